Context: an optimization exercise on an open-source flow, tuned for small area and a short achievable clock period. The choices shown serve that exercise and are no tape-out recipe. At most, simulation tests tie the RTL to the original design; equivalence was not proved. Order is by start time. A run may have started before the one above it ended, and the first run may already hold edits. Not every run is shown, and edits may drop behaviour that the tests do not exercise. The RTL of runs 2 to 12, 16, 19, 21 and 25 was laid out without a check of its function. Power and IR drop assume default switching activity.

### flow/config.mk
export PLATFORM = sky130hd
export DESIGN_NAME = fir_filter
export DESIGN_NICKNAME = fir_filter
export VERILOG_FILES = /design/flow/design.v
export SDC_FILE = /design/flow/constraint.sdc
export NUM_CORES = 4
export LEC_CHECK = 0
export CAP_MARGIN = 20
export CORE_MARGIN = 2
export CORE_UTILIZATION = 40
export SLEW_MARGIN = 20
### flow/constraint.sdc
create_clock -name core_clock -period 7.0 [get_ports {clk}]
set_input_delay 1.4000 -clock core_clock [delete_from_list [all_inputs] [get_ports {clk}]]
set_output_delay 1.4000 -clock core_clock [all_outputs]
set_load 0.01 [all_outputs]
### flow/design.v
`timescale 1ns/1ps
module fir_filter #(
    parameter DATA_WIDTH = 16,
    parameter TAPS       = 8
)(
    input  wire                      clk,
    input  wire                      rst,
    input  wire [DATA_WIDTH-1:0]     s_axis_tdata,
    input  wire                      s_axis_tvalid,
    output wire                      s_axis_tready,   
    input  wire                      s_axis_tlast,
    output reg  [DATA_WIDTH-1:0]     m_axis_tdata,
    output reg                       m_axis_tvalid,
    input  wire                      m_axis_tready,   
    output reg                       m_axis_tlast
);
    reg signed [DATA_WIDTH-1:0] coeffs [0:TAPS-1];
    integer i;
    initial begin
        coeffs[0] = 16'd2;
        coeffs[1] = 16'd4;
        coeffs[2] = 16'd6;
        coeffs[3] = 16'd8;
        coeffs[4] = 16'd6;
        coeffs[5] = 16'd4;
        coeffs[6] = 16'd2;
        coeffs[7] = 16'd1;
    end
    reg signed [DATA_WIDTH-1:0] shift_reg [0:TAPS-1];
    reg signed [2*DATA_WIDTH-1:0] acc;
    reg flushing;   
    reg [$clog2(TAPS):0] flush_count;   
    assign s_axis_tready = !flushing;
    always @(posedge clk) begin
        if (rst) begin
            m_axis_tdata    <= 0;
            m_axis_tvalid   <= 0;
            m_axis_tlast    <= 0;
            flushing        <= 0;
            flush_count     <= 0;
            for (i = 0; i < TAPS; i = i + 1)
                shift_reg[i] <= 0;
        end else begin
            m_axis_tvalid <= 0;
            m_axis_tlast  <= 0;
            if (s_axis_tvalid && !flushing) begin
                for (i = TAPS-1; i > 0; i = i - 1)
                    shift_reg[i] <= shift_reg[i-1];
                shift_reg[0] <= s_axis_tdata;
                acc = 0;
                for (i = 0; i < TAPS; i = i + 1)
                    acc = acc + shift_reg[i] * coeffs[i];
                m_axis_tdata  <= acc[DATA_WIDTH-1:0];
                m_axis_tvalid <= 1;
                if (s_axis_tlast) begin
                    flushing    <= 1;
                    flush_count <= TAPS - 1;  
                end
            end 
            else if (flushing) begin
                for (i = TAPS-1; i > 0; i = i - 1)
                    shift_reg[i] <= shift_reg[i-1];
                shift_reg[0] <= 0;
                acc = 0;
                for (i = 0; i < TAPS; i = i + 1)
                    acc = acc + shift_reg[i] * coeffs[i];
                m_axis_tdata  <= acc[DATA_WIDTH-1:0];
                m_axis_tvalid <= 1;
                if (flush_count == 0) begin
                    m_axis_tlast <= 1;
                    flushing    <= 0;
                end else begin
                    flush_count <= flush_count - 1;
                end
            end
        end
    end
endmodule
### flow/run.sh
#!/bin/bash
# synth_recipe.tcl (not shown) runs the flow's synth.tcl, then flattens the netlist and writes it again
# the make line also repeats each setting of config.mk as NAME=value (left out here)
make -C /OpenROAD-flow-scripts/flow DESIGN_CONFIG=/design/flow/config.mk WORK_HOME=/design/flow/orfs CLKGATE_MAP_FILE= SYNTH_SCRIPT=/design/flow/synth_recipe.tcl finish
==> flow_summary.toml, run 1 <==
[sta]
worst_pin_slew_ps = 1040
fin_setup_tns_ps = 0
rsz0062_at_grt = "false"
fin_skew_ps = 10.0
slew_headroom_pct = 30.5
setup_viol = 0
drv_slew = 0
period_minus_slack_ps = 6380
period_share_pct = 91.2
hold_viol_final = 0
timing.fmax_mhz = 157

[route]
first_pass_iters = 4
drt-initial-drc-count = 360
post_drt_via_cell_ratio = 4.77
vias = 7146
wl_per_cell_um = 14.0
totalWireLength_um = 21000
ant_nets = 0
drc = 0

[yosys]
post_synth_num_cell_types = 38
netlist_area_sq_um = 10300
ys_top_cells_by_area = "dfxtp_1, ha_1, fa_1"
yosysTopAreaCell = "dfxtp_1"
ys_seq_area_share_pct = 29.3
synth_top_area_share_pct = 29.3
syn_inst = 1140
syn_area_per_cell_sq_um = 9.04
synth_warnings = 2
ys_seq_elements = 151
syn_nets = 1420

[place]
post-dp-hpwl_um = 15400
gp_congestion = 0.796
portBuffers = 38

[clocking]
root_buffer = "clkbuf_16"
clock_sinks = 151
clk_latency_ps = 440
cts_setup_buffers = 0
numCtsBuffers = 17
cts_tree = "done"
cts_resized = 0
htreeDepth = 4
ctsHoldBuffers = 0
path_clk_slew_ps = 70
cts_buffer_depth = 2

[worst_setup_path]
crit_path_top_delay_cell = "fa_1"
r2r_cells = 22
end_kind = "flop"
max_stage_delay_ps = 540
worstSetupStartpointType = "flop"
path_common_cell = "ha_1"
path_delay_family = "adder cells"
r2r_end = "m_axis_tdata[15]"
r2r-start = "shift_reg[4][5]"
setup.worst_path.class = "reg -> reg"
cp.depth = 22
crit_required_ps = 7340
setup.worst_path.end = "m_axis_tdata[15]"
critPathBufInv = 4
cp.arrival_ps = 6730
reg2reg_slack_ps = 620
cp_cell_sequence = "ha_1 > ha_1 > ha_1 > ha_1 > ha_1 > inv_1 > fa_1 > inv_1 > fa_1 > fa_1 > fa_1 > inv_1 > fa_1 > inv_1 > ha_1 > a21o_1 > a21oi_2 > o211ai_2 > a21o_1 > o311a_1 > or3_1 > a311oi_1"
cp_max_fo = 4
startpoint = "shift_reg[4][5]"

[finish]
diodes = 0
layout-drive-gt1-share_pct = 3.85
fin_util_pct = 45.8
finalNetCount = 1436
largest_register_ffs = 128
syn2layout_area_growth_pct = 12.1
num-fill-cells = 2457

[floorplanning]
die_area_sq_um = 27100
start_util_pct = 40.8
rows = 58
fp.dieH_um = 165
io_pins = 40
die_w_um = 165
coreArea_sq_um = 25300

[grt]
antenna_found_initial = 0
grt_use_total_pct = 16.7
grt-ovfl-total = 0
grt_max_degree = 101
grt_pass1_wl_um = 35000
grt_pass1_vias = 6927

[run]
timing.max_cap.violations = 0

[power]
power.total_mw = 2.04
power_leakage_nw = 5.50
p_per_area_nw_per_um2 = 177
ir_drop_uv = 119

[status]
outcome = "timing/DRC/antenna clean"

[hold_path]
hold_path.class = "reg -> reg"
worst register-to-register path, delay by kind of cell, from the launching register on:
| kind | cells | cell delay [ps] |
|---|---|---|
| fa+ha+maj | 11 | 4230 |
| flops | 1 | 340 |
| simple gates | 1 | 310 |
| buf+inv | 4 | 190 |
| compound gates | 6 | 1210 |
cell type report:
class                           count  area [sq um]  area share, %
Timing Repair Buffer               44           443           3.83
Sequential cell                   151          3020           26.2
Clock inverter                     14           133           1.15
Tap cell                          330           413           3.57
Clock buffer                       18           429           3.71
Multi-Input combinational cell    770          6470           56.0
Inverter                          172           646           5.59
cells in the mapped netlist, drive strengths merged:
| master | instances |
|---|---|
| a21oi | 133 |
| nand2b | 1 |
| o21a | 2 |
| nand3b | 2 |
| o21bai | 2 |
| clkbuf | 43 |
| mux2i | 16 |
| inv | 172 |
| buf | 4 |
| o311a | 1 |
| nand3 | 3 |
| xor2 | 10 |
| a21o | 6 |
| nor2 | 28 |
| nor4 | 1 |
| and2 | 3 |
| a31oi | 1 |
| a311oi | 1 |
| nand2 | 246 |
| nand4 | 1 |
| or3 | 1 |
| o21ba | 1 |
| fa | 89 |
| o21ai | 4 |
| o221ai | 1 |
| o211ai | 1 |
| or4 | 3 |
| ha | 170 |
| dfxtp | 151 |
| a211o | 1 |
| nand4b | 3 |
| and3 | 1 |
| a211oi | 3 |
| nor3 | 4 |
| or2 | 2 |
| xnor2 | 29 |
power breakdown:
group          leakage (nW)  internal, mW  switching, mW
clock                 0.263         0.469          0.431
combinational          4.01        0.0944          0.143
sequential             1.22         0.882         0.0215
per-layer routing:
layer / vias to the layer above / track usage (%) / wire [um]
li1: 3649 / - / -
met1: 3402 / 20.4 / 9330
met2: 73 / 30.0 / 10900
met3: 22 / 2.66 / 446
met4: 0 / 5.10 / 358
met5: - / 0 / 0
worst min path at each step:
stage	start	end	slack, ps	depth (start not counted)
after CTS	shift_reg[7][13]	shift_reg[7][13]	450	2
final	shift_reg[7][13]	shift_reg[7][13]	450	2
after floorplan	shift_reg[7][10]	shift_reg[7][10]	430	2
after global routing	m_axis_tdata[9]	m_axis_tdata[9]	470	2
after detailed placement	shift_reg[3][14]	shift_reg[3][14]	450	2
after global placement	m_axis_tdata[1]	m_axis_tdata[1]	440	2
kinds of logic (layout without fill, tap and decap cells):
group                      Yosys count  after routing  share of synthesized area [%]
and+or+nand+nor                    299            299                           11.5
adders and majority gates          259            259                           37.9
buffers and inverters              219            248                           7.97
AOI/OAI and AO/OA                  157            157                           8.37
DFF                                151            151                           29.3
xor gates and xnor gates            39             39                           3.31
muxes                               16             16                           1.55
through the flow:
step                worst slack, ps  cells  hold WS, ps  instance area, sq um
floorplan                       882   1140          432                 10300
global placement                653   1466          438                 11000
detailed placement              579   1466          445                 11000
CTS                             563   1498          455                 11500
global route                    333   1499          472                 11600
finish                          616   1499          451                 11600
layout by cell type (no fill, tap or decap), types with 2 or more instances in the layout:
master	Yosys	layout
nand2_1	246	246
inv_1	172	172
ha_1	170	170
dfxtp_1	151	151
a21oi_1	131	131
fa_1	89	89
clkdlybuf4s50_1	0	37
xnor2_1	29	29
nor2_1	28	27
clkbuf_16	0	17
mux2i_1	16	16
xor2_1	10	10
a21o_1	6	6
buf_4	0	6
o21ai_0	4	4
nor3_1	4	4
clkinvlp_4	0	4
inv_6	0	4
and2_1	3	3
nand4b_1	3	3
a211oi_1	3	3
nand3_1	3	3
or4_1	3	3
inv_8	0	3
o21a_1	2	2
nand3b_1	2	2
o21bai_1	2	2
clkinv_4	0	2
==> run 2, diff against run 1 <==
==> flow/design.v (replaced) <==
`timescale 1ns/1ps
module fir_filter #(
    parameter DATA_WIDTH = 16,
    parameter TAPS       = 8
)(
    input  wire                      clk,
    input  wire                      rst,
    input  wire [DATA_WIDTH-1:0]     s_axis_tdata,
    input  wire                      s_axis_tvalid,
    output wire                      s_axis_tready,   
    input  wire                      s_axis_tlast,
    output reg  [DATA_WIDTH-1:0]     m_axis_tdata,
    output reg                       m_axis_tvalid,
    input  wire                      m_axis_tready,   
    output reg                       m_axis_tlast
);
    reg [15:0] s0, b1, b2, b3, b4, b5, b6, b7;
    reg       flushing;
    reg [2:0] flush_count;
    assign s_axis_tready = !flushing;
    wire step = s_axis_tvalid | flushing;
    wire [15:0] x = flushing ? 16'd0 : s_axis_tdata;
    wire [15:0] s0x2 = {s0[14:0], 1'b0};
    wire [15:0] s0x4 = {s0[13:0], 2'b0};
    wire [15:0] s0x8 = {s0[12:0], 3'b0};
    wire [15:0] s0x6 = s0x4 + s0x2;
    always @(posedge clk) begin
        m_axis_tdata <= s0x2 + b1;
        if (rst) begin
            s0 <= 0; b1 <= 0; b2 <= 0; b3 <= 0;
            b4 <= 0; b5 <= 0; b6 <= 0; b7 <= 0;
        end else if (step) begin
            s0 <= x;
            b1 <= s0x4 + b2;
            b2 <= s0x6 + b3;
            b3 <= s0x8 + b4;
            b4 <= s0x6 + b5;
            b5 <= s0x4 + b6;
            b6 <= s0x2 + b7;
            b7 <= s0;
        end
        if (rst) begin
            m_axis_tvalid <= 0;
            m_axis_tlast  <= 0;
            flushing      <= 0;
            flush_count   <= 0;
        end else begin
            m_axis_tvalid <= step;
            m_axis_tlast  <= flushing && flush_count == 0;
            if (!flushing) begin
                if (s_axis_tvalid && s_axis_tlast) begin
                    flushing    <= 1;
                    flush_count <= 3'd7;
                end
            end else begin
                if (flush_count == 0)
                    flushing <= 0;
                flush_count <= flush_count - 1'b1;
            end
        end
    end
endmodule
==> run 2 against run 1 <==
Synthesized cell count fell by 1.6%; critical path depth decreased by 4; maximum frequency up 45%; cell area is 8.2% lower; clock-buffer cell count did not move; global-route usage grew 1.3 points; cell count shrank 1.9%; first-iteration DRC count decreased by 2.8%; sequential cell count down 1; clock power rose by 2.3%; via count rose by 8.5%; power rose by 19%; largest cell class unchanged; largest power group unchanged.
==> flow_summary.toml, run 2 <==
[clocking]
clk_latency_ps = 430
htreeDepth = 4
clock_sinks = 150
cts_setup_buffers = 0
cts_tree = "done"
ctsHoldBuffers = 0
cts_buffer_depth = 2
numCtsBuffers = 17
cts_resized = 0
path_clk_slew_ps = 70
root_buffer = "clkbuf_16"

[place]
post-dp-hpwl_um = 15500
gp_congestion = 0.834
preCtsSetupSlack_ps = 2620
portBuffers = 38

[power]
p_per_area_nw_per_um2 = 229
power_leakage_nw = 4.63
power.total_mw = 2.43
ir_drop_uv = 160

[finish]
layout-drive-gt1-share_pct = 4.15
finalNetCount = 1284
fin_util_pct = 46.6
syn2layout_area_growth_pct = 13.6
seq_area_sq_um = 3000
layout_common_cells = "nand2_1, dfxtp_1, a21oi_1"
layout_commonest_cell = "nand2_1"
diodes = 0
num-fill-cells = 2215
multiInputGateArea_sq_um = 6050

[worst_setup_path]
r2r-start = "s0[1]"
crit_required_ps = 7320
cp_max_fo = 11
cp.arrival_ps = 4740
cp_cell_sequence = "ha_1 > fa_1 > a21o_1 > a21oi_1 > o21bai_1 > a21oi_1 > o21ai_0 > a31oi_1 > xnor2_1 > ha_1 > and4_1 > a21oi_1 > o21ai_0 > a21o_1 > a21oi_1 > xor2_1 > xnor2_1 > a22o_1"
path_common_cell = "a21oi_1"
setup.worst_path.class = "reg -> reg"
path_delay_family = "compound AO/OA/AOI/OAI gates"
worstSetupStartpointType = "flop"
end_kind = "flop"
max_stage_delay_ps = 490
crit_path_top_delay_cell = "dfxtp_1"
critPathBufInv = 0
reg2reg_slack_ps = 2580
startpoint = "s0[1]"

[route]
ant_nets = 0
drc = 0
wl_per_cell_um = 14.6
first_pass_iters = 5
vias = 7750
post_drt_via_cell_ratio = 5.27
drt-initial-drc-count = 350
totalWireLength_um = 21500

[sta]
period_share_pct = 63.1
setup_viol = 0
drv_slew = 0
setup_slack_ps = 2580
period_minus_slack_ps = 4420
fin_hold_ws_ps = 359
worst_pin_slew_ps = 826
hold_viol_final = 0
fin_setup_tns_ps = 0
slew_headroom_pct = 44.9
timing.fmax_mhz = 226
rsz0062_at_grt = "false"
fin_skew_ps = 11.3

[floorplanning]
coreArea_sq_um = 22800
die_area_sq_um = 24600
start_util_pct = 41.0
die_w_um = 157
rows = 55
io_pins = 40
fp.dieH_um = 157

[yosys]
ys.flop_type = "dfxtp_1"
syn_inst = 1122
synthTopCellsByCount = "nand2_1, dfxtp_1, a21oi_1, ha_1, nor2_1"
ys_seq_area_share_pct = 32.1
synth_most_common_cell = "nand2_1"
post_synth_num_cell_types = 53
async_reset_ff_share_pct = 0
ys_seq_elements = 150
synth_warnings = 1
syn_area_per_cell_sq_um = 8.33
synth_top_area_share_pct = 32.1
syn_nets = 1262
ys_top_cells_by_area = "dfxtp_1, ha_1, a21oi_1"
synth-edff-count = 0
netlist_area_sq_um = 9340
yosysTopAreaCell = "dfxtp_1"

[hold_path]
worstHoldStart = "b1[0]"
hold_path.class = "reg -> reg"

[grt]
grt_max_degree = 72
grt_pass1_vias = 7430
antenna_found_initial = 0
grt-ovfl-total = 0
grt_pass1_wl_um = 35500
grt_use_total_pct = 18.0

[run]
timing.max_cap.violations = 0

[status]
outcome = "timing/DRC/antenna clean"
run 2: cell count changes in the layout (fill, tap and decap cells not counted), sizes merged, moves of 18 or more:
cell    previous run  this run
a21o               6        32
o21ai              4        43
nor3               4        22
nand2            246       168
inv              179        45
a211oi             3        22
ha               170       111
xnor2             29        73
nor2              28        86
fa                89         8
run 2: cells by family (layout without fill, tap and decap cells):
logic type | after synthesis | count (layout) | synth area share [%]
buffers and inverters | 81 | 116 | 3.25
AOI/OAI and AO/OA | 332 | 332 | 22.4
and+or+nand+nor | 332 | 332 | 15.2
xor gates and xnor gates | 89 | 89 | 8.34
adders and majority gates | 119 | 119 | 16.6
DFF | 150 | 150 | 32.1
muxes | 19 | 19 | 2.04
run 2: final cells by class:
cell class	instances	area share, %
clock buffers	18	4.05
clock inverters	14	1.50
inverters	39	1.38
multi-input cells	891	57.0
flip-flops and latches	150	28.3
well taps	313	3.69
repair buffers	45	4.06
run 2: worst paths after layout:
path / to / cells after the start
max: b2[15] / 18
min: m_axis_tdata[0] / 0
max reg2reg: b2[15] / 18
min reg2reg: m_axis_tdata[0] / 0
run 2: metrics by stage:
stage               cells  area [sq um]
floorplan            1122          9340
global placement     1438         10000
detailed placement   1438         10000
CTS                  1470         10600
global route         1470         10600
finish               1470         10600
run 2: report_power, final:
part,internal (mW),switching (mW)
combinational,0.236,0.288
clock,0.507,0.413
sequential,0.928,0.0544
run 2: metal layers:
| metal | vias to the layer above | global-route usage, % | wire length [um] |
|---|---|---|---|
| met5 | - | 0 | 0 |
| li1 | 4031 | - | - |
| met2 | 88 | 30.7 | 9840 |
| met3 | 23 | 3.21 | 554 |
| met4 | 0 | 5.24 | 387 |
| met1 | 3608 | 23.1 | 10700 |
==> run 3, diff against run 2 <==
--- a/flow/config.mk
+++ b/flow/config.mk
@@ -5,7 +5,9 @@
 export SDC_FILE = /design/flow/constraint.sdc
 export NUM_CORES = 4
 export LEC_CHECK = 0
+export ABC_CLOCK_PERIOD_IN_PS = 2500
 export CAP_MARGIN = 20
 export CORE_MARGIN = 2
 export CORE_UTILIZATION = 40
+export SETUP_SLACK_MARGIN = 4.5
 export SLEW_MARGIN = 20
==> run 3 against run 2 <==
Setup slack better by 760 ps; register-to-register slack better by 760 ps; hold slack worse by 7.1 ps; cell area up 16%; non-clock buffer count grew 79; first-iteration DRC count increased by 49%; clock skew is 1.2 ps higher; power is 4.6% higher; clock-buffer cell count up 1; die area unchanged; largest cell class unchanged; largest power group unchanged; highest routed layer unchanged.
==> flow_summary.toml, run 3 <==
[yosys]
synth_most_common_cell = "nand2_1"
ys_top_cells_by_area = "dfxtp_1, ha_1, a21oi_1"
syn_inst = 1122
ys_seq_elements = 150
syn_nets = 1262
yosysTopAreaCell = "dfxtp_1"
synthTopCellsByCount = "nand2_1, dfxtp_1, a21oi_1, ha_1, nor2_1"
synth_top_area_share_pct = 32.1
synth_warnings = 1
netlist_area_sq_um = 9340
ys.flop_type = "dfxtp_1"
ys_seq_area_share_pct = 32.1
synth-edff-count = 0
post_synth_num_cell_types = 53
async_reset_ff_share_pct = 0
syn_area_per_cell_sq_um = 8.33

[grt]
grt-ovfl-total = 0
grt_use_total_pct = 21.0
antenna_found_initial = 0
grt_pass1_vias = 8038
grt_pass1_wl_um = 40600
grt_max_degree = 66

[place]
post-dp-hpwl_um = 15700
placedCellCount = 1438
portBuffers = 38
gp_congestion = 0.862

[worst_setup_path]
cp.arrival_ps = 3980
end_kind = "flop"
r2r_cells = 18
crit_required_ps = 7320
setup.worst_path.class = "reg -> reg"
worstSetupStartpointType = "flop"
cp_max_fo = 4

[hold_path]
holdPathStages = 0
hold_path.class = "reg -> reg"

[route]
vias = 8245
drc = 0
first_pass_iters = 4
totalWireLength_um = 25300
post_drt_via_cell_ratio = 5.31
wl_per_cell_um = 16.3
drt-initial-drc-count = 521
ant_nets = 0

[finish]
finalNetCount = 1366
layout_commonest_cell = "nand2_1"
layout-drive-gt1-share_pct = 21.9
layout_common_cells = "nand2_1, dfxtp_1, a21oi_1"
diodes = 0
num-fill-cells = 2046
syn2layout_area_growth_pct = 31.3
fin_util_pct = 53.9
stdcell_count = 1552

[power]
p_per_area_nw_per_um2 = 207
power.total_mw = 2.54
power_leakage_nw = 5.31
ir_drop_uv = 165

[status]
outcome = "timing/DRC/antenna clean"

[sta]
slew_headroom_pct = 59.8
fin_setup_tns_ps = 0
hold_viol_final = 0
drv_slew = 0
timing.fmax_mhz = 273
rsz0062_at_grt = "true"
worst_pin_slew_ps = 603
period_minus_slack_ps = 3660
setup_viol = 0
period_share_pct = 52.3
fin_skew_ps = 12.5

[clocking]
numCtsBuffers = 17
clk_latency_ps = 430
htreeDepth = 4
cts_tree = "done"
cts_buffer_depth = 2
root_buffer = "clkbuf_16"
clock_sinks = 150
path_clk_slew_ps = 70

[floorplanning]
fp.dieH_um = 157
rows = 55
coreArea_sq_um = 22800
die_w_um = 157
die_area_sq_um = 24600
start_util_pct = 41.0
io_pins = 40

[run]
timing.max_cap.violations = 0
==> run 3: where the power goes <==
part           switching, mW  leakage [nW]  internal [mW]
Clock                  0.408         0.266          0.475
Sequential            0.0563          1.23          0.927
Combinational          0.362          3.82          0.310
Total                  0.826          5.31           1.71
==> run 3: logic make-up after synthesis <==
kind of cell	Yosys count	share of synthesized area, %
AO/OA/AOI/OAI	332	22.4
AND/OR/NAND/NOR	332	15.2
flip-flops	150	32.1
adder cells (fa/ha/maj)	119	16.6
XOR/XNOR	89	8.34
buffers and inverters	81	3.25
multiplexers	19	2.04
==> run 3: area by class of cell <==
| class | instances | area [sq um] | area share (%) |
|---|---|---|---|
| repair buffers | 124 | 1170 | 9.51 |
| clock buffers | 19 | 443 | 3.61 |
| flip-flops and latches | 150 | 3030 | 24.7 |
| clock inverters | 13 | 111 | 0.908 |
| multi-input cells | 894 | 6980 | 56.9 |
| inverters | 39 | 153 | 1.24 |
| well taps | 313 | 392 | 3.19 |
==> run 3: path summary, 6_finish.rpt <==
kind,start,slack [ps],endpoint
setup reg to reg,s0[1],3340,b2[15]
hold reg to reg,b1[0],350,m_axis_tdata[0]
setup / recovery,s0[1],3340,b2[15]
hold / removal,b1[0],350,m_axis_tdata[0]
==> run 3: critical path, cell delays in order (launching register included) <==
cell and delay [ps]:
dfxtp_4 380, ha_4 180, fa_2 330, a21o_1 200, a21oi_2 150, o21bai_1 100
a21oi_2 220, o21ai_2 90, a31oi_2 240, xnor2_2 210, ha_1 320, and4_1 170
a21oi_1 130, o21ai_1 80, a21o_1 180, a21oi_2 130, xor2_1 180, xnor2_1 80
a22o_1 170
==> run 3: per-layer routing <==
layer	wire [um]	up-vias	track usage (%)	share of wire, %
met2	12200	139	36.0	48
met3	898	38	3.18	3.5
li1	-	4194	-	-
met1	11700	3874	26.5	46
met5	0	-	0	0
met4	514	0	7.65	2.0
==> run 3: repair_timing <==
action / 4_1_cts / 5_1_grt
resized for setup: 136 / 86
pin swaps: 103 / 74
endpoints found under the setup margin: 151 / 82
hold endpoints to repair: 0 / 0
buffers inserted: 62 / 16
hold buffers: 0 / 0
gates cloned: 4 / 0
==> run 3: per-stage QoR <==
step / cell area (sq um) / hold slack (ps) / setup WS, ps
2_1_floorplan: 9490 / 331 / 3590
3_3_place_gp: 10100 / 335 / 2970
3_5_place_dp: 10100 / 337 / 2960
4_1_cts: 11700 / 352 / 3410
5_1_grt: 12300 / 357 / 3200
6_report: 12300 / 352 / 3340
==> run 4, diff against run 3 <==
--- a/flow/design.v
+++ b/flow/design.v
@@ -23,7 +23,6 @@
     wire [15:0] s0x2 = {s0[14:0], 1'b0};
     wire [15:0] s0x4 = {s0[13:0], 2'b0};
     wire [15:0] s0x8 = {s0[12:0], 3'b0};
-    wire [15:0] s0x6 = s0x4 + s0x2;
     always @(posedge clk) begin
         m_axis_tdata <= s0x2 + b1;
         if (rst) begin
@@ -32,9 +31,9 @@
         end else if (step) begin
             s0 <= x;
             b1 <= s0x4 + b2;
-            b2 <= s0x6 + b3;
+            b2 <= s0x4 + s0x2 + b3;
             b3 <= s0x8 + b4;
-            b4 <= s0x6 + b5;
+            b4 <= s0x4 + s0x2 + b5;
             b5 <= s0x4 + b6;
             b6 <= s0x2 + b7;
             b7 <= s0;
==> run 4 against run 3 <==
Cell count about the same; setup slack improved by 24 ps; utilization decreased by 1.1 points; cell area increased by 0.34%; largest cell class unchanged; register-to-register slack improved by 20 ps; via count about the same; global-route usage decreased by 0.88 points; synthesized cell count decreased by 0.18%; sequential share of layout area about the same; power increased by 1.6%; highest routed layer unchanged; die area increased by 1.1%; combinational power decreased by 1%.
==> flow_summary.toml, run 4 <==
[status]
outcome = "timing/DRC/antenna clean"

[floorplanning]
die_area_sq_um = 24900
die_w_um = 158
fp.dieH_um = 158
start_util_pct = 40.5
coreArea_sq_um = 23300
io_pins = 40
rows = 56

[worst_setup_path]
max_stage_delay_ps = 380
end_kind = "flop"
worstSetupStartpointType = "flop"
critPathBufInv = 1
crit_required_ps = 7340
path_delay_family = "compound AO/OA/AOI/OAI gates"
path_common_cell = "a21oi_2"
r2r-start = "s0[1]"
crit_path_top_delay_cell = "dfxtp_4"
cp_cell_sequence = "ha_4 > fa_2 > a21o_1 > a21oi_2 > o21bai_1 > a21oi_2 > buf_4 > o21bai_1 > a21oi_1 > xnor2_1 > ha_1 > a21oi_2 > o21bai_1 > a22oi_2 > a21oi_2 > xor2_1 > xnor2_1 > a22o_1"
cp.arrival_ps = 3970
r2r_end = "b2[15]"
r2r_cells = 18
startpoint = "s0[1]"
reg2reg_slack_ps = 3360
setup.worst_path.class = "reg -> reg"
cp_max_fo = 4

[route]
wl_per_cell_um = 16.4
totalWireLength_um = 25400
first_pass_iters = 5
ant_nets = 0
drc = 0
drt-initial-drc-count = 409
post_drt_via_cell_ratio = 5.31
vias = 8250

[yosys]
async_reset_ff_share_pct = 0
ys_top_cells_by_area = "dfxtp_1, ha_1, a21oi_1"
ys_seq_area_share_pct = 31.8
synth_warnings = 1
syn_nets = 1260
ys.flop_type = "dfxtp_1"
synth_most_common_cell = "nand2_1"
post_synth_num_cell_types = 58
synth_top_area_share_pct = 31.8
syn_inst = 1120
ys_seq_elements = 150
netlist_area_sq_um = 9440
yosysTopAreaCell = "dfxtp_1"
syn_area_per_cell_sq_um = 8.43
synthTopCellsByCount = "nand2_1, dfxtp_1, a21oi_1, ha_1"
synth-edff-count = 0

[hold_path]
worstHoldStart = "b1[0]"
holdPathStages = 0
hold_path.class = "reg -> reg"
worstHoldEndpoint = "m_axis_tdata[0]"

[sta]
fin_skew_ps = 12.0
fin_setup_tns_ps = 0
hold_viol_final = 0
worst_pin_slew_ps = 760
timing.fmax_mhz = 275
drv_slew = 0
setup_slack_ps = 3360
rsz0062_at_grt = "true"
setup_viol = 0
period_minus_slack_ps = 3640
period_share_pct = 51.9
slew_headroom_pct = 49.3

[clocking]
clock_sinks = 150
cts_buffer_depth = 2
htreeDepth = 4
clk_latency_ps = 440
numCtsBuffers = 17
path_clk_slew_ps = 70
cts_tree = "done"
root_buffer = "clkbuf_16"

[grt]
grt_max_degree = 61
grt_pass1_vias = 7913
antenna_found_initial = 0
grt-ovfl-total = 0
grt_pass1_wl_um = 39400
grt_use_total_pct = 20.1

[place]
gp_congestion = 0.840
post-dp-hpwl_um = 15600
preCtsSetupSlack_ps = 3130
portBuffers = 38

[power]
p_per_area_nw_per_um2 = 209
ir_drop_uv = 184
power_leakage_nw = 5.35
power.total_mw = 2.58

[finish]
finalNetCount = 1361
layout_commonest_cell = "nand2_1"
diodes = 0
layout-drive-gt1-share_pct = 23.3
layout_common_cells = "nand2_1, dfxtp_1, a21oi_1"
syn2layout_area_growth_pct = 30.4

[run]
timing.max_cap.violations = 0
## run 4: cell count changes in the layout (fill, tap and decap cells not counted), sizes merged, moves of 6 or more
cell / change
a211oi: +6
and2: +9
nor2: -10
inv: -10
a311oi: +6
a211o: -8
a21o: -7
o21ai: -9
## run 4: per-layer routing
metal  part of all wire [%]  vias to the layer above  global-route usage (%)
met5                      0                        -                       0
met4                    1.6                        0                    6.32
met3                    3.4                       30                    2.85
met2                     50                      165                    34.5
met1                     46                     3874                    26.0
li1                       -                     4181                       -
## run 4: timing repair
item / in CTS / in global routing
buffers inserted: 48 / 27
endpoints found under the hold margin: 0 / 0
hold buffers: 0 / 0
setup endpoints to repair: 136 / 106
gates cloned: 3 / 2
gates resized for setup: 122 / 100
pin swaps: 73 / 114
## run 4: metrics by stage
step,util (%),area (sq um),cells,hold WS [ps]
2_1_floorplan,-,9530,1120,331
3_3_place_gp,43.7,10200,1441,335
3_5_place_dp,43.7,10200,1441,338
4_1_cts,49.7,11600,1524,349
5_1_grt,52.8,12300,1553,366
6_report,52.8,12300,1553,349
## run 4: cell families after synthesis
group	after synthesis	synth area share (%)
adders and majority gates	119	16.4
and+or+nand+nor	354	16.8
DFF	150	31.8
AOI/OAI and AO/OA	312	21.5
buffers and inverters	73	2.90
xor gates and xnor gates	96	8.90
muxes	16	1.70
## run 4: layout make-up
cell class                      count  area, sq um
Fill cell                        2120        11000
Inverter                           30          116
Clock buffer                       19          454
Sequential cell                   150         3040
Multi-Input combinational cell    899         7000
Tap cell                          319          399
Timing Repair Buffer              123         1170
Clock inverter                     13          135
## run 4: how the worst max path moves through the flow
stage / to / cells after the start
after floorplan: b4[15] / 17
after global placement: b2[2] / 6
after detailed placement: b4[3] / 6
after CTS: b4[15] / 17
after global routing: b2[15] / 18
final: b2[15] / 18
## run 4: where the power goes
part | internal (mW) | switching (mW)
registers | 0.926 | 0.0570
logic | 0.309 | 0.355
clock network | 0.521 | 0.410
==> run 5, diff against run 4 <==
--- a/flow/design.v
+++ b/flow/design.v
@@ -20,22 +20,34 @@
     assign s_axis_tready = !flushing;
     wire step = s_axis_tvalid | flushing;
     wire [15:0] x = flushing ? 16'd0 : s_axis_tdata;
-    wire [15:0] s0x2 = {s0[14:0], 1'b0};
-    wire [15:0] s0x4 = {s0[13:0], 2'b0};
-    wire [15:0] s0x8 = {s0[12:0], 3'b0};
+    wire [15:0] y, n1, n2, n3, n4, n5, n6;
+    fir_add #(15) a_y (.a(s0[14:0]), .b(b1[15:1]), .s(y[15:1]));
+    assign y[0] = b1[0];
+    fir_add #(14) a_1 (.a(s0[13:0]), .b(b2[15:2]), .s(n1[15:2]));
+    assign n1[1:0] = b2[1:0];
+    fir_add3 #(15) a_2 (.a({s0[13:0], 1'b0}), .b(s0[14:0]), .c(b3[15:1]), .s(n2[15:1]));
+    assign n2[0] = b3[0];
+    fir_add #(13) a_3 (.a(s0[12:0]), .b(b4[15:3]), .s(n3[15:3]));
+    assign n3[2:0] = b4[2:0];
+    fir_add3 #(15) a_4 (.a({s0[13:0], 1'b0}), .b(s0[14:0]), .c(b5[15:1]), .s(n4[15:1]));
+    assign n4[0] = b5[0];
+    fir_add #(14) a_5 (.a(s0[13:0]), .b(b6[15:2]), .s(n5[15:2]));
+    assign n5[1:0] = b6[1:0];
+    fir_add #(15) a_6 (.a(s0[14:0]), .b(b7[15:1]), .s(n6[15:1]));
+    assign n6[0] = b7[0];
     always @(posedge clk) begin
-        m_axis_tdata <= s0x2 + b1;
+        m_axis_tdata <= y;
         if (rst) begin
             s0 <= 0; b1 <= 0; b2 <= 0; b3 <= 0;
             b4 <= 0; b5 <= 0; b6 <= 0; b7 <= 0;
         end else if (step) begin
             s0 <= x;
-            b1 <= s0x4 + b2;
-            b2 <= s0x4 + s0x2 + b3;
-            b3 <= s0x8 + b4;
-            b4 <= s0x4 + s0x2 + b5;
-            b5 <= s0x4 + b6;
-            b6 <= s0x2 + b7;
+            b1 <= n1;
+            b2 <= n2;
+            b3 <= n3;
+            b4 <= n4;
+            b5 <= n5;
+            b6 <= n6;
             b7 <= s0;
         end
         if (rst) begin
@@ -59,3 +71,44 @@
         end
     end
 endmodule
+module fir_add #(
+    parameter W = 16
+)(
+    input  wire [W-1:0] a,
+    input  wire [W-1:0] b,
+    output wire [W-1:0] s
+);
+    localparam L = $clog2(W);
+    wire [W-1:0] g [0:L];
+    wire [W-1:0] p [0:L];
+    assign g[0] = a & b;
+    assign p[0] = a ^ b;
+    genvar l, i;
+    generate
+        for (l = 0; l < L; l = l + 1) begin : lvl
+            for (i = 0; i < W; i = i + 1) begin : bt
+                if ((i >> l) & 1) begin : merge
+                    localparam integer J = ((i >> l) << l) - 1;
+                    assign g[l+1][i] = g[l][i] | (p[l][i] & g[l][J]);
+                    assign p[l+1][i] = p[l][i] & p[l][J];
+                end else begin : pass
+                    assign g[l+1][i] = g[l][i];
+                    assign p[l+1][i] = p[l][i];
+                end
+            end
+        end
+    endgenerate
+    assign s = p[0] ^ {g[L][W-2:0], 1'b0};
+endmodule
+module fir_add3 #(
+    parameter W = 16
+)(
+    input  wire [W-1:0] a,
+    input  wire [W-1:0] b,
+    input  wire [W-1:0] c,
+    output wire [W-1:0] s
+);
+    wire [W-1:0] hs = a ^ b ^ c;
+    wire [W-1:0] hc = (a & b) | (a & c) | (b & c);
+    fir_add #(W) add (.a(hs), .b({hc[W-2:0], 1'b0}), .s(s));
+endmodule
==> run 5 against run 4 <==
Clock-buffer cell count up 1; still clean; sequential power up 0.4%; combinational power down 12%; via count down 13%.
==> flow_summary.toml, run 5 <==
[floorplanning]
die_w_um = 155
coreArea_sq_um = 22600
start_util_pct = 40.5
io_pins = 40
die_area_sq_um = 24100
fp.dieH_um = 155
rows = 55

[yosys]
yosysTopAreaCell = "dfxtp_1"
synth.mux.area_fraction_pct = 1.86
ys.flop_type = "dfxtp_1"
synth-edff-count = 0
syn_nets = 1182
async_reset_ff_share_pct = 0
syn_inst = 1018
synth_warnings = 4
synth_top_family_by_area = "adder cells"
synthAdderAreaFrac_pct = 23.8
synth_top_area_share_pct = 32.8
ys_top_cells_by_area = "dfxtp_1, ha_1, fa_1"
ys_seq_area_share_pct = 32.8
ys_seq_elements = 150
synth_compound_area_share_pct = 17.3
syn_area_per_cell_sq_um = 8.99
synthSimpleGateAreaFrac_pct = 14.0
netlist_area_sq_um = 9150
post_synth_num_cell_types = 56
synth_xor_area_share_pct = 5.93
synth_most_common_cell = "nand2_1"
synthTopCellsByCount = "nand2_1, dfxtp_1, a21oi_1, ha_1, nor2_1"

[finish]
diodes = 0
num-fill-cells = 2120
design_area_sq_um = 11400
layout_common_cells = "nand2_1, dfxtp_1, a21oi_1"
layout_commonest_cell = "nand2_1"
finalNetCount = 1260
syn2layout_area_growth_pct = 24.5
layout-drive-gt1-share_pct = 19.2

[clocking]
clk_latency_ps = 430
cts_tree = "done"
numCtsBuffers = 17
htreeDepth = 4
clock_sinks = 150
cts_buffer_depth = 2
ctsHoldBuffers = 0
path_clk_slew_ps = 70
root_buffer = "clkbuf_16"

[route]
drt-initial-drc-count = 371
vias = 7150
ant_nets = 0
wl_per_cell_um = 14.9
first_pass_iters = 4
totalWireLength_um = 20800
post_drt_via_cell_ratio = 5.13
drc = 0

[grt]
antenna_found_initial = 0
grt_pass1_vias = 7093
grt_use_total_pct = 18.0
grt_pass1_wl_um = 34400
grt-ovfl-total = 0
grt_max_degree = 75

[power]
p_per_area_nw_per_um2 = 227
ir_drop_uv = 166
power.total_mw = 2.58
power_leakage_nw = 4.79

[worst_setup_path]
crit_path_top_delay_cell = "fa_1"
max_stage_delay_ps = 580
critPathBufInv = 0
cp.arrival_ps = 3120
worstSetupStartpointType = "flop"
end_kind = "flop"
path_delay_family = "adder cells"
cp_cell_sequence = "fa_1 > ha_4 > a211oi_4 > o21bai_4 > or4_4 > nand2_2 > fa_1 > a211oi_1"
setup.worst_path.class = "reg -> reg"
path_common_cell = "fa_1"
crit_required_ps = 7350
cp_max_fo = 6

[hold_path]
hold_path.class = "reg -> reg"

[sta]
timing.fmax_mhz = 360
period_minus_slack_ps = 2780
period_share_pct = 39.7
hold_viol_final = 0
setup_slack_ps = 4220
fin_setup_tns_ps = 0
rsz0062_at_grt = "true"
drv_slew = 0
worst_pin_slew_ps = 918
fin_skew_ps = 7.49
setup_viol = 0
slew_headroom_pct = 38.7

[place]
place_area_sq_um = 9850
portBuffers = 38
gp_congestion = 0.798
post-dp-hpwl_um = 12600
preCtsSetupSlack_ps = 2380

[run]
timing.max_cap.violations = 0

[status]
outcome = "timing/DRC/antenna clean"
[run 5: kinds of logic after synthesis]
group           Yosys count
mux                      17
buf+inv                 103
compound gates          247
simple gates            296
fa+ha+maj               143
flops                   150
xor+xnor                 62
[run 5: power by group]
group	switching [mW]	internal [mW]	leakage [nW]	total [mW]
Clock	0.393	0.617	0.311	1.01
Sequential	0.0575	0.930	1.24	0.987
Combinational	0.310	0.274	3.24	0.584
Total	0.761	1.82	4.79	2.58
[run 5: worst reg2reg max path, cell delays in order (launching register included)]
cell and delay, ps:
dfxtp_4 390, fa_1 590, ha_4 230, a211oi_4 260, o21bai_4 100, or4_4 440
nand2_2 90, fa_1 400, a211oi_1 190
[run 5: worst paths after layout]
check,endpoint,from,cells past startpoint,slack [ps]
worst max-delay path,b4[9],s0[1],8,4220
worst min-delay path,m_axis_tdata[0],b1[0],0,350
worst min register to register,m_axis_tdata[0],b1[0],0,350
worst max register to register,b4[9],s0[1],8,4220
[run 5: metrics by stage]
step           instances  util, %  hold WS (ps)
2_1_floorplan       1018        -           331
3_3_place_gp        1300     43.6           337
3_5_place_dp        1300     43.6           343
4_1_cts             1382     49.2           356
5_1_grt             1394     50.5           378
6_report            1394     50.5           353
[run 5: area by class of cell]
class                   count  area, sq um  area share, %
well taps                 285          357           3.13
clock buffers              20          489           4.29
flip-flops and latches    150         3050           26.8
repair buffers            100          872           7.66
clock inverters            12          160           1.41
multi-input cells         768         6230           54.7
inverters                  59          228           2.00
[run 5: metal layers]
metal  up-vias  global-route usage, %  wire length [um]
li1       3667                      -                 -
met1      3350                   23.9              9750
met2       110                   30.0              9780
met3        23                   3.48               983
met4         0                   5.37               283
met5         -                      0                 0
[run 5: what timing repair did]
action | 4_1_cts | 5_1_grt
buffers inserted | 47 | 12
endpoints found under the setup margin | 155 | 49
resized for setup | 83 | 41
pin swaps | 41 | 52
cloned | 3 | 0
==> run 6, diff against run 5 <==
--- a/flow/config.mk
+++ b/flow/config.mk
@@ -9,5 +9,7 @@
 export CAP_MARGIN = 20
 export CORE_MARGIN = 2
 export CORE_UTILIZATION = 40
+export CTS_BUF_LIST = sky130_fd_sc_hd__clkbuf_8
+export CTS_CLUSTER_SIZE = 30
 export SETUP_SLACK_MARGIN = 4.5
 export SLEW_MARGIN = 20
==> run 6 against run 5 <==
Clock skew grew 6.5 ps; critical path depth is the same; cell area shrank 1.7%; global-route usage shrank 0.074 points; clock power shrank 21%; largest cell class unchanged; highest routed layer unchanged.
==> flow_summary.toml, run 6 <==
[status]
outcome = "timing/DRC/antenna clean"

[worst_setup_path]
crit_required_ps = 7380
reg2reg_slack_ps = 4210
crit_path_top_delay_cell = "fa_1"
cp_max_fo = 4
max_stage_delay_ps = 580
setup.worst_path.class = "reg -> reg"
end_kind = "flop"
path_common_cell = "fa_1"
cp.arrival_ps = 3170
cp_cell_sequence = "fa_1 > ha_4 > a211oi_4 > o21bai_2 > or4_4 > nand2_2 > fa_1 > a211oi_1"
worstSetupStartpointType = "flop"

[route]
post_drt_via_cell_ratio = 5.13
totalWireLength_um = 20600
first_pass_iters = 4
ant_nets = 0
drt-initial-drc-count = 337
vias = 7153
drc = 0
wl_per_cell_um = 14.8

[finish]
layout_commonest_cell = "nand2_1"
layout_common_cells = "nand2_1, dfxtp_1, a21oi_1"
diodes = 0
finalNetCount = 1259
layout-drive-gt1-share_pct = 19.0
syn2layout_area_growth_pct = 22.4

[power]
p_per_area_nw_per_um2 = 211
power.total_mw = 2.37
power_leakage_nw = 4.70
ir_drop_uv = 117

[yosys]
syn_area_per_cell_sq_um = 8.99
synth_top_area_share_pct = 32.8
netlist_area_sq_um = 9150
synth-edff-count = 0
syn_inst = 1018
syn_nets = 1182
async_reset_ff_share_pct = 0
synth_most_common_cell = "nand2_1"
ys_seq_elements = 150
synthTopCellsByCount = "nand2_1, dfxtp_1, a21oi_1, ha_1, nor2_1"
post_synth_num_cell_types = 56
synth_warnings = 4
ys.flop_type = "dfxtp_1"
yosysTopAreaCell = "dfxtp_1"
ys_seq_area_share_pct = 32.8
ys_top_cells_by_area = "dfxtp_1, ha_1, fa_1"

[sta]
worst_pin_slew_ps = 864
slew_headroom_pct = 42.4
setup_viol = 0
timing.fmax_mhz = 358
rsz0062_at_grt = "true"
period_minus_slack_ps = 2790
fin_setup_tns_ps = 0
drv_slew = 0
fin_skew_ps = 14.0
hold_viol_final = 0
period_share_pct = 39.9

[grt]
grt_use_total_pct = 17.9
grt_pass1_vias = 7106
grt_pass1_wl_um = 34300
grt-ovfl-total = 0
antenna_found_initial = 1
grt_max_degree = 75

[clocking]
numCtsBuffers = 17
cts_buffer_depth = 2
path_clk_slew_ps = 90
cts_tree = "done"
root_buffer = "clkbuf_8"
htreeDepth = 4
clock_sinks = 150
clk_latency_ps = 470

[place]
gp_congestion = 0.798
post-dp-hpwl_um = 12600
portBuffers = 38

[floorplanning]
die_area_sq_um = 24100
io_pins = 40
die_w_um = 155
start_util_pct = 40.5
rows = 55
fp.dieH_um = 155
coreArea_sq_um = 22600

[hold_path]
hold_path.class = "reg -> reg"

[run]
timing.max_cap.violations = 0
## run 6: stage by stage
stage,hold WS [ps],cells,worst slack [ps],cell area [sq um],utilization [%]
after floorplan,331,1018,4280,9250,-
after global placement,337,1300,2380,9850,43.6
after detailed placement,343,1300,2380,9850,43.6
after CTS,360,1380,4210,11000,48.6
after global routing,382,1393,4110,11200,49.6
final,359,1393,4210,11200,49.6
## run 6: kinds of logic (layout without fill, tap and decap cells)
logic type      after synthesis  count (layout)  share of synthesized area (%)
simple gates                296             299                           14.0
mux                          17              17                           1.86
fa+ha+maj                   143             143                           23.8
buf+inv                     103             190                           4.28
compound gates              247             247                           17.3
xor+xnor                     62              62                           5.93
flops                       150             150                           32.8
## run 6: layout make-up
type / instances / area (sq um)
tap: 285 / 357
inverter: 59 / 225
multi-input combinational: 768 / 6220
clock inverter: 14 / 220
sequential: 150 / 3060
fill: 2135 / 11400
timing repair buffer: 99 / 872
clock buffer: 18 / 248
## run 6: critical path, delay by kind of cell, from the launching register on
kind / cells / cell delay, ps
AOI/OAI and AO/OA: 3 / 580
adders and majority gates: 3 / 1210
DFF: 1 / 380
and+or+nand+nor: 2 / 540
## run 6: repair_timing
action                                  CTS  global route
gates cloned                              3             0
buffers inserted                         45            13
pin swaps                                45            48
gates resized for setup                  93            35
hold buffers                              0             0
endpoints found under the setup margin  155            77
## run 6: per-layer routing
layer	wire, um	track usage, %
met4	343	6.33
met1	10200	23.8
met3	557	2.90
met2	9520	29.8
met5	0	0
## run 6: path summary, 6_finish.rpt
path / to / start / depth (start not counted)
setup / recovery: b4[9] / s0[2] / 8
hold / removal: m_axis_tdata[0] / b1[0] / 0
setup reg to reg: b4[9] / s0[2] / 8
hold reg to reg: m_axis_tdata[0] / b1[0] / 0
## run 6: power by group
group	switching (mW)	internal, mW
logic	0.308	0.272
registers	0.0570	0.928
clock network	0.363	0.438
total	0.728	1.64
==> run 7, diff against run 6 <==
--- a/flow/design.v
+++ b/flow/design.v
@@ -14,41 +14,42 @@
     input  wire                      m_axis_tready,   
     output reg                       m_axis_tlast
 );
-    reg [15:0] s0, b1, b2, b3, b4, b5, b6, b7;
+    reg [15:0] s0, s1, t, r1, r2, r3, r4, r5, r6;
     reg       flushing;
     reg [2:0] flush_count;
     assign s_axis_tready = !flushing;
     wire step = s_axis_tvalid | flushing;
     wire [15:0] x = flushing ? 16'd0 : s_axis_tdata;
-    wire [15:0] y, n1, n2, n3, n4, n5, n6;
-    fir_add #(15) a_y (.a(s0[14:0]), .b(b1[15:1]), .s(y[15:1]));
-    assign y[0] = b1[0];
-    fir_add #(14) a_1 (.a(s0[13:0]), .b(b2[15:2]), .s(n1[15:2]));
-    assign n1[1:0] = b2[1:0];
-    fir_add3 #(15) a_2 (.a({s0[13:0], 1'b0}), .b(s0[14:0]), .c(b3[15:1]), .s(n2[15:1]));
-    assign n2[0] = b3[0];
-    fir_add #(13) a_3 (.a(s0[12:0]), .b(b4[15:3]), .s(n3[15:3]));
-    assign n3[2:0] = b4[2:0];
-    fir_add3 #(15) a_4 (.a({s0[13:0], 1'b0}), .b(s0[14:0]), .c(b5[15:1]), .s(n4[15:1]));
-    assign n4[0] = b5[0];
-    fir_add #(14) a_5 (.a(s0[13:0]), .b(b6[15:2]), .s(n5[15:2]));
-    assign n5[1:0] = b6[1:0];
-    fir_add #(15) a_6 (.a(s0[14:0]), .b(b7[15:1]), .s(n6[15:1]));
-    assign n6[0] = b7[0];
+    wire [15:0] y, nt, n1, n2, n3, n4, n5;
+    fir_add3 #(15) a_y (.a(s0[14:0]), .b({s1[13:0], 1'b0}), .c(r1[15:1]), .s(y[15:1]));
+    assign y[0] = r1[0];
+    fir_add #(15) a_t (.a(s0[14:0]), .b(s0[15:1]), .s(nt[15:1]));
+    assign nt[0] = s0[0];
+    fir_add #(15) a_1 (.a(t[14:0]), .b(r2[15:1]), .s(n1[15:1]));
+    assign n1[0] = r2[0];
+    fir_add #(13) a_2 (.a(s1[12:0]), .b(r3[15:3]), .s(n2[15:3]));
+    assign n2[2:0] = r3[2:0];
+    fir_add #(15) a_3 (.a(t[14:0]), .b(r4[15:1]), .s(n3[15:1]));
+    assign n3[0] = r4[0];
+    fir_add #(14) a_4 (.a(s1[13:0]), .b(r5[15:2]), .s(n4[15:2]));
+    assign n4[1:0] = r5[1:0];
+    fir_add #(15) a_5 (.a(s1[14:0]), .b(r6[15:1]), .s(n5[15:1]));
+    assign n5[0] = r6[0];
     always @(posedge clk) begin
         m_axis_tdata <= y;
         if (rst) begin
-            s0 <= 0; b1 <= 0; b2 <= 0; b3 <= 0;
-            b4 <= 0; b5 <= 0; b6 <= 0; b7 <= 0;
+            s0 <= 0; s1 <= 0; t <= 0;
+            r1 <= 0; r2 <= 0; r3 <= 0; r4 <= 0; r5 <= 0; r6 <= 0;
         end else if (step) begin
             s0 <= x;
-            b1 <= n1;
-            b2 <= n2;
-            b3 <= n3;
-            b4 <= n4;
-            b5 <= n5;
-            b6 <= n6;
-            b7 <= s0;
+            s1 <= s0;
+            t  <= nt;
+            r1 <= n1;
+            r2 <= n2;
+            r3 <= n3;
+            r4 <= n4;
+            r5 <= n5;
+            r6 <= s1;
         end
         if (rst) begin
             m_axis_tvalid <= 0;
==> run 7 against run 6 <==
Still clean on timing, DRC and antenna; setup slack better by 230 ps; cell area increased by 2.4%; power shrank 8.3%; critical path type unchanged; critical endpoint is now r5[9].
==> flow_summary.toml, run 7 <==
[status]
outcome = "timing/DRC/antenna clean"

[yosys]
ys_seq_elements = 164
syn_area_per_cell_sq_um = 8.83
synth_warnings = 4
syn_nets = 1237
ys_seq_area_share_pct = 34.2
netlist_area_sq_um = 9590
synth_most_common_cell = "nand2_1"
post_synth_num_cell_types = 61
ys.flop_type = "dfxtp_1"
async_reset_ff_share_pct = 0
synthTopCellsByCount = "nand2_1, dfxtp_1, a21oi_1, ha_1, inv_1"
synth_top_area_share_pct = 34.2
yosysTopAreaCell = "dfxtp_1"
ys_top_cells_by_area = "dfxtp_1, ha_1, fa_1"
synth-edff-count = 0
syn_inst = 1086

[sta]
fin_setup_tns_ps = 0
fin_skew_ps = 21.7
period_minus_slack_ps = 2570
rsz0062_at_grt = "true"
setup_viol = 0
timing.fmax_mhz = 389
fin_hold_ws_ps = 364
drv_slew = 0
slew_headroom_pct = 59.9
period_share_pct = 36.7
worst_pin_slew_ps = 601
hold_viol_final = 0

[clocking]
path_clk_slew_ps = 90
cts_tree = "done"
ctsHoldBuffers = 0
cts_buffer_depth = 2
root_buffer = "clkbuf_8"
clock_sinks = 164
clk_latency_ps = 470
numCtsBuffers = 17
htreeDepth = 4

[worst_setup_path]
crit_path_top_delay_cell = "fa_2"
cp_max_fo = 6
setup.worst_path.class = "reg -> reg"
setup.worst_path.end = "r5[9]"
r2r-start = "s1[0]"
cp_cell_sequence = "buf_12 > ha_4 > fa_2 > a211oi_4 > o21ai_2 > a21oi_2 > nor2b_1 > nor2_1 > fa_2 > a211oi_2"
cp.arrival_ps = 2960
end_kind = "flop"
max_stage_delay_ps = 460
reg2reg_slack_ps = 4430
path_common_cell = "fa_2"
worstSetupStartpointType = "flop"
r2r_end = "r5[9]"
crit_required_ps = 7390
r2r_cells = 10
startpoint = "s1[0]"

[route]
drt-initial-drc-count = 435
totalWireLength_um = 22400
first_pass_iters = 4
ant_nets = 0
post_drt_via_cell_ratio = 5.27
drc = 0
wl_per_cell_um = 15.2
vias = 7783

[grt]
antenna_found_initial = 0
grt-ovfl-total = 0
grt_max_degree = 94
grt_use_total_pct = 18.0
grt_pass1_wl_um = 37100
grt_pass1_vias = 7676

[place]
post-dp-hpwl_um = 14400
gp_congestion = 0.795
portBuffers = 38

[floorplanning]
io_pins = 40
fp.dieH_um = 159
die_w_um = 159
rows = 56
coreArea_sq_um = 23500
die_area_sq_um = 25200
start_util_pct = 40.8

[finish]
diodes = 0
finalNetCount = 1297
layout-drive-gt1-share_pct = 16.0
layout_common_cells = "nand2_1, dfxtp_1, a21oi_1"
seq_area_sq_um = 3340
syn2layout_area_growth_pct = 19.7
num-fill-cells = 2215
multiInputGateArea_sq_um = 6210
layout_commonest_cell = "nand2_1"

[power]
power_leakage_nw = 4.73
power.total_mw = 2.17
p_per_area_nw_per_um2 = 189
ir_drop_uv = 115

[run]
timing.max_cap.violations = 0

[hold_path]
hold_path.class = "reg -> reg"
## run 7: layout make-up
class / instances / area share, %
well taps: 319 / 3.48
multi-input cells: 811 / 54.2
inverters: 63 / 2.08
repair buffers: 89 / 7.69
clock buffers: 18 / 2.16
clock inverters: 14 / 1.30
flip-flops and latches: 164 / 29.1
## run 7: cells by family after synthesis
logic type	share of synthesized area [%]
adders and majority gates	20.1
muxes	1.88
AOI/OAI and AO/OA	18.5
and+or+nand+nor	16.3
buffers and inverters	4.63
DFF	34.2
xor gates and xnor gates	4.29
## run 7: per-layer routing
layer,up-vias,global-route usage (%),wire [um]
met5,-,0,0
met4,0,5.75,334
met3,26,3.27,693
met2,121,29.6,10500
met1,3715,24.1,10800
li1,3921,-,-
## run 7: per-stage QoR
stage	instance area (sq um)	setup slack, ps	cells	util (%)
final	11500	4430	1478	48.9
after global routing	11500	4300	1478	48.9
after CTS	11100	4430	1463	47.4
after detailed placement	10200	2960	1398	43.6
after global placement	10200	3000	1398	43.6
after floorplan	9630	4420	1086	-
## run 7: worst min-delay path by stage
| stage | start | end | slack, ps | cells after the start |
|---|---|---|---|---|
| after floorplan | r1[0] | m_axis_tdata[0] | 330 | 0 |
| after global placement | r1[0] | m_axis_tdata[0] | 340 | 0 |
| after detailed placement | r1[0] | m_axis_tdata[0] | 350 | 0 |
| after CTS | r1[0] | m_axis_tdata[0] | 360 | 0 |
| after global routing | r1[0] | m_axis_tdata[0] | 370 | 0 |
| final | r1[0] | m_axis_tdata[0] | 360 | 0 |
## run 7: repair_timing
item	CTS	global route
endpoints found under the setup margin	172	84
gates cloned	5	0
setup buffers	28	15
resized for setup	93	59
pin swaps	32	47
## run 7: critical path: cells and delay by family, from the launching register on
family	cells	cell delay, ps
adder cells (fa/ha/maj)	3	1020
AO/OA/AOI/OAI	4	730
flip-flops	1	400
AND/OR/NAND/NOR	2	210
buffers and inverters	1	140
## run 7: power breakdown
part / switching, mW / internal (mW)
combinational: 0.231 / 0.189
clock: 0.377 / 0.329
sequential: 0.0493 / 0.995
==> run 8, diff against run 7 <==
==> flow/flow/run.sh (new file) <==
#!/bin/bash
# Standard ORFS layout, with the port buffers made of plain buffers
# (buf_2) instead of delay cells, and the resizer free to swap a cell for
# one of another footprint. ORFS keeps each step's own log under orfs/logs.
set -euo pipefail
cat >> config.mk <<'EOC'
export BUFFER_PORTS_ARGS = -buffer_cell sky130_fd_sc_hd__buf_2
EOC
bash standard.sh MATCH_CELL_FOOTPRINT=0 finish > layout.log 2>&1
==> flow/standard.sh (new file) <==
#!/bin/bash
# synth_recipe.tcl (not shown) runs the flow's synth.tcl, then flattens the netlist and writes it again
# the make line also repeats each setting of config.mk as NAME=value (left out here)
make -C /OpenROAD-flow-scripts/flow DESIGN_CONFIG=/design/flow/config.mk WORK_HOME=/design/flow/orfs CLKGATE_MAP_FILE= SYNTH_SCRIPT=/design/flow/synth_recipe.tcl "${@:-finish}"
--- a/flow/config.mk
+++ b/flow/config.mk
@@ -13,3 +13,4 @@
 export CTS_CLUSTER_SIZE = 30
 export SETUP_SLACK_MARGIN = 4.5
 export SLEW_MARGIN = 20
+export BUFFER_PORTS_ARGS = -buffer_cell sky130_fd_sc_hd__buf_2
removed: flow/run.sh
==> run 8 against run 7 <==
Still clean; cell count is 0.20% lower; critical path depth down 2; die area is the same; wire length shrank 2.5%; global-route usage decreased by 0.82 points; sequential cell count is the same; clock power rose by 7.1%; synthesized area stayed put; first-iteration DRC count decreased by 24%; clock skew fell by 4.9 ps; register-to-register slack hardly changed; largest cell class unchanged; largest power group unchanged; highest routed layer unchanged.
==> flow_summary.toml, run 8 <==
[clocking]
cts_buffer_depth = 2
cts_tree = "done"
clk_latency_ps = 480
path_clk_slew_ps = 90
numCtsBuffers = 17
root_buffer = "clkbuf_8"
htreeDepth = 4
ctsHoldBuffers = 0
clock_sinks = 164

[yosys]
yosysTopAreaCell = "dfxtp_1"
synthTopCellsByCount = "nand2_1, dfxtp_1, a21oi_1, ha_1, inv_1"
synth_top_area_share_pct = 34.2
post_synth_num_cell_types = 61
async_reset_ff_share_pct = 0
syn_area_per_cell_sq_um = 8.83
synth_warnings = 4
ys_seq_area_share_pct = 34.2
ys.flop_type = "dfxtp_1"
ys_top_cells_by_area = "dfxtp_1, ha_1, fa_1"
syn_inst = 1086
syn_nets = 1237
synth_most_common_cell = "nand2_1"
synth-edff-count = 0
netlist_area_sq_um = 9590
ys_seq_elements = 164

[worst_setup_path]
end_kind = "flop"
cp.arrival_ps = 2940
cp_cell_sequence = "fa_1 > ha_4 > o211ai_1 > o211ai_1 > buf_4 > a41oi_4 > or4b_1 > o311ai_1"
cp_max_fo = 4
setup.worst_path.class = "reg -> reg"
crit_path_top_delay_cell = "fa_1"
worstSetupStartpointType = "flop"
path_common_cell = "o211ai_1"
max_stage_delay_ps = 600
crit_required_ps = 7380

[sta]
fin_setup_tns_ps = 0
setup_viol = 0
slew_headroom_pct = 44.2
worst_pin_slew_ps = 837
rsz0062_at_grt = "true"
period_share_pct = 36.6
hold_viol_final = 0
timing.fmax_mhz = 390
fin_hold_ws_ps = 355
setup_slack_ps = 4440
fin_skew_ps = 16.8
drv_slew = 0
period_minus_slack_ps = 2560

[floorplanning]
io_pins = 40
rows = 56
die_w_um = 159
start_util_pct = 40.8
coreArea_sq_um = 23500
die_area_sq_um = 25200
fp.dieH_um = 159

[grt]
antenna_found_initial = 0
grt_pass1_vias = 7356
grt_max_degree = 81
grt_pass1_wl_um = 35500
grt-ovfl-total = 0
grt_use_total_pct = 17.2

[place]
portBuffers = 38
preCtsSetupSlack_ps = 3130
post-dp-hpwl_um = 14200
place_area_sq_um = 10000
gp_congestion = 0.795

[status]
outcome = "timing/DRC/antenna clean"

[finish]
layout-drive-gt1-share_pct = 18.3
finalNetCount = 1294
fin_util_pct = 48.0
design_area_sq_um = 11300
layout_common_cells = "nand2_1, dfxtp_1, a21oi_1"
syn2layout_area_growth_pct = 17.4
diodes = 0
layout_commonest_cell = "nand2_1"

[power]
ir_drop_uv = 110
power_leakage_nw = 4.67
p_per_area_nw_per_um2 = 194

[route]
first_pass_iters = 4
drc = 0
drt-initial-drc-count = 332
totalWireLength_um = 21800
post_drt_via_cell_ratio = 5.20
wl_per_cell_um = 14.8
vias = 7675
ant_nets = 0

[run]
timing.max_cap.violations = 0

[hold_path]
hold_path.class = "reg -> reg"
[run 8: cell counts after synthesis]
No cell type changed its count.
[run 8: per-stage QoR]
step | instances | total power [mW]
finish | 1475 | 2.19
global route | 1475 | 2.30
CTS | 1464 | 2.20
detailed placement | 1397 | 1.42
global placement | 1397 | 1.41
floorplan | 1086 | 1.32
[run 8: path summary, 6_finish.rpt]
path / from / endpoint / slack, ps / depth (start not counted)
worst max-delay path: r1[4] / m_axis_tdata[14] / 4440 / 8
worst min-delay path: r1[0] / m_axis_tdata[0] / 350 / 0
worst max register to register: r1[4] / m_axis_tdata[14] / 4440 / 8
worst min register to register: r1[0] / m_axis_tdata[0] / 350 / 0
[run 8: cells by family after synthesis]
kind of cell,share of synthesized area [%]
and+or+nand+nor,16.3
buffers and inverters,4.63
AOI/OAI and AO/OA,18.5
muxes,1.88
DFF,34.2
xor gates and xnor gates,4.29
adders and majority gates,20.1
[run 8: worst max-delay path: cells and delay by family (launching register included)]
kind                       cells  cell delay (ps)
adders and majority gates      2              830
and+or+nand+nor                1              460
AOI/OAI and AO/OA              4              670
DFF                            1              350
buffers and inverters          1              170
[run 8: report_power, final]
group          internal [mW]  switching (mW)
Combinational          0.163           0.226
Clock                  0.363           0.393
Sequential             0.995          0.0487
Total                   1.52           0.668
[run 8: final cells by class]
class / instances / area [sq um]
Tap cell: 319 / 399
Clock inverter: 15 / 195
Multi-Input combinational cell: 810 / 6210
Clock buffer: 17 / 234
Fill cell: 2222 / 12200
Sequential cell: 164 / 3340
Inverter: 63 / 239
Timing Repair Buffer: 87 / 634
[run 8: what timing repair did]
item                                    CTS  global route
setup buffers                            33            11
endpoints found under the setup margin  136            31
cloned                                    2             0
resized for setup                        78            51
pin swaps                                35            39
[run 8: per-layer routing]
layer,vias up,global-route usage (%),routed length (um),share of wire [%]
met5,-,0,0,0
met2,82,29.0,10500,48
met3,21,2.43,495,2.3
met1,3651,22.8,10500,48
li1,3921,-,-,-
met4,0,5.42,301,1.4
==> run 9, diff against run 8 <==
--- a/flow/config.mk
+++ b/flow/config.mk
@@ -11,6 +11,6 @@
 export CORE_UTILIZATION = 40
 export CTS_BUF_LIST = sky130_fd_sc_hd__clkbuf_8
 export CTS_CLUSTER_SIZE = 30
-export SETUP_SLACK_MARGIN = 4.5
+export SETUP_SLACK_MARGIN = 5
 export SLEW_MARGIN = 20
 export BUFFER_PORTS_ARGS = -buffer_cell sky130_fd_sc_hd__buf_2
==> run 9 against run 8 <==
Still clean; clock power shrank 4.8%; synthesized cell count unchanged; clock-buffer cell count is 1 higher; die area unchanged; hold slack better by 7.2 ps; sequential share of layout area down 4.8 points; wire length is 34% higher; register-to-register slack worse by 40 ps; global-route usage grew 4.5 points; critical endpoint is now r1[9].
==> flow_summary.toml, run 9 <==
[yosys]
synth.mux.area_fraction_pct = 1.88
syn_nets = 1237
async_reset_ff_share_pct = 0
syn_inst = 1086
netlist_area_sq_um = 9590
synthTopCellsByCount = "nand2_1, dfxtp_1, a21oi_1, ha_1, inv_1"
yosysTopAreaCell = "dfxtp_1"
synth_warnings = 4
synthSimpleGateAreaFrac_pct = 16.3
ys_seq_elements = 164
synth_top_family_by_area = "adder cells"
synth_xor_area_share_pct = 4.29
synth_most_common_cell = "nand2_1"
ys_seq_area_share_pct = 34.2
synth_top_area_share_pct = 34.2
ys_top_cells_by_area = "dfxtp_1, ha_1, fa_1"
ys.flop_type = "dfxtp_1"
synth-edff-count = 0
syn_area_per_cell_sq_um = 8.83
post_synth_num_cell_types = 61
synthAdderAreaFrac_pct = 20.1
synth_compound_area_share_pct = 18.5

[place]
preCtsSetupSlack_ps = 2950
portBuffers = 38
placedCellCount = 1395
post-dp-hpwl_um = 14400
gp_congestion = 0.777

[floorplanning]
die_area_sq_um = 25200
io_pins = 40
fp.dieH_um = 159
rows = 56
start_util_pct = 40.8
coreArea_sq_um = 23500
die_w_um = 159

[sta]
fin_skew_ps = 19.8
worst_pin_slew_ps = 518
setup_viol = 0
period_share_pct = 37.1
hold_viol_final = 0
setup_slack_ps = 4400
slew_headroom_pct = 65.3
fin_setup_tns_ps = 0
period_minus_slack_ps = 2600
drv_slew = 0
timing.fmax_mhz = 385
rsz0062_at_grt = "true"

[clocking]
cts_buffer_depth = 2
clock_sinks = 164
cts_tree = "done"
ctsHoldBuffers = 0
clk_latency_ps = 480
root_buffer = "clkbuf_8"
path_clk_slew_ps = 100
htreeDepth = 4
numCtsBuffers = 17

[route]
vias = 8515
ant_nets = 0
first_pass_iters = 5
drt-initial-drc-count = 540
post_drt_via_cell_ratio = 5.45
drc = 0
wl_per_cell_um = 18.8
totalWireLength_um = 29300

[grt]
antenna_found_initial = 0
grt_pass1_wl_um = 43600
grt_use_total_pct = 21.7
grt_pass1_vias = 8242
grt_max_degree = 65
grt-ovfl-total = 0

[status]
outcome = "timing/DRC/antenna clean"

[worst_setup_path]
cp.arrival_ps = 2990
crit_path_top_delay_cell = "fa_2"
cp_cell_sequence = "buf_6 > ha_4 > fa_2 > a211oi_4 > o21ai_2 > a211o_1 > nand2_2 > fa_2 > a211oi_2"
worstSetupStartpointType = "flop"
cp_max_fo = 7
crit_required_ps = 7390
path_common_cell = "fa_2"
setup.worst_path.class = "reg -> reg"
path_delay_family = "adder cells"
critPathBufInv = 1
end_kind = "flop"
max_stage_delay_ps = 450

[finish]
diodes = 0
num-fill-cells = 1952
syn2layout_area_growth_pct = 40.8
finalNetCount = 1380
layout_common_cells = "nand2_1, dfxtp_1, ha_1"
layout_commonest_cell = "nand2_1"
layout-drive-gt1-share_pct = 39.0
stdcell_count = 1561

[hold_path]
hold_path.class = "reg -> reg"

[power]
ir_drop_uv = 116
p_per_area_nw_per_um2 = 175
power_leakage_nw = 5.62

[run]
timing.max_cap.violations = 0
[run 9: cell counts after synthesis]
Identical to the previous run, type by type.
[run 9: worst register-to-register path, cell delays in order, from the launching register on]
cell	delay (ps)
dfxtp_4	410
buf_6	140
ha_4	150
fa_2	390
a211oi_4	280
o21ai_2	110
a211o_1	320
nand2_2	110
fa_2	450
a211oi_2	170
[run 9: cell families after synthesis]
family          Yosys count
flops                   164
fa+ha+maj               130
buf+inv                 114
xor+xnor                 47
simple gates            341
compound gates          272
mux                      18
[run 9: through the flow]
step	hold slack [ps]	cell area (sq um)	utilization (%)	total power [mW]
detailed placement	350	10200	43.4	1.43
global placement	346	10200	43.4	1.42
finish	362	13500	57.5	2.36
global route	374	13500	57.5	2.46
CTS	364	12300	52.4	2.27
floorplan	331	10000	-	1.35
[run 9: power breakdown]
part           internal (mW)  total, mW  switching, mW
logic                  0.276      0.587          0.311
clock network          0.330      0.720          0.390
registers              0.997       1.05         0.0554
total                   1.60       2.36          0.756
[run 9: worst paths after layout]
kind	start	endpoint	slack (ps)	cells past startpoint
worst min register to register	r1[0]	m_axis_tdata[0]	360	0
worst min-delay path	r1[0]	m_axis_tdata[0]	360	0
worst max register to register	s1[0]	r1[9]	4400	9
worst max-delay path	s1[0]	r1[9]	4400	9
[run 9: per-layer routing]
layer	wire, um	GRT usage, %	share of wire, %
met1	13600	29.8	46
met2	13800	35.3	47
met3	1210	3.42	4.1
met4	699	6.13	2.4
met5	0	0	0
[run 9: timing repair]
item,CTS,global route
gates cloned,21,6
pin swaps,100,146
endpoints found under the setup margin,174,142
setup buffers,73,34
gates resized for setup,183,211
[run 9: cell type report]
| cell class | instances | area [sq um] | area share [%] |
|---|---|---|---|
| Multi-Input combinational cell | 812 | 7210 | 53.4 |
| Sequential cell | 164 | 3360 | 24.9 |
| Timing Repair Buffer | 171 | 1900 | 14.0 |
| Tap cell | 319 | 399 | 2.96 |
| Clock buffer | 18 | 248 | 1.83 |
| Inverter | 63 | 241 | 1.79 |
| Clock inverter | 14 | 151 | 1.12 |
==> run 10, diff against run 9 <==
==> flow/run.sh (new file) <==
#!/bin/bash
# synth_recipe.tcl (not shown) runs the flow's synth.tcl, then flattens the netlist and writes it again
# the make line also repeats each setting of config.mk as NAME=value (left out here)
make -C /OpenROAD-flow-scripts/flow DESIGN_CONFIG=/design/flow/config.mk WORK_HOME=/design/flow/orfs CLKGATE_MAP_FILE= SYNTH_SCRIPT=/design/flow/synth_recipe.tcl finish
--- a/flow/config.mk
+++ b/flow/config.mk
@@ -13,4 +13,3 @@
 export CTS_CLUSTER_SIZE = 30
 export SETUP_SLACK_MARGIN = 5
 export SLEW_MARGIN = 20
-export BUFFER_PORTS_ARGS = -buffer_cell sky130_fd_sc_hd__buf_2
removed: flow/flow/run.sh
removed: flow/standard.sh
==> run 10 against run 9 <==
Via count is 2.0% higher; sequential share of layout area down 1.0 points; wire length is 1.6% higher; register-to-register slack is essentially flat; critical path type unchanged; critical endpoint is now r3[9]; largest power group unchanged.
==> flow_summary.toml, run 10 <==
[worst_setup_path]
critPathBufInv = 1
path_common_cell = "fa_2"
end_kind = "flop"
crit_path_top_delay_cell = "fa_2"
cp.arrival_ps = 2980
cp_max_fo = 7
worstSetupStartpointType = "flop"
max_stage_delay_ps = 430
path_delay_family = "adder cells"
crit_required_ps = 7380
cp_cell_sequence = "buf_4 > ha_4 > fa_2 > a211oi_4 > o21ai_2 > a21oi_2 > nor2b_1 > nor2_2 > fa_2 > a211oi_1"
setup.worst_path.class = "reg -> reg"

[clocking]
root_buffer = "clkbuf_8"
path_clk_slew_ps = 90
clock_sinks = 164
cts_tree = "done"
ctsHoldBuffers = 0
numCtsBuffers = 17
clk_latency_ps = 470
cts_buffer_depth = 2
htreeDepth = 4

[grt]
use_met3_pct = 3.47
busiest_layer = "met2"
antenna_found_initial = 0
grt_use_total_pct = 22.6
met1_usage_pct = 30.2
grt_max_degree = 65
grt_util_met2_pct = 37.8
grt-ovfl-total = 0
grt_pass1_wl_um = 45100
grt_pass1_vias = 8336

[route]
post_drt_via_cell_ratio = 5.46
vias = 8688
drc = 0
totalWireLength_um = 29800
drt-initial-drc-count = 510
wl_per_cell_um = 18.7
first_pass_iters = 5
ant_nets = 0

[yosys]
synth-edff-count = 0
syn_area_per_cell_sq_um = 8.83
syn_inst = 1086
ys.flop_type = "dfxtp_1"
synth_most_common_cell = "nand2_1"
yosysTopAreaCell = "dfxtp_1"
synth_warnings = 4
netlist_area_sq_um = 9590
syn_nets = 1237
ys_seq_elements = 164
async_reset_ff_share_pct = 0
ys_top_cells_by_area = "dfxtp_1, ha_1, fa_1"
post_synth_num_cell_types = 61
synth_top_area_share_pct = 34.2
ys_seq_area_share_pct = 34.2
synthTopCellsByCount = "nand2_1, dfxtp_1, a21oi_1, ha_1, inv_1"

[finish]
layout-drive-gt1-share_pct = 39.1
num-fill-cells = 1889
fin_util_pct = 59.9
finalNetCount = 1409
layout_common_cells = "dfxtp_1, nand2_1, ha_1"
multiInputGateArea_sq_um = 7300
layout_commonest_cell = "dfxtp_1"
syn2layout_area_growth_pct = 46.6
diodes = 0
seq_area_sq_um = 3350

[power]
power.total_mw = 2.36
p_per_area_nw_per_um2 = 168
ir_drop_uv = 128
power_leakage_nw = 5.95

[sta]
worst_pin_slew_ps = 512
fin_setup_tns_ps = 0
setup_viol = 0
rsz0062_at_grt = "true"
fin_skew_ps = 17.4
drv_slew = 0
setup_slack_ps = 4390
period_share_pct = 37.2
slew_headroom_pct = 65.5
period_minus_slack_ps = 2610
timing.fmax_mhz = 384
hold_viol_final = 0

[floorplanning]
start_util_pct = 40.8
io_pins = 40
die_area_sq_um = 25200
fp.dieH_um = 159
coreArea_sq_um = 23500
rows = 56
die_w_um = 159

[place]
gp_congestion = 0.791
portBuffers = 38
preCtsSetupSlack_ps = 2750
post-dp-hpwl_um = 14700

[hold_path]
hold_path.class = "reg -> reg"

[status]
outcome = "timing/DRC/antenna clean"

[run]
timing.max_cap.violations = 0
[run 10: path summary, 6_finish.rpt]
check         from         endpoint  slack [ps]  depth (start not counted)
max          s1[0]            r3[9]        4390                         10
min          r1[0]  m_axis_tdata[0]         370                          0
max reg2reg  s1[0]            r3[9]        4390                         10
min reg2reg  r1[0]  m_axis_tdata[0]         370                          0
[run 10: cell families after synthesis]
family,share of synthesized area [%]
DFF,34.2
muxes,1.88
buffers and inverters,4.63
xor gates and xnor gates,4.29
adders and majority gates,20.1
and+or+nand+nor,16.3
AOI/OAI and AO/OA,18.5
[run 10: area by class of cell]
| type | count | share of cell area, % |
|---|---|---|
| multi-input combinational | 814 | 51.9 |
| sequential | 164 | 23.9 |
| timing repair buffer | 197 | 17.1 |
| tap | 319 | 2.84 |
| clock buffer | 18 | 1.76 |
| inverter | 63 | 1.75 |
| clock inverter | 14 | 0.801 |
| timing repair inverter | 1 | 0.0445 |
[run 10: where the power goes]
part / switching [mW] / internal (mW)
logic: 0.328 / 0.323
clock network: 0.370 / 0.287
registers: 0.0535 / 0.995
total: 0.751 / 1.61
[run 10: timing repair]
item,CTS,global route
buffers inserted,94,38
endpoints found under the setup margin,177,154
resized for setup,311,188
pin swaps,138,150
gates cloned,27,2
[run 10: routing by layer]
| metal | part of all wire, % | wire (um) |
|---|---|---|
| met1 | 44 | 13100 |
| met3 | 5.0 | 1490 |
| met2 | 49 | 14500 |
| met4 | 2.3 | 689 |
| met5 | 0 | 0 |
[run 10: metrics by stage]
step	instance area (sq um)	std cells	hold WS, ps
after floorplan	10100	1086	331
after global placement	10400	1396	344
after detailed placement	10400	1397	340
after CTS	13000	1550	362
after global routing	14100	1590	371
final	14100	1590	366
==> run 11, diff against run 10 <==
==> flow/design.v (replaced) <==
`timescale 1ns/1ps
module fir_filter #(
    parameter DATA_WIDTH = 16,
    parameter TAPS       = 8
)(
    input  wire                      clk,
    input  wire                      rst,
    input  wire [DATA_WIDTH-1:0]     s_axis_tdata,
    input  wire                      s_axis_tvalid,
    output wire                      s_axis_tready,   
    input  wire                      s_axis_tlast,
    output reg  [DATA_WIDTH-1:0]     m_axis_tdata,
    output reg                       m_axis_tvalid,
    input  wire                      m_axis_tready,   
    output reg                       m_axis_tlast
);
    reg [15:0] s0, s1, t, r1, r2, r3, r4, r5, r6;
    reg       flushing;
    reg [2:0] flush_count;
    assign s_axis_tready = !flushing;
    wire step = s_axis_tvalid | flushing;
    wire [15:0] x = flushing ? 16'd0 : s_axis_tdata;
    wire [15:0] y, nt, n1, n2, n3, n4, n5;
    fir_add3_15 a_y (.a(s0[14:0]), .b({s1[13:0], 1'b0}), .c(r1[15:1]), .s(y[15:1]));
    assign y[0] = r1[0];
    fir_add15 a_t (.a(s0[14:0]), .b(s0[15:1]), .s(nt[15:1]));
    assign nt[0] = s0[0];
    fir_add15 a_1 (.a(t[14:0]), .b(r2[15:1]), .s(n1[15:1]));
    assign n1[0] = r2[0];
    fir_add13 a_2 (.a(s1[12:0]), .b(r3[15:3]), .s(n2[15:3]));
    assign n2[2:0] = r3[2:0];
    fir_add15 a_3 (.a(t[14:0]), .b(r4[15:1]), .s(n3[15:1]));
    assign n3[0] = r4[0];
    fir_add14 a_4 (.a(s1[13:0]), .b(r5[15:2]), .s(n4[15:2]));
    assign n4[1:0] = r5[1:0];
    fir_add15 a_5 (.a(s1[14:0]), .b(r6[15:1]), .s(n5[15:1]));
    assign n5[0] = r6[0];
    always @(posedge clk) begin
        m_axis_tdata <= y;
        if (rst) begin
            s0 <= 0; s1 <= 0; t <= 0;
            r1 <= 0; r2 <= 0; r3 <= 0; r4 <= 0; r5 <= 0; r6 <= 0;
        end else if (step) begin
            s0 <= x;
            s1 <= s0;
            t  <= nt;
            r1 <= n1;
            r2 <= n2;
            r3 <= n3;
            r4 <= n4;
            r5 <= n5;
            r6 <= s1;
        end
        if (rst) begin
            m_axis_tvalid <= 0;
            m_axis_tlast  <= 0;
            flushing      <= 0;
            flush_count   <= 0;
        end else begin
            m_axis_tvalid <= step;
            m_axis_tlast  <= flushing && flush_count == 0;
            if (!flushing) begin
                if (s_axis_tvalid && s_axis_tlast) begin
                    flushing    <= 1;
                    flush_count <= 3'd7;
                end
            end else begin
                if (flush_count == 0)
                    flushing <= 0;
                flush_count <= flush_count - 1'b1;
            end
        end
    end
endmodule
module fir_add3_15 (
    input  wire [14:0] a,
    input  wire [14:0] b,
    input  wire [14:0] c,
    output wire [14:0] s
);
    wire [14:0] hs = a ^ b ^ c;
    wire [14:0] hc = (a & b) | (a & c) | (b & c);
    fir_add15 add (.a(hs), .b({hc[13:0], 1'b0}), .s(s));
endmodule
module fir_add13 (
    input  wire [12:0] a,
    input  wire [12:0] b,
    output wire [12:0] s
);
    wire [12:0] p0 = a ^ b;
    wire [12:0] g0 = a & b;
    wire g1_1 = g0[1] | (p0[1] & g0[0]);
    wire p1_1 = p0[1] & p0[0];
    wire g1_3 = g0[3] | (p0[3] & g0[2]);
    wire p1_3 = p0[3] & p0[2];
    wire g1_5 = g0[5] | (p0[5] & g0[4]);
    wire p1_5 = p0[5] & p0[4];
    wire g1_7 = g0[7] | (p0[7] & g0[6]);
    wire p1_7 = p0[7] & p0[6];
    wire g1_9 = g0[9] | (p0[9] & g0[8]);
    wire p1_9 = p0[9] & p0[8];
    wire g1_11 = g0[11] | (p0[11] & g0[10]);
    wire p1_11 = p0[11] & p0[10];
    wire g2_2 = g0[2] | (p0[2] & g1_1);
    wire p2_2 = p0[2] & p1_1;
    wire g2_3 = g1_3 | (p1_3 & g1_1);
    wire p2_3 = p1_3 & p1_1;
    wire g2_6 = g0[6] | (p0[6] & g1_5);
    wire p2_6 = p0[6] & p1_5;
    wire g2_7 = g1_7 | (p1_7 & g1_5);
    wire p2_7 = p1_7 & p1_5;
    wire g2_10 = g0[10] | (p0[10] & g1_9);
    wire p2_10 = p0[10] & p1_9;
    wire g2_11 = g1_11 | (p1_11 & g1_9);
    wire p2_11 = p1_11 & p1_9;
    wire g3_4 = g0[4] | (p0[4] & g2_3);
    wire p3_4 = p0[4] & p2_3;
    wire g3_5 = g1_5 | (p1_5 & g2_3);
    wire p3_5 = p1_5 & p2_3;
    wire g3_6 = g2_6 | (p2_6 & g2_3);
    wire p3_6 = p2_6 & p2_3;
    wire g3_7 = g2_7 | (p2_7 & g2_3);
    wire p3_7 = p2_7 & p2_3;
    wire g3_12 = g0[12] | (p0[12] & g2_11);
    wire p3_12 = p0[12] & p2_11;
    wire g4_8 = g0[8] | (p0[8] & g3_7);
    wire p4_8 = p0[8] & p3_7;
    wire g4_9 = g1_9 | (p1_9 & g3_7);
    wire p4_9 = p1_9 & p3_7;
    wire g4_10 = g2_10 | (p2_10 & g3_7);
    wire p4_10 = p2_10 & p3_7;
    wire g4_11 = g2_11 | (p2_11 & g3_7);
    wire p4_11 = p2_11 & p3_7;
    wire g4_12 = g3_12 | (p3_12 & g3_7);
    wire p4_12 = p3_12 & p3_7;
    assign s[0] = p0[0];
    assign s[1] = p0[1] ^ g0[0];
    assign s[2] = p0[2] ^ g1_1;
    assign s[3] = p0[3] ^ g2_2;
    assign s[4] = p0[4] ^ g2_3;
    assign s[5] = p0[5] ^ g3_4;
    assign s[6] = p0[6] ^ g3_5;
    assign s[7] = p0[7] ^ g3_6;
    assign s[8] = p0[8] ^ g3_7;
    assign s[9] = p0[9] ^ g4_8;
    assign s[10] = p0[10] ^ g4_9;
    assign s[11] = p0[11] ^ g4_10;
    assign s[12] = p0[12] ^ g4_11;
endmodule
module fir_add14 (
    input  wire [13:0] a,
    input  wire [13:0] b,
    output wire [13:0] s
);
    wire [13:0] p0 = a ^ b;
    wire [13:0] g0 = a & b;
    wire g1_1 = g0[1] | (p0[1] & g0[0]);
    wire p1_1 = p0[1] & p0[0];
    wire g1_3 = g0[3] | (p0[3] & g0[2]);
    wire p1_3 = p0[3] & p0[2];
    wire g1_5 = g0[5] | (p0[5] & g0[4]);
    wire p1_5 = p0[5] & p0[4];
    wire g1_7 = g0[7] | (p0[7] & g0[6]);
    wire p1_7 = p0[7] & p0[6];
    wire g1_9 = g0[9] | (p0[9] & g0[8]);
    wire p1_9 = p0[9] & p0[8];
    wire g1_11 = g0[11] | (p0[11] & g0[10]);
    wire p1_11 = p0[11] & p0[10];
    wire g1_13 = g0[13] | (p0[13] & g0[12]);
    wire p1_13 = p0[13] & p0[12];
    wire g2_2 = g0[2] | (p0[2] & g1_1);
    wire p2_2 = p0[2] & p1_1;
    wire g2_3 = g1_3 | (p1_3 & g1_1);
    wire p2_3 = p1_3 & p1_1;
    wire g2_6 = g0[6] | (p0[6] & g1_5);
    wire p2_6 = p0[6] & p1_5;
    wire g2_7 = g1_7 | (p1_7 & g1_5);
    wire p2_7 = p1_7 & p1_5;
    wire g2_10 = g0[10] | (p0[10] & g1_9);
    wire p2_10 = p0[10] & p1_9;
    wire g2_11 = g1_11 | (p1_11 & g1_9);
    wire p2_11 = p1_11 & p1_9;
    wire g3_4 = g0[4] | (p0[4] & g2_3);
    wire p3_4 = p0[4] & p2_3;
    wire g3_5 = g1_5 | (p1_5 & g2_3);
    wire p3_5 = p1_5 & p2_3;
    wire g3_6 = g2_6 | (p2_6 & g2_3);
    wire p3_6 = p2_6 & p2_3;
    wire g3_7 = g2_7 | (p2_7 & g2_3);
    wire p3_7 = p2_7 & p2_3;
    wire g3_12 = g0[12] | (p0[12] & g2_11);
    wire p3_12 = p0[12] & p2_11;
    wire g3_13 = g1_13 | (p1_13 & g2_11);
    wire p3_13 = p1_13 & p2_11;
    wire g4_8 = g0[8] | (p0[8] & g3_7);
    wire p4_8 = p0[8] & p3_7;
    wire g4_9 = g1_9 | (p1_9 & g3_7);
    wire p4_9 = p1_9 & p3_7;
    wire g4_10 = g2_10 | (p2_10 & g3_7);
    wire p4_10 = p2_10 & p3_7;
    wire g4_11 = g2_11 | (p2_11 & g3_7);
    wire p4_11 = p2_11 & p3_7;
    wire g4_12 = g3_12 | (p3_12 & g3_7);
    wire p4_12 = p3_12 & p3_7;
    wire g4_13 = g3_13 | (p3_13 & g3_7);
    wire p4_13 = p3_13 & p3_7;
    assign s[0] = p0[0];
    assign s[1] = p0[1] ^ g0[0];
    assign s[2] = p0[2] ^ g1_1;
    assign s[3] = p0[3] ^ g2_2;
    assign s[4] = p0[4] ^ g2_3;
    assign s[5] = p0[5] ^ g3_4;
    assign s[6] = p0[6] ^ g3_5;
    assign s[7] = p0[7] ^ g3_6;
    assign s[8] = p0[8] ^ g3_7;
    assign s[9] = p0[9] ^ g4_8;
    assign s[10] = p0[10] ^ g4_9;
    assign s[11] = p0[11] ^ g4_10;
    assign s[12] = p0[12] ^ g4_11;
    assign s[13] = p0[13] ^ g4_12;
endmodule
module fir_add15 (
    input  wire [14:0] a,
    input  wire [14:0] b,
    output wire [14:0] s
);
    wire [14:0] p0 = a ^ b;
    wire [14:0] g0 = a & b;
    wire g1_1 = g0[1] | (p0[1] & g0[0]);
    wire p1_1 = p0[1] & p0[0];
    wire g1_3 = g0[3] | (p0[3] & g0[2]);
    wire p1_3 = p0[3] & p0[2];
    wire g1_5 = g0[5] | (p0[5] & g0[4]);
    wire p1_5 = p0[5] & p0[4];
    wire g1_7 = g0[7] | (p0[7] & g0[6]);
    wire p1_7 = p0[7] & p0[6];
    wire g1_9 = g0[9] | (p0[9] & g0[8]);
    wire p1_9 = p0[9] & p0[8];
    wire g1_11 = g0[11] | (p0[11] & g0[10]);
    wire p1_11 = p0[11] & p0[10];
    wire g1_13 = g0[13] | (p0[13] & g0[12]);
    wire p1_13 = p0[13] & p0[12];
    wire g2_2 = g0[2] | (p0[2] & g1_1);
    wire p2_2 = p0[2] & p1_1;
    wire g2_3 = g1_3 | (p1_3 & g1_1);
    wire p2_3 = p1_3 & p1_1;
    wire g2_6 = g0[6] | (p0[6] & g1_5);
    wire p2_6 = p0[6] & p1_5;
    wire g2_7 = g1_7 | (p1_7 & g1_5);
    wire p2_7 = p1_7 & p1_5;
    wire g2_10 = g0[10] | (p0[10] & g1_9);
    wire p2_10 = p0[10] & p1_9;
    wire g2_11 = g1_11 | (p1_11 & g1_9);
    wire p2_11 = p1_11 & p1_9;
    wire g2_14 = g0[14] | (p0[14] & g1_13);
    wire p2_14 = p0[14] & p1_13;
    wire g3_4 = g0[4] | (p0[4] & g2_3);
    wire p3_4 = p0[4] & p2_3;
    wire g3_5 = g1_5 | (p1_5 & g2_3);
    wire p3_5 = p1_5 & p2_3;
    wire g3_6 = g2_6 | (p2_6 & g2_3);
    wire p3_6 = p2_6 & p2_3;
    wire g3_7 = g2_7 | (p2_7 & g2_3);
    wire p3_7 = p2_7 & p2_3;
    wire g3_12 = g0[12] | (p0[12] & g2_11);
    wire p3_12 = p0[12] & p2_11;
    wire g3_13 = g1_13 | (p1_13 & g2_11);
    wire p3_13 = p1_13 & p2_11;
    wire g3_14 = g2_14 | (p2_14 & g2_11);
    wire p3_14 = p2_14 & p2_11;
    wire g4_8 = g0[8] | (p0[8] & g3_7);
    wire p4_8 = p0[8] & p3_7;
    wire g4_9 = g1_9 | (p1_9 & g3_7);
    wire p4_9 = p1_9 & p3_7;
    wire g4_10 = g2_10 | (p2_10 & g3_7);
    wire p4_10 = p2_10 & p3_7;
    wire g4_11 = g2_11 | (p2_11 & g3_7);
    wire p4_11 = p2_11 & p3_7;
    wire g4_12 = g3_12 | (p3_12 & g3_7);
    wire p4_12 = p3_12 & p3_7;
    wire g4_13 = g3_13 | (p3_13 & g3_7);
    wire p4_13 = p3_13 & p3_7;
    wire g4_14 = g3_14 | (p3_14 & g3_7);
    wire p4_14 = p3_14 & p3_7;
    assign s[0] = p0[0];
    assign s[1] = p0[1] ^ g0[0];
    assign s[2] = p0[2] ^ g1_1;
    assign s[3] = p0[3] ^ g2_2;
    assign s[4] = p0[4] ^ g2_3;
    assign s[5] = p0[5] ^ g3_4;
    assign s[6] = p0[6] ^ g3_5;
    assign s[7] = p0[7] ^ g3_6;
    assign s[8] = p0[8] ^ g3_7;
    assign s[9] = p0[9] ^ g4_8;
    assign s[10] = p0[10] ^ g4_9;
    assign s[11] = p0[11] ^ g4_10;
    assign s[12] = p0[12] ^ g4_11;
    assign s[13] = p0[13] ^ g4_12;
    assign s[14] = p0[14] ^ g4_13;
endmodule
==> flow/flow/run.sh (new file) <==
#!/bin/bash
# Standard ORFS layout, with the port buffers made of plain buffers
# (buf_2) instead of delay cells, and the resizer free to swap a cell for
# one of another footprint. ORFS keeps each step's own log under orfs/logs.
set -euo pipefail
cat >> config.mk <<'EOC'
export BUFFER_PORTS_ARGS = -buffer_cell sky130_fd_sc_hd__buf_2
EOC
bash standard.sh MATCH_CELL_FOOTPRINT=0 finish > layout.log 2>&1
==> flow/standard.sh (new file) <==
#!/bin/bash
# synth_recipe.tcl (not shown) runs the flow's synth.tcl, then flattens the netlist and writes it again
# the make line also repeats each setting of config.mk as NAME=value (left out here)
make -C /OpenROAD-flow-scripts/flow DESIGN_CONFIG=/design/flow/config.mk WORK_HOME=/design/flow/orfs CLKGATE_MAP_FILE= SYNTH_SCRIPT=/design/flow/synth_recipe.tcl "${@:-finish}"
--- a/flow/config.mk
+++ b/flow/config.mk
@@ -11,5 +11,6 @@
 export CORE_UTILIZATION = 40
 export CTS_BUF_LIST = sky130_fd_sc_hd__clkbuf_8
 export CTS_CLUSTER_SIZE = 30
-export SETUP_SLACK_MARGIN = 5
+export SETUP_SLACK_MARGIN = 4.5
 export SLEW_MARGIN = 20
+export BUFFER_PORTS_ARGS = -buffer_cell sky130_fd_sc_hd__buf_2
removed: flow/run.sh
==> run 11 against run 10 <==
Maximum frequency is 2.1% higher; cell count is 6.6% lower; hold slack worse by 8.7 ps; setup slack better by 53 ps; combinational power is 37% lower; register-to-register slack better by 50 ps; sequential share of layout area is 5.3 points higher; wire length is 23% lower; sequential cell count stayed put; synthesized cell count is 0.55% higher; power is 3.2% lower; critical path type unchanged; highest routed layer unchanged.
==> flow_summary.toml, run 11 <==
[status]
outcome = "timing/DRC/antenna clean"

[sta]
setup_slack_ps = 4450
period_minus_slack_ps = 2550
slew_headroom_pct = 50.6
setup_viol = 0
drv_slew = 0
rsz0062_at_grt = "true"
fin_skew_ps = 15.4
fin_setup_tns_ps = 0
period_share_pct = 36.5
timing.fmax_mhz = 391
worst_pin_slew_ps = 741
hold_viol_final = 0

[clocking]
numCtsBuffers = 17
ctsHoldBuffers = 0
cts_buffer_depth = 2
clk_latency_ps = 470
root_buffer = "clkbuf_8"
clock_sinks = 164
htreeDepth = 4
cts_tree = "done"
path_clk_slew_ps = 90

[worst_setup_path]
r2r_cells = 11
startpoint = "s1[0]"
path_delay_family = "adder cells"
path_common_cell = "inv_1"
worstSetupStartpointType = "flop"
max_stage_delay_ps = 510
cp_cell_sequence = "inv_1 > fa_2 > inv_1 > ha_4 > a21oi_4 > nor2_4 > a211o_1 > a21o_1 > a21oi_2 > fa_1 > inv_1"
r2r-start = "s1[0]"
reg2reg_slack_ps = 4450
end_kind = "flop"
crit_required_ps = 7420
setup.worst_path.class = "reg -> reg"
cp.arrival_ps = 2970
crit_path_top_delay_cell = "fa_2"
cp.depth = 11
critPathBufInv = 3
cp_max_fo = 5

[route]
wl_per_cell_um = 15.5
vias = 7741
ant_nets = 0
drt-initial-drc-count = 458
post_drt_via_cell_ratio = 5.21
drc = 0
totalWireLength_um = 22900
first_pass_iters = 5

[grt]
grt_pass1_vias = 7540
grt_max_degree = 69
antenna_found_initial = 0
grt_use_total_pct = 18.9
grt_pass1_wl_um = 36900
grt-ovfl-total = 0

[finish]
diodes = 0
syn2layout_area_growth_pct = 20.4
num-fill-cells = 2253
multiInputGateArea_sq_um = 6310
layout_commonest_cell = "nand2_1"
finalNetCount = 1305
layout_common_cells = "nand2_1, dfxtp_1, a21oi_1"
layout-drive-gt1-share_pct = 20.5
seq_area_sq_um = 3340
design_area_sq_um = 11500

[yosys]
yosysTopAreaCell = "dfxtp_1"
ys.flop_type = "dfxtp_1"
syn_inst = 1092
post_synth_num_cell_types = 67
synth_top_area_share_pct = 34.5
syn_area_per_cell_sq_um = 8.72
synth_most_common_cell = "nand2_1"
synth-edff-count = 0
syn_nets = 1243
async_reset_ff_share_pct = 0
netlist_area_sq_um = 9520
ys_seq_area_share_pct = 34.5
ys_seq_elements = 164
ys_top_cells_by_area = "dfxtp_1, ha_1, fa_1"
synthTopCellsByCount = "nand2_1, dfxtp_1, a21oi_1, ha_1, nor2_1"
synth_warnings = 1

[power]
power.total_mw = 2.28
ir_drop_uv = 117
p_per_area_nw_per_um2 = 199
power_leakage_nw = 4.78

[floorplanning]
coreArea_sq_um = 23400
start_util_pct = 40.7
die_w_um = 158
fp.dieH_um = 158
die_area_sq_um = 25100
io_pins = 40
rows = 56

[hold_path]
holdPathStages = 0
hold_path.class = "reg -> reg"
worstHoldStart = "r1[0]"

[run]
timing.max_cap.violations = 0

[place]
portBuffers = 38
gp_congestion = 0.842
preCtsSetupSlack_ps = 3020
post-dp-hpwl_um = 14400
place_area_sq_um = 9960
## run 11: cell types whose count changed in the layout (fill, tap and decap cells not counted), moves of 16 or more
cell             before  now
buf_6                49    5
a211oi_1              7   28
nand2_4              38    0
nand3_1              17   34
nand2_1             118  175
buf_2                16   35
a21oi_2              69    7
buf_4                71   43
buf_16               21    2
clkdlybuf4s50_1      16    0
a21oi_1              49   98
nor2_1               48   70
nand2_2              20    2
## run 11: routing by layer
metal	track usage (%)	vias up	share of wire (%)
met1	24.3	3659	47
met3	3.57	26	3.6
met5	0	-	0
met2	32.1	127	47
met4	5.96	0	2.0
li1	-	3929	-
## run 11: logic make-up after synthesis
family / after synthesis / synth area share [%]
and+or+nand+nor: 367 / 17.3
AOI/OAI and AO/OA: 255 / 17.2
DFF: 164 / 34.5
adders and majority gates: 130 / 20.2
buffers and inverters: 116 / 5.06
xor gates and xnor gates: 44 / 4.05
muxes: 16 / 1.68
## run 11: power breakdown
part / switching, mW / internal [mW]
Sequential: 0.0504 / 0.997
Combinational: 0.237 / 0.175
Clock: 0.368 / 0.454
## run 11: final cells by class
class / instances / area share, %
Timing Repair Buffer: 89 / 6.00
Clock inverter: 11 / 1.72
Inverter: 68 / 2.29
Clock buffer: 20 / 2.40
Tap cell: 319 / 3.48
Multi-Input combinational cell: 814 / 55.0
Sequential cell: 164 / 29.1
## run 11: final timing paths
kind                     endpoint
setup / recovery  m_axis_tdata[9]
setup reg to reg  m_axis_tdata[9]
hold / removal    m_axis_tdata[0]
hold reg to reg   m_axis_tdata[0]
## run 11: stage by stage
stage	hold slack, ps	utilization (%)	cells
3_5_place_dp	339	42.6	1406
6_report	357	49.0	1485
4_1_cts	357	46.8	1467
3_3_place_gp	336	42.6	1406
5_1_grt	373	49.0	1485
2_1_floorplan	331	-	1092
## run 11: what timing repair did
item                                    CTS  global route
endpoints found under the hold margin     0             0
buffers inserted                         27            17
pin swaps                                26            59
resized for setup                        81            84
cloned                                    3             1
endpoints found under the setup margin  147            31
==> run 12, diff against run 11 <==
--- a/flow/design.v
+++ b/flow/design.v
@@ -101,51 +101,45 @@
     wire p1_9 = p0[9] & p0[8];
     wire g1_11 = g0[11] | (p0[11] & g0[10]);
     wire p1_11 = p0[11] & p0[10];
-    wire g2_2 = g0[2] | (p0[2] & g1_1);
-    wire p2_2 = p0[2] & p1_1;
     wire g2_3 = g1_3 | (p1_3 & g1_1);
     wire p2_3 = p1_3 & p1_1;
-    wire g2_6 = g0[6] | (p0[6] & g1_5);
-    wire p2_6 = p0[6] & p1_5;
     wire g2_7 = g1_7 | (p1_7 & g1_5);
     wire p2_7 = p1_7 & p1_5;
-    wire g2_10 = g0[10] | (p0[10] & g1_9);
-    wire p2_10 = p0[10] & p1_9;
     wire g2_11 = g1_11 | (p1_11 & g1_9);
     wire p2_11 = p1_11 & p1_9;
-    wire g3_4 = g0[4] | (p0[4] & g2_3);
-    wire p3_4 = p0[4] & p2_3;
-    wire g3_5 = g1_5 | (p1_5 & g2_3);
-    wire p3_5 = p1_5 & p2_3;
-    wire g3_6 = g2_6 | (p2_6 & g2_3);
-    wire p3_6 = p2_6 & p2_3;
     wire g3_7 = g2_7 | (p2_7 & g2_3);
     wire p3_7 = p2_7 & p2_3;
-    wire g3_12 = g0[12] | (p0[12] & g2_11);
-    wire p3_12 = p0[12] & p2_11;
-    wire g4_8 = g0[8] | (p0[8] & g3_7);
-    wire p4_8 = p0[8] & p3_7;
-    wire g4_9 = g1_9 | (p1_9 & g3_7);
-    wire p4_9 = p1_9 & p3_7;
-    wire g4_10 = g2_10 | (p2_10 & g3_7);
-    wire p4_10 = p2_10 & p3_7;
-    wire g4_11 = g2_11 | (p2_11 & g3_7);
-    wire p4_11 = p2_11 & p3_7;
-    wire g4_12 = g3_12 | (p3_12 & g3_7);
-    wire p4_12 = p3_12 & p3_7;
+    wire g5_11 = g2_11 | (p2_11 & g3_7);
+    wire p5_11 = p2_11 & p3_7;
+    wire g6_5 = g1_5 | (p1_5 & g2_3);
+    wire p6_5 = p1_5 & p2_3;
+    wire g6_9 = g1_9 | (p1_9 & g3_7);
+    wire p6_9 = p1_9 & p3_7;
+    wire g7_2 = g0[2] | (p0[2] & g1_1);
+    wire p7_2 = p0[2] & p1_1;
+    wire g7_4 = g0[4] | (p0[4] & g2_3);
+    wire p7_4 = p0[4] & p2_3;
+    wire g7_6 = g0[6] | (p0[6] & g6_5);
+    wire p7_6 = p0[6] & p6_5;
+    wire g7_8 = g0[8] | (p0[8] & g3_7);
+    wire p7_8 = p0[8] & p3_7;
+    wire g7_10 = g0[10] | (p0[10] & g6_9);
+    wire p7_10 = p0[10] & p6_9;
+    wire g7_12 = g0[12] | (p0[12] & g5_11);
+    wire p7_12 = p0[12] & p5_11;
     assign s[0] = p0[0];
     assign s[1] = p0[1] ^ g0[0];
     assign s[2] = p0[2] ^ g1_1;
-    assign s[3] = p0[3] ^ g2_2;
+    assign s[3] = p0[3] ^ g7_2;
     assign s[4] = p0[4] ^ g2_3;
-    assign s[5] = p0[5] ^ g3_4;
-    assign s[6] = p0[6] ^ g3_5;
-    assign s[7] = p0[7] ^ g3_6;
+    assign s[5] = p0[5] ^ g7_4;
+    assign s[6] = p0[6] ^ g6_5;
+    assign s[7] = p0[7] ^ g7_6;
     assign s[8] = p0[8] ^ g3_7;
-    assign s[9] = p0[9] ^ g4_8;
-    assign s[10] = p0[10] ^ g4_9;
-    assign s[11] = p0[11] ^ g4_10;
-    assign s[12] = p0[12] ^ g4_11;
+    assign s[9] = p0[9] ^ g7_8;
+    assign s[10] = p0[10] ^ g6_9;
+    assign s[11] = p0[11] ^ g7_10;
+    assign s[12] = p0[12] ^ g5_11;
 endmodule
 module fir_add14 (
     input  wire [13:0] a,
@@ -168,56 +162,48 @@
     wire p1_11 = p0[11] & p0[10];
     wire g1_13 = g0[13] | (p0[13] & g0[12]);
     wire p1_13 = p0[13] & p0[12];
-    wire g2_2 = g0[2] | (p0[2] & g1_1);
-    wire p2_2 = p0[2] & p1_1;
     wire g2_3 = g1_3 | (p1_3 & g1_1);
     wire p2_3 = p1_3 & p1_1;
-    wire g2_6 = g0[6] | (p0[6] & g1_5);
-    wire p2_6 = p0[6] & p1_5;
     wire g2_7 = g1_7 | (p1_7 & g1_5);
     wire p2_7 = p1_7 & p1_5;
-    wire g2_10 = g0[10] | (p0[10] & g1_9);
-    wire p2_10 = p0[10] & p1_9;
     wire g2_11 = g1_11 | (p1_11 & g1_9);
     wire p2_11 = p1_11 & p1_9;
-    wire g3_4 = g0[4] | (p0[4] & g2_3);
-    wire p3_4 = p0[4] & p2_3;
-    wire g3_5 = g1_5 | (p1_5 & g2_3);
-    wire p3_5 = p1_5 & p2_3;
-    wire g3_6 = g2_6 | (p2_6 & g2_3);
-    wire p3_6 = p2_6 & p2_3;
     wire g3_7 = g2_7 | (p2_7 & g2_3);
     wire p3_7 = p2_7 & p2_3;
-    wire g3_12 = g0[12] | (p0[12] & g2_11);
-    wire p3_12 = p0[12] & p2_11;
-    wire g3_13 = g1_13 | (p1_13 & g2_11);
-    wire p3_13 = p1_13 & p2_11;
-    wire g4_8 = g0[8] | (p0[8] & g3_7);
-    wire p4_8 = p0[8] & p3_7;
-    wire g4_9 = g1_9 | (p1_9 & g3_7);
-    wire p4_9 = p1_9 & p3_7;
-    wire g4_10 = g2_10 | (p2_10 & g3_7);
-    wire p4_10 = p2_10 & p3_7;
-    wire g4_11 = g2_11 | (p2_11 & g3_7);
-    wire p4_11 = p2_11 & p3_7;
-    wire g4_12 = g3_12 | (p3_12 & g3_7);
-    wire p4_12 = p3_12 & p3_7;
-    wire g4_13 = g3_13 | (p3_13 & g3_7);
-    wire p4_13 = p3_13 & p3_7;
+    wire g5_11 = g2_11 | (p2_11 & g3_7);
+    wire p5_11 = p2_11 & p3_7;
+    wire g6_5 = g1_5 | (p1_5 & g2_3);
+    wire p6_5 = p1_5 & p2_3;
+    wire g6_9 = g1_9 | (p1_9 & g3_7);
+    wire p6_9 = p1_9 & p3_7;
+    wire g6_13 = g1_13 | (p1_13 & g5_11);
+    wire p6_13 = p1_13 & p5_11;
+    wire g7_2 = g0[2] | (p0[2] & g1_1);
+    wire p7_2 = p0[2] & p1_1;
+    wire g7_4 = g0[4] | (p0[4] & g2_3);
+    wire p7_4 = p0[4] & p2_3;
+    wire g7_6 = g0[6] | (p0[6] & g6_5);
+    wire p7_6 = p0[6] & p6_5;
+    wire g7_8 = g0[8] | (p0[8] & g3_7);
+    wire p7_8 = p0[8] & p3_7;
+    wire g7_10 = g0[10] | (p0[10] & g6_9);
+    wire p7_10 = p0[10] & p6_9;
+    wire g7_12 = g0[12] | (p0[12] & g5_11);
+    wire p7_12 = p0[12] & p5_11;
     assign s[0] = p0[0];
     assign s[1] = p0[1] ^ g0[0];
     assign s[2] = p0[2] ^ g1_1;
-    assign s[3] = p0[3] ^ g2_2;
+    assign s[3] = p0[3] ^ g7_2;
     assign s[4] = p0[4] ^ g2_3;
-    assign s[5] = p0[5] ^ g3_4;
-    assign s[6] = p0[6] ^ g3_5;
-    assign s[7] = p0[7] ^ g3_6;
+    assign s[5] = p0[5] ^ g7_4;
+    assign s[6] = p0[6] ^ g6_5;
+    assign s[7] = p0[7] ^ g7_6;
     assign s[8] = p0[8] ^ g3_7;
-    assign s[9] = p0[9] ^ g4_8;
-    assign s[10] = p0[10] ^ g4_9;
-    assign s[11] = p0[11] ^ g4_10;
-    assign s[12] = p0[12] ^ g4_11;
-    assign s[13] = p0[13] ^ g4_12;
+    assign s[9] = p0[9] ^ g7_8;
+    assign s[10] = p0[10] ^ g6_9;
+    assign s[11] = p0[11] ^ g7_10;
+    assign s[12] = p0[12] ^ g5_11;
+    assign s[13] = p0[13] ^ g7_12;
 endmodule
 module fir_add15 (
     input  wire [14:0] a,
@@ -240,61 +226,49 @@
     wire p1_11 = p0[11] & p0[10];
     wire g1_13 = g0[13] | (p0[13] & g0[12]);
     wire p1_13 = p0[13] & p0[12];
-    wire g2_2 = g0[2] | (p0[2] & g1_1);
-    wire p2_2 = p0[2] & p1_1;
     wire g2_3 = g1_3 | (p1_3 & g1_1);
     wire p2_3 = p1_3 & p1_1;
-    wire g2_6 = g0[6] | (p0[6] & g1_5);
-    wire p2_6 = p0[6] & p1_5;
     wire g2_7 = g1_7 | (p1_7 & g1_5);
     wire p2_7 = p1_7 & p1_5;
-    wire g2_10 = g0[10] | (p0[10] & g1_9);
-    wire p2_10 = p0[10] & p1_9;
     wire g2_11 = g1_11 | (p1_11 & g1_9);
     wire p2_11 = p1_11 & p1_9;
-    wire g2_14 = g0[14] | (p0[14] & g1_13);
-    wire p2_14 = p0[14] & p1_13;
-    wire g3_4 = g0[4] | (p0[4] & g2_3);
-    wire p3_4 = p0[4] & p2_3;
-    wire g3_5 = g1_5 | (p1_5 & g2_3);
-    wire p3_5 = p1_5 & p2_3;
-    wire g3_6 = g2_6 | (p2_6 & g2_3);
-    wire p3_6 = p2_6 & p2_3;
     wire g3_7 = g2_7 | (p2_7 & g2_3);
     wire p3_7 = p2_7 & p2_3;
-    wire g3_12 = g0[12] | (p0[12] & g2_11);
-    wire p3_12 = p0[12] & p2_11;
-    wire g3_13 = g1_13 | (p1_13 & g2_11);
-    wire p3_13 = p1_13 & p2_11;
-    wire g3_14 = g2_14 | (p2_14 & g2_11);
-    wire p3_14 = p2_14 & p2_11;
-    wire g4_8 = g0[8] | (p0[8] & g3_7);
-    wire p4_8 = p0[8] & p3_7;
-    wire g4_9 = g1_9 | (p1_9 & g3_7);
-    wire p4_9 = p1_9 & p3_7;
-    wire g4_10 = g2_10 | (p2_10 & g3_7);
-    wire p4_10 = p2_10 & p3_7;
-    wire g4_11 = g2_11 | (p2_11 & g3_7);
-    wire p4_11 = p2_11 & p3_7;
-    wire g4_12 = g3_12 | (p3_12 & g3_7);
-    wire p4_12 = p3_12 & p3_7;
-    wire g4_13 = g3_13 | (p3_13 & g3_7);
-    wire p4_13 = p3_13 & p3_7;
-    wire g4_14 = g3_14 | (p3_14 & g3_7);
-    wire p4_14 = p3_14 & p3_7;
+    wire g5_11 = g2_11 | (p2_11 & g3_7);
+    wire p5_11 = p2_11 & p3_7;
+    wire g6_5 = g1_5 | (p1_5 & g2_3);
+    wire p6_5 = p1_5 & p2_3;
+    wire g6_9 = g1_9 | (p1_9 & g3_7);
+    wire p6_9 = p1_9 & p3_7;
+    wire g6_13 = g1_13 | (p1_13 & g5_11);
+    wire p6_13 = p1_13 & p5_11;
+    wire g7_2 = g0[2] | (p0[2] & g1_1);
+    wire p7_2 = p0[2] & p1_1;
+    wire g7_4 = g0[4] | (p0[4] & g2_3);
+    wire p7_4 = p0[4] & p2_3;
+    wire g7_6 = g0[6] | (p0[6] & g6_5);
+    wire p7_6 = p0[6] & p6_5;
+    wire g7_8 = g0[8] | (p0[8] & g3_7);
+    wire p7_8 = p0[8] & p3_7;
+    wire g7_10 = g0[10] | (p0[10] & g6_9);
+    wire p7_10 = p0[10] & p6_9;
+    wire g7_12 = g0[12] | (p0[12] & g5_11);
+    wire p7_12 = p0[12] & p5_11;
+    wire g7_14 = g0[14] | (p0[14] & g6_13);
+    wire p7_14 = p0[14] & p6_13;
     assign s[0] = p0[0];
     assign s[1] = p0[1] ^ g0[0];
     assign s[2] = p0[2] ^ g1_1;
-    assign s[3] = p0[3] ^ g2_2;
+    assign s[3] = p0[3] ^ g7_2;
     assign s[4] = p0[4] ^ g2_3;
-    assign s[5] = p0[5] ^ g3_4;
-    assign s[6] = p0[6] ^ g3_5;
-    assign s[7] = p0[7] ^ g3_6;
+    assign s[5] = p0[5] ^ g7_4;
+    assign s[6] = p0[6] ^ g6_5;
+    assign s[7] = p0[7] ^ g7_6;
     assign s[8] = p0[8] ^ g3_7;
-    assign s[9] = p0[9] ^ g4_8;
-    assign s[10] = p0[10] ^ g4_9;
-    assign s[11] = p0[11] ^ g4_10;
-    assign s[12] = p0[12] ^ g4_11;
-    assign s[13] = p0[13] ^ g4_12;
-    assign s[14] = p0[14] ^ g4_13;
-endmodule
+    assign s[9] = p0[9] ^ g7_8;
+    assign s[10] = p0[10] ^ g6_9;
+    assign s[11] = p0[11] ^ g7_10;
+    assign s[12] = p0[12] ^ g5_11;
+    assign s[13] = p0[13] ^ g7_12;
+    assign s[14] = p0[14] ^ g6_13;
+endmodule
==> run 12 against run 11 <==
Still clean; wire length is 13% lower; utilization is 0.52 points lower; first-iteration DRC count is 43% lower; synthesized area is 2.6% lower; die area is 2.5% lower; combinational power is 4% lower; synthesized cell count is 7.0% lower; critical path depth is 2 higher; clock-buffer cell count is 2 lower; largest cell class unchanged; largest power group unchanged.
==> flow_summary.toml, run 12 <==
[status]
outcome = "timing/DRC/antenna clean"

[grt]
grt_pass1_wl_um = 33500
grt_pass1_vias = 6759
grt_max_degree = 78
antenna_found_initial = 0
grt_use_total_pct = 17.1
grt-ovfl-total = 0

[route]
vias = 6896
first_pass_iters = 5
totalWireLength_um = 20000
ant_nets = 0
drt-initial-drc-count = 261
drc = 0
wl_per_cell_um = 14.5
post_drt_via_cell_ratio = 5.02

[clocking]
clock_sinks = 164
clk_latency_ps = 470
cts_buffer_depth = 2
path_clk_slew_ps = 100
cts_tree = "done"
numCtsBuffers = 17
ctsHoldBuffers = 0
htreeDepth = 4
root_buffer = "clkbuf_8"

[yosys]
synth_compound_area_share_pct = 14.9
yosysTopAreaCell = "dfxtp_1"
ys.flop_type = "dfxtp_1"
netlist_area_sq_um = 9280
synth_warnings = 1
syn_nets = 1184
post_synth_num_cell_types = 56
ys_seq_area_share_pct = 35.4
syn_inst = 1016
synthAdderAreaFrac_pct = 24.6
ys_top_cells_by_area = "dfxtp_1, fa_1, ha_1"
syn_area_per_cell_sq_um = 9.13
synth_top_family_by_area = "adder cells"
synthSimpleGateAreaFrac_pct = 13.9
synth_xor_area_share_pct = 4.72
ys_seq_elements = 164
async_reset_ff_share_pct = 0
synth.mux.area_fraction_pct = 1.83
synth_most_common_cell = "nand2_1"
synthTopCellsByCount = "nand2_1, dfxtp_1, a21oi_1, ha_1, nor2_1"
synth-edff-count = 0
synth_top_area_share_pct = 35.4

[floorplanning]
io_pins = 40
rows = 55
die_area_sq_um = 24400
die_w_um = 156
start_util_pct = 40.8
fp.dieH_um = 156
coreArea_sq_um = 22700

[worst_setup_path]
worstSetupStartpointType = "flop"
reg2reg_slack_ps = 4130
r2r_end = "m_axis_tdata[12]"
r2r-start = "s1[0]"
setup.worst_path.class = "reg -> reg"
crit_required_ps = 7350
r2r_cells = 13
end_kind = "flop"
cp_max_fo = 7
cp.arrival_ps = 3220

[hold_path]
holdPathStages = 0
worstHoldStart = "r1[0]"
worstHoldEndpoint = "m_axis_tdata[0]"
hold_path.class = "reg -> reg"

[power]
swShare_pct = 29.7
power_leakage_nw = 4.66
switchingPower_uw = 649
power_frac_seq_pct = 48.7
internal_power_mw = 1.53
p_per_area_nw_per_um2 = 198
combPwrFrac_pct = 18.1
ir_drop_uv = 112
pwr-share-clk_pct = 33.2

[finish]
layout_common_cells = "nand2_1, dfxtp_1, a21oi_1"
fin_util_pct = 48.5
layout-drive-gt1-share_pct = 22.8
layout_commonest_cell = "nand2_1"
num-fill-cells = 2166
design_area_sq_um = 11000
syn2layout_area_growth_pct = 18.7
diodes = 0
finalNetCount = 1245

[place]
portBuffers = 38
gp_congestion = 0.795
post-dp-hpwl_um = 12900
preCtsSetupSlack_ps = 3350
place_area_sq_um = 9800

[run]
timing.max_cap.violations = 0

[sta]
period_minus_slack_ps = 2870
timing.fmax_mhz = 348
setup_viol = 0
fin_skew_ps = 14.3
rsz0062_at_grt = "true"
period_share_pct = 41.0
fin_setup_tns_ps = 0
worst_pin_slew_ps = 823
slew_headroom_pct = 45.0
hold_viol_final = 0
setup_slack_ps = 4130
drv_slew = 0
[run 12: cell count changes after synthesis, sizes merged, moves of 5 or more]
cell,previous run,this run
or3,10,1
o21ai,29,19
o211ai,10,5
xnor2,35,42
a211oi,31,42
nand2,178,186
o31ai,9,1
or4,5,0
fa,40,59
nand3,35,6
nor3,17,3
[run 12: worst max-delay path by stage]
stage                             start               end  slack (ps)
after global routing              s1[7]            r4[15]        4030
after floorplan                   s1[0]            r4[15]        4360
after CTS                         s1[0]            r4[15]        4180
final                             s1[0]  m_axis_tdata[12]        4130
after global placement    s_axis_tvalid            r1[15]        3340
after detailed placement  s_axis_tvalid            r1[15]        3350
[run 12: layout make-up]
| type | instances | area [sq um] | share of cell area (%) |
|---|---|---|---|
| Clock inverter | 14 | 163 | 1.48 |
| Tap cell | 285 | 357 | 3.24 |
| Sequential cell | 164 | 3330 | 30.3 |
| Clock buffer | 18 | 248 | 2.25 |
| Inverter | 67 | 256 | 2.33 |
| Multi-Input combinational cell | 743 | 6030 | 54.8 |
| Timing Repair Buffer | 84 | 624 | 5.67 |
[run 12: power groups by stage]
stage	Combinational (mW)	Sequential, mW	Clock, mW
after CTS	0.381	1.07	0.750
after global routing	0.451	1.08	0.793
after floorplan	0.265	1.08	0
after global placement	0.355	1.09	0
final	0.394	1.06	0.725
after detailed placement	0.359	1.09	0
[run 12: layer usage]
layer | wire [um] | track usage [%] | share of wire [%] | up-vias
met1 | 9520 | 23.1 | 48 | 3293
met5 | 0 | 0 | 0 | -
met3 | 335 | 2.77 | 1.7 | 16
met4 | 202 | 4.85 | 1.0 | 0
li1 | - | - | - | 3538
met2 | 9920 | 28.5 | 50 | 49
[run 12: per-stage QoR]
stage          instances  power, mW  hold slack, ps
2_1_floorplan       1016       1.35             331
3_3_place_gp        1298       1.44             338
3_5_place_dp        1298       1.45             343
4_1_cts             1363       2.20             360
5_1_grt             1375       2.32             368
6_report            1375       2.18             358
[run 12: cells by family after synthesis]
family	count (synthesis)
compound gates	219
flops	164
mux	17
fa+ha+maj	147
buf+inv	112
simple gates	307
xor+xnor	50
[run 12: critical path: stages (launching register included)]
cell and delay, ps:
dfxtp_4 420, buf_4 130, inv_2 30, fa_2 510, inv_2 40, ha_4 160
a21oi_4 130, and4b_1 240, o211ai_2 260, a21oi_2 90, o21ai_1 130, nand2b_1 90
fa_2 340, xor2_1 160
[run 12: what timing repair did]
action                     4_1_cts  5_1_grt
cloned                           3        0
gates resized for setup         80       61
setup endpoints to repair      140       85
buffers inserted                30       12
pin swaps                       48       45
==> run 13, diff against run 12 <==
==> flow/design.v (replaced) <==
`timescale 1ns/1ps
module fir_filter #(
    parameter DATA_WIDTH = 16,
    parameter TAPS       = 8
)(
    input  wire                      clk,
    input  wire                      rst,
    input  wire [DATA_WIDTH-1:0]     s_axis_tdata,
    input  wire                      s_axis_tvalid,
    output wire                      s_axis_tready,   
    input  wire                      s_axis_tlast,
    output reg  [DATA_WIDTH-1:0]     m_axis_tdata,
    output reg                       m_axis_tvalid,
    input  wire                      m_axis_tready,   
    output reg                       m_axis_tlast
);
    reg [15:0] s0, s1, t, r1, r2, r3, r4, r5, r6;
    reg       ready;
    reg [2:0] flush_count;
    assign s_axis_tready = ready;
    wire step = s_axis_tvalid | !ready;
    wire [15:0] x = ready ? s_axis_tdata : 16'd0;
    wire [15:0] y, nt, n1, n2, n3, n4, n5;
    fir_add3 #(15) a_y (.a(s0[14:0]), .b({s1[13:0], 1'b0}), .c(r1[15:1]), .s(y[15:1]));
    assign y[0] = r1[0];
    fir_add #(15) a_t (.a(s0[14:0]), .b(s0[15:1]), .s(nt[15:1]));
    assign nt[0] = s0[0];
    fir_add #(15) a_1 (.a(t[14:0]), .b(r2[15:1]), .s(n1[15:1]));
    assign n1[0] = r2[0];
    fir_add #(13) a_2 (.a(s1[12:0]), .b(r3[15:3]), .s(n2[15:3]));
    assign n2[2:0] = r3[2:0];
    fir_add #(15) a_3 (.a(t[14:0]), .b(r4[15:1]), .s(n3[15:1]));
    assign n3[0] = r4[0];
    fir_add #(14) a_4 (.a(s1[13:0]), .b(r5[15:2]), .s(n4[15:2]));
    assign n4[1:0] = r5[1:0];
    fir_add #(15) a_5 (.a(s1[14:0]), .b(r6[15:1]), .s(n5[15:1]));
    assign n5[0] = r6[0];
    always @(posedge clk) begin
        m_axis_tdata <= y;
        if (rst) begin
            s0 <= 0; s1 <= 0; t <= 0;
            r1 <= 0; r2 <= 0; r3 <= 0; r4 <= 0; r5 <= 0; r6 <= 0;
        end else if (step) begin
            s0 <= x;
            s1 <= s0;
            t  <= nt;
            r1 <= n1;
            r2 <= n2;
            r3 <= n3;
            r4 <= n4;
            r5 <= n5;
            r6 <= s1;
        end
        if (rst) begin
            m_axis_tvalid <= 0;
            m_axis_tlast  <= 0;
            ready         <= 1;
            flush_count   <= 0;
        end else begin
            m_axis_tvalid <= step;
            m_axis_tlast  <= !ready && flush_count == 0;
            if (ready) begin
                if (s_axis_tvalid && s_axis_tlast) begin
                    ready       <= 0;
                    flush_count <= 3'd7;
                end
            end else begin
                if (flush_count == 0)
                    ready <= 1;
                flush_count <= flush_count - 1'b1;
            end
        end
    end
endmodule
module fir_add #(
    parameter W = 16
)(
    input  wire [W-1:0] a,
    input  wire [W-1:0] b,
    output wire [W-1:0] s
);
    localparam L = $clog2(W);
    wire [W-1:0] g [0:L];
    wire [W-1:0] p [0:L];
    assign g[0] = a & b;
    assign p[0] = a ^ b;
    genvar l, i;
    generate
        for (l = 0; l < L; l = l + 1) begin : lvl
            for (i = 0; i < W; i = i + 1) begin : bt
                if ((i >> l) & 1) begin : merge
                    localparam integer J = ((i >> l) << l) - 1;
                    assign g[l+1][i] = g[l][i] | (p[l][i] & g[l][J]);
                    assign p[l+1][i] = p[l][i] & p[l][J];
                end else begin : pass
                    assign g[l+1][i] = g[l][i];
                    assign p[l+1][i] = p[l][i];
                end
            end
        end
    endgenerate
    assign s = p[0] ^ {g[L][W-2:0], 1'b0};
endmodule
module fir_add3 #(
    parameter W = 16
)(
    input  wire [W-1:0] a,
    input  wire [W-1:0] b,
    input  wire [W-1:0] c,
    output wire [W-1:0] s
);
    wire [W-1:0] hs = a ^ b ^ c;
    wire [W-1:0] hc = (a & b) | (a & c) | (b & c);
    fir_add #(W) add (.a(hs), .b({hc[W-2:0], 1'b0}), .s(s));
endmodule
--- a/flow/config.mk
+++ b/flow/config.mk
@@ -8,9 +8,11 @@
 export ABC_CLOCK_PERIOD_IN_PS = 2500
 export CAP_MARGIN = 20
 export CORE_MARGIN = 2
-export CORE_UTILIZATION = 40
+export CORE_UTILIZATION = 55
 export CTS_BUF_LIST = sky130_fd_sc_hd__clkbuf_8
-export CTS_CLUSTER_SIZE = 30
-export SETUP_SLACK_MARGIN = 4.5
+export CTS_CLUSTER_DIAMETER = 60
+export CTS_CLUSTER_SIZE = 40
+export PLACE_DENSITY = 0.7
+export SETUP_SLACK_MARGIN = 4.6
 export SLEW_MARGIN = 20
 export BUFFER_PORTS_ARGS = -buffer_cell sky130_fd_sc_hd__buf_2
==> run 13 against run 12 <==
Critical endpoint is now r5[9]; still clean; sequential power is essentially flat; hold slack worse by 0.83 ps; first-iteration DRC count grew 110%; via count is 17% higher; die area down 25%; highest routed layer unchanged; non-clock buffer count increased by 17.
==> flow_summary.toml, run 13 <==
[route]
post_drt_via_cell_ratio = 5.78
totalWireLength_um = 24100
first_pass_iters = 5
drc = 0
drt-initial-drc-count = 538
ant_nets = 0
wl_per_cell_um = 17.3
vias = 8058

[yosys]
synth_most_common_cell = "nand2_1"
syn_inst = 1080
ys_top_cells_by_area = "dfxtp_1, ha_1, fa_1"
netlist_area_sq_um = 9500
syn_nets = 1231
yosysTopAreaCell = "dfxtp_1"
synth-edff-count = 0
synthTopCellsByCount = "nand2_1, dfxtp_1, a21oi_1, ha_1, inv_1"
syn_area_per_cell_sq_um = 8.79
synth_warnings = 4
ys_seq_elements = 164
post_synth_num_cell_types = 63
ys.flop_type = "dfxtp_1"
async_reset_ff_share_pct = 0
synth_top_area_share_pct = 34.6
ys_seq_area_share_pct = 34.6

[place]
portBuffers = 38
post-dp-hpwl_um = 14100
place_area_sq_um = 9840
gp_congestion = 0.816

[sta]
slew_headroom_pct = 45.6
period_minus_slack_ps = 2490
timing.fmax_mhz = 402
worst_pin_slew_ps = 814
fin_hold_ws_ps = 358
period_share_pct = 35.5
setup_viol = 0
rsz0062_at_grt = "true"
drv_slew = 0
hold_viol_final = 0
fin_setup_tns_ps = 0
fin_skew_ps = 13.6

[floorplanning]
rows = 48
io_pins = 40
coreArea_sq_um = 17100
start_util_pct = 55.7
die_w_um = 135
fp.dieH_um = 135
die_area_sq_um = 18300

[hold_path]
hold_path.class = "reg -> reg"

[clocking]
ctsHoldBuffers = 0
clock_sinks = 164
htreeDepth = 4
numCtsBuffers = 17
path_clk_slew_ps = 100
cts_tree = "done"
root_buffer = "clkbuf_8"
clk_latency_ps = 460
cts_buffer_depth = 2

[power]
power_leakage_nw = 4.76
p_per_area_nw_per_um2 = 190
ir_drop_uv = 180

[status]
outcome = "timing/DRC/antenna clean"

[grt]
grt_pass1_vias = 7788
grt_use_total_pct = 26.4
grt_pass1_wl_um = 38300
grt_max_degree = 98
grt-ovfl-total = 0
antenna_found_initial = 0

[finish]
design_area_sq_um = 11300
layout_commonest_cell = "nand2_1"
syn2layout_area_growth_pct = 19.2
diodes = 0
layout_common_cells = "nand2_1, dfxtp_1, a21oi_1"
layout-drive-gt1-share_pct = 20.9
finalNetCount = 1308
fin_util_pct = 66.4

[worst_setup_path]
cp_max_fo = 8
worstSetupStartpointType = "flop"
cp.arrival_ps = 2870
critPathBufInv = 0
setup.worst_path.class = "reg -> reg"
cp_cell_sequence = "ha_2 > fa_2 > a211oi_4 > o21ai_2 > a21oi_2 > nor2b_1 > nor2_1 > fa_2 > a211oi_2"
crit_required_ps = 7380
path_delay_family = "adder cells"
end_kind = "flop"
crit_path_top_delay_cell = "fa_2"
path_common_cell = "fa_2"
max_stage_delay_ps = 460

[run]
timing.max_cap.violations = 0
run 13: cell count changes in the layout (fill, tap and decap cells not counted), sizes merged, moves of 15 or more:
cell    before  now
a211oi      42   26
nand3        6   39
fa          59   40
nor2        74   54
buf         84   99
run 13: cell families (layout without fill, tap and decap cells):
logic type | after synthesis | in the layout | share of synthesized area (%)
AND/OR/NAND/NOR | 344 | 348 | 16.0
flip-flops | 164 | 164 | 34.6
XOR/XNOR | 48 | 48 | 4.43
multiplexers | 17 | 17 | 1.79
AO/OA/AOI/OAI | 274 | 274 | 18.3
buffers and inverters | 103 | 189 | 4.65
adder cells (fa/ha/maj) | 130 | 130 | 20.3
run 13: through the flow:
step / instances / total power [mW] / setup slack (ps)
floorplan: 1080 / 1.32 / 4470
global placement: 1300 / 1.40 / 3020
detailed placement: 1300 / 1.40 / 2990
CTS: 1383 / 2.14 / 4490
global route: 1395 / 2.27 / 4420
finish: 1395 / 2.16 / 4510
run 13: layout make-up:
| type | instances | area [sq um] |
|---|---|---|
| clock inverter | 15 | 159 |
| multi-input combinational | 817 | 6260 |
| tap | 225 | 282 |
| timing repair buffer | 101 | 833 |
| sequential | 164 | 3340 |
| inverter | 56 | 218 |
| clock buffer | 17 | 234 |
| fill | 1379 | 5730 |
run 13: power by group:
| part | switching [mW] | leakage (nW) | internal, mW |
|---|---|---|---|
| Combinational | 0.240 | 3.22 | 0.175 |
| Clock | 0.376 | 0.197 | 0.321 |
| Sequential | 0.0487 | 1.35 | 0.995 |
run 13: path summary, 6_finish.rpt:
path | slack, ps | cells past startpoint | endpoint | startpoint
hold / removal | 360 | 0 | m_axis_tdata[0] | r1[0]
hold reg to reg | 360 | 0 | m_axis_tdata[0] | r1[0]
setup / recovery | 4510 | 9 | r5[9] | s1[0]
setup reg to reg | 4510 | 9 | r5[9] | s1[0]
run 13: timing repair:
action / 4_1_cts / 5_1_grt
pin swaps: 54 / 48
setup buffers: 46 / 11
resized for setup: 95 / 35
endpoints found under the setup margin: 135 / 33
cloned: 5 / 1
run 13: layer usage:
metal,share of wire (%),global-route usage (%),up-vias
met5,0,0,-
met2,49,44.5,171
met4,2.8,9.32,0
met3,4.0,5.13,49
met1,44,34.0,3871
li1,-,-,3967
run 13: worst register-to-register path, delay by kind of cell, from the launching register on:
family,cells,cell delay [ps]
adders and majority gates,3,1040
AOI/OAI and AO/OA,4,740
and+or+nand+nor,2,200
DFF,1,410
==> run 14, diff against run 13 <==
--- a/flow/config.mk
+++ b/flow/config.mk
@@ -8,11 +8,9 @@
 export ABC_CLOCK_PERIOD_IN_PS = 2500
 export CAP_MARGIN = 20
 export CORE_MARGIN = 2
-export CORE_UTILIZATION = 55
+export CORE_UTILIZATION = 40
 export CTS_BUF_LIST = sky130_fd_sc_hd__clkbuf_8
-export CTS_CLUSTER_DIAMETER = 60
-export CTS_CLUSTER_SIZE = 40
-export PLACE_DENSITY = 0.7
-export SETUP_SLACK_MARGIN = 4.6
+export CTS_CLUSTER_SIZE = 30
+export SETUP_SLACK_MARGIN = 4.5
 export SLEW_MARGIN = 20
 export BUFFER_PORTS_ARGS = -buffer_cell sky130_fd_sc_hd__buf_2
==> run 14 against run 13 <==
Setup slack got worse by 56 ps; clock-buffer cell count unchanged; synthesized cell count unchanged; maximum frequency decreased by 2.2%; clock skew increased by 3.0 ps; hold slack improved by 4.3 ps; first-iteration DRC count decreased by 30%; cell area decreased by 1.2%; sequential share of layout area increased by 0.38 points.
==> flow_summary.toml, run 14 <==
[finish]
layout-drive-gt1-share_pct = 19.6
layout_common_cells = "nand2_1, dfxtp_1, a21oi_1"
design_area_sq_um = 11200
syn2layout_area_growth_pct = 17.8
finalNetCount = 1300
multiInputGateArea_sq_um = 6150
num-fill-cells = 2326
seq_area_sq_um = 3340
layout_commonest_cell = "nand2_1"
fin_util_pct = 47.8
diodes = 0

[route]
drc = 0
first_pass_iters = 5
wl_per_cell_um = 15.8
totalWireLength_um = 23400
ant_nets = 0
post_drt_via_cell_ratio = 5.29
vias = 7838
drt-initial-drc-count = 378

[floorplanning]
rows = 56
die_area_sq_um = 25000
die_w_um = 158
coreArea_sq_um = 23400
start_util_pct = 40.6
fp.dieH_um = 158
io_pins = 40

[power]
power.total_mw = 2.09
ir_drop_uv = 108
power_leakage_nw = 4.67
p_per_area_nw_per_um2 = 187

[worst_setup_path]
critPathBufInv = 1
cp_cell_sequence = "buf_4 > ha_1 > o211ai_1 > o21ai_2 > a21oi_2 > nor2b_1 > nor2_2 > fa_2 > a211oi_1"
end_kind = "flop"
r2r-start = "s0[4]"
crit_path_top_delay_cell = "o211ai_1"
cp_max_fo = 4
setup.worst_path.class = "reg -> reg"
cp.arrival_ps = 2930
path_delay_family = "compound AO/OA/AOI/OAI gates"
max_stage_delay_ps = 460
crit_required_ps = 7380
worstSetupStartpointType = "flop"
startpoint = "s0[4]"

[clocking]
cts_buffer_depth = 2
clk_latency_ps = 470
cts_tree = "done"
numCtsBuffers = 17
clock_sinks = 164
path_clk_slew_ps = 100
htreeDepth = 4
root_buffer = "clkbuf_8"

[sta]
timing.fmax_mhz = 393
fin_setup_tns_ps = 0
hold_viol_final = 0
period_minus_slack_ps = 2540
drv_slew = 0
slew_headroom_pct = 50.5
fin_hold_ws_ps = 362
rsz0062_at_grt = "true"
worst_pin_slew_ps = 743
setup_viol = 0
period_share_pct = 36.3
fin_skew_ps = 16.6

[yosys]
synth_xor_area_share_pct = 4.43
ys_seq_elements = 164
ys.flop_type = "dfxtp_1"
async_reset_ff_share_pct = 0
synth_compound_area_share_pct = 18.3
syn_area_per_cell_sq_um = 8.79
synth-edff-count = 0
syn_inst = 1080
ys_top_cells_by_area = "dfxtp_1, ha_1, fa_1"
post_synth_num_cell_types = 63
synth_most_common_cell = "nand2_1"
ys_seq_area_share_pct = 34.6
synth.mux.area_fraction_pct = 1.79
synth_warnings = 4
syn_nets = 1231
synth_top_family_by_area = "adder cells"
synthSimpleGateAreaFrac_pct = 16.0
synthAdderAreaFrac_pct = 20.3
synthTopCellsByCount = "nand2_1, dfxtp_1, a21oi_1, ha_1, inv_1"
yosysTopAreaCell = "dfxtp_1"
netlist_area_sq_um = 9500
synth_top_area_share_pct = 34.6

[grt]
grt_pass1_vias = 7503
met1_usage_pct = 25.6
antenna_found_initial = 0
use_met3_pct = 3.64
busiest_layer = "met2"
grt-ovfl-total = 0
grt_use_total_pct = 18.9
grt_max_degree = 84
grt_pass1_wl_um = 37600
grt_util_met2_pct = 30.8

[place]
gp_congestion = 0.803
place_area_sq_um = 9930
post-dp-hpwl_um = 14800
portBuffers = 38

[hold_path]
worstHoldStart = "r1[0]"
hold_path.class = "reg -> reg"

[run]
timing.max_cap.violations = 0

[status]
outcome = "timing/DRC/antenna clean"
## run 14: cell counts after synthesis
Identical to the previous run, type by type.
## run 14: final cells by class
type / count / area share [%]
inverters: 56 / 1.95
well taps: 319 / 3.57
clock buffers: 17 / 2.09
clock inverters: 15 / 1.09
multi-input cells: 815 / 55.0
repair buffers: 95 / 6.42
flip-flops and latches: 164 / 29.9
## run 14: cells by family after synthesis
logic type	count (synthesis)
mux	17
compound gates	274
flops	164
xor+xnor	48
fa+ha+maj	130
buf+inv	103
simple gates	344
## run 14: through the flow
stage / worst slack, ps / instances
4_1_cts: 4440 / 1467
3_5_place_dp: 2980 / 1395
2_1_floorplan: 4470 / 1080
5_1_grt: 4400 / 1481
6_report: 4460 / 1481
3_3_place_gp: 2950 / 1395
## run 14: metal layers
metal / vias to the layer above / part of all wire, %
met3: 26 / 3.2
met2: 101 / 48
li1: 3932 / -
met4: 0 / 1.3
met5: - / 0
met1: 3779 / 48
## run 14: worst paths after layout
| path | slack [ps] | to | cells after the start |
|---|---|---|---|
| hold reg to reg | 360 | m_axis_tdata[0] | 0 |
| setup reg to reg | 4460 | t[9] | 9 |
| hold / removal | 360 | m_axis_tdata[0] | 0 |
| setup / recovery | 4460 | t[9] | 9 |
## run 14: report_power, final
group / total, mW / switching, mW / internal [mW] / leakage (nW)
Combinational: 0.391 / 0.226 / 0.165 / 3.14
Sequential: 1.04 / 0.0479 / 0.995 / 1.35
Clock: 0.653 / 0.399 / 0.254 / 0.178
Total: 2.09 / 0.673 / 1.41 / 4.67
## run 14: timing repair
action	4_1_cts	5_1_grt
resized for setup	69	66
setup endpoints to repair	132	35
hold buffers	0	0
buffers inserted	37	14
pin swaps	33	51
gates cloned	3	0
endpoints found under the hold margin	0	0
==> run 15, diff against run 14 <==
==> flow/flow/run.sh (replaced) <==
#!/bin/bash
# Standard ORFS layout, except: the port buffers are plain buffers (buf_2)
# instead of delay cells, the resizer may swap a cell for one of another
# footprint, and CTS adds no dummy loads to balance the clock tree.
# ORFS keeps each step's own log under orfs/logs; make's output goes to layout.log.
set -euo pipefail
cat >> config.mk <<'EOC'
export BUFFER_PORTS_ARGS = -buffer_cell sky130_fd_sc_hd__buf_2
export CTS_ARGS = -sink_clustering_enable -repair_clock_nets -dont_use_dummy_load -sink_clustering_size 30 -buf_list sky130_fd_sc_hd__clkbuf_8
EOC
bash standard.sh MATCH_CELL_FOOTPRINT=0 finish > layout.log 2>&1
--- a/flow/config.mk
+++ b/flow/config.mk
@@ -14,3 +14,4 @@
 export SETUP_SLACK_MARGIN = 4.5
 export SLEW_MARGIN = 20
 export BUFFER_PORTS_ARGS = -buffer_cell sky130_fd_sc_hd__buf_2
+export CTS_ARGS = -sink_clustering_enable -repair_clock_nets -dont_use_dummy_load -sink_clustering_size 30 -buf_list sky130_fd_sc_hd__clkbuf_8
==> run 15 against run 14 <==
Critical path depth decreased by 3; cell count decreased by 1.0%; setup slack improved by 50 ps; utilization decreased by 0.45 points; via count decreased by 1.2%; combinational power about the same; synthesized cell count unchanged; cell area decreased by 0.95%; sequential cell count unchanged; clock power decreased by about 20%; hold slack improved by 11 ps; global-route usage decreased by 0.30 points; critical path type is now in -> reg; critical endpoint is now r1[15].
==> flow_summary.toml, run 15 <==
[floorplanning]
fp.dieH_um = 158
rows = 56
die_w_um = 158
coreArea_sq_um = 23400
start_util_pct = 40.6
io_pins = 40
die_area_sq_um = 25000

[hold_path]
worstHoldStart = "r1[0]"
worstHoldEndpoint = "m_axis_tdata[0]"
holdPathStages = 0
hold_path.class = "reg -> reg"

[worst_setup_path]
crit_required_ps = 7360
setup.worst_path.class = "in -> reg"
max_stage_delay_ps = 440
end_kind = "flop"
cp.arrival_ps = 2850
r2r-start = "s1[0]"
path_delay_family = "simple AND/OR/NAND/NOR gates"
r2r_end = "r5[9]"
worstSetupStartpointType = "input port"
cp_cell_sequence = "buf_12 > nand2b_4 > nand2_8 > or3_1 > or4_1 > o211ai_1"
r2r_cells = 9
critPathBufInv = 1
crit_path_top_delay_cell = "or4_1"
cp_max_fo = 21
reg2reg_slack_ps = 4520

[power]
ir_drop_uv = 108
power_leakage_nw = 4.61
internal_power_mw = 1.38
switchingPower_uw = 584
swShare_pct = 29.8
power_frac_seq_pct = 53.3
pwr-share-clk_pct = 26.7
p_per_area_nw_per_um2 = 177
power.total_mw = 1.96
combPwrFrac_pct = 20.0

[grt]
grt_pass1_wl_um = 37100
grt_pass1_vias = 7461
antenna_found_initial = 0
grt_use_total_pct = 18.6
grt_max_degree = 84
grt-ovfl-total = 0

[route]
first_pass_iters = 4
drt-initial-drc-count = 371
wl_per_cell_um = 15.8
post_drt_via_cell_ratio = 5.28
vias = 7744
totalWireLength_um = 23100
ant_nets = 0
drc = 0

[yosys]
syn_area_per_cell_sq_um = 8.79
synthSimpleGateAreaFrac_pct = 16.0
netlist_area_sq_um = 9500
ys_seq_area_share_pct = 34.6
synth_most_common_cell = "nand2_1"
synth-edff-count = 0
ys_top_cells_by_area = "dfxtp_1, ha_1, fa_1"
syn_nets = 1231
synth_xor_area_share_pct = 4.43
synth_top_family_by_area = "adder cells"
syn_inst = 1080
post_synth_num_cell_types = 63
yosysTopAreaCell = "dfxtp_1"
synth.mux.area_fraction_pct = 1.79
synthAdderAreaFrac_pct = 20.3
synthTopCellsByCount = "nand2_1, dfxtp_1, a21oi_1, ha_1, inv_1"
synth_compound_area_share_pct = 18.3
synth_top_area_share_pct = 34.6
ys_seq_elements = 164
async_reset_ff_share_pct = 0
synth_warnings = 4
ys.flop_type = "dfxtp_1"

[run]
timing.max_cap.violations = 0

[place]
portBuffers = 38
preCtsSetupSlack_ps = 2980
post-dp-hpwl_um = 14800
gp_congestion = 0.803
place_area_sq_um = 9930

[finish]
layout_common_cells = "nand2_1, dfxtp_1, a21oi_1"
num-fill-cells = 2350
layout_commonest_cell = "nand2_1"
design_area_sq_um = 11100
seq_area_sq_um = 3330
syn2layout_area_growth_pct = 16.7
multiInputGateArea_sq_um = 6170
layout-drive-gt1-share_pct = 18.3
diodes = 0
finalNetCount = 1300

[sta]
fin_skew_ps = 33.9
setup_slack_ps = 4510
period_minus_slack_ps = 2490
setup_viol = 0
timing.fmax_mhz = 401
slew_headroom_pct = 50.1
fin_setup_tns_ps = 0
drv_slew = 0
hold_viol_final = 0
period_share_pct = 35.6
worst_pin_slew_ps = 749
rsz0062_at_grt = "true"

[clocking]
clock_sinks = 164
numCtsBuffers = 17
htreeDepth = 4
cts_tree = "done"
path_clk_slew_ps = 80
root_buffer = "clkbuf_8"
clk_latency_ps = 470
cts_buffer_depth = 2

[status]
outcome = "timing/DRC/antenna clean"
==> run 15: worst max path at each step <==
stage                              from      to  slack [ps]  depth (start not counted)
after global routing              s1[0]   r1[9]        4410                          9
after CTS                         s1[0]  r2[12]        4430                          9
final                     s_axis_tvalid  r1[15]        4510                          6
after floorplan           s_axis_tvalid  r1[15]        4470                          6
after detailed placement  s_axis_tvalid  r1[14]        2980                          6
after global placement    s_axis_tvalid  r1[14]        2950                          6
==> run 15: per-layer routing <==
| layer | part of all wire (%) | vias to the layer above | track usage, % |
|---|---|---|---|
| met2 | 47 | 81 | 30.4 |
| met4 | 1.8 | 0 | 4.89 |
| met1 | 49 | 3721 | 25.3 |
| li1 | - | 3917 | - |
| met3 | 2.5 | 25 | 3.42 |
| met5 | 0 | - | 0 |
==> run 15: layout make-up <==
class                   count  area share, %
repair buffers             95           6.61
clock buffers              17           2.11
multi-input cells         815           55.7
well taps                 319           3.60
inverters                  56           1.97
flip-flops and latches    164           30.0
==> run 15: cells by family (layout without fill, tap and decap cells) <==
group / Yosys count / count (layout)
muxes: 17 / 17
buffers and inverters: 103 / 168
AOI/OAI and AO/OA: 274 / 274
adders and majority gates: 130 / 130
xor gates and xnor gates: 48 / 48
DFF: 164 / 164
and+or+nand+nor: 344 / 346
==> run 15: through the flow <==
step	hold slack, ps	utilization (%)	instances
3_3_place_gp	341	42.5	1395
3_5_place_dp	341	42.5	1395
5_1_grt	386	47.3	1466
4_1_cts	378	45.7	1454
6_report	373	47.3	1466
2_1_floorplan	331	-	1080
==> run 15: power groups by stage <==
stage                     clock (mW)  sequential [mW]  combinational, mW
after floorplan                    0             1.06              0.250
after global placement             0             1.07              0.330
after detailed placement           0             1.07              0.337
after CTS                      0.543             1.05              0.368
after global routing           0.583             1.05              0.439
final                          0.524             1.04              0.391
==> run 15: timing repair <==
item                       in CTS  in global routing
pin swaps                      35                 53
hold buffers                    0                  0
setup buffers                  39                 12
gates resized for setup        69                 63
hold endpoints to repair        0                  0
setup endpoints to repair     135                 36
cloned                          3                  0
==> run 16, diff against run 15 <==
--- a/flow/design.v
+++ b/flow/design.v
@@ -79,27 +79,7 @@
     input  wire [W-1:0] b,
     output wire [W-1:0] s
 );
-    localparam L = $clog2(W);
-    wire [W-1:0] g [0:L];
-    wire [W-1:0] p [0:L];
-    assign g[0] = a & b;
-    assign p[0] = a ^ b;
-    genvar l, i;
-    generate
-        for (l = 0; l < L; l = l + 1) begin : lvl
-            for (i = 0; i < W; i = i + 1) begin : bt
-                if ((i >> l) & 1) begin : merge
-                    localparam integer J = ((i >> l) << l) - 1;
-                    assign g[l+1][i] = g[l][i] | (p[l][i] & g[l][J]);
-                    assign p[l+1][i] = p[l][i] & p[l][J];
-                end else begin : pass
-                    assign g[l+1][i] = g[l][i];
-                    assign p[l+1][i] = p[l][i];
-                end
-            end
-        end
-    endgenerate
-    assign s = p[0] ^ {g[L][W-2:0], 1'b0};
+    assign s = a + b;
 endmodule
 module fir_add3 #(
     parameter W = 16
@@ -111,5 +91,5 @@
 );
     wire [W-1:0] hs = a ^ b ^ c;
     wire [W-1:0] hc = (a & b) | (a & c) | (b & c);
-    fir_add #(W) add (.a(hs), .b({hc[W-2:0], 1'b0}), .s(s));
+    assign s = hs + {hc[W-2:0], 1'b0};
 endmodule
==> run 16 against run 15 <==
Critical endpoint is now m_axis_tdata[12]; clock skew decreased by 2.1 ps; maximum frequency decreased by 3.4%; hold slack got worse by 15 ps; synthesized cell count increased by 8.9%; utilization is 1.3 points lower; non-clock buffer count fell by 22; critical path depth up 5.
==> flow_summary.toml, run 16 <==
[status]
outcome = "timing/DRC/antenna clean"

[grt]
grt_max_degree = 95
grt-ovfl-total = 0
grt_pass1_wl_um = 40000
grt_use_total_pct = 19.1
antenna_found_initial = 0
grt_pass1_vias = 8160

[yosys]
synthSimpleGateAreaFrac_pct = 18.3
synth_warnings = 1
synth_most_common_cell = "nand2_1"
synth.mux.area_fraction_pct = 2.23
synth_top_area_share_pct = 33.2
synth-edff-count = 0
async_reset_ff_share_pct = 0
synth_xor_area_share_pct = 6.02
ys_seq_area_share_pct = 33.2
synth_compound_area_share_pct = 20.5
netlist_area_sq_um = 9890
synth_top_family_by_area = "compound AO/OA/AOI/OAI gates"
ys_top_cells_by_area = "dfxtp_1, ha_1, nand2_1"
syn_inst = 1176
post_synth_num_cell_types = 66
ys.flop_type = "dfxtp_1"
ys_seq_elements = 164
yosysTopAreaCell = "dfxtp_1"
syn_area_per_cell_sq_um = 8.41
synthTopCellsByCount = "nand2_1, dfxtp_1, a21oi_1, ha_1, nor2_1"
syn_nets = 1313
synthAdderAreaFrac_pct = 16.2

[floorplanning]
die_w_um = 161
io_pins = 40
die_area_sq_um = 26000
start_util_pct = 40.6
fp.dieH_um = 161
coreArea_sq_um = 24300
rows = 57

[route]
drc = 0
ant_nets = 0
first_pass_iters = 5
post_drt_via_cell_ratio = 5.46
totalWireLength_um = 24600
wl_per_cell_um = 16.0
drt-initial-drc-count = 562
vias = 8415

[clocking]
clock_sinks = 164
numCtsBuffers = 17
path_clk_slew_ps = 100
root_buffer = "clkbuf_8"
clk_latency_ps = 460
ctsHoldBuffers = 0
cts_buffer_depth = 2
htreeDepth = 4
cts_tree = "done"

[sta]
worst_pin_slew_ps = 818
drv_slew = 0
fin_setup_tns_ps = 0
setup_slack_ps = 4420
hold_viol_final = 0
period_minus_slack_ps = 2580
slew_headroom_pct = 45.5
fin_skew_ps = 31.9
timing.fmax_mhz = 387
rsz0062_at_grt = "true"
period_share_pct = 36.9
setup_viol = 0

[worst_setup_path]
cp.arrival_ps = 2910
r2r_cells = 11
crit_required_ps = 7330
setup.worst_path.class = "reg -> reg"
cp_max_fo = 7
end_kind = "flop"
worstSetupStartpointType = "flop"

[finish]
layout_common_cells = "nand2_1, dfxtp_1, a21oi_1"
diodes = 0
layout_commonest_cell = "nand2_1"
layout-drive-gt1-share_pct = 14.6
syn2layout_area_growth_pct = 13.2
fin_util_pct = 46.0
stdcell_count = 1541
finalNetCount = 1356

[power]
internal_power_mw = 1.37
power_frac_seq_pct = 53.0
switchingPower_uw = 599
swShare_pct = 30.4
pwr-share-clk_pct = 26.6
p_per_area_nw_per_um2 = 176
ir_drop_uv = 116
power_leakage_nw = 4.84
combPwrFrac_pct = 20.4

[run]
timing.max_cap.violations = 0

[place]
placedCellCount = 1491
preCtsSetupSlack_ps = 2910
gp_congestion = 0.885
post-dp-hpwl_um = 16200
portBuffers = 38

[hold_path]
holdPathStages = 0
hold_path.class = "reg -> reg"
[run 16: power groups by stage]
stage / Combinational, mW / Clock (mW) / Sequential [mW]
floorplan: 0.277 / 0 / 1.06
global placement: 0.361 / 0 / 1.07
detailed placement: 0.368 / 0 / 1.07
CTS: 0.390 / 0.546 / 1.04
global route: 0.452 / 0.578 / 1.05
finish: 0.402 / 0.524 / 1.04
[run 16: worst max-delay path, stage by stage, from the launching register on]
cell and delay, ps:
dfxtp_4 400, fa_1 490, ha_2 180, inv_2 40
fa_2 330, nor2b_1 120, o21a_1 150, o21ai_2 80
a21oi_2 190, a41oi_2 170, nor2b_2 190, xnor2_1 110
[run 16: logic make-up after synthesis]
logic type	after synthesis
simple gates	401
xor+xnor	68
fa+ha+maj	116
compound gates	323
flops	164
buf+inv	82
mux	22
[run 16: per-stage QoR]
| stage | total power [mW] | hold slack [ps] | instance area [sq um] |
|---|---|---|---|
| final | 1.97 | 357 | 11200 |
| after floorplan | 1.34 | 331 | 9900 |
| after CTS | 1.98 | 359 | 10800 |
| after global placement | 1.43 | 341 | 10300 |
| after detailed placement | 1.44 | 346 | 10300 |
| after global routing | 2.08 | 367 | 11200 |
[run 16: path summary, 6_finish.rpt]
| kind | startpoint | endpoint | slack [ps] |
|---|---|---|---|
| max reg2reg | s1[0] | m_axis_tdata[12] | 4420 |
| min | r1[0] | m_axis_tdata[0] | 360 |
| min reg2reg | r1[0] | m_axis_tdata[0] | 360 |
| max | s1[0] | m_axis_tdata[12] | 4420 |
[run 16: area by class of cell]
cell class,instances,area [sq um]
clock buffer,17,234
fill,2397,13100
inverter,30,113
multi-input combinational,933,6600
sequential,164,3320
tap,324,405
timing repair buffer,73,520
[run 16: metal layers]
layer,share of wire (%),wire length (um),global-route usage [%]
met2,49,12100,33.5
met5,0,0,0
met3,3.3,813,2.59
met1,46,11400,24.3
met4,1.2,305,6.17
[run 16: what timing repair did]
action                                 in CTS  in global routing
gates cloned                                3                  0
setup endpoints to repair                 136                 34
setup buffers                              13                 17
pin swaps                                  11                 48
endpoints found under the hold margin       0                  0
resized for setup                          55                 51
==> run 17, diff against run 16 <==
--- a/flow/design.v
+++ b/flow/design.v
@@ -79,7 +79,27 @@
     input  wire [W-1:0] b,
     output wire [W-1:0] s
 );
-    assign s = a + b;
+    localparam L = $clog2(W);
+    wire [W-1:0] g [0:L];
+    wire [W-1:0] p [0:L];
+    assign g[0] = a & b;
+    assign p[0] = a ^ b;
+    genvar l, i;
+    generate
+        for (l = 0; l < L; l = l + 1) begin : lvl
+            for (i = 0; i < W; i = i + 1) begin : bt
+                if ((i >> l) & 1) begin : merge
+                    localparam integer J = ((i >> l) << l) - 1;
+                    assign g[l+1][i] = g[l][i] | (p[l][i] & g[l][J]);
+                    assign p[l+1][i] = p[l][i] & p[l][J];
+                end else begin : pass
+                    assign g[l+1][i] = g[l][i];
+                    assign p[l+1][i] = p[l][i];
+                end
+            end
+        end
+    endgenerate
+    assign s = p[0] ^ {g[L][W-2:0], 1'b0};
 endmodule
 module fir_add3 #(
     parameter W = 16
@@ -91,5 +111,5 @@
 );
     wire [W-1:0] hs = a ^ b ^ c;
     wire [W-1:0] hc = (a & b) | (a & c) | (b & c);
-    assign s = hs + {hc[W-2:0], 1'b0};
+    fir_add #(W) add (.a(hs), .b({hc[W-2:0], 1'b0}), .s(s));
 endmodule
--- a/flow/config.mk
+++ b/flow/config.mk
@@ -11,7 +11,7 @@
 export CORE_UTILIZATION = 40
 export CTS_BUF_LIST = sky130_fd_sc_hd__clkbuf_8
 export CTS_CLUSTER_SIZE = 30
-export SETUP_SLACK_MARGIN = 4.5
+export SETUP_SLACK_MARGIN = 4.75
 export SLEW_MARGIN = 20
 export BUFFER_PORTS_ARGS = -buffer_cell sky130_fd_sc_hd__buf_2
 export CTS_ARGS = -sink_clustering_enable -repair_clock_nets -dont_use_dummy_load -sink_clustering_size 30 -buf_list sky130_fd_sc_hd__clkbuf_8
==> run 17 against run 16 <==
Still clean; synthesized cell count shrank 8.2%; die area shrank 3.9%; maximum frequency grew 3.1%; non-clock buffer count grew 45; via count shrank 4.3%; sequential share of layout area shrank 1.0 points; sequential power is essentially flat; clock power grew 2%; register-to-register slack gained 80 ps; sequential cell count is the same; utilization grew 3.9 points; critical endpoint is now r1[9].
==> flow_summary.toml, run 17 <==
[yosys]
ys_top_cells_by_area = "dfxtp_1, ha_1, fa_1"
netlist_area_sq_um = 9500
ys.flop_type = "dfxtp_1"
ys_seq_area_share_pct = 34.6
synth-edff-count = 0
synthTopCellsByCount = "nand2_1, dfxtp_1, a21oi_1, ha_1, inv_1"
syn_nets = 1231
synth_top_area_share_pct = 34.6
syn_inst = 1080
ys_seq_elements = 164
async_reset_ff_share_pct = 0
yosysTopAreaCell = "dfxtp_1"
synth_warnings = 4
post_synth_num_cell_types = 63
syn_area_per_cell_sq_um = 8.79
synth_most_common_cell = "nand2_1"

[power]
power_frac_seq_pct = 51.6
ir_drop_uv = 109
internal_power_mw = 1.41
pwr-share-clk_pct = 26.4
switchingPower_uw = 618
combPwrFrac_pct = 22.0
power_leakage_nw = 4.84
p_per_area_nw_per_um2 = 174
swShare_pct = 30.5

[worst_setup_path]
cp_max_fo = 8
reg2reg_slack_ps = 4500
worstSetupStartpointType = "flop"
crit_required_ps = 7370
setup.worst_path.class = "reg -> reg"
end_kind = "flop"
cp.arrival_ps = 2880

[place]
post-dp-hpwl_um = 14700
gp_congestion = 0.810
portBuffers = 38
placedCellCount = 1396

[sta]
hold_viol_final = 0
slew_headroom_pct = 42.3
period_minus_slack_ps = 2500
worst_pin_slew_ps = 864
period_share_pct = 35.8
setup_viol = 0
fin_skew_ps = 30.2
drv_slew = 0
fin_setup_tns_ps = 0
timing.fmax_mhz = 399
rsz0062_at_grt = "true"

[floorplanning]
die_area_sq_um = 25000
start_util_pct = 40.6
coreArea_sq_um = 23400
die_w_um = 158
io_pins = 40
rows = 56
fp.dieH_um = 158

[finish]
layout_commonest_cell = "nand2_1"
syn2layout_area_growth_pct = 22.9
stdcell_count = 1491
diodes = 0
finalNetCount = 1325
layout-drive-gt1-share_pct = 23.3
layout_common_cells = "nand2_1, dfxtp_1, a21oi_1"

[route]
vias = 8056
drc = 0
wl_per_cell_um = 17.5
first_pass_iters = 5
totalWireLength_um = 26100
ant_nets = 0
post_drt_via_cell_ratio = 5.40
drt-initial-drc-count = 490

[grt]
grt_use_total_pct = 20.8
antenna_found_initial = 0
grt-ovfl-total = 0
grt_pass1_wl_um = 40100
grt_max_degree = 68
grt_pass1_vias = 7478

[hold_path]
hold_path.class = "reg -> reg"

[clocking]
htreeDepth = 4
root_buffer = "clkbuf_8"
cts_tree = "done"
clock_sinks = 164
numCtsBuffers = 17
path_clk_slew_ps = 80
cts_buffer_depth = 2
clk_latency_ps = 470

[run]
timing.max_cap.violations = 0

[status]
outcome = "timing/DRC/antenna clean"
[run 17: worst paths after layout]
check | startpoint | to | depth (start not counted)
worst min-delay path | r1[0] | m_axis_tdata[0] | 0
worst max-delay path | s1[0] | r1[9] | 9
worst min register to register | r1[0] | m_axis_tdata[0] | 0
worst max register to register | s1[0] | r1[9] | 9
[run 17: per-stage QoR]
step	setup slack, ps	hold WS (ps)	utilization, %	cell area [sq um]	power [mW]
3_3_place_gp	2920	340	42.9	10000	1.40
6_report	4500	357	49.9	11700	2.03
3_5_place_dp	2880	346	42.9	10000	1.41
5_1_grt	4410	361	49.9	11700	2.13
4_1_cts	4490	359	47.6	11100	2.00
2_1_floorplan	4470	331	-	9650	1.32
[run 17: critical path: stages, from the launching register on]
cell	delay, ps
dfxtp_4	400
ha_4	170
fa_2	380
a211oi_4	320
o21ai_2	120
a21oi_2	180
nor2b_1	80
nor2_2	150
fa_2	450
a211oi_2	170
[run 17: cells by family (layout without fill, tap and decap cells)]
kind of cell             Yosys count  count (layout)  share of synthesized area (%)
AO/OA/AOI/OAI                    274             274                           18.3
AND/OR/NAND/NOR                  344             348                           16.0
multiplexers                      17              17                           1.79
adder cells (fa/ha/maj)          130             130                           20.3
flip-flops                       164             164                           34.6
buffers and inverters            103             191                           4.65
XOR/XNOR                          48              48                           4.43
[run 17: routing by layer]
| metal | GRT usage [%] | vias up | wire, um |
|---|---|---|---|
| met5 | 0 | - | 0 |
| met4 | 5.45 | 0 | 374 |
| met3 | 3.28 | 28 | 843 |
| met2 | 33.4 | 158 | 12400 |
| met1 | 29.2 | 3898 | 12500 |
| li1 | - | 3972 | - |
[run 17: layout make-up]
cell class / count / area, sq um
sequential: 164 / 3340
fill: 2262 / 11700
multi-input combinational: 817 / 6360
inverter: 56 / 218
tap: 319 / 399
clock buffer: 17 / 234
timing repair buffer: 118 / 1120
[run 17: power groups by stage]
stage	Sequential (mW)	Combinational [mW]	Clock, mW
floorplan	1.07	0.255	0
global placement	1.07	0.333	0
detailed placement	1.07	0.340	0
CTS	1.04	0.409	0.544
global route	1.05	0.491	0.584
finish	1.05	0.445	0.535
[run 17: repair_timing]
action / in CTS / in global routing
hold buffers: 0 / 0
setup buffers: 42 / 24
endpoints found under the setup margin: 171 / 65
endpoints found under the hold margin: 0 / 0
gates cloned: 10 / 2
pin swaps: 57 / 74
resized for setup: 92 / 65
==> run 18, diff against run 17 <==
==> flow/config.mk (replaced) <==
export PLATFORM = sky130hd
export DESIGN_NAME = fir_filter
export DESIGN_NICKNAME = fir_filter
export VERILOG_FILES = /design/flow/design.v
export SDC_FILE = /design/flow/constraint.sdc
export NUM_CORES = 4
export LEC_CHECK = 0
export ABC_AREA = 1
export CAP_MARGIN = 20
export CORE_MARGIN = 2
export CORE_UTILIZATION = 40
export CTS_BUF_LIST = sky130_fd_sc_hd__clkbuf_8
export CTS_CLUSTER_SIZE = 30
export SETUP_SLACK_MARGIN = 4.5
export SLEW_MARGIN = 20
export BUFFER_PORTS_ARGS = -buffer_cell sky130_fd_sc_hd__buf_2
export CTS_ARGS = -sink_clustering_enable -repair_clock_nets -dont_use_dummy_load -sink_clustering_size 30 -buf_list sky130_fd_sc_hd__clkbuf_8
==> run 18 against run 17 <==
Sequential power grew 9%; sequential cell count unchanged; die area grew 2.1%; critical endpoint is now t[14]; maximum frequency increased by 2.4%; cell area fell by 9.8%; utilization down 5.3 points; synthesized area up 2.1%; sequential share of layout area increased by 2.7 points; via count fell by 1.8%; power increased by 14%; clock skew up 5.8 ps; still clean.
==> flow_summary.toml, run 18 <==
[run]
timing.max_cap.violations = 0

[route]
wl_per_cell_um = 13.7
totalWireLength_um = 22300
ant_nets = 0
drt-initial-drc-count = 372
post_drt_via_cell_ratio = 4.85
vias = 7913
first_pass_iters = 5
drc = 0

[sta]
timing.fmax_mhz = 409
setup_viol = 0
period_minus_slack_ps = 2450
period_share_pct = 35.0
worst_pin_slew_ps = 638
fin_setup_tns_ps = 0
rsz0062_at_grt = "false"
hold_viol_final = 0
drv_slew = 0
slew_headroom_pct = 57.4
fin_skew_ps = 36.0

[hold_path]
worstHoldEndpoint = "m_axis_tdata[0]"
holdPathStages = 0
hold_path.class = "reg -> reg"
worstHoldStart = "r1[0]"

[grt]
grt_pass1_wl_um = 37400
met1_usage_pct = 25.5
grt_util_met2_pct = 29.2
grt_use_total_pct = 18.0
antenna_found_initial = 0
use_met3_pct = 2.60
grt_max_degree = 89
grt-ovfl-total = 0
grt_pass1_vias = 7567
busiest_layer = "met2"

[worst_setup_path]
cp_max_fo = 67
crit_required_ps = 7340
r2r_cells = 9
cp_cell_sequence = "clkbuf_4 > nor2_8 > inv_8 > buf_16 > nand3_1 > nand2_1 > inv_1"
crit_path_top_delay_cell = "clkbuf_4"
setup.worst_path.class = "in -> reg"
r2r-start = "s1[3]"
reg2reg_slack_ps = 4630
cp.arrival_ps = 2780
end_kind = "flop"
r2r_end = "m_axis_tdata[9]"
max_stage_delay_ps = 340
worstSetupStartpointType = "input port"

[power]
p_per_area_nw_per_um2 = 219
power_frac_seq_pct = 49.4
power_leakage_nw = 5.28
swShare_pct = 33.8
ir_drop_uv = 124
internal_power_mw = 1.53
combPwrFrac_pct = 27.8
switchingPower_uw = 781
pwr-share-clk_pct = 22.8
power.total_mw = 2.31

[floorplanning]
coreArea_sq_um = 23600
die_area_sq_um = 25500
io_pins = 40
fp.dieH_um = 160
die_w_um = 160
rows = 56
start_util_pct = 41.1

[status]
outcome = "timing/DRC/antenna clean"

[clocking]
clock_sinks = 164
root_buffer = "clkbuf_8"
cts_tree = "done"
path_clk_slew_ps = 100
htreeDepth = 4
cts_buffer_depth = 2
clk_latency_ps = 460
numCtsBuffers = 17

[yosys]
synth_warnings = 4
ys_top_cells_by_area = "dfxtp_1, ha_1, nand2_1"
synthSimpleGateAreaFrac_pct = 20.4
async_reset_ff_share_pct = 0
synth_top_area_share_pct = 33.8
syn_inst = 1291
synthAdderAreaFrac_pct = 19.9
yosysTopAreaCell = "dfxtp_1"
synth_top_family_by_area = "simple AND/OR/NAND/NOR gates"
ys_seq_elements = 164
ys.flop_type = "dfxtp_1"
post_synth_num_cell_types = 30
syn_nets = 1442
synth_xor_area_share_pct = 3.43
synthTopCellsByCount = "nand2_1, nor2_1, dfxtp_1, inv_1, o21ai_0"
synth-edff-count = 0
netlist_area_sq_um = 9700
synth_compound_area_share_pct = 13.8
synth.mux.area_fraction_pct = 0
synth_most_common_cell = "nand2_1"
ys_seq_area_share_pct = 33.8
syn_area_per_cell_sq_um = 7.51

[finish]
layout_common_cells = "nand2_1, nor2_1, inv_1"
syn2layout_area_growth_pct = 8.62
diodes = 0
layout_commonest_cell = "nand2_1"
finalNetCount = 1464
layout-drive-gt1-share_pct = 7.48

[place]
gp_congestion = 0.798
post-dp-hpwl_um = 14500
portBuffers = 38
## run 18: cell types whose count changed after synthesis, moves of 16 or more
cell,before,now
mux2i_1,17,0
a21o_1,20,4
o211ai_1,18,0
nor2_1,52,174
nand2_1,186,234
nand3_1,39,71
a211oi_1,25,1
o21ai_0,31,123
inv_1,55,161
## run 18: kinds of logic (layout without fill, tap and decap cells)
family | after synthesis | count (layout)
adders and majority gates | 130 | 130
DFF | 164 | 164
and+or+nand+nor | 492 | 495
AOI/OAI and AO/OA | 258 | 258
buffers and inverters | 209 | 226
xor gates and xnor gates | 38 | 38
## run 18: how the worst max path moves through the flow
stage / startpoint / slack, ps / depth (start not counted) / to
3_3_place_gp: s_axis_tvalid / 2760 / 7 / r5[7]
3_5_place_dp: s_axis_tvalid / 2690 / 7 / r2[9]
5_1_grt: s1[3] / 4500 / 9 / m_axis_tdata[10]
6_report: s_axis_tvalid / 4550 / 7 / t[14]
2_1_floorplan: s1[1] / 4640 / 9 / m_axis_tdata[10]
4_1_cts: s1[4] / 4510 / 9 / m_axis_tdata[9]
## run 18: timing repair
action                     CTS  global route
setup buffers                2             1
pin swaps                    2             2
setup endpoints to repair  134            22
resized for setup           26            17
hold buffers                 0             0
cloned                       4             1
## run 18: per-stage QoR
stage,std cells,worst slack (ps),hold slack [ps],area (sq um),utilization [%]
floorplan,1291,4640,331,9700,-
detailed placement,1604,2690,353,10100,42.7
CTS,1627,4510,367,10400,44.2
global placement,1604,2760,342,10100,42.7
global route,1630,4500,377,10500,44.6
finish,1630,4550,368,10500,44.6
## run 18: worst max-delay path: cells and delay by family
kind,cells,cell delay (ps)
buffers and inverters,4,980
and+or+nand+nor,3,350
## run 18: per-layer routing
metal,wire length (um),vias up
li1,-,4171
met1,11500,3630
met2,9960,98
met3,669,14
met4,167,0
met5,0,-
## run 18: cell type report
class | instances | area [sq um]
Fill cell | 2432 | 13100
Sequential cell | 164 | 3300
Clock buffer | 17 | 234
Multi-Input combinational cell | 921 | 5650
Tap cell | 319 | 399
Inverter | 163 | 624
Timing Repair Buffer | 46 | 329
## run 18: power by group through the flow
stage | clock (mW) | combinational, mW | sequential, mW
after global routing | 0.575 | 0.743 | 1.16
after CTS | 0.542 | 0.634 | 1.14
after detailed placement | 0 | 0.609 | 1.16
final | 0.527 | 0.641 | 1.14
after floorplan | 0 | 0.452 | 1.15
after global placement | 0 | 0.599 | 1.16
==> run 19, diff against run 18 <==
==> flow/design.v (replaced) <==
`timescale 1ns/1ps
module fir_filter #(
    parameter DATA_WIDTH = 16,
    parameter TAPS       = 8
)(
    input  wire                      clk,
    input  wire                      rst,
    input  wire [DATA_WIDTH-1:0]     s_axis_tdata,
    input  wire                      s_axis_tvalid,
    output wire                      s_axis_tready,   
    input  wire                      s_axis_tlast,
    output reg  [DATA_WIDTH-1:0]     m_axis_tdata,
    output reg                       m_axis_tvalid,
    input  wire                      m_axis_tready,   
    output reg                       m_axis_tlast
);
    reg [15:0] s0, s1, t, r1, r2, r3, r4, r5, r6;
    reg       ready;
    reg [2:0] flush_count;
    assign s_axis_tready = ready;
    wire step = s_axis_tvalid | !ready;
    wire [15:0] x = ready ? s_axis_tdata : 16'd0;
    wire [15:0] y, nt, n1, n2, n3, n4, n5;
    fir_add3_15 a_y (.a(s0[14:0]), .b({s1[13:0], 1'b0}), .c(r1[15:1]), .s(y[15:1]));
    assign y[0] = r1[0];
    fir_add15 a_t (.a(s0[14:0]), .b(s0[15:1]), .s(nt[15:1]));
    assign nt[0] = s0[0];
    fir_add15 a_1 (.a(t[14:0]), .b(r2[15:1]), .s(n1[15:1]));
    assign n1[0] = r2[0];
    fir_add13 a_2 (.a(s1[12:0]), .b(r3[15:3]), .s(n2[15:3]));
    assign n2[2:0] = r3[2:0];
    fir_add15 a_3 (.a(t[14:0]), .b(r4[15:1]), .s(n3[15:1]));
    assign n3[0] = r4[0];
    fir_add14 a_4 (.a(s1[13:0]), .b(r5[15:2]), .s(n4[15:2]));
    assign n4[1:0] = r5[1:0];
    fir_add15 a_5 (.a(s1[14:0]), .b(r6[15:1]), .s(n5[15:1]));
    assign n5[0] = r6[0];
    always @(posedge clk) begin
        m_axis_tdata <= y;
        if (rst) begin
            s0 <= 0; s1 <= 0; t <= 0;
            r1 <= 0; r2 <= 0; r3 <= 0; r4 <= 0; r5 <= 0; r6 <= 0;
        end else if (step) begin
            s0 <= x;
            s1 <= s0;
            t  <= nt;
            r1 <= n1;
            r2 <= n2;
            r3 <= n3;
            r4 <= n4;
            r5 <= n5;
            r6 <= s1;
        end
        if (rst) begin
            m_axis_tvalid <= 0;
            m_axis_tlast  <= 0;
            ready         <= 1;
            flush_count   <= 0;
        end else begin
            m_axis_tvalid <= step;
            m_axis_tlast  <= !ready && flush_count == 0;
            if (ready) begin
                if (s_axis_tvalid && s_axis_tlast) begin
                    ready       <= 0;
                    flush_count <= 3'd7;
                end
            end else begin
                if (flush_count == 0)
                    ready <= 1;
                flush_count <= flush_count - 1'b1;
            end
        end
    end
endmodule
module fir_add3_15 (
    input  wire [14:0] a,
    input  wire [14:0] b,
    input  wire [14:0] c,
    output wire [14:0] s
);
    wire [14:0] hs = a ^ b ^ c;
    wire [14:0] hc = (a & b) | (a & c) | (b & c);
    fir_add15 add (.a(hs), .b({hc[13:0], 1'b0}), .s(s));
endmodule
module fir_add13 (
    input  wire [12:0] a,
    input  wire [12:0] b,
    output wire [12:0] s
);
    wire [12:0] p0 = a ^ b;
    wire [12:0] g0 = a & b;
    wire g1_1 = g0[1] | (p0[1] & g0[0]);
    wire p1_1 = p0[1] & p0[0];
    wire g1_3 = g0[3] | (p0[3] & g0[2]);
    wire p1_3 = p0[3] & p0[2];
    wire g1_5 = g0[5] | (p0[5] & g0[4]);
    wire p1_5 = p0[5] & p0[4];
    wire g1_7 = g0[7] | (p0[7] & g0[6]);
    wire p1_7 = p0[7] & p0[6];
    wire g1_9 = g0[9] | (p0[9] & g0[8]);
    wire p1_9 = p0[9] & p0[8];
    wire g1_11 = g0[11] | (p0[11] & g0[10]);
    wire p1_11 = p0[11] & p0[10];
    wire g2_3 = g1_3 | (p1_3 & g1_1);
    wire p2_3 = p1_3 & p1_1;
    wire g2_7 = g1_7 | (p1_7 & g1_5);
    wire p2_7 = p1_7 & p1_5;
    wire g2_11 = g1_11 | (p1_11 & g1_9);
    wire p2_11 = p1_11 & p1_9;
    wire g3_7 = g2_7 | (p2_7 & g2_3);
    wire p3_7 = p2_7 & p2_3;
    wire g5_11 = g2_11 | (p2_11 & g3_7);
    wire p5_11 = p2_11 & p3_7;
    wire g6_5 = g1_5 | (p1_5 & g2_3);
    wire p6_5 = p1_5 & p2_3;
    wire g6_9 = g1_9 | (p1_9 & g3_7);
    wire p6_9 = p1_9 & p3_7;
    wire g7_2 = g0[2] | (p0[2] & g1_1);
    wire p7_2 = p0[2] & p1_1;
    wire g7_4 = g0[4] | (p0[4] & g2_3);
    wire p7_4 = p0[4] & p2_3;
    wire g7_6 = g0[6] | (p0[6] & g6_5);
    wire p7_6 = p0[6] & p6_5;
    wire g7_8 = g0[8] | (p0[8] & g3_7);
    wire p7_8 = p0[8] & p3_7;
    wire g7_10 = g0[10] | (p0[10] & g6_9);
    wire p7_10 = p0[10] & p6_9;
    wire g7_12 = g0[12] | (p0[12] & g5_11);
    wire p7_12 = p0[12] & p5_11;
    assign s[0] = p0[0];
    assign s[1] = p0[1] ^ g0[0];
    assign s[2] = p0[2] ^ g1_1;
    assign s[3] = p0[3] ^ g7_2;
    assign s[4] = p0[4] ^ g2_3;
    assign s[5] = p0[5] ^ g7_4;
    assign s[6] = p0[6] ^ g6_5;
    assign s[7] = p0[7] ^ g7_6;
    assign s[8] = p0[8] ^ g3_7;
    assign s[9] = p0[9] ^ g7_8;
    assign s[10] = p0[10] ^ g6_9;
    assign s[11] = p0[11] ^ g7_10;
    assign s[12] = p0[12] ^ g5_11;
endmodule
module fir_add14 (
    input  wire [13:0] a,
    input  wire [13:0] b,
    output wire [13:0] s
);
    wire [13:0] p0 = a ^ b;
    wire [13:0] g0 = a & b;
    wire g1_1 = g0[1] | (p0[1] & g0[0]);
    wire p1_1 = p0[1] & p0[0];
    wire g1_3 = g0[3] | (p0[3] & g0[2]);
    wire p1_3 = p0[3] & p0[2];
    wire g1_5 = g0[5] | (p0[5] & g0[4]);
    wire p1_5 = p0[5] & p0[4];
    wire g1_7 = g0[7] | (p0[7] & g0[6]);
    wire p1_7 = p0[7] & p0[6];
    wire g1_9 = g0[9] | (p0[9] & g0[8]);
    wire p1_9 = p0[9] & p0[8];
    wire g1_11 = g0[11] | (p0[11] & g0[10]);
    wire p1_11 = p0[11] & p0[10];
    wire g1_13 = g0[13] | (p0[13] & g0[12]);
    wire p1_13 = p0[13] & p0[12];
    wire g2_3 = g1_3 | (p1_3 & g1_1);
    wire p2_3 = p1_3 & p1_1;
    wire g2_7 = g1_7 | (p1_7 & g1_5);
    wire p2_7 = p1_7 & p1_5;
    wire g2_11 = g1_11 | (p1_11 & g1_9);
    wire p2_11 = p1_11 & p1_9;
    wire g3_7 = g2_7 | (p2_7 & g2_3);
    wire p3_7 = p2_7 & p2_3;
    wire g5_11 = g2_11 | (p2_11 & g3_7);
    wire p5_11 = p2_11 & p3_7;
    wire g6_5 = g1_5 | (p1_5 & g2_3);
    wire p6_5 = p1_5 & p2_3;
    wire g6_9 = g1_9 | (p1_9 & g3_7);
    wire p6_9 = p1_9 & p3_7;
    wire g6_13 = g1_13 | (p1_13 & g5_11);
    wire p6_13 = p1_13 & p5_11;
    wire g7_2 = g0[2] | (p0[2] & g1_1);
    wire p7_2 = p0[2] & p1_1;
    wire g7_4 = g0[4] | (p0[4] & g2_3);
    wire p7_4 = p0[4] & p2_3;
    wire g7_6 = g0[6] | (p0[6] & g6_5);
    wire p7_6 = p0[6] & p6_5;
    wire g7_8 = g0[8] | (p0[8] & g3_7);
    wire p7_8 = p0[8] & p3_7;
    wire g7_10 = g0[10] | (p0[10] & g6_9);
    wire p7_10 = p0[10] & p6_9;
    wire g7_12 = g0[12] | (p0[12] & g5_11);
    wire p7_12 = p0[12] & p5_11;
    assign s[0] = p0[0];
    assign s[1] = p0[1] ^ g0[0];
    assign s[2] = p0[2] ^ g1_1;
    assign s[3] = p0[3] ^ g7_2;
    assign s[4] = p0[4] ^ g2_3;
    assign s[5] = p0[5] ^ g7_4;
    assign s[6] = p0[6] ^ g6_5;
    assign s[7] = p0[7] ^ g7_6;
    assign s[8] = p0[8] ^ g3_7;
    assign s[9] = p0[9] ^ g7_8;
    assign s[10] = p0[10] ^ g6_9;
    assign s[11] = p0[11] ^ g7_10;
    assign s[12] = p0[12] ^ g5_11;
    assign s[13] = p0[13] ^ g7_12;
endmodule
module fir_add15 (
    input  wire [14:0] a,
    input  wire [14:0] b,
    output wire [14:0] s
);
    wire [14:0] p0 = a ^ b;
    wire [14:0] g0 = a & b;
    wire g1_1 = g0[1] | (p0[1] & g0[0]);
    wire p1_1 = p0[1] & p0[0];
    wire g1_3 = g0[3] | (p0[3] & g0[2]);
    wire p1_3 = p0[3] & p0[2];
    wire g1_5 = g0[5] | (p0[5] & g0[4]);
    wire p1_5 = p0[5] & p0[4];
    wire g1_7 = g0[7] | (p0[7] & g0[6]);
    wire p1_7 = p0[7] & p0[6];
    wire g1_9 = g0[9] | (p0[9] & g0[8]);
    wire p1_9 = p0[9] & p0[8];
    wire g1_11 = g0[11] | (p0[11] & g0[10]);
    wire p1_11 = p0[11] & p0[10];
    wire g1_13 = g0[13] | (p0[13] & g0[12]);
    wire p1_13 = p0[13] & p0[12];
    wire g2_3 = g1_3 | (p1_3 & g1_1);
    wire p2_3 = p1_3 & p1_1;
    wire g2_7 = g1_7 | (p1_7 & g1_5);
    wire p2_7 = p1_7 & p1_5;
    wire g2_11 = g1_11 | (p1_11 & g1_9);
    wire p2_11 = p1_11 & p1_9;
    wire g3_7 = g2_7 | (p2_7 & g2_3);
    wire p3_7 = p2_7 & p2_3;
    wire g5_11 = g2_11 | (p2_11 & g3_7);
    wire p5_11 = p2_11 & p3_7;
    wire g6_5 = g1_5 | (p1_5 & g2_3);
    wire p6_5 = p1_5 & p2_3;
    wire g6_9 = g1_9 | (p1_9 & g3_7);
    wire p6_9 = p1_9 & p3_7;
    wire g6_13 = g1_13 | (p1_13 & g5_11);
    wire p6_13 = p1_13 & p5_11;
    wire g7_2 = g0[2] | (p0[2] & g1_1);
    wire p7_2 = p0[2] & p1_1;
    wire g7_4 = g0[4] | (p0[4] & g2_3);
    wire p7_4 = p0[4] & p2_3;
    wire g7_6 = g0[6] | (p0[6] & g6_5);
    wire p7_6 = p0[6] & p6_5;
    wire g7_8 = g0[8] | (p0[8] & g3_7);
    wire p7_8 = p0[8] & p3_7;
    wire g7_10 = g0[10] | (p0[10] & g6_9);
    wire p7_10 = p0[10] & p6_9;
    wire g7_12 = g0[12] | (p0[12] & g5_11);
    wire p7_12 = p0[12] & p5_11;
    wire g7_14 = g0[14] | (p0[14] & g6_13);
    wire p7_14 = p0[14] & p6_13;
    assign s[0] = p0[0];
    assign s[1] = p0[1] ^ g0[0];
    assign s[2] = p0[2] ^ g1_1;
    assign s[3] = p0[3] ^ g7_2;
    assign s[4] = p0[4] ^ g2_3;
    assign s[5] = p0[5] ^ g7_4;
    assign s[6] = p0[6] ^ g6_5;
    assign s[7] = p0[7] ^ g7_6;
    assign s[8] = p0[8] ^ g3_7;
    assign s[9] = p0[9] ^ g7_8;
    assign s[10] = p0[10] ^ g6_9;
    assign s[11] = p0[11] ^ g7_10;
    assign s[12] = p0[12] ^ g5_11;
    assign s[13] = p0[13] ^ g7_12;
    assign s[14] = p0[14] ^ g6_13;
endmodule
==> run 19 against run 18 <==
Utilization increased by 0.73 points; sequential share of layout area increased by 0.98 points; clock power fell by 1%; largest cell class unchanged.
==> flow_summary.toml, run 19 <==
[clocking]
cts_tree = "done"
numCtsBuffers = 17
htreeDepth = 4
root_buffer = "clkbuf_8"
ctsHoldBuffers = 0
clk_latency_ps = 470
clock_sinks = 164
cts_buffer_depth = 2
path_clk_slew_ps = 80

[sta]
period_share_pct = 35.1
timing.fmax_mhz = 407
fin_skew_ps = 40.4
slew_headroom_pct = 71.1
drv_slew = 0
worst_pin_slew_ps = 433
fin_setup_tns_ps = 0
hold_viol_final = 0
period_minus_slack_ps = 2460
setup_viol = 0
rsz0062_at_grt = "true"

[floorplanning]
die_w_um = 156
start_util_pct = 40.9
io_pins = 40
fp.dieH_um = 156
rows = 55
die_area_sq_um = 24500
coreArea_sq_um = 22700

[place]
place_area_sq_um = 9630
post-dp-hpwl_um = 12600
portBuffers = 38
placedCellCount = 1350
gp_congestion = 0.764

[finish]
layout-drive-gt1-share_pct = 14.2
layout_common_cells = "dfxtp_1, nor2_1, a21oi_1"
fin_util_pct = 45.3
stdcell_count = 1381
layout_commonest_cell = "dfxtp_1"
finalNetCount = 1266
syn2layout_area_growth_pct = 10.8
num-fill-cells = 2280
diodes = 0
design_area_sq_um = 10300

[yosys]
post_synth_num_cell_types = 34
ys.flop_type = "dfxtp_1"
netlist_area_sq_um = 9300
ys_seq_area_share_pct = 35.3
syn_area_per_cell_sq_um = 8.67
synth_most_common_cell = "dfxtp_1"
ys_top_cells_by_area = "dfxtp_1, fa_1, ha_1"
yosysTopAreaCell = "dfxtp_1"
async_reset_ff_share_pct = 0
syn_nets = 1240
synth-edff-count = 0
synthTopCellsByCount = "dfxtp_1, nor2_1, a21oi_1, nand2_1, inv_1"
ys_seq_elements = 164
syn_inst = 1072
synth_top_area_share_pct = 35.3
synth_warnings = 1

[route]
totalWireLength_um = 19900
drt-initial-drc-count = 268
vias = 6932
first_pass_iters = 4
wl_per_cell_um = 14.4
ant_nets = 0
drc = 0
post_drt_via_cell_ratio = 5.02

[worst_setup_path]
setup.worst_path.class = "reg -> reg"
r2r-start = "s1[4]"
r2r_end = "m_axis_tdata[12]"
cp_max_fo = 3
r2r_cells = 11
reg2reg_slack_ps = 4540
crit_required_ps = 7330
worstSetupStartpointType = "flop"
end_kind = "flop"
cp.arrival_ps = 2790

[grt]
grt_max_degree = 98
antenna_found_initial = 0
grt_pass1_wl_um = 33000
grt_use_total_pct = 16.9
grt-ovfl-total = 0
grt_pass1_vias = 6633

[power]
p_per_area_nw_per_um2 = 220
power_leakage_nw = 4.69
ir_drop_uv = 118

[hold_path]
holdPathStages = 0
worstHoldEndpoint = "m_axis_tdata[0]"
hold_path.class = "reg -> reg"
worstHoldStart = "r1[0]"

[status]
outcome = "timing/DRC/antenna clean"

[run]
timing.max_cap.violations = 0
-- run 19: per-stage QoR --
| step | setup WS, ps | power [mW] | hold slack, ps |
|---|---|---|---|
| global route | 4380 | 2.42 | 368 |
| floorplan | 4520 | 1.57 | 331 |
| global placement | 3000 | 1.71 | 342 |
| CTS | 4480 | 2.27 | 356 |
| detailed placement | 2950 | 1.71 | 340 |
| finish | 4540 | 2.27 | 353 |
-- run 19: report_power, final --
group | internal, mW | switching (mW) | total (mW)
logic | 0.255 | 0.348 | 0.602
registers | 1.05 | 0.0909 | 1.14
clock network | 0.215 | 0.305 | 0.520
-- run 19: per-layer routing --
layer	GRT usage, %	wire length, um
met1	24.1	10300
met2	26.9	8970
met3	2.10	410
met4	4.98	272
met5	0	0
-- run 19: worst max-delay path, stage by stage (launching register included) --
cell and delay [ps]:
dfxtp_4 370, clkinvlp_4 140, fa_1 500, inv_1 70
ha_4 230, a21o_1 180, nand3_2 90, nand3_4 100
nand3_1 80, nand2_1 60, fa_1 370, xor2_1 170
-- run 19: cell type report --
cell class	instances	area, sq um	area share (%)
clock buffers	17	234	2.27
multi-input cells	758	5560	54.0
inverters	101	409	3.97
well taps	285	357	3.46
flip-flops and latches	164	3330	32.3
repair buffers	56	407	3.95
-- run 19: kinds of logic (layout without fill, tap and decap cells) --
group	count (synthesis)	in the layout	synth area share, %
AND/OR/NAND/NOR	296	296	13.5
AO/OA/AOI/OAI	265	265	15.1
flip-flops	164	164	35.3
buffers and inverters	150	174	6.78
adder cells (fa/ha/maj)	147	147	24.5
XOR/XNOR	50	50	4.71
-- run 19: what timing repair did --
action | in CTS | in global routing
resized for setup | 63 | 32
pin swaps | 4 | 12
gates cloned | 2 | 1
setup buffers | 7 | 4
setup endpoints to repair | 136 | 93
-- run 19: worst max path at each step --
stage,start,endpoint,slack [ps],cells past startpoint
2_1_floorplan,s1[4],m_axis_tdata[12],4520,11
3_3_place_gp,s_axis_tvalid,r4[5],3000,7
3_5_place_dp,s_axis_tvalid,r4[3],2950,7
5_1_grt,s0[0],t[14],4380,17
4_1_cts,s0[3],t[14],4480,17
6_report,s1[4],m_axis_tdata[12],4540,11
==> run 20, diff against run 19 <==
==> flow/design.v: back to that of run 13 <==
--- a/flow/config.mk
+++ b/flow/config.mk
@@ -11,7 +11,7 @@
 export CORE_UTILIZATION = 40
 export CTS_BUF_LIST = sky130_fd_sc_hd__clkbuf_8
 export CTS_CLUSTER_SIZE = 30
-export SETUP_SLACK_MARGIN = 4.5
+export SETUP_SLACK_MARGIN = 4.85
 export SLEW_MARGIN = 20
 export BUFFER_PORTS_ARGS = -buffer_cell sky130_fd_sc_hd__buf_2
 export CTS_ARGS = -sink_clustering_enable -repair_clock_nets -dont_use_dummy_load -sink_clustering_size 30 -buf_list sky130_fd_sc_hd__clkbuf_8
==> run 20 against run 19 <==
Non-clock buffer count rose by 27; first-iteration DRC count rose by 23%; sequential power barely moved; sequential cell count did not move; hold slack improved by 3.8 ps; synthesized area rose by 4.3%; critical path depth fell by 2; global-route usage rose by 1.3 points; setup slack improved by 87 ps; wire length rose by 19%; via count rose by 19%; still clean; largest cell class unchanged.
==> flow_summary.toml, run 20 <==
[status]
outcome = "timing/DRC/antenna clean"

[floorplanning]
fp.dieH_um = 160
io_pins = 40
die_w_um = 160
die_area_sq_um = 25500
start_util_pct = 41.1
coreArea_sq_um = 23600
rows = 56

[sta]
period_share_pct = 33.9
timing.fmax_mhz = 421
fin_hold_ws_ps = 357
drv_slew = 0
setup_viol = 0
slew_headroom_pct = 70.2
period_minus_slack_ps = 2370
fin_setup_tns_ps = 0
hold_viol_final = 0
fin_skew_ps = 43.8
rsz0062_at_grt = "true"
worst_pin_slew_ps = 446

[worst_setup_path]
crit_required_ps = 7360
crit_path_top_delay_cell = "fa_1"
cp_cell_sequence = "inv_4 > fa_1 > inv_2 > ha_4 > nand4_1 > o21ai_4 > inv_2 > fa_2 > inv_1"
reg2reg_slack_ps = 4630
max_stage_delay_ps = 550
worstSetupStartpointType = "flop"
setup.worst_path.class = "reg -> reg"
critPathBufInv = 4
cp.arrival_ps = 2740
path_common_cell = "inv_2"
cp_max_fo = 2
path_delay_family = "adder cells"
end_kind = "flop"

[place]
gp_congestion = 0.805
placedCellCount = 1606
portBuffers = 38
post-dp-hpwl_um = 14500

[route]
first_pass_iters = 5
drc = 0
vias = 8221
wl_per_cell_um = 14.2
ant_nets = 0
drt-initial-drc-count = 330
totalWireLength_um = 23800
post_drt_via_cell_ratio = 4.93

[yosys]
netlist_area_sq_um = 9700
ys_seq_elements = 164
yosysTopAreaCell = "dfxtp_1"
syn_area_per_cell_sq_um = 7.51
ys_seq_area_share_pct = 33.8
syn_nets = 1442
synth_warnings = 4
post_synth_num_cell_types = 30
ys.flop_type = "dfxtp_1"
synth-edff-count = 0
async_reset_ff_share_pct = 0
synth_top_area_share_pct = 33.8
synthTopCellsByCount = "nand2_1, nor2_1, dfxtp_1, inv_1, o21ai_0"
ys_top_cells_by_area = "dfxtp_1, ha_1, nand2_1"
syn_inst = 1291
synth_most_common_cell = "nand2_1"

[grt]
grt_use_total_pct = 18.2
grt_pass1_vias = 7684
grt-ovfl-total = 0
grt_max_degree = 55
grt_pass1_wl_um = 37900
antenna_found_initial = 0

[hold_path]
hold_path.class = "reg -> reg"

[finish]
layout-drive-gt1-share_pct = 19.0
syn2layout_area_growth_pct = 20.0
layout_commonest_cell = "nand2_1"
stdcell_count = 1668
finalNetCount = 1502
layout_common_cells = "nand2_1, nor2_1, inv_1"
diodes = 0

[clocking]
htreeDepth = 4
ctsHoldBuffers = 0
cts_tree = "done"
root_buffer = "clkbuf_8"
path_clk_slew_ps = 100
clock_sinks = 164
clk_latency_ps = 470
numCtsBuffers = 17
cts_buffer_depth = 2

[power]
ir_drop_uv = 108
power_leakage_nw = 5.73
p_per_area_nw_per_um2 = 209

[run]
timing.max_cap.violations = 0
run 20: cell type report:
| type | count | area (sq um) |
|---|---|---|
| well taps | 319 | 399 |
| clock buffers | 17 | 234 |
| multi-input cells | 919 | 6150 |
| repair buffers | 83 | 803 |
| flip-flops and latches | 164 | 3340 |
| fillers | 2295 | 12000 |
| repair inverters | 3 | 42.5 |
| inverters | 163 | 667 |
run 20: path summary, 6_finish.rpt:
path | startpoint | to | cells past startpoint
setup reg to reg | s0[4] | m_axis_tdata[9] | 9
setup / recovery | s0[4] | m_axis_tdata[9] | 9
hold reg to reg | r1[0] | m_axis_tdata[0] | 0
hold / removal | r1[0] | m_axis_tdata[0] | 0
run 20: report_power, final:
group	leakage, nW	internal (mW)	switching, mW	total [mW]
sequential	1.37	1.06	0.0865	1.14
clock	0.122	0.215	0.314	0.529
combinational	4.24	0.327	0.428	0.755
total	5.73	1.60	0.828	2.43
run 20: kinds of logic after synthesis:
logic type      count (synthesis)  share of synthesized area, %
xor+xnor                       38                          3.43
buf+inv                       209                          8.64
flops                         164                          33.8
fa+ha+maj                     130                          19.9
simple gates                  492                          20.4
compound gates                258                          13.8
run 20: per-layer routing:
| metal | vias up | routed length (um) | global-route usage, % |
|---|---|---|---|
| li1 | 4245 | - | - |
| met5 | - | 0 | 0 |
| met1 | 3842 | 11400 | 24.9 |
| met3 | 25 | 820 | 2.91 |
| met4 | 0 | 253 | 3.60 |
| met2 | 109 | 11200 | 30.6 |
run 20: what timing repair did:
| action | 4_1_cts | 5_1_grt |
|---|---|---|
| gates cloned | 6 | 4 |
| endpoints found under the setup margin | 157 | 90 |
| pin swaps | 33 | 40 |
| buffers inserted | 24 | 11 |
| gates resized for setup | 113 | 105 |
run 20: worst reg2reg max path: cells and delay by family (launching register included):
| kind | cells | cell delay [ps] |
|---|---|---|
| compound gates | 1 | 250 |
| simple gates | 1 | 130 |
| buf+inv | 4 | 190 |
| fa+ha+maj | 3 | 1330 |
| flops | 1 | 370 |
run 20: per-stage QoR:
stage	setup slack [ps]	util (%)	cell area, sq um	total power, mW
2_1_floorplan	4740	-	9820	1.63
3_3_place_gp	3110	43.1	10200	1.77
3_5_place_dp	3090	43.1	10200	1.78
4_1_cts	4620	46.9	11100	2.38
5_1_grt	4550	49.3	11600	2.60
6_report	4630	49.3	11600	2.43
==> run 21, diff against run 20 <==
==> flow/design.v: back to that of run 19 <==
--- a/flow/config.mk
+++ b/flow/config.mk
@@ -11,7 +11,7 @@
 export CORE_UTILIZATION = 40
 export CTS_BUF_LIST = sky130_fd_sc_hd__clkbuf_8
 export CTS_CLUSTER_SIZE = 30
-export SETUP_SLACK_MARGIN = 4.85
+export SETUP_SLACK_MARGIN = 4.7
 export SLEW_MARGIN = 20
 export BUFFER_PORTS_ARGS = -buffer_cell sky130_fd_sc_hd__buf_2
 export CTS_ARGS = -sink_clustering_enable -repair_clock_nets -dont_use_dummy_load -sink_clustering_size 30 -buf_list sky130_fd_sc_hd__clkbuf_8
==> run 21 against run 20 <==
Via count fell by 13%; cell count decreased by 15%; maximum frequency fell by 2.2%; highest routed layer unchanged; still clean; clock power barely moved; wire length decreased by 10%; power decreased by 2.8%.
==> flow_summary.toml, run 21 <==
[yosys]
synth_xor_area_share_pct = 4.71
post_synth_num_cell_types = 34
ys_top_cells_by_area = "dfxtp_1, fa_1, ha_1"
synthAdderAreaFrac_pct = 24.5
synthSimpleGateAreaFrac_pct = 13.5
syn_inst = 1072
async_reset_ff_share_pct = 0
ys.flop_type = "dfxtp_1"
ys_seq_elements = 164
synth_compound_area_share_pct = 15.1
yosysTopAreaCell = "dfxtp_1"
syn_area_per_cell_sq_um = 8.67
ys_seq_area_share_pct = 35.3
netlist_area_sq_um = 9300
synth_most_common_cell = "dfxtp_1"
synth-edff-count = 0
synth_warnings = 1
synth_top_area_share_pct = 35.3
synth.mux.area_fraction_pct = 0
synth_top_family_by_area = "adder cells"
synthTopCellsByCount = "dfxtp_1, nor2_1, a21oi_1, nand2_1, inv_1"
syn_nets = 1240

[finish]
layout_common_cells = "dfxtp_1, nor2_1, a21oi_1"
diodes = 0
syn2layout_area_growth_pct = 18.2
stdcell_count = 1414
layout_commonest_cell = "dfxtp_1"
finalNetCount = 1299
layout-drive-gt1-share_pct = 23.2

[sta]
timing.fmax_mhz = 412
setup_viol = 0
drv_slew = 0
slew_headroom_pct = 66.4
worst_pin_slew_ps = 505
setup_slack_ps = 4580
hold_viol_final = 0
fin_setup_tns_ps = 0
fin_skew_ps = 28.2
period_minus_slack_ps = 2420
period_share_pct = 34.6
rsz0062_at_grt = "true"

[worst_setup_path]
cp.arrival_ps = 2750
reg2reg_slack_ps = 4580
end_kind = "flop"
worstSetupStartpointType = "flop"
setup.worst_path.class = "reg -> reg"
r2r-start = "s1[2]"
cp_max_fo = 5
r2r_end = "m_axis_tdata[11]"
r2r_cells = 11
crit_required_ps = 7330

[hold_path]
worstHoldStart = "r1[0]"
hold_path.class = "reg -> reg"
holdPathStages = 0
worstHoldEndpoint = "m_axis_tdata[0]"

[power]
power_frac_seq_pct = 48.6
ir_drop_uv = 134
power.total_mw = 2.36
pwr-share-clk_pct = 22.4
power_leakage_nw = 4.91
internal_power_mw = 1.57
combPwrFrac_pct = 29.0
switchingPower_uw = 786
p_per_area_nw_per_um2 = 215
swShare_pct = 33.3

[route]
ant_nets = 0
first_pass_iters = 5
totalWireLength_um = 21300
post_drt_via_cell_ratio = 5.04
vias = 7124
drt-initial-drc-count = 383
drc = 0
wl_per_cell_um = 15.1

[grt]
antenna_found_initial = 0
grt_pass1_vias = 6863
grt_max_degree = 122
grt-ovfl-total = 0
grt_use_total_pct = 17.1
grt_pass1_wl_um = 33700

[clocking]
clock_sinks = 164
cts_tree = "done"
clk_latency_ps = 470
root_buffer = "clkbuf_8"
cts_buffer_depth = 2
numCtsBuffers = 17
htreeDepth = 4
path_clk_slew_ps = 80

[floorplanning]
rows = 55
fp.dieH_um = 156
die_w_um = 156
start_util_pct = 40.9
coreArea_sq_um = 22700
io_pins = 40
die_area_sq_um = 24500

[place]
portBuffers = 38
gp_congestion = 0.751
placedCellCount = 1351
post-dp-hpwl_um = 12900
preCtsSetupSlack_ps = 3370

[status]
outcome = "timing/DRC/antenna clean"

[run]
timing.max_cap.violations = 0
[run 21: cell count changes after synthesis, sizes merged, moves of 6 or more]
cell / before / now
nand3: 71 / 38
xnor2: 18 / 28
buf: 19 / 38
o21ai: 124 / 130
nor3: 1 / 7
nand2: 234 / 118
clkbuf: 27 / 11
fa: 40 / 59
inv: 163 / 101
nor2: 175 / 129
[run 21: logic make-up after synthesis]
group | count (synthesis)
buffers and inverters | 150
flip-flops | 164
AND/OR/NAND/NOR | 296
adder cells (fa/ha/maj) | 147
AO/OA/AOI/OAI | 265
XOR/XNOR | 50
[run 21: power groups by stage]
stage	Combinational, mW	Clock, mW	Sequential (mW)
global placement	0.553	0	1.17
finish	0.683	0.529	1.15
detailed placement	0.556	0	1.16
CTS	0.617	0.545	1.14
floorplan	0.415	0	1.16
global route	0.774	0.574	1.16
[run 21: worst max path at each step]
stage                                  end  slack, ps  depth (start not counted)           from
after floorplan                     r1[15]       4690                          7  s_axis_tvalid
after global placement               t[14]       3360                          9  s_axis_tvalid
after detailed placement             t[14]       3370                          9  s_axis_tvalid
after CTS                 m_axis_tdata[13]       4580                         11          r1[4]
after global routing      m_axis_tdata[13]       4490                         11          r1[4]
final                     m_axis_tdata[11]       4580                         11          s1[2]
[run 21: cell type report]
class / instances / area, sq um
multi-input combinational: 758 / 5830
inverter: 101 / 428
fill: 2169 / 11700
timing repair inverter: 2 / 22.5
timing repair buffer: 87 / 764
sequential: 164 / 3350
tap: 285 / 357
clock buffer: 17 / 234
[run 21: repair_timing]
action,4_1_cts,5_1_grt
pin swaps,19,51
hold buffers,0,0
setup endpoints to repair,160,125
buffers inserted,22,19
cloned,2,3
gates resized for setup,96,101
[run 21: through the flow]
step                      hold slack (ps)  util, %  cell area [sq um]
after floorplan                       331        -               9360
after global placement                344     42.7               9700
after detailed placement              344     42.7               9700
after CTS                             357     45.8              10400
after global routing                  356     48.4              11000
final                                 348     48.4              11000
[run 21: per-layer routing]
metal	up-vias	share of wire, %	track usage, %
met5	-	0	0
met4	0	1.0	3.63
met3	24	3.6	2.99
met2	104	46	27.0
met1	3365	50	24.5
li1	3631	-	-
[run 21: critical path: stages, from the launching register on]
cell      delay, ps
dfxtp_4         390
inv_6            60
fa_1            500
inv_2            50
ha_4            280
inv_2            40
o211ai_4        190
nand2_2         100
nand3_4          90
nand3_2          70
nand2_2          70
fa_2            440
==> run 22, diff against run 21 <==
==> flow/design.v: back to that of run 13 <==
==> run 22 against run 21 <==
Sequential share of layout area grew 0.30 points; synthesized cell count grew 20%; critical path depth shrank 10; non-clock buffer count shrank 30; first-iteration DRC count shrank 12%; clock power grew 0.9%; via count grew 13%; die area grew 4.2%; cell area shrank 1.3%.
==> flow_summary.toml, run 22 <==
[floorplanning]
start_util_pct = 41.1
die_w_um = 160
io_pins = 40
coreArea_sq_um = 23600
fp.dieH_um = 160
die_area_sq_um = 25500
rows = 56

[grt]
grt_pass1_vias = 7722
grt_pass1_wl_um = 38100
antenna_found_initial = 0
grt_use_total_pct = 18.3
grt_max_degree = 71
grt-ovfl-total = 0

[yosys]
ys_seq_area_share_pct = 33.8
ys_top_cells_by_area = "dfxtp_1, ha_1, nand2_1"
syn_nets = 1442
async_reset_ff_share_pct = 0
ys.flop_type = "dfxtp_1"
synth_warnings = 4
synthTopCellsByCount = "nand2_1, nor2_1, dfxtp_1, inv_1, o21ai_0"
syn_area_per_cell_sq_um = 7.51
synth-edff-count = 0
post_synth_num_cell_types = 30
yosysTopAreaCell = "dfxtp_1"
synth_top_area_share_pct = 33.8
syn_inst = 1291
netlist_area_sq_um = 9700
synth_most_common_cell = "nand2_1"
ys_seq_elements = 164

[worst_setup_path]
max_stage_delay_ps = 360
cp_max_fo = 2
cp_cell_sequence = "buf_6"
critPathBufInv = 1
worstSetupStartpointType = "flop"
setup.worst_path.class = "reg -> out"
crit_required_ps = 5600
crit_path_top_delay_cell = "dfxtp_4"
end_kind = "output port"
path_delay_family = "flip-flops"
cp.arrival_ps = 950

[run]
timing.max_cap.violations = 0

[hold_path]
hold_path.class = "reg -> reg"

[finish]
layout_common_cells = "nand2_1, nor2_1, inv_1"
syn2layout_area_growth_pct = 11.8
diodes = 0
layout_commonest_cell = "nand2_1"
stdcell_count = 1642
fin_util_pct = 45.9
layout-drive-gt1-share_pct = 11.3
finalNetCount = 1476
num-fill-cells = 2382

[sta]
drv_slew = 0
timing.fmax_mhz = 426
setup_viol = 0
period_share_pct = 33.5
period_minus_slack_ps = 2350
slew_headroom_pct = 52.6
fin_setup_tns_ps = 0
hold_viol_final = 0
rsz0062_at_grt = "true"
worst_pin_slew_ps = 710
fin_hold_ws_ps = 352
fin_skew_ps = 41.4

[route]
drc = 0
first_pass_iters = 5
wl_met2_um = 10200
ant_nets = 0
totalWireLength_um = 22800
drt-initial-drc-count = 337
post_drt_via_cell_ratio = 4.89
wl_met1_um = 11600
routed-wl-met3_um = 702
dr.max_layer_used = "met4"
vias = 8029
wl_per_cell_um = 13.9

[clocking]
numCtsBuffers = 17
htreeDepth = 4
clock_sinks = 164
cts_buffer_depth = 2
path_clk_slew_ps = 110
cts_tree = "done"
ctsHoldBuffers = 0
root_buffer = "clkbuf_8"
clk_latency_ps = 470

[place]
portBuffers = 38
placedCellCount = 1604
post-dp-hpwl_um = 14500
gp_congestion = 0.804

[power]
ir_drop_uv = 144
p_per_area_nw_per_um2 = 218
power_leakage_nw = 5.35

[status]
outcome = "timing/DRC/antenna clean"
==> run 22: cell types whose count changed after synthesis, moves of 35 or more <==
cell     before  now
inv_1        98  161
o21ai_0      86  123
nand2_1     106  234
nor2_1      128  174
o21ai_1      44    0
nand3_1      36   71
==> run 22: where the power goes <==
part | internal, mW | switching (mW)
Combinational | 0.286 | 0.398
Clock | 0.215 | 0.319
Sequential | 1.06 | 0.0857
==> run 22: path summary, 6_finish.rpt <==
path / start / to / slack (ps) / depth (start not counted)
setup / recovery: ready / s_axis_tready / 4650 / 1
hold reg to reg: r1[0] / m_axis_tdata[0] / 350 / 0
setup reg to reg: r1[3] / m_axis_tdata[10] / 4670 / 9
hold / removal: r1[0] / m_axis_tdata[0] / 350 / 0
==> run 22: final cells by class <==
type                       count  area (sq um)  area share, %
multi-input combinational    922          5770           53.2
sequential                   164          3340           30.8
inverter                     163           644           5.94
timing repair buffer          57           450           4.15
tap                          319           399           3.68
clock buffer                  17           234           2.16
==> run 22: kinds of logic (layout without fill, tap and decap cells) <==
kind of cell / after synthesis / count (layout) / synth area share, %
buffers and inverters: 209 / 237 / 8.64
adders and majority gates: 130 / 130 / 19.9
DFF: 164 / 164 / 33.8
xor gates and xnor gates: 38 / 38 / 3.43
AOI/OAI and AO/OA: 258 / 258 / 13.8
and+or+nand+nor: 492 / 496 / 20.4
==> run 22: metrics by stage <==
| step | power [mW] | cell area, sq um | worst slack (ps) |
|---|---|---|---|
| floorplan | 1.61 | 9710 | 4710 |
| global placement | 1.76 | 10100 | 2770 |
| detailed placement | 1.77 | 10100 | 2790 |
| CTS | 2.35 | 10700 | 4630 |
| global route | 2.53 | 10800 | 4570 |
| finish | 2.36 | 10800 | 4650 |
==> run 22: timing repair <==
item                                    CTS  global route
resized for setup                        74            38
endpoints found under the setup margin  166            49
gates cloned                              5             1
setup buffers                            10             5
pin swaps                                 8            13
==> run 22: per-layer routing <==
| metal | GRT usage [%] | vias up |
|---|---|---|
| met1 | 25.9 | 3701 |
| met5 | 0 | - |
| met2 | 29.5 | 105 |
| met3 | 2.99 | 19 |
| li1 | - | 4204 |
| met4 | 4.13 | 0 |
==> run 23, diff against run 22 <==
--- a/flow/flow/run.sh
+++ b/flow/flow/run.sh
@@ -6,6 +6,6 @@
 set -euo pipefail
 cat >> config.mk <<'EOC'
 export BUFFER_PORTS_ARGS = -buffer_cell sky130_fd_sc_hd__buf_2
-export CTS_ARGS = -sink_clustering_enable -repair_clock_nets -dont_use_dummy_load -sink_clustering_size 30 -buf_list sky130_fd_sc_hd__clkbuf_8
+export CTS_ARGS = -sink_clustering_enable -repair_clock_nets -dont_use_dummy_load -sink_clustering_size 40 -sink_clustering_max_diameter 100 -root_buf sky130_fd_sc_hd__clkbuf_16 -buf_list sky130_fd_sc_hd__clkbuf_16
 EOC
 bash standard.sh MATCH_CELL_FOOTPRINT=0 finish > layout.log 2>&1
--- a/flow/config.mk
+++ b/flow/config.mk
@@ -14,4 +14,4 @@
 export SETUP_SLACK_MARGIN = 4.7
 export SLEW_MARGIN = 20
 export BUFFER_PORTS_ARGS = -buffer_cell sky130_fd_sc_hd__buf_2
-export CTS_ARGS = -sink_clustering_enable -repair_clock_nets -dont_use_dummy_load -sink_clustering_size 30 -buf_list sky130_fd_sc_hd__clkbuf_8
+export CTS_ARGS = -sink_clustering_enable -repair_clock_nets -dont_use_dummy_load -sink_clustering_size 40 -sink_clustering_max_diameter 100 -root_buf sky130_fd_sc_hd__clkbuf_16 -buf_list sky130_fd_sc_hd__clkbuf_16
==> run 23 against run 22 <==
Largest cell class unchanged; clock power grew 44%; sequential cell count is the same; cell count decreased by 0.12%; sequential power about the same; synthesized area unchanged; clock skew is 12 ps lower; hold slack lost 5.6 ps; sequential share of layout area down 0.57 points; utilization is 0.81 points higher; combinational power is 0.6% higher.
==> flow_summary.toml, run 23 <==
[status]
outcome = "timing/DRC/antenna clean"

[floorplanning]
coreArea_sq_um = 23600
die_area_sq_um = 25500
die_w_um = 160
fp.dieH_um = 160
start_util_pct = 41.1
io_pins = 40
rows = 56

[clocking]
root_buffer = "clkbuf_16"
numCtsBuffers = 17
clk_latency_ps = 430
cts_buffer_depth = 2
htreeDepth = 4
path_clk_slew_ps = 80
cts_tree = "done"
clock_sinks = 164

[yosys]
synthTopCellsByCount = "nand2_1, nor2_1, dfxtp_1, inv_1, o21ai_0"
async_reset_ff_share_pct = 0
synth_warnings = 4
netlist_area_sq_um = 9700
syn_inst = 1291
synth-edff-count = 0
synth_top_area_share_pct = 33.8
syn_nets = 1442
ys_seq_elements = 164
ys_seq_area_share_pct = 33.8
ys_top_cells_by_area = "dfxtp_1, ha_1, nand2_1"
ys.flop_type = "dfxtp_1"
post_synth_num_cell_types = 30
yosysTopAreaCell = "dfxtp_1"
syn_area_per_cell_sq_um = 7.51
synth_most_common_cell = "nand2_1"

[route]
wl_met2_um = 10300
wl_met1_um = 11700
post_drt_via_cell_ratio = 4.94
first_pass_iters = 4
vias = 8102
drc = 0
wl_per_cell_um = 14.1
routed-wl-met3_um = 728
ant_nets = 0
totalWireLength_um = 23100
dr.max_layer_used = "met4"
drt-initial-drc-count = 404

[finish]
design_area_sq_um = 11000
layout_commonest_cell = "nand2_1"
diodes = 0
layout-drive-gt1-share_pct = 11.4
finalNetCount = 1474
num-fill-cells = 2355
fin_util_pct = 46.7
layout_common_cells = "nand2_1, nor2_1, inv_1"
syn2layout_area_growth_pct = 13.7

[power]
p_per_area_nw_per_um2 = 235
ir_drop_uv = 164
power.total_mw = 2.60
power_leakage_nw = 5.43

[worst_setup_path]
cp_max_fo = 3
cp.arrival_ps = 2690
setup.worst_path.class = "reg -> reg"
worstSetupStartpointType = "flop"
crit_required_ps = 7330
end_kind = "flop"

[sta]
slew_headroom_pct = 53.1
drv_slew = 0
period_share_pct = 33.8
fin_skew_ps = 29.2
hold_viol_final = 0
rsz0062_at_grt = "true"
worst_pin_slew_ps = 703
timing.fmax_mhz = 423
period_minus_slack_ps = 2360
setup_viol = 0
fin_setup_tns_ps = 0
setup_slack_ps = 4640

[place]
place_area_sq_um = 10100
portBuffers = 38
gp_congestion = 0.804
post-dp-hpwl_um = 14500
preCtsSetupSlack_ps = 2790

[grt]
grt_pass1_vias = 7804
grt_max_degree = 71
grt-ovfl-total = 0
grt_pass1_wl_um = 38400
antenna_found_initial = 0
grt_use_total_pct = 18.5

[hold_path]
hold_path.class = "reg -> reg"

[run]
timing.max_cap.violations = 0
## run 23: per-layer routing
metal / GRT usage, % / vias to the layer above
met5: 0 / -
met3: 3.19 / 19
met4: 5.21 / 0
li1: - / 4198
met1: 25.8 / 3775
met2: 29.5 / 110
## run 23: path summary, 6_finish.rpt
kind               from         endpoint  slack, ps  cells past startpoint
setup / recovery  s0[4]  m_axis_tdata[9]       4640                      9
hold reg to reg   r1[0]  m_axis_tdata[0]        350                      0
setup reg to reg  s0[4]  m_axis_tdata[9]       4640                      9
hold / removal    r1[0]  m_axis_tdata[0]        350                      0
## run 23: cell type report
cell class,count,area [sq um],share of cell area (%)
Clock buffer,17,425,3.86
Inverter,163,647,5.86
Multi-Input combinational cell,922,5800,52.6
Sequential cell,164,3340,30.3
Tap cell,319,399,3.62
Timing Repair Buffer,55,420,3.81
## run 23: per-stage QoR
stage	hold slack, ps	cells
after detailed placement	344	1604
after global placement	341	1604
after global routing	364	1640
after CTS	357	1635
final	346	1640
after floorplan	331	1291
## run 23: power breakdown
part	total (mW)	switching, mW	leakage [nW]	internal (mW)
Combinational	0.688	0.404	3.85	0.284
Clock	0.770	0.348	0.209	0.422
Sequential	1.14	0.0833	1.37	1.06
Total	2.60	0.835	5.43	1.76
## run 23: kinds of logic (layout without fill, tap and decap cells)
| family | after synthesis | count (layout) | synth area share [%] |
|---|---|---|---|
| AOI/OAI and AO/OA | 258 | 258 | 13.8 |
| xor gates and xnor gates | 38 | 38 | 3.43 |
| adders and majority gates | 130 | 130 | 19.9 |
| buffers and inverters | 209 | 235 | 8.64 |
| DFF | 164 | 164 | 33.8 |
| and+or+nand+nor | 492 | 496 | 20.4 |
## run 23: what timing repair did
item,CTS,global route
hold endpoints to repair,0,0
cloned,5,2
pin swaps,9,13
hold buffers,0,0
gates resized for setup,75,39
setup endpoints to repair,148,43
buffers inserted,9,3
## run 23: worst max-delay path: stages (launching register included)
cell,delay (ps)
dfxtp_4,370
inv_4,40
fa_1,550
inv_2,60
ha_4,260
nand4_1,120
o21ai_4,240
inv_2,60
fa_2,530
inv_2,30
==> run 24, diff against run 23 <==
--- a/flow/flow/run.sh
+++ b/flow/flow/run.sh
@@ -6,6 +6,6 @@
 set -euo pipefail
 cat >> config.mk <<'EOC'
 export BUFFER_PORTS_ARGS = -buffer_cell sky130_fd_sc_hd__buf_2
-export CTS_ARGS = -sink_clustering_enable -repair_clock_nets -dont_use_dummy_load -sink_clustering_size 40 -sink_clustering_max_diameter 100 -root_buf sky130_fd_sc_hd__clkbuf_16 -buf_list sky130_fd_sc_hd__clkbuf_16
+export CTS_ARGS = -sink_clustering_enable -repair_clock_nets -dont_use_dummy_load -sink_clustering_size 30 -buf_list sky130_fd_sc_hd__clkbuf_8
 EOC
 bash standard.sh MATCH_CELL_FOOTPRINT=0 finish > layout.log 2>&1
==> flow/config.mk (replaced) <==
export PLATFORM = sky130hd
export DESIGN_NAME = fir_filter
export DESIGN_NICKNAME = fir_filter
export VERILOG_FILES = /design/flow/design.v
export SDC_FILE = /design/flow/constraint.sdc
export NUM_CORES = 4
export LEC_CHECK = 0
export ABC_AREA = 1
export CAP_MARGIN = 20
export CORE_MARGIN = 2
export CORE_UTILIZATION = 40
export PLACE_DENSITY = 0.6
export SETUP_SLACK_MARGIN = 4.7
export SLEW_MARGIN = 20
export BUFFER_PORTS_ARGS = -buffer_cell sky130_fd_sc_hd__buf_2
export CTS_ARGS = -sink_clustering_enable -repair_clock_nets -dont_use_dummy_load -sink_clustering_size 30 -buf_list sky130_fd_sc_hd__clkbuf_8
==> run 24 against run 23 <==
Critical path depth decreased by 8; non-clock buffer count increased by 2; synthesized area unchanged; clock power decreased by 31%; maximum frequency increased by 0.72%; first-iteration DRC count decreased by 17%; cell area decreased by 1.7%; wire length decreased by 1.5%; power decreased by 9.1%; combinational power decreased by 0.6%; register-to-register slack improved by 30 ps; critical endpoint is now s_axis_tready; highest routed layer unchanged.
==> flow_summary.toml, run 24 <==
[worst_setup_path]
max_stage_delay_ps = 360
end_kind = "output port"
setup.worst_path.class = "reg -> out"
path_delay_family = "flip-flops"
crit_path_top_delay_cell = "dfxtp_4"
critPathBufInv = 1
cp_cell_sequence = "buf_6"
crit_required_ps = 5600
worstSetupStartpointType = "flop"
cp_max_fo = 2
cp.arrival_ps = 950

[sta]
timing.fmax_mhz = 426
period_minus_slack_ps = 2350
period_share_pct = 33.5
hold_viol_final = 0
rsz0062_at_grt = "true"
fin_setup_tns_ps = 0
slew_headroom_pct = 52.6
drv_slew = 0
fin_skew_ps = 41.4
setup_viol = 0
worst_pin_slew_ps = 710

[finish]
syn2layout_area_growth_pct = 11.8
fin_util_pct = 45.9
finalNetCount = 1476
seq_area_sq_um = 3340
diodes = 0
layout-drive-gt1-share_pct = 11.3
layout_common_cells = "nand2_1, nor2_1, inv_1"
num-fill-cells = 2382
layout_commonest_cell = "nand2_1"
multiInputGateArea_sq_um = 5770

[yosys]
post_synth_num_cell_types = 30
async_reset_ff_share_pct = 0
syn_area_per_cell_sq_um = 7.51
ys.flop_type = "dfxtp_1"
synthTopCellsByCount = "nand2_1, nor2_1, dfxtp_1, inv_1, o21ai_0"
synth-edff-count = 0
synth_most_common_cell = "nand2_1"
synth_top_area_share_pct = 33.8
ys_seq_elements = 164
yosysTopAreaCell = "dfxtp_1"
syn_inst = 1291
ys_seq_area_share_pct = 33.8
netlist_area_sq_um = 9700
syn_nets = 1442
synth_warnings = 4
ys_top_cells_by_area = "dfxtp_1, ha_1, nand2_1"

[route]
drt-initial-drc-count = 337
drc = 0
wl_per_cell_um = 13.9
first_pass_iters = 5
totalWireLength_um = 22800
vias = 8029
post_drt_via_cell_ratio = 4.89
ant_nets = 0

[floorplanning]
die_w_um = 160
io_pins = 40
fp.dieH_um = 160
die_area_sq_um = 25500
start_util_pct = 41.1
coreArea_sq_um = 23600
rows = 56

[place]
portBuffers = 38
gp_congestion = 0.804
post-dp-hpwl_um = 14500

[clocking]
cts_buffer_depth = 2
ctsHoldBuffers = 0
cts_tree = "done"
clock_sinks = 164
clk_latency_ps = 470
numCtsBuffers = 17
path_clk_slew_ps = 110
root_buffer = "clkbuf_8"
htreeDepth = 4

[power]
p_per_area_nw_per_um2 = 218
ir_drop_uv = 144
power_leakage_nw = 5.35
power.total_mw = 2.36

[grt]
antenna_found_initial = 0
busiest_layer = "met2"
grt_util_met2_pct = 29.5
use_met3_pct = 2.99
grt_use_total_pct = 18.3
grt-ovfl-total = 0
grt_pass1_wl_um = 38100
grt_pass1_vias = 7722
met1_usage_pct = 25.9
grt_max_degree = 71

[run]
timing.max_cap.violations = 0

[status]
outcome = "timing/DRC/antenna clean"

[hold_path]
hold_path.class = "reg -> reg"
-- run 24: cell count changes in the layout (fill, tap and decap cells not counted), sizes merged --
cell and delta:
buf +2
-- run 24: through the flow --
step                      setup WS, ps  instances  cell area, sq um  hold WS [ps]
after global routing              4570       1642             10800           370
final                             4650       1642             10800           352
after floorplan                   4710       1291              9710           331
after detailed placement          2790       1604             10100           344
after global placement            2770       1604             10100           341
after CTS                         4630       1636             10700           361
-- run 24: area by class of cell --
type,count,area share (%)
Multi-Input combinational cell,922,53.2
Sequential cell,164,30.8
Inverter,163,5.94
Timing Repair Buffer,57,4.15
Tap cell,319,3.68
Clock buffer,17,2.16
-- run 24: power breakdown --
| part | internal (mW) | leakage (nW) | switching (mW) |
|---|---|---|---|
| combinational | 0.286 | 3.86 | 0.398 |
| clock | 0.215 | 0.122 | 0.319 |
| sequential | 1.06 | 1.37 | 0.0857 |
-- run 24: logic make-up after synthesis --
| kind of cell | synth area share (%) |
|---|---|
| flops | 33.8 |
| fa+ha+maj | 19.9 |
| simple gates | 20.4 |
| xor+xnor | 3.43 |
| compound gates | 13.8 |
| buf+inv | 8.64 |
-- run 24: what timing repair did --
action / 4_1_cts / 5_1_grt
gates resized for setup: 74 / 38
gates cloned: 5 / 1
endpoints found under the setup margin: 166 / 49
pin swaps: 8 / 13
buffers inserted: 10 / 5
-- run 24: routing by layer --
layer / wire, um / share of wire [%]
met2: 10200 / 45
met3: 702 / 3.1
met4: 246 / 1.1
met1: 11600 / 51
met5: 0 / 0
-- run 24: path summary, 6_finish.rpt --
kind | startpoint | end | slack [ps] | cells after the start
setup / recovery | ready | s_axis_tready | 4650 | 1
hold / removal | r1[0] | m_axis_tdata[0] | 350 | 0
hold reg to reg | r1[0] | m_axis_tdata[0] | 350 | 0
setup reg to reg | r1[3] | m_axis_tdata[10] | 4670 | 9
==> run 25, diff against run 24 <==
==> flow/design.v: back to that of run 19 <==
--- a/flow/config.mk
+++ b/flow/config.mk
@@ -9,8 +9,7 @@
 export CAP_MARGIN = 20
 export CORE_MARGIN = 2
 export CORE_UTILIZATION = 40
-export PLACE_DENSITY = 0.6
-export SETUP_SLACK_MARGIN = 4.7
+export SETUP_SLACK_MARGIN = 4.6
 export SLEW_MARGIN = 20
 export BUFFER_PORTS_ARGS = -buffer_cell sky130_fd_sc_hd__buf_2
 export CTS_ARGS = -sink_clustering_enable -repair_clock_nets -dont_use_dummy_load -sink_clustering_size 30 -buf_list sky130_fd_sc_hd__clkbuf_8
==> run 25 against run 24 <==
Setup slack got worse by 120 ps; utilization rose by 0.67 points; critical path depth up 7; combinational power is 7.2% lower; critical endpoint is now m_axis_tdata[14]; largest cell class unchanged; die area is 4.1% lower; synthesized cell count shrank 17%; clock skew down 14 ps; clock-buffer cell count is the same; wire length is 11% lower; critical path type is now reg -> reg; sequential share of layout area up 0.75 points.
==> flow_summary.toml, run 25 <==
[status]
outcome = "timing/DRC/antenna clean"

[yosys]
syn_inst = 1072
ys_top_cells_by_area = "dfxtp_1, fa_1, ha_1"
synth_warnings = 1
ys_seq_elements = 164
async_reset_ff_share_pct = 0
synth_top_area_share_pct = 35.3
ys_seq_area_share_pct = 35.3
netlist_area_sq_um = 9300
syn_nets = 1240
yosysTopAreaCell = "dfxtp_1"
synthTopCellsByCount = "dfxtp_1, nor2_1, a21oi_1, nand2_1, inv_1"
syn_area_per_cell_sq_um = 8.67
synth-edff-count = 0
synth_most_common_cell = "dfxtp_1"
post_synth_num_cell_types = 34
ys.flop_type = "dfxtp_1"

[route]
first_pass_iters = 4
drc = 0
vias = 7033
post_drt_via_cell_ratio = 5.05
totalWireLength_um = 20300
wl_per_cell_um = 14.6
drt-initial-drc-count = 417
ant_nets = 0

[worst_setup_path]
crit_path_top_delay_cell = "dfxtp_2"
worstSetupStartpointType = "flop"
end_kind = "flop"
setup.worst_path.class = "reg -> reg"
cp.depth = 8
cp_max_fo = 9
crit_required_ps = 7350
startpoint = "s1[10]"
setup.worst_path.end = "m_axis_tdata[14]"
cp_cell_sequence = "fa_1 > ha_1 > nand2_1 > nor2_1 > a211oi_2 > nand2_4 > fa_2 > xor2_1"
reg2reg_slack_ps = 4540
r2r-start = "s1[10]"
r2r_end = "m_axis_tdata[14]"
max_stage_delay_ps = 510
path_delay_family = "adder cells"
critPathBufInv = 0
r2r_cells = 8
cp.arrival_ps = 2820

[sta]
setup_viol = 0
period_share_pct = 35.2
timing.fmax_mhz = 406
fin_setup_tns_ps = 0
slew_headroom_pct = 69.0
worst_pin_slew_ps = 465
setup_slack_ps = 4540
hold_viol_final = 0
fin_skew_ps = 27.8
period_minus_slack_ps = 2460
drv_slew = 0
rsz0062_at_grt = "true"

[grt]
antenna_found_initial = 0
grt_pass1_vias = 7027
grt_pass1_wl_um = 34700
grt_max_degree = 72
grt_use_total_pct = 17.9
grt-ovfl-total = 0

[place]
portBuffers = 38
gp_congestion = 0.758
preCtsSetupSlack_ps = 2930
post-dp-hpwl_um = 12500

[power]
ir_drop_uv = 159
combPwrFrac_pct = 27.6
pwr-share-clk_pct = 22.7
power_frac_seq_pct = 49.7
switchingPower_uw = 763
p_per_area_nw_per_um2 = 217
swShare_pct = 33.1
internal_power_mw = 1.54
power_leakage_nw = 4.78

[clocking]
numCtsBuffers = 17
ctsHoldBuffers = 0
cts_buffer_depth = 2
clk_latency_ps = 460
htreeDepth = 4
clock_sinks = 164
root_buffer = "clkbuf_8"
path_clk_slew_ps = 90
cts_tree = "done"

[floorplanning]
start_util_pct = 40.9
die_area_sq_um = 24500
io_pins = 40
die_w_um = 156
coreArea_sq_um = 22700
rows = 55
fp.dieH_um = 156

[finish]
layout-drive-gt1-share_pct = 18.5
diodes = 0
fin_util_pct = 46.6
layout_common_cells = "dfxtp_1, nor2_1, a21oi_1"
finalNetCount = 1279
layout_commonest_cell = "dfxtp_1"
syn2layout_area_growth_pct = 13.8

[hold_path]
hold_path.class = "reg -> reg"

[run]
timing.max_cap.violations = 0
## run 25: cell count changes in the layout (fill, tap and decap cells not counted), sizes merged, moves of 6 or more
cell	previous run	this run
fa	40	59
nor2	179	129
inv	163	101
o21ai	124	130
nand3	71	38
nand2	234	118
buf	55	64
xnor2	18	28
nor3	1	7
## run 25: kinds of logic after synthesis
family / count (synthesis) / share of synthesized area, %
AOI/OAI and AO/OA: 265 / 15.1
xor gates and xnor gates: 50 / 4.71
adders and majority gates: 147 / 24.5
buffers and inverters: 150 / 6.78
DFF: 164 / 35.3
and+or+nand+nor: 296 / 13.5
## run 25: worst min path at each step
stage,from,to,slack (ps),cells past startpoint
floorplan,r1[0],m_axis_tdata[0],330,0
global placement,r1[0],m_axis_tdata[0],340,0
detailed placement,r1[0],m_axis_tdata[0],350,0
CTS,r1[0],m_axis_tdata[0],360,0
global route,r1[0],m_axis_tdata[0],380,0
finish,r1[0],m_axis_tdata[0],360,0
## run 25: layer usage
| layer | track usage [%] | up-vias | wire (um) |
|---|---|---|---|
| li1 | - | 3587 | - |
| met1 | 25.5 | 3330 | 10100 |
| met2 | 28.4 | 103 | 9320 |
| met3 | 2.88 | 13 | 682 |
| met4 | 4.59 | 0 | 204 |
| met5 | 0 | - | 0 |
## run 25: power groups by stage
stage	clock network, mW	registers, mW	logic [mW]
after floorplan	0	1.16	0.408
after global placement	0	1.17	0.543
after detailed placement	0	1.17	0.546
after CTS	0.539	1.14	0.607
after global routing	0.577	1.16	0.730
final	0.522	1.14	0.635
## run 25: layout make-up
class	instances	area (sq um)
well taps	285	357
clock buffers	17	234
inverters	101	442
repair buffers	68	482
flip-flops and latches	164	3340
multi-input cells	758	5710
fillers	2258	12100
repair inverters	1	11.3
## run 25: worst reg2reg max path: stages (launching register included)
cell      delay, ps
dfxtp_2         510
fa_1            500
ha_1            360
nand2_1         110
nor2_1           60
a211oi_2        220
nand2_4         100
fa_2            380
xor2_1          140
## run 25: what timing repair did
| action | in CTS | in global routing |
|---|---|---|
| setup buffers | 17 | 6 |
| pin swaps | 14 | 26 |
| cloned | 4 | 0 |
| setup endpoints to repair | 141 | 50 |
| resized for setup | 88 | 58 |
## run 25: metrics by stage
step / hold WS (ps) / instance area, sq um / power, mW / instances
6_report: 362 / 10600 / 2.30 / 1394
5_1_grt: 382 / 10600 / 2.47 / 1394
4_1_cts: 364 / 10300 / 2.29 / 1388
3_5_place_dp: 352 / 9640 / 1.71 / 1350
3_3_place_gp: 344 / 9640 / 1.71 / 1350
2_1_floorplan: 331 / 9310 / 1.57 / 1072
==> run 26, diff against run 25 <==
==> flow/design.v: back to that of run 13 <==
--- a/flow/flow/run.sh
+++ b/flow/flow/run.sh
@@ -6,6 +6,6 @@
 set -euo pipefail
 cat >> config.mk <<'EOC'
 export BUFFER_PORTS_ARGS = -buffer_cell sky130_fd_sc_hd__buf_2
-export CTS_ARGS = -sink_clustering_enable -repair_clock_nets -dont_use_dummy_load -sink_clustering_size 30 -buf_list sky130_fd_sc_hd__clkbuf_8
+export CTS_ARGS = -sink_clustering_enable -repair_clock_nets -dont_use_dummy_load -sink_clustering_size 30 -root_buf sky130_fd_sc_hd__clkbuf_16 -buf_list sky130_fd_sc_hd__clkbuf_8
 EOC
 bash standard.sh MATCH_CELL_FOOTPRINT=0 finish > layout.log 2>&1
--- a/flow/config.mk
+++ b/flow/config.mk
@@ -9,7 +9,9 @@
 export CAP_MARGIN = 20
 export CORE_MARGIN = 2
 export CORE_UTILIZATION = 40
-export SETUP_SLACK_MARGIN = 4.6
+export CTS_BUF_LIST = sky130_fd_sc_hd__clkbuf_8
+export CTS_CLUSTER_SIZE = 30
+export SETUP_SLACK_MARGIN = 4.7
 export SLEW_MARGIN = 20
 export BUFFER_PORTS_ARGS = -buffer_cell sky130_fd_sc_hd__buf_2
-export CTS_ARGS = -sink_clustering_enable -repair_clock_nets -dont_use_dummy_load -sink_clustering_size 30 -buf_list sky130_fd_sc_hd__clkbuf_8
+export CTS_ARGS = -sink_clustering_enable -repair_clock_nets -dont_use_dummy_load -sink_clustering_size 30 -root_buf sky130_fd_sc_hd__clkbuf_16 -buf_list sky130_fd_sc_hd__clkbuf_8
==> run 26 against run 25 <==
Sequential power hardly changed; wire length is 15% higher; critical endpoint is now m_axis_tdata[10]; power up 3.0%; critical path depth increased by 1.
==> flow_summary.toml, run 26 <==
[status]
outcome = "timing/DRC/antenna clean"

[finish]
layout_common_cells = "nand2_1, nor2_1, inv_1"
fin_util_pct = 46.0
syn2layout_area_growth_pct = 12.0
num-fill-cells = 2379
diodes = 0
multiInputGateArea_sq_um = 5780
layout-drive-gt1-share_pct = 11.2
seq_area_sq_um = 3340
finalNetCount = 1480
design_area_sq_um = 10900
layout_commonest_cell = "nand2_1"

[route]
totalWireLength_um = 23300
wl_per_cell_um = 14.2
drc = 0
drt-initial-drc-count = 375
vias = 8123
first_pass_iters = 5
ant_nets = 0
post_drt_via_cell_ratio = 4.93

[yosys]
synth_most_common_cell = "nand2_1"
synthTopCellsByCount = "nand2_1, nor2_1, dfxtp_1, inv_1, o21ai_0"
syn_inst = 1291
syn_area_per_cell_sq_um = 7.51
post_synth_num_cell_types = 30
ys_seq_area_share_pct = 33.8
ys.flop_type = "dfxtp_1"
synth_top_area_share_pct = 33.8
syn_nets = 1442
synth_warnings = 4
ys_seq_elements = 164
netlist_area_sq_um = 9700
ys_top_cells_by_area = "dfxtp_1, ha_1, nand2_1"
async_reset_ff_share_pct = 0
yosysTopAreaCell = "dfxtp_1"
synth-edff-count = 0

[power]
power.total_mw = 2.37
ir_drop_uv = 144
p_per_area_nw_per_um2 = 218
power_leakage_nw = 5.37

[floorplanning]
die_w_um = 160
coreArea_sq_um = 23600
io_pins = 40
rows = 56
die_area_sq_um = 25500
start_util_pct = 41.1
fp.dieH_um = 160

[sta]
worst_pin_slew_ps = 686
drv_slew = 0
period_share_pct = 33.2
period_minus_slack_ps = 2320
timing.fmax_mhz = 430
fin_skew_ps = 41.6
rsz0062_at_grt = "true"
setup_slack_ps = 4680
hold_viol_final = 0
fin_setup_tns_ps = 0
slew_headroom_pct = 54.2
setup_viol = 0

[clocking]
path_clk_slew_ps = 100
root_buffer = "clkbuf_16"
cts_tree = "done"
numCtsBuffers = 17
htreeDepth = 4
cts_buffer_depth = 2
ctsHoldBuffers = 0
clock_sinks = 164
clk_latency_ps = 400

[worst_setup_path]
cp.arrival_ps = 2590
reg2reg_slack_ps = 4680
r2r_cells = 9
crit_required_ps = 7260
setup.worst_path.class = "reg -> reg"
r2r_end = "m_axis_tdata[10]"
r2r-start = "r1[3]"
cp_max_fo = 2
end_kind = "flop"
worstSetupStartpointType = "flop"

[grt]
grt_max_degree = 71
grt_use_total_pct = 18.3
grt_pass1_wl_um = 38100
antenna_found_initial = 0
grt-ovfl-total = 0
grt_pass1_vias = 7721

[place]
place_area_sq_um = 10100
preCtsSetupSlack_ps = 2790
post-dp-hpwl_um = 14500
gp_congestion = 0.804
portBuffers = 38

[hold_path]
worstHoldStart = "r1[0]"
worstHoldEndpoint = "m_axis_tdata[0]"
holdPathStages = 0
hold_path.class = "reg -> reg"

[run]
timing.max_cap.violations = 0
## run 26: cell count changes in the layout (fill, tap and decap cells not counted), sizes merged, moves of 6 or more
cell,delta
nand2,+116
inv,+63
nor2,+50
nand3,+33
fa,-19
xnor2,-10
buf,-7
nor3,-6
o21ai,-6
## run 26: repair_timing
item | CTS | global route
buffers inserted | 10 | 7
endpoints found under the setup margin | 149 | 56
pin swaps | 8 | 14
cloned | 5 | 3
resized for setup | 74 | 31
## run 26: layout make-up
class,count,area share (%)
multi-input cells,922,53.2
flip-flops and latches,164,30.7
inverters,163,6.02
repair buffers,59,3.99
well taps,319,3.67
clock buffers,17,2.26
repair inverters,2,0.207
## run 26: worst max path at each step
stage / from / to / slack, ps / cells after the start
final: r1[3] / m_axis_tdata[10] / 4680 / 9
after global routing: r1[5] / m_axis_tdata[9] / 4570 / 9
after CTS: r1[5] / m_axis_tdata[10] / 4690 / 9
after detailed placement: s_axis_tvalid / r5[7] / 2790 / 7
after global placement: s_axis_tvalid / r5[7] / 2770 / 7
after floorplan: s0[4] / m_axis_tdata[10] / 4710 / 9
## run 26: per-layer routing
layer	vias to the layer above	share of wire, %	GRT usage (%)
met5	-	0	0
li1	4216	-	-
met4	0	1.1	4.38
met1	3755	51	25.9
met2	135	44	29.6
met3	17	3.8	2.68
## run 26: per-stage QoR
stage                     std cells  hold WS, ps
final                          1646          359
after global routing           1646          377
after CTS                      1636          361
after detailed placement       1604          344
after global placement         1604          341
after floorplan                1291          331
## run 26: power by group
part | leakage [nW] | internal (mW) | switching (mW)
Sequential | 1.37 | 1.06 | 0.0833
Clock | 0.127 | 0.230 | 0.318
Combinational | 3.88 | 0.278 | 0.404
Total | 5.37 | 1.56 | 0.806
## run 26: critical path: stages (launching register included)
cell     delay (ps)
dfxtp_2         360
fa_1            500
ha_1            290
nand2_1          50
nand2_1         100
o21ai_4          90
o21ai_4         220
inv_2            50
fa_1            380
xnor2_1         140
## run 26: cells by family after synthesis
| logic type | count (synthesis) | synth area share [%] |
|---|---|---|
| AOI/OAI and AO/OA | 258 | 13.8 |
| buffers and inverters | 209 | 8.64 |
| adders and majority gates | 130 | 19.9 |
| DFF | 164 | 33.8 |
| and+or+nand+nor | 492 | 20.4 |
| xor gates and xnor gates | 38 | 3.43 |
==> run 27, diff against run 26 <==
--- a/flow/flow/run.sh
+++ b/flow/flow/run.sh
@@ -6,6 +6,6 @@
 set -euo pipefail
 cat >> config.mk <<'EOC'
 export BUFFER_PORTS_ARGS = -buffer_cell sky130_fd_sc_hd__buf_2
-export CTS_ARGS = -sink_clustering_enable -repair_clock_nets -dont_use_dummy_load -sink_clustering_size 30 -root_buf sky130_fd_sc_hd__clkbuf_16 -buf_list sky130_fd_sc_hd__clkbuf_8
+export CTS_ARGS = -sink_clustering_enable -repair_clock_nets -dont_use_dummy_load -sink_clustering_size 30 -buf_list sky130_fd_sc_hd__clkbuf_8
 EOC
 bash standard.sh MATCH_CELL_FOOTPRINT=0 finish > layout.log 2>&1
==> flow/config.mk (replaced) <==
export PLATFORM = sky130hd
export DESIGN_NAME = fir_filter
export DESIGN_NICKNAME = fir_filter
export VERILOG_FILES = /design/flow/design.v
export SDC_FILE = /design/flow/constraint.sdc
export NUM_CORES = 4
export LEC_CHECK = 0
export ABC_AREA = 1
export CAP_MARGIN = 20
export CELL_PAD_IN_SITES_DETAIL_PLACEMENT = 0
export CELL_PAD_IN_SITES_GLOBAL_PLACEMENT = 0
export CORE_MARGIN = 2
export CORE_UTILIZATION = 40
export GPL_ROUTABILITY_DRIVEN = 0
export SETUP_SLACK_MARGIN = 4.6
export SLEW_MARGIN = 20
export BUFFER_PORTS_ARGS = -buffer_cell sky130_fd_sc_hd__buf_2
export CTS_ARGS = -sink_clustering_enable -repair_clock_nets -dont_use_dummy_load -sink_clustering_size 30 -buf_list sky130_fd_sc_hd__clkbuf_8
==> run 27 against run 26 <==
Still clean; sequential share of layout area up 0.58 points; synthesized area unchanged; sequential cell count unchanged; critical path depth unchanged; synthesized cell count unchanged; first-iteration DRC count up 7.5%; combinational power down 3.4%; global-route usage down 0.091 points; register-to-register slack worse by 20 ps.
==> flow_summary.toml, run 27 <==
[status]
outcome = "timing/DRC/antenna clean"

[worst_setup_path]
end_kind = "flop"
max_stage_delay_ps = 580
setup.worst_path.class = "reg -> reg"
cp.arrival_ps = 2710
worstSetupStartpointType = "flop"
crit_path_top_delay_cell = "fa_1"
cp_max_fo = 2
startpoint = "s1[3]"
crit_required_ps = 7360
cp_cell_sequence = "inv_2 > fa_1 > inv_2 > ha_4 > nand4_1 > o21ai_2 > inv_1 > fa_2 > inv_1"
r2r-start = "s1[3]"
reg2reg_slack_ps = 4660

[sta]
fin_skew_ps = 36.1
timing.fmax_mhz = 426
period_share_pct = 33.5
period_minus_slack_ps = 2340
fin_setup_tns_ps = 0
drv_slew = 0
rsz0062_at_grt = "true"
worst_pin_slew_ps = 664
hold_viol_final = 0
slew_headroom_pct = 55.6
setup_viol = 0

[hold_path]
hold_path.class = "reg -> reg"
worstHoldStart = "r1[0]"

[floorplanning]
die_area_sq_um = 25500
die_w_um = 160
rows = 56
start_util_pct = 41.1
fp.dieH_um = 160
coreArea_sq_um = 23600
io_pins = 40

[clocking]
cts_tree = "done"
cts_buffer_depth = 2
clk_latency_ps = 460
htreeDepth = 4
root_buffer = "clkbuf_8"
clock_sinks = 164
path_clk_slew_ps = 100
numCtsBuffers = 17

[place]
post-dp-hpwl_um = 14500
portBuffers = 38
place_area_sq_um = 10100

[yosys]
syn_nets = 1442
synth_most_common_cell = "nand2_1"
ys_top_cells_by_area = "dfxtp_1, ha_1, nand2_1"
yosysTopAreaCell = "dfxtp_1"
ys_seq_elements = 164
synth_warnings = 4
synth_top_area_share_pct = 33.8
ys_seq_area_share_pct = 33.8
synth-edff-count = 0
ys.flop_type = "dfxtp_1"
synthTopCellsByCount = "nand2_1, nor2_1, dfxtp_1, inv_1, o21ai_0"
syn_area_per_cell_sq_um = 7.51
netlist_area_sq_um = 9700
syn_inst = 1291
post_synth_num_cell_types = 30
async_reset_ff_share_pct = 0

[finish]
layout_commonest_cell = "nand2_1"
layout-drive-gt1-share_pct = 8.97
syn2layout_area_growth_pct = 9.80
design_area_sq_um = 10700
diodes = 0
layout_common_cells = "nand2_1, nor2_1, inv_1"
finalNetCount = 1468

[run]
timing.max_cap.violations = 0

[grt]
grt_pass1_wl_um = 37700
antenna_found_initial = 0
grt_pass1_vias = 7584
grt_max_degree = 89
grt_use_total_pct = 18.2
grt-ovfl-total = 0

[power]
power.total_mw = 2.32
ir_drop_uv = 124
power_leakage_nw = 5.30
p_per_area_nw_per_um2 = 218

[route]
totalWireLength_um = 22200
wl_per_cell_um = 13.6
drc = 0
drt-initial-drc-count = 403
ant_nets = 0
post_drt_via_cell_ratio = 4.85
vias = 7929
first_pass_iters = 6
run 27: changes by cell type in the layout (fill, tap and decap cells not counted), moves of 3 or more:
cell     change
inv_1        +3
inv_2        -3
nand2_4      -3
fa_2         -3
fa_1         +3
nand2_2      -3
nand2_1      +6
buf_4        -8
run 27: report_power, final:
part / internal [mW] / switching (mW) / total [mW]
Clock: 0.215 / 0.311 / 0.526
Sequential: 1.06 / 0.0816 / 1.14
Combinational: 0.267 / 0.392 / 0.659
run 27: cells by family after synthesis:
| kind of cell | after synthesis | synth area share [%] |
|---|---|---|
| buffers and inverters | 209 | 8.64 |
| adder cells (fa/ha/maj) | 130 | 19.9 |
| flip-flops | 164 | 33.8 |
| AND/OR/NAND/NOR | 492 | 20.4 |
| XOR/XNOR | 38 | 3.43 |
| AO/OA/AOI/OAI | 258 | 13.8 |
run 27: area by class of cell:
class                   instances  area [sq um]
clock buffers                  17           234
flip-flops and latches        164          3330
fillers                      2421         13000
inverters                     163           641
multi-input cells             922          5710
repair buffers                 49           339
well taps                     319           399
run 27: path summary, 6_finish.rpt:
path                                         to  cells after the start
worst max-delay path            m_axis_tdata[9]                      9
worst min-delay path            m_axis_tdata[0]                      0
worst max register to register  m_axis_tdata[9]                      9
worst min register to register  m_axis_tdata[0]                      0
run 27: timing repair:
action | 4_1_cts | 5_1_grt
gates resized for setup | 47 | 30
hold buffers | 0 | 0
pin swaps | 3 | 5
gates cloned | 5 | 0
endpoints found under the hold margin | 0 | 0
endpoints found under the setup margin | 143 | 32
buffers inserted | 4 | 4
run 27: metrics by stage:
step	hold slack (ps)	std cells	setup slack (ps)	utilization (%)
6_report	368	1634	4660	45.1
5_1_grt	377	1634	4570	45.1
4_1_cts	367	1630	4600	44.6
3_5_place_dp	353	1604	2690	42.7
3_3_place_gp	342	1604	2760	42.7
2_1_floorplan	331	1291	4640	-
run 27: worst max-delay path: cells and delay by family (launching register included):
kind	cells	cell delay, ps
adder cells (fa/ha/maj)	3	1380
AND/OR/NAND/NOR	1	80
AO/OA/AOI/OAI	1	200
flip-flops	1	360
buffers and inverters	4	220
run 27: layer usage:
metal / GRT usage [%] / part of all wire, % / vias up
met3: 2.60 / 3.7 / 12
li1: - / - / 4183
met4: 3.88 / 0.68 / 0
met5: 0 / 0 / -
met1: 25.7 / 51 / 3605
met2: 29.7 / 45 / 129
==> run 28, diff against run 27 <==
--- a/flow/config.mk
+++ b/flow/config.mk
@@ -7,11 +7,8 @@
 export LEC_CHECK = 0
 export ABC_AREA = 1
 export CAP_MARGIN = 20
-export CELL_PAD_IN_SITES_DETAIL_PLACEMENT = 0
-export CELL_PAD_IN_SITES_GLOBAL_PLACEMENT = 0
 export CORE_MARGIN = 2
-export CORE_UTILIZATION = 40
-export GPL_ROUTABILITY_DRIVEN = 0
+export CORE_UTILIZATION = 65
 export SETUP_SLACK_MARGIN = 4.6
 export SLEW_MARGIN = 20
 export BUFFER_PORTS_ARGS = -buffer_cell sky130_fd_sc_hd__buf_2
==> run 28 against run 27 <==
Utilization is 27 points higher; sequential power barely moved; power is essentially flat; clock-buffer cell count unchanged; synthesized cell count did not move; clock power fell by 1%; setup slack got worse by 4.1 ps; via count is 2.3% higher; cell area shrank 2.0%; largest power group unchanged; critical endpoint is now r4[8]; combinational power hardly changed.
==> flow_summary.toml, run 28 <==
[hold_path]
hold_path.class = "reg -> reg"

[yosys]
netlist_area_sq_um = 9700
synth_top_area_share_pct = 33.8
synthTopCellsByCount = "nand2_1, nor2_1, dfxtp_1, inv_1, o21ai_0"
synth-edff-count = 0
async_reset_ff_share_pct = 0
ys_top_cells_by_area = "dfxtp_1, ha_1, nand2_1"
ys_seq_elements = 164
synth_warnings = 4
ys.flop_type = "dfxtp_1"
post_synth_num_cell_types = 30
syn_nets = 1442
syn_inst = 1291
synth_most_common_cell = "nand2_1"
yosysTopAreaCell = "dfxtp_1"
ys_seq_area_share_pct = 33.8
syn_area_per_cell_sq_um = 7.51

[clocking]
root_buffer = "clkbuf_8"
htreeDepth = 4
path_clk_slew_ps = 80
clk_latency_ps = 470
ctsHoldBuffers = 0
numCtsBuffers = 17
clock_sinks = 164
cts_tree = "done"
cts_buffer_depth = 2

[place]
preCtsSetupSlack_ps = 2720
gp_congestion = 0.820
post-dp-hpwl_um = 14200
placedCellCount = 1469
portBuffers = 38
place_area_sq_um = 9910

[route]
drc = 0
first_pass_iters = 5
ant_nets = 0
wl_per_cell_um = 14.5
drt-initial-drc-count = 557
totalWireLength_um = 21800
vias = 8112
post_drt_via_cell_ratio = 5.40

[floorplanning]
coreArea_sq_um = 14500
io_pins = 40
fp.dieH_um = 126
start_util_pct = 66.7
rows = 44
die_area_sq_um = 15900
die_w_um = 126

[finish]
syn2layout_area_growth_pct = 7.65
stdcell_count = 1502
finalNetCount = 1471
layout_common_cells = "nand2_1, nor2_1, inv_1"
layout_commonest_cell = "nand2_1"
fin_util_pct = 71.8
diodes = 0
layout-drive-gt1-share_pct = 8.27
design_area_sq_um = 10400

[grt]
grt-ovfl-total = 0
grt_use_total_pct = 28.1
grt_max_degree = 87
grt_pass1_vias = 7560
grt_pass1_wl_um = 36200
antenna_found_initial = 0

[sta]
slew_headroom_pct = 54.9
worst_pin_slew_ps = 674
period_minus_slack_ps = 2350
setup_viol = 0
fin_skew_ps = 23.1
timing.fmax_mhz = 426
hold_viol_final = 0
rsz0062_at_grt = "true"
period_share_pct = 33.6
fin_hold_ws_ps = 354
setup_slack_ps = 4650
fin_setup_tns_ps = 0
drv_slew = 0

[worst_setup_path]
end_kind = "flop"
setup.worst_path.class = "in -> reg"
cp.arrival_ps = 2700
cp_max_fo = 65
crit_path_top_delay_cell = "or2_2"
crit_required_ps = 7350
worstSetupStartpointType = "input port"
max_stage_delay_ps = 300
cp_cell_sequence = "buf_4 > nor2_8 > clkinv_16 > buf_12 > or2_2 > nand3_1 > inv_1"

[power]
power.total_mw = 2.32
ir_drop_uv = 261
power_leakage_nw = 5.30
p_per_area_nw_per_um2 = 222

[run]
timing.max_cap.violations = 0

[status]
outcome = "timing/DRC/antenna clean"
==> run 28: cell counts after synthesis <==
No cell type changed its count.
==> run 28: what timing repair did <==
item                                    in CTS  in global routing
endpoints found under the hold margin        0                  0
gates cloned                                 4                  2
endpoints found under the setup margin     130                 78
buffers inserted                             5                  5
resized for setup                           31                 27
pin swaps                                    4                  3
==> run 28: report_power, final <==
| group | switching, mW | internal, mW | leakage [nW] |
|---|---|---|---|
| Sequential | 0.0887 | 1.06 | 1.37 |
| Combinational | 0.394 | 0.266 | 3.82 |
| Clock | 0.305 | 0.214 | 0.122 |
| Total | 0.787 | 1.54 | 5.30 |
==> run 28: worst paths after layout <==
kind	from	to	slack (ps)	depth (start not counted)
worst min-delay path	r1[0]	m_axis_tdata[0]	350	0
worst max register to register	s1[4]	m_axis_tdata[9]	4660	9
worst max-delay path	s_axis_tvalid	r4[8]	4650	7
worst min register to register	r1[0]	m_axis_tdata[0]	350	0
==> run 28: logic make-up after synthesis <==
| kind of cell | synth area share, % |
|---|---|
| flops | 33.8 |
| simple gates | 20.4 |
| xor+xnor | 3.43 |
| buf+inv | 8.64 |
| fa+ha+maj | 19.9 |
| compound gates | 13.8 |
==> run 28: layout make-up <==
type	count	area (sq um)
Sequential cell	164	3320
Clock buffer	17	234
Timing Repair inverter	2	22.5
Multi-Input combinational cell	922	5660
Tap cell	184	230
Timing Repair Buffer	50	330
Inverter	163	643
Fill cell	1216	4090
==> run 28: layer usage <==
| layer | global-route usage (%) | part of all wire, % |
|---|---|---|
| met5 | 0 | 0 |
| met4 | 7.63 | 1.2 |
| met1 | 41.0 | 50 |
| met2 | 43.3 | 44 |
| met3 | 5.01 | 5.0 |
==> run 28: worst max-delay path, delay by kind of cell <==
kind,cells,cell delay [ps]
AND/OR/NAND/NOR,3,640
buffers and inverters,4,630
==> run 29, diff against run 28 <==
--- a/flow/config.mk
+++ b/flow/config.mk
@@ -8,7 +8,9 @@
 export ABC_AREA = 1
 export CAP_MARGIN = 20
 export CORE_MARGIN = 2
-export CORE_UTILIZATION = 65
+export CORE_UTILIZATION = 40
+export CTS_BUF_LIST = sky130_fd_sc_hd__clkbuf_8
+export CTS_CLUSTER_SIZE = 30
 export SETUP_SLACK_MARGIN = 4.6
 export SLEW_MARGIN = 20
 export BUFFER_PORTS_ARGS = -buffer_cell sky130_fd_sc_hd__buf_2
==> run 29 against run 28 <==
Wire length up 1.8%; combinational power about the same; critical endpoint is now m_axis_tdata[9]; still clean; utilization down 27 points; sequential power about the same; sequential share of layout area down 0.53 points; critical path type is now reg -> reg; cell area up 2.0%; largest cell class unchanged; synthesized cell count unchanged; sequential cell count unchanged; setup slack better by 4.1 ps.
==> flow_summary.toml, run 29 <==
[worst_setup_path]
reg2reg_slack_ps = 4660
crit_required_ps = 7360
cp_cell_sequence = "inv_2 > fa_1 > inv_2 > ha_4 > nand4_1 > o21ai_2 > inv_1 > fa_2 > inv_1"
critPathBufInv = 4
cp.arrival_ps = 2710
startpoint = "s1[3]"
max_stage_delay_ps = 580
end_kind = "flop"
r2r-start = "s1[3]"
crit_path_top_delay_cell = "fa_1"
path_delay_family = "adder cells"
setup.worst_path.class = "reg -> reg"
cp_max_fo = 2
worstSetupStartpointType = "flop"

[finish]
diodes = 0
layout_common_cells = "nand2_1, nor2_1, inv_1"
layout-drive-gt1-share_pct = 8.97
finalNetCount = 1468
syn2layout_area_growth_pct = 9.80
layout_commonest_cell = "nand2_1"

[clocking]
numCtsBuffers = 17
htreeDepth = 4
cts_buffer_depth = 2
path_clk_slew_ps = 100
cts_tree = "done"
clock_sinks = 164
root_buffer = "clkbuf_8"
clk_latency_ps = 460

[yosys]
synth_xor_area_share_pct = 3.43
syn_nets = 1442
synth_compound_area_share_pct = 13.8
synth_warnings = 4
synth_top_area_share_pct = 33.8
yosysTopAreaCell = "dfxtp_1"
async_reset_ff_share_pct = 0
ys_seq_elements = 164
synth-edff-count = 0
ys.flop_type = "dfxtp_1"
post_synth_num_cell_types = 30
ys_seq_area_share_pct = 33.8
synth_top_family_by_area = "simple AND/OR/NAND/NOR gates"
syn_area_per_cell_sq_um = 7.51
synth.mux.area_fraction_pct = 0
synth_most_common_cell = "nand2_1"
netlist_area_sq_um = 9700
ys_top_cells_by_area = "dfxtp_1, ha_1, nand2_1"
synthSimpleGateAreaFrac_pct = 20.4
synthAdderAreaFrac_pct = 19.9
syn_inst = 1291
synthTopCellsByCount = "nand2_1, nor2_1, dfxtp_1, inv_1, o21ai_0"

[route]
first_pass_iters = 6
post_drt_via_cell_ratio = 4.85
drt-initial-drc-count = 403
drc = 0
ant_nets = 0
wl_per_cell_um = 13.6
totalWireLength_um = 22200
vias = 7929

[floorplanning]
start_util_pct = 41.1
die_area_sq_um = 25500
die_w_um = 160
rows = 56
coreArea_sq_um = 23600
fp.dieH_um = 160
io_pins = 40

[grt]
antenna_found_initial = 0
grt_pass1_wl_um = 37700
busiest_layer = "met2"
grt_use_total_pct = 18.2
grt_pass1_vias = 7584
met1_usage_pct = 25.7
grt_max_degree = 89
grt_util_met2_pct = 29.7
grt-ovfl-total = 0
use_met3_pct = 2.60

[hold_path]
worstHoldStart = "r1[0]"
hold_path.class = "reg -> reg"

[status]
outcome = "timing/DRC/antenna clean"

[power]
power.total_mw = 2.32
ir_drop_uv = 124
p_per_area_nw_per_um2 = 218
power_leakage_nw = 5.30

[run]
timing.max_cap.violations = 0

[sta]
timing.fmax_mhz = 426
rsz0062_at_grt = "true"
hold_viol_final = 0
fin_setup_tns_ps = 0
slew_headroom_pct = 55.6
drv_slew = 0
period_minus_slack_ps = 2340
period_share_pct = 33.5
worst_pin_slew_ps = 664
fin_skew_ps = 36.1
setup_viol = 0

[place]
post-dp-hpwl_um = 14500
gp_congestion = 0.798
portBuffers = 38
-- run 29: cell types whose count changed in the layout (fill, tap and decap cells not counted), sizes merged --
cell	delta
buf	-1
inv	-2
-- run 29: kinds of logic (layout without fill, tap and decap cells) --
kind of cell,Yosys count,count (layout)
AND/OR/NAND/NOR,492,496
buffers and inverters,209,229
AO/OA/AOI/OAI,258,258
adder cells (fa/ha/maj),130,130
XOR/XNOR,38,38
flip-flops,164,164
-- run 29: through the flow --
step                      hold slack [ps]  util [%]  std cells  cell area, sq um  setup WS (ps)
after floorplan                       331         -       1291              9700           4640
after global placement                342      42.7       1604             10100           2760
after detailed placement              353      42.7       1604             10100           2690
after CTS                             367      44.6       1630             10500           4600
after global routing                  377      45.1       1634             10700           4570
final                                 368      45.1       1634             10700           4660
-- run 29: layout make-up --
type	count	area [sq um]
well taps	319	399
multi-input cells	922	5710
clock buffers	17	234
inverters	163	641
repair buffers	49	339
flip-flops and latches	164	3330
fillers	2421	13000
-- run 29: worst register-to-register path, stage by stage, from the launching register on --
cell and delay [ps]:
dfxtp_4 360, inv_2 40, fa_1 580, inv_2 50
ha_4 260, nand4_1 80, o21ai_2 200, inv_1 90
fa_2 540, inv_1 40
-- run 29: power breakdown --
group	total (mW)	switching (mW)	internal (mW)
logic	0.659	0.392	0.267
clock network	0.526	0.311	0.215
registers	1.14	0.0816	1.06
-- run 29: layer usage --
metal / share of wire [%] / vias up / wire length [um]
met3: 3.7 / 12 / 833
met4: 0.68 / 0 / 152
met2: 45 / 129 / 9970
li1: - / 4183 / -
met5: 0 / - / 0
met1: 51 / 3605 / 11300
-- run 29: repair_timing --
| action | CTS | global route |
|---|---|---|
| pin swaps | 3 | 5 |
| hold buffers | 0 | 0 |
| endpoints found under the setup margin | 143 | 32 |
| buffers inserted | 4 | 4 |
| gates cloned | 5 | 0 |
| resized for setup | 47 | 30 |
-- run 29: final timing paths --
check        cells after the start              end
max                              9  m_axis_tdata[9]
min                              0  m_axis_tdata[0]
max reg2reg                      9  m_axis_tdata[9]
min reg2reg                      0  m_axis_tdata[0]
==> run 30, diff against run 29 <==
--- a/flow/flow/run.sh
+++ b/flow/flow/run.sh
@@ -6,6 +6,6 @@
 set -euo pipefail
 cat >> config.mk <<'EOC'
 export BUFFER_PORTS_ARGS = -buffer_cell sky130_fd_sc_hd__buf_2
-export CTS_ARGS = -sink_clustering_enable -repair_clock_nets -dont_use_dummy_load -sink_clustering_size 30 -buf_list sky130_fd_sc_hd__clkbuf_8
+export CTS_ARGS = -sink_clustering_enable -repair_clock_nets -dont_use_dummy_load -sink_clustering_size 30 -root_buf sky130_fd_sc_hd__clkbuf_16 -buf_list sky130_fd_sc_hd__clkbuf_8
 EOC
 bash standard.sh MATCH_CELL_FOOTPRINT=0 finish > layout.log 2>&1
--- a/flow/config.mk
+++ b/flow/config.mk
@@ -14,4 +14,4 @@
 export SETUP_SLACK_MARGIN = 4.6
 export SLEW_MARGIN = 20
 export BUFFER_PORTS_ARGS = -buffer_cell sky130_fd_sc_hd__buf_2
-export CTS_ARGS = -sink_clustering_enable -repair_clock_nets -dont_use_dummy_load -sink_clustering_size 30 -buf_list sky130_fd_sc_hd__clkbuf_8
+export CTS_ARGS = -sink_clustering_enable -repair_clock_nets -dont_use_dummy_load -sink_clustering_size 30 -root_buf sky130_fd_sc_hd__clkbuf_16 -buf_list sky130_fd_sc_hd__clkbuf_8
==> run 30 against run 29 <==
Combinational power fell by 0.6%; setup slack got worse by 5.7 ps; sequential share of layout area fell by 0.051 points; hold slack barely moved; via count rose by 0.21%; cell area barely moved; utilization barely moved; cell count barely moved; non-clock buffer count rose by 1; sequential power barely moved; clock skew fell by 0.51 ps; die area did not move; largest power group unchanged.
==> flow_summary.toml, run 30 <==
[worst_setup_path]
r2r-start = "r1[5]"
worstSetupStartpointType = "flop"
cp_max_fo = 2
end_kind = "flop"
startpoint = "r1[5]"
cp.arrival_ps = 2640
crit_required_ps = 7290
setup.worst_path.class = "reg -> reg"

[clocking]
root_buffer = "clkbuf_16"
ctsHoldBuffers = 0
clk_latency_ps = 390
numCtsBuffers = 17
htreeDepth = 4
cts_buffer_depth = 2
path_clk_slew_ps = 100
clock_sinks = 164
cts_tree = "done"

[yosys]
ys_seq_elements = 164
post_synth_num_cell_types = 30
ys_seq_area_share_pct = 33.8
syn_nets = 1442
ys.flop_type = "dfxtp_1"
synth_most_common_cell = "nand2_1"
async_reset_ff_share_pct = 0
syn_area_per_cell_sq_um = 7.51
synth_warnings = 4
ys_top_cells_by_area = "dfxtp_1, ha_1, nand2_1"
synthTopCellsByCount = "nand2_1, nor2_1, dfxtp_1, inv_1, o21ai_0"
synth_top_area_share_pct = 33.8
yosysTopAreaCell = "dfxtp_1"
syn_inst = 1291
synth-edff-count = 0
netlist_area_sq_um = 9700

[grt]
grt_use_total_pct = 18.5
grt_pass1_wl_um = 38200
grt_max_degree = 67
antenna_found_initial = 0
grt_pass1_vias = 7641
grt-ovfl-total = 0

[finish]
stdcell_count = 1635
finalNetCount = 1469
num-fill-cells = 2419
layout_common_cells = "nand2_1, nor2_1, inv_1"
layout_commonest_cell = "nand2_1"
syn2layout_area_growth_pct = 9.78
layout-drive-gt1-share_pct = 8.43
diodes = 0

[power]
ir_drop_uv = 133
power.total_mw = 2.34
power_leakage_nw = 5.32
p_per_area_nw_per_um2 = 219

[sta]
period_share_pct = 33.6
period_minus_slack_ps = 2350
setup_viol = 0
hold_viol_final = 0
fin_setup_tns_ps = 0
rsz0062_at_grt = "true"
worst_pin_slew_ps = 670
fin_skew_ps = 35.6
slew_headroom_pct = 55.3
timing.fmax_mhz = 425
drv_slew = 0

[floorplanning]
die_w_um = 160
fp.dieH_um = 160
start_util_pct = 41.1
rows = 56
die_area_sq_um = 25500
io_pins = 40
coreArea_sq_um = 23600

[place]
post-dp-hpwl_um = 14500
gp_congestion = 0.798
portBuffers = 38
placedCellCount = 1604

[route]
drt-initial-drc-count = 413
post_drt_via_cell_ratio = 4.86
wl_per_cell_um = 13.8
drc = 0
vias = 7946
first_pass_iters = 4
ant_nets = 0
totalWireLength_um = 22600

[run]
timing.max_cap.violations = 0

[hold_path]
worstHoldStart = "r1[0]"
hold_path.class = "reg -> reg"

[status]
outcome = "timing/DRC/antenna clean"
run 30: changes by cell type in the layout (fill, tap and decap cells not counted), moves of 2 or more:
cell	previous run	this run
clkbuf_16	1	3
inv_2	3	1
dfxtp_1	144	147
dfxtp_2	11	9
ha_1	86	89
ha_4	3	1
inv_1	158	160
run 30: cell families after synthesis:
family / synth area share, %
buf+inv: 8.64
simple gates: 20.4
xor+xnor: 3.43
compound gates: 13.8
flops: 33.8
fa+ha+maj: 19.9
run 30: area by class of cell:
type	instances	area [sq um]	share of cell area, %
clock buffers	17	245	2.30
inverters	163	636	5.97
multi-input cells	922	5680	53.3
flip-flops and latches	164	3320	31.2
well taps	319	399	3.75
repair buffers	50	364	3.42
run 30: per-layer routing:
metal	GRT usage, %	vias to the layer above	wire [um]
li1	-	4184	-
met1	26.0	3626	11500
met2	30.1	120	10100
met3	2.68	16	796
met4	4.50	0	256
met5	0	-	0
run 30: critical path, stage by stage (launching register included):
cell and delay (ps):
dfxtp_1 320, inv_1 70, fa_1 570, inv_1 50, ha_1 290, nand4_1 90
o21ai_2 210, inv_1 80, fa_2 530, inv_1 40
run 30: path summary, 6_finish.rpt:
path,to,slack [ps],depth (start not counted)
worst max register to register,m_axis_tdata[9],4650,9
worst min-delay path,m_axis_tdata[0],370,0
worst max-delay path,m_axis_tdata[9],4650,9
worst min register to register,m_axis_tdata[0],370,0
run 30: metrics by stage:
stage | utilization [%] | instance area (sq um) | setup WS, ps | hold slack, ps
2_1_floorplan | - | 9700 | 4640 | 331
6_report | 45.1 | 10600 | 4650 | 368
4_1_cts | 44.7 | 10600 | 4600 | 367
5_1_grt | 45.1 | 10600 | 4560 | 377
3_5_place_dp | 42.7 | 10100 | 2690 | 353
3_3_place_gp | 42.7 | 10100 | 2760 | 342
run 30: report_power, final:
group	switching (mW)	total (mW)	internal, mW	leakage (nW)
combinational	0.390	0.655	0.265	3.83
clock	0.313	0.543	0.230	0.127
sequential	0.0828	1.14	1.05	1.37
total	0.787	2.34	1.55	5.32
run 30: what timing repair did:
item	in CTS	in global routing
gates cloned	6	0
buffers inserted	3	5
resized for setup	48	18
setup endpoints to repair	147	41
pin swaps	3	1
endpoints found under the hold margin	0	0
==> run 31, diff against run 30 <==
--- a/flow/flow/run.sh
+++ b/flow/flow/run.sh
@@ -6,6 +6,6 @@
 set -euo pipefail
 cat >> config.mk <<'EOC'
 export BUFFER_PORTS_ARGS = -buffer_cell sky130_fd_sc_hd__buf_2
-export CTS_ARGS = -sink_clustering_enable -repair_clock_nets -dont_use_dummy_load -sink_clustering_size 30 -root_buf sky130_fd_sc_hd__clkbuf_16 -buf_list sky130_fd_sc_hd__clkbuf_8
+export CTS_ARGS = -sink_clustering_enable -repair_clock_nets -dont_use_dummy_load -sink_clustering_size 30 -buf_list sky130_fd_sc_hd__clkbuf_8
 EOC
 bash standard.sh MATCH_CELL_FOOTPRINT=0 finish > layout.log 2>&1
==> flow/config.mk (replaced) <==
export PLATFORM = sky130hd
export DESIGN_NAME = fir_filter
export DESIGN_NICKNAME = fir_filter
export VERILOG_FILES = /design/flow/design.v
export SDC_FILE = /design/flow/constraint.sdc
export NUM_CORES = 4
export LEC_CHECK = 0
export ABC_AREA = 1
export CAP_MARGIN = 20
export CORE_MARGIN = 2
export CORE_UTILIZATION = 40
export SETUP_SLACK_MARGIN = 4.7
export SLEW_MARGIN = 20
export TNS_END_PERCENT = 10
export BUFFER_PORTS_ARGS = -buffer_cell sky130_fd_sc_hd__buf_2
export CTS_ARGS = -sink_clustering_enable -repair_clock_nets -dont_use_dummy_load -sink_clustering_size 30 -buf_list sky130_fd_sc_hd__clkbuf_8
==> run 31 against run 30 <==
Power is essentially flat; maximum frequency shrank 1.9%; sequential power is essentially flat; cell count is essentially flat; hold slack lost 9.6 ps; setup slack lost 45 ps; sequential share of layout area shrank 0.10 points.
==> flow_summary.toml, run 31 <==
[status]
outcome = "timing/DRC/antenna clean"

[yosys]
async_reset_ff_share_pct = 0
ys_top_cells_by_area = "dfxtp_1, ha_1, nand2_1"
netlist_area_sq_um = 9700
ys.flop_type = "dfxtp_1"
syn_area_per_cell_sq_um = 7.51
synth-edff-count = 0
syn_nets = 1442
ys_seq_elements = 164
synthTopCellsByCount = "nand2_1, nor2_1, dfxtp_1, inv_1, o21ai_0"
syn_inst = 1291
synth_most_common_cell = "nand2_1"
post_synth_num_cell_types = 30
ys_seq_area_share_pct = 33.8
yosysTopAreaCell = "dfxtp_1"
synth_top_area_share_pct = 33.8
synth_warnings = 4

[floorplanning]
die_w_um = 160
fp.dieH_um = 160
die_area_sq_um = 25500
io_pins = 40
start_util_pct = 41.1
coreArea_sq_um = 23600
rows = 56

[worst_setup_path]
cp_max_fo = 2
path_delay_family = "adder cells"
startpoint = "s1[3]"
crit_path_top_delay_cell = "fa_1"
worstSetupStartpointType = "flop"
setup.worst_path.class = "reg -> reg"
end_kind = "flop"
r2r-start = "s1[3]"
critPathBufInv = 4
cp_cell_sequence = "inv_2 > fa_1 > inv_2 > ha_4 > nand4_1 > o21ai_2 > inv_2 > fa_2 > inv_1"
crit_required_ps = 7350
cp.arrival_ps = 2740
max_stage_delay_ps = 580
path_common_cell = "inv_2"

[sta]
worst_pin_slew_ps = 699
timing.fmax_mhz = 417
fin_setup_tns_ps = 0
period_minus_slack_ps = 2400
setup_slack_ps = 4600
slew_headroom_pct = 53.3
setup_viol = 0
period_share_pct = 34.2
fin_skew_ps = 42.2
hold_viol_final = 0
drv_slew = 0
rsz0062_at_grt = "true"

[hold_path]
hold_path.class = "reg -> reg"
worstHoldStart = "r1[0]"

[finish]
finalNetCount = 1470
num-fill-cells = 2399
layout_common_cells = "nand2_1, nor2_1, inv_1"
diodes = 0
layout_commonest_cell = "nand2_1"
syn2layout_area_growth_pct = 10.4
layout-drive-gt1-share_pct = 10.1

[clocking]
cts_buffer_depth = 2
cts_tree = "done"
path_clk_slew_ps = 110
numCtsBuffers = 17
ctsHoldBuffers = 0
htreeDepth = 4
clock_sinks = 164
root_buffer = "clkbuf_8"
clk_latency_ps = 460

[route]
totalWireLength_um = 22400
post_drt_via_cell_ratio = 4.87
first_pass_iters = 7
wl_per_cell_um = 13.7
drt-initial-drc-count = 313
vias = 7971
drc = 0
ant_nets = 0

[grt]
grt_use_total_pct = 18.2
grt_pass1_wl_um = 37800
antenna_found_initial = 0
grt-ovfl-total = 0
grt_pass1_vias = 7678
grt_max_degree = 71

[place]
portBuffers = 38
gp_congestion = 0.804
post-dp-hpwl_um = 14500
preCtsSetupSlack_ps = 2790

[power]
swShare_pct = 33.9
power_frac_seq_pct = 48.8
power_leakage_nw = 5.31
pwr-share-clk_pct = 22.7
p_per_area_nw_per_um2 = 218
switchingPower_uw = 791
internal_power_mw = 1.54
combPwrFrac_pct = 28.6
ir_drop_uv = 144

[run]
timing.max_cap.violations = 0
==> run 31: changes by cell type in the layout (fill, tap and decap cells not counted), moves of 3 or more <==
cell / before / now
inv_2: 1 / 4
nand2_1: 228 / 225
dfxtp_1: 147 / 142
dfxtp_2: 9 / 13
inv_1: 160 / 157
ha_1: 89 / 86
buf_6: 1 / 4
fa_1: 38 / 35
fa_2: 2 / 5
==> run 31: cell families after synthesis <==
kind of cell	synth area share (%)
AOI/OAI and AO/OA	13.8
xor gates and xnor gates	3.43
adders and majority gates	19.9
buffers and inverters	8.64
DFF	33.8
and+or+nand+nor	20.4
==> run 31: final timing paths <==
kind / endpoint / slack [ps] / cells past startpoint
min reg2reg: m_axis_tdata[0] / 360 / 0
min: m_axis_tdata[0] / 360 / 0
max: m_axis_tdata[9] / 4600 / 9
max reg2reg: m_axis_tdata[9] / 4600 / 9
==> run 31: power by group through the flow <==
stage	Sequential [mW]	Clock (mW)	Combinational, mW
final	1.14	0.530	0.667
after global routing	1.15	0.586	0.770
after CTS	1.14	0.549	0.645
after detailed placement	1.16	0	0.606
after global placement	1.16	0	0.599
after floorplan	1.16	0	0.453
==> run 31: metal layers <==
layer / track usage, % / part of all wire, % / vias up
met5: 0 / 0 / -
met4: 3.93 / 0.52 / 0
met3: 2.91 / 3.5 / 4
met2: 29.3 / 45 / 98
met1: 25.7 / 51 / 3684
li1: - / - / 4185
==> run 31: what timing repair did <==
action / CTS / global route
setup buffers: 7 / 3
gates resized for setup: 53 / 37
pin swaps: 5 / 10
endpoints found under the setup margin: 166 / 73
hold endpoints to repair: 0 / 0
cloned: 5 / 0
==> run 31: through the flow <==
step / power (mW) / instances / utilization [%] / instance area, sq um / hold slack [ps]
CTS: 2.33 / 1633 / 44.7 / 10600 / 361
finish: 2.33 / 1636 / 45.4 / 10700 / 359
global placement: 1.76 / 1604 / 42.7 / 10100 / 341
global route: 2.51 / 1636 / 45.4 / 10700 / 377
detailed placement: 1.77 / 1604 / 42.7 / 10100 / 344
floorplan: 1.61 / 1291 / - / 9710 / 331
==> run 31: layout make-up <==
cell class	instances	area [sq um]	share of cell area, %
Inverter	163	641	5.98
Multi-Input combinational cell	922	5750	53.7
Tap cell	319	399	3.73
Sequential cell	164	3330	31.1
Timing Repair Buffer	51	355	3.32
Clock buffer	17	234	2.18
==> run 32, diff against run 31 <==
--- a/flow/config.mk
+++ b/flow/config.mk
@@ -9,7 +9,7 @@
 export CAP_MARGIN = 20
 export CORE_MARGIN = 2
 export CORE_UTILIZATION = 40
-export SETUP_SLACK_MARGIN = 4.7
+export SETUP_SLACK_MARGIN = 4.6
 export SLEW_MARGIN = 20
 export TNS_END_PERCENT = 10
 export BUFFER_PORTS_ARGS = -buffer_cell sky130_fd_sc_hd__buf_2
==> run 32 against run 31 <==
Wire length fell by 0.17%; first-iteration DRC count rose by 22%; sequential share of layout area rose by 0.22 points; setup slack got worse by 1.5 ps; register-to-register slack improved by 30 ps; cell count fell by 0.12%; clock power barely moved; synthesized area did not move; die area did not move; cell area fell by 1.3%; critical path type is now in -> reg.
==> flow_summary.toml, run 32 <==
[clocking]
htreeDepth = 4
cts_tree = "done"
clock_sinks = 164
path_clk_slew_ps = 100
cts_buffer_depth = 2
clk_latency_ps = 470
numCtsBuffers = 17
root_buffer = "clkbuf_8"

[yosys]
synth_top_area_share_pct = 33.8
synth_top_family_by_area = "simple AND/OR/NAND/NOR gates"
ys_seq_elements = 164
syn_area_per_cell_sq_um = 7.51
synth-edff-count = 0
ys.flop_type = "dfxtp_1"
netlist_area_sq_um = 9700
synth_most_common_cell = "nand2_1"
ys_seq_area_share_pct = 33.8
synth.mux.area_fraction_pct = 0
synthTopCellsByCount = "nand2_1, nor2_1, dfxtp_1, inv_1, o21ai_0"
syn_nets = 1442
synthSimpleGateAreaFrac_pct = 20.4
ys_top_cells_by_area = "dfxtp_1, ha_1, nand2_1"
synth_xor_area_share_pct = 3.43
async_reset_ff_share_pct = 0
synthAdderAreaFrac_pct = 19.9
post_synth_num_cell_types = 30
syn_inst = 1291
synth_warnings = 4
yosysTopAreaCell = "dfxtp_1"
synth_compound_area_share_pct = 13.8

[finish]
num-fill-cells = 2429
finalNetCount = 1468
syn2layout_area_growth_pct = 9.02
fin_util_pct = 44.8
layout_commonest_cell = "nand2_1"
diodes = 0
layout_common_cells = "nand2_1, nor2_1, inv_1"
layout-drive-gt1-share_pct = 7.98

[hold_path]
hold_path.class = "reg -> reg"

[floorplanning]
fp.dieH_um = 160
start_util_pct = 41.1
coreArea_sq_um = 23600
die_area_sq_um = 25500
rows = 56
io_pins = 40
die_w_um = 160

[place]
portBuffers = 38
post-dp-hpwl_um = 14500
gp_congestion = 0.798

[power]
pwr-share-clk_pct = 22.8
power_frac_seq_pct = 49.2
p_per_area_nw_per_um2 = 219
switchingPower_uw = 783
swShare_pct = 33.9
internal_power_mw = 1.53
ir_drop_uv = 124
power_leakage_nw = 5.30
combPwrFrac_pct = 28.0

[worst_setup_path]
path_delay_family = "buffers and inverters"
max_stage_delay_ps = 320
critPathBufInv = 3
end_kind = "flop"
cp_max_fo = 88
worstSetupStartpointType = "input port"
cp_cell_sequence = "clkbuf_4 > inv_6 > buf_16 > o21ai_0 > nor2_1"
crit_required_ps = 7390
cp.arrival_ps = 2790
crit_path_top_delay_cell = "clkbuf_4"
setup.worst_path.class = "in -> reg"

[route]
post_drt_via_cell_ratio = 4.85
ant_nets = 0
drt-initial-drc-count = 382
first_pass_iters = 4
vias = 7925
drc = 0
totalWireLength_um = 22400
wl_per_cell_um = 13.7

[sta]
period_share_pct = 34.2
slew_headroom_pct = 55.1
fin_skew_ps = 36.4
timing.fmax_mhz = 417
fin_setup_tns_ps = 0
drv_slew = 0
hold_viol_final = 0
worst_pin_slew_ps = 671
setup_viol = 0
period_minus_slack_ps = 2400
rsz0062_at_grt = "true"

[status]
outcome = "timing/DRC/antenna clean"

[grt]
grt_max_degree = 89
grt_pass1_vias = 7577
grt-ovfl-total = 0
grt_pass1_wl_um = 37700
antenna_found_initial = 0
grt_use_total_pct = 18.2

[run]
timing.max_cap.violations = 0
==> run 32: final cells by class <==
type	count	area, sq um	share of cell area (%)
well taps	319	399	3.77
multi-input cells	922	5660	53.5
flip-flops and latches	164	3310	31.3
clock buffers	17	234	2.21
repair buffers	49	335	3.17
inverters	163	633	5.99
==> run 32: repair_timing <==
action	CTS	global route
hold buffers	0	0
pin swaps	2	2
resized for setup	32	21
cloned	5	0
setup buffers	2	6
setup endpoints to repair	143	35
==> run 32: final timing paths <==
path | from | endpoint | slack [ps] | depth (start not counted)
setup / recovery | rst | r6[15] | 4600 | 5
hold / removal | r1[0] | m_axis_tdata[0] | 370 | 0
setup reg to reg | s1[0] | r1[10] | 4630 | 10
hold reg to reg | r1[0] | m_axis_tdata[0] | 370 | 0
==> run 32: cell families (layout without fill, tap and decap cells) <==
group | count (synthesis) | count (layout)
and+or+nand+nor | 492 | 496
buffers and inverters | 209 | 229
DFF | 164 | 164
AOI/OAI and AO/OA | 258 | 258
xor gates and xnor gates | 38 | 38
adders and majority gates | 130 | 130
==> run 32: layer usage <==
metal | track usage [%] | vias up | wire, um
li1 | - | 4182 | -
met1 | 25.7 | 3619 | 11500
met2 | 29.6 | 109 | 10000
met3 | 2.60 | 15 | 681
met4 | 3.88 | 0 | 171
met5 | 0 | - | 0
==> run 32: power groups by stage <==
stage                     sequential, mW  combinational (mW)  clock [mW]
after detailed placement            1.16               0.609           0
after CTS                           1.14               0.637       0.542
after global placement              1.16               0.599           0
after global routing                1.15               0.749       0.576
final                               1.14               0.647       0.528
after floorplan                     1.15               0.452           0
==> run 32: worst register-to-register path, stage by stage, from the launching register on <==
cell     delay [ps]
dfxtp_2         430
ha_1            210
fa_1            230
nand3_1         110
nand2_2         150
nand2_1          80
nand2_2         160
inv_1           100
fa_1            470
xor2_2          240
a21oi_1          90
==> run 32: stage by stage <==
step	cells	area, sq um	power [mW]	hold slack [ps]	worst slack [ps]
floorplan	1291	9700	1.61	331	4640
global placement	1604	10100	1.76	342	2760
detailed placement	1604	10100	1.77	353	2690
CTS	1628	10500	2.32	367	4520
global route	1634	10600	2.48	377	4520
finish	1634	10600	2.31	369	4600
==> run 33, diff against run 32 <==
--- a/flow/flow/run.sh
+++ b/flow/flow/run.sh
@@ -8,4 +8,4 @@
 export BUFFER_PORTS_ARGS = -buffer_cell sky130_fd_sc_hd__buf_2
 export CTS_ARGS = -sink_clustering_enable -repair_clock_nets -dont_use_dummy_load -sink_clustering_size 30 -buf_list sky130_fd_sc_hd__clkbuf_8
 EOC
-bash standard.sh MATCH_CELL_FOOTPRINT=0 finish > layout.log 2>&1
+bash standard.sh MATCH_CELL_FOOTPRINT=0 ADDER_MAP_FILE= finish > layout.log 2>&1
--- a/flow/config.mk
+++ b/flow/config.mk
@@ -9,8 +9,9 @@
 export CAP_MARGIN = 20
 export CORE_MARGIN = 2
 export CORE_UTILIZATION = 40
+export CTS_BUF_LIST = sky130_fd_sc_hd__clkbuf_8
+export CTS_CLUSTER_SIZE = 30
 export SETUP_SLACK_MARGIN = 4.6
 export SLEW_MARGIN = 20
-export TNS_END_PERCENT = 10
 export BUFFER_PORTS_ARGS = -buffer_cell sky130_fd_sc_hd__buf_2
 export CTS_ARGS = -sink_clustering_enable -repair_clock_nets -dont_use_dummy_load -sink_clustering_size 30 -buf_list sky130_fd_sc_hd__clkbuf_8
==> run 33 against run 32 <==
Via count increased by 20%; clock power about the same; setup slack improved by 62 ps; critical path depth decreased by 4; clock-buffer cell count unchanged; synthesized area increased by 7.0%; global-route usage increased by 0.40 points; first-iteration DRC count increased by 40%; cell area increased by 4.8%; critical endpoint is now m_axis_tdata[0]; hold slack got worse by 7.3 ps; cell count increased by 21%; sequential cell count unchanged.
==> flow_summary.toml, run 33 <==
[finish]
diodes = 0
num-fill-cells = 2689
finalNetCount = 1669
syn2layout_area_growth_pct = 6.74
stdcell_count = 1976
fin_util_pct = 43.7
layout_commonest_cell = "nand2_1"
layout_common_cells = "nand2_1, nor2_1, inv_1"
layout-drive-gt1-share_pct = 10.3

[sta]
rsz0062_at_grt = "true"
worst_pin_slew_ps = 495
setup_slack_ps = 4670
period_minus_slack_ps = 2330
period_share_pct = 33.3
setup_viol = 0
fin_setup_tns_ps = 0
timing.fmax_mhz = 428
slew_headroom_pct = 67.0
drv_slew = 0
fin_skew_ps = 48.6
fin_hold_ws_ps = 361
hold_viol_final = 0

[yosys]
async_reset_ff_share_pct = 0
syn_inst = 1654
yosysTopAreaCell = "dfxtp_1"
post_synth_num_cell_types = 42
ys.flop_type = "dfxtp_1"
synth_warnings = 4
synth_top_area_share_pct = 31.6
synthTopCellsByCount = "nand2_1, nor2_1, inv_1, dfxtp_1, o21ai_0"
syn_area_per_cell_sq_um = 6.27
ys_seq_elements = 164
synth_most_common_cell = "nand2_1"
ys_seq_area_share_pct = 31.6
syn_nets = 1675
ys_top_cells_by_area = "dfxtp_1, nand2_1, nor2_1"
synth-edff-count = 0
netlist_area_sq_um = 10400

[route]
ant_nets = 0
first_pass_iters = 5
post_drt_via_cell_ratio = 4.83
totalWireLength_um = 23800
vias = 9543
drc = 0
wl_per_cell_um = 12.1
drt-initial-drc-count = 536

[grt]
grt_pass1_vias = 8696
grt_max_degree = 89
antenna_found_initial = 0
grt-ovfl-total = 0
grt_pass1_wl_um = 40800
grt_use_total_pct = 18.6

[place]
portBuffers = 38
gp_congestion = 0.760
post-dp-hpwl_um = 16200
placedCellCount = 1954
preCtsSetupSlack_ps = 3300

[worst_setup_path]
cp_cell_sequence = "buf_2"
crit_required_ps = 5600
setup.worst_path.class = "reg -> out"
reg2reg_slack_ps = 4900
cp_max_fo = 1
worstSetupStartpointType = "flop"
max_stage_delay_ps = 340
critPathBufInv = 1
cp.arrival_ps = 930
path_delay_family = "flip-flops"
crit_path_top_delay_cell = "dfxtp_1"
end_kind = "output port"

[power]
swShare_pct = 34.6
power_frac_seq_pct = 50.0
p_per_area_nw_per_um2 = 205
combPwrFrac_pct = 26.8
power_leakage_nw = 5.83
internal_power_mw = 1.48
switchingPower_uw = 786
ir_drop_uv = 101
pwr-share-clk_pct = 23.2

[floorplanning]
die_w_um = 165
coreArea_sq_um = 25300
io_pins = 40
start_util_pct = 41.0
rows = 58
die_area_sq_um = 27300
fp.dieH_um = 165

[status]
outcome = "timing/DRC/antenna clean"

[clocking]
clk_latency_ps = 480
numCtsBuffers = 17
root_buffer = "clkbuf_8"
htreeDepth = 4
clock_sinks = 164
path_clk_slew_ps = 110
cts_tree = "done"
cts_buffer_depth = 2

[run]
timing.max_cap.violations = 0

[hold_path]
hold_path.class = "reg -> reg"
==> run 33: metal layers <==
metal  vias to the layer above  part of all wire, %  track usage, %
li1                       5204                    -               -
met3                         6                  3.1            2.97
met1                      4215                   53            26.4
met2                       118                   43            29.9
met4                         0                 0.57            3.52
met5                         -                    0               0
==> run 33: layout make-up <==
cell class,instances,area (sq um),share of cell area [%]
Clock buffer,17,234,2.11
Timing Repair Buffer,45,332,2.99
Multi-Input combinational cell,1208,5970,53.9
Sequential cell,164,3290,29.7
Inverter,211,831,7.50
Tap cell,330,413,3.73
Timing Repair inverter,1,11.3,0.102
==> run 33: cells by family after synthesis <==
| group | count (synthesis) | share of synthesized area [%] |
|---|---|---|
| buffers and inverters | 282 | 10.9 |
| AO/OA/AOI/OAI | 340 | 18.3 |
| AND/OR/NAND/NOR | 800 | 33.4 |
| flip-flops | 164 | 31.6 |
| XOR/XNOR | 68 | 5.74 |
==> run 33: per-stage QoR <==
stage / area, sq um / power, mW
after floorplan: 10400 / 1.62
after global placement: 10700 / 1.74
after detailed placement: 10700 / 1.75
after CTS: 11000 / 2.29
after global routing: 11100 / 2.44
final: 11100 / 2.27
==> run 33: worst reg2reg max path, delay by kind of cell (launching register included) <==
kind / cells / cell delay [ps]
compound gates: 1 / 290
simple gates: 10 / 1170
flops: 1 / 520
==> run 33: timing repair <==
action / 4_1_cts / 5_1_grt
endpoints found under the setup margin: 114 / 58
pin swaps: 1 / 0
gates resized for setup: 22 / 9
gates cloned: 1 / 1
buffers inserted: 3 / 0
hold buffers: 0 / 0
==> run 33: worst paths after layout <==
path	cells after the start	to	startpoint
worst min register to register	0	m_axis_tdata[0]	r1[0]
worst max-delay path	1	m_axis_tdata[0]	m_axis_tdata[0]
worst max register to register	11	r1[15]	s1[0]
worst min-delay path	0	m_axis_tdata[0]	r1[0]
==> run 33: power by group through the flow <==
stage	combinational [mW]	clock (mW)	sequential [mW]
3_3_place_gp	0.579	0	1.16
3_5_place_dp	0.589	0	1.16
6_report	0.609	0.527	1.13
5_1_grt	0.707	0.581	1.15
4_1_cts	0.606	0.548	1.13
2_1_floorplan	0.495	0	1.13
==> run 34, diff against run 33 <==
--- a/flow/flow/run.sh
+++ b/flow/flow/run.sh
@@ -8,4 +8,4 @@
 export BUFFER_PORTS_ARGS = -buffer_cell sky130_fd_sc_hd__buf_2
 export CTS_ARGS = -sink_clustering_enable -repair_clock_nets -dont_use_dummy_load -sink_clustering_size 30 -buf_list sky130_fd_sc_hd__clkbuf_8
 EOC
-bash standard.sh MATCH_CELL_FOOTPRINT=0 ADDER_MAP_FILE= finish > layout.log 2>&1
+bash standard.sh MATCH_CELL_FOOTPRINT=0 finish > layout.log 2>&1
--- a/flow/config.mk
+++ b/flow/config.mk
@@ -9,9 +9,9 @@
 export CAP_MARGIN = 20
 export CORE_MARGIN = 2
 export CORE_UTILIZATION = 40
-export CTS_BUF_LIST = sky130_fd_sc_hd__clkbuf_8
-export CTS_CLUSTER_SIZE = 30
 export SETUP_SLACK_MARGIN = 4.6
 export SLEW_MARGIN = 20
+export SYNTH_HIERARCHICAL = 1
+export SYNTH_MINIMUM_KEEP_SIZE = 0
 export BUFFER_PORTS_ARGS = -buffer_cell sky130_fd_sc_hd__buf_2
 export CTS_ARGS = -sink_clustering_enable -repair_clock_nets -dont_use_dummy_load -sink_clustering_size 30 -buf_list sky130_fd_sc_hd__clkbuf_8
==> run 34 against run 33 <==
Utilization is 0.073 points higher; cell area down 0.41%; synthesized area fell by 1.2%; via count is 15% lower; register-to-register slack got worse by 230 ps; clock skew shrank 5.2 ps; first-iteration DRC count down 24%; global-route usage decreased by 2.1 points; critical endpoint is now s_axis_tready.
==> flow_summary.toml, run 34 <==
[sta]
period_minus_slack_ps = 2340
fin_hold_ws_ps = 356
hold_viol_final = 0
worst_pin_slew_ps = 520
timing.fmax_mhz = 428
drv_slew = 0
rsz0062_at_grt = "true"
fin_skew_ps = 43.4
period_share_pct = 33.4
slew_headroom_pct = 65.3
setup_viol = 0
fin_setup_tns_ps = 0

[floorplanning]
die_area_sq_um = 26900
coreArea_sq_um = 25200
rows = 58
die_w_um = 164
fp.dieH_um = 164
io_pins = 40
start_util_pct = 40.7

[worst_setup_path]
critPathBufInv = 1
r2r_cells = 7
cp_max_fo = 2
r2r_end = "m_axis_tdata[10]"
max_stage_delay_ps = 360
path_delay_family = "flip-flops"
crit_required_ps = 5600
cp.arrival_ps = 940
reg2reg_slack_ps = 4670
setup.worst_path.class = "reg -> out"
cp.depth = 1
cp_cell_sequence = "buf_6"
r2r-start = "s0[3]"
startpoint = "ready"
crit_path_top_delay_cell = "dfxtp_4"
worstSetupStartpointType = "flop"
end_kind = "output port"

[yosys]
syn_area_per_cell_sq_um = 7.37
synth_warnings = 10
syn_inst = 1391
syn_nets = 1544
netlist_area_sq_um = 10300

[place]
post-dp-hpwl_um = 14600
placedCellCount = 1710
portBuffers = 38
gp_congestion = 0.815
place_area_sq_um = 10600

[grt]
grt_pass1_vias = 7653
grt_max_degree = 82
antenna_found_initial = 0
grt_use_total_pct = 16.5
grt_pass1_wl_um = 36200
grt-ovfl-total = 0

[clocking]
numCtsBuffers = 17
htreeDepth = 4
clk_latency_ps = 460
cts_tree = "done"
root_buffer = "clkbuf_8"
ctsHoldBuffers = 0
path_clk_slew_ps = 110
cts_buffer_depth = 2
clock_sinks = 164

[power]
ir_drop_uv = 125
power.total_mw = 2.34
p_per_area_nw_per_um2 = 212
power_leakage_nw = 5.71

[finish]
diodes = 0
layout_common_cells = "nor2_1, nand2_1, dfxtp_1"
layout-drive-gt1-share_pct = 11.1
stdcell_count = 1731
layout_commonest_cell = "nor2_1"
finalNetCount = 1556
syn2layout_area_growth_pct = 7.63
design_area_sq_um = 11000

[route]
drt-initial-drc-count = 408
drc = 0
vias = 8116
ant_nets = 0
post_drt_via_cell_ratio = 4.69
totalWireLength_um = 21000
wl_per_cell_um = 12.1
first_pass_iters = 5

[hold_path]
holdPathStages = 0
hold_path.class = "reg -> reg"
worstHoldStart = "r1[0]"
worstHoldEndpoint = "m_axis_tdata[0]"

[run]
timing.max_cap.violations = 0

[status]
outcome = "timing/DRC/antenna clean"
## run 34: timing repair
item / in CTS / in global routing
pin swaps: 0 / 8
resized for setup: 37 / 17
setup buffers: 2 / 2
endpoints found under the setup margin: 140 / 111
## run 34: report_power, final
group / switching [mW] / internal, mW / total [mW]
sequential: 0.0849 / 1.05 / 1.14
clock: 0.316 / 0.215 / 0.531
combinational: 0.393 / 0.276 / 0.669
## run 34: layout make-up
class / count / area [sq um]
clock buffer: 17 / 234
fill: 2537 / 14100
inverter: 142 / 567
multi-input combinational: 1033 / 6210
sequential: 164 / 3330
tap: 330 / 413
timing repair buffer: 45 / 277
## run 34: routing by layer
| metal | wire length, um | global-route usage (%) |
|---|---|---|
| met4 | 191 | 3.19 |
| met5 | 0 | 0 |
| met2 | 9790 | 28.3 |
| met1 | 10500 | 21.6 |
| met3 | 505 | 3.33 |
## run 34: worst max path at each step
stage / slack (ps) / endpoint
global placement: 3360 / r1[2]
floorplan: 4690 / m_axis_tdata[10]
finish: 4660 / s_axis_tready
global route: 4590 / s_axis_tready
detailed placement: 3350 / r1[2]
CTS: 4550 / r4[3]
## run 34: metrics by stage
stage	util, %	worst slack [ps]
after floorplan	-	4690
after global placement	42.1	3360
after detailed placement	42.1	3350
after CTS	43.5	4550
after global routing	43.8	4590
final	43.8	4660
==> run 35, diff against run 34 <==
==> flow/config.mk (replaced) <==
export PLATFORM = sky130hd
export DESIGN_NAME = fir_filter
export DESIGN_NICKNAME = fir_filter
export VERILOG_FILES = /design/flow/design.v
export SDC_FILE = /design/flow/constraint.sdc
export NUM_CORES = 4
export LEC_CHECK = 0
export ABC_AREA = 1
export CAP_MARGIN = 10
export CORE_MARGIN = 2
export CORE_UTILIZATION = 40
export SETUP_SLACK_MARGIN = 4.65
export SLEW_MARGIN = 10
export BUFFER_PORTS_ARGS = -buffer_cell sky130_fd_sc_hd__buf_2
export CTS_ARGS = -sink_clustering_enable -repair_clock_nets -dont_use_dummy_load -sink_clustering_size 30 -buf_list sky130_fd_sc_hd__clkbuf_8
==> run 35 against run 34 <==
Utilization grew 1.7 points; non-clock buffer count grew 5; cell area fell by 2.7%; via count shrank 2.2%; maximum frequency rose by 0.83%; sequential power hardly changed; register-to-register slack is essentially flat; setup slack better by 19 ps; global-route usage is 1.5 points higher; critical path type is now reg -> reg; hold slack improved by 0.74 ps; wire length is 4.3% higher.
==> flow_summary.toml, run 35 <==
[sta]
worst_pin_slew_ps = 687
setup_viol = 0
hold_viol_final = 0
timing.fmax_mhz = 431
fin_skew_ps = 36.1
slew_headroom_pct = 54.1
period_minus_slack_ps = 2320
drv_slew = 0
rsz0062_at_grt = "true"
period_share_pct = 33.1
fin_setup_tns_ps = 0

[route]
totalWireLength_um = 21900
drt-initial-drc-count = 453
first_pass_iters = 4
drc = 0
post_drt_via_cell_ratio = 4.85
wl_per_cell_um = 13.4
vias = 7934
ant_nets = 0

[finish]
layout_common_cells = "nand2_1, nor2_1, inv_1"
syn2layout_area_growth_pct = 10.7
diodes = 0
layout_commonest_cell = "nand2_1"
finalNetCount = 1469
layout-drive-gt1-share_pct = 10.6

[worst_setup_path]
max_stage_delay_ps = 580
path_common_cell = "inv_2"
end_kind = "flop"
crit_required_ps = 7360
reg2reg_slack_ps = 4680
setup.worst_path.class = "reg -> reg"
cp_cell_sequence = "inv_2 > fa_1 > inv_2 > ha_4 > nand4_1 > o21ai_4 > inv_2 > fa_2 > inv_1"
worstSetupStartpointType = "flop"
cp_max_fo = 2
crit_path_top_delay_cell = "fa_1"
cp.arrival_ps = 2680

[yosys]
netlist_area_sq_um = 9700
yosysTopAreaCell = "dfxtp_1"
ys.flop_type = "dfxtp_1"
synth_warnings = 4
syn_area_per_cell_sq_um = 7.51
syn_nets = 1442
post_synth_num_cell_types = 30
synth-edff-count = 0
ys_seq_elements = 164
async_reset_ff_share_pct = 0
ys_top_cells_by_area = "dfxtp_1, ha_1, nand2_1"
ys_seq_area_share_pct = 33.8
syn_inst = 1291
synth_top_area_share_pct = 33.8
synth_most_common_cell = "nand2_1"
synthTopCellsByCount = "nand2_1, nor2_1, dfxtp_1, inv_1, o21ai_0"

[place]
portBuffers = 38
gp_congestion = 0.781
post-dp-hpwl_um = 14400

[floorplanning]
fp.dieH_um = 160
coreArea_sq_um = 23600
die_w_um = 160
io_pins = 40
rows = 56
start_util_pct = 41.1
die_area_sq_um = 25500

[power]
switchingPower_uw = 781
pwr-share-clk_pct = 22.3
internal_power_mw = 1.55
power_frac_seq_pct = 49.0
combPwrFrac_pct = 28.7
ir_drop_uv = 165
power_leakage_nw = 5.32
power.total_mw = 2.33
p_per_area_nw_per_um2 = 217
swShare_pct = 33.5

[grt]
grt_use_total_pct = 18.0
antenna_found_initial = 0
grt-ovfl-total = 0
grt_pass1_wl_um = 37100
grt_max_degree = 78
grt_pass1_vias = 7496

[clocking]
cts_buffer_depth = 2
ctsHoldBuffers = 0
htreeDepth = 4
numCtsBuffers = 17
path_clk_slew_ps = 100
clock_sinks = 164
cts_tree = "done"
root_buffer = "clkbuf_8"
clk_latency_ps = 470

[status]
outcome = "timing/DRC/antenna clean"

[hold_path]
hold_path.class = "reg -> reg"

[run]
timing.max_cap.violations = 0
## run 35: worst max-delay path: cells and delay by family (launching register included)
| family | cells | cell delay [ps] |
|---|---|---|
| adders and majority gates | 3 | 1360 |
| DFF | 1 | 340 |
| AOI/OAI and AO/OA | 1 | 210 |
| buffers and inverters | 4 | 190 |
| and+or+nand+nor | 1 | 120 |
## run 35: power by group through the flow
| stage | combinational (mW) | clock, mW | sequential, mW |
|---|---|---|---|
| CTS | 0.648 | 0.543 | 1.14 |
| detailed placement | 0.607 | 0 | 1.16 |
| floorplan | 0.452 | 0 | 1.15 |
| finish | 0.670 | 0.519 | 1.14 |
| global placement | 0.601 | 0 | 1.16 |
| global route | 0.769 | 0.575 | 1.16 |
## run 35: worst paths after layout
path | startpoint | endpoint | cells past startpoint
setup reg to reg | r1[5] | m_axis_tdata[9] | 9
hold / removal | r1[0] | m_axis_tdata[0] | 0
setup / recovery | r1[5] | m_axis_tdata[9] | 9
hold reg to reg | r1[0] | m_axis_tdata[0] | 0
## run 35: final cells by class
class	instances	area [sq um]
Clock buffer	17	234
Timing Repair Buffer	50	372
Sequential cell	164	3340
Tap cell	319	399
Inverter	163	644
Multi-Input combinational cell	922	5750
Fill cell	2394	12900
## run 35: layer usage
layer  part of all wire (%)  track usage (%)
met1                     51             25.3
met2                     45             28.9
met3                    3.5             2.94
met4                   0.87             4.46
met5                      0                0
## run 35: what timing repair did
action,in CTS,in global routing
setup buffers,7,1
cloned,5,0
endpoints found under the setup margin,147,54
pin swaps,4,6
gates resized for setup,52,52
endpoints found under the hold margin,0,0
## run 35: cells by family after synthesis
logic type / Yosys count / share of synthesized area, %
xor+xnor: 38 / 3.43
simple gates: 492 / 20.4
compound gates: 258 / 13.8
flops: 164 / 33.8
fa+ha+maj: 130 / 19.9
buf+inv: 209 / 8.64
## run 35: per-stage QoR
step	cell area, sq um	hold slack (ps)	worst slack [ps]	cells	util [%]
after floorplan	9700	331	4670	1291	-
after global placement	10100	342	2740	1605	42.7
after detailed placement	10100	341	2710	1605	42.7
after CTS	10600	360	4650	1634	44.8
after global routing	10700	369	4570	1635	45.5
final	10700	356	4680	1635	45.5
==> run 36, diff against run 35 <==
--- a/flow/config.mk
+++ b/flow/config.mk
@@ -6,10 +6,10 @@
 export NUM_CORES = 4
 export LEC_CHECK = 0
 export ABC_AREA = 1
-export CAP_MARGIN = 10
+export CAP_MARGIN = 5
 export CORE_MARGIN = 2
 export CORE_UTILIZATION = 40
-export SETUP_SLACK_MARGIN = 4.65
-export SLEW_MARGIN = 10
+export SETUP_SLACK_MARGIN = 4.6
+export SLEW_MARGIN = 5
 export BUFFER_PORTS_ARGS = -buffer_cell sky130_fd_sc_hd__buf_2
 export CTS_ARGS = -sink_clustering_enable -repair_clock_nets -dont_use_dummy_load -sink_clustering_size 30 -buf_list sky130_fd_sc_hd__clkbuf_8
==> run 36 against run 35 <==
Still clean on timing, DRC and antenna; global-route usage rose by 0.22 points; first-iteration DRC count fell by 11%; sequential share of layout area rose by 0.19 points; hold slack improved by 12 ps; clock skew barely moved; clock-buffer cell count did not move; setup slack got worse by 27 ps; via count barely moved; critical path depth did not move; synthesized area did not move; largest cell class unchanged; largest power group unchanged.
==> flow_summary.toml, run 36 <==
[sta]
drv_slew = 0
timing.fmax_mhz = 426
rsz0062_at_grt = "true"
slew_headroom_pct = 55.6
worst_pin_slew_ps = 664
hold_viol_final = 0
fin_setup_tns_ps = 0
fin_skew_ps = 36.1
setup_viol = 0
period_share_pct = 33.5
setup_slack_ps = 4660
period_minus_slack_ps = 2340

[grt]
grt_use_total_pct = 18.2
grt_pass1_wl_um = 37700
grt-ovfl-total = 0
grt_pass1_vias = 7584
grt_max_degree = 89
antenna_found_initial = 0

[place]
post-dp-hpwl_um = 14500
placedCellCount = 1604
preCtsSetupSlack_ps = 2690
gp_congestion = 0.798
portBuffers = 38

[floorplanning]
start_util_pct = 41.1
fp.dieH_um = 160
coreArea_sq_um = 23600
io_pins = 40
die_area_sq_um = 25500
rows = 56
die_w_um = 160

[clocking]
cts_tree = "done"
root_buffer = "clkbuf_8"
htreeDepth = 4
clk_latency_ps = 460
ctsHoldBuffers = 0
path_clk_slew_ps = 100
cts_buffer_depth = 2
clock_sinks = 164
numCtsBuffers = 17

[finish]
num-fill-cells = 2421
seq_area_sq_um = 3330
finalNetCount = 1468
syn2layout_area_growth_pct = 9.80
stdcell_count = 1634
diodes = 0
layout_commonest_cell = "nand2_1"
layout-drive-gt1-share_pct = 8.97
layout_common_cells = "nand2_1, nor2_1, inv_1"
multiInputGateArea_sq_um = 5710

[power]
p_per_area_nw_per_um2 = 218
power.total_mw = 2.32
internal_power_mw = 1.54
switchingPower_uw = 785
power_frac_seq_pct = 49.0
swShare_pct = 33.8
pwr-share-clk_pct = 22.7
ir_drop_uv = 124
power_leakage_nw = 5.30
combPwrFrac_pct = 28.4

[route]
dr.max_layer_used = "met4"
routed-wl-met3_um = 833
wl_per_cell_um = 13.6
vias = 7929
first_pass_iters = 6
wl_met2_um = 9970
wl_met1_um = 11300
post_drt_via_cell_ratio = 4.85
drc = 0
ant_nets = 0
drt-initial-drc-count = 403
totalWireLength_um = 22200

[yosys]
yosysTopAreaCell = "dfxtp_1"
ys_top_cells_by_area = "dfxtp_1, ha_1, nand2_1"
netlist_area_sq_um = 9700
syn_nets = 1442
ys_seq_elements = 164
syn_inst = 1291
synthTopCellsByCount = "nand2_1, nor2_1, dfxtp_1, inv_1, o21ai_0"
async_reset_ff_share_pct = 0
synth_top_area_share_pct = 33.8
synth-edff-count = 0
post_synth_num_cell_types = 30
ys.flop_type = "dfxtp_1"
syn_area_per_cell_sq_um = 7.51
synth_most_common_cell = "nand2_1"
synth_warnings = 4
ys_seq_area_share_pct = 33.8

[worst_setup_path]
worstSetupStartpointType = "flop"
end_kind = "flop"
cp_max_fo = 2
setup.worst_path.class = "reg -> reg"
crit_required_ps = 7360
cp.arrival_ps = 2710

[status]
outcome = "timing/DRC/antenna clean"

[hold_path]
hold_path.class = "reg -> reg"

[run]
timing.max_cap.violations = 0
run 36: cell types whose count changed in the layout (fill, tap and decap cells not counted), sizes merged:
cell,previous run,this run
buf,49,48
clkinv,0,1
inv,163,162
run 36: power by group through the flow:
stage                     sequential (mW)  clock, mW  combinational (mW)
after floorplan                      1.15          0               0.452
after global placement               1.16          0               0.599
after detailed placement             1.16          0               0.609
after CTS                            1.14      0.542               0.645
after global routing                 1.15      0.576               0.762
final                                1.14      0.526               0.659
run 36: through the flow:
step	hold WS [ps]	util, %	area [sq um]
floorplan	331	-	9700
global placement	342	42.7	10100
detailed placement	353	42.7	10100
CTS	367	44.6	10500
global route	377	45.1	10700
finish	368	45.1	10700
run 36: per-layer routing:
metal  vias to the layer above  track usage, %
met4                         0            3.88
li1                       4183               -
met5                         -               0
met1                      3605            25.7
met2                       129            29.7
met3                        12            2.60
run 36: timing repair:
action,CTS,global route
cloned,5,0
buffers inserted,4,4
setup endpoints to repair,143,32
pin swaps,3,5
gates resized for setup,47,30
run 36: cells by family after synthesis:
logic type | share of synthesized area, %
AOI/OAI and AO/OA | 13.8
buffers and inverters | 8.64
adders and majority gates | 19.9
DFF | 33.8
and+or+nand+nor | 20.4
xor gates and xnor gates | 3.43
run 36: layout make-up:
cell class,count,area share [%]
clock buffers,17,2.20
inverters,163,6.02
multi-input cells,922,53.6
flip-flops and latches,164,31.3
well taps,319,3.75
repair buffers,49,3.18
run 36: final timing paths:
path	from	to	slack [ps]	depth (start not counted)
setup / recovery	s1[3]	m_axis_tdata[9]	4660	9
hold / removal	r1[0]	m_axis_tdata[0]	370	0
setup reg to reg	s1[3]	m_axis_tdata[9]	4660	9
hold reg to reg	r1[0]	m_axis_tdata[0]	370	0
run 36: critical path, stage by stage (launching register included):
cell	delay, ps
dfxtp_4	360
inv_2	40
fa_1	580
inv_2	50
ha_4	260
nand4_1	80
o21ai_2	200
inv_1	90
fa_2	540
inv_1	40

-- what the ideal ports hide --
How much do the figures lean on ideal ports? The routed layouts below were timed once more, with nothing changed but the port constraints.
Step 1, drivers: a clkbuf_16 drives clk and a buf_2 each remaining input, both assumed.
Step 2 times the ports against the registers' clock, not the clock port: input delays grow and output delays shrink by t, the midpoint of the rising clock arrivals with the driver on.
a / b / c = ideal ports / drivers / drivers and shift; a / b = the first two.
| run | t (ns) | setup WS [ns] | pins driven straight from the clock port |
|---|---|---|---|
| run 1 | 0.477 | 0.616 / 0.616 / 0.616 | 1 |
| run 2 | 0.475 | 2.582 / 2.582 / 2.582 | 1 |
| run 3 | 0.475 | 3.340 / 3.340 / 3.340 | 1 |
| run 4 | 0.477 | 3.364 / 3.364 / 3.364 | 1 |
| run 5 | 0.472 | 4.223 / 4.223 / 4.145 | 1 |
| run 6 | 0.500 | 4.206 / 4.206 / 4.171 | 1 |
| run 7 | 0.504 | 4.431 / 4.431 / 4.146 | 1 |
| run 8 | 0.507 | 4.438 / 4.438 / 4.087 | 1 |
| run 9 | 0.508 | 4.403 / 4.403 / 4.228 | 1 |
| run 10 | 0.506 | 4.393 / 4.393 / 4.123 | 1 |
| run 11 | 0.506 | 4.445 / 4.445 / 3.958 | 1 |
| run 12 | 0.500 | 4.130 / 4.130 / 4.119 | 1 |
| run 13 | 0.500 | 4.512 / 4.512 / 4.062 | 1 |
| run 14 | 0.503 | 4.456 / 4.456 / 4.012 | 1 |
| run 15 | 0.493 | 4.506 / 4.486 / 3.993 | 1 |
| run 16 | 0.489 | 4.418 / 4.418 / 4.047 | 1 |
| run 17 | 0.493 | 4.495 / 4.462 / 3.969 | 1 |
| run 18 | 0.485 | 4.553 / 4.535 / 4.086 | 1 |
| run 19 | 0.491 | 4.540 / 4.540 / 4.148 | 1 |
| run 20 | 0.492 | 4.627 / 4.611 / 4.400 | 1 |
| run 21 | 0.491 | 4.575 / 4.575 / 4.261 | 1 |
| run 22 | 0.491 | 4.653 / 4.610 / 4.315 | 1 |
| run 23 | 0.468 | 4.636 / 4.636 / 4.365 | 1 |
| run 24 | 0.491 | 4.653 / 4.610 / 4.315 | 1 |
| run 25 | 0.489 | 4.536 / 4.536 / 4.206 | 1 |
| run 26 | 0.423 | 4.676 / 4.676 / 4.390 | 1 |
| run 27 | 0.485 | 4.655 / 4.644 / 4.195 | 1 |
| run 28 | 0.493 | 4.651 / 4.643 / 4.177 | 1 |
| run 29 | 0.485 | 4.655 / 4.644 / 4.195 | 1 |
| run 30 | 0.414 | 4.649 / 4.649 / 4.262 | 1 |
| run 31 | 0.484 | 4.605 / 4.605 / 4.236 | 1 |
| run 32 | 0.486 | 4.603 / 4.605 / 4.119 | 1 |
| run 33 | 0.492 | 4.666 / 4.626 / 4.209 | 1 |
| run 34 | 0.484 | 4.662 / 4.620 / 4.242 | 1 |
| run 35 | 0.491 | 4.682 / 4.643 / 4.309 | 1 |
| run 36 | 0.485 | 4.655 / 4.644 / 4.195 | 1 |
After both steps every run listed still meets setup and hold. The setup slack of run 17, which loses most, moves by -0.033 ns with the drivers and by -0.526 ns with both steps.
